What follows belongs to an exercise in optimizing a design on an open flow for small area; a production flow would make more cautious choices. Where RTL was checked, it was by simulation tests only, not by an equivalence proof against the original. Runs are listed by start time; runs that overlapped did not see each other's results, and the first one shown may already differ from the original design. Some runs may be left out. An edit can pass the tests and still lose a function that they never use. The RTL of runs 13, 20 to 22, 30 to 32, 34 and 38 was laid out without a check of its function.

## flow/config.mk

```make
export PLATFORM = sky130hd
export DESIGN_NAME = chen_cordic
export DESIGN_NICKNAME = chen_cordic
export VERILOG_FILES = /design/flow/design.v
export SDC_FILE = /design/flow/constraint.sdc
export NUM_CORES = 4
export LEC_CHECK = 0
export CAP_MARGIN = 20
export CORE_MARGIN = 2
export CORE_UTILIZATION = 40
export SLEW_MARGIN = 20
```

## flow/constraint.sdc

```tcl
create_clock -name core_clock -period 6.5 [get_ports {clk}]
set_input_delay 1.3000 -clock core_clock [delete_from_list [all_inputs] [get_ports {clk}]]
set_output_delay 1.3000 -clock core_clock [all_outputs]
set_load 0.01 [all_outputs]
```

## flow/design.v

```verilog
module  chen_cordic #(
    parameter ROTATE_TYPE = "ROTATE",   
    parameter DATABITS = 17,   
    parameter ITERATIONS = 16   
    )(
    input clk,
    input rst_n,
    input Validin,
    input signed [DATABITS-1:0] Xin,
    input signed [DATABITS-1:0] Yin,  
    input signed [17:0] Ain,
    output reg Validout,
    output reg signed [DATABITS-1:0] Xout,
    output reg signed [DATABITS-1:0] Yout,
    output reg signed [17:0] Aout
    );
    localparam pi = 18'sd102943;  
    localparam half_pi = 18'sd51471;   
    localparam K = 16'sb0100110110111010; 
    reg signed [DATABITS-1:0] xtemp,ytemp;
    reg signed [17:0] atemp;
generate
if (ROTATE_TYPE == "ROTATE") begin: Rotating
    always@(posedge clk)
    if(!rst_n)
        {xtemp,ytemp,atemp} <= 0;
    else if( Ain <= half_pi && Ain >= -half_pi)     
        begin
            xtemp <= Xin;
            ytemp <= Yin;
            atemp <= Ain;
        end
    else if( Ain > half_pi )
        begin
            xtemp <= -Xin;
            ytemp <= -Yin;
            atemp <= Ain - pi;
        end
    else if( Ain < -half_pi )
        begin
            xtemp <= -Xin;
            ytemp <= -Yin;
            atemp <= Ain + pi;
        end
end else if(ROTATE_TYPE == "VECTOR") begin : Vectoring
    always@(posedge clk)
    if(!rst_n)
        {xtemp,ytemp,atemp} <= 0;
    else if(Xin>=0)
        begin
            xtemp <= Xin;
            ytemp <= Yin;
            atemp <= 0;
        end
    else if( Xin < 0 && Yin >= 0 )   
        begin 
            xtemp <= -Xin;
            ytemp <= -Yin;
            atemp <= +pi;
        end
    else if( Xin < 0 && Yin < 0 )
        begin 
            xtemp <= -Xin;
            ytemp <= -Yin;
            atemp <= -pi;
        end
end
endgenerate
    wire [DATABITS-1:0] x[ITERATIONS:0];
    wire [DATABITS-1:0] y[ITERATIONS:0];
    wire [17:0] a[ITERATIONS:0];
    assign { x[0],y[0],a[0] } = {xtemp,ytemp,atemp};
    genvar i;
    generate for(i=0;i<=ITERATIONS-1;i=i+1) begin
      rotator #(
        .ROTATE_TYPE(ROTATE_TYPE),
        .ITERATE_INDEX(i),
        .DATABITS(DATABITS),
        .angle(angle(i))
      ) inst_rotator (clk,rst_n,x[i],y[i],a[i],x[i+1],y[i+1],a[i+1]);
    end 
    endgenerate
    reg [ITERATIONS:0] valid_temp;
    always@(posedge clk)
    if(~rst_n)
        valid_temp <= 0;
    else 
        valid_temp <= {valid_temp[ITERATIONS-1:0],Validin};
    reg Validout_reg;
    reg signed [DATABITS+16-1:0] Xout_reg,Yout_reg;
    reg signed [17:0] Aout_reg;
    always@(posedge clk)
    if(!rst_n)
        begin
            { Validout_reg,Xout_reg,Yout_reg,Aout_reg } <= 0;
            { Validout,Xout,Yout,Aout } <= 0;
        end
    else 
        begin
            Validout_reg <= valid_temp[ITERATIONS];
            Xout_reg <= K*$signed(x[ITERATIONS]);
            Yout_reg <= K*$signed(y[ITERATIONS]);
            Aout_reg <= a[ITERATIONS];
            if(Validout_reg)
                begin
                    Validout <= Validout_reg;
                    Xout <= Xout_reg[DATABITS+14:15];
                    Yout <= Yout_reg[DATABITS+14:15];
                    Aout <= Aout_reg;
                end
            else 
                { Validout,Xout,Yout,Aout } <= 0;
        end
function signed [18:0] angle;   
  input [3:0] i;
  begin
    case (i)
    4'b0000: angle = 18'd25736 ;    
    4'b0001: angle = 18'd15192;     
    4'b0010: angle = 18'd8027;      
    4'b0011: angle = 18'd4075;      
    4'b0100: angle = 18'd2045;      
    4'b0101: angle = 18'd1024;      
    4'b0110: angle = 18'd512;       
    4'b0111: angle = 18'd256;       
    4'b1000: angle = 18'd128;       
    4'b1001: angle = 18'd64;        
    4'b1010: angle = 18'd32;        
    4'b1011: angle = 18'd16;        
    4'b1100: angle = 18'd8;         
    4'b1101: angle = 18'd4;         
    4'b1110: angle = 18'd2;         
    4'b1111: angle = 18'd1;         
    endcase
  end
endfunction
endmodule
module rotator(clk,rst_n,xin,yin,ain,xout,yout,aout);
    parameter ROTATE_TYPE = "ROTATE";   
    parameter ITERATE_INDEX = 0;
    parameter DATABITS = 17;
    parameter signed [17:0] angle=0;
    input clk;
    input rst_n;
    input signed [DATABITS-1:0] xin,yin;
    input signed [17:0] ain;
    output reg signed [DATABITS-1:0] xout,yout;
    output reg signed [17:0] aout;
generate
    if (ROTATE_TYPE == "ROTATE") begin: Rotating
    always@(posedge clk)
    if(!rst_n)
        {xout,yout,aout} <= 0;
    else if(ain < 0)
        begin       
            xout <= xin + (yin>>>ITERATE_INDEX);
            yout <= yin - (xin>>>ITERATE_INDEX);
            aout <= ain + angle;
        end
    else 
        begin
            xout <= xin - (yin>>>ITERATE_INDEX);
            yout <= yin + (xin>>>ITERATE_INDEX);
            aout <= ain - angle;
        end
    end else if(ROTATE_TYPE == "VECTOR") begin : Vectoring
    always@(posedge clk)
    if(!rst_n)
        {xout,yout,aout} <= 0;
    else if(yin > 0)
        begin       
            xout <= xin + (yin>>>ITERATE_INDEX);
            yout <= yin - (xin>>>ITERATE_INDEX);
            aout <= ain + angle;
        end
    else 
        begin
            xout <= xin - (yin>>>ITERATE_INDEX);
            yout <= yin + (xin>>>ITERATE_INDEX);
            aout <= ain - angle;
        end
end
endgenerate
endmodule
```

## flow/run.sh

```bash
#!/bin/bash
# synth_recipe.tcl (not shown) runs the flow's synth.tcl, then flattens the netlist and writes it again
# the make line also repeats each setting of config.mk as NAME=value (left out here)
make -C /OpenROAD-flow-scripts/flow DESIGN_CONFIG=/design/flow/config.mk WORK_HOME=/design/flow/orfs CLKGATE_MAP_FILE= SYNTH_SCRIPT=/design/flow/synth_recipe.tcl finish
```

==> flow_metrics.py, run 1 <==
metrics = {
    "global_route": {
        "grt_pass1_wl_um": 276000,
        "antenna_found_initial": 2,
        "grt_pass1_vias": 56000,
        "grt.overflow.total": 0,
        "grt.total_usage": 0.179,
        "grt_max_degree": 198,
    },
    "floorplan": {
        "core_area_mm2": 0.181,
        "ioPinCount": 108,
        "num_rows": 156,
        "die_h_um": 430,
        "die_x_um": 430,
        "start_util": 0.402,
        "die_area_mm2": 0.185,
    },
    "cts": {
        "cts_tree": "yes",
        "clkSinkCount": 1006,
        "htreeDepth": 3,
        "post_cts_buffers": 0,
        "post_cts_resized": 0,
        "hold_buffers": 0,
        "cts.path.max_buffers": 3,
        "root_buffer": "clkbuf_16",
        "numCtsBuffers": 114,
        "clock_latency_ns": 0.74,
        "clk_pin_slew_worst_paths_ns": 0.06,
    },
    "yosys": {
        "synthCells": 8401,
        "synth_area_leader_cell": "dfxtp_1",
        "synthTopCellsByArea": "dfxtp_1 28%, ha_1 18%, fa_1 7.6%",
        "netlist_area_mm2": 0.0726,
        "seq_area_frac_synth": 0.278,
        "synth_cell_types": 69,
        "synth-edff-count": 0,
        "synth_top_area_share": 0.278,
        "ys_ff_latch": 1006,
        "ys_async_sr_fraction": 0,
        "yosysWarnings": 17,
        "syn_nets": 9749,
        "synth-main-ff-cell": "dfxtp_1",
        "syn_avg_cell_area_um2": 8.64,
    },
    "setup_path": {
        "worstPathMaxFanout": 5,
        "crit_path_end_kind": "flop",
        "worstPathArrival_ns": 6.77,
        "required_ns": 7.12,
        "critPathKind": "reg -> reg",
        "critPathLaunchType": "flop",
    },
    "routing": {
        "remaining_drc_errors": 0,
        "antenna_left": 0,
        "viasPerCell": 5.13,
        "drtIter0Drc": 2449,
        "via_count": 56100,
        "wl_per_cell_um": 15.2,
        "firstDrtPassIters": 5,
        "totalWireLength_um": 166000,
    },
    "final_layout": {
        "syn2layout_area_growth_pct": 10.9,
        "reg_top3": "genblk2.inst_rotator.aout: 288 flops, genblk2.inst_rotator.xout: 272 flops, genblk2.inst_rotator.yout: 271 flops",
        "register_area_mm2": 0.0201,
        "multiInputGateArea_mm2": 0.0486,
        "layout.nets": 9812,
        "utilization": 0.446,
        "fillers": 17700,
        "regMostFlops": "genblk2.inst_rotator.aout",
        "drive_gt1_frac": 0.0339,
        "largest_reg_flops": 288,
    },
    "sta": {
        "finalCriticalPeriod_ns": 6.15,
        "finalSetupTns_ns": 0,
        "timing.final.crit_share": 0.947,
        "fmax_mhz": 162,
        "worstMarginPinSlew_ns": 1.07,
        "relSlewSlack": 0.267,
        "fin_skew_ns": 0.0251,
        "rsz0062_at_grt": "false",
        "hold_viol": 0,
        "final_max_slew_viol_count": 0,
        "setup_viol": 0,
    },
    "placed_design": {
        "hpwl_um": 131000,
        "port_buffers": 107,
        "place_congestion": 0.864,
    },
    "worst_hold_path": {
        "hold_path.class": "reg -> reg",
    },
    "outcome": {
        "status": "complete, no violations",
    },
    "run": {
        "maxCapViolations": 0,
    },
}
## worst max-delay path: stages (launching register included)
cell and delay, ns:
dfxtp_1 0.48, ha_1 0.31, inv_1 0.14, fa_1 0.43, fa_1 0.52, inv_1 0.07
fa_1 0.50, fa_1 0.56, inv_1 0.06, fa_1 0.53, inv_1 0.05, ha_1 0.33
nand4_1 0.14, a211oi_1 0.10, a2111oi_2 0.46, o21a_1 0.22, o21ai_1 0.14, a31o_2 0.31
or2_2 0.30, a21oi_1 0.18, xor2_1 0.15, nor2_1 0.05
## cells by family after synthesis
| kind of cell | Yosys count | share of synthesized area |
|---|---|---|
| flip-flops | 1006 | 0.278 |
| XOR/XNOR | 825 | 0.0996 |
| adder cells (fa/ha/maj) | 1293 | 0.251 |
| buffers and inverters | 1020 | 0.0528 |
| AND/OR/NAND/NOR | 2494 | 0.163 |
| multiplexers | 71 | 0.0101 |
| AO/OA/AOI/OAI | 1692 | 0.146 |
## final cells by class
type,instances,area share
multi-input cells,6375,0.604
flip-flops and latches,1006,0.250
clock buffers,147,0.0397
inverters,828,0.0387
well taps,2370,0.0368
repair buffers,139,0.0168
clock inverters,66,0.0136
diodes,2,0.0000622
## Yosys cell counts, types with 43 or more instances
library cell,n
o21bai_1,127
nor4_1,47
dfxtp_1,1006
xnor2_1,498
nor2b_1,96
and3_1,116
nand3_1,106
and2_1,208
nand2_1,332
nand4_1,50
xor2_1,327
nor3b_1,57
o21ai_0,303
a21oi_1,637
fa_1,274
a31oi_1,60
mux2i_1,52
nor2_1,1065
ha_1,1019
clkbuf_1,179
nand2b_1,99
a21o_1,242
or3_1,43
nor3_1,243
inv_1,824
## metrics by stage
step	cells	area (um2)	setup WS [ns]	hold WS (ns)
3_5_place_dp	10700	76200	0.241	0.415
4_1_cts	10900	80500	0.220	0.428
3_3_place_gp	10700	76200	0.329	0.415
5_1_grt	10900	80500	0.00880	0.436
2_1_floorplan	8401	72600	0.880	0.406
6_report	10900	80500	0.346	0.426
## placed cells by master, fill, tap and decap left out, types with 96 or more instances in the layout
cell,count
and2_1,208
ha_1,1019
a21oi_1,637
clkdlybuf4s50_1,106
o21bai_1,127
xor2_1,327
fa_1,274
nor2_1,1065
o21ai_0,301
nor2b_1,96
nand2_1,332
nand3_1,106
nand2b_1,99
dfxtp_1,1004
clkbuf_16,114
a21o_1,242
and3_1,116
inv_1,823
xnor2_1,498
nor3_1,243
## routing by layer
layer / routed length [um] / global-route usage / share of wire
met5: 0 / 0 / 0
met1: 76700 / 0.228 / 0.46
met2: 81200 / 0.319 / 0.49
met4: 3770 / 0.0446 / 0.023
met3: 4560 / 0.0204 / 0.027
## worst paths after layout
check	startpoint	endpoint	slack [ns]	cells past startpoint
max reg2reg	genblk2[15].inst_rotator.yout[8]	Yout_reg[28]	0.35	21
min	genblk2[5].inst_rotator.aout[7]	genblk2[6].inst_rotator.aout[7]	0.43	1
max	genblk2[15].inst_rotator.yout[8]	Yout_reg[28]	0.35	21
min reg2reg	genblk2[5].inst_rotator.aout[7]	genblk2[6].inst_rotator.aout[7]	0.43	1
Power of run 1 is not shown: default switching activity piles up to over one toggle a cycle in this logic, so the estimate is an artifact.
==> run 2, diff against run 1 <==
==> flow/design.v (replaced) <==
module chen_cordic #(
    parameter ROTATE_TYPE = "ROTATE",
    parameter DATABITS = 17,
    parameter ITERATIONS = 16
)(
    input clk,
    input rst_n,
    input Validin,
    input signed [DATABITS-1:0] Xin,
    input signed [DATABITS-1:0] Yin,
    input signed [17:0] Ain,
    output Validout,
    output signed [DATABITS-1:0] Xout,
    output signed [DATABITS-1:0] Yout,
    output signed [17:0] Aout
);
    reg [8:0] vld;
    always @(posedge clk)
        if (!rst_n) vld <= 0;
        else vld <= {vld[7:0], Validin};
    assign Validout = vld[8];
    wire hi = $signed(Ain) > 18'sd51471;
    wire lo = $signed(Ain) < -18'sd51471;
    wire neg = hi | lo;
    wire hp = $signed(Ain) >= 18'sd102943;
    wire p_0 = neg ? (lo | hp) : ~Ain[17];
    wire [17:0] c0 = hi ? (p_0 ? -18'sd102943-18'sd25736 : -18'sd102943+18'sd25736) : lo ? (18'sd102943-18'sd25736) : Ain[17] ? 18'sd25736 : -18'sd25736;
    wire [17:0] a1f = Ain + c0;
    wire [15:0] a1 = a1f[15:0];
    wire signed [16:0] xq = neg ? -Xin : Xin;
    wire signed [16:0] yq = neg ? -Yin : Yin;
    wire signed [16:0] x1 = p_0 ? xq - ($signed(yq) >>> 0) : xq + ($signed(yq) >>> 0);
    wire signed [16:0] y1 = ~p_0 ? yq - ($signed(xq) >>> 0) : yq + ($signed(xq) >>> 0);
    reg signed [16:0] xr1;
    always @(posedge clk) xr1 <= x1;
    reg signed [16:0] yr1;
    always @(posedge clk) yr1 <= y1;
    reg signed [15:0] ar1;
    always @(posedge clk) ar1 <= a1;
    wire p_1 = ~ar1[15];
    wire [14:0] a2 = p_1 ? ar1 - 15192 : ar1 + 15192;
    wire signed [16:0] x2 = p_1 ? xr1 - ($signed(yr1) >>> 1) : xr1 + ($signed(yr1) >>> 1);
    wire signed [16:0] y2 = ~p_1 ? yr1 - ($signed(xr1) >>> 1) : yr1 + ($signed(xr1) >>> 1);
    reg signed [16:0] xr2;
    always @(posedge clk) xr2 <= x2;
    reg signed [16:0] yr2;
    always @(posedge clk) yr2 <= y2;
    reg signed [14:0] ar2;
    always @(posedge clk) ar2 <= a2;
    wire p_2 = ~ar2[14];
    wire [13:0] a3 = p_2 ? ar2 - 8027 : ar2 + 8027;
    wire signed [16:0] x3 = p_2 ? xr2 - ($signed(yr2) >>> 2) : xr2 + ($signed(yr2) >>> 2);
    wire signed [16:0] y3 = ~p_2 ? yr2 - ($signed(xr2) >>> 2) : yr2 + ($signed(xr2) >>> 2);
    wire p_3 = ~a3[13];
    wire [12:0] a4 = p_3 ? a3 - 4075 : a3 + 4075;
    wire signed [16:0] x4 = p_3 ? x3 - ($signed(y3) >>> 3) : x3 + ($signed(y3) >>> 3);
    wire signed [16:0] y4 = ~p_3 ? y3 - ($signed(x3) >>> 3) : y3 + ($signed(x3) >>> 3);
    reg signed [16:0] xr4;
    always @(posedge clk) xr4 <= x4;
    reg signed [16:0] yr4;
    always @(posedge clk) yr4 <= y4;
    reg signed [12:0] ar4;
    always @(posedge clk) ar4 <= a4;
    wire p_4 = ~ar4[12];
    wire [11:0] a5 = p_4 ? ar4 - 2045 : ar4 + 2045;
    wire signed [16:0] x5 = p_4 ? xr4 - ($signed(yr4) >>> 4) : xr4 + ($signed(yr4) >>> 4);
    wire signed [16:0] y5 = ~p_4 ? yr4 - ($signed(xr4) >>> 4) : yr4 + ($signed(xr4) >>> 4);
    wire p_5 = ~a5[11];
    wire signed [16:0] x6 = p_5 ? x5 - ($signed(y5) >>> 5) : x5 + ($signed(y5) >>> 5);
    wire signed [16:0] y6 = ~p_5 ? y5 - ($signed(x5) >>> 5) : y5 + ($signed(x5) >>> 5);
    reg signed [16:0] xr6;
    always @(posedge clk) xr6 <= x6;
    reg signed [16:0] yr6;
    always @(posedge clk) yr6 <= y6;
    reg [11:0] ar6;
    always @(posedge clk) ar6 <= a5;
    wire p_6 = ar6[10];
    wire signed [16:0] x7 = p_6 ? xr6 - ($signed(yr6) >>> 6) : xr6 + ($signed(yr6) >>> 6);
    wire signed [16:0] y7 = ~p_6 ? yr6 - ($signed(xr6) >>> 6) : yr6 + ($signed(xr6) >>> 6);
    wire p_7 = ar6[9];
    wire signed [16:0] x8 = p_7 ? x7 - ($signed(y7) >>> 7) : x7 + ($signed(y7) >>> 7);
    wire signed [16:0] y8 = ~p_7 ? y7 - ($signed(x7) >>> 7) : y7 + ($signed(x7) >>> 7);
    reg signed [16:0] xr8;
    always @(posedge clk) xr8 <= x8;
    reg signed [16:0] yr8;
    always @(posedge clk) yr8 <= y8;
    reg [11:0] ar8;
    always @(posedge clk) ar8 <= ar6;
    wire p_8 = ar8[8];
    wire signed [16:0] x9 = p_8 ? xr8 - ($signed(yr8) >>> 8) : xr8 + ($signed(yr8) >>> 8);
    wire signed [16:0] y9 = ~p_8 ? yr8 - ($signed(xr8) >>> 8) : yr8 + ($signed(xr8) >>> 8);
    wire p_9 = ar8[7];
    wire signed [16:0] x10 = p_9 ? x9 - ($signed(y9) >>> 9) : x9 + ($signed(y9) >>> 9);
    wire signed [16:0] y10 = ~p_9 ? y9 - ($signed(x9) >>> 9) : y9 + ($signed(x9) >>> 9);
    reg signed [16:0] xr10;
    always @(posedge clk) xr10 <= x10;
    reg signed [16:0] yr10;
    always @(posedge clk) yr10 <= y10;
    reg [11:0] ar10;
    always @(posedge clk) ar10 <= ar8;
    wire p_10 = ar10[6];
    wire signed [16:0] x11 = p_10 ? xr10 - ($signed(yr10) >>> 10) : xr10 + ($signed(yr10) >>> 10);
    wire signed [16:0] y11 = ~p_10 ? yr10 - ($signed(xr10) >>> 10) : yr10 + ($signed(xr10) >>> 10);
    wire p_11 = ar10[5];
    wire signed [16:0] x12 = p_11 ? x11 - ($signed(y11) >>> 11) : x11 + ($signed(y11) >>> 11);
    wire signed [16:0] y12 = ~p_11 ? y11 - ($signed(x11) >>> 11) : y11 + ($signed(x11) >>> 11);
    reg signed [16:0] xr12;
    always @(posedge clk) xr12 <= x12;
    reg signed [16:0] yr12;
    always @(posedge clk) yr12 <= y12;
    reg [11:0] ar12;
    always @(posedge clk) ar12 <= ar10;
    wire p_12 = ar12[4];
    wire signed [16:0] x13 = p_12 ? xr12 - ($signed(yr12) >>> 12) : xr12 + ($signed(yr12) >>> 12);
    wire signed [16:0] y13 = ~p_12 ? yr12 - ($signed(xr12) >>> 12) : yr12 + ($signed(xr12) >>> 12);
    wire p_13 = ar12[3];
    wire signed [16:0] x14 = p_13 ? x13 - ($signed(y13) >>> 13) : x13 + ($signed(y13) >>> 13);
    wire signed [16:0] y14 = ~p_13 ? y13 - ($signed(x13) >>> 13) : y13 + ($signed(x13) >>> 13);
    reg signed [16:0] xr14;
    always @(posedge clk) xr14 <= x14;
    reg signed [16:0] yr14;
    always @(posedge clk) yr14 <= y14;
    reg [11:0] ar14;
    always @(posedge clk) ar14 <= ar12;
    wire p_14 = ar14[2];
    wire signed [16:0] x15 = p_14 ? xr14 - ($signed(yr14) >>> 14) : xr14 + ($signed(yr14) >>> 14);
    wire signed [16:0] y15 = ~p_14 ? yr14 - ($signed(xr14) >>> 14) : yr14 + ($signed(xr14) >>> 14);
    wire p_15 = ar14[1];
    wire signed [16:0] x16 = p_15 ? x15 - ($signed(y15) >>> 15) : x15 + ($signed(y15) >>> 15);
    wire signed [16:0] y16 = ~p_15 ? y15 - ($signed(x15) >>> 15) : y15 + ($signed(x15) >>> 15);
    reg signed [16:0] xr16;
    always @(posedge clk) xr16 <= x16;
    reg signed [16:0] yr16;
    always @(posedge clk) yr16 <= y16;
    reg [0:0] ar16;
    always @(posedge clk) ar16 <= ar14[0];
    assign Aout = {18{~ar16}};
    wire signed [32:0] mx_e = $signed(xr16);
    wire signed [32:0] mx_p = (mx_e <<< 14) + (mx_e <<< 12) - (mx_e <<< 9) - (mx_e <<< 6) - (mx_e <<< 3) + (mx_e <<< 1);
    wire signed [32:0] my_e = $signed(yr16);
    wire signed [32:0] my_p = (my_e <<< 14) + (my_e <<< 12) - (my_e <<< 9) - (my_e <<< 6) - (my_e <<< 3) + (my_e <<< 1);
    assign Xout = mx_p[31:15];
    assign Yout = my_p[31:15];
endmodule
==> run 2 against run 1 <==
Compared with the run above:
- register-to-register slack lost 0.06 ns
- utilization rose by 0.57 points
- wire length is 25% lower
- non-clock buffer count increased by 121
- area after synthesis shrank 33%
- synthesized cell count decreased by 29%
- clock skew rose by 0.0020 ns
- hold slack worse by 0.10 ns
- critical path depth is 8 lower
- via count shrank 25%
- critical path type is now reg -> out
- sequential share of layout area is 11 points lower
==> flow_metrics.py, run 2 <==
metrics = {
    "global_route": {
        "grt_max_degree": 50,
        "grt_pass1_vias": 40800,
        "grt_pass1_wl_um": 205000,
        "grt.overflow.total": 0,
        "antenna_found_initial": 1,
        "grt.total_usage": 0.196,
    },
    "setup_path": {
        "reg2reg_slack_ns": 0.29,
        "worst_r2r_path_depth": 27,
        "critPathMaxStageDelay_ns": 0.61,
        "reg2reg_to": "yr14[15]",
        "worstPathMaxFanout": 4,
        "critPathKind": "reg -> out",
        "cpMostUsedCell": "fa_1",
        "critPathLaunchType": "flop",
        "required_ns": 5.20,
        "path_cells": "inv_1 > fa_1 > fa_1 > fa_1 > ha_4 > o21a_1 > or2_2 > a31o_2 > a21o_1 > a21oi_1 > o21ai_0 > xor2_1 > clkdlybuf4s50_1",
        "crit_path_end_kind": "output pin",
        "cpMaxStageDelayCell": "fa_1",
        "worstPathArrival_ns": 5.03,
        "reg2reg_from": "yr12[13]",
    },
    "yosys": {
        "synthCells": 5967,
        "netlist_area_mm2": 0.0489,
        "syn_avg_cell_area_um2": 8.19,
        "synth-edff-count": 0,
        "syn_nets": 6963,
        "synth_cell_types": 94,
        "synth-main-ff-cell": "dfxtp_1",
        "synth_commonest_cells": "784 x ha_1, 571 x nor2_1, 526 x xnor2_1",
        "synth_area_leader_cell": "ha_1",
        "ys_async_sr_fraction": 0,
        "seq_area_frac_synth": 0.161,
        "synth_top_area_share": 0.201,
        "yosysMostFrequentCell": "ha_1",
        "synthTopCellsByArea": "ha_1 20%, dfxtp_1 16%, xnor2_1 9.4%",
        "ys_ff_latch": 394,
        "yosysWarnings": 1,
    },
    "cts": {
        "clock_latency_ns": 0.64,
        "numCtsBuffers": 49,
        "hold_buffers": 0,
        "root_buffer": "clkbuf_16",
        "clk_pin_slew_worst_paths_ns": 0.06,
        "cts.path.max_buffers": 3,
        "clkSinkCount": 394,
        "htreeDepth": 2,
        "cts_tree": "yes",
    },
    "placed_design": {
        "dp_cells": 7739,
        "place_congestion": 0.881,
        "port_buffers": 107,
        "hpwl_um": 105000,
    },
    "floorplan": {
        "die_x_um": 354,
        "start_util": 0.402,
        "num_rows": 128,
        "core_area_mm2": 0.122,
        "die_h_um": 354,
        "ioPinCount": 108,
        "die_area_mm2": 0.125,
    },
    "routing": {
        "remaining_drc_errors": 0,
        "wl_per_cell_um": 16.0,
        "via_count": 41900,
        "drtIter0Drc": 2275,
        "antenna_left": 0,
        "totalWireLength_um": 125000,
        "viasPerCell": 5.34,
        "firstDrtPassIters": 6,
    },
    "sta": {
        "timing.final.crit_share": 0.973,
        "final_max_slew_viol_count": 0,
        "setup_viol": 0,
        "finalSetupTns_ns": 0,
        "fin_skew_ns": 0.0270,
        "finalCriticalPeriod_ns": 6.33,
        "hold_viol": 0,
        "fmax_mhz": 158,
        "relSlewSlack": 0.424,
        "worstMarginPinSlew_ns": 0.850,
    },
    "worst_hold_path": {
        "hold_path.class": "reg -> reg",
        "worstHoldPathCells": 0,
        "hp-start": "ar8[4]",
        "hold_path_end": "ar10[4]",
    },
    "run": {
        "maxCapViolations": 0,
    },
    "outcome": {
        "status": "complete, no violations",
    },
    "final_layout": {
        "drive_gt1_frac": 0.0748,
        "final_common_cell": "ha_1",
        "final_cell_mix": "773 x ha_1, 568 x nor2_1, 521 x xnor2_1",
        "syn2layout_area_growth_pct": 12.3,
        "finalNonFillerCells": 7845,
        "layout.nets": 7179,
        "n_antenna_cell": 0,
    },
}
[run 2: per-layer routing]
metal  vias to the layer above  global-route usage  wire length [um]
li1                      21700                   -                 -
met1                     19500               0.257             59000
met2                       592               0.342             59000
met3                       159              0.0177              3860
met4                         2              0.0577              3400
met5                         -                   0                13
[run 2: what timing repair did]
| action | in CTS | in global routing |
|---|---|---|
| setup buffers | 7 | 11 |
| gates cloned | 0 | 0 |
| setup endpoints to repair | 22 | 48 |
| resized for setup | 53 | 113 |
| pin swaps | 5 | 24 |
[run 2: layout make-up]
cell class	instances	area (um2)
fillers	12000	66700
multi-input cells	4990	39200
flip-flops and latches	394	7920
repair buffers	260	2220
well taps	1625	2030
inverters	488	1840
clock buffers	59	1340
clock inverters	29	328
[run 2: critical path, delay by kind of cell, from the launching register on]
family | cells | cell delay (ns)
buffers and inverters | 2 | 0.70
AO/OA/AOI/OAI | 5 | 0.93
AND/OR/NAND/NOR | 1 | 0.32
XOR/XNOR | 1 | 0.22
adder cells (fa/ha/maj) | 4 | 1.90
flip-flops | 1 | 0.33
[run 2: how the worst max path moves through the flow]
stage / cells past startpoint / startpoint / slack, ns / to
detailed placement: 27 / xr14[14] / -0.09 / xr16[16]
global route: 27 / yr10[15] / -0.03 / yr12[16]
global placement: 27 / xr14[14] / -0.12 / xr16[16]
floorplan: 28 / yr10[15] / 0.11 / yr12[16]
finish: 13 / yr16[12] / 0.17 / Yout[11]
CTS: 14 / yr16[10] / 0.0003 / Yout[10]
[run 2: kinds of logic (layout without fill, tap and decap cells)]
logic type | Yosys count | after routing | synth area share
AOI/OAI and AO/OA | 1553 | 1553 | 0.209
muxes | 68 | 68 | 0.0146
DFF | 394 | 394 | 0.161
adders and majority gates | 942 | 942 | 0.265
xor gates and xnor gates | 740 | 740 | 0.135
and+or+nand+nor | 1687 | 1687 | 0.168
buffers and inverters | 583 | 836 | 0.0462
[run 2: stage by stage]
stage	hold WS, ns	area [um2]	setup slack [ns]	util
2_1_floorplan	0.310	48900	0.105	-
3_3_place_gp	0.313	52600	-0.118	0.433
3_5_place_dp	0.312	52600	-0.0930	0.433
4_1_cts	0.325	54400	0.000297	0.448
5_1_grt	0.329	54900	-0.0335	0.452
6_report	0.324	54900	0.173	0.452
Power of run 2 is left out for the same reason.
==> run 3: too many edits to list; what changed since run 2 <==
flow/design.v: 144 -> 5618 lines; modules unchanged: 0
  chen_cordic: edited, 144 -> 5618 lines, shown in part
==> module chen_cordic, changes in run 3, first 35 of 5731 lines <==
@@ -14,131 +14,5605 @@
     output signed [DATABITS-1:0] Yout,
     output signed [17:0] Aout
 );
-    reg [8:0] vld;
+    function hi_; input [17:0] v; hi_ = $signed(v) > 18'sd51471; endfunction
+    function lo_; input [17:0] v; lo_ = $signed(v) < -18'sd51471; endfunction
+    function hp_; input [17:0] v; hp_ = $signed(v) >= 18'sd102943; endfunction
+    function [15:0] a1_; input [17:0] v; input hi, lo, p0;
+        reg [17:0] c0;
+        begin
+            c0 = hi ? (p0 ? -18'sd102943-18'sd25736 : -18'sd102943+18'sd25736) : lo ? (18'sd102943-18'sd25736) : v[17] ? 18'sd25736 : -18'sd25736;
+            a1_ = v + c0;
+        end
+    endfunction
+    function [10:0] trunc11_; input [11:0] v; trunc11_ = v[10:0]; endfunction
+    function [11:0] trunc12_; input [12:0] v; trunc12_ = v[11:0]; endfunction
+    function [12:0] trunc13_; input [13:0] v; trunc13_ = v[12:0]; endfunction
+    function [13:0] trunc14_; input [14:0] v; trunc14_ = v[13:0]; endfunction
+    function [14:0] trunc15_; input [15:0] v; trunc15_ = v[14:0]; endfunction
+    reg [14:1] vld;
     always @(posedge clk)
         if (!rst_n) vld <= 0;
-        else vld <= {vld[7:0], Validin};
-    assign Validout = vld[8];
-    wire hi = $signed(Ain) > 18'sd51471;
-    wire lo = $signed(Ain) < -18'sd51471;
-    wire neg = hi | lo;
-    wire hp = $signed(Ain) >= 18'sd102943;
-    wire p_0 = neg ? (lo | hp) : ~Ain[17];
-    wire [17:0] c0 = hi ? (p_0 ? -18'sd102943-18'sd25736 : -18'sd102943+18'sd25736) : lo ? (18'sd102943-18'sd25736) : Ain[17] ? 18'sd25736 : -18'sd25736;
-    wire [17:0] a1f = Ain + c0;
-    wire [15:0] a1 = a1f[15:0];
-    wire signed [16:0] xq = neg ? -Xin : Xin;
-    wire signed [16:0] yq = neg ? -Yin : Yin;
==> run 3 against run 2 <==
Compared with the run above:
- sequential share of layout area rose by 20 points
- critical path type is now reg -> reg
- global-route usage fell by 6.8 points
- design area is 19% lower
- highest routed layer is now met4
- first-iteration DRC count decreased by 72%
- clock skew down 0.0050 ns
- register-to-register slack got worse by 0.07 ns
- utilization up 0.86 points
- synthesized cell count shrank 46%
- die area shrank 20%
- largest cell class unchanged
==> flow_metrics.py, run 3 <==
metrics = {
    "yosys": {
        "netlist_area_mm2": 0.0390,
        "synthCells": 3229,
        "seq_area_frac_synth": 0.392,
        "yosysWarnings": 1,
        "synth-main-ff-cell": "dfxtp_1",
        "ys_ff_latch": 764,
        "synth_commonest_cells": "821 x inv_1, 764 x dfxtp_1, 605 x fa_1",
        "synth_top_area_share": 0.392,
        "synth_area_leader_cell": "dfxtp_1",
        "ys_async_sr_fraction": 0,
        "syn_avg_cell_area_um2": 12.1,
        "syn_nets": 4025,
        "synth-edff-count": 0,
        "synth_cell_types": 62,
        "synthTopCellsByArea": "dfxtp_1 39%, fa_1 31%, inv_1 7.9%",
        "yosysMostFrequentCell": "inv_1",
    },
    "cts": {
        "htreeDepth": 3,
        "cts.path.max_buffers": 3,
        "numCtsBuffers": 84,
        "clock_latency_ns": 0.65,
        "cts_tree": "yes",
        "clkSinkCount": 764,
        "root_buffer": "clkbuf_16",
        "clk_pin_slew_worst_paths_ns": 0.06,
    },
    "worst_hold_path": {
        "hold_path_end": "r13_n915_s",
        "worstHoldPathCells": 0,
        "hold_path.class": "reg -> reg",
        "hp-start": "r12_n915_s",
    },
    "setup_path": {
        "critPathKind": "reg -> reg",
        "crit_path_end_kind": "flop",
        "required_ns": 7.03,
        "worstPathArrival_ns": 6.81,
        "cpMaxStageDelayCell": "fa_1",
        "critPathLaunchType": "flop",
        "critical-path-top-delay-family": "adder cells",
        "worstPathMaxFanout": 2,
        "cp_num_buf_inv": 2,
        "critPathMaxStageDelay_ns": 0.51,
        "path_cells": "fa_1 > inv_1 > fa_1 > xnor2_1 > fa_1 > fa_2 > fa_1 > fa_1 > xnor2_1 > fa_1 > fa_2 > fa_1 > fa_1 > fa_2 > fa_2 > fa_1 > inv_1",
        "worst_r2r_path_depth": 17,
        "reg2reg_from": "r3_n283_s",
        "reg2reg_to": "r4_n475_s",
        "reg2reg_slack_ns": 0.22,
        "cpMostUsedCell": "fa_1",
    },
    "global_route": {
        "grt_pass1_vias": 21900,
        "antenna_found_initial": 0,
        "grt.total_usage": 0.129,
        "grt_max_degree": 35,
        "grt.overflow.total": 0,
        "grt_pass1_wl_um": 103000,
    },
    "placed_design": {
        "hpwl_um": 48500,
        "port_buffers": 107,
        "place_congestion": 0.812,
        "postPlaceCellArea_mm2": 0.0415,
        "post-place-ws_ns": -0.0111,
    },
    "outcome": {
        "status": "complete, no violations",
    },
    "sta": {
        "fmax_mhz": 159,
        "final_max_slew_viol_count": 0,
        "timing.final.crit_share": 0.966,
        "finalCriticalPeriod_ns": 6.28,
        "fin_skew_ns": 0.0221,
        "hold_viol": 0,
        "holdWs_ns": 0.321,
        "rsz0062_at_grt": "false",
        "relSlewSlack": 0.330,
        "worstMarginPinSlew_ns": 0.999,
        "fin_ws_ns": 0.223,
        "setup_viol": 0,
    },
    "final_layout": {
        "utilization": 0.460,
        "final_common_cell": "inv_1",
        "final_cell_mix": "821 x inv_1, 761 x dfxtp_1, 572 x fa_1",
        "n_antenna_cell": 0,
        "fillers": 8871,
        "stdcell_area_mm2": 0.0445,
        "largest_reg_flops": 14,
        "syn2layout_area_growth_pct": 14.1,
        "regMostFlops": "vld",
        "drive_gt1_frac": 0.0700,
        "layout.nets": 4176,
    },
    "routing": {
        "viasPerCell": 4.14,
        "wl_per_cell_um": 12.6,
        "antenna_left": 0,
        "drtIter0Drc": 640,
        "remaining_drc_errors": 0,
        "totalWireLength_um": 59400,
        "via_count": 19600,
        "firstDrtPassIters": 4,
    },
    "floorplan": {
        "num_rows": 114,
        "start_util": 0.403,
        "die_x_um": 316,
        "die_h_um": 316,
        "ioPinCount": 108,
        "die_area_mm2": 0.100,
        "core_area_mm2": 0.0967,
    },
    "run": {
        "maxCapViolations": 0,
    },
}
==> run 3: cell count changes after synthesis, moves of 89 or more <==
cell and change:
nand3_1 -92, ha_1 -648, a21o_1 -102, dfxtp_1 +370
nor3_1 -174, nor2b_1 -89, o21ai_0 -260, a21oi_1 -395
fa_1 +448, xnor2_1 -218, o21a_1 -104, nand2_1 -270
nor2_1 -524, inv_1 +337
==> run 3: logic make-up after synthesis <==
| group | after synthesis | synth area share |
|---|---|---|
| buffers and inverters | 910 | 0.0927 |
| DFF | 764 | 0.392 |
| adders and majority gates | 743 | 0.355 |
| xor gates and xnor gates | 469 | 0.107 |
| AOI/OAI and AO/OA | 183 | 0.0307 |
| and+or+nand+nor | 139 | 0.0176 |
| muxes | 21 | 0.00565 |
==> run 3: final cells by class <==
cell class	instances	area, um2	share of cell area
clock buffers	113	2370	0.0533
inverters	822	3090	0.0693
multi-input cells	1555	20200	0.454
repair buffers	153	1420	0.0318
flip-flops and latches	764	15300	0.344
well taps	1276	1600	0.0359
clock inverters	37	510	0.0115
==> run 3: worst max path at each step <==
stage / from / to / slack [ns] / cells past startpoint
after floorplan: r1_n6_w_15 / r2_n179_s / 0.04 / 15
after global placement: r3_n283_s / r4_n475_s / 0.03 / 17
after detailed placement: r5_n503_s / r6_n661_s / -0.01 / 17
after CTS: r1_n55_s / r2_n184_y / 0.005 / 19
after global routing: r1_n55_s / r2_n179_s / 0.0004 / 15
final: r3_n283_s / r4_n475_s / 0.22 / 17
==> run 3: routing by layer <==
metal	up-vias	GRT usage	share of wire
met5	-	0	0
met4	0	0.0426	0.030
li1	9667	-	-
met1	9589	0.133	0.37
met2	201	0.255	0.57
met3	107	0.0249	0.031
==> run 3: metrics by stage <==
| stage | instances | setup TNS, ns |
|---|---|---|
| after floorplan | 3229 | 0 |
| after detailed placement | 4569 | -0.0201 |
| after global placement | 4569 | 0 |
| final | 4720 | 0 |
| after CTS | 4719 | 0 |
| after global routing | 4720 | 0 |
==> run 3: what timing repair did <==
item | CTS | global route
setup buffers | 0 | 1
setup endpoints to repair | 2 | 29
hold buffers | 0 | 0
resized for setup | 2 | 38
pin swaps | 0 | 7
Power of run 3 is left out for the same reason.
--- run 4: outline of the changes from run 3 ---
flow/design.v: 5618 -> 4800 lines; modules unchanged: 0
  chen_cordic: edited, 5618 -> 4792 lines, shown in part
  cfa: new, 4 lines
  cha: new, 4 lines
==> module chen_cordic as of run 4, first 53 of 4792 lines <==
module chen_cordic #(
    parameter ROTATE_TYPE = "ROTATE",
    parameter DATABITS = 17,
    parameter ITERATIONS = 16
)(
    input clk,
    input rst_n,
    input Validin,
    input signed [DATABITS-1:0] Xin,
    input signed [DATABITS-1:0] Yin,
    input signed [17:0] Ain,
    output Validout,
    output signed [DATABITS-1:0] Xout,
    output signed [DATABITS-1:0] Yout,
    output signed [17:0] Aout
);
    function hi_; input [17:0] v; hi_ = $signed(v) > 18'sd51471; endfunction
    function lo_; input [17:0] v; lo_ = $signed(v) < -18'sd51471; endfunction
    function hp_; input [17:0] v; hp_ = $signed(v) >= 18'sd102943; endfunction
    function [15:0] a1_; input [17:0] v; input hi, lo, p0;
        reg [17:0] c0;
        begin
            c0 = hi ? (p0 ? -18'sd102943-18'sd25736 : -18'sd102943+18'sd25736) : lo ? (18'sd102943-18'sd25736) : v[17] ? 18'sd25736 : -18'sd25736;
            a1_ = v + c0;
        end
    endfunction
    function [10:0] trunc11_; input [11:0] v; trunc11_ = v[10:0]; endfunction
    function [11:0] trunc12_; input [12:0] v; trunc12_ = v[11:0]; endfunction
    function [12:0] trunc13_; input [13:0] v; trunc13_ = v[12:0]; endfunction
    function [13:0] trunc14_; input [14:0] v; trunc14_ = v[13:0]; endfunction
    function [14:0] trunc15_; input [15:0] v; trunc15_ = v[14:0]; endfunction
    reg [14:1] vld;
    always @(posedge clk)
        if (!rst_n) vld <= 0;
        else vld <= {vld[13:1], Validin};
    assign Validout = vld[14];
    wire [3:0] n4_w;
    wire [1:0] n5_w;
    wire [15:0] n6_w;
    wire n7_y;
    wire [14:0] n8_w;
    wire n9_y;
    wire [13:0] n10_w;
    wire n11_y;
    wire [12:0] n12_w;
    wire n13_y;
    wire [11:0] n14_w;
    wire n15_y;
    wire n16_y;
    wire n17_s;
    wire n17_c;
    wire n18_y;
    wire n19_s;
==> module cfa as of run 4 <==
module cfa(input a, input b, input c, output s, output co);
    assign s = a ^ b ^ c;
    assign co = (a & b) | (a & c) | (b & c);
endmodule
==> module cha as of run 4 <==
module cha(input a, input b, output s, output co);
    assign s = a ^ b;
    assign co = a & b;
endmodule
--- a/flow/config.mk
+++ b/flow/config.mk
@@ -9,3 +9,5 @@
 export CORE_MARGIN = 2
 export CORE_UTILIZATION = 40
 export SLEW_MARGIN = 20
+export SYNTH_HIERARCHICAL = 1
+export SYNTH_MINIMUM_KEEP_SIZE = 0
==> run 4 against run 3 <==
Compared with the run above:
- flip-flop and latch count fell by 50
- wire length fell by 2.4%
- area after synthesis fell by 8.3%
- utilization rose by 0.36 points
- cell count fell by 20%
- critical path type unchanged
- worst setup slack got worse by 0.049 ns
- count of clock-buffer cells in the layout fell by 6
- critical endpoint is now r6_n661_s
==> flow_metrics.py, run 4 <==
metrics = {
    "placed_design": {
        "port_buffers": 107,
        "postPlaceCellArea_mm2": 0.0381,
        "place_congestion": 0.802,
        "hpwl_um": 48000,
    },
    "final_layout": {
        "largest_reg_flops": 14,
        "n_antenna_cell": 0,
        "layout.nets": 3419,
        "regMostFlops": "vld",
        "stdcell_area_mm2": 0.0411,
        "utilization": 0.464,
        "register_area_mm2": 0.0143,
        "final_cell_mix": "711 x dfxtp_1, 617 x fa_1, 245 x xnor2_1",
        "multiInputGateArea_mm2": 0.0207,
        "fillers": 7697,
        "syn2layout_area_growth_pct": 14.8,
        "drive_gt1_frac": 0.0998,
        "final_common_cell": "dfxtp_1",
    },
    "yosys": {
        "yosysWarnings": 7,
        "synth_commonest_cells": "714 x dfxtp_1, 658 x fa_1, 251 x xnor2_1",
        "synth_area_leader_cell": "dfxtp_1",
        "ys_ff_latch": 714,
        "syn_nets": 3272,
        "synthTopCellsByArea": "dfxtp_1 40%, fa_1 37%, xnor2_1 6.1%",
        "synth-edff-count": 0,
        "synth_top_area_share": 0.400,
        "syn_avg_cell_area_um2": 14.8,
        "seq_area_frac_synth": 0.400,
        "netlist_area_mm2": 0.0357,
        "synth_cell_types": 58,
        "yosysMostFrequentCell": "dfxtp_1",
        "ys_async_sr_fraction": 0,
        "synth-main-ff-cell": "dfxtp_1",
        "synthCells": 2423,
    },
    "cts": {
        "root_buffer": "clkbuf_16",
        "hold_buffers": 0,
        "htreeDepth": 3,
        "cts_tree": "yes",
        "clk_pin_slew_worst_paths_ns": 0.06,
        "clock_latency_ns": 0.63,
        "cts.path.max_buffers": 3,
        "numCtsBuffers": 79,
        "clkSinkCount": 714,
    },
    "setup_path": {
        "crit_path_end_kind": "flop",
        "cp_num_buf_inv": 0,
        "critPathKind": "reg -> reg",
        "worstPathArrival_ns": 6.82,
        "reg2reg_slack_ns": 0.17,
        "cpMostUsedCell": "fa_1",
        "critPathMaxStageDelay_ns": 0.58,
        "reg2reg_from": "r5_n571_s",
        "required_ns": 7.00,
        "path_cells": "fa_1 > fa_1 > fa_1 > fa_1 > fa_2 > fa_1 > fa_2 > fa_2 > fa_1 > fa_1 > fa_1 > fa_2 > fa_2 > xor2_2 > fa_1",
        "cpMaxStageDelayCell": "fa_2",
        "critPathLaunchType": "flop",
        "worstPathMaxFanout": 2,
        "crit_start": "r5_n571_s",
        "worst_r2r_path_depth": 15,
        "critical-path-top-delay-family": "adder cells",
        "reg2reg_to": "r6_n661_s",
    },
    "global_route": {
        "grt_pass1_wl_um": 100000,
        "grt.overflow.total": 0,
        "grt.total_usage": 0.137,
        "antenna_found_initial": 0,
        "grt_max_degree": 35,
        "grt_pass1_vias": 19800,
    },
    "worst_hold_path": {
        "hold_path.class": "reg -> reg",
        "worstHoldPathCells": 0,
        "hold_path_end": "r5_n14_w_1",
        "hp-start": "r4_n14_w_1",
    },
    "routing": {
        "firstDrtPassIters": 19,
        "remaining_drc_errors": 0,
        "antenna_left": 0,
        "via_count": 16600,
        "viasPerCell": 4.36,
        "wl_per_cell_um": 15.3,
        "totalWireLength_um": 58000,
        "drtIter0Drc": 567,
    },
    "sta": {
        "fmax_mhz": 158,
        "finalCriticalPeriod_ns": 6.33,
        "final_max_slew_viol_count": 0,
        "worstMarginPinSlew_ns": 1.00,
        "relSlewSlack": 0.333,
        "fin_skew_ns": 0.0171,
        "setup_viol": 0,
        "hold_viol": 0,
        "timing.final.crit_share": 0.973,
    },
    "outcome": {
        "status": "complete, no violations",
    },
    "floorplan": {
        "start_util": 0.404,
        "die_x_um": 303,
        "num_rows": 109,
        "die_h_um": 303,
        "core_area_mm2": 0.0885,
        "die_area_mm2": 0.0918,
        "ioPinCount": 108,
    },
    "run": {
        "maxCapViolations": 0,
    },
}
-- run 4: changes by cell type after synthesis, moves of 17 or more --
cell     before  now
a21oi_1      60   35
dfxtp_1     764  714
fa_1        605  658
nor2_1       47   30
xor2_1      157  211
inv_1       821  111
xnor2_1     308  251
-- run 4: what timing repair did --
| item | CTS | global route |
|---|---|---|
| setup endpoints to repair | 3 | 25 |
| setup buffers | 0 | 4 |
| resized for setup | 3 | 53 |
| pin swaps | 0 | 13 |
-- run 4: modules after synthesis (local to each module, per instance) --
module       cell area, um2  copies in the design
chen_cordic           22000                     1
cha                    12.5                    54
cfa                    20.0                   654
-- run 4: how the worst max path moves through the flow --
stage	cells past startpoint	endpoint
after floorplan	16	r3_n370_s
after global placement	15	r4_n492_s
after detailed placement	15	r6_n661_s
after CTS	15	r6_n661_s
after global routing	15	r5_n625_s
final	15	r6_n661_s
-- run 4: cells by family (layout without fill, tap and decap cells) --
family | Yosys count | in the layout | synth area share
AO/OA/AOI/OAI | 131 | 131 | 0.0257
XOR/XNOR | 463 | 463 | 0.114
adder cells (fa/ha/maj) | 794 | 794 | 0.416
buffers and inverters | 205 | 416 | 0.0277
flip-flops | 714 | 714 | 0.400
multiplexers | 4 | 4 | 0.00115
AND/OR/NAND/NOR | 112 | 112 | 0.0160
-- run 4: final cells by class --
cell class | count | area share
clock inverter | 38 | 0.0117
multi-input combinational | 1504 | 0.504
inverter | 112 | 0.0102
timing repair buffer | 159 | 0.0356
clock buffer | 107 | 0.0544
tap | 1165 | 0.0355
sequential | 714 | 0.348
-- run 4: through the flow --
step	hold WS, ns	cells	setup TNS (ns)	setup WS [ns]
global placement	0.311	3650	0	0.0339
finish	0.318	3799	0	0.174
detailed placement	0.312	3650	-0.0630	-0.0301
floorplan	0.310	2423	0	0.154
global route	0.322	3799	-0.0350	-0.0215
CTS	0.317	3795	0	0.0209
-- run 4: routing by layer --
metal / share of wire / track usage / up-vias
met5: 0 / 0 / -
met4: 0.023 / 0.0425 / 0
met3: 0.031 / 0.0232 / 98
met2: 0.53 / 0.249 / 196
met1: 0.42 / 0.166 / 8474
li1: - / - / 7793
-- run 4: worst reg2reg max path, stage by stage (launching register included) --
cell     delay, ns
dfxtp_1       0.31
fa_1          0.44
fa_1          0.39
fa_1          0.40
fa_1          0.41
fa_2          0.36
fa_1          0.40
fa_2          0.38
fa_2          0.36
fa_1          0.39
fa_1          0.40
fa_1          0.40
fa_2          0.36
fa_2          0.58
xor2_2        0.17
fa_1          0.43
Power of run 4 is left out for the same reason.
==> run 5, diff against run 4 <==
--- a/flow/config.mk
+++ b/flow/config.mk
@@ -8,6 +8,9 @@
 export CAP_MARGIN = 20
 export CORE_MARGIN = 2
 export CORE_UTILIZATION = 40
+export CTS_BUF_LIST = sky130_fd_sc_hd__clkbuf_4 sky130_fd_sc_hd__clkbuf_8 sky130_fd_sc_hd__clkbuf_16
+export CTS_CLUSTER_DIAMETER = 40
+export CTS_CLUSTER_SIZE = 16
 export SLEW_MARGIN = 20
 export SYNTH_HIERARCHICAL = 1
 export SYNTH_MINIMUM_KEEP_SIZE = 0
==> run 5 against run 4 <==
Compared with the run above:
- still clean
- flip-flop and latch count stayed put
- clock skew is 0.011 ns higher
- via count is 0.48% higher
- area after synthesis is the same
- cell count up 0.82%
- utilization grew 0.83 points
- critical path depth unchanged
==> flow_metrics.py, run 5 <==
metrics = {
    "setup_path": {
        "critPathLaunchType": "flop",
        "path_cells": "fa_1 > fa_1 > fa_1 > fa_1 > fa_2 > fa_1 > fa_2 > fa_2 > fa_1 > xor2_1 > fa_1 > fa_1 > fa_1 > fa_1 > fa_1",
        "critPathMaxStageDelay_ns": 0.47,
        "worstPathMaxFanout": 2,
        "crit_path_end_kind": "flop",
        "cpMostUsedCell": "fa_1",
        "critPathKind": "reg -> reg",
        "required_ns": 7.00,
        "cpMaxStageDelayCell": "fa_1",
        "worstPathArrival_ns": 6.86,
    },
    "cts": {
        "htreeDepth": 3,
        "numCtsBuffers": 95,
        "hold_buffers": 0,
        "clkSinkCount": 714,
        "cts.path.max_buffers": 3,
        "clk_pin_slew_worst_paths_ns": 0.06,
        "root_buffer": "clkbuf_16",
        "clock_latency_ns": 0.65,
        "cts_tree": "yes",
    },
    "final_layout": {
        "largest_reg_flops": 14,
        "layout.nets": 3437,
        "n_antenna_cell": 0,
        "syn2layout_area_growth_pct": 16.9,
        "regMostFlops": "vld",
        "final_common_cell": "dfxtp_1",
        "final_cell_mix": "711 x dfxtp_1, 621 x fa_1, 245 x xnor2_1",
        "finalNonFillerCells": 3830,
        "drive_gt1_frac": 0.114,
        "utilization": 0.472,
    },
    "yosys": {
        "seq_area_frac_synth": 0.400,
        "syn_avg_cell_area_um2": 14.8,
        "yosysWarnings": 7,
        "syn_nets": 3272,
        "synthCells": 2423,
        "yosysMostFrequentCell": "dfxtp_1",
        "synth_area_leader_cell": "dfxtp_1",
        "ys_ff_latch": 714,
        "netlist_area_mm2": 0.0357,
        "synth-main-ff-cell": "dfxtp_1",
        "ys_async_sr_fraction": 0,
        "synth_commonest_cells": "714 x dfxtp_1, 658 x fa_1, 251 x xnor2_1",
        "synth-edff-count": 0,
        "synthTopCellsByArea": "dfxtp_1 40%, fa_1 37%, xnor2_1 6.1%",
        "synth_top_area_share": 0.400,
        "synth_cell_types": 58,
    },
    "floorplan": {
        "die_x_um": 303,
        "num_rows": 109,
        "die_area_mm2": 0.0918,
        "ioPinCount": 108,
        "core_area_mm2": 0.0885,
        "die_h_um": 303,
        "start_util": 0.404,
    },
    "sta": {
        "timing.final.crit_share": 0.977,
        "hold_viol": 0,
        "finalCriticalPeriod_ns": 6.35,
        "fin_skew_ns": 0.0280,
        "relSlewSlack": 0.341,
        "worstMarginPinSlew_ns": 0.987,
        "setup_viol": 0,
        "final_max_slew_viol_count": 0,
        "fmax_mhz": 157,
        "holdWs_ns": 0.320,
        "finalSetupTns_ns": 0,
    },
    "global_route": {
        "antenna_found_initial": 0,
        "grt_max_degree": 35,
        "grt_pass1_vias": 19900,
        "grt.overflow.total": 0,
        "grt_pass1_wl_um": 100000,
        "grt.total_usage": 0.137,
    },
    "placed_design": {
        "port_buffers": 107,
        "place_congestion": 0.802,
        "dp_cells": 3650,
        "hpwl_um": 48000,
    },
    "routing": {
        "wl_per_cell_um": 15.1,
        "remaining_drc_errors": 0,
        "drtIter0Drc": 577,
        "totalWireLength_um": 57900,
        "viasPerCell": 4.34,
        "antenna_left": 0,
        "via_count": 16600,
        "firstDrtPassIters": 18,
    },
    "outcome": {
        "status": "complete, no violations",
    },
    "worst_hold_path": {
        "hold_path.class": "reg -> reg",
    },
    "run": {
        "maxCapViolations": 0,
    },
}
==> run 5: changes by cell type in the layout (fill, tap and decap cells not counted), moves of 2 or more <==
cell	before	now
buf_4	52	54
bufinv_16	6	11
clkbuf_1	13	0
clkbuf_16	79	97
clkbuf_4	0	7
clkbuf_8	15	12
clkinv_2	14	10
clkinv_4	5	8
clkinv_8	2	6
fa_1	617	621
fa_2	41	37
inv_6	2	12
inv_8	0	4
==> run 5: cells by family after synthesis <==
kind of cell	share of synthesized area
compound gates	0.0257
mux	0.00115
simple gates	0.0160
flops	0.400
buf+inv	0.0277
xor+xnor	0.114
fa+ha+maj	0.416
==> run 5: layout make-up <==
type | count | area (um2)
flip-flops and latches | 714 | 14300
multi-input cells | 1504 | 20700
well taps | 1165 | 1460
clock inverters | 58 | 795
clock buffers | 116 | 2650
inverters | 112 | 420
repair buffers | 161 | 1480
fillers | 7636 | 46700
==> run 5: stage by stage <==
stage               area (um2)  setup WS [ns]
floorplan                35800          0.154
detailed placement       38100        -0.0301
global placement         38100         0.0339
finish                   41800          0.147
CTS                      41500         0.0131
global route             41800       -0.00154
==> run 5: modules after synthesis (local to each module, per instance) <==
| module | flops+latches | cells inside | area, um2 | copies in the design |
|---|---|---|---|---|
| cha | 0 | 1 | 12.5 | 54 |
| chen_cordic | 714 | 1715 | 22000 | 1 |
| cfa | 0 | 1 | 20.0 | 654 |
==> run 5: per-layer routing <==
metal | vias up | routed length, um | part of all wire | track usage
met5 | - | 0 | 0 | 0
met4 | 0 | 1270 | 0.022 | 0.0426
met3 | 89 | 2180 | 0.038 | 0.0271
met2 | 213 | 30500 | 0.53 | 0.246
met1 | 8495 | 23900 | 0.41 | 0.164
li1 | 7843 | - | - | -
==> run 5: path summary, 6_finish.rpt <==
kind | start | end | slack [ns] | cells after the start
hold / removal | r6_n14_w_5 | r7_n14_w_5 | 0.32 | 0
setup / recovery | r5_n571_s | r6_n661_s | 0.15 | 15
hold reg to reg | r6_n14_w_5 | r7_n14_w_5 | 0.32 | 0
setup reg to reg | r5_n571_s | r6_n661_s | 0.15 | 15
==> run 5: timing repair <==
item | 4_1_cts | 5_1_grt
gates resized for setup | 3 | 49
setup buffers | 0 | 6
setup endpoints to repair | 3 | 24
pin swaps | 0 | 17
==> run 5: worst max-delay path: cells and delay by family (launching register included) <==
kind | cells | cell delay [ns]
adder cells (fa/ha/maj) | 14 | 5.69
XOR/XNOR | 1 | 0.19
flip-flops | 1 | 0.31
Power of run 5 is left out for the same reason.
==> run 6, diff against run 5 <==
--- a/flow/config.mk
+++ b/flow/config.mk
@@ -8,8 +8,8 @@
 export CAP_MARGIN = 20
 export CORE_MARGIN = 2
 export CORE_UTILIZATION = 40
-export CTS_BUF_LIST = sky130_fd_sc_hd__clkbuf_4 sky130_fd_sc_hd__clkbuf_8 sky130_fd_sc_hd__clkbuf_16
-export CTS_CLUSTER_DIAMETER = 40
+export CTS_BUF_LIST = sky130_fd_sc_hd__clkbuf_8
+export CTS_CLUSTER_DIAMETER = 50
 export CTS_CLUSTER_SIZE = 16
 export SLEW_MARGIN = 20
 export SYNTH_HIERARCHICAL = 1
==> run 6 against run 5 <==
Compared with the run above:
- still clean
- fmax grew 0.36%
- register-to-register slack improved by 0.02 ns
- hold slack better by 0.0038 ns
- via count fell by 0.37%
- critical path depth stayed put
- non-clock buffer count down 2
- critical path type unchanged
==> flow_metrics.py, run 6 <==
metrics = {
    "floorplan": {
        "core_area_mm2": 0.0885,
        "ioPinCount": 108,
        "start_util": 0.404,
        "num_rows": 109,
        "die_x_um": 303,
        "die_h_um": 303,
        "die_area_mm2": 0.0918,
    },
    "sta": {
        "worstMarginPinSlew_ns": 0.975,
        "final_max_slew_viol_count": 0,
        "hold_viol": 0,
        "relSlewSlack": 0.349,
        "finalCriticalPeriod_ns": 6.33,
        "setup_viol": 0,
        "fin_skew_ns": 0.0410,
        "fmax_mhz": 158,
        "timing.final.crit_share": 0.974,
    },
    "final_layout": {
        "fillers": 7820,
        "final_common_cell": "dfxtp_1",
        "layout.nets": 3422,
        "largest_reg_flops": 14,
        "drive_gt1_frac": 0.103,
        "utilization": 0.454,
        "final_cell_mix": "710 x dfxtp_1, 623 x fa_1, 246 x xnor2_1",
        "finalNonFillerCells": 3807,
        "regMostFlops": "vld",
        "syn2layout_area_growth_pct": 12.5,
    },
    "setup_path": {
        "required_ns": 7.08,
        "path_cells": "fa_1 > fa_1 > fa_1 > fa_1 > fa_2 > fa_1 > fa_2 > fa_2 > fa_1 > fa_1 > fa_1 > fa_2 > fa_2 > xor2_2 > fa_1",
        "worstPathMaxFanout": 2,
        "crit_start": "r5_n571_s",
        "critPathKind": "reg -> reg",
        "critPathMaxStageDelay_ns": 0.59,
        "worstPathArrival_ns": 6.91,
        "cpMostUsedCell": "fa_1",
        "cpMaxStageDelayCell": "fa_2",
        "reg2reg_from": "r5_n571_s",
        "crit_path_end_kind": "flop",
        "critPathLaunchType": "flop",
    },
    "routing": {
        "firstDrtPassIters": 19,
        "viasPerCell": 4.35,
        "wl_per_cell_um": 15.2,
        "via_count": 16600,
        "remaining_drc_errors": 0,
        "drtIter0Drc": 530,
        "totalWireLength_um": 57700,
        "antenna_left": 0,
    },
    "cts": {
        "clkSinkCount": 714,
        "numCtsBuffers": 82,
        "cts_tree": "yes",
        "clk_pin_slew_worst_paths_ns": 0.09,
        "cts.path.max_buffers": 3,
        "clock_latency_ns": 0.71,
        "root_buffer": "clkbuf_8",
        "htreeDepth": 3,
    },
    "placed_design": {
        "hpwl_um": 48000,
        "place_congestion": 0.802,
        "port_buffers": 107,
        "dp_cells": 3650,
    },
    "yosys": {
        "synth_cell_types": 58,
        "syn_nets": 3272,
        "yosysMostFrequentCell": "dfxtp_1",
        "syn_avg_cell_area_um2": 14.8,
        "synth-edff-count": 0,
        "netlist_area_mm2": 0.0357,
        "ys_ff_latch": 714,
        "ys_async_sr_fraction": 0,
        "seq_area_frac_synth": 0.400,
        "synthCells": 2423,
        "synth_commonest_cells": "714 x dfxtp_1, 658 x fa_1, 251 x xnor2_1",
        "yosysWarnings": 7,
        "synth-main-ff-cell": "dfxtp_1",
        "synth_top_area_share": 0.400,
        "synth_area_leader_cell": "dfxtp_1",
        "synthTopCellsByArea": "dfxtp_1 40%, fa_1 37%, xnor2_1 6.1%",
    },
    "global_route": {
        "grt_pass1_wl_um": 99400,
        "antenna_found_initial": 1,
        "grt.overflow.total": 0,
        "grt.total_usage": 0.136,
        "grt_pass1_vias": 19600,
        "grt_max_degree": 35,
    },
    "run": {
        "maxCapViolations": 0,
    },
    "worst_hold_path": {
        "hp-start": "r4_n14_w_1",
        "hold_path.class": "reg -> reg",
    },
    "outcome": {
        "status": "complete, no violations",
    },
}
-- run 6: worst max-delay path, delay by kind of cell (launching register included) --
| kind | cells | cell delay [ns] |
|---|---|---|
| XOR/XNOR | 1 | 0.17 |
| adder cells (fa/ha/maj) | 14 | 5.72 |
| flip-flops | 1 | 0.32 |
-- run 6: logic make-up (layout without fill, tap and decap cells) --
group           after synthesis  after routing  synth area share
mux                           4              4           0.00115
fa+ha+maj                   794            794             0.416
xor+xnor                    463            463             0.114
other cells                   0              4                 0
compound gates              131            131            0.0257
buf+inv                     205            420            0.0277
flops                       714            714             0.400
simple gates                112            112            0.0160
-- run 6: repair_timing --
action,in CTS,in global routing
pin swaps,0,12
hold buffers,0,0
gates resized for setup,3,48
setup endpoints to repair,3,25
buffers inserted,0,4
-- run 6: final cells by class --
class	count	area (um2)	share of cell area
clock inverters	63	686	0.0171
inverters	112	420	0.0105
repair buffers	159	1460	0.0363
well taps	1165	1460	0.0363
multi-input cells	1504	20700	0.515
clock buffers	86	1180	0.0294
flip-flops and latches	714	14300	0.356
diodes	4	10.0	0.000249
-- run 6: stage by stage --
stage	TNS [ns]	instance area, um2	hold WS, ns	worst slack (ns)
6_report	0	40200	0.324	0.170
5_1_grt	-0.000441	40200	0.328	-0.000441
3_3_place_gp	0	38100	0.311	0.0339
3_5_place_dp	-0.0630	38100	0.312	-0.0301
4_1_cts	0	40000	0.325	0.00703
2_1_floorplan	0	35800	0.310	0.154
-- run 6: final timing paths --
| check | endpoint | slack (ns) | cells after the start |
|---|---|---|---|
| setup reg to reg | r6_n661_s | 0.17 | 15 |
| setup / recovery | r6_n661_s | 0.17 | 15 |
| hold / removal | r5_n14_w_1 | 0.32 | 0 |
| hold reg to reg | r5_n14_w_1 | 0.32 | 0 |
-- run 6: per-module statistics from Yosys (local to each module, per instance) --
module / cell area (um2) / flops+latches / cells / copies in the design
chen_cordic: 22000 / 714 / 1715 / 1
cfa: 20.0 / 0 / 1 / 654
cha: 12.5 / 0 / 1 / 54
-- run 6: layer usage --
| layer | track usage | part of all wire | vias to the layer above |
|---|---|---|---|
| met5 | 0 | 0 | - |
| met4 | 0.0413 | 0.020 | 0 |
| met3 | 0.0238 | 0.034 | 86 |
| met2 | 0.246 | 0.53 | 207 |
| met1 | 0.165 | 0.42 | 8470 |
| li1 | - | - | 7816 |
Power of run 6 is left out for the same reason.
==> run 7, diff against run 6 <==
--- a/flow/config.mk
+++ b/flow/config.mk
@@ -9,8 +9,8 @@
 export CORE_MARGIN = 2
 export CORE_UTILIZATION = 40
 export CTS_BUF_LIST = sky130_fd_sc_hd__clkbuf_8
-export CTS_CLUSTER_DIAMETER = 50
-export CTS_CLUSTER_SIZE = 16
+export CTS_CLUSTER_DIAMETER = 40
+export CTS_CLUSTER_SIZE = 20
 export SLEW_MARGIN = 20
 export SYNTH_HIERARCHICAL = 1
 export SYNTH_MINIMUM_KEEP_SIZE = 0
==> run 7 against run 6 <==
Compared with the run above:
- hold slack got worse by 0.013 ns
- still clean
- clock skew decreased by 0.0041 ns
- highest routed layer unchanged
- non-clock buffer count increased by 4
- first-iteration DRC count decreased by 3.8%
- sequential share of layout area decreased by 0.40 points
- global-route usage about the same
- critical path depth unchanged
- design area increased by 1.1%
- register-to-register slack about the same
==> flow_metrics.py, run 7 <==
metrics = {
    "setup_path": {
        "critical-path-top-delay-family": "adder cells",
        "worstPathArrival_ns": 6.89,
        "cpMaxStageDelayCell": "fa_2",
        "worstPathMaxFanout": 2,
        "required_ns": 7.07,
        "worst_r2r_path_depth": 15,
        "path_cells": "fa_1 > fa_1 > fa_1 > fa_1 > fa_2 > fa_1 > fa_2 > fa_2 > fa_1 > fa_1 > fa_1 > fa_2 > fa_2 > xor2_2 > fa_1",
        "cpMostUsedCell": "fa_1",
        "critPathMaxStageDelay_ns": 0.58,
        "reg2reg_from": "r5_n571_s",
        "critPathLaunchType": "flop",
        "cp_num_buf_inv": 0,
        "reg2reg_slack_ns": 0.18,
        "crit_path_end_kind": "flop",
        "reg2reg_to": "r6_n661_s",
        "critPathKind": "reg -> reg",
    },
    "global_route": {
        "grt_pass1_vias": 19800,
        "grt.overflow.total": 0,
        "antenna_found_initial": 1,
        "grt_max_degree": 35,
        "grt.total_usage": 0.136,
        "grt_pass1_wl_um": 99700,
    },
    "floorplan": {
        "die_x_um": 303,
        "num_rows": 109,
        "die_area_mm2": 0.0918,
        "die_h_um": 303,
        "core_area_mm2": 0.0885,
        "start_util": 0.404,
        "ioPinCount": 108,
    },
    "final_layout": {
        "largest_reg_flops": 14,
        "final_common_cell": "dfxtp_1",
        "multiInputGateArea_mm2": 0.0207,
        "final_cell_mix": "710 x dfxtp_1, 619 x fa_1, 246 x xnor2_1",
        "drive_gt1_frac": 0.114,
        "register_area_mm2": 0.0143,
        "syn2layout_area_growth_pct": 13.7,
        "regMostFlops": "vld",
        "layout.nets": 3439,
        "fillers": 7761,
    },
    "outcome": {
        "status": "complete, no violations",
    },
    "yosys": {
        "syn_nets": 3272,
        "netlist_area_mm2": 0.0357,
        "synth_cell_types": 58,
        "synth-main-ff-cell": "dfxtp_1",
        "ys_async_sr_fraction": 0,
        "synthTopCellsByArea": "dfxtp_1 40%, fa_1 37%, xnor2_1 6.1%",
        "ys_ff_latch": 714,
        "seq_area_frac_synth": 0.400,
        "synth_commonest_cells": "714 x dfxtp_1, 658 x fa_1, 251 x xnor2_1",
        "synth_area_leader_cell": "dfxtp_1",
        "synth_top_area_share": 0.400,
        "yosysMostFrequentCell": "dfxtp_1",
        "syn_avg_cell_area_um2": 14.8,
        "synthCells": 2423,
        "yosysWarnings": 7,
        "synth-edff-count": 0,
    },
    "cts": {
        "cts.path.max_buffers": 3,
        "root_buffer": "clkbuf_8",
        "cts_tree": "yes",
        "htreeDepth": 3,
        "clkSinkCount": 714,
        "clk_pin_slew_worst_paths_ns": 0.08,
        "clock_latency_ns": 0.71,
        "numCtsBuffers": 95,
    },
    "sta": {
        "timing.final.crit_share": 0.972,
        "finalCriticalPeriod_ns": 6.32,
        "fin_skew_ns": 0.0369,
        "hold_viol": 0,
        "relSlewSlack": 0.321,
        "holdWs_ns": 0.311,
        "worstMarginPinSlew_ns": 1.02,
        "fmax_mhz": 158,
        "setup_viol": 0,
        "final_max_slew_viol_count": 0,
    },
    "routing": {
        "remaining_drc_errors": 0,
        "viasPerCell": 4.35,
        "via_count": 16700,
        "drtIter0Drc": 510,
        "wl_per_cell_um": 15.1,
        "antenna_left": 0,
        "firstDrtPassIters": 18,
        "totalWireLength_um": 57800,
    },
    "placed_design": {
        "hpwl_um": 48000,
        "port_buffers": 107,
        "place_congestion": 0.802,
    },
    "worst_hold_path": {
        "hold_path_end": "r7_n14_w_5",
        "hp-start": "r6_n14_w_5",
        "worstHoldPathCells": 0,
        "hold_path.class": "reg -> reg",
    },
    "run": {
        "maxCapViolations": 0,
    },
}
[run 7: changes by cell type in the layout (fill, tap and decap cells not counted), sizes merged]
cell,change
clkbuf,+23
bufinv,+7
clkinv,+6
inv,-6
clkinvlp,-5
buf,+4
diode,-3
[run 7: per-module statistics from Yosys, one instance, submodules excluded]
module       times used  cell area, um2  flops+latches  cells
cfa                 654            20.0              0      1
cha                  54            12.5              0      1
chen_cordic           1           22000            714   1715
[run 7: worst max-delay path by stage]
stage / startpoint / to / slack [ns] / cells past startpoint
floorplan: r2_n11_y / r3_n370_s / 0.15 / 16
global placement: r3_n283_s / r4_n492_s / 0.03 / 15
detailed placement: r5_n571_s / r6_n661_s / -0.03 / 15
CTS: r5_n571_s / r6_n661_s / 0.01 / 15
global route: r4_n442_y / r5_n625_s / -0.01 / 15
finish: r5_n571_s / r6_n661_s / 0.18 / 15
[run 7: repair_timing]
item / CTS / global route
pin swaps: 0 / 18
hold buffers: 0 / 0
setup endpoints to repair: 3 / 26
gates resized for setup: 3 / 54
buffers inserted: 0 / 8
[run 7: per-stage QoR]
stage	TNS, ns	std cells	util	instance area, um2	setup WS [ns]
global route	-0.0205	3833	0.459	40700	-0.0137
floorplan	0	2423	-	35800	0.154
detailed placement	-0.0630	3650	0.430	38100	-0.0301
CTS	0	3824	0.456	40400	0.0132
finish	0	3833	0.459	40700	0.181
global placement	0	3650	0.430	38100	0.0339
[run 7: cells by family (layout without fill, tap and decap cells)]
family                     after synthesis  after routing  share of synthesized area
DFF                                    714            714                      0.400
buffers and inverters                  205            449                     0.0277
adders and majority gates              794            794                      0.416
and+or+nand+nor                        112            112                     0.0160
AOI/OAI and AO/OA                      131            131                     0.0257
muxes                                    4              4                    0.00115
other                                    0              1                          0
xor gates and xnor gates               463            463                      0.114
[run 7: final cells by class]
type,count,area share
sequential,714,0.352
multi-input combinational,1504,0.509
timing repair buffer,163,0.0367
antenna,1,0.0000615
inverter,112,0.0103
clock inverter,65,0.0194
tap,1165,0.0358
clock buffer,109,0.0369
[run 7: routing by layer]
layer,global-route usage,part of all wire,vias to the layer above,wire (um)
met1,0.163,0.41,8522,23900
li1,-,-,7839,-
met4,0.0442,0.022,0,1280
met2,0.246,0.53,220,30400
met3,0.0258,0.036,101,2110
met5,0,0,-,0
Power of run 7 is left out for the same reason.
==> run 8, diff against run 7 <==
--- a/flow/config.mk
+++ b/flow/config.mk
@@ -9,7 +9,7 @@
 export CORE_MARGIN = 2
 export CORE_UTILIZATION = 40
 export CTS_BUF_LIST = sky130_fd_sc_hd__clkbuf_8
-export CTS_CLUSTER_DIAMETER = 40
+export CTS_CLUSTER_DIAMETER = 60
 export CTS_CLUSTER_SIZE = 20
 export SLEW_MARGIN = 20
 export SYNTH_HIERARCHICAL = 1
==> run 8 against run 7 <==
Compared with the run above:
- still clean
- wire length shrank 1.4%
- worst setup slack worse by 0.040 ns
- die area unchanged
- register-to-register slack worse by 0.04 ns
- first-iteration DRC count rose by 9.6%
- flip-flop and latch count unchanged
- fmax down 0.63%
- utilization down 0.98 points
- clock skew grew 0.015 ns
- via count fell by 1.4%
- design area shrank 2.1%
- hold slack better by 0.0065 ns
==> flow_metrics.py, run 8 <==
metrics = {
    "sta": {
        "hold_viol": 0,
        "final_max_slew_viol_count": 0,
        "setup_viol": 0,
        "finalCriticalPeriod_ns": 6.36,
        "worstMarginPinSlew_ns": 0.981,
        "relSlewSlack": 0.345,
        "fin_skew_ns": 0.0523,
        "timing.final.crit_share": 0.978,
        "fmax_mhz": 157,
        "fin_ws_ns": 0.140,
    },
    "yosys": {
        "yosysWarnings": 7,
        "seq_area_frac_synth": 0.400,
        "ys_ff_latch": 714,
        "netlist_area_mm2": 0.0357,
        "synth-edff-count": 0,
        "ys_async_sr_fraction": 0,
        "yosysMostFrequentCell": "dfxtp_1",
        "synthTopCellsByArea": "dfxtp_1 40%, fa_1 37%, xnor2_1 6.1%",
        "synthCells": 2423,
        "synth_area_leader_cell": "dfxtp_1",
        "synth-main-ff-cell": "dfxtp_1",
        "syn_avg_cell_area_um2": 14.8,
        "synth_cell_types": 58,
        "synth_commonest_cells": "714 x dfxtp_1, 658 x fa_1, 251 x xnor2_1",
        "syn_nets": 3272,
        "synth_top_area_share": 0.400,
    },
    "final_layout": {
        "multiInputGateArea_mm2": 0.0207,
        "finalNonFillerCells": 3767,
        "final_cell_mix": "710 x dfxtp_1, 616 x fa_1, 247 x xnor2_1",
        "final_common_cell": "dfxtp_1",
        "regMostFlops": "vld",
        "stdcell_area_mm2": 0.0398,
        "largest_reg_flops": 14,
        "drive_gt1_frac": 0.0927,
        "layout.nets": 3403,
        "syn2layout_area_growth_pct": 11.3,
        "fillers": 7811,
        "register_area_mm2": 0.0143,
    },
    "routing": {
        "wl_per_cell_um": 15.1,
        "totalWireLength_um": 57000,
        "drtIter0Drc": 559,
        "via_count": 16400,
        "viasPerCell": 4.37,
        "remaining_drc_errors": 0,
        "antenna_left": 0,
        "firstDrtPassIters": 19,
    },
    "cts": {
        "cts_tree": "yes",
        "clkSinkCount": 714,
        "root_buffer": "clkbuf_8",
        "cts.path.max_buffers": 3,
        "htreeDepth": 2,
        "hold_buffers": 0,
        "clk_pin_slew_worst_paths_ns": 0.11,
        "numCtsBuffers": 59,
        "clock_latency_ns": 0.73,
    },
    "setup_path": {
        "reg2reg_from": "r5_n571_s",
        "cpMaxStageDelayCell": "fa_1",
        "critical-path-top-delay-family": "adder cells",
        "path_cells": "fa_1 > fa_1 > fa_1 > fa_1 > fa_2 > fa_1 > fa_2 > fa_1 > fa_1 > xor2_1 > fa_1 > fa_1 > fa_1 > fa_1 > fa_1",
        "required_ns": 7.12,
        "worstPathArrival_ns": 6.98,
        "reg2reg_to": "r6_n661_s",
        "critPathLaunchType": "flop",
        "crit_path_end_kind": "flop",
        "reg2reg_slack_ns": 0.14,
        "cp.depth": 15,
        "cpMostUsedCell": "fa_1",
        "critPathKind": "reg -> reg",
        "worstPathMaxFanout": 2,
        "critPathMaxStageDelay_ns": 0.48,
        "worst_r2r_path_depth": 15,
        "cp_num_buf_inv": 0,
    },
    "placed_design": {
        "place_congestion": 0.802,
        "post-place-ws_ns": -0.0301,
        "hpwl_um": 48000,
        "postPlaceCellArea_mm2": 0.0381,
        "port_buffers": 107,
        "dp_cells": 3650,
    },
    "run": {
        "maxCapViolations": 0,
    },
    "floorplan": {
        "ioPinCount": 108,
        "core_area_mm2": 0.0885,
        "die_area_mm2": 0.0918,
        "start_util": 0.404,
        "num_rows": 109,
        "die_x_um": 303,
        "die_h_um": 303,
    },
    "outcome": {
        "status": "complete, no violations",
    },
    "worst_hold_path": {
        "worstHoldPathCells": 0,
        "hp-start": "r5_n14_w_0",
        "hold_path.class": "reg -> reg",
        "hold_path_end": "r6_n14_w_0",
    },
    "global_route": {
        "antenna_found_initial": 1,
        "grt_pass1_vias": 19400,
        "grt.overflow.total": 0,
        "grt_pass1_wl_um": 98300,
        "grt_max_degree": 35,
        "grt.total_usage": 0.134,
    },
}
[run 8: how the worst max path moves through the flow]
stage                    from         to  slack, ns
CTS                 r5_n571_s  r6_n661_s      0.007
global route        r4_n433_s  r5_n600_s     -0.007
detailed placement  r5_n571_s  r6_n661_s      -0.03
global placement    r3_n283_s  r4_n492_s       0.03
floorplan            r2_n11_y  r3_n370_s       0.15
finish              r5_n571_s  r6_n661_s       0.14
[run 8: cells by family (layout without fill, tap and decap cells)]
kind of cell | count (synthesis) | after routing | synth area share
fa+ha+maj | 794 | 794 | 0.416
flops | 714 | 714 | 0.400
xor+xnor | 463 | 463 | 0.114
buf+inv | 205 | 383 | 0.0277
compound gates | 131 | 131 | 0.0257
simple gates | 112 | 112 | 0.0160
mux | 4 | 4 | 0.00115
other cells | 0 | 1 | 0
[run 8: layer usage]
metal | track usage | wire length (um) | vias up
li1 | - | - | 7746
met1 | 0.165 | 24100 | 8459
met2 | 0.244 | 30100 | 173
met3 | 0.0213 | 1620 | 69
met4 | 0.0321 | 1160 | 0
met5 | 0 | 0 | -
[run 8: per-stage QoR]
step / hold WS, ns / util / setup TNS, ns
6_report: 0.317 / 0.450 / 0
5_1_grt: 0.322 / 0.450 / -0.00690
4_1_cts: 0.319 / 0.447 / 0
3_5_place_dp: 0.312 / 0.430 / -0.0630
3_3_place_gp: 0.311 / 0.430 / 0
2_1_floorplan: 0.310 / - / 0
[run 8: cell type report]
cell class	count	share of cell area
inverter	112	0.0106
antenna	1	0.0000629
multi-input combinational	1504	0.520
clock buffer	61	0.0211
timing repair buffer	163	0.0375
clock inverter	47	0.0148
tap	1165	0.0366
sequential	714	0.359
[run 8: what timing repair did]
| action | 4_1_cts | 5_1_grt |
|---|---|---|
| endpoints found under the setup margin | 4 | 27 |
| buffers inserted | 0 | 8 |
| pin swaps | 1 | 17 |
| resized for setup | 2 | 55 |
[run 8: modules after synthesis, one instance, submodules excluded]
module	cells	flops+latches
chen_cordic	1715	714
cha	1	0
cfa	1	0
Power of run 8 is left out for the same reason.
==> run 9, diff against run 8 <==
--- a/flow/config.mk
+++ b/flow/config.mk
@@ -8,9 +8,9 @@
 export CAP_MARGIN = 20
 export CORE_MARGIN = 2
 export CORE_UTILIZATION = 40
-export CTS_BUF_LIST = sky130_fd_sc_hd__clkbuf_8
-export CTS_CLUSTER_DIAMETER = 60
-export CTS_CLUSTER_SIZE = 20
+export CTS_BUF_LIST = sky130_fd_sc_hd__clkbuf_4 sky130_fd_sc_hd__clkbuf_8
+export CTS_CLUSTER_DIAMETER = 40
+export CTS_CLUSTER_SIZE = 12
 export SLEW_MARGIN = 20
 export SYNTH_HIERARCHICAL = 1
 export SYNTH_MINIMUM_KEEP_SIZE = 0
==> run 9 against run 8 <==
Compared with the run above:
- fmax rose by 0.66%
- first-iteration DRC count increased by 11%
- clock skew shrank 0.0051 ns
- register-to-register slack better by 0.04 ns
- utilization up 0.83 points
- cell count is 1.5% higher
- wire length increased by 1.1%
- worst setup slack better by 0.042 ns
- die area did not move
- largest cell class unchanged
- highest routed layer unchanged
- count of clock-buffer cells in the layout increased by 56
- via count grew 1.3%
- flip-flop and latch count unchanged
- still clean on timing, DRC and antenna
==> flow_metrics.py, run 9 <==
metrics = {
    "yosys": {
        "synthTopCellsByArea": "dfxtp_1 40%, fa_1 37%, xnor2_1 6.1%",
        "ys_ff_latch": 714,
        "synth-main-ff-cell": "dfxtp_1",
        "synthCells": 2423,
        "yosysMostFrequentCell": "dfxtp_1",
        "synth_cell_types": 58,
        "synth_area_leader_cell": "dfxtp_1",
        "netlist_area_mm2": 0.0357,
        "synth_top_area_share": 0.400,
        "synth-edff-count": 0,
        "syn_nets": 3272,
        "syn_avg_cell_area_um2": 14.8,
        "ys_async_sr_fraction": 0,
        "yosysWarnings": 7,
        "synth_commonest_cells": "714 x dfxtp_1, 658 x fa_1, 251 x xnor2_1",
        "seq_area_frac_synth": 0.400,
    },
    "floorplan": {
        "die_x_um": 303,
        "die_area_mm2": 0.0918,
        "die_h_um": 303,
        "core_area_mm2": 0.0885,
        "start_util": 0.404,
        "num_rows": 109,
        "ioPinCount": 108,
    },
    "outcome": {
        "status": "complete, no violations",
    },
    "final_layout": {
        "fillers": 7772,
        "syn2layout_area_growth_pct": 13.4,
        "final_common_cell": "dfxtp_1",
        "finalNonFillerCells": 3825,
        "final_cell_mix": "710 x dfxtp_1, 620 x fa_1, 246 x xnor2_1",
        "multiInputGateArea_mm2": 0.0207,
        "largest_reg_flops": 14,
        "register_area_mm2": 0.0143,
        "stdcell_area_mm2": 0.0405,
        "regMostFlops": "vld",
        "drive_gt1_frac": 0.113,
        "layout.nets": 3438,
    },
    "sta": {
        "final_max_slew_viol_count": 0,
        "hold_viol": 0,
        "worstMarginPinSlew_ns": 1.02,
        "finalCriticalPeriod_ns": 6.32,
        "relSlewSlack": 0.321,
        "timing.final.crit_share": 0.972,
        "fin_ws_ns": 0.182,
        "fin_skew_ns": 0.0472,
        "setup_viol": 0,
        "fmax_mhz": 158,
    },
    "cts": {
        "root_buffer": "clkbuf_8",
        "cts_tree": "yes",
        "clk_pin_slew_worst_paths_ns": 0.07,
        "numCtsBuffers": 95,
        "clock_latency_ns": 0.72,
        "htreeDepth": 3,
        "cts.path.max_buffers": 3,
        "clkSinkCount": 714,
        "hold_buffers": 0,
    },
    "setup_path": {
        "worst_r2r_path_depth": 15,
        "reg2reg_to": "r6_n661_s",
        "critPathKind": "reg -> reg",
        "reg2reg_slack_ns": 0.18,
        "worstPathMaxFanout": 2,
        "crit_path_end_kind": "flop",
        "required_ns": 7.08,
        "critPathLaunchType": "flop",
        "worstPathArrival_ns": 6.90,
        "reg2reg_from": "r5_n571_s",
    },
    "placed_design": {
        "place_congestion": 0.802,
        "hpwl_um": 48000,
        "post-place-ws_ns": -0.0301,
        "port_buffers": 107,
        "dp_cells": 3650,
        "postPlaceCellArea_mm2": 0.0381,
    },
    "routing": {
        "wl_per_cell_um": 15.1,
        "via_count": 16700,
        "remaining_drc_errors": 0,
        "viasPerCell": 4.36,
        "totalWireLength_um": 57600,
        "drtIter0Drc": 622,
        "antenna_left": 0,
        "firstDrtPassIters": 18,
    },
    "worst_hold_path": {
        "hold_path_end": "r7_n14_w_5",
        "hold_path.class": "reg -> reg",
        "hp-start": "r6_n14_w_5",
        "worstHoldPathCells": 0,
    },
    "global_route": {
        "grt_pass1_vias": 19800,
        "grt.total_usage": 0.136,
        "grt_pass1_wl_um": 99500,
        "antenna_found_initial": 1,
        "grt_max_degree": 35,
        "grt.overflow.total": 0,
    },
    "run": {
        "maxCapViolations": 0,
    },
}
run 9: final cells by class:
| class | instances | share of cell area |
|---|---|---|
| clock inverter | 50 | 0.0153 |
| multi-input combinational | 1504 | 0.511 |
| inverter | 112 | 0.0104 |
| sequential | 714 | 0.353 |
| tap | 1165 | 0.0360 |
| timing repair buffer | 162 | 0.0366 |
| antenna | 1 | 0.0000617 |
| clock buffer | 117 | 0.0382 |
run 9: timing repair:
item	4_1_cts	5_1_grt
endpoints found under the hold margin	0	0
gates cloned	0	0
resized for setup	3	53
setup endpoints to repair	3	26
setup buffers	0	7
pin swaps	0	17
run 9: worst max path at each step:
stage / start / end / slack, ns / depth (start not counted)
3_3_place_gp: r3_n283_s / r4_n492_s / 0.03 / 15
4_1_cts: r5_n571_s / r6_n661_s / 0.02 / 15
5_1_grt: r4_n442_y / r5_n625_s / -0.02 / 15
6_report: r5_n571_s / r6_n661_s / 0.18 / 15
3_5_place_dp: r5_n571_s / r6_n661_s / -0.03 / 15
2_1_floorplan: r2_n11_y / r3_n370_s / 0.15 / 16
run 9: kinds of logic after synthesis:
family / count (synthesis) / synth area share
xor gates and xnor gates: 463 / 0.114
muxes: 4 / 0.00115
DFF: 714 / 0.400
and+or+nand+nor: 112 / 0.0160
AOI/OAI and AO/OA: 131 / 0.0257
adders and majority gates: 794 / 0.416
buffers and inverters: 205 / 0.0277
run 9: through the flow:
| step | TNS, ns | util | hold WS, ns |
|---|---|---|---|
| 6_report | 0 | 0.458 | 0.297 |
| 3_3_place_gp | 0 | 0.430 | 0.311 |
| 5_1_grt | -0.0237 | 0.458 | 0.302 |
| 3_5_place_dp | -0.0630 | 0.430 | 0.312 |
| 2_1_floorplan | 0 | - | 0.310 |
| 4_1_cts | 0 | 0.455 | 0.289 |
run 9: layer usage:
| metal | vias to the layer above | wire length, um | track usage |
|---|---|---|---|
| li1 | 7827 | - | - |
| met1 | 8526 | 24000 | 0.163 |
| met3 | 102 | 1910 | 0.0253 |
| met2 | 213 | 30400 | 0.246 |
| met5 | - | 0 | 0 |
| met4 | 0 | 1330 | 0.0440 |
run 9: Yosys stat by module, one instance, submodules excluded:
module,area [um2],cells
cfa,20.0,1
chen_cordic,22000,1715
cha,12.5,1
run 9: critical path, cell delays in order, from the launching register on:
cell	delay, ns
dfxtp_1	0.32
fa_1	0.44
fa_1	0.39
fa_1	0.40
fa_1	0.40
fa_2	0.36
fa_1	0.39
fa_2	0.38
fa_2	0.36
fa_1	0.39
fa_1	0.40
fa_1	0.40
fa_2	0.36
fa_2	0.58
xor2_2	0.17
fa_1	0.43
Power of run 9 is left out for the same reason.
==> run 10, diff against run 9 <==
==> flow/flow/run.sh (new file) <==
#!/bin/bash
# The standard layout (standard.sh, all steps), with one change: the buffer that
# placement puts on every input and output port is a plain sky130_fd_sc_hd__buf_2 instead of
# the cell buffer_ports picks by itself (a 10 um2 delay buffer). Every port still gets its buffer.
set -euo pipefail
export BUFFER_PORTS_ARGS="-buffer_cell sky130_fd_sc_hd__buf_2"
bash standard.sh > standard.log 2>&1
==> flow/standard.sh (new file) <==
#!/bin/bash
# synth_recipe.tcl (not shown) runs the flow's synth.tcl, then flattens the netlist and writes it again
# the make line also repeats each setting of config.mk as NAME=value (left out here)
make -C /OpenROAD-flow-scripts/flow DESIGN_CONFIG=/design/flow/config.mk WORK_HOME=/design/flow/orfs CLKGATE_MAP_FILE= SYNTH_SCRIPT=/design/flow/synth_recipe.tcl "${@:-finish}"
--- a/flow/config.mk
+++ b/flow/config.mk
@@ -8,9 +8,9 @@
 export CAP_MARGIN = 20
 export CORE_MARGIN = 2
 export CORE_UTILIZATION = 40
-export CTS_BUF_LIST = sky130_fd_sc_hd__clkbuf_4 sky130_fd_sc_hd__clkbuf_8
-export CTS_CLUSTER_DIAMETER = 40
-export CTS_CLUSTER_SIZE = 12
+export CTS_BUF_LIST = sky130_fd_sc_hd__clkbuf_8
+export CTS_CLUSTER_DIAMETER = 50
+export CTS_CLUSTER_SIZE = 16
 export SLEW_MARGIN = 20
 export SYNTH_HIERARCHICAL = 1
 export SYNTH_MINIMUM_KEEP_SIZE = 0
removed: flow/run.sh
==> run 10 against run 9 <==
Compared with the run above:
- cell count shrank 0.52%
- fmax shrank 0.42%
- synthesized cell count did not move
- critical path type unchanged
- hold slack better by 0.022 ns
- critical path depth unchanged
- register-to-register slack worse by 0.03 ns
- die area stayed put
- first-iteration DRC count down 15%
- design area is 1.8% lower
- sequential share of layout area rose by 0.66 points
- count of clock-buffer cells in the layout fell by 31
==> flow_metrics.py, run 10 <==
metrics = {
    "cts": {
        "root_buffer": "clkbuf_8",
        "clkSinkCount": 714,
        "cts.path.max_buffers": 3,
        "numCtsBuffers": 83,
        "htreeDepth": 3,
        "cts_tree": "yes",
        "hold_buffers": 0,
        "clk_pin_slew_worst_paths_ns": 0.09,
        "clock_latency_ns": 0.70,
    },
    "routing": {
        "remaining_drc_errors": 0,
        "wl_per_cell_um": 15.3,
        "antenna_left": 0,
        "totalWireLength_um": 58200,
        "via_count": 16700,
        "viasPerCell": 4.39,
        "firstDrtPassIters": 20,
        "drtIter0Drc": 531,
    },
    "yosys": {
        "netlist_area_mm2": 0.0357,
        "syn_avg_cell_area_um2": 14.8,
        "syn_nets": 3272,
        "ys_ff_latch": 714,
        "synth-main-ff-cell": "dfxtp_1",
        "synth_commonest_cells": "714 x dfxtp_1, 658 x fa_1, 251 x xnor2_1",
        "yosysMostFrequentCell": "dfxtp_1",
        "seq_area_frac_synth": 0.400,
        "synth_top_area_share": 0.400,
        "synth_cell_types": 58,
        "synth_area_leader_cell": "dfxtp_1",
        "yosysWarnings": 7,
        "synthCells": 2423,
        "synth-edff-count": 0,
        "synthTopCellsByArea": "dfxtp_1 40%, fa_1 37%, xnor2_1 6.1%",
        "ys_async_sr_fraction": 0,
    },
    "sta": {
        "relSlewSlack": 0.318,
        "fmax_mhz": 158,
        "finalCriticalPeriod_ns": 6.34,
        "worstMarginPinSlew_ns": 1.02,
        "setup_viol": 0,
        "finalSetupTns_ns": 0,
        "timing.final.crit_share": 0.976,
        "holdWs_ns": 0.319,
        "hold_viol": 0,
        "fin_skew_ns": 0.0343,
        "final_max_slew_viol_count": 0,
    },
    "global_route": {
        "grt_max_degree": 35,
        "grt_pass1_wl_um": 99800,
        "antenna_found_initial": 1,
        "grt_pass1_vias": 19900,
        "grt.total_usage": 0.137,
        "grt.overflow.total": 0,
    },
    "floorplan": {
        "core_area_mm2": 0.0885,
        "ioPinCount": 108,
        "die_area_mm2": 0.0918,
        "die_x_um": 303,
        "die_h_um": 303,
        "start_util": 0.404,
        "num_rows": 109,
    },
    "setup_path": {
        "critPathMaxStageDelay_ns": 0.62,
        "required_ns": 7.07,
        "cpMaxStageDelayCell": "fa_2",
        "critPathKind": "reg -> reg",
        "cp_num_buf_inv": 0,
        "critical-path-top-delay-family": "adder cells",
        "cpMostUsedCell": "fa_1",
        "crit_path_end_kind": "flop",
        "worstPathMaxFanout": 2,
        "worstPathArrival_ns": 6.91,
        "critPathLaunchType": "flop",
        "path_cells": "fa_2 > xor2_2 > fa_1 > xor2_1 > fa_1 > fa_2 > fa_1 > fa_1 > fa_1 > fa_1 > fa_1 > fa_1 > fa_1 > fa_1 > fa_1",
    },
    "worst_hold_path": {
        "hold_path.class": "reg -> reg",
    },
    "final_layout": {
        "final_common_cell": "dfxtp_1",
        "largest_reg_flops": 14,
        "drive_gt1_frac": 0.145,
        "final_cell_mix": "711 x dfxtp_1, 620 x fa_1, 248 x xnor2_1",
        "syn2layout_area_growth_pct": 11.3,
        "utilization": 0.450,
        "regMostFlops": "vld",
        "layout.nets": 3421,
    },
    "placed_design": {
        "hpwl_um": 48500,
        "place_congestion": 0.813,
        "port_buffers": 107,
    },
    "outcome": {
        "status": "complete, no violations",
    },
    "run": {
        "maxCapViolations": 0,
    },
}
-- run 10: cell counts after synthesis --
No cell type changed its count.
-- run 10: worst paths after layout --
check | startpoint | endpoint | slack, ns | depth (start not counted)
worst min register to register | r12_n915_s | r13_n915_s | 0.32 | 0
worst max register to register | r4_n383_s | r5_n560_s | 0.16 | 15
worst min-delay path | r12_n915_s | r13_n915_s | 0.32 | 0
worst max-delay path | r4_n383_s | r5_n560_s | 0.16 | 15
-- run 10: kinds of logic (layout without fill, tap and decap cells) --
| group | after synthesis | count (layout) | synth area share |
|---|---|---|---|
| XOR/XNOR | 463 | 463 | 0.114 |
| multiplexers | 4 | 4 | 0.00115 |
| flip-flops | 714 | 714 | 0.400 |
| AND/OR/NAND/NOR | 112 | 112 | 0.0160 |
| AO/OA/AOI/OAI | 131 | 131 | 0.0257 |
| buffers and inverters | 205 | 421 | 0.0277 |
| adder cells (fa/ha/maj) | 794 | 794 | 0.416 |
| other | 0 | 1 | 0 |
-- run 10: timing repair --
action,in CTS,in global routing
buffers inserted,0,4
endpoints found under the setup margin,1,30
resized for setup,2,51
pin swaps,1,16
-- run 10: cell type report --
| cell class | count | area [um2] |
|---|---|---|
| clock inverter | 66 | 828 |
| sequential | 714 | 14300 |
| clock buffer | 86 | 1180 |
| antenna | 1 | 2.50 |
| tap | 1165 | 1460 |
| timing repair buffer | 157 | 911 |
| fill | 7794 | 48700 |
| inverter | 112 | 420 |
| multi-input combinational | 1504 | 20700 |
-- run 10: metrics by stage --
step / cell area, um2 / setup slack, ns / instances
detailed placement: 37500 / -0.00310 / 3648
finish: 39800 / 0.156 / 3805
global route: 39800 / -0.0174 / 3805
global placement: 37500 / 0.0388 / 3648
CTS: 39600 / 0.00426 / 3800
floorplan: 35800 / 0.154 / 2423
-- run 10: layer usage --
layer / track usage / part of all wire
met5: 0 / 0
met4: 0.0408 / 0.023
met3: 0.0282 / 0.042
met2: 0.247 / 0.52
met1: 0.163 / 0.41
-- run 10: per-module statistics from Yosys, one instance, submodules excluded --
module / flops+latches / cells / copies in the design / area (um2)
cfa: 0 / 1 / 654 / 20.0
cha: 0 / 1 / 54 / 12.5
chen_cordic: 714 / 1715 / 1 / 22000
Power of run 10 is left out for the same reason.
## Run 11: large edit since run 10, in outline
flow/design.v: 4800 -> 4740 lines; modules unchanged: 2
  chen_cordic: edited, 4792 -> 4732 lines, shown in part
==> module chen_cordic, changes in run 11, first 77 of 2821 lines <==
@@ -29,11 +29,11 @@
     function [12:0] trunc13_; input [13:0] v; trunc13_ = v[12:0]; endfunction
     function [13:0] trunc14_; input [14:0] v; trunc14_ = v[13:0]; endfunction
     function [14:0] trunc15_; input [15:0] v; trunc15_ = v[14:0]; endfunction
-    reg [14:1] vld;
+    reg [13:1] vld;
     always @(posedge clk)
         if (!rst_n) vld <= 0;
-        else vld <= {vld[13:1], Validin};
-    assign Validout = vld[14];
+        else vld <= {vld[12:1], Validin};
+    assign Validout = vld[13];
     wire [3:0] n4_w;
     wire [1:0] n5_w;
     wire [15:0] n6_w;
@@ -2063,7 +2063,7 @@
     reg r1_n6_w_7;
     reg r1_n6_w_8;
     reg r1_n6_w_9;
-    reg r2_n7_y;
+    reg r1_n7_y;
     reg r2_n9_y;
     reg r2_n10_w_0;
     reg r2_n10_w_1;
@@ -2092,7 +2092,6 @@
     reg r11_n14_w_0;
     reg r12_n14_w_0;
     reg r13_n14_w_0;
-    reg r14_n14_w_0;
     reg r3_n14_w_1;
     reg r4_n14_w_1;
     reg r5_n14_w_1;
@@ -2144,130 +2143,145 @@
     reg r3_n14_w_9;
     reg r4_n14_w_9;
     reg r3_n15_y;
-    reg r1_n21_s;
-    reg r1_n23_s;
-    reg r1_n25_s;
-    reg r1_n27_c;
-    reg r1_n27_s;
-    reg r1_n28_y;
-    reg r1_n30_y;
-    reg r1_n32_y;
-    reg r1_n34_y;
-    reg r1_n36_y;
-    reg r1_n38_y;
+    reg r1_n29_s;
+    reg r1_n31_s;
+    reg r1_n33_s;
+    reg r1_n35_s;
+    reg r1_n37_s;
+    reg r1_n39_c;
+    reg r1_n39_s;
     reg r1_n40_y;
     reg r1_n42_y;
     reg r1_n44_y;
     reg r1_n46_y;
     reg r1_n48_y;
-    reg r1_n55_s;
-    reg r1_n57_s;
-    reg r1_n59_s;
-    reg r1_n61_c;
-    reg r1_n61_s;
-    reg r1_n62_y;
-    reg r1_n64_y;
-    reg r1_n66_y;
-    reg r1_n68_y;
-    reg r1_n70_y;
-    reg r1_n72_y;
+    reg r1_n63_s;
+    reg r1_n65_s;
+    reg r1_n67_s;
+    reg r1_n69_s;
+    reg r1_n71_s;
+    reg r1_n73_c;
+    reg r1_n73_s;
removed: flow/flow/run.sh
removed: flow/standard.sh
==> flow/run.sh (new file) <==
#!/bin/bash
# synth_recipe.tcl (not shown) runs the flow's synth.tcl, then flattens the netlist and writes it again
# the make line also repeats each setting of config.mk as NAME=value (left out here)
make -C /OpenROAD-flow-scripts/flow DESIGN_CONFIG=/design/flow/config.mk WORK_HOME=/design/flow/orfs CLKGATE_MAP_FILE= SYNTH_SCRIPT=/design/flow/synth_recipe.tcl finish
--- a/flow/config.mk
+++ b/flow/config.mk
@@ -9,8 +9,8 @@
 export CORE_MARGIN = 2
 export CORE_UTILIZATION = 40
 export CTS_BUF_LIST = sky130_fd_sc_hd__clkbuf_8
-export CTS_CLUSTER_DIAMETER = 50
-export CTS_CLUSTER_SIZE = 16
+export CTS_CLUSTER_DIAMETER = 60
+export CTS_CLUSTER_SIZE = 20
 export SLEW_MARGIN = 20
 export SYNTH_HIERARCHICAL = 1
 export SYNTH_MINIMUM_KEEP_SIZE = 0
==> run 11 against run 10 <==
Compared with the run above:
- highest routed layer unchanged
- worst setup slack better by 0.023 ns
- sequential share of layout area down 1.6 points
- utilization is 0.62 points higher
- via count down 2.1%
- non-clock buffer count is 56 higher
- first-iteration DRC count down 0.19%
- global-route usage is 0.17 points lower
- design area fell by 0.48%
- critical path depth is the same
- area after synthesis decreased by 1.8%
- still clean on timing, DRC and antenna
==> flow_metrics.py, run 11 <==
metrics = {
    "routing": {
        "via_count": 16400,
        "firstDrtPassIters": 5,
        "antenna_left": 0,
        "drtIter0Drc": 530,
        "totalWireLength_um": 56200,
        "viasPerCell": 4.32,
        "wl_per_cell_um": 14.9,
        "remaining_drc_errors": 0,
    },
    "placed_design": {
        "hpwl_um": 47500,
        "place_congestion": 0.874,
        "port_buffers": 107,
        "postPlaceCellArea_mm2": 0.0378,
    },
    "cts": {
        "htreeDepth": 2,
        "clkSinkCount": 680,
        "cts.path.max_buffers": 3,
        "numCtsBuffers": 59,
        "clk_pin_slew_worst_paths_ns": 0.11,
        "root_buffer": "clkbuf_8",
        "clock_latency_ns": 0.72,
        "cts_tree": "yes",
    },
    "yosys": {
        "synth-main-ff-cell": "dfxtp_1",
        "synth_top_family_by_area": "adder cells",
        "synth_commonest_cells": "680 x dfxtp_1, 658 x fa_1, 269 x xnor2_1",
        "synthCells": 2399,
        "yosysMostFrequentCell": "dfxtp_1",
        "synth_top_area_share": 0.388,
        "synth-compound-area-share": 0.0243,
        "synthSimpleGateAreaFrac": 0.0175,
        "syn_avg_cell_area_um2": 14.6,
        "netlist_area_mm2": 0.0351,
        "synthTopCellsByArea": "dfxtp_1 39%, fa_1 38%, xnor2_1 6.7%",
        "synth_cell_types": 64,
        "seq_area_frac_synth": 0.388,
        "muxShareOfSynthArea": 0.000570,
        "ys_async_sr_fraction": 0,
        "syn_nets": 3248,
        "ys_ff_latch": 680,
        "synth-edff-count": 0,
        "synth_area_leader_cell": "dfxtp_1",
        "yosysWarnings": 7,
        "synthAdderAreaFrac": 0.424,
        "synth_xor_area_frac": 0.117,
    },
    "floorplan": {
        "die_area_mm2": 0.0902,
        "num_rows": 108,
        "die_x_um": 300,
        "core_area_mm2": 0.0869,
        "ioPinCount": 108,
        "start_util": 0.404,
        "die_h_um": 300,
    },
    "global_route": {
        "grt.total_usage": 0.135,
        "antenna_found_initial": 1,
        "grt_pass1_wl_um": 98400,
        "grt_pass1_vias": 20000,
        "grt.overflow.total": 0,
        "grt_max_degree": 31,
    },
    "sta": {
        "relSlewSlack": 0.427,
        "timing.final.crit_share": 0.973,
        "fin_skew_ns": 0.0707,
        "rsz0062_at_grt": "true",
        "hold_viol": 0,
        "fmax_mhz": 158,
        "setup_viol": 0,
        "final_max_slew_viol_count": 0,
        "finalCriticalPeriod_ns": 6.32,
        "worstMarginPinSlew_ns": 0.856,
        "finalSetupTns_ns": 0,
    },
    "final_layout": {
        "stdcell_area_mm2": 0.0396,
        "largest_reg_flops": 13,
        "final_common_cell": "dfxtp_1",
        "syn2layout_area_growth_pct": 12.8,
        "regMostFlops": "vld",
        "utilization": 0.456,
        "layout.nets": 3429,
        "drive_gt1_frac": 0.123,
        "final_cell_mix": "679 x dfxtp_1, 578 x fa_1, 265 x xnor2_1",
    },
    "setup_path": {
        "crit_path_end_kind": "flop",
        "critPathKind": "reg -> reg",
        "worstPathMaxFanout": 2,
        "worstPathArrival_ns": 6.92,
        "crit_start": "r5_n571_s",
        "critPathLaunchType": "flop",
        "reg2reg_from": "r5_n571_s",
        "required_ns": 7.10,
    },
    "worst_hold_path": {
        "hp-start": "r6_n14_w_5",
        "hold_path.class": "reg -> reg",
    },
    "outcome": {
        "status": "complete, no violations",
    },
    "run": {
        "maxCapViolations": 0,
    },
}
[run 11: worst paths after layout]
path	end	slack, ns	cells after the start
worst min register to register	r7_n14_w_5	0.32	0
worst max register to register	r6_n661_s	0.18	15
worst max-delay path	r6_n661_s	0.18	15
worst min-delay path	r7_n14_w_5	0.32	0
[run 11: routing by layer]
metal	GRT usage	vias to the layer above	part of all wire
met5	0	-	0
met4	0.0375	0	0.025
met3	0.0204	93	0.033
met2	0.252	199	0.53
met1	0.160	8316	0.41
li1	-	7751	-
[run 11: cell type report]
cell class	count	area, um2
antenna	1	2.50
clock buffer	63	867
clock inverter	45	608
fill	7680	47300
inverter	123	462
multi-input combinational	1503	20700
sequential	680	13600
tap	1155	1450
timing repair buffer	213	1870
[run 11: stage by stage]
step / hold slack (ns) / std cells / setup slack (ns)
2_1_floorplan: 0.310 / 2399 / 0.0904
3_3_place_gp: 0.310 / 3669 / -0.109
3_5_place_dp: 0.312 / 3669 / -0.235
4_1_cts: 0.325 / 3777 / 0.0158
5_1_grt: 0.323 / 3783 / -0.0284
6_report: 0.324 / 3783 / 0.179
[run 11: modules after synthesis, one instance, submodules excluded]
module | copies in the design | flip-flops and latches | cell area, um2
cfa | 654 | 0 | 20.0
cha | 54 | 0 | 12.5
chen_cordic | 1 | 680 | 21300
[run 11: kinds of logic (layout without fill, tap and decap cells)]
family / count (synthesis) / after routing
AOI/OAI and AO/OA: 129 / 129
xor gates and xnor gates: 457 / 457
adders and majority gates: 794 / 794
buffers and inverters: 216 / 444
DFF: 680 / 680
muxes: 2 / 2
other: 0 / 1
and+or+nand+nor: 121 / 121
[run 11: worst max-delay path, cell delays in order, from the launching register on]
cell,delay [ns]
dfxtp_1,0.33
fa_1,0.45
fa_2,0.36
fa_1,0.39
fa_1,0.40
fa_1,0.40
fa_2,0.38
fa_2,0.36
fa_1,0.41
fa_1,0.40
fa_1,0.40
fa_1,0.40
fa_1,0.39
fa_1,0.53
xor2_1,0.20
fa_1,0.45
[run 11: repair_timing]
item / in CTS / in global routing
endpoints found under the hold margin: 0 / 0
endpoints found under the setup margin: 6 / 46
hold buffers: 0 / 0
gates resized for setup: 13 / 77
setup buffers: 0 / 5
pin swaps: 5 / 10
Power of run 11 is left out for the same reason.
==> run 12, diff against run 11 <==
==> flow/flow/run.sh (new file) <==
#!/bin/bash
# The standard layout (standard.sh, all steps), with one change: the buffer that
# placement puts on every input and output port is a plain sky130_fd_sc_hd__buf_1 instead of
# the cell buffer_ports picks by itself (a 10 um2 delay buffer). Every port still gets its buffer.
set -euo pipefail
export BUFFER_PORTS_ARGS="-buffer_cell sky130_fd_sc_hd__buf_1"
bash standard.sh > standard.log 2>&1
==> flow/standard.sh (new file) <==
#!/bin/bash
# synth_recipe.tcl (not shown) runs the flow's synth.tcl, then flattens the netlist and writes it again
# the make line also repeats each setting of config.mk as NAME=value (left out here)
make -C /OpenROAD-flow-scripts/flow DESIGN_CONFIG=/design/flow/config.mk WORK_HOME=/design/flow/orfs CLKGATE_MAP_FILE= SYNTH_SCRIPT=/design/flow/synth_recipe.tcl "${@:-finish}"
removed: flow/run.sh
==> run 12 against run 11 <==
Compared with the run above:
- non-clock buffer count decreased by 29
- via count decreased by 0.71%
- global-route usage shrank 0.21 points
- cell count shrank 0.82%
- fmax decreased by 0.41%
- sequential share of layout area up 0.81 points
- design area fell by 2.3%
- critical endpoint is now r11_n929_s
- largest cell class unchanged
==> flow_metrics.py, run 12 <==
metrics = {
    "routing": {
        "drtIter0Drc": 457,
        "via_count": 16200,
        "viasPerCell": 4.33,
        "wl_per_cell_um": 14.9,
        "totalWireLength_um": 55900,
        "antenna_left": 0,
        "remaining_drc_errors": 0,
        "firstDrtPassIters": 5,
    },
    "setup_path": {
        "path_cells": "fa_1 > fa_1 > fa_1 > fa_2 > fa_1 > fa_1 > xnor2_1 > fa_2 > fa_1 > fa_1 > fa_2 > fa_2 > fa_1 > fa_2 > fa_1",
        "crit_path_end_kind": "flop",
        "worstPathArrival_ns": 6.93,
        "worstPathMaxFanout": 2,
        "critPathKind": "reg -> reg",
        "critPathMaxStageDelay_ns": 0.54,
        "cpMaxStageDelayCell": "fa_1",
        "critPathLaunchType": "flop",
        "reg2reg_slack_ns": 0.15,
        "required_ns": 7.08,
        "cpMostUsedCell": "fa_1",
    },
    "final_layout": {
        "syn2layout_area_growth_pct": 10.2,
        "stdcell_area_mm2": 0.0387,
        "largest_reg_flops": 13,
        "final_cell_mix": "677 x dfxtp_1, 574 x fa_1, 263 x xnor2_1",
        "drive_gt1_frac": 0.117,
        "layout.nets": 3400,
        "regMostFlops": "vld",
        "utilization": 0.445,
        "final_common_cell": "dfxtp_1",
    },
    "global_route": {
        "grt_pass1_vias": 19300,
        "antenna_found_initial": 1,
        "grt_max_degree": 32,
        "grt.overflow.total": 0,
        "grt.total_usage": 0.133,
        "grt_pass1_wl_um": 96900,
    },
    "floorplan": {
        "start_util": 0.404,
        "ioPinCount": 108,
        "die_h_um": 300,
        "die_x_um": 300,
        "core_area_mm2": 0.0869,
        "die_area_mm2": 0.0902,
        "num_rows": 108,
    },
    "placed_design": {
        "postPlaceCellArea_mm2": 0.0369,
        "port_buffers": 107,
        "hpwl_um": 47200,
        "place_congestion": 0.820,
        "post-place-ws_ns": -0.0513,
    },
    "yosys": {
        "netlist_area_mm2": 0.0351,
        "synth_commonest_cells": "680 x dfxtp_1, 658 x fa_1, 269 x xnor2_1",
        "syn_nets": 3248,
        "seq_area_frac_synth": 0.388,
        "ys_async_sr_fraction": 0,
        "synth-edff-count": 0,
        "yosysMostFrequentCell": "dfxtp_1",
        "synth_area_leader_cell": "dfxtp_1",
        "synth-main-ff-cell": "dfxtp_1",
        "synth_cell_types": 64,
        "synthCells": 2399,
        "ys_ff_latch": 680,
        "syn_avg_cell_area_um2": 14.6,
        "synth_top_area_share": 0.388,
        "yosysWarnings": 7,
        "synthTopCellsByArea": "dfxtp_1 39%, fa_1 38%, xnor2_1 6.7%",
    },
    "worst_hold_path": {
        "hold_path.class": "reg -> reg",
    },
    "sta": {
        "fin_skew_ns": 0.0896,
        "fin_ws_ns": 0.152,
        "finalCriticalPeriod_ns": 6.35,
        "timing.final.crit_share": 0.977,
        "worstMarginPinSlew_ns": 0.825,
        "final_max_slew_viol_count": 0,
        "relSlewSlack": 0.449,
        "holdWs_ns": 0.316,
        "setup_viol": 0,
        "fmax_mhz": 158,
        "hold_viol": 0,
    },
    "cts": {
        "root_buffer": "clkbuf_8",
        "clkSinkCount": 680,
        "clock_latency_ns": 0.73,
        "hold_buffers": 0,
        "clk_pin_slew_worst_paths_ns": 0.11,
        "cts_tree": "yes",
        "htreeDepth": 2,
        "numCtsBuffers": 59,
        "cts.path.max_buffers": 3,
    },
    "outcome": {
        "status": "complete, no violations",
    },
    "run": {
        "maxCapViolations": 0,
    },
}
[run 12: path summary, 6_finish.rpt]
kind / from / end / cells past startpoint
worst min register to register: r3_n14_w_5 / r4_n14_w_5 / 0
worst min-delay path: r3_n14_w_5 / r4_n14_w_5 / 0
worst max register to register: r10_n820_s / r11_n929_s / 15
worst max-delay path: r10_n820_s / r11_n929_s / 15
[run 12: cell type report]
type / instances / area [um2]
fill: 7763 / 48200
multi-input combinational: 1503 / 20800
sequential: 680 / 13600
tap: 1155 / 1450
timing repair buffer: 184 / 980
clock buffer: 66 / 908
clock inverter: 40 / 518
inverter: 123 / 462
antenna: 1 / 2.50
[run 12: cell families (layout without fill, tap and decap cells)]
| family | Yosys count | after routing | synth area share |
|---|---|---|---|
| mux | 2 | 2 | 0.000570 |
| simple gates | 121 | 121 | 0.0175 |
| xor+xnor | 457 | 457 | 0.117 |
| fa+ha+maj | 794 | 794 | 0.424 |
| buf+inv | 216 | 413 | 0.0296 |
| compound gates | 129 | 129 | 0.0243 |
| flops | 680 | 680 | 0.388 |
| other cells | 0 | 1 | 0 |
[run 12: Yosys stat by module, one instance, submodules excluded]
module	copies in the design	area (um2)	flip-flops and latches
chen_cordic	1	21300	680
cha	54	12.5	0
cfa	654	20.0	0
[run 12: stage by stage]
| stage | setup TNS [ns] | cells |
|---|---|---|
| after floorplan | 0 | 2399 |
| after CTS | 0 | 3746 |
| after detailed placement | -0.160 | 3639 |
| final | 0 | 3752 |
| after global routing | -0.0394 | 3752 |
| after global placement | 0 | 3639 |
[run 12: repair_timing]
action / CTS / global route
endpoints found under the setup margin: 6 / 51
gates resized for setup: 8 / 91
pin swaps: 1 / 16
setup buffers: 1 / 5
[run 12: critical path, delay by kind of cell, from the launching register on]
family / cells / cell delay [ns]
flops: 1 / 0.35
xor+xnor: 1 / 0.17
fa+ha+maj: 14 / 5.69
[run 12: per-layer routing]
layer / global-route usage / vias to the layer above / part of all wire
met5: 0 / - / 0
met4: 0.0286 / 0 / 0.019
met1: 0.160 / 8293 / 0.41
li1: - / 7688 / -
met3: 0.0212 / 71 / 0.033
met2: 0.248 / 191 / 0.54
Power of run 12 is left out for the same reason.
## Run 13: large edit since run 12, in outline
flow/design.v: 4740 -> 4692 lines; modules unchanged: 2
  chen_cordic: edited, 4732 -> 4684 lines, shown in part
==> module chen_cordic, changes in run 13, first 88 of 2287 lines <==
@@ -2079,7 +2079,7 @@
     reg r2_n10_w_7;
     reg r2_n10_w_8;
     reg r2_n10_w_9;
-    reg r2_n11_y;
+    reg r3_n11_y;
     reg r3_n13_y;
     reg r3_n14_w_0;
     reg r4_n14_w_0;
@@ -2103,6 +2103,7 @@
     reg r11_n14_w_1;
     reg r3_n14_w_10;
     reg r4_n14_w_10;
+    reg r3_n14_w_11;
     reg r3_n14_w_2;
     reg r4_n14_w_2;
     reg r5_n14_w_2;
@@ -2142,7 +2143,6 @@
     reg r5_n14_w_8;
     reg r3_n14_w_9;
     reg r4_n14_w_9;
-    reg r3_n15_y;
     reg r1_n29_s;
     reg r1_n31_s;
     reg r1_n33_s;
@@ -2174,11 +2174,9 @@
     reg r1_n94_s;
     reg r1_n96_c;
     reg r1_n96_s;
-    reg r1_n97_y;
-    reg r1_n99_y;
-    reg r1_n101_y;
-    reg r1_n103_y;
-    reg r1_n105_y;
+    reg r2_n112_s;
+    reg r2_n114_s;
+    reg r2_n116_s;
     reg r1_n121_s;
     reg r1_n123_s;
     reg r1_n125_s;
@@ -2186,46 +2184,36 @@
     reg r1_n129_s;
     reg r1_n131_c;
     reg r1_n131_s;
-    reg r1_n132_y;
-    reg r1_n134_y;
-    reg r1_n136_y;
-    reg r1_n138_y;
-    reg r1_n140_y;
+    reg r2_n145_s;
+    reg r2_n147_s;
     reg r2_n149_s;
     reg r2_n151_s;
     reg r1_n155_y;
     reg r1_n157_c;
     reg r1_n157_s;
-    reg r1_n158_y;
-    reg r1_n160_y;
-    reg r1_n162_y;
-    reg r1_n164_y;
+    reg r2_n169_s;
     reg r2_n171_s;
     reg r2_n173_s;
     reg r2_n175_s;
     reg r2_n177_s;
     reg r2_n179_s;
+    reg r2_n181_c;
     reg r2_n181_s;
-    reg r2_n183_s;
-    reg r2_n185_s;
-    reg r2_n187_c;
-    reg r2_n187_s;
+    reg r2_n182_y;
+    reg r2_n184_y;
+    reg r2_n186_y;
     reg r2_n188_y;
-    reg r1_n190_y;
-    reg r1_n192_y;
-    reg r1_n194_y;
-    reg r1_n196_y;
-    reg r1_n198_y;
+    reg r2_n199_s;
     reg r2_n201_s;
     reg r2_n203_s;
     reg r2_n205_s;
     reg r2_n207_s;
     reg r2_n209_s;
     reg r2_n211_s;
==> run 13 against run 12 <==
Compared with the run above:
- cell count rose by 0.45%
- critical path depth stayed put
- sequential share of layout area down 1.2 points
- flip-flop and latch count down 26
- die area down 1.2%
- wire length up 0.89%
- clock skew fell by 0.024 ns
- count of clock-buffer cells in the layout shrank 7
- critical path type unchanged
- utilization increased by 0.061 points
- still clean
- global-route usage about the same
==> flow_metrics.py, run 13 <==
metrics = {
    "floorplan": {
        "die_x_um": 299,
        "ioPinCount": 108,
        "core_area_mm2": 0.0863,
        "die_h_um": 299,
        "start_util": 0.402,
        "die_area_mm2": 0.0891,
        "num_rows": 108,
    },
    "final_layout": {
        "multiInputGateArea_mm2": 0.0210,
        "regMostFlops": "vld",
        "final_cell_mix": "651 x dfxtp_1, 559 x fa_1, 245 x xor2_1",
        "utilization": 0.446,
        "syn2layout_area_growth_pct": 11.0,
        "finalNonFillerCells": 3769,
        "drive_gt1_frac": 0.132,
        "largest_reg_flops": 13,
        "final_common_cell": "dfxtp_1",
        "register_area_mm2": 0.0131,
        "fillers": 7724,
        "layout.nets": 3420,
    },
    "routing": {
        "remaining_drc_errors": 0,
        "antenna_left": 0,
        "wl_per_cell_um": 15.0,
        "firstDrtPassIters": 4,
        "viasPerCell": 4.39,
        "drtIter0Drc": 492,
        "totalWireLength_um": 56400,
        "via_count": 16500,
    },
    "setup_path": {
        "worstPathArrival_ns": 6.93,
        "worstPathMaxFanout": 2,
        "critPathLaunchType": "flop",
        "critPathKind": "reg -> reg",
        "required_ns": 7.08,
        "crit_path_end_kind": "flop",
    },
    "yosys": {
        "yosysWarnings": 7,
        "synth_cell_types": 62,
        "seq_area_frac_synth": 0.377,
        "synthTopCellsByArea": "fa_1 38%, dfxtp_1 38%, xor2_1 6.5%",
        "ys_async_sr_fraction": 0,
        "ys_ff_latch": 654,
        "synth-main-ff-cell": "dfxtp_1",
        "synth_top_area_share": 0.380,
        "netlist_area_mm2": 0.0347,
        "synth-edff-count": 0,
        "syn_nets": 3245,
        "synthCells": 2396,
        "yosysMostFrequentCell": "fa_1",
        "synth_commonest_cells": "658 x fa_1, 654 x dfxtp_1, 256 x xor2_1",
        "synth_area_leader_cell": "fa_1",
        "syn_avg_cell_area_um2": 14.5,
    },
    "global_route": {
        "grt_max_degree": 33,
        "grt_pass1_vias": 19800,
        "grt.total_usage": 0.133,
        "grt_pass1_wl_um": 96300,
        "antenna_found_initial": 1,
        "grt.overflow.total": 0,
    },
    "run": {
        "maxCapViolations": 0,
    },
    "sta": {
        "hold_viol": 0,
        "setup_viol": 0,
        "timing.final.crit_share": 0.977,
        "rsz0062_at_grt": "true",
        "finalCriticalPeriod_ns": 6.35,
        "fin_skew_ns": 0.0658,
        "finalSetupTns_ns": 0,
        "relSlewSlack": 0.489,
        "worstMarginPinSlew_ns": 0.761,
        "final_max_slew_viol_count": 0,
        "fmax_mhz": 157,
    },
    "cts": {
        "clock_latency_ns": 0.70,
        "hold_buffers": 0,
        "numCtsBuffers": 56,
        "cts.path.max_buffers": 3,
        "root_buffer": "clkbuf_8",
        "clk_pin_slew_worst_paths_ns": 0.10,
        "cts_tree": "yes",
        "htreeDepth": 2,
        "clkSinkCount": 654,
    },
    "placed_design": {
        "dp_cells": 3662,
        "hpwl_um": 47500,
        "place_congestion": 0.815,
        "port_buffers": 107,
    },
    "worst_hold_path": {
        "hold_path.class": "reg -> reg",
    },
    "outcome": {
        "status": "complete, no violations",
    },
}
## run 13: cell families after synthesis
family | share of synthesized area
AO/OA/AOI/OAI | 0.0247
multiplexers | 0.00151
adder cells (fa/ha/maj) | 0.429
flip-flops | 0.377
AND/OR/NAND/NOR | 0.0225
buffers and inverters | 0.0294
XOR/XNOR | 0.116
## run 13: stage by stage
step | setup slack, ns | hold slack [ns] | area (um2)
detailed placement | -0.324 | 0.312 | 36700
global placement | -0.304 | 0.310 | 36700
finish | 0.148 | 0.316 | 38500
CTS | 0.0124 | 0.320 | 38200
global route | -0.0580 | 0.327 | 38500
floorplan | -0.00767 | 0.310 | 34700
## run 13: final timing paths
check,startpoint,end,slack (ns),depth (start not counted)
max,r4_n429_s,r5_n587_s,0.15,15
min reg2reg,r12_n14_w_0,r13_n14_w_0,0.32,0
min,r12_n14_w_0,r13_n14_w_0,0.32,0
max reg2reg,r4_n429_s,r5_n587_s,0.15,15
## run 13: worst max-delay path, cell delays in order (launching register included)
cell and delay (ns):
dfxtp_1 0.33, fa_1 0.46, fa_1 0.41, fa_2 0.37, fa_2 0.62, xnor2_1 0.09
fa_2 0.38, fa_2 0.37, fa_1 0.40, fa_1 0.41, fa_1 0.40, fa_2 0.36
fa_1 0.40, fa_2 0.39, fa_1 0.40, fa_1 0.43
## run 13: final cells by class
class                   instances  share of cell area
flip-flops and latches        654               0.340
clock inverters                40              0.0142
multi-input cells            1532               0.545
well taps                    1155              0.0375
repair buffers                211              0.0307
diodes                          2            0.000130
clock buffers                  59              0.0211
inverters                     116              0.0113
## run 13: layer usage
metal	track usage	part of all wire	wire [um]	up-vias
met3	0.0193	0.030	1690	90
met4	0.0402	0.028	1600	0
met1	0.140	0.37	20800	8455
met2	0.269	0.57	32400	225
li1	-	-	-	7760
met5	0	0	0	-
## run 13: repair_timing
action | in CTS | in global routing
resized for setup | 33 | 84
buffers inserted | 0 | 6
endpoints found under the setup margin | 21 | 49
pin swaps | 6 | 23
## run 13: modules after synthesis (local to each module, per instance)
| module | copies in the design | flops+latches | cell area, um2 | cells inside |
|---|---|---|---|---|
| chen_cordic | 1 | 654 | 20900 | 1688 |
| cha | 54 | 0 | 12.5 | 1 |
| cfa | 654 | 0 | 20.0 | 1 |
Power of run 13 is left out for the same reason.
==> run 14, diff against run 13 <==
--- a/flow/design.v
+++ b/flow/design.v
@@ -2079,7 +2079,6 @@
     reg r2_n10_w_7;
     reg r2_n10_w_8;
     reg r2_n10_w_9;
-    reg r3_n11_y;
     reg r3_n13_y;
     reg r3_n14_w_0;
     reg r4_n14_w_0;
@@ -2174,7 +2173,6 @@
     reg r1_n94_s;
     reg r1_n96_c;
     reg r1_n96_s;
-    reg r2_n112_s;
     reg r2_n114_s;
     reg r2_n116_s;
     reg r1_n121_s;
@@ -2184,35 +2182,32 @@
     reg r1_n129_s;
     reg r1_n131_c;
     reg r1_n131_s;
-    reg r2_n145_s;
     reg r2_n147_s;
     reg r2_n149_s;
     reg r2_n151_s;
     reg r1_n155_y;
     reg r1_n157_c;
     reg r1_n157_s;
-    reg r2_n169_s;
     reg r2_n171_s;
     reg r2_n173_s;
     reg r2_n175_s;
     reg r2_n177_s;
     reg r2_n179_s;
-    reg r2_n181_c;
     reg r2_n181_s;
-    reg r2_n182_y;
+    reg r2_n183_c;
+    reg r2_n183_s;
     reg r2_n184_y;
     reg r2_n186_y;
     reg r2_n188_y;
-    reg r2_n199_s;
     reg r2_n201_s;
     reg r2_n203_s;
     reg r2_n205_s;
     reg r2_n207_s;
     reg r2_n209_s;
     reg r2_n211_s;
-    reg r2_n213_c;
     reg r2_n213_s;
-    reg r2_n214_y;
+    reg r2_n215_c;
+    reg r2_n215_s;
     reg r2_n216_y;
     reg r2_n218_y;
     reg r2_n220_y;
@@ -2223,45 +2218,45 @@
     reg r2_n230_s;
     reg r2_n232_s;
     reg r2_n234_s;
-    reg r2_n236_c;
     reg r2_n236_s;
-    reg r3_n248_s;
-    reg r3_n250_s;
+    reg r2_n238_c;
+    reg r2_n238_s;
     reg r3_n252_s;
     reg r3_n254_s;
     reg r3_n255_s;
-    reg r3_n257_y;
     reg r2_n259_s;
     reg r2_n261_s;
     reg r2_n263_s;
-    reg r2_n265_c;
     reg r2_n265_s;
-    reg r3_n279_s;
+    reg r2_n267_c;
+    reg r2_n267_s;
     reg r3_n281_s;
     reg r3_n283_s;
     reg r3_n285_s;
     reg r3_n287_s;
     reg r3_n288_s;
-    reg r3_n290_y;
     reg r3_n303_s;
     reg r3_n305_s;
     reg r3_n307_s;
     reg r3_n309_s;
     reg r3_n311_s;
-    reg r3_n313_c;
     reg r3_n313_s;
-    reg r3_n314_y;
-    reg r3_n333_s;
+    reg r3_n315_s;
+    reg r3_n317_c;
+    reg r3_n317_s;
+    reg r3_n318_y;
+    reg r3_n322_y;
     reg r3_n335_s;
     reg r3_n337_s;
     reg r3_n339_s;
     reg r3_n341_s;
-    reg r3_n343_c;
     reg r3_n343_s;
-    reg r3_n344_y;
+    reg r3_n345_c;
+    reg r3_n345_s;
     reg r3_n346_y;
     reg r3_n348_y;
     reg r3_n350_y;
+    reg r3_n354_y;
     reg r3_n356_y;
     reg r3_n358_s;
     reg r3_n360_s;
@@ -2269,17 +2264,18 @@
     reg r3_n364_s;
     reg r3_n366_c;
     reg r3_n366_s;
-    reg r4_n380_s;
+    reg r3_n367_y;
+    reg r3_n369_y;
     reg r4_n382_s;
     reg r4_n383_s;
     reg r4_n384_s;
     reg r4_n385_s;
-    reg r4_n387_y;
     reg r3_n389_s;
     reg r3_n391_s;
     reg r3_n393_s;
-    reg r3_n395_c;
     reg r3_n395_s;
+    reg r3_n397_c;
+    reg r3_n397_s;
     reg r4_n413_s;
     reg r4_n414_s;
     reg r4_n415_s;
@@ -2290,10 +2286,11 @@
     reg r4_n435_s;
     reg r4_n437_s;
     reg r4_n439_s;
-    reg r4_n441_c;
     reg r4_n441_s;
     reg r4_n442_y;
-    reg r4_n457_s;
+    reg r4_n443_c;
+    reg r4_n443_s;
+    reg r4_n448_y;
     reg r4_n459_s;
     reg r4_n461_s;
     reg r4_n463_s;
@@ -2312,19 +2309,18 @@
     reg r4_n488_c;
     reg r4_n488_s;
     reg r4_n489_y;
-    reg r5_n500_s;
     reg r5_n502_s;
     reg r5_n503_s;
     reg r5_n504_s;
     reg r5_n505_s;
     reg r5_n506_s;
     reg r5_n507_s;
-    reg r5_n509_y;
     reg r4_n511_s;
     reg r4_n513_s;
-    reg r4_n515_c;
     reg r4_n515_s;
-    reg r4_n516_y;
+    reg r4_n517_c;
+    reg r4_n517_s;
+    reg r4_n518_y;
     reg r5_n531_s;
     reg r5_n532_s;
     reg r5_n533_s;
@@ -2339,11 +2335,13 @@
     reg r5_n551_s;
     reg r5_n553_s;
     reg r5_n555_s;
-    reg r5_n557_c;
     reg r5_n557_s;
     reg r5_n558_y;
+    reg r5_n559_c;
+    reg r5_n559_s;
     reg r6_n564_s;
     reg r6_n565_s;
+    reg r5_n566_y;
     reg r5_n569_s;
     reg r5_n571_s;
     reg r5_n573_s;
@@ -2356,12 +2354,11 @@
     reg r5_n586_y;
     reg r5_n587_c;
     reg r5_n587_s;
-    reg r6_n591_s;
     reg r6_n592_s;
     reg r6_n593_s;
     reg r5_n594_y;
-    reg r6_n602_s;
-    reg r6_n604_s;
+    reg r5_n596_y;
+    reg r5_n597_y;
     reg r6_n606_s;
     reg r6_n608_s;
     reg r6_n610_s;
@@ -2375,7 +2372,7 @@
     reg r6_n619_c;
     reg r6_n619_s;
     reg r6_n622_y;
-    reg r6_n631_s;
+    reg r5_n624_y;
     reg r6_n633_s;
     reg r6_n635_s;
     reg r6_n637_s;
@@ -2385,14 +2382,17 @@
     reg r6_n642_s;
     reg r6_n643_s;
     reg r6_n644_s;
-    reg r6_n645_c;
     reg r6_n645_s;
+    reg r6_n646_c;
+    reg r6_n646_s;
     reg r6_n649_y;
     reg r6_n651_y;
     reg r6_n653_s;
-    reg r6_n655_c;
     reg r6_n655_s;
-    reg r6_n656_y;
+    reg r6_n657_s;
+    reg r6_n659_c;
+    reg r6_n659_s;
+    reg r6_n660_y;
     reg r7_n665_s;
     reg r7_n667_s;
     reg r7_n668_s;
@@ -2405,9 +2405,10 @@
     reg r7_n675_s;
     reg r6_n679_s;
     reg r6_n681_s;
-    reg r6_n683_c;
     reg r6_n683_s;
-    reg r6_n684_y;
+    reg r6_n685_c;
+    reg r6_n685_s;
+    reg r6_n686_y;
     reg r7_n691_s;
     reg r7_n693_s;
     reg r7_n694_s;
@@ -2418,7 +2419,6 @@
     reg r7_n699_s;
     reg r7_n700_s;
     reg r7_n701_s;
-    reg r7_n703_y;
     reg r7_n706_s;
     reg r7_n708_s;
     reg r7_n710_s;
@@ -2452,6 +2452,7 @@
     reg r8_n750_s;
     reg r8_n751_s;
     reg r8_n752_s;
+    reg r7_n753_y;
     reg r8_n757_s;
     reg r8_n759_s;
     reg r8_n761_s;
@@ -2573,6 +2574,7 @@
     reg r11_n903_s;
     reg r11_n904_s;
     reg r11_n905_s;
+    reg r12_n905_s;
     reg r11_n906_s;
     reg r12_n906_s;
     reg r11_n907_c;
@@ -2594,6 +2596,7 @@
     reg r11_n924_s;
     reg r11_n925_s;
     reg r11_n926_s;
+    reg r12_n926_s;
     reg r11_n927_s;
     reg r12_n927_s;
     reg r11_n928_c;
@@ -2613,9 +2616,8 @@
     reg r12_n943_s;
     reg r12_n944_s;
     reg r12_n945_s;
+    reg r12_n946_c;
     reg r12_n946_s;
-    reg r12_n947_c;
-    reg r12_n947_s;
     reg r13_n957_s;
     reg r12_n958_y;
     reg r12_n961_s;
@@ -2623,30 +2625,27 @@
     reg r12_n963_s;
     reg r12_n964_s;
     reg r12_n965_s;
+    reg r12_n966_c;
     reg r12_n966_s;
-    reg r12_n967_c;
-    reg r12_n967_s;
     reg r13_n977_s;
     reg r12_n978_y;
     reg r13_n980_y;
-    reg r12_n984_y;
-    reg r12_n987_y;
-    reg r12_n1002_y;
-    reg r12_n1005_y;
-    reg r12_n1023_y;
-    reg r12_n1039_c;
+    reg r12_n983_y;
+    reg r12_n1001_y;
+    reg r12_n1004_y;
+    reg r12_n1020_y;
+    reg r12_n1022_y;
+    reg r12_n1038_c;
+    reg r12_n1040_c;
     reg r12_n1040_s;
-    reg r12_n1042_c;
-    reg r12_n1042_s;
+    reg r12_n1046_c;
     reg r12_n1046_s;
-    reg r12_n1049_c;
-    reg r12_n1049_s;
     reg r13_n1072_s;
     reg r13_n1077_s;
+    reg r13_n1083_c;
     reg r13_n1083_s;
     reg r13_n1088_c;
-    reg r13_n1089_c;
-    reg r13_n1089_s;
+    reg r13_n1088_s;
     reg r13_n1093_s;
     reg r13_n1097_c;
     reg r13_n1098_c;
@@ -2665,19 +2664,27 @@
     reg r13_n1128_c;
     reg r13_n1128_s;
     reg r13_n1132_y;
-    reg r12_n1191_c;
+    reg r12_n1135_y;
+    reg r12_n1136_y;
+    reg r12_n1137_y;
+    reg r13_n1149_y;
+    reg r12_n1153_y;
+    reg r12_n1154_y;
+    reg r12_n1156_y;
+    reg r13_n1167_y;
+    reg r12_n1172_y;
+    reg r12_n1174_y;
+    reg r12_n1190_c;
+    reg r12_n1192_c;
     reg r12_n1192_s;
-    reg r12_n1194_c;
-    reg r12_n1194_s;
+    reg r12_n1198_c;
     reg r12_n1198_s;
-    reg r12_n1201_c;
-    reg r12_n1201_s;
     reg r13_n1224_s;
     reg r13_n1229_s;
+    reg r13_n1235_c;
     reg r13_n1235_s;
     reg r13_n1240_c;
-    reg r13_n1241_c;
-    reg r13_n1241_s;
+    reg r13_n1240_s;
     reg r13_n1245_s;
     reg r13_n1250_c;
     reg r13_n1250_s;
@@ -2727,7 +2734,6 @@
         r2_n10_w_7 <= n10_w[7];
         r2_n10_w_8 <= n10_w[8];
         r2_n10_w_9 <= n10_w[9];
-        r3_n11_y <= n11_y;
         r3_n13_y <= n13_y;
         r3_n14_w_0 <= n14_w[0];
         r4_n14_w_0 <= r3_n14_w_0;
@@ -2822,7 +2828,6 @@
         r1_n94_s <= n94_s;
         r1_n96_c <= n96_c;
         r1_n96_s <= n96_s;
-        r2_n112_s <= n112_s;
         r2_n114_s <= n114_s;
         r2_n116_s <= n116_s;
         r1_n121_s <= n121_s;
@@ -2832,35 +2837,32 @@
         r1_n129_s <= n129_s;
         r1_n131_c <= n131_c;
         r1_n131_s <= n131_s;
-        r2_n145_s <= n145_s;
         r2_n147_s <= n147_s;
         r2_n149_s <= n149_s;
         r2_n151_s <= n151_s;
         r1_n155_y <= n155_y;
         r1_n157_c <= n157_c;
         r1_n157_s <= n157_s;
-        r2_n169_s <= n169_s;
         r2_n171_s <= n171_s;
         r2_n173_s <= n173_s;
         r2_n175_s <= n175_s;
         r2_n177_s <= n177_s;
         r2_n179_s <= n179_s;
-        r2_n181_c <= n181_c;
         r2_n181_s <= n181_s;
-        r2_n182_y <= n182_y;
+        r2_n183_c <= n183_c;
+        r2_n183_s <= n183_s;
         r2_n184_y <= n184_y;
         r2_n186_y <= n186_y;
         r2_n188_y <= n188_y;
-        r2_n199_s <= n199_s;
         r2_n201_s <= n201_s;
         r2_n203_s <= n203_s;
         r2_n205_s <= n205_s;
         r2_n207_s <= n207_s;
         r2_n209_s <= n209_s;
         r2_n211_s <= n211_s;
-        r2_n213_c <= n213_c;
         r2_n213_s <= n213_s;
-        r2_n214_y <= n214_y;
+        r2_n215_c <= n215_c;
+        r2_n215_s <= n215_s;
         r2_n216_y <= n216_y;
         r2_n218_y <= n218_y;
         r2_n220_y <= n220_y;
@@ -2871,45 +2873,45 @@
         r2_n230_s <= n230_s;
         r2_n232_s <= n232_s;
         r2_n234_s <= n234_s;
-        r2_n236_c <= n236_c;
         r2_n236_s <= n236_s;
-        r3_n248_s <= n248_s;
-        r3_n250_s <= n250_s;
+        r2_n238_c <= n238_c;
+        r2_n238_s <= n238_s;
         r3_n252_s <= n252_s;
         r3_n254_s <= n254_s;
         r3_n255_s <= n255_s;
-        r3_n257_y <= n257_y;
         r2_n259_s <= n259_s;
         r2_n261_s <= n261_s;
         r2_n263_s <= n263_s;
-        r2_n265_c <= n265_c;
         r2_n265_s <= n265_s;
-        r3_n279_s <= n279_s;
+        r2_n267_c <= n267_c;
+        r2_n267_s <= n267_s;
         r3_n281_s <= n281_s;
         r3_n283_s <= n283_s;
         r3_n285_s <= n285_s;
         r3_n287_s <= n287_s;
         r3_n288_s <= n288_s;
-        r3_n290_y <= n290_y;
         r3_n303_s <= n303_s;
         r3_n305_s <= n305_s;
         r3_n307_s <= n307_s;
         r3_n309_s <= n309_s;
         r3_n311_s <= n311_s;
-        r3_n313_c <= n313_c;
         r3_n313_s <= n313_s;
-        r3_n314_y <= n314_y;
-        r3_n333_s <= n333_s;
+        r3_n315_s <= n315_s;
+        r3_n317_c <= n317_c;
+        r3_n317_s <= n317_s;
+        r3_n318_y <= n318_y;
+        r3_n322_y <= n322_y;
         r3_n335_s <= n335_s;
         r3_n337_s <= n337_s;
         r3_n339_s <= n339_s;
         r3_n341_s <= n341_s;
-        r3_n343_c <= n343_c;
         r3_n343_s <= n343_s;
-        r3_n344_y <= n344_y;
+        r3_n345_c <= n345_c;
+        r3_n345_s <= n345_s;
         r3_n346_y <= n346_y;
         r3_n348_y <= n348_y;
         r3_n350_y <= n350_y;
+        r3_n354_y <= n354_y;
         r3_n356_y <= n356_y;
         r3_n358_s <= n358_s;
         r3_n360_s <= n360_s;
@@ -2917,17 +2919,18 @@
         r3_n364_s <= n364_s;
         r3_n366_c <= n366_c;
         r3_n366_s <= n366_s;
-        r4_n380_s <= n380_s;
+        r3_n367_y <= n367_y;
+        r3_n369_y <= n369_y;
         r4_n382_s <= n382_s;
         r4_n383_s <= n383_s;
         r4_n384_s <= n384_s;
         r4_n385_s <= n385_s;
-        r4_n387_y <= n387_y;
         r3_n389_s <= n389_s;
         r3_n391_s <= n391_s;
         r3_n393_s <= n393_s;
-        r3_n395_c <= n395_c;
         r3_n395_s <= n395_s;
+        r3_n397_c <= n397_c;
+        r3_n397_s <= n397_s;
         r4_n413_s <= n413_s;
         r4_n414_s <= n414_s;
         r4_n415_s <= n415_s;
@@ -2938,10 +2941,11 @@
         r4_n435_s <= n435_s;
         r4_n437_s <= n437_s;
         r4_n439_s <= n439_s;
-        r4_n441_c <= n441_c;
         r4_n441_s <= n441_s;
         r4_n442_y <= n442_y;
-        r4_n457_s <= n457_s;
+        r4_n443_c <= n443_c;
+        r4_n443_s <= n443_s;
+        r4_n448_y <= n448_y;
         r4_n459_s <= n459_s;
         r4_n461_s <= n461_s;
         r4_n463_s <= n463_s;
@@ -2960,19 +2964,18 @@
         r4_n488_c <= n488_c;
         r4_n488_s <= n488_s;
         r4_n489_y <= n489_y;
-        r5_n500_s <= n500_s;
         r5_n502_s <= n502_s;
         r5_n503_s <= n503_s;
         r5_n504_s <= n504_s;
         r5_n505_s <= n505_s;
         r5_n506_s <= n506_s;
         r5_n507_s <= n507_s;
-        r5_n509_y <= n509_y;
         r4_n511_s <= n511_s;
         r4_n513_s <= n513_s;
-        r4_n515_c <= n515_c;
         r4_n515_s <= n515_s;
-        r4_n516_y <= n516_y;
+        r4_n517_c <= n517_c;
+        r4_n517_s <= n517_s;
+        r4_n518_y <= n518_y;
         r5_n531_s <= n531_s;
         r5_n532_s <= n532_s;
         r5_n533_s <= n533_s;
@@ -2987,11 +2990,13 @@
         r5_n551_s <= n551_s;
         r5_n553_s <= n553_s;
         r5_n555_s <= n555_s;
-        r5_n557_c <= n557_c;
         r5_n557_s <= n557_s;
         r5_n558_y <= n558_y;
+        r5_n559_c <= n559_c;
+        r5_n559_s <= n559_s;
         r6_n564_s <= n564_s;
         r6_n565_s <= n565_s;
+        r5_n566_y <= n566_y;
         r5_n569_s <= n569_s;
         r5_n571_s <= n571_s;
         r5_n573_s <= n573_s;
@@ -3004,12 +3009,11 @@
         r5_n586_y <= n586_y;
         r5_n587_c <= n587_c;
         r5_n587_s <= n587_s;
-        r6_n591_s <= n591_s;
         r6_n592_s <= n592_s;
         r6_n593_s <= n593_s;
         r5_n594_y <= n594_y;
-        r6_n602_s <= n602_s;
-        r6_n604_s <= n604_s;
+        r5_n596_y <= n596_y;
+        r5_n597_y <= n597_y;
         r6_n606_s <= n606_s;
         r6_n608_s <= n608_s;
         r6_n610_s <= n610_s;
@@ -3023,7 +3027,7 @@
         r6_n619_c <= n619_c;
         r6_n619_s <= n619_s;
         r6_n622_y <= n622_y;
-        r6_n631_s <= n631_s;
+        r5_n624_y <= n624_y;
         r6_n633_s <= n633_s;
         r6_n635_s <= n635_s;
         r6_n637_s <= n637_s;
@@ -3033,14 +3037,17 @@
         r6_n642_s <= n642_s;
         r6_n643_s <= n643_s;
         r6_n644_s <= n644_s;
-        r6_n645_c <= n645_c;
         r6_n645_s <= n645_s;
+        r6_n646_c <= n646_c;
+        r6_n646_s <= n646_s;
         r6_n649_y <= n649_y;
         r6_n651_y <= n651_y;
         r6_n653_s <= n653_s;
-        r6_n655_c <= n655_c;
         r6_n655_s <= n655_s;
-        r6_n656_y <= n656_y;
+        r6_n657_s <= n657_s;
+        r6_n659_c <= n659_c;
+        r6_n659_s <= n659_s;
+        r6_n660_y <= n660_y;
         r7_n665_s <= n665_s;
         r7_n667_s <= n667_s;
         r7_n668_s <= n668_s;
@@ -3053,9 +3060,10 @@
         r7_n675_s <= n675_s;
         r6_n679_s <= n679_s;
         r6_n681_s <= n681_s;
-        r6_n683_c <= n683_c;
         r6_n683_s <= n683_s;
-        r6_n684_y <= n684_y;
+        r6_n685_c <= n685_c;
+        r6_n685_s <= n685_s;
+        r6_n686_y <= n686_y;
         r7_n691_s <= n691_s;
         r7_n693_s <= n693_s;
         r7_n694_s <= n694_s;
@@ -3066,7 +3074,6 @@
         r7_n699_s <= n699_s;
         r7_n700_s <= n700_s;
         r7_n701_s <= n701_s;
-        r7_n703_y <= n703_y;
         r7_n706_s <= n706_s;
         r7_n708_s <= n708_s;
         r7_n710_s <= n710_s;
@@ -3100,6 +3107,7 @@
         r8_n750_s <= n750_s;
         r8_n751_s <= n751_s;
         r8_n752_s <= n752_s;
+        r7_n753_y <= n753_y;
         r8_n757_s <= n757_s;
         r8_n759_s <= n759_s;
         r8_n761_s <= n761_s;
@@ -3221,6 +3229,7 @@
         r11_n903_s <= n903_s;
         r11_n904_s <= n904_s;
         r11_n905_s <= n905_s;
+        r12_n905_s <= r11_n905_s;
         r11_n906_s <= n906_s;
         r12_n906_s <= r11_n906_s;
         r11_n907_c <= n907_c;
@@ -3242,6 +3251,7 @@
         r11_n924_s <= n924_s;
         r11_n925_s <= n925_s;
         r11_n926_s <= n926_s;
+        r12_n926_s <= r11_n926_s;
         r11_n927_s <= n927_s;
         r12_n927_s <= r11_n927_s;
         r11_n928_c <= n928_c;
@@ -3261,9 +3271,8 @@
         r12_n943_s <= n943_s;
         r12_n944_s <= n944_s;
         r12_n945_s <= n945_s;
+        r12_n946_c <= n946_c;
         r12_n946_s <= n946_s;
-        r12_n947_c <= n947_c;
-        r12_n947_s <= n947_s;
         r13_n957_s <= n957_s;
         r12_n958_y <= n958_y;
         r12_n961_s <= n961_s;
@@ -3271,30 +3280,27 @@
         r12_n963_s <= n963_s;
         r12_n964_s <= n964_s;
         r12_n965_s <= n965_s;
+        r12_n966_c <= n966_c;
         r12_n966_s <= n966_s;
-        r12_n967_c <= n967_c;
-        r12_n967_s <= n967_s;
         r13_n977_s <= n977_s;
         r12_n978_y <= n978_y;
         r13_n980_y <= n980_y;
-        r12_n984_y <= n984_y;
-        r12_n987_y <= n987_y;
-        r12_n1002_y <= n1002_y;
-        r12_n1005_y <= n1005_y;
-        r12_n1023_y <= n1023_y;
-        r12_n1039_c <= n1039_c;
+        r12_n983_y <= n983_y;
+        r12_n1001_y <= n1001_y;
+        r12_n1004_y <= n1004_y;
+        r12_n1020_y <= n1020_y;
+        r12_n1022_y <= n1022_y;
+        r12_n1038_c <= n1038_c;
+        r12_n1040_c <= n1040_c;
         r12_n1040_s <= n1040_s;
-        r12_n1042_c <= n1042_c;
-        r12_n1042_s <= n1042_s;
+        r12_n1046_c <= n1046_c;
         r12_n1046_s <= n1046_s;
-        r12_n1049_c <= n1049_c;
-        r12_n1049_s <= n1049_s;
         r13_n1072_s <= n1072_s;
         r13_n1077_s <= n1077_s;
+        r13_n1083_c <= n1083_c;
         r13_n1083_s <= n1083_s;
         r13_n1088_c <= n1088_c;
-        r13_n1089_c <= n1089_c;
-        r13_n1089_s <= n1089_s;
+        r13_n1088_s <= n1088_s;
         r13_n1093_s <= n1093_s;
         r13_n1097_c <= n1097_c;
         r13_n1098_c <= n1098_c;
@@ -3313,19 +3319,27 @@
         r13_n1128_c <= n1128_c;
         r13_n1128_s <= n1128_s;
         r13_n1132_y <= n1132_y;
-        r12_n1191_c <= n1191_c;
+        r12_n1135_y <= n1135_y;
+        r12_n1136_y <= n1136_y;
+        r12_n1137_y <= n1137_y;
+        r13_n1149_y <= n1149_y;
+        r12_n1153_y <= n1153_y;
+        r12_n1154_y <= n1154_y;
+        r12_n1156_y <= n1156_y;
+        r13_n1167_y <= n1167_y;
+        r12_n1172_y <= n1172_y;
+        r12_n1174_y <= n1174_y;
+        r12_n1190_c <= n1190_c;
+        r12_n1192_c <= n1192_c;
         r12_n1192_s <= n1192_s;
-        r12_n1194_c <= n1194_c;
-        r12_n1194_s <= n1194_s;
+        r12_n1198_c <= n1198_c;
         r12_n1198_s <= n1198_s;
-        r12_n1201_c <= n1201_c;
-        r12_n1201_s <= n1201_s;
         r13_n1224_s <= n1224_s;
         r13_n1229_s <= n1229_s;
+        r13_n1235_c <= n1235_c;
         r13_n1235_s <= n1235_s;
         r13_n1240_c <= n1240_c;
-        r13_n1241_c <= n1241_c;
-        r13_n1241_s <= n1241_s;
+        r13_n1240_s <= n1240_s;
         r13_n1245_s <= n1245_s;
         r13_n1250_c <= n1250_c;
         r13_n1250_s <= n1250_s;
@@ -3521,9 +3535,9 @@
     assign n180_y = ~(n147_s ^ ~r1_n7_y);
     cfa u_n181 (.a(n110_s), .b(n180_y), .c(n179_c), .s(n181_s), .co(n181_c));
     assign n182_y = ~(n149_s ^ ~r1_n7_y);
-    cfa u_n183 (.a(r2_n112_s), .b(r2_n182_y), .c(r2_n181_c), .s(n183_s), .co(n183_c));
+    cfa u_n183 (.a(n112_s), .b(n182_y), .c(n181_c), .s(n183_s), .co(n183_c));
     assign n184_y = ~(n151_s ^ ~r1_n7_y);
-    cfa u_n185 (.a(r2_n114_s), .b(r2_n184_y), .c(n183_c), .s(n185_s), .co(n185_c));
+    cfa u_n185 (.a(r2_n114_s), .b(r2_n184_y), .c(r2_n183_c), .s(n185_s), .co(n185_c));
     assign n186_y = ~(n154_y ^ ~r1_n7_y);
     cfa u_n187 (.a(r2_n116_s), .b(r2_n186_y), .c(n185_c), .s(n187_s), .co(n187_c));
     assign n188_y = ~(n119_y ^ ~n186_y);
@@ -3553,9 +3567,9 @@
     assign n212_y = ~(n110_s ^ ~r1_n155_y);
     cfa u_n213 (.a(n143_s), .b(n212_y), .c(n211_c), .s(n213_s), .co(n213_c));
     assign n214_y = ~(n112_s ^ ~r1_n155_y);
-    cfa u_n215 (.a(r2_n145_s), .b(r2_n214_y), .c(r2_n213_c), .s(n215_s), .co(n215_c));
+    cfa u_n215 (.a(n145_s), .b(n214_y), .c(n213_c), .s(n215_s), .co(n215_c));
     assign n216_y = ~(n114_s ^ ~r1_n155_y);
-    cfa u_n217 (.a(r2_n147_s), .b(r2_n216_y), .c(n215_c), .s(n217_s), .co(n217_c));
+    cfa u_n217 (.a(r2_n147_s), .b(r2_n216_y), .c(r2_n215_c), .s(n217_s), .co(n217_c));
     assign n218_y = ~(n116_s ^ ~r1_n155_y);
     cfa u_n219 (.a(r2_n149_s), .b(r2_n218_y), .c(n217_c), .s(n219_s), .co(n219_c));
     assign n220_y = ~(n119_y ^ ~r1_n155_y);
@@ -3575,22 +3589,22 @@
     cfa u_n234 (.a(n165_s), .b(n233_y), .c(n232_c), .s(n234_s), .co(n234_c));
     assign n235_y = ~(n205_s ^ ~n9_y);
     cfa u_n236 (.a(n167_s), .b(n235_y), .c(n234_c), .s(n236_s), .co(n236_c));
-    assign n237_y = ~(r2_n207_s ^ ~r2_n9_y);
-    cfa u_n238 (.a(r2_n169_s), .b(n237_y), .c(r2_n236_c), .s(n238_s), .co(n238_c));
+    assign n237_y = ~(n207_s ^ ~n9_y);
+    cfa u_n238 (.a(n169_s), .b(n237_y), .c(n236_c), .s(n238_s), .co(n238_c));
     assign n239_y = ~(r2_n209_s ^ ~r2_n9_y);
-    cfa u_n240 (.a(r2_n171_s), .b(n239_y), .c(n238_c), .s(n240_s), .co(n240_c));
+    cfa u_n240 (.a(r2_n171_s), .b(n239_y), .c(r2_n238_c), .s(n240_s), .co(n240_c));
     assign n241_y = ~(r2_n211_s ^ ~r2_n9_y);
     cfa u_n242 (.a(r2_n173_s), .b(n241_y), .c(n240_c), .s(n242_s), .co(n242_c));
     assign n243_y = ~(r2_n213_s ^ ~r2_n9_y);
     cfa u_n244 (.a(r2_n175_s), .b(n243_y), .c(n242_c), .s(n244_s), .co(n244_c));
-    assign n245_y = ~(n215_s ^ ~r2_n9_y);
+    assign n245_y = ~(r2_n215_s ^ ~r2_n9_y);
     cfa u_n246 (.a(r2_n177_s), .b(n245_y), .c(n244_c), .s(n246_s), .co(n246_c));
     assign n247_y = ~(n217_s ^ ~r2_n9_y);
     cfa u_n248 (.a(r2_n179_s), .b(n247_y), .c(n246_c), .s(n248_s), .co(n248_c));
     assign n249_y = ~(n219_s ^ ~r2_n9_y);
     cfa u_n250 (.a(r2_n181_s), .b(n249_y), .c(n248_c), .s(n250_s), .co(n250_c));
     assign n251_y = ~(n221_s ^ ~r2_n9_y);
-    cfa u_n252 (.a(n183_s), .b(n251_y), .c(n250_c), .s(n252_s), .co(n252_c));
+    cfa u_n252 (.a(r2_n183_s), .b(n251_y), .c(n250_c), .s(n252_s), .co(n252_c));
     assign n253_y = ~(n223_y ^ ~r2_n9_y);
     cfa u_n254 (.a(n185_s), .b(n253_y), .c(n252_c), .s(n254_s), .co(n254_c));
     cfa u_n255 (.a(n187_s), .b(n253_y), .c(n254_c), .s(n255_s), .co(n255_c));
@@ -3604,10 +3618,10 @@
     cfa u_n263 (.a(n195_s), .b(n262_y), .c(n261_c), .s(n263_s), .co(n263_c));
     assign n264_y = ~(n167_s ^ ~n224_y);
     cfa u_n265 (.a(n197_s), .b(n264_y), .c(n263_c), .s(n265_s), .co(n265_c));
-    assign n266_y = ~(r2_n169_s ^ ~r2_n224_y);
-    cfa u_n267 (.a(r2_n199_s), .b(n266_y), .c(r2_n265_c), .s(n267_s), .co(n267_c));
+    assign n266_y = ~(n169_s ^ ~n224_y);
+    cfa u_n267 (.a(n199_s), .b(n266_y), .c(n265_c), .s(n267_s), .co(n267_c));
     assign n268_y = ~(r2_n171_s ^ ~r2_n224_y);
-    cfa u_n269 (.a(r2_n201_s), .b(n268_y), .c(n267_c), .s(n269_s), .co(n269_c));
+    cfa u_n269 (.a(r2_n201_s), .b(n268_y), .c(r2_n267_c), .s(n269_s), .co(n269_c));
     assign n270_y = ~(r2_n173_s ^ ~r2_n224_y);
     cfa u_n271 (.a(r2_n203_s), .b(n270_y), .c(n269_c), .s(n271_s), .co(n271_c));
     assign n272_y = ~(r2_n175_s ^ ~r2_n224_y);
@@ -3618,10 +3632,10 @@
     cfa u_n277 (.a(r2_n209_s), .b(n276_y), .c(n275_c), .s(n277_s), .co(n277_c));
     assign n278_y = ~(r2_n181_s ^ ~r2_n224_y);
     cfa u_n279 (.a(r2_n211_s), .b(n278_y), .c(n277_c), .s(n279_s), .co(n279_c));
-    assign n280_y = ~(n183_s ^ ~r2_n224_y);
+    assign n280_y = ~(r2_n183_s ^ ~r2_n224_y);
     cfa u_n281 (.a(r2_n213_s), .b(n280_y), .c(n279_c), .s(n281_s), .co(n281_c));
     assign n282_y = ~(n185_s ^ ~r2_n224_y);
-    cfa u_n283 (.a(n215_s), .b(n282_y), .c(n281_c), .s(n283_s), .co(n283_c));
+    cfa u_n283 (.a(r2_n215_s), .b(n282_y), .c(n281_c), .s(n283_s), .co(n283_c));
     assign n284_y = ~(n187_s ^ ~r2_n224_y);
     cfa u_n285 (.a(n217_s), .b(n284_y), .c(n283_c), .s(n285_s), .co(n285_c));
     assign n286_y = ~(n189_y ^ ~r2_n224_y);
@@ -3632,7 +3646,7 @@
     assign n291_y = ~n11_y;
     assign n292_y = ~(r2_n265_s ^ ~n11_y);
     cfa u_n293 (.a(r2_n226_s), .b(n292_y), .c(n11_y), .s(n293_s), .co(n293_c));
-    assign n294_y = ~(n267_s ^ ~n11_y);
+    assign n294_y = ~(r2_n267_s ^ ~n11_y);
     cfa u_n295 (.a(r2_n228_s), .b(n294_y), .c(n293_c), .s(n295_s), .co(n295_c));
     assign n296_y = ~(n269_s ^ ~n11_y);
     cfa u_n297 (.a(r2_n230_s), .b(n296_y), .c(n295_c), .s(n297_s), .co(n297_c));
@@ -3643,7 +3657,7 @@
     assign n302_y = ~(n275_s ^ ~n11_y);
     cfa u_n303 (.a(r2_n236_s), .b(n302_y), .c(n301_c), .s(n303_s), .co(n303_c));
     assign n304_y = ~(n277_s ^ ~n11_y);
-    cfa u_n305 (.a(n238_s), .b(n304_y), .c(n303_c), .s(n305_s), .co(n305_c));
+    cfa u_n305 (.a(r2_n238_s), .b(n304_y), .c(n303_c), .s(n305_s), .co(n305_c));
     assign n306_y = ~(n279_s ^ ~n11_y);
     cfa u_n307 (.a(n240_s), .b(n306_y), .c(n305_c), .s(n307_s), .co(n307_c));
     assign n308_y = ~(n281_s ^ ~n11_y);
@@ -3653,25 +3667,25 @@
     assign n312_y = ~(n285_s ^ ~n11_y);
     cfa u_n313 (.a(n246_s), .b(n312_y), .c(n311_c), .s(n313_s), .co(n313_c));
     assign n314_y = ~(n287_s ^ ~n11_y);
-    cfa u_n315 (.a(r3_n248_s), .b(r3_n314_y), .c(r3_n313_c), .s(n315_s), .co(n315_c));
-    assign n316_y = ~(r3_n288_s ^ ~r3_n11_y);
-    cfa u_n317 (.a(r3_n250_s), .b(n316_y), .c(n315_c), .s(n317_s), .co(n317_c));
-    assign n318_y = ~(r3_n290_y ^ ~r3_n11_y);
-    cfa u_n319 (.a(r3_n252_s), .b(n318_y), .c(n317_c), .s(n319_s), .co(n319_c));
-    cfa u_n320 (.a(r3_n254_s), .b(n318_y), .c(n319_c), .s(n320_s), .co(n320_c));
-    cfa u_n321 (.a(r3_n255_s), .b(n318_y), .c(n320_c), .s(n321_s), .co(n321_c));
-    assign n322_y = ~(r3_n257_y ^ ~n318_y);
-    assign n323_y = ~(n322_y ^ ~n321_c);
+    cfa u_n315 (.a(n248_s), .b(n314_y), .c(n313_c), .s(n315_s), .co(n315_c));
+    assign n316_y = ~(n288_s ^ ~n11_y);
+    cfa u_n317 (.a(n250_s), .b(n316_y), .c(n315_c), .s(n317_s), .co(n317_c));
+    assign n318_y = ~(n290_y ^ ~n11_y);
+    cfa u_n319 (.a(r3_n252_s), .b(r3_n318_y), .c(r3_n317_c), .s(n319_s), .co(n319_c));
+    cfa u_n320 (.a(r3_n254_s), .b(r3_n318_y), .c(n319_c), .s(n320_s), .co(n320_c));
+    cfa u_n321 (.a(r3_n255_s), .b(r3_n318_y), .c(n320_c), .s(n321_s), .co(n321_c));
+    assign n322_y = ~(n257_y ^ ~n318_y);
+    assign n323_y = ~(r3_n322_y ^ ~n321_c);
     assign n324_y = ~(r2_n232_s ^ ~n291_y);
     cfa u_n325 (.a(r2_n259_s), .b(n324_y), .c(n291_y), .s(n325_s), .co(n325_c));
     assign n326_y = ~(r2_n234_s ^ ~n291_y);
     cfa u_n327 (.a(r2_n261_s), .b(n326_y), .c(n325_c), .s(n327_s), .co(n327_c));
     assign n328_y = ~(r2_n236_s ^ ~n291_y);
     cfa u_n329 (.a(r2_n263_s), .b(n328_y), .c(n327_c), .s(n329_s), .co(n329_c));
-    assign n330_y = ~(n238_s ^ ~n291_y);
+    assign n330_y = ~(r2_n238_s ^ ~n291_y);
     cfa u_n331 (.a(r2_n265_s), .b(n330_y), .c(n329_c), .s(n331_s), .co(n331_c));
     assign n332_y = ~(n240_s ^ ~n291_y);
-    cfa u_n333 (.a(n267_s), .b(n332_y), .c(n331_c), .s(n333_s), .co(n333_c));
+    cfa u_n333 (.a(r2_n267_s), .b(n332_y), .c(n331_c), .s(n333_s), .co(n333_c));
     assign n334_y = ~(n242_s ^ ~n291_y);
     cfa u_n335 (.a(n269_s), .b(n334_y), .c(n333_c), .s(n335_s), .co(n335_c));
     assign n336_y = ~(n244_s ^ ~n291_y);
@@ -3683,17 +3697,17 @@
     assign n342_y = ~(n250_s ^ ~n291_y);
     cfa u_n343 (.a(n277_s), .b(n342_y), .c(n341_c), .s(n343_s), .co(n343_c));
     assign n344_y = ~(n252_s ^ ~n291_y);
-    cfa u_n345 (.a(r3_n279_s), .b(r3_n344_y), .c(r3_n343_c), .s(n345_s), .co(n345_c));
+    cfa u_n345 (.a(n279_s), .b(n344_y), .c(n343_c), .s(n345_s), .co(n345_c));
     assign n346_y = ~(n254_s ^ ~n291_y);
-    cfa u_n347 (.a(r3_n281_s), .b(r3_n346_y), .c(n345_c), .s(n347_s), .co(n347_c));
+    cfa u_n347 (.a(r3_n281_s), .b(r3_n346_y), .c(r3_n345_c), .s(n347_s), .co(n347_c));
     assign n348_y = ~(n255_s ^ ~n291_y);
     cfa u_n349 (.a(r3_n283_s), .b(r3_n348_y), .c(n347_c), .s(n349_s), .co(n349_c));
     assign n350_y = ~(n257_y ^ ~n291_y);
     cfa u_n351 (.a(r3_n285_s), .b(r3_n350_y), .c(n349_c), .s(n351_s), .co(n351_c));
     cfa u_n352 (.a(r3_n287_s), .b(r3_n350_y), .c(n351_c), .s(n352_s), .co(n352_c));
     cfa u_n353 (.a(r3_n288_s), .b(r3_n350_y), .c(n352_c), .s(n353_s), .co(n353_c));
-    assign n354_y = ~(r3_n290_y ^ ~r3_n350_y);
-    assign n355_y = ~(n354_y ^ ~n353_c);
+    assign n354_y = ~(n290_y ^ ~n350_y);
+    assign n355_y = ~(r3_n354_y ^ ~n353_c);
     assign n356_y = ~n13_y;
     assign n357_y = ~(n333_s ^ ~n13_y);
     cfa u_n358 (.a(n293_s), .b(n357_y), .c(n13_y), .s(n358_s), .co(n358_c));
@@ -3705,10 +3719,10 @@
     cfa u_n364 (.a(n299_s), .b(n363_y), .c(n362_c), .s(n364_s), .co(n364_c));
     assign n365_y = ~(n341_s ^ ~n13_y);
     cfa u_n366 (.a(n301_s), .b(n365_y), .c(n364_c), .s(n366_s), .co(n366_c));
-    assign n367_y = ~(r3_n343_s ^ ~r3_n13_y);
-    cfa u_n368 (.a(r3_n303_s), .b(n367_y), .c(r3_n366_c), .s(n368_s), .co(n368_c));
-    assign n369_y = ~(n345_s ^ ~r3_n13_y);
-    cfa u_n370 (.a(r3_n305_s), .b(n369_y), .c(n368_c), .s(n370_s), .co(n370_c));
+    assign n367_y = ~(n343_s ^ ~n13_y);
+    cfa u_n368 (.a(r3_n303_s), .b(r3_n367_y), .c(r3_n366_c), .s(n368_s), .co(n368_c));
+    assign n369_y = ~(n345_s ^ ~n13_y);
+    cfa u_n370 (.a(r3_n305_s), .b(r3_n369_y), .c(n368_c), .s(n370_s), .co(n370_c));
     assign n371_y = ~(n347_s ^ ~r3_n13_y);
     cfa u_n372 (.a(r3_n307_s), .b(n371_y), .c(n370_c), .s(n372_s), .co(n372_c));
     assign n373_y = ~(n349_s ^ ~r3_n13_y);
@@ -3718,9 +3732,9 @@
     assign n377_y = ~(n352_s ^ ~r3_n13_y);
     cfa u_n378 (.a(r3_n313_s), .b(n377_y), .c(n376_c), .s(n378_s), .co(n378_c));
     assign n379_y = ~(n353_s ^ ~r3_n13_y);
-    cfa u_n380 (.a(n315_s), .b(n379_y), .c(n378_c), .s(n380_s), .co(n380_c));
+    cfa u_n380 (.a(r3_n315_s), .b(n379_y), .c(n378_c), .s(n380_s), .co(n380_c));
     assign n381_y = ~(n355_y ^ ~r3_n13_y);
-    cfa u_n382 (.a(n317_s), .b(n381_y), .c(n380_c), .s(n382_s), .co(n382_c));
+    cfa u_n382 (.a(r3_n317_s), .b(n381_y), .c(n380_c), .s(n382_s), .co(n382_c));
     cfa u_n383 (.a(n319_s), .b(n381_y), .c(n382_c), .s(n383_s), .co(n383_c));
     cfa u_n384 (.a(n320_s), .b(n381_y), .c(n383_c), .s(n384_s), .co(n384_c));
     cfa u_n385 (.a(n321_s), .b(n381_y), .c(n384_c), .s(n385_s), .co(n385_c));
@@ -3734,20 +3748,20 @@
     cfa u_n393 (.a(n329_s), .b(n392_y), .c(n391_c), .s(n393_s), .co(n393_c));
     assign n394_y = ~(n307_s ^ ~n356_y);
     cfa u_n395 (.a(n331_s), .b(n394_y), .c(n393_c), .s(n395_s), .co(n395_c));
-    assign n396_y = ~(r3_n309_s ^ ~r3_n356_y);
-    cfa u_n397 (.a(r3_n333_s), .b(n396_y), .c(r3_n395_c), .s(n397_s), .co(n397_c));
+    assign n396_y = ~(n309_s ^ ~n356_y);
+    cfa u_n397 (.a(n333_s), .b(n396_y), .c(n395_c), .s(n397_s), .co(n397_c));
     assign n398_y = ~(r3_n311_s ^ ~r3_n356_y);
-    cfa u_n399 (.a(r3_n335_s), .b(n398_y), .c(n397_c), .s(n399_s), .co(n399_c));
+    cfa u_n399 (.a(r3_n335_s), .b(n398_y), .c(r3_n397_c), .s(n399_s), .co(n399_c));
     assign n400_y = ~(r3_n313_s ^ ~r3_n356_y);
     cfa u_n401 (.a(r3_n337_s), .b(n400_y), .c(n399_c), .s(n401_s), .co(n401_c));
-    assign n402_y = ~(n315_s ^ ~r3_n356_y);
+    assign n402_y = ~(r3_n315_s ^ ~r3_n356_y);
     cfa u_n403 (.a(r3_n339_s), .b(n402_y), .c(n401_c), .s(n403_s), .co(n403_c));
-    assign n404_y = ~(n317_s ^ ~r3_n356_y);
+    assign n404_y = ~(r3_n317_s ^ ~r3_n356_y);
     cfa u_n405 (.a(r3_n341_s), .b(n404_y), .c(n403_c), .s(n405_s), .co(n405_c));
     assign n406_y = ~(n319_s ^ ~r3_n356_y);
     cfa u_n407 (.a(r3_n343_s), .b(n406_y), .c(n405_c), .s(n407_s), .co(n407_c));
     assign n408_y = ~(n320_s ^ ~r3_n356_y);
-    cfa u_n409 (.a(n345_s), .b(n408_y), .c(n407_c), .s(n409_s), .co(n409_c));
+    cfa u_n409 (.a(r3_n345_s), .b(n408_y), .c(n407_c), .s(n409_s), .co(n409_c));
     assign n410_y = ~(n321_s ^ ~r3_n356_y);
     cfa u_n411 (.a(n347_s), .b(n410_y), .c(n409_c), .s(n411_s), .co(n411_c));
     assign n412_y = ~(n323_y ^ ~r3_n356_y);
@@ -3781,13 +3795,13 @@
     assign n440_y = ~(n416_s ^ ~n15_y);
     cfa u_n441 (.a(n378_s), .b(n440_y), .c(n439_c), .s(n441_s), .co(n441_c));
     assign n442_y = ~(n418_y ^ ~n15_y);
-    cfa u_n443 (.a(r4_n380_s), .b(r4_n442_y), .c(r4_n441_c), .s(n443_s), .co(n443_c));
-    cfa u_n444 (.a(r4_n382_s), .b(r4_n442_y), .c(n443_c), .s(n444_s), .co(n444_c));
+    cfa u_n443 (.a(n380_s), .b(n442_y), .c(n441_c), .s(n443_s), .co(n443_c));
+    cfa u_n444 (.a(r4_n382_s), .b(r4_n442_y), .c(r4_n443_c), .s(n444_s), .co(n444_c));
     cfa u_n445 (.a(r4_n383_s), .b(r4_n442_y), .c(n444_c), .s(n445_s), .co(n445_c));
     cfa u_n446 (.a(r4_n384_s), .b(r4_n442_y), .c(n445_c), .s(n446_s), .co(n446_c));
     cfa u_n447 (.a(r4_n385_s), .b(r4_n442_y), .c(n446_c), .s(n447_s), .co(n447_c));
-    assign n448_y = ~(r4_n387_y ^ ~r4_n442_y);
-    assign n449_y = ~(n448_y ^ ~n447_c);
+    assign n448_y = ~(n387_y ^ ~n442_y);
+    assign n449_y = ~(r4_n448_y ^ ~n447_c);
     assign n450_y = ~(n368_s ^ ~n419_y);
     cfa u_n451 (.a(r3_n389_s), .b(n450_y), .c(n419_y), .s(n451_s), .co(n451_c));
     assign n452_y = ~(n370_s ^ ~n419_y);
@@ -3797,7 +3811,7 @@
     assign n456_y = ~(n374_s ^ ~n419_y);
     cfa u_n457 (.a(r3_n395_s), .b(n456_y), .c(n455_c), .s(n457_s), .co(n457_c));
     assign n458_y = ~(n376_s ^ ~n419_y);
-    cfa u_n459 (.a(n397_s), .b(n458_y), .c(n457_c), .s(n459_s), .co(n459_c));
+    cfa u_n459 (.a(r3_n397_s), .b(n458_y), .c(n457_c), .s(n459_s), .co(n459_c));
     assign n460_y = ~(n378_s ^ ~n419_y);
     cfa u_n461 (.a(n399_s), .b(n460_y), .c(n459_c), .s(n461_s), .co(n461_c));
     assign n462_y = ~(n380_s ^ ~n419_y);
@@ -3841,7 +3855,7 @@
     cfa u_n500 (.a(r4_n439_s), .b(n499_y), .c(n498_c), .s(n500_s), .co(n500_c));
     assign n501_y = ~(n479_y ^ ~r4_n14_w_10);
     cfa u_n502 (.a(r4_n441_s), .b(n501_y), .c(n500_c), .s(n502_s), .co(n502_c));
-    cfa u_n503 (.a(n443_s), .b(n501_y), .c(n502_c), .s(n503_s), .co(n503_c));
+    cfa u_n503 (.a(r4_n443_s), .b(n501_y), .c(n502_c), .s(n503_s), .co(n503_c));
     cfa u_n504 (.a(n444_s), .b(n501_y), .c(n503_c), .s(n504_s), .co(n504_c));
     cfa u_n505 (.a(n445_s), .b(n501_y), .c(n504_c), .s(n505_s), .co(n505_c));
     cfa u_n506 (.a(n446_s), .b(n501_y), .c(n505_c), .s(n506_s), .co(n506_c));
@@ -3855,10 +3869,10 @@
     assign n514_y = ~(n437_s ^ ~n480_y);
     cfa u_n515 (.a(n455_s), .b(n514_y), .c(n513_c), .s(n515_s), .co(n515_c));
     assign n516_y = ~(n439_s ^ ~n480_y);
-    cfa u_n517 (.a(r4_n457_s), .b(r4_n516_y), .c(r4_n515_c), .s(n517_s), .co(n517_c));
-    assign n518_y = ~(r4_n441_s ^ ~r4_n480_y);
-    cfa u_n519 (.a(r4_n459_s), .b(n518_y), .c(n517_c), .s(n519_s), .co(n519_c));
-    assign n520_y = ~(n443_s ^ ~r4_n480_y);
+    cfa u_n517 (.a(n457_s), .b(n516_y), .c(n515_c), .s(n517_s), .co(n517_c));
+    assign n518_y = ~(n441_s ^ ~n480_y);
+    cfa u_n519 (.a(r4_n459_s), .b(r4_n518_y), .c(r4_n517_c), .s(n519_s), .co(n519_c));
+    assign n520_y = ~(r4_n443_s ^ ~r4_n480_y);
     cfa u_n521 (.a(r4_n461_s), .b(n520_y), .c(n519_c), .s(n521_s), .co(n521_c));
     assign n522_y = ~(n444_s ^ ~r4_n480_y);
     cfa u_n523 (.a(r4_n463_s), .b(n522_y), .c(n521_c), .s(n523_s), .co(n523_c));
@@ -3897,15 +3911,15 @@
     assign n556_y = ~(n536_s ^ ~r4_n14_w_9);
     cfa u_n557 (.a(n498_s), .b(n556_y), .c(n555_c), .s(n557_s), .co(n557_c));
     assign n558_y = ~(n538_y ^ ~r4_n14_w_9);
-    cfa u_n559 (.a(r5_n500_s), .b(r5_n558_y), .c(r5_n557_c), .s(n559_s), .co(n559_c));
-    cfa u_n560 (.a(r5_n502_s), .b(r5_n558_y), .c(n559_c), .s(n560_s), .co(n560_c));
+    cfa u_n559 (.a(n500_s), .b(n558_y), .c(n557_c), .s(n559_s), .co(n559_c));
+    cfa u_n560 (.a(r5_n502_s), .b(r5_n558_y), .c(r5_n559_c), .s(n560_s), .co(n560_c));
     cfa u_n561 (.a(r5_n503_s), .b(r5_n558_y), .c(n560_c), .s(n561_s), .co(n561_c));
     cfa u_n562 (.a(r5_n504_s), .b(r5_n558_y), .c(n561_c), .s(n562_s), .co(n562_c));
     cfa u_n563 (.a(r5_n505_s), .b(r5_n558_y), .c(n562_c), .s(n563_s), .co(n563_c));
     cfa u_n564 (.a(r5_n506_s), .b(r5_n558_y), .c(n563_c), .s(n564_s), .co(n564_c));
     cfa u_n565 (.a(r5_n507_s), .b(r5_n558_y), .c(n564_c), .s(n565_s), .co(n565_c));
-    assign n566_y = ~(r5_n509_y ^ ~r5_n558_y);
-    assign n567_y = ~(n566_y ^ ~n565_c);
+    assign n566_y = ~(n509_y ^ ~n558_y);
+    assign n567_y = ~(r5_n566_y ^ ~n565_c);
     assign n568_y = ~(n496_s ^ ~n539_y);
     cfa u_n569 (.a(r4_n511_s), .b(n568_y), .c(n539_y), .s(n569_s), .co(n569_c));
     assign n570_y = ~(n498_s ^ ~n539_y);
@@ -3913,7 +3927,7 @@
     assign n572_y = ~(n500_s ^ ~n539_y);
     cfa u_n573 (.a(r4_n515_s), .b(n572_y), .c(n571_c), .s(n573_s), .co(n573_c));
     assign n574_y = ~(n502_s ^ ~n539_y);
-    cfa u_n575 (.a(n517_s), .b(n574_y), .c(n573_c), .s(n575_s), .co(n575_c));
+    cfa u_n575 (.a(r4_n517_s), .b(n574_y), .c(n573_c), .s(n575_s), .co(n575_c));
     assign n576_y = ~(n503_s ^ ~n539_y);
     cfa u_n577 (.a(n519_s), .b(n576_y), .c(n575_c), .s(n577_s), .co(n577_c));
     assign n578_y = ~(n504_s ^ ~n539_y);
@@ -3934,9 +3948,9 @@
     cfa u_n593 (.a(r5_n536_s), .b(r5_n586_y), .c(n592_c), .s(n593_s), .co(n593_c));
     assign n594_y = ~(n538_y ^ ~n586_y);
     assign n595_y = ~(r5_n594_y ^ ~n593_c);
-    assign n596_y = ~r5_n14_w_8;
-    assign n597_y = ~(r5_n585_s ^ ~r5_n14_w_8);
-    cfa u_n598 (.a(r5_n541_s), .b(n597_y), .c(r5_n14_w_8), .s(n598_s), .co(n598_c));
+    assign n596_y = ~r4_n14_w_8;
+    assign n597_y = ~(n585_s ^ ~r4_n14_w_8);
+    cfa u_n598 (.a(r5_n541_s), .b(r5_n597_y), .c(r5_n14_w_8), .s(n598_s), .co(n598_c));
     assign n599_y = ~(r5_n587_s ^ ~r5_n14_w_8);
     cfa u_n600 (.a(r5_n543_s), .b(n599_y), .c(n598_c), .s(n600_s), .co(n600_c));
     assign n601_y = ~(n588_s ^ ~r5_n14_w_8);
@@ -3953,7 +3967,7 @@
     cfa u_n612 (.a(r5_n555_s), .b(n611_y), .c(n610_c), .s(n612_s), .co(n612_c));
     assign n613_y = ~(n595_y ^ ~r5_n14_w_8);
     cfa u_n614 (.a(r5_n557_s), .b(n613_y), .c(n612_c), .s(n614_s), .co(n614_c));
-    cfa u_n615 (.a(n559_s), .b(n613_y), .c(n614_c), .s(n615_s), .co(n615_c));
+    cfa u_n615 (.a(r5_n559_s), .b(n613_y), .c(n614_c), .s(n615_s), .co(n615_c));
     cfa u_n616 (.a(n560_s), .b(n613_y), .c(n615_c), .s(n616_s), .co(n616_c));
     cfa u_n617 (.a(n561_s), .b(n613_y), .c(n616_c), .s(n617_s), .co(n617_c));
     cfa u_n618 (.a(n562_s), .b(n613_y), .c(n617_c), .s(n618_s), .co(n618_c));
@@ -3962,30 +3976,30 @@
     cfa u_n621 (.a(r6_n565_s), .b(r6_n613_y), .c(n620_c), .s(n621_s), .co(n621_c));
     assign n622_y = ~(n567_y ^ ~n613_y);
     assign n623_y = ~(r6_n622_y ^ ~n621_c);
-    assign n624_y = ~(r5_n557_s ^ ~n596_y);
-    cfa u_n625 (.a(r5_n569_s), .b(n624_y), .c(n596_y), .s(n625_s), .co(n625_c));
-    assign n626_y = ~(n559_s ^ ~n596_y);
+    assign n624_y = ~(n557_s ^ ~n596_y);
+    cfa u_n625 (.a(r5_n569_s), .b(r5_n624_y), .c(r5_n596_y), .s(n625_s), .co(n625_c));
+    assign n626_y = ~(r5_n559_s ^ ~r5_n596_y);
     cfa u_n627 (.a(r5_n571_s), .b(n626_y), .c(n625_c), .s(n627_s), .co(n627_c));
-    assign n628_y = ~(n560_s ^ ~n596_y);
+    assign n628_y = ~(n560_s ^ ~r5_n596_y);
     cfa u_n629 (.a(r5_n573_s), .b(n628_y), .c(n627_c), .s(n629_s), .co(n629_c));
-    assign n630_y = ~(n561_s ^ ~n596_y);
+    assign n630_y = ~(n561_s ^ ~r5_n596_y);
     cfa u_n631 (.a(r5_n575_s), .b(n630_y), .c(n629_c), .s(n631_s), .co(n631_c));
-    assign n632_y = ~(n562_s ^ ~n596_y);
+    assign n632_y = ~(n562_s ^ ~r5_n596_y);
     cfa u_n633 (.a(r5_n577_s), .b(n632_y), .c(n631_c), .s(n633_s), .co(n633_c));
-    assign n634_y = ~(n563_s ^ ~n596_y);
+    assign n634_y = ~(n563_s ^ ~r5_n596_y);
     cfa u_n635 (.a(r5_n579_s), .b(n634_y), .c(n633_c), .s(n635_s), .co(n635_c));
-    assign n636_y = ~(n564_s ^ ~n596_y);
+    assign n636_y = ~(n564_s ^ ~r5_n596_y);
     cfa u_n637 (.a(r5_n581_s), .b(n636_y), .c(n635_c), .s(n637_s), .co(n637_c));
-    assign n638_y = ~(n565_s ^ ~n596_y);
+    assign n638_y = ~(n565_s ^ ~r5_n596_y);
     cfa u_n639 (.a(r5_n583_s), .b(n638_y), .c(n637_c), .s(n639_s), .co(n639_c));
-    assign n640_y = ~(n567_y ^ ~n596_y);
+    assign n640_y = ~(n567_y ^ ~r5_n596_y);
     cfa u_n641 (.a(r5_n585_s), .b(n640_y), .c(n639_c), .s(n641_s), .co(n641_c));
     cfa u_n642 (.a(r5_n587_s), .b(n640_y), .c(n641_c), .s(n642_s), .co(n642_c));
     cfa u_n643 (.a(n588_s), .b(n640_y), .c(n642_c), .s(n643_s), .co(n643_c));
     cfa u_n644 (.a(n589_s), .b(n640_y), .c(n643_c), .s(n644_s), .co(n644_c));
     cfa u_n645 (.a(n590_s), .b(n640_y), .c(n644_c), .s(n645_s), .co(n645_c));
-    cfa u_n646 (.a(r6_n591_s), .b(r6_n640_y), .c(r6_n645_c), .s(n646_s), .co(n646_c));
-    cfa u_n647 (.a(r6_n592_s), .b(r6_n640_y), .c(n646_c), .s(n647_s), .co(n647_c));
+    cfa u_n646 (.a(n591_s), .b(n640_y), .c(n645_c), .s(n646_s), .co(n646_c));
+    cfa u_n647 (.a(r6_n592_s), .b(r6_n640_y), .c(r6_n646_c), .s(n647_s), .co(n647_c));
     cfa u_n648 (.a(r6_n593_s), .b(r6_n640_y), .c(n647_c), .s(n648_s), .co(n648_c));
     assign n649_y = ~(n595_y ^ ~n640_y);
     assign n650_y = ~(r6_n649_y ^ ~n648_c);
@@ -3995,11 +4009,11 @@
     assign n654_y = ~(n643_s ^ ~r5_n14_w_7);
     cfa u_n655 (.a(n600_s), .b(n654_y), .c(n653_c), .s(n655_s), .co(n655_c));
     assign n656_y = ~(n644_s ^ ~r5_n14_w_7);
-    cfa u_n657 (.a(r6_n602_s), .b(r6_n656_y), .c(r6_n655_c), .s(n657_s), .co(n657_c));
-    assign n658_y = ~(r6_n645_s ^ ~r6_n14_w_7);
-    cfa u_n659 (.a(r6_n604_s), .b(n658_y), .c(n657_c), .s(n659_s), .co(n659_c));
-    assign n660_y = ~(n646_s ^ ~r6_n14_w_7);
-    cfa u_n661 (.a(r6_n606_s), .b(n660_y), .c(n659_c), .s(n661_s), .co(n661_c));
+    cfa u_n657 (.a(n602_s), .b(n656_y), .c(n655_c), .s(n657_s), .co(n657_c));
+    assign n658_y = ~(n645_s ^ ~r5_n14_w_7);
+    cfa u_n659 (.a(n604_s), .b(n658_y), .c(n657_c), .s(n659_s), .co(n659_c));
+    assign n660_y = ~(n646_s ^ ~r5_n14_w_7);
+    cfa u_n661 (.a(r6_n606_s), .b(r6_n660_y), .c(r6_n659_c), .s(n661_s), .co(n661_c));
     assign n662_y = ~(n647_s ^ ~r6_n14_w_7);
     cfa u_n663 (.a(r6_n608_s), .b(n662_y), .c(n661_c), .s(n663_s), .co(n663_c));
     assign n664_y = ~(n648_s ^ ~r6_n14_w_7);
@@ -4023,9 +4037,9 @@
     assign n682_y = ~(n617_s ^ ~n651_y);
     cfa u_n683 (.a(n629_s), .b(n682_y), .c(n681_c), .s(n683_s), .co(n683_c));
     assign n684_y = ~(n618_s ^ ~n651_y);
-    cfa u_n685 (.a(r6_n631_s), .b(r6_n684_y), .c(r6_n683_c), .s(n685_s), .co(n685_c));
-    assign n686_y = ~(r6_n619_s ^ ~r6_n651_y);
-    cfa u_n687 (.a(r6_n633_s), .b(n686_y), .c(n685_c), .s(n687_s), .co(n687_c));
+    cfa u_n685 (.a(n631_s), .b(n684_y), .c(n683_c), .s(n685_s), .co(n685_c));
+    assign n686_y = ~(n619_s ^ ~n651_y);
+    cfa u_n687 (.a(r6_n633_s), .b(r6_n686_y), .c(r6_n685_c), .s(n687_s), .co(n687_c));
     assign n688_y = ~(n620_s ^ ~r6_n651_y);
     cfa u_n689 (.a(r6_n635_s), .b(n688_y), .c(n687_c), .s(n689_s), .co(n689_c));
     assign n690_y = ~(n621_s ^ ~r6_n651_y);
@@ -4037,7 +4051,7 @@
     cfa u_n696 (.a(r6_n643_s), .b(n692_y), .c(n695_c), .s(n696_s), .co(n696_c));
     cfa u_n697 (.a(r6_n644_s), .b(n692_y), .c(n696_c), .s(n697_s), .co(n697_c));
     cfa u_n698 (.a(r6_n645_s), .b(n692_y), .c(n697_c), .s(n698_s), .co(n698_c));
-    cfa u_n699 (.a(n646_s), .b(n692_y), .c(n698_c), .s(n699_s), .co(n699_c));
+    cfa u_n699 (.a(r6_n646_s), .b(n692_y), .c(n698_c), .s(n699_s), .co(n699_c));
     cfa u_n700 (.a(n647_s), .b(n692_y), .c(n699_c), .s(n700_s), .co(n700_c));
     cfa u_n701 (.a(n648_s), .b(n692_y), .c(n700_c), .s(n701_s), .co(n701_c));
     assign n702_y = ~(n650_y ^ ~n692_y);
@@ -4048,9 +4062,9 @@
     assign n707_y = ~(n697_s ^ ~r6_n14_w_6);
     cfa u_n708 (.a(r6_n655_s), .b(n707_y), .c(n706_c), .s(n708_s), .co(n708_c));
     assign n709_y = ~(n698_s ^ ~r6_n14_w_6);
-    cfa u_n710 (.a(n657_s), .b(n709_y), .c(n708_c), .s(n710_s), .co(n710_c));
+    cfa u_n710 (.a(r6_n657_s), .b(n709_y), .c(n708_c), .s(n710_s), .co(n710_c));
     assign n711_y = ~(n699_s ^ ~r6_n14_w_6);
-    cfa u_n712 (.a(n659_s), .b(n711_y), .c(n710_c), .s(n712_s), .co(n712_c));
+    cfa u_n712 (.a(r6_n659_s), .b(n711_y), .c(n710_c), .s(n712_s), .co(n712_c));
     assign n713_y = ~(n700_s ^ ~r6_n14_w_6);
     cfa u_n714 (.a(n661_s), .b(n713_y), .c(n712_c), .s(n714_s), .co(n714_c));
     assign n715_y = ~(n701_s ^ ~r6_n14_w_6);
@@ -4075,7 +4089,7 @@
     assign n734_y = ~(n672_s ^ ~n704_y);
     cfa u_n735 (.a(r6_n683_s), .b(n734_y), .c(n733_c), .s(n735_s), .co(n735_c));
     assign n736_y = ~(n673_s ^ ~n704_y);
-    cfa u_n737 (.a(n685_s), .b(n736_y), .c(n735_c), .s(n737_s), .co(n737_c));
+    cfa u_n737 (.a(r6_n685_s), .b(n736_y), .c(n735_c), .s(n737_s), .co(n737_c));
     assign n738_y = ~(n674_s ^ ~n704_y);
     cfa u_n739 (.a(n687_s), .b(n738_y), .c(n737_c), .s(n739_s), .co(n739_c));
     assign n740_y = ~(n675_s ^ ~n704_y);
@@ -4091,8 +4105,8 @@
     cfa u_n750 (.a(r7_n699_s), .b(r7_n742_y), .c(n749_c), .s(n750_s), .co(n750_c));
     cfa u_n751 (.a(r7_n700_s), .b(r7_n742_y), .c(n750_c), .s(n751_s), .co(n751_c));
     cfa u_n752 (.a(r7_n701_s), .b(r7_n742_y), .c(n751_c), .s(n752_s), .co(n752_c));
-    assign n753_y = ~(r7_n703_y ^ ~r7_n742_y);
-    assign n754_y = ~(n753_y ^ ~n752_c);
+    assign n753_y = ~(n703_y ^ ~n742_y);
+    assign n754_y = ~(r7_n753_y ^ ~n752_c);
     assign n755_y = ~r7_n14_w_5;
     assign n756_y = ~(n748_s ^ ~r7_n14_w_5);
     cfa u_n757 (.a(r7_n706_s), .b(n756_y), .c(r7_n14_w_5), .s(n757_s), .co(n757_c));
@@ -4285,8 +4299,8 @@
     cfa u_n944 (.a(r11_n902_s), .b(n942_y), .c(n943_c), .s(n944_s), .co(n944_c));
     cfa u_n945 (.a(r11_n903_s), .b(n942_y), .c(n944_c), .s(n945_s), .co(n945_c));
     cfa u_n946 (.a(r11_n904_s), .b(n942_y), .c(n945_c), .s(n946_s), .co(n946_c));
-    cfa u_n947 (.a(r11_n905_s), .b(n942_y), .c(n946_c), .s(n947_s), .co(n947_c));
-    cfa u_n948 (.a(r12_n906_s), .b(r12_n942_y), .c(r12_n947_c), .s(n948_s), .co(n948_c));
+    cfa u_n947 (.a(r12_n905_s), .b(r12_n942_y), .c(r12_n946_c), .s(n947_s), .co(n947_c));
+    cfa u_n948 (.a(r12_n906_s), .b(r12_n942_y), .c(n947_c), .s(n948_s), .co(n948_c));
     cfa u_n949 (.a(r12_n907_s), .b(r12_n942_y), .c(n948_c), .s(n949_s), .co(n949_c));
     cfa u_n950 (.a(r12_n908_s), .b(r12_n942_y), .c(n949_c), .s(n950_s), .co(n950_c));
     cfa u_n951 (.a(r12_n909_s), .b(r12_n942_y), .c(n950_c), .s(n951_s), .co(n951_c));
@@ -4305,8 +4319,8 @@
     cfa u_n964 (.a(r11_n923_s), .b(n962_y), .c(n963_c), .s(n964_s), .co(n964_c));
     cfa u_n965 (.a(r11_n924_s), .b(n962_y), .c(n964_c), .s(n965_s), .co(n965_c));
     cfa u_n966 (.a(r11_n925_s), .b(n962_y), .c(n965_c), .s(n966_s), .co(n966_c));
-    cfa u_n967 (.a(r11_n926_s), .b(n962_y), .c(n966_c), .s(n967_s), .co(n967_c));
-    cfa u_n968 (.a(r12_n927_s), .b(r12_n962_y), .c(r12_n967_c), .s(n968_s), .co(n968_c));
+    cfa u_n967 (.a(r12_n926_s), .b(r12_n962_y), .c(r12_n966_c), .s(n967_s), .co(n967_c));
+    cfa u_n968 (.a(r12_n927_s), .b(r12_n962_y), .c(n967_c), .s(n968_s), .co(n968_c));
     cfa u_n969 (.a(r12_n928_s), .b(r12_n962_y), .c(n968_c), .s(n969_s), .co(n969_c));
     cfa u_n970 (.a(r12_n929_s), .b(r12_n962_y), .c(n969_c), .s(n970_s), .co(n970_c));
     cfa u_n971 (.a(r12_n930_s), .b(r12_n962_y), .c(n970_c), .s(n971_s), .co(n971_c));
@@ -4322,7 +4336,7 @@
     assign n981_y = ~n959_y;
     assign n982_y = ~n941_s;
     assign n983_y = ~n943_s;
-    assign n984_y = ~n944_s;
+    assign n984_y = ~r12_n944_s;
     assign n985_y = ~r12_n945_s;
     assign n986_y = ~r12_n946_s;
     assign n987_y = ~n947_s;
@@ -4340,7 +4354,7 @@
     assign n999_y = ~n998_y;
     assign n1000_y = ~n941_s;
     assign n1001_y = ~n943_s;
-    assign n1002_y = ~n944_s;
+    assign n1002_y = ~r12_n944_s;
     assign n1003_y = ~n945_s;
     assign n1004_y = ~n946_s;
     assign n1005_y = ~n947_s;
@@ -4378,22 +4392,22 @@
     assign n1037_s = ~(n1018_y ^ n944_s);
     assign n1037_c = n1018_y | n944_s;
     cfa u_n1038 (.a(n1019_y), .b(n1037_c), .c(n945_s), .s(n1038_s), .co(n1038_c));
-    cfa u_n1039 (.a(n1020_y), .b(n946_s), .c(n1038_c), .s(n1039_s), .co(n1039_c));
+    cfa u_n1039 (.a(r12_n1020_y), .b(r12_n946_s), .c(r12_n1038_c), .s(n1039_s), .co(n1039_c));
     assign n1040_s = ~(n1000_y ^ n1021_y);
     assign n1040_c = n1000_y | n1021_y;
-    cfa u_n1041 (.a(r12_n1040_s), .b(r12_n947_s), .c(r12_n1039_c), .s(n1041_s), .co(n1041_c));
-    cfa u_n1042 (.a(n1001_y), .b(n1040_c), .c(n1022_y), .s(n1042_s), .co(n1042_c));
-    cfa u_n1043 (.a(r12_n1042_s), .b(n948_s), .c(n1041_c), .s(n1043_s), .co(n1043_c));
-    cfa u_n1044 (.a(r12_n1002_y), .b(r12_n1023_y), .c(r12_n1042_c), .s(n1044_s), .co(n1044_c));
+    cfa u_n1041 (.a(r12_n1040_s), .b(n947_s), .c(n1039_c), .s(n1041_s), .co(n1041_c));
+    cfa u_n1042 (.a(r12_n1001_y), .b(r12_n1040_c), .c(r12_n1022_y), .s(n1042_s), .co(n1042_c));
+    cfa u_n1043 (.a(n1042_s), .b(n948_s), .c(n1041_c), .s(n1043_s), .co(n1043_c));
+    cfa u_n1044 (.a(n1002_y), .b(n1023_y), .c(n1042_c), .s(n1044_s), .co(n1044_c));
     cfa u_n1045 (.a(n1044_s), .b(n949_s), .c(n1043_c), .s(n1045_s), .co(n1045_c));
     assign n1046_s = ~(n982_y ^ n1003_y);
     assign n1046_c = n982_y | n1003_y;
     cfa u_n1047 (.a(r12_n1046_s), .b(n1024_y), .c(n1044_c), .s(n1047_s), .co(n1047_c));
     cfa u_n1048 (.a(n1047_s), .b(n950_s), .c(n1045_c), .s(n1048_s), .co(n1048_c));
-    cfa u_n1049 (.a(n983_y), .b(n1046_c), .c(n1004_y), .s(n1049_s), .co(n1049_c));
-    cfa u_n1050 (.a(r12_n1049_s), .b(n1025_y), .c(n1047_c), .s(n1050_s), .co(n1050_c));
+    cfa u_n1049 (.a(r12_n983_y), .b(r12_n1046_c), .c(r12_n1004_y), .s(n1049_s), .co(n1049_c));
+    cfa u_n1050 (.a(n1049_s), .b(n1025_y), .c(n1047_c), .s(n1050_s), .co(n1050_c));
     cfa u_n1051 (.a(n1050_s), .b(n951_s), .c(n1048_c), .s(n1051_s), .co(n1051_c));
-    cfa u_n1052 (.a(r12_n984_y), .b(r12_n1005_y), .c(r12_n1049_c), .s(n1052_s), .co(n1052_c));
+    cfa u_n1052 (.a(n984_y), .b(n1005_y), .c(n1049_c), .s(n1052_s), .co(n1052_c));
     cfa u_n1053 (.a(n1052_s), .b(n1026_y), .c(n1050_c), .s(n1053_s), .co(n1053_c));
     cfa u_n1054 (.a(n1053_s), .b(n952_s), .c(n1051_c), .s(n1054_s), .co(n1054_c));
     cfa u_n1055 (.a(r12_n941_s), .b(n985_y), .c(n1006_y), .s(n1055_s), .co(n1055_c));
@@ -4404,7 +4418,7 @@
     cfa u_n1060 (.a(n1055_c), .b(n1059_s), .c(n1028_y), .s(n1060_s), .co(n1060_c));
     cfa u_n1061 (.a(n1056_c), .b(n1060_s), .c(n954_s), .s(n1061_s), .co(n1061_c));
     cfa u_n1062 (.a(n1057_c), .b(n1058_c), .c(n1061_s), .s(n1062_s), .co(n1062_c));
-    cfa u_n1063 (.a(r12_n941_s), .b(r12_n944_s), .c(r12_n987_y), .s(n1063_s), .co(n1063_c));
+    cfa u_n1063 (.a(r12_n941_s), .b(r12_n944_s), .c(n987_y), .s(n1063_s), .co(n1063_c));
     cfa u_n1064 (.a(n1063_s), .b(n1008_y), .c(n1059_c), .s(n1064_s), .co(n1064_c));
     cfa u_n1065 (.a(n1064_s), .b(n1029_y), .c(n1060_c), .s(n1065_s), .co(n1065_c));
     cfa u_n1066 (.a(n1065_s), .b(n955_s), .c(n1061_c), .s(n1066_s), .co(n1066_c));
@@ -4419,8 +4433,8 @@
     cfa u_n1075 (.a(n1069_c), .b(n1074_s), .c(n1031_y), .s(n1075_s), .co(n1075_c));
     cfa u_n1076 (.a(n1070_c), .b(n1075_s), .c(n957_s), .s(n1076_s), .co(n1076_c));
     cfa u_n1077 (.a(n1071_c), .b(n1072_c), .c(n1076_s), .s(n1077_s), .co(n1077_c));
-    assign n1078_s = ~(r12_n945_s ^ r12_n947_s);
-    assign n1078_c = r12_n945_s | r12_n947_s;
+    assign n1078_s = ~(r12_n945_s ^ n947_s);
+    assign n1078_c = r12_n945_s | n947_s;
     cfa u_n1079 (.a(n1078_s), .b(n990_y), .c(n1073_c), .s(n1079_s), .co(n1079_c));
     cfa u_n1080 (.a(n1079_s), .b(n1011_y), .c(n1074_c), .s(n1080_s), .co(n1080_c));
     cfa u_n1081 (.a(n1080_s), .b(n1032_y), .c(n1075_c), .s(n1081_s), .co(n1081_c));
@@ -4432,12 +4446,12 @@
     cfa u_n1086 (.a(n1079_c), .b(n1085_s), .c(n1012_y), .s(n1086_s), .co(n1086_c));
     cfa u_n1087 (.a(n1080_c), .b(n1086_s), .c(n1033_y), .s(n1087_s), .co(n1087_c));
     cfa u_n1088 (.a(n1081_c), .b(n1087_s), .c(n1082_c), .s(n1088_s), .co(n1088_c));
-    cha u_n1089 (.a(n1083_c), .b(n1088_s), .s(n1089_s), .co(n1089_c));
-    cfa u_n1090 (.a(r12_n947_s), .b(n1084_c), .c(n949_s), .s(n1090_s), .co(n1090_c));
+    cha u_n1089 (.a(r13_n1083_c), .b(r13_n1088_s), .s(n1089_s), .co(n1089_c));
+    cfa u_n1090 (.a(n947_s), .b(n1084_c), .c(n949_s), .s(n1090_s), .co(n1090_c));
     cfa u_n1091 (.a(n1090_s), .b(n992_y), .c(n1085_c), .s(n1091_s), .co(n1091_c));
     cfa u_n1092 (.a(n1091_s), .b(n1013_y), .c(n1086_c), .s(n1092_s), .co(n1092_c));
     cfa u_n1093 (.a(n1092_s), .b(n1035_y), .c(n1087_c), .s(n1093_s), .co(n1093_c));
-    cfa u_n1094 (.a(r13_n1093_s), .b(r13_n1088_c), .c(r13_n1089_c), .s(n1094_s), .co(n1094_c));
+    cfa u_n1094 (.a(r13_n1093_s), .b(r13_n1088_c), .c(n1089_c), .s(n1094_s), .co(n1094_c));
     assign n1095_s = ~(n948_s ^ n950_s);
     assign n1095_c = n948_s | n950_s;
     cfa u_n1096 (.a(n1090_c), .b(n1095_s), .c(n993_y), .s(n1096_s), .co(n1096_c));
@@ -4486,10 +4500,10 @@
     assign n1133_y = ~n979_y;
     assign n1134_y = ~n961_s;
     assign n1135_y = ~n963_s;
-    assign n1136_y = ~r12_n964_s;
-    assign n1137_y = ~r12_n965_s;
+    assign n1136_y = ~n964_s;
+    assign n1137_y = ~n965_s;
     assign n1138_y = ~r12_n966_s;
-    assign n1139_y = ~r12_n967_s;
+    assign n1139_y = ~n967_s;
     assign n1140_y = ~n968_s;
     assign n1141_y = ~n969_s;
     assign n1142_y = ~n970_s;
@@ -4499,15 +4513,15 @@
     assign n1146_y = ~n974_s;
     assign n1147_y = ~n975_s;
     assign n1148_y = ~n976_s;
-    assign n1149_y = ~r13_n977_s;
+    assign n1149_y = ~n977_s;
     assign n1150_y = ~n979_y;
     assign n1151_y = ~n1150_y;
     assign n1152_y = ~n961_s;
     assign n1153_y = ~n963_s;
-    assign n1154_y = ~r12_n964_s;
+    assign n1154_y = ~n964_s;
     assign n1155_y = ~n965_s;
     assign n1156_y = ~n966_s;
-    assign n1157_y = ~r12_n967_s;
+    assign n1157_y = ~n967_s;
     assign n1158_y = ~n968_s;
     assign n1159_y = ~n969_s;
     assign n1160_y = ~n970_s;
@@ -4517,7 +4531,7 @@
     assign n1164_y = ~n974_s;
     assign n1165_y = ~n975_s;
     assign n1166_y = ~n976_s;
-    assign n1167_y = ~r13_n977_s;
+    assign n1167_y = ~n977_s;
     assign n1168_y = ~n979_y;
     assign n1169_y = ~n1168_y;
     assign n1170_y = ~n961_s;
@@ -4525,7 +4539,7 @@
     assign n1172_y = ~n964_s;
     assign n1173_y = ~n965_s;
     assign n1174_y = ~n966_s;
-    assign n1175_y = ~r12_n967_s;
+    assign n1175_y = ~n967_s;
     assign n1176_y = ~n968_s;
     assign n1177_y = ~n969_s;
     assign n1178_y = ~n970_s;
@@ -4542,25 +4556,25 @@
     assign n1189_s = ~(n1170_y ^ n964_s);
     assign n1189_c = n1170_y | n964_s;
     cfa u_n1190 (.a(n1171_y), .b(n1189_c), .c(n965_s), .s(n1190_s), .co(n1190_c));
-    cfa u_n1191 (.a(n1172_y), .b(n966_s), .c(n1190_c), .s(n1191_s), .co(n1191_c));
+    cfa u_n1191 (.a(r12_n1172_y), .b(r12_n966_s), .c(r12_n1190_c), .s(n1191_s), .co(n1191_c));
     assign n1192_s = ~(n1152_y ^ n1173_y);
     assign n1192_c = n1152_y | n1173_y;
-    cfa u_n1193 (.a(r12_n1192_s), .b(r12_n967_s), .c(r12_n1191_c), .s(n1193_s), .co(n1193_c));
-    cfa u_n1194 (.a(n1153_y), .b(n1192_c), .c(n1174_y), .s(n1194_s), .co(n1194_c));
-    cfa u_n1195 (.a(r12_n1194_s), .b(n968_s), .c(n1193_c), .s(n1195_s), .co(n1195_c));
-    cfa u_n1196 (.a(n1154_y), .b(n1175_y), .c(r12_n1194_c), .s(n1196_s), .co(n1196_c));
+    cfa u_n1193 (.a(r12_n1192_s), .b(n967_s), .c(n1191_c), .s(n1193_s), .co(n1193_c));
+    cfa u_n1194 (.a(r12_n1153_y), .b(r12_n1192_c), .c(r12_n1174_y), .s(n1194_s), .co(n1194_c));
+    cfa u_n1195 (.a(n1194_s), .b(n968_s), .c(n1193_c), .s(n1195_s), .co(n1195_c));
+    cfa u_n1196 (.a(r12_n1154_y), .b(n1175_y), .c(n1194_c), .s(n1196_s), .co(n1196_c));
     cfa u_n1197 (.a(n1196_s), .b(n969_s), .c(n1195_c), .s(n1197_s), .co(n1197_c));
     assign n1198_s = ~(n1134_y ^ n1155_y);
     assign n1198_c = n1134_y | n1155_y;
     cfa u_n1199 (.a(r12_n1198_s), .b(n1176_y), .c(n1196_c), .s(n1199_s), .co(n1199_c));
     cfa u_n1200 (.a(n1199_s), .b(n970_s), .c(n1197_c), .s(n1200_s), .co(n1200_c));
-    cfa u_n1201 (.a(n1135_y), .b(n1198_c), .c(n1156_y), .s(n1201_s), .co(n1201_c));
-    cfa u_n1202 (.a(r12_n1201_s), .b(n1177_y), .c(n1199_c), .s(n1202_s), .co(n1202_c));
+    cfa u_n1201 (.a(r12_n1135_y), .b(r12_n1198_c), .c(r12_n1156_y), .s(n1201_s), .co(n1201_c));
+    cfa u_n1202 (.a(n1201_s), .b(n1177_y), .c(n1199_c), .s(n1202_s), .co(n1202_c));
     cfa u_n1203 (.a(n1202_s), .b(n971_s), .c(n1200_c), .s(n1203_s), .co(n1203_c));
-    cfa u_n1204 (.a(n1136_y), .b(n1157_y), .c(r12_n1201_c), .s(n1204_s), .co(n1204_c));
+    cfa u_n1204 (.a(r12_n1136_y), .b(n1157_y), .c(n1201_c), .s(n1204_s), .co(n1204_c));
     cfa u_n1205 (.a(n1204_s), .b(n1178_y), .c(n1202_c), .s(n1205_s), .co(n1205_c));
     cfa u_n1206 (.a(n1205_s), .b(n972_s), .c(n1203_c), .s(n1206_s), .co(n1206_c));
-    cfa u_n1207 (.a(r12_n961_s), .b(n1137_y), .c(n1158_y), .s(n1207_s), .co(n1207_c));
+    cfa u_n1207 (.a(r12_n961_s), .b(r12_n1137_y), .c(n1158_y), .s(n1207_s), .co(n1207_c));
     cfa u_n1208 (.a(n1204_c), .b(n1207_s), .c(n1179_y), .s(n1208_s), .co(n1208_c));
     cfa u_n1209 (.a(n1205_c), .b(n1208_s), .c(n973_s), .s(n1209_s), .co(n1209_c));
     cha u_n1210 (.a(n1206_c), .b(n1209_s), .s(n1210_s), .co(n1210_c));
@@ -4583,8 +4597,8 @@
     cfa u_n1227 (.a(n1221_c), .b(n1226_s), .c(n1183_y), .s(n1227_s), .co(n1227_c));
     cfa u_n1228 (.a(n1222_c), .b(n1227_s), .c(n1223_c), .s(n1228_s), .co(n1228_c));
     cfa u_n1229 (.a(n977_s), .b(n1224_c), .c(n1228_s), .s(n1229_s), .co(n1229_c));
-    assign n1230_s = ~(r12_n965_s ^ r12_n967_s);
-    assign n1230_c = r12_n965_s | r12_n967_s;
+    assign n1230_s = ~(r12_n965_s ^ n967_s);
+    assign n1230_c = r12_n965_s | n967_s;
     cfa u_n1231 (.a(n1230_s), .b(n1142_y), .c(n1225_c), .s(n1231_s), .co(n1231_c));
     cfa u_n1232 (.a(n1231_s), .b(n1163_y), .c(n1226_c), .s(n1232_s), .co(n1232_c));
     cfa u_n1233 (.a(n1232_s), .b(n1184_y), .c(n1227_c), .s(n1233_s), .co(n1233_c));
@@ -4596,12 +4610,12 @@
     cfa u_n1238 (.a(n1231_c), .b(n1237_s), .c(n1164_y), .s(n1238_s), .co(n1238_c));
     cfa u_n1239 (.a(n1232_c), .b(n1238_s), .c(n1185_y), .s(n1239_s), .co(n1239_c));
     cfa u_n1240 (.a(n1233_c), .b(n1239_s), .c(n1234_c), .s(n1240_s), .co(n1240_c));
-    cha u_n1241 (.a(n1235_c), .b(n1240_s), .s(n1241_s), .co(n1241_c));
-    cfa u_n1242 (.a(r12_n967_s), .b(n1236_c), .c(n969_s), .s(n1242_s), .co(n1242_c));
+    cha u_n1241 (.a(r13_n1235_c), .b(r13_n1240_s), .s(n1241_s), .co(n1241_c));
+    cfa u_n1242 (.a(n967_s), .b(n1236_c), .c(n969_s), .s(n1242_s), .co(n1242_c));
     cfa u_n1243 (.a(n1242_s), .b(n1144_y), .c(n1237_c), .s(n1243_s), .co(n1243_c));
     cfa u_n1244 (.a(n1243_s), .b(n1165_y), .c(n1238_c), .s(n1244_s), .co(n1244_c));
     cfa u_n1245 (.a(n1244_s), .b(n1187_y), .c(n1239_c), .s(n1245_s), .co(n1245_c));
-    cfa u_n1246 (.a(r13_n1245_s), .b(r13_n1240_c), .c(r13_n1241_c), .s(n1246_s), .co(n1246_c));
+    cfa u_n1246 (.a(r13_n1245_s), .b(r13_n1240_c), .c(n1241_c), .s(n1246_s), .co(n1246_c));
     assign n1247_s = ~(n968_s ^ n970_s);
     assign n1247_c = n968_s | n970_s;
     cfa u_n1248 (.a(n1242_c), .b(n1247_s), .c(n1145_y), .s(n1248_s), .co(n1248_c));
@@ -4612,7 +4626,7 @@
     assign n1252_c = n969_s | n1247_c;
     cfa u_n1253 (.a(n971_s), .b(n1252_s), .c(n1146_y), .s(n1253_s), .co(n1253_c));
     cfa u_n1254 (.a(n1248_c), .b(n1253_s), .c(n1249_c), .s(n1254_s), .co(n1254_c));
-    cfa u_n1255 (.a(n1167_y), .b(r13_n1254_s), .c(r13_n1250_c), .s(n1255_s), .co(n1255_c));
+    cfa u_n1255 (.a(r13_n1167_y), .b(r13_n1254_s), .c(r13_n1250_c), .s(n1255_s), .co(n1255_c));
     cha u_n1256 (.a(n1255_s), .b(n1251_c), .s(n1256_s), .co(n1256_c));
     cfa u_n1257 (.a(n970_s), .b(n1252_c), .c(n972_s), .s(n1257_s), .co(n1257_c));
     cfa u_n1258 (.a(n1257_s), .b(n1147_y), .c(n1253_c), .s(n1258_s), .co(n1258_c));
@@ -4626,7 +4640,7 @@
     assign n1265_s = ~(n972_s ^ n1261_c);
     assign n1265_c = n972_s | n1261_c;
     cfa u_n1266 (.a(n974_s), .b(n1265_s), .c(n1262_c), .s(n1266_s), .co(n1266_c));
-    cfa u_n1267 (.a(n1149_y), .b(r13_n1266_s), .c(r13_n1263_c), .s(n1267_s), .co(n1267_c));
+    cfa u_n1267 (.a(r13_n1149_y), .b(r13_n1266_s), .c(r13_n1263_c), .s(n1267_s), .co(n1267_c));
     cha u_n1268 (.a(n1267_s), .b(n1264_c), .s(n1268_s), .co(n1268_c));
     cfa u_n1269 (.a(n973_s), .b(n1265_c), .c(n975_s), .s(n1269_s), .co(n1269_c));
     cfa u_n1270 (.a(n1269_s), .b(n1151_y), .c(n1266_c), .s(n1270_s), .co(n1270_c));
@@ -4649,7 +4663,7 @@
     assign Xout[0] = r13_n1072_s;
     assign Xout[1] = r13_n1077_s;
     assign Xout[2] = r13_n1083_s;
-    assign Xout[3] = r13_n1089_s;
+    assign Xout[3] = n1089_s;
     assign Xout[4] = n1094_s;
     assign Xout[5] = n1099_s;
     assign Xout[6] = n1104_s;
@@ -4666,7 +4680,7 @@
     assign Yout[0] = r13_n1224_s;
     assign Yout[1] = r13_n1229_s;
     assign Yout[2] = r13_n1235_s;
-    assign Yout[3] = r13_n1241_s;
+    assign Yout[3] = n1241_s;
     assign Yout[4] = n1246_s;
     assign Yout[5] = n1251_s;
     assign Yout[6] = n1256_s;
==> run 14 against run 13 <==
Compared with the run above:
- wire length is essentially flat
- sequential share of layout area up 0.54 points
- flip-flop and latch count increased by 1
- register-to-register slack better by 0.02 ns
- largest cell class unchanged
- synthesized cell count down 1.9%
- via count shrank 2.9%
- fmax increased by 0.27%
- count of clock-buffer cells in the layout up 3
- cell count is 2.0% lower
- critical endpoint is now r9_n841_c
==> flow_metrics.py, run 14 <==
metrics = {
    "yosys": {
        "synthAdderAreaFrac": 0.432,
        "synth-main-ff-cell": "dfxtp_1",
        "synth-edff-count": 0,
        "ys_async_sr_fraction": 0,
        "yosysMostFrequentCell": "fa_1",
        "synth_top_area_share": 0.383,
        "synth_commonest_cells": "658 x fa_1, 655 x dfxtp_1, 245 x xnor2_1",
        "syn_nets": 3200,
        "synth_area_leader_cell": "fa_1",
        "synth_xor_area_frac": 0.117,
        "synth_top_family_by_area": "adder cells",
        "synthCells": 2351,
        "netlist_area_mm2": 0.0344,
        "seq_area_frac_synth": 0.381,
        "synthSimpleGateAreaFrac": 0.0169,
        "synth-compound-area-share": 0.0253,
        "muxShareOfSynthArea": 0,
        "synth_cell_types": 56,
        "syn_avg_cell_area_um2": 14.6,
        "ys_ff_latch": 655,
        "yosysWarnings": 7,
        "synthTopCellsByArea": "fa_1 38%, dfxtp_1 38%, xnor2_1 6.2%",
    },
    "final_layout": {
        "final_cell_mix": "651 x dfxtp_1, 589 x fa_1, 241 x xnor2_1",
        "syn2layout_area_growth_pct": 10.3,
        "final_common_cell": "dfxtp_1",
        "largest_reg_flops": 13,
        "regMostFlops": "vld",
        "utilization": 0.445,
        "drive_gt1_frac": 0.106,
        "fillers": 7751,
        "layout.nets": 3346,
    },
    "sta": {
        "timing.final.crit_share": 0.975,
        "setup_viol": 0,
        "worstMarginPinSlew_ns": 0.873,
        "hold_viol": 0,
        "rsz0062_at_grt": "true",
        "fmax_mhz": 158,
        "finalCriticalPeriod_ns": 6.33,
        "final_max_slew_viol_count": 0,
        "relSlewSlack": 0.415,
        "fin_skew_ns": 0.0621,
        "fin_ws_ns": 0.165,
    },
    "placed_design": {
        "port_buffers": 107,
        "hpwl_um": 48000,
        "post-place-ws_ns": -0.00346,
        "place_congestion": 0.837,
    },
    "routing": {
        "totalWireLength_um": 56500,
        "firstDrtPassIters": 4,
        "wirelength_met1_um": 23700,
        "antenna_left": 0,
        "met3_length_um": 2130,
        "viasPerCell": 4.35,
        "top_layer": "met4",
        "remaining_drc_errors": 0,
        "drtIter0Drc": 464,
        "via_count": 16100,
        "dr_wl_met2_um": 29400,
        "wl_per_cell_um": 15.3,
    },
    "floorplan": {
        "ioPinCount": 108,
        "core_area_mm2": 0.0853,
        "start_util": 0.404,
        "die_x_um": 297,
        "die_area_mm2": 0.0884,
        "die_h_um": 297,
        "num_rows": 107,
    },
    "global_route": {
        "grt.total_usage": 0.136,
        "grt.overflow.total": 0,
        "grt_pass1_wl_um": 98100,
        "antenna_found_initial": 1,
        "grt_max_degree": 33,
        "grt_pass1_vias": 19100,
    },
    "setup_path": {
        "crit_path_end_kind": "flop",
        "critPathLaunchType": "flop",
        "critPathKind": "reg -> reg",
        "worstPathArrival_ns": 6.91,
        "reg2reg_slack_ns": 0.17,
        "required_ns": 7.08,
        "worst_r2r_path_depth": 15,
        "worstPathMaxFanout": 2,
    },
    "cts": {
        "root_buffer": "clkbuf_8",
        "clock_latency_ns": 0.72,
        "clkSinkCount": 655,
        "cts_tree": "yes",
        "numCtsBuffers": 59,
        "cts.path.max_buffers": 3,
        "htreeDepth": 2,
        "clk_pin_slew_worst_paths_ns": 0.11,
    },
    "worst_hold_path": {
        "hold_path.class": "reg -> reg",
        "worstHoldPathCells": 0,
    },
    "run": {
        "maxCapViolations": 0,
    },
    "outcome": {
        "status": "complete, no violations",
    },
}
run 14: timing repair:
item / CTS / global route
gates cloned: 0 / 0
endpoints found under the hold margin: 0 / 0
setup endpoints to repair: 1 / 42
gates resized for setup: 1 / 82
setup buffers: 0 / 7
pin swaps: 0 / 16
hold buffers: 0 / 0
run 14: kinds of logic (layout without fill, tap and decap cells):
logic type                 after synthesis  in the layout
adders and majority gates              794            794
DFF                                    655            655
xor gates and xnor gates               459            459
buffers and inverters                  206            402
AOI/OAI and AO/OA                      125            125
and+or+nand+nor                        112            112
other                                    0              2
run 14: final cells by class:
cell class,count,area (um2),share of cell area
Inverter,118,443,0.0117
Multi-Input combinational cell,1490,20600,0.543
Clock buffer,62,853,0.0225
Sequential cell,655,13100,0.345
Timing Repair Buffer,173,897,0.0236
Tap cell,1144,1430,0.0377
Antenna cell,2,5.00,0.000132
Clock inverter,49,607,0.0160
run 14: final timing paths:
check | start | endpoint
worst max-delay path | r8_n720_s | r9_n841_c
worst min register to register | r4_n14_w_5 | r5_n14_w_5
worst max register to register | r8_n720_s | r9_n841_c
worst min-delay path | r4_n14_w_5 | r5_n14_w_5
run 14: metal layers:
metal | global-route usage | vias up
li1 | - | 7563
met1 | 0.168 | 8221
met2 | 0.248 | 192
met3 | 0.0232 | 79
met4 | 0.0343 | 0
met5 | 0 | -
run 14: worst max-delay path: stages, from the launching register on:
cell and delay (ns):
dfxtp_1 0.33, fa_1 0.43, fa_1 0.39, fa_1 0.40
fa_1 0.39, fa_1 0.39, fa_1 0.39, fa_1 0.49
xnor2_1 0.16, fa_1 0.44, fa_1 0.40, fa_1 0.40
fa_1 0.39, fa_1 0.39, fa_1 0.39, fa_1 0.41
run 14: Yosys stat by module, one instance, submodules excluded:
module / cell area (um2) / times used / flops+latches / cells inside
chen_cordic: 20700 / 1 / 655 / 1643
cfa: 20.0 / 654 / 0 / 1
cha: 12.5 / 54 / 0 / 1
run 14: metrics by stage:
step                      setup TNS, ns  cells  instance area (um2)  hold slack (ns)
after global routing            -0.0298   3692                38000            0.299
after floorplan                       0   2351                34400            0.310
after global placement                0   3573                36200            0.310
after detailed placement       -0.00346   3573                36200            0.312
after CTS                             0   3684                37700            0.280
final                                 0   3693                38000            0.294
Power of run 14 is left out for the same reason.
==> run 15, diff against run 14 <==
--- a/flow/config.mk
+++ b/flow/config.mk
@@ -7,7 +7,7 @@
 export LEC_CHECK = 0
 export CAP_MARGIN = 20
 export CORE_MARGIN = 2
-export CORE_UTILIZATION = 40
+export CORE_UTILIZATION = 55
 export CTS_BUF_LIST = sky130_fd_sc_hd__clkbuf_8
 export CTS_CLUSTER_DIAMETER = 60
 export CTS_CLUSTER_SIZE = 20
==> run 15 against run 14 <==
Compared with the run above:
- die area decreased by 27%
- synthesized cell count unchanged
- critical endpoint is now r13_n1250_s
- cell count down 8.8%
==> flow_metrics.py, run 15 <==
metrics = {
    "final_layout": {
        "final_cell_mix": "651 x dfxtp_1, 590 x fa_1, 241 x xnor2_1",
        "largest_reg_flops": 13,
        "syn2layout_area_growth_pct": 8.31,
        "fillers": 4856,
        "regMostFlops": "vld",
        "layout.nets": 3348,
        "multiInputGateArea_mm2": 0.0206,
        "drive_gt1_frac": 0.0992,
        "register_area_mm2": 0.0131,
        "final_common_cell": "dfxtp_1",
    },
    "cts": {
        "cts_tree": "yes",
        "numCtsBuffers": 50,
        "clock_latency_ns": 0.67,
        "clk_pin_slew_worst_paths_ns": 0.12,
        "htreeDepth": 2,
        "cts.path.max_buffers": 3,
        "clkSinkCount": 655,
        "root_buffer": "clkbuf_8",
    },
    "routing": {
        "viasPerCell": 4.76,
        "drtIter0Drc": 566,
        "wl_per_cell_um": 17.5,
        "totalWireLength_um": 58800,
        "firstDrtPassIters": 4,
        "remaining_drc_errors": 0,
        "via_count": 16100,
        "antenna_left": 0,
    },
    "sta": {
        "relSlewSlack": 0.420,
        "worstMarginPinSlew_ns": 0.849,
        "hold_viol": 0,
        "finalCriticalPeriod_ns": 6.32,
        "timing.final.crit_share": 0.973,
        "fin_skew_ns": 0.0487,
        "fin_ws_ns": 0.178,
        "fmax_mhz": 158,
        "rsz0062_at_grt": "false",
        "final_max_slew_viol_count": 0,
        "setup_viol": 0,
    },
    "setup_path": {
        "critPathKind": "reg -> reg",
        "cpMaxStageDelayCell": "fa_1",
        "critical-path-top-delay-family": "adder cells",
        "cp_num_buf_inv": 1,
        "worstPathMaxFanout": 3,
        "critPathLaunchType": "flop",
        "crit_path_end_kind": "flop",
        "critPathMaxStageDelay_ns": 0.55,
        "cpMostUsedCell": "fa_1",
        "path_cells": "fa_1 > fa_1 > fa_1 > fa_1 > fa_1 > fa_1 > fa_1 > fa_1 > fa_2 > fa_1 > fa_1 > inv_1 > fa_1 > fa_1 > fa_1",
        "required_ns": 7.04,
        "worstPathArrival_ns": 6.86,
    },
    "yosys": {
        "synth_xor_area_frac": 0.117,
        "muxShareOfSynthArea": 0,
        "synth-edff-count": 0,
        "netlist_area_mm2": 0.0344,
        "yosysWarnings": 7,
        "synth_commonest_cells": "658 x fa_1, 655 x dfxtp_1, 245 x xnor2_1",
        "synthAdderAreaFrac": 0.432,
        "syn_nets": 3200,
        "ys_ff_latch": 655,
        "synth-compound-area-share": 0.0253,
        "synthSimpleGateAreaFrac": 0.0169,
        "seq_area_frac_synth": 0.381,
        "synthCells": 2351,
        "synth_area_leader_cell": "fa_1",
        "synth_cell_types": 56,
        "synth-main-ff-cell": "dfxtp_1",
        "synthTopCellsByArea": "fa_1 38%, dfxtp_1 38%, xnor2_1 6.2%",
        "yosysMostFrequentCell": "fa_1",
        "ys_async_sr_fraction": 0,
        "synth_top_area_share": 0.383,
        "syn_avg_cell_area_um2": 14.6,
        "synth_top_family_by_area": "adder cells",
    },
    "global_route": {
        "grt.overflow.total": 0,
        "grt_pass1_wl_um": 98400,
        "grt_max_degree": 31,
        "grt.total_usage": 0.199,
        "grt_pass1_vias": 19000,
        "antenna_found_initial": 1,
    },
    "outcome": {
        "status": "complete, no violations",
    },
    "floorplan": {
        "ioPinCount": 108,
        "die_x_um": 254,
        "die_h_um": 254,
        "core_area_mm2": 0.0618,
        "num_rows": 91,
        "die_area_mm2": 0.0646,
        "start_util": 0.557,
    },
    "placed_design": {
        "place_congestion": 0.851,
        "post-place-ws_ns": -0.0156,
        "port_buffers": 107,
        "hpwl_um": 49300,
    },
    "run": {
        "maxCapViolations": 0,
    },
    "worst_hold_path": {
        "hold_path.class": "reg -> reg",
    },
}
-- run 15: modules after synthesis, one instance, submodules excluded --
| module | cell area [um2] | flip-flops and latches | times used |
|---|---|---|---|
| cfa | 20.0 | 0 | 654 |
| cha | 12.5 | 0 | 54 |
| chen_cordic | 20700 | 655 | 1 |
-- run 15: worst paths after layout --
path | startpoint | end | slack [ns] | depth (start not counted)
setup / recovery | r12_n926_s | r13_n1250_s | 0.18 | 15
hold / removal | r12_n14_w_0 | r13_n14_w_0 | 0.34 | 0
hold reg to reg | r12_n14_w_0 | r13_n14_w_0 | 0.34 | 0
setup reg to reg | r12_n926_s | r13_n1250_s | 0.18 | 15
-- run 15: worst register-to-register path: cells and delay by family (launching register included) --
| family | cells | cell delay [ns] |
|---|---|---|
| flip-flops | 1 | 0.34 |
| buffers and inverters | 1 | 0.13 |
| adder cells (fa/ha/maj) | 14 | 5.73 |
-- run 15: kinds of logic (layout without fill, tap and decap cells) --
group,after synthesis,after routing
buffers and inverters,206,386
AOI/OAI and AO/OA,125,125
xor gates and xnor gates,459,459
and+or+nand+nor,112,112
other,0,1
DFF,655,655
adders and majority gates,794,794
-- run 15: layout make-up --
cell class,instances,area share
Multi-Input combinational cell,1490,0.553
Sequential cell,655,0.352
Tap cell,837,0.0281
Timing Repair Buffer,184,0.0263
Clock buffer,56,0.0207
Inverter,118,0.0119
Clock inverter,28,0.00856
Antenna cell,1,0.0000671
-- run 15: metal layers --
layer / vias to the layer above / track usage / wire, um / share of wire
li1: 7538 / - / - / -
met5: - / 0 / 0 / 0
met1: 8244 / 0.242 / 23700 / 0.40
met2: 170 / 0.366 / 31700 / 0.54
met3: 99 / 0.0277 / 1680 / 0.029
met4: 0 / 0.0588 / 1710 / 0.029
-- run 15: per-stage QoR --
step                      cell area, um2   util  hold WS [ns]  TNS, ns  instances
after floorplan                    34400      -         0.310        0       2351
after global placement             35900  0.581         0.311        0       3276
after detailed placement           35900  0.581         0.312  -0.0156       3276
after CTS                          37000  0.598         0.338        0       3360
after global routing               37300  0.603         0.331        0       3369
final                              37300  0.603         0.336        0       3369
-- run 15: timing repair --
item                       4_1_cts  5_1_grt
resized for setup                2       81
pin swaps                        0       14
hold buffers                     0        0
buffers inserted                 0        8
setup endpoints to repair        2       39
Power of run 15 is left out for the same reason.
==> run 16, diff against run 15 <==
--- a/flow/config.mk
+++ b/flow/config.mk
@@ -8,9 +8,9 @@
 export CAP_MARGIN = 20
 export CORE_MARGIN = 2
 export CORE_UTILIZATION = 55
-export CTS_BUF_LIST = sky130_fd_sc_hd__clkbuf_8
-export CTS_CLUSTER_DIAMETER = 60
-export CTS_CLUSTER_SIZE = 20
+export CTS_BUF_LIST = sky130_fd_sc_hd__clkbuf_16
+export CTS_CLUSTER_DIAMETER = 80
+export CTS_CLUSTER_SIZE = 32
 export SLEW_MARGIN = 20
 export SYNTH_HIERARCHICAL = 1
 export SYNTH_MINIMUM_KEEP_SIZE = 0
==> run 16 against run 15 <==
Compared with the run above:
- utilization rose by 0.38 points
- critical path depth did not move
- sequential share of layout area fell by 0.22 points
- register-to-register slack barely moved
- area after synthesis did not move
- worst setup slack got worse by 0.014 ns
- clock skew fell by 0.011 ns
- design area rose by 0.63%
- die area did not move
- via count fell by 0.60%
- non-clock buffer count rose by 1
- fmax fell by 0.22%
==> flow_metrics.py, run 16 <==
metrics = {
    "floorplan": {
        "start_util": 0.557,
        "ioPinCount": 108,
        "die_x_um": 254,
        "die_area_mm2": 0.0646,
        "num_rows": 91,
        "die_h_um": 254,
        "core_area_mm2": 0.0618,
    },
    "yosys": {
        "syn_nets": 3200,
        "syn_avg_cell_area_um2": 14.6,
        "ys_async_sr_fraction": 0,
        "yosysMostFrequentCell": "fa_1",
        "synthCells": 2351,
        "synth_area_leader_cell": "fa_1",
        "synth-edff-count": 0,
        "netlist_area_mm2": 0.0344,
        "yosysWarnings": 7,
        "synth_commonest_cells": "658 x fa_1, 655 x dfxtp_1, 245 x xnor2_1",
        "synth_cell_types": 56,
        "seq_area_frac_synth": 0.381,
        "synth_top_area_share": 0.383,
        "synth-main-ff-cell": "dfxtp_1",
        "synthTopCellsByArea": "fa_1 38%, dfxtp_1 38%, xnor2_1 6.2%",
        "ys_ff_latch": 655,
    },
    "final_layout": {
        "drive_gt1_frac": 0.0936,
        "largest_reg_flops": 13,
        "n_antenna_cell": 0,
        "final_cell_mix": "651 x dfxtp_1, 592 x fa_1, 240 x xnor2_1",
        "final_common_cell": "dfxtp_1",
        "syn2layout_area_growth_pct": 8.99,
        "finalNonFillerCells": 3348,
        "regMostFlops": "vld",
        "layout.nets": 3336,
    },
    "global_route": {
        "grt.overflow.total": 0,
        "use_met2": 0.367,
        "grtUsageMet1": 0.243,
        "grt_pass1_wl_um": 98100,
        "antenna_found_initial": 0,
        "gr-max-usage-layer": "met2",
        "grt.total_usage": 0.198,
        "grt_util_met3": 0.0264,
        "grt_pass1_vias": 18900,
        "grt_max_degree": 33,
    },
    "routing": {
        "antenna_left": 0,
        "totalWireLength_um": 58200,
        "via_count": 16000,
        "wl_per_cell_um": 17.4,
        "drtIter0Drc": 561,
        "firstDrtPassIters": 6,
        "viasPerCell": 4.77,
        "remaining_drc_errors": 0,
    },
    "cts": {
        "htreeDepth": 2,
        "cts_tree": "yes",
        "clkSinkCount": 655,
        "cts.path.max_buffers": 3,
        "clock_latency_ns": 0.58,
        "numCtsBuffers": 37,
        "root_buffer": "clkbuf_16",
        "clk_pin_slew_worst_paths_ns": 0.11,
        "hold_buffers": 0,
    },
    "sta": {
        "rsz0062_at_grt": "true",
        "fmax_mhz": 158,
        "fin_skew_ns": 0.0381,
        "finalCriticalPeriod_ns": 6.34,
        "setup_viol": 0,
        "fin_ws_ns": 0.164,
        "timing.final.crit_share": 0.975,
        "relSlewSlack": 0.454,
        "worstMarginPinSlew_ns": 0.799,
        "hold_viol": 0,
        "final_max_slew_viol_count": 0,
    },
    "setup_path": {
        "critPathLaunchType": "flop",
        "worstPathArrival_ns": 6.80,
        "critPathKind": "reg -> reg",
        "worstPathMaxFanout": 2,
        "crit_path_end_kind": "flop",
        "required_ns": 6.96,
    },
    "worst_hold_path": {
        "hold_path.class": "reg -> reg",
    },
    "placed_design": {
        "hpwl_um": 49300,
        "place_congestion": 0.851,
        "port_buffers": 107,
        "dp_cells": 3276,
        "post-place-ws_ns": -0.0156,
    },
    "run": {
        "maxCapViolations": 0,
    },
    "outcome": {
        "status": "complete, no violations",
    },
}
[run 16: repair_timing]
action | CTS | global route
resized for setup | 2 | 79
setup endpoints to repair | 2 | 41
setup buffers | 0 | 9
pin swaps | 0 | 15
[run 16: final cells by class]
class	count	area [um2]
Multi-Input combinational cell	1490	20600
Clock inverter	26	392
Timing Repair Buffer	185	987
Fill cell	4827	24300
Clock buffer	37	926
Sequential cell	655	13100
Tap cell	837	1050
Inverter	118	443
[run 16: cells by family (layout without fill, tap and decap cells)]
logic type / Yosys count / in the layout / share of synthesized area
AO/OA/AOI/OAI: 125 / 125 / 0.0253
XOR/XNOR: 459 / 459 / 0.117
adder cells (fa/ha/maj): 794 / 794 / 0.432
buffers and inverters: 206 / 366 / 0.0281
flip-flops: 655 / 655 / 0.381
AND/OR/NAND/NOR: 112 / 112 / 0.0169
[run 16: layer usage]
layer | up-vias | share of wire
met5 | - | 0
met4 | 0 | 0.026
met3 | 83 | 0.029
met2 | 152 | 0.54
met1 | 8198 | 0.40
li1 | 7522 | -
[run 16: worst max-delay path, cell delays in order (launching register included)]
cell,delay [ns]
dfxtp_1,0.34
fa_1,0.44
fa_1,0.39
fa_1,0.39
fa_1,0.39
fa_1,0.40
fa_2,0.36
fa_1,0.54
xnor2_2,0.17
fa_2,0.39
fa_1,0.39
fa_1,0.40
fa_1,0.39
fa_1,0.39
fa_1,0.38
fa_1,0.43
[run 16: per-stage QoR]
step	hold WS, ns	utilization	instance area, um2	TNS (ns)
4_1_cts	0.328	0.602	37200	0
3_3_place_gp	0.311	0.581	35900	0
3_5_place_dp	0.312	0.581	35900	-0.0156
6_report	0.327	0.607	37500	0
2_1_floorplan	0.310	-	34400	0
5_1_grt	0.334	0.607	37500	-0.00306
[run 16: final timing paths]
| path | slack, ns | from | cells past startpoint | endpoint |
|---|---|---|---|---|
| setup reg to reg | 0.16 | r10_n819_s | 15 | r11_n928_s |
| setup / recovery | 0.16 | r10_n819_s | 15 | r11_n928_s |
| hold reg to reg | 0.33 | r6_n14_w_5 | 0 | r7_n14_w_5 |
| hold / removal | 0.33 | r6_n14_w_5 | 0 | r7_n14_w_5 |
[run 16: Yosys stat by module (local to each module, per instance)]
module	cell area, um2	flops+latches
chen_cordic	20700	655
cfa	20.0	0
cha	12.5	0
Power of run 16 is left out for the same reason.
==> run 17, diff against run 16 <==
==> flow/config.mk (replaced) <==
export PLATFORM = sky130hd
export DESIGN_NAME = chen_cordic
export DESIGN_NICKNAME = chen_cordic
export VERILOG_FILES = /design/flow/design.v
export SDC_FILE = /design/flow/constraint.sdc
export NUM_CORES = 4
export LEC_CHECK = 0
export CAP_MARGIN = 20
export CORE_MARGIN = 2
export CORE_UTILIZATION = 70
export CTS_BUF_LIST = sky130_fd_sc_hd__clkbuf_8
export CTS_CLUSTER_DIAMETER = 60
export CTS_CLUSTER_SIZE = 20
export SLEW_MARGIN = 20
export SYNTH_HIERARCHICAL = 1
export SYNTH_MINIMUM_KEEP_SIZE = 0
==> run 17 against run 16 <==
Compared with the run above:
- still clean on timing, DRC and antenna
- worst setup slack worse by 0.044 ns
- first-iteration DRC count up 9.8%
- design area down 1.8%
- via count up 2.0%
- die area down 21%
- synthesized cell count unchanged
- global-route usage up 4.5 points
- wire length down 2.9%
- fmax down 0.69%
- clock skew up 0.0033 ns
- register-to-register slack worse by 0.04 ns
==> flow_metrics.py, run 17 <==
metrics = {
    "cts": {
        "cts_tree": "yes",
        "clk_pin_slew_worst_paths_ns": 0.12,
        "numCtsBuffers": 46,
        "root_buffer": "clkbuf_8",
        "cts.path.max_buffers": 3,
        "clock_latency_ns": 0.69,
        "clkSinkCount": 655,
        "hold_buffers": 0,
        "htreeDepth": 2,
    },
    "sta": {
        "fmax_mhz": 157,
        "relSlewSlack": 0.401,
        "final_max_slew_viol_count": 0,
        "hold_viol": 0,
        "timing.final.crit_share": 0.982,
        "setup_viol": 0,
        "finalCriticalPeriod_ns": 6.38,
        "fin_skew_ns": 0.0415,
        "worstMarginPinSlew_ns": 0.898,
    },
    "final_layout": {
        "layout.nets": 3331,
        "final_common_cell": "dfxtp_1",
        "stdcell_area_mm2": 0.0369,
        "utilization": 0.756,
        "regMostFlops": "vld",
        "drive_gt1_frac": 0.0927,
        "syn2layout_area_growth_pct": 7.08,
        "largest_reg_flops": 13,
        "final_cell_mix": "652 x dfxtp_1, 590 x fa_1, 241 x xnor2_1",
    },
    "outcome": {
        "status": "complete, no violations",
    },
    "routing": {
        "antenna_left": 0,
        "via_count": 16300,
        "firstDrtPassIters": 4,
        "remaining_drc_errors": 0,
        "totalWireLength_um": 56500,
        "wl_per_cell_um": 17.8,
        "viasPerCell": 5.12,
        "drtIter0Drc": 616,
    },
    "yosys": {
        "synth_top_area_share": 0.383,
        "seq_area_frac_synth": 0.381,
        "syn_nets": 3200,
        "synth_commonest_cells": "658 x fa_1, 655 x dfxtp_1, 245 x xnor2_1",
        "synthTopCellsByArea": "fa_1 38%, dfxtp_1 38%, xnor2_1 6.2%",
        "synth-main-ff-cell": "dfxtp_1",
        "synth_area_leader_cell": "fa_1",
        "yosysMostFrequentCell": "fa_1",
        "syn_avg_cell_area_um2": 14.6,
        "synthCells": 2351,
        "ys_async_sr_fraction": 0,
        "yosysWarnings": 7,
        "synth-edff-count": 0,
        "netlist_area_mm2": 0.0344,
        "ys_ff_latch": 655,
        "synth_cell_types": 56,
    },
    "setup_path": {
        "reg2reg_slack_ns": 0.12,
        "critPathLaunchType": "flop",
        "worstPathMaxFanout": 4,
        "crit_path_end_kind": "flop",
        "required_ns": 7.03,
        "critPathKind": "reg -> reg",
        "worstPathArrival_ns": 6.91,
    },
    "global_route": {
        "grt.overflow.total": 0,
        "antenna_found_initial": 1,
        "grt_pass1_wl_um": 95100,
        "grt_pass1_vias": 19200,
        "grt_max_degree": 31,
        "grt.total_usage": 0.243,
    },
    "floorplan": {
        "die_area_mm2": 0.0510,
        "die_h_um": 226,
        "die_x_um": 226,
        "start_util": 0.706,
        "core_area_mm2": 0.0487,
        "num_rows": 81,
        "ioPinCount": 108,
    },
    "placed_design": {
        "port_buffers": 107,
        "postPlaceCellArea_mm2": 0.0356,
        "hpwl_um": 48000,
        "place_congestion": 0.874,
    },
    "worst_hold_path": {
        "hold_path.class": "reg -> reg",
    },
    "run": {
        "maxCapViolations": 0,
    },
}
==> run 17: cell counts after synthesis <==
Identical to the previous run, type by type.
==> run 17: worst max-delay path, stage by stage (launching register included) <==
cell     delay, ns
dfxtp_1       0.33
fa_1          0.43
fa_1          0.41
fa_1          0.42
fa_1          0.42
fa_1          0.40
fa_1          0.41
fa_1          0.42
fa_1          0.51
xnor2_1       0.19
fa_1          0.43
fa_1          0.41
fa_1          0.48
fa_1          0.55
fa_1          0.41
==> run 17: logic make-up after synthesis <==
family	synth area share
AND/OR/NAND/NOR	0.0169
adder cells (fa/ha/maj)	0.432
XOR/XNOR	0.117
AO/OA/AOI/OAI	0.0253
buffers and inverters	0.0281
flip-flops	0.381
==> run 17: per-layer routing <==
layer | vias to the layer above | part of all wire | wire length, um | global-route usage
met5 | - | 0 | 0 | 0
met4 | 0 | 0.031 | 1740 | 0.0775
met3 | 85 | 0.025 | 1440 | 0.0284
met2 | 167 | 0.56 | 31700 | 0.463
met1 | 8501 | 0.38 | 21700 | 0.284
li1 | 7517 | - | - | -
==> run 17: metrics by stage <==
| step | instances | worst slack [ns] | hold WS, ns | TNS [ns] |
|---|---|---|---|---|
| final | 3178 | 0.120 | 0.304 | 0 |
| after global routing | 3178 | -0.0254 | 0.307 | -0.0454 |
| after CTS | 3173 | -0.0195 | 0.314 | -0.0195 |
| after detailed placement | 3094 | -0.0503 | 0.312 | -0.0740 |
| after global placement | 3094 | 0.0161 | 0.310 | 0 |
| after floorplan | 2351 | 0.0166 | 0.310 | 0 |
==> run 17: repair_timing <==
action | CTS | global route
endpoints found under the hold margin | 0 | 0
resized for setup | 5 | 76
cloned | 0 | 0
pin swaps | 0 | 15
setup buffers | 0 | 4
setup endpoints to repair | 6 | 39
==> run 17: per-module statistics from Yosys (local to each module, per instance) <==
module | cells | copies in the design
chen_cordic | 1643 | 1
cfa | 1 | 654
cha | 1 | 54
==> run 17: final cells by class <==
class	count	area, um2
multi-input cells	1490	20600
flip-flops and latches	655	13100
fillers	3100	11900
repair buffers	171	882
well taps	664	831
clock buffers	51	702
inverters	118	443
clock inverters	28	279
diodes	1	2.50
==> run 17: final timing paths <==
path,from,endpoint,depth (start not counted)
min,r3_n14_w_3,r4_n14_w_3,0
max,r11_n864_s,r12_n1190_c,14
max reg2reg,r11_n864_s,r12_n1190_c,14
min reg2reg,r3_n14_w_3,r4_n14_w_3,0
Power of run 17 is left out for the same reason.
==> run 18, diff against run 17 <==
--- a/flow/config.mk
+++ b/flow/config.mk
@@ -7,7 +7,7 @@
 export LEC_CHECK = 0
 export CAP_MARGIN = 20
 export CORE_MARGIN = 2
-export CORE_UTILIZATION = 70
+export CORE_UTILIZATION = 82
 export CTS_BUF_LIST = sky130_fd_sc_hd__clkbuf_8
 export CTS_CLUSTER_DIAMETER = 60
 export CTS_CLUSTER_SIZE = 20
==> run 18 against run 17 <==
Compared with the run above:
- now fails the layout checks on negative setup slack
- hold slack got worse by 0.0013 ns
- non-clock buffer count rose by 3
- die area fell by 14%
- first-iteration DRC count grew 61%
- clock skew decreased by 0.0072 ns
- critical path type unchanged
- critical endpoint is now r7_n716_s
==> flow_metrics.py, run 18 <==
metrics = {
    "setup_path": {
        "required_ns": 7.05,
        "worstPathMaxFanout": 2,
        "reg2reg_to": "r7_n716_s",
        "critPathLaunchType": "flop",
        "crit_start": "r6_n613_y",
        "crit_path_end_kind": "flop",
        "critPathKind": "reg -> reg",
        "worstPathArrival_ns": 7.12,
        "reg2reg_slack_ns": -0.06,
        "worst_r2r_path_depth": 15,
        "crit_path_end": "r7_n716_s",
        "reg2reg_from": "r6_n613_y",
    },
    "global_route": {
        "grt.total_usage": 0.314,
        "grt_pass1_vias": 20200,
        "antenna_found_initial": 1,
        "grt_max_degree": 32,
        "grt.overflow.total": 0,
        "grt_pass1_wl_um": 104000,
    },
    "yosys": {
        "yosysMostFrequentCell": "fa_1",
        "synth_top_area_share": 0.383,
        "synthTopCellsByArea": "fa_1 38%, dfxtp_1 38%, xnor2_1 6.2%",
        "synth_cell_types": 56,
        "yosysWarnings": 7,
        "synth-edff-count": 0,
        "synth_area_leader_cell": "fa_1",
        "netlist_area_mm2": 0.0344,
        "synth-main-ff-cell": "dfxtp_1",
        "synth_commonest_cells": "658 x fa_1, 655 x dfxtp_1, 245 x xnor2_1",
        "ys_ff_latch": 655,
        "synthCells": 2351,
        "seq_area_frac_synth": 0.381,
        "syn_avg_cell_area_um2": 14.6,
        "syn_nets": 3200,
        "ys_async_sr_fraction": 0,
    },
    "floorplan": {
        "die_area_mm2": 0.0436,
        "die_x_um": 209,
        "core_area_mm2": 0.0417,
        "ioPinCount": 108,
        "die_h_um": 209,
        "num_rows": 75,
        "start_util": 0.826,
    },
    "final_layout": {
        "regMostFlops": "vld",
        "n_antenna_cell": 0,
        "stdcell_area_mm2": 0.0367,
        "largest_reg_flops": 13,
        "layout.nets": 3332,
        "syn2layout_area_growth_pct": 6.61,
        "final_cell_mix": "652 x dfxtp_1, 565 x fa_1, 240 x xnor2_1",
        "finalNonFillerCells": 3044,
        "drive_gt1_frac": 0.100,
        "fillers": 1741,
        "final_common_cell": "dfxtp_1",
    },
    "cts": {
        "cts_tree": "yes",
        "cts.path.max_buffers": 3,
        "clkSinkCount": 655,
        "clk_pin_slew_worst_paths_ns": 0.12,
        "clock_latency_ns": 0.67,
        "numCtsBuffers": 44,
        "htreeDepth": 2,
        "root_buffer": "clkbuf_8",
    },
    "sta": {
        "setup_viol": 2,
        "fin_skew_ns": 0.0343,
        "relSlewSlack": 0.326,
        "hold_viol": 0,
        "worstMarginPinSlew_ns": 1.01,
        "final_max_slew_viol_count": 0,
        "finalCriticalPeriod_ns": 6.56,
        "timing.final.crit_share": 1.01,
        "fmax_mhz": 152,
        "fin_ws_ns": -0.0647,
    },
    "routing": {
        "firstDrtPassIters": 5,
        "via_count": 17100,
        "antenna_left": 0,
        "remaining_drc_errors": 0,
        "wl_per_cell_um": 22.2,
        "drtIter0Drc": 990,
        "viasPerCell": 5.62,
        "totalWireLength_um": 67400,
    },
    "placed_design": {
        "port_buffers": 107,
        "postPlaceCellArea_mm2": 0.0355,
        "post-place-ws_ns": -0.240,
        "dp_cells": 2969,
        "hpwl_um": 50800,
        "place_congestion": 0.893,
    },
    "outcome": {
        "status": "complete, but fails checks",
        "violations": "negative setup slack",
    },
    "run": {
        "maxCapViolations": 0,
    },
    "worst_hold_path": {
        "hold_path.class": "reg -> reg",
    },
}
[run 18: cell counts after synthesis]
Identical to the previous run, type by type.
[run 18: metrics by stage]
stage | hold slack, ns | util | TNS (ns)
CTS | 0.313 | 0.875 | 0
global placement | 0.311 | 0.851 | 0
global route | 0.330 | 0.881 | -0.820
floorplan | 0.310 | - | 0
detailed placement | 0.312 | 0.851 | -0.654
finish | 0.303 | 0.881 | -0.0945
[run 18: how the worst min path moves through the flow]
stage	start	endpoint	slack, ns	cells past startpoint
2_1_floorplan	r9_n14_w_0	r10_n14_w_0	0.31	0
3_3_place_gp	r8_n14_w_3	r9_n14_w_3	0.31	0
3_5_place_dp	r3_n14_w_9	r4_n14_w_9	0.31	0
4_1_cts	r3_n14_w_9	r4_n14_w_9	0.31	0
5_1_grt	r6_n14_w_3	r7_n14_w_3	0.33	0
6_report	r3_n14_w_9	r4_n14_w_9	0.30	0
[run 18: cell families after synthesis]
group	share of synthesized area
adder cells (fa/ha/maj)	0.432
buffers and inverters	0.0281
AO/OA/AOI/OAI	0.0253
flip-flops	0.381
XOR/XNOR	0.117
AND/OR/NAND/NOR	0.0169
[run 18: timing repair]
item / CTS / global route
setup buffers: 3 / 4
resized for setup: 33 / 75
pin swaps: 6 / 13
setup endpoints to repair: 19 / 43
gates cloned: 0 / 0
hold buffers: 0 / 0
[run 18: worst max-delay path: stages, from the launching register on]
cell	delay, ns
dfxtp_2	0.37
fa_2	0.40
fa_1	0.65
xor2_1	0.15
fa_1	0.45
fa_2	0.38
fa_1	0.42
fa_2	0.39
fa_2	0.38
fa_1	0.41
fa_1	0.40
fa_1	0.41
fa_2	0.37
fa_1	0.63
xor2_2	0.21
fa_1	0.45
[run 18: area by class of cell]
class	instances	area (um2)	area share
Sequential cell	655	13100	0.357
Timing Repair Buffer	174	905	0.0246
Tap cell	539	674	0.0184
Clock buffer	45	619	0.0169
Clock inverter	23	267	0.00726
Inverter	118	443	0.0121
Multi-Input combinational cell	1490	20700	0.563
[run 18: per-layer routing]
metal	global-route usage	wire length, um	vias up
met5	0	9	-
met4	0.114	3060	2
met3	0.0490	2280	195
met2	0.609	39100	413
met1	0.348	23000	8989
li1	-	-	7522
[run 18: per-module statistics from Yosys, one instance, submodules excluded]
module       cell area, um2  cells inside  copies in the design  flops+latches
chen_cordic           20700          1643                     1            655
cfa                    20.0             1                   654              0
cha                    12.5             1                    54              0
Power of run 18 is left out for the same reason.
--- run 19: outline of the changes from run 18 ---
flow/design.v: 4706 -> 4666 lines; modules unchanged: 2
  chen_cordic: edited, 4698 -> 4633 lines, shown in part
  wm4: new, 4 lines
  wm6: new, 7 lines
  wm8: new, 4 lines
  wm11: new, 3 lines
  wm13: new, 4 lines
  wm16: new, 3 lines
==> module chen_cordic, changes in run 19, first 54 of 5647 lines <==
@@ -14,21 +14,6 @@
     output signed [DATABITS-1:0] Yout,
     output signed [17:0] Aout
 );
-    function hi_; input [17:0] v; hi_ = $signed(v) > 18'sd51471; endfunction
-    function lo_; input [17:0] v; lo_ = $signed(v) < -18'sd51471; endfunction
-    function hp_; input [17:0] v; hp_ = $signed(v) >= 18'sd102943; endfunction
-    function [15:0] a1_; input [17:0] v; input hi, lo, p0;
-        reg [17:0] c0;
-        begin
-            c0 = hi ? (p0 ? -18'sd102943-18'sd25736 : -18'sd102943+18'sd25736) : lo ? (18'sd102943-18'sd25736) : v[17] ? 18'sd25736 : -18'sd25736;
-            a1_ = v + c0;
-        end
-    endfunction
-    function [10:0] trunc11_; input [11:0] v; trunc11_ = v[10:0]; endfunction
-    function [11:0] trunc12_; input [12:0] v; trunc12_ = v[11:0]; endfunction
-    function [12:0] trunc13_; input [13:0] v; trunc13_ = v[12:0]; endfunction
-    function [13:0] trunc14_; input [14:0] v; trunc14_ = v[13:0]; endfunction
-    function [14:0] trunc15_; input [15:0] v; trunc15_ = v[14:0]; endfunction
     reg [13:1] vld;
     always @(posedge clk)
         if (!rst_n) vld <= 0;
@@ -38,17 +23,16 @@
     wire [1:0] n5_w;
     wire [15:0] n6_w;
     wire n7_y;
-    wire [14:0] n8_w;
-    wire n9_y;
+    wire [1:0] n8_w;
+    wire [0:0] n9_w;
     wire [13:0] n10_w;
-    wire n11_y;
-    wire [12:0] n12_w;
-    wire n13_y;
-    wire [11:0] n14_w;
-    wire n15_y;
-    wire n16_y;
-    wire n17_s;
-    wire n17_c;
+    wire [13:0] n11_w;
+    wire n12_y;
+    wire [1:0] n13_w;
+    wire [0:0] n14_w;
+    wire [11:0] n15_w;
+    wire [11:0] n16_w;
+    wire n17_y;
     wire n18_y;
     wire n19_s;
     wire n19_c;
@@ -95,10 +79,10 @@
     wire n47_s;
     wire n47_c;
     wire n48_y;
-    wire n49_y;
==> module wm4 as of run 19 <==
module wm4(input [17:0] i, output [3:0] o);
    wire signed [17:0] v = i;
    assign o = {1'b0, v >= 18'sd102943, v < -18'sd51471, v > 18'sd51471};
endmodule
==> module wm6 as of run 19 <==
module wm6(input [20:0] i, output [15:0] o);
    wire [17:0] v = i[17:0];
    wire hi = i[18], lo = i[19], p0 = i[20];
    wire [17:0] c0 = hi ? (p0 ? -18'sd102943-18'sd25736 : -18'sd102943+18'sd25736) : lo ? (18'sd102943-18'sd25736) : v[17] ? 18'sd25736 : -18'sd25736;
    wire [17:0] sum = v + c0;
    assign o = sum[15:0];
endmodule
==> module wm8 as of run 19 <==
module wm8(input [15:0] i, output [1:0] o);
    wire signed [15:0] v = i;
    assign o = {v >= -16'sd15192, v >= 16'sd15192};
endmodule
==> module wm11 as of run 19 <==
module wm11(input [27:0] i, output [13:0] o);
    assign o = i[13:0] + i[27:14];
endmodule
==> module wm13 as of run 19 <==
module wm13(input [13:0] i, output [1:0] o);
    wire signed [13:0] v = i;
    assign o = {v >= -14'sd4075, v >= 14'sd4075};
endmodule
==> module wm16 as of run 19 <==
module wm16(input [23:0] i, output [11:0] o);
    assign o = i[11:0] + i[23:12];
endmodule
--- a/flow/config.mk
+++ b/flow/config.mk
@@ -7,7 +7,7 @@
 export LEC_CHECK = 0
 export CAP_MARGIN = 20
 export CORE_MARGIN = 2
-export CORE_UTILIZATION = 82
+export CORE_UTILIZATION = 70
 export CTS_BUF_LIST = sky130_fd_sc_hd__clkbuf_8
 export CTS_CLUSTER_DIAMETER = 60
 export CTS_CLUSTER_SIZE = 20
==> run 19 against run 18 <==
Compared with the run above:
- the run now finishes clean
- flip-flop and latch count shrank 18
- worst setup slack improved by 0.22 ns
- die area increased by 15%
- first-iteration DRC count down 36%
- fmax up 3.5%
- count of clock-buffer cells in the layout up 5
- synthesized cell count decreased by 0.81%
- non-clock buffer count decreased by 5
- utilization decreased by 12 points
==> flow_metrics.py, run 19 <==
metrics = {
    "sta": {
        "final_max_slew_viol_count": 0,
        "hold_viol": 0,
        "finalCriticalPeriod_ns": 6.34,
        "finalSetupTns_ns": 0,
        "fin_skew_ns": 0.0261,
        "fin_ws_ns": 0.159,
        "setup_viol": 0,
        "relSlewSlack": 0.388,
        "worstMarginPinSlew_ns": 0.917,
        "timing.final.crit_share": 0.976,
        "fmax_mhz": 158,
    },
    "final_layout": {
        "layout.nets": 3279,
        "n_antenna_cell": 0,
        "largest_reg_flops": 13,
        "final_cell_mix": "631 x dfxtp_1, 616 x fa_1, 214 x xor2_1",
        "finalNonFillerCells": 3095,
        "drive_gt1_frac": 0.0891,
        "regMostFlops": "vld",
        "syn2layout_area_growth_pct": 6.70,
        "final_common_cell": "dfxtp_1",
    },
    "setup_path": {
        "critPathLaunchType": "flop",
        "worstPathMaxFanout": 2,
        "crit_path_end": "r6_n696_s",
        "crit_start": "r5_n553_s",
        "reg2reg_to": "r6_n696_s",
        "worstPathArrival_ns": 6.90,
        "reg2reg_from": "r5_n553_s",
        "worst_r2r_path_depth": 15,
        "required_ns": 7.06,
        "crit_path_end_kind": "flop",
        "critPathKind": "reg -> reg",
        "reg2reg_slack_ns": 0.16,
    },
    "global_route": {
        "grt_max_degree": 33,
        "grt.overflow.total": 0,
        "antenna_found_initial": 0,
        "grt.total_usage": 0.240,
        "grt_pass1_vias": 18900,
        "grt_pass1_wl_um": 94600,
    },
    "cts": {
        "htreeDepth": 2,
        "hold_buffers": 0,
        "clk_pin_slew_worst_paths_ns": 0.12,
        "cts.path.max_buffers": 3,
        "numCtsBuffers": 47,
        "clkSinkCount": 637,
        "clock_latency_ns": 0.66,
        "root_buffer": "clkbuf_8",
        "cts_tree": "yes",
    },
    "yosys": {
        "netlist_area_mm2": 0.0340,
        "synthCells": 2332,
        "syn_nets": 3157,
        "yosysWarnings": 7,
        "syn_avg_cell_area_um2": 14.6,
    },
    "routing": {
        "antenna_left": 0,
        "viasPerCell": 5.18,
        "wl_per_cell_um": 17.6,
        "drtIter0Drc": 635,
        "firstDrtPassIters": 5,
        "remaining_drc_errors": 0,
        "totalWireLength_um": 54500,
        "via_count": 16000,
    },
    "run": {
        "maxCapViolations": 0,
    },
    "placed_design": {
        "post-place-ws_ns": -0.0164,
        "port_buffers": 107,
        "place_congestion": 0.884,
        "hpwl_um": 45600,
        "dp_cells": 3016,
    },
    "floorplan": {
        "die_h_um": 224,
        "die_x_um": 224,
        "core_area_mm2": 0.0478,
        "start_util": 0.711,
        "die_area_mm2": 0.0504,
        "num_rows": 80,
        "ioPinCount": 108,
    },
    "worst_hold_path": {
        "hold_path.class": "reg -> reg",
    },
    "outcome": {
        "status": "complete, no violations",
    },
}
run 19: worst min path at each step:
stage	slack, ns	startpoint	end	depth (start not counted)
CTS	0.33	r11_n932_s	r12_n932_s	0
floorplan	0.31	r9_n16_w_0	r10_n16_w_0	0
global route	0.33	r11_n932_s	r12_n932_s	0
detailed placement	0.31	r12_n16_w_0	r13_n16_w_0	0
global placement	0.31	r3_n16_w_1	r4_n16_w_1	0
finish	0.33	r11_n932_s	r12_n932_s	0
run 19: stage by stage:
| step | util | area, um2 | hold slack [ns] |
|---|---|---|---|
| after CTS | 0.754 | 36100 | 0.329 |
| after floorplan | - | 34000 | 0.310 |
| after detailed placement | 0.733 | 35100 | 0.312 |
| after global routing | 0.759 | 36300 | 0.333 |
| final | 0.759 | 36300 | 0.332 |
| after global placement | 0.733 | 35100 | 0.311 |
run 19: per-layer routing:
metal / routed length, um / global-route usage
met1: 22900 / 0.315
met2: 29100 / 0.430
met3: 1520 / 0.0291
met4: 921 / 0.0564
met5: 0 / 0
run 19: timing repair:
item,in CTS,in global routing
buffers inserted,0,4
setup endpoints to repair,1,22
pin swaps,0,8
resized for setup,1,60
run 19: critical path: stages (launching register included):
cell and delay (ns):
dfxtp_1 0.34, fa_1 0.43, fa_1 0.40, fa_2 0.37, fa_1 0.40, fa_2 0.57
xnor2_1 0.09, fa_1 0.42, fa_1 0.39, fa_1 0.39, fa_1 0.39, fa_1 0.40
fa_1 0.39, fa_1 0.43, fa_1 0.40, fa_1 0.42
run 19: final cells by class:
type / count / area, um2
Inverter: 116 / 438
Multi-Input combinational cell: 1483 / 20500
Clock inverter: 25 / 308
Fill cell: 3055 / 11600
Tap cell: 615 / 769
Clock buffer: 50 / 688
Sequential cell: 637 / 12800
Timing Repair Buffer: 169 / 867
Power of run 19 is left out for the same reason.
--- run 20: outline of the changes from run 19 ---
flow/design.v: 4666 -> 4533 lines; modules unchanged: 8
  chen_cordic: edited, 4633 -> 4491 lines, shown in part
  cao: new, 3 lines
  hbit: new, 6 lines
==> module chen_cordic, changes in run 20, first 80 of 3411 lines <==
@@ -14,11 +14,11 @@
     output signed [DATABITS-1:0] Yout,
     output signed [17:0] Aout
 );
-    reg [13:1] vld;
+    reg [11:1] vld;
     always @(posedge clk)
         if (!rst_n) vld <= 0;
-        else vld <= {vld[12:1], Validin};
-    assign Validout = vld[13];
+        else vld <= {vld[10:1], Validin};
+    assign Validout = vld[11];
     wire [3:0] n4_w;
     wire [1:0] n5_w;
     wire [15:0] n6_w;
@@ -2050,8 +2050,7 @@
     reg r1_n6_w_9;
     reg r1_n7_y;
     reg r2_n7_y;
-    reg r1_n8_w_0;
-    reg r1_n8_w_1;
+    reg r1_n9_w_0;
     reg r2_n9_w_0;
     reg r2_n11_w_0;
     reg r2_n11_w_1;
@@ -2067,7 +2066,18 @@
     reg r2_n11_w_9;
     reg r2_n12_y;
     reg r2_n14_w_0;
-    reg r3_n14_w_0;
+    reg r2_n15_w_0;
+    reg r2_n15_w_1;
+    reg r2_n15_w_10;
+    reg r2_n15_w_11;
+    reg r2_n15_w_2;
+    reg r2_n15_w_3;
+    reg r2_n15_w_4;
+    reg r2_n15_w_5;
+    reg r2_n15_w_6;
+    reg r2_n15_w_7;
+    reg r2_n15_w_8;
+    reg r2_n15_w_9;
     reg r3_n16_w_0;
     reg r4_n16_w_0;
     reg r5_n16_w_0;
@@ -2077,8 +2087,6 @@
     reg r9_n16_w_0;
     reg r10_n16_w_0;
     reg r11_n16_w_0;
-    reg r12_n16_w_0;
-    reg r13_n16_w_0;
     reg r3_n16_w_1;
     reg r4_n16_w_1;
     reg r5_n16_w_1;
@@ -2086,8 +2094,6 @@
     reg r7_n16_w_1;
     reg r8_n16_w_1;
     reg r9_n16_w_1;
-    reg r10_n16_w_1;
-    reg r11_n16_w_1;
     reg r3_n16_w_10;
     reg r3_n16_w_2;
     reg r4_n16_w_2;
@@ -2095,26 +2101,20 @@
     reg r6_n16_w_2;
     reg r7_n16_w_2;
     reg r8_n16_w_2;
-    reg r9_n16_w_2;
-    reg r10_n16_w_2;
     reg r3_n16_w_3;
     reg r4_n16_w_3;
     reg r5_n16_w_3;
     reg r6_n16_w_3;
     reg r7_n16_w_3;
-    reg r8_n16_w_3;
-    reg r9_n16_w_3;
     reg r3_n16_w_4;
     reg r4_n16_w_4;
     reg r5_n16_w_4;
     reg r6_n16_w_4;
==> module cao as of run 20 <==
module cao(input g, input p, input c, output co);
    assign co = g | (p & c);
endmodule
==> module hbit as of run 20 <==
module hbit(input a, input b, input c, output s, output co);
    wire p, g;
    cha u (.a(a), .b(b), .s(p), .co(g));
    cao v (.g(g), .p(p), .c(c), .co(co));
    assign s = p ^ c;
endmodule
==> run 20 against run 19 <==
Compared with the run above:
- synthesized cell count rose by 13%
- largest cell class unchanged
- utilization fell by 0.17 points
- first-iteration DRC count rose by 2.2%
- flip-flop and latch count fell by 82
- via count rose by 13%
- critical path type unchanged
==> flow_metrics.py, run 20 <==
metrics = {
    "routing": {
        "viasPerCell": 5.31,
        "totalWireLength_um": 58300,
        "remaining_drc_errors": 0,
        "drtIter0Drc": 649,
        "via_count": 18000,
        "firstDrtPassIters": 5,
        "antenna_left": 0,
        "wl_per_cell_um": 17.2,
    },
    "yosys": {
        "syn_nets": 3460,
        "netlist_area_mm2": 0.0342,
        "syn_avg_cell_area_um2": 13.0,
        "synthCells": 2637,
        "yosysWarnings": 7,
    },
    "final_layout": {
        "final_common_cell": "dfxtp_1",
        "largest_reg_flops": 11,
        "drive_gt1_frac": 0.0716,
        "n_antenna_cell": 0,
        "syn2layout_area_growth_pct": 6.18,
        "final_cell_mix": "554 x dfxtp_1, 445 x fa_1, 398 x xor2_1",
        "layout.nets": 3579,
        "regMostFlops": "vld",
    },
    "global_route": {
        "grt.total_usage": 0.249,
        "grt_pass1_wl_um": 100000,
        "grt_pass1_vias": 20200,
        "grt_max_degree": 32,
        "antenna_found_initial": 0,
        "grt.overflow.total": 0,
    },
    "cts": {
        "root_buffer": "clkbuf_8",
        "clock_latency_ns": 0.66,
        "hold_buffers": 0,
        "htreeDepth": 2,
        "cts.path.max_buffers": 3,
        "numCtsBuffers": 42,
        "cts_tree": "yes",
        "clk_pin_slew_worst_paths_ns": 0.11,
        "clkSinkCount": 555,
    },
    "sta": {
        "final_max_slew_viol_count": 0,
        "worstMarginPinSlew_ns": 0.686,
        "hold_viol": 0,
        "fin_skew_ns": 0.0372,
        "setup_viol": 0,
        "timing.final.crit_share": 0.975,
        "fmax_mhz": 158,
        "rsz0062_at_grt": "false",
        "finalSetupTns_ns": 0,
        "finalCriticalPeriod_ns": 6.34,
        "relSlewSlack": 0.542,
        "fin_ws_ns": 0.165,
    },
    "setup_path": {
        "crit_path_end_kind": "flop",
        "reg2reg_to": "r6_n673_s",
        "reg2reg_from": "r5_n587_s",
        "worstPathMaxFanout": 2,
        "critPathLaunchType": "flop",
        "critPathKind": "reg -> reg",
        "worstPathArrival_ns": 6.88,
        "reg2reg_slack_ns": 0.16,
        "required_ns": 7.04,
        "worst_r2r_path_depth": 15,
    },
    "floorplan": {
        "die_x_um": 225,
        "die_area_mm2": 0.0506,
        "num_rows": 80,
        "start_util": 0.713,
        "ioPinCount": 108,
        "die_h_um": 225,
        "core_area_mm2": 0.0479,
    },
    "placed_design": {
        "hpwl_um": 48900,
        "place_congestion": 0.917,
        "post-place-ws_ns": -0.00182,
        "port_buffers": 107,
    },
    "outcome": {
        "status": "complete, no violations",
    },
    "worst_hold_path": {
        "hold_path.class": "reg -> reg",
        "hold_path_end": "r8_n16_w_0",
        "hp-start": "r7_n16_w_0",
        "worstHoldPathCells": 0,
    },
    "run": {
        "maxCapViolations": 0,
    },
}
## run 20: timing repair
item	CTS	global route
pin swaps	2	5
gates resized for setup	4	28
setup endpoints to repair	2	26
buffers inserted	1	0
## run 20: metrics by stage
stage | util | cell area (um2) | hold slack [ns] | std cells
2_1_floorplan | - | 34200 | 0.310 | 2637
3_3_place_gp | 0.735 | 35300 | 0.310 | 3326
3_5_place_dp | 0.735 | 35300 | 0.312 | 3326
4_1_cts | 0.754 | 36200 | 0.335 | 3396
5_1_grt | 0.757 | 36300 | 0.326 | 3396
6_report | 0.757 | 36300 | 0.335 | 3396
## run 20: critical path, cell delays in order, from the launching register on
cell     delay, ns
dfxtp_1       0.34
fa_2          0.41
fa_2          0.37
fa_1          0.45
fa_2          0.35
fa_1          0.39
fa_1          0.39
fa_1          0.39
fa_1          0.49
xor2_1        0.19
fa_1          0.42
fa_2          0.37
fa_1          0.39
fa_1          0.42
fa_1          0.41
fa_1          0.45
## run 20: routing by layer
layer  vias up  track usage  share of wire
li1       8738            -              -
met1      8994        0.309           0.42
met4         0       0.0662          0.025
met5         -            0              0
met2       211        0.459           0.53
met3        98       0.0321          0.030
## run 20: worst max-delay path by stage
stage	start	end	slack [ns]	depth (start not counted)
final	r5_n587_s	r6_n673_s	0.16	15
after global routing	r3_n383_y	r4_n506_s	0.0001	15
after CTS	r5_n559_s	r6_n699_s	0.01	15
after detailed placement	r5_n559_s	r6_n699_s	-0.002	15
after global placement	r5_n559_s	r6_n699_s	0.15	15
after floorplan	r1_n7_y	r2_n283_s	0.01	17
## run 20: final cells by class
type / instances / area (um2)
clock inverters: 26 / 295
repair buffers: 176 / 920
flip-flops and latches: 555 / 11100
well taps: 615 / 769
clock buffers: 43 / 592
inverters: 119 / 449
fillers: 3166 / 11700
multi-input cells: 1862 / 22100
Power of run 20 is left out for the same reason.
==> run 21: too many edits to list; what changed since run 20 <==
flow/design.v: 4533 -> 4499 lines; modules unchanged: 10
  chen_cordic: edited, 4491 -> 4457 lines, shown in part
==> module chen_cordic, changes in run 21, first 88 of 1290 lines <==
@@ -2180,6 +2180,7 @@
     reg r2_n187_s;
     reg r1_n193_c;
     reg r1_n193_s;
+    reg r2_n215_s;
     reg r2_n217_s;
     reg r2_n219_c;
     reg r2_n219_s;
@@ -2195,9 +2196,8 @@
     reg r2_n275_s;
     reg r2_n277_s;
     reg r2_n279_s;
+    reg r2_n281_c;
     reg r2_n281_s;
-    reg r2_n283_c;
-    reg r2_n283_s;
     reg r2_n293_y;
     reg r2_n295_s;
     reg r2_n297_s;
@@ -2291,7 +2291,7 @@
     reg r4_n547_s;
     reg r4_n549_c;
     reg r4_n549_s;
-    reg r5_n559_s;
+    reg r4_n550_y;
     reg r5_n561_s;
     reg r5_n562_s;
     reg r5_n563_s;
@@ -2305,7 +2305,7 @@
     reg r4_n575_s;
     reg r4_n577_c;
     reg r4_n577_s;
-    reg r5_n587_s;
+    reg r4_n578_y;
     reg r5_n589_s;
     reg r5_n590_s;
     reg r5_n591_s;
@@ -2321,10 +2321,10 @@
     reg r5_n608_s;
     reg r5_n610_s;
     reg r5_n612_s;
-    reg r5_n614_c;
     reg r5_n614_s;
     reg r5_n615_y;
-    reg r6_n620_s;
+    reg r5_n616_c;
+    reg r5_n616_s;
     reg r6_n621_s;
     reg r6_n622_s;
     reg r6_n623_s;
@@ -2336,16 +2336,14 @@
     reg r5_n635_s;
     reg r5_n637_s;
     reg r5_n639_s;
-    reg r5_n641_c;
     reg r5_n641_s;
     reg r5_n642_y;
-    reg r6_n647_s;
+    reg r5_n643_c;
+    reg r5_n643_s;
     reg r6_n648_s;
     reg r6_n649_s;
     reg r6_n650_s;
     reg r6_n652_y;
-    reg r6_n655_s;
-    reg r6_n657_s;
     reg r6_n659_s;
     reg r6_n661_s;
     reg r6_n663_s;
@@ -2356,10 +2354,9 @@
     reg r6_n670_s;
     reg r6_n671_s;
     reg r6_n672_s;
-    reg r6_n673_c;
     reg r6_n673_s;
-    reg r6_n681_s;
-    reg r6_n683_s;
+    reg r6_n674_c;
+    reg r6_n674_s;
     reg r6_n685_s;
     reg r6_n687_s;
     reg r6_n689_s;
@@ -2370,10 +2367,13 @@
     reg r6_n696_s;
     reg r6_n697_s;
     reg r6_n698_s;
-    reg r6_n699_c;
     reg r6_n699_s;
==> run 21 against run 20 <==
Compared with the run above:
- flip-flop and latch count fell by 17
- wire length fell by 0.33%
- critical path depth rose by 2
- die area fell by 1.1%
- hold slack barely moved
- first-iteration DRC count rose by 4.6%
- sequential share of layout area fell by 0.93 points
- synthesized cell count fell by 0.76%
- via count fell by 0.95%
- worst setup slack got worse by 0.024 ns
- global-route usage rose by 0.24 points
- register-to-register slack got worse by 0.02 ns
==> flow_metrics.py, run 21 <==
metrics = {
    "final_layout": {
        "register_area_mm2": 0.0108,
        "layout.nets": 3567,
        "fillers": 3096,
        "syn2layout_area_growth_pct": 7.43,
        "final_cell_mix": "532 x dfxtp_1, 405 x xor2_1, 400 x fa_1",
        "utilization": 0.760,
        "multiInputGateArea_mm2": 0.0223,
        "largest_reg_flops": 11,
        "drive_gt1_frac": 0.0994,
        "final_common_cell": "dfxtp_1",
        "finalNonFillerCells": 3393,
        "regMostFlops": "vld",
    },
    "cts": {
        "cts.path.max_buffers": 3,
        "clock_latency_ns": 0.67,
        "cts_tree": "yes",
        "clkSinkCount": 538,
        "htreeDepth": 2,
        "hold_buffers": 0,
        "clk_pin_slew_worst_paths_ns": 0.11,
        "root_buffer": "clkbuf_8",
        "numCtsBuffers": 44,
    },
    "floorplan": {
        "ioPinCount": 108,
        "die_x_um": 224,
        "core_area_mm2": 0.0477,
        "die_area_mm2": 0.0501,
        "start_util": 0.708,
        "die_h_um": 224,
        "num_rows": 80,
    },
    "yosys": {
        "syn_avg_cell_area_um2": 12.9,
        "synthCells": 2617,
        "netlist_area_mm2": 0.0338,
        "yosysWarnings": 7,
        "syn_nets": 3440,
    },
    "global_route": {
        "grt_pass1_vias": 20300,
        "grt.overflow.total": 0,
        "antenna_found_initial": 1,
        "grt_max_degree": 32,
        "grt.total_usage": 0.252,
        "grt_pass1_wl_um": 100000,
    },
    "worst_hold_path": {
        "worstHoldPathCells": 0,
        "hold_path.class": "reg -> reg",
        "hold_path_end": "r6_n16_w_0",
        "hp-start": "r5_n16_w_0",
    },
    "setup_path": {
        "crit_path_end_kind": "flop",
        "worstPathArrival_ns": 6.91,
        "worstPathMaxFanout": 2,
        "reg2reg_slack_ns": 0.14,
        "worst_r2r_path_depth": 17,
        "reg2reg_to": "r6_n735_c",
        "required_ns": 7.05,
        "critPathLaunchType": "flop",
        "critPathKind": "reg -> reg",
        "reg2reg_from": "r5_n589_s",
    },
    "sta": {
        "relSlewSlack": 0.462,
        "worstMarginPinSlew_ns": 0.801,
        "fmax_mhz": 157,
        "hold_viol": 0,
        "setup_viol": 0,
        "timing.final.crit_share": 0.978,
        "finalCriticalPeriod_ns": 6.36,
        "fin_skew_ns": 0.0438,
        "holdWs_ns": 0.335,
        "finalSetupTns_ns": 0,
        "final_max_slew_viol_count": 0,
    },
    "placed_design": {
        "hpwl_um": 48000,
        "dp_cells": 3305,
        "port_buffers": 107,
        "place_congestion": 0.920,
    },
    "routing": {
        "totalWireLength_um": 58100,
        "viasPerCell": 5.27,
        "firstDrtPassIters": 5,
        "wl_per_cell_um": 17.1,
        "drtIter0Drc": 679,
        "antenna_left": 0,
        "remaining_drc_errors": 0,
        "via_count": 17900,
    },
    "run": {
        "maxCapViolations": 0,
    },
    "outcome": {
        "status": "complete, no violations",
    },
}
-- run 21: critical path, cell delays in order (launching register included) --
cell and delay, ns:
dfxtp_1 0.34, fa_2 0.42, fa_2 0.56, xor2_1 0.09, fa_1 0.43, fa_1 0.39
fa_2 0.35, fa_2 0.35, fa_2 0.36, fa_2 0.35, fa_2 0.37, fa_2 0.35
fa_1 0.39, fa_2 0.35, fa_1 0.47, xnor2_1 0.14, ha_1 0.33, a21o_1 0.20
-- run 21: how the worst max path moves through the flow --
stage | cells past startpoint | slack [ns] | endpoint | from
2_1_floorplan | 15 | 0.006 | r5_n616_s | r4_n503_y
3_3_place_gp | 17 | -0.1 | r6_n710_c | r5_n615_y
3_5_place_dp | 17 | -0.32 | r6_n735_c | r5_n589_s
4_1_cts | 15 | 0.003 | r4_n535_s | r3_n353_s
5_1_grt | 25 | -0.03 | r7_n797_s | r6_n694_y
6_report | 17 | 0.14 | r6_n735_c | r5_n589_s
-- run 21: what timing repair did --
item | CTS | global route
endpoints found under the setup margin | 9 | 29
hold endpoints to repair | 0 | 0
pin swaps | 3 | 18
setup buffers | 1 | 7
resized for setup | 23 | 65
-- run 21: layer usage --
| metal | up-vias | global-route usage | share of wire |
|---|---|---|---|
| met5 | - | 0 | 0 |
| met4 | 0 | 0.0624 | 0.021 |
| met3 | 77 | 0.0323 | 0.027 |
| met2 | 213 | 0.462 | 0.54 |
| met1 | 8868 | 0.316 | 0.41 |
| li1 | 8712 | - | - |
-- run 21: cell type report --
cell class                 instances  share of cell area
multi-input combinational       1863               0.614
timing repair buffer             184              0.0270
antenna                            1           0.0000689
clock buffer                      48              0.0182
inverter                         113              0.0118
sequential                       538               0.297
clock inverter                    31              0.0108
tap                              615              0.0212
-- run 21: metrics by stage --
step                      setup slack, ns  instance area (um2)
after floorplan                   0.00619                33800
after global placement            -0.0956                34900
after detailed placement           -0.316                34900
after CTS                         0.00331                36000
after global routing              -0.0264                36300
final                               0.141                36300
Power of run 21 is left out for the same reason.
## Run 22: large edit since run 21, in outline
flow/design.v: 4499 -> 4309 lines; modules unchanged: 10
  chen_cordic: edited, 4457 -> 4267 lines, shown in part
==> module chen_cordic, changes in run 22, first 82 of 3757 lines <==
@@ -14,11 +14,11 @@
     output signed [DATABITS-1:0] Yout,
     output signed [17:0] Aout
 );
-    reg [11:1] vld;
+    reg [9:1] vld;
     always @(posedge clk)
         if (!rst_n) vld <= 0;
-        else vld <= {vld[10:1], Validin};
-    assign Validout = vld[11];
+        else vld <= {vld[8:1], Validin};
+    assign Validout = vld[9];
     wire [3:0] n4_w;
     wire [1:0] n5_w;
     wire [15:0] n6_w;
@@ -2049,9 +2049,8 @@
     reg r1_n6_w_8;
     reg r1_n6_w_9;
     reg r1_n7_y;
-    reg r2_n7_y;
-    reg r1_n9_w_0;
-    reg r2_n9_w_0;
+    reg r1_n8_w_0;
+    reg r1_n8_w_1;
     reg r2_n11_w_0;
     reg r2_n11_w_1;
     reg r2_n11_w_10;
@@ -2085,52 +2084,34 @@
     reg r7_n16_w_0;
     reg r8_n16_w_0;
     reg r9_n16_w_0;
-    reg r10_n16_w_0;
-    reg r11_n16_w_0;
     reg r3_n16_w_1;
     reg r4_n16_w_1;
     reg r5_n16_w_1;
     reg r6_n16_w_1;
     reg r7_n16_w_1;
-    reg r8_n16_w_1;
-    reg r9_n16_w_1;
     reg r3_n16_w_10;
     reg r3_n16_w_2;
     reg r4_n16_w_2;
     reg r5_n16_w_2;
     reg r6_n16_w_2;
     reg r7_n16_w_2;
-    reg r8_n16_w_2;
     reg r3_n16_w_3;
     reg r4_n16_w_3;
     reg r5_n16_w_3;
     reg r6_n16_w_3;
-    reg r7_n16_w_3;
     reg r3_n16_w_4;
     reg r4_n16_w_4;
     reg r5_n16_w_4;
-    reg r6_n16_w_4;
-    reg r7_n16_w_4;
     reg r3_n16_w_5;
     reg r4_n16_w_5;
     reg r5_n16_w_5;
-    reg r6_n16_w_5;
     reg r3_n16_w_6;
     reg r4_n16_w_6;
-    reg r5_n16_w_6;
-    reg r6_n16_w_6;
     reg r3_n16_w_7;
     reg r4_n16_w_7;
-    reg r5_n16_w_7;
     reg r3_n16_w_8;
-    reg r4_n16_w_8;
     reg r3_n16_w_9;
-    reg r4_n16_w_9;
-    reg r3_n17_y;
-    reg r1_n31_c;
-    reg r1_n32_y;
-    reg r1_n34_y;
-    reg r1_n36_y;
+    reg r1_n37_c;
     reg r1_n38_y;
     reg r1_n40_y;
     reg r1_n42_y;
@@ -2138,10 +2119,7 @@
==> run 22 against run 21 <==
Compared with the run above:
- still clean
- design area is 1.8% higher
- wire length up 11%
- die area up 2.2%
- largest cell class unchanged
==> flow_metrics.py, run 22 <==
metrics = {
    "placed_design": {
        "port_buffers": 107,
        "dp_cells": 3864,
        "place_congestion": 0.866,
        "hpwl_um": 52800,
        "postPlaceCellArea_mm2": 0.0356,
    },
    "final_layout": {
        "syn2layout_area_growth_pct": 6.95,
        "multiInputGateArea_mm2": 0.0251,
        "stdcell_area_mm2": 0.0370,
        "drive_gt1_frac": 0.0655,
        "largest_reg_flops": 9,
        "register_area_mm2": 0.00880,
        "final_common_cell": "xor2_1",
        "final_cell_mix": "679 x xor2_1, 621 x ha_1, 528 x a21o_1",
        "finalNonFillerCells": 3946,
        "layout.nets": 4072,
        "regMostFlops": "vld",
        "fillers": 3362,
    },
    "cts": {
        "cts_tree": "yes",
        "numCtsBuffers": 41,
        "cts.path.max_buffers": 3,
        "root_buffer": "clkbuf_8",
        "clkSinkCount": 439,
        "clk_pin_slew_worst_paths_ns": 0.11,
        "clock_latency_ns": 0.66,
        "htreeDepth": 2,
    },
    "routing": {
        "via_count": 21500,
        "drtIter0Drc": 727,
        "antenna_left": 0,
        "viasPerCell": 5.46,
        "totalWireLength_um": 64600,
        "remaining_drc_errors": 0,
        "firstDrtPassIters": 6,
        "wl_per_cell_um": 16.4,
    },
    "sta": {
        "final_max_slew_viol_count": 0,
        "worstMarginPinSlew_ns": 0.632,
        "relSlewSlack": 0.578,
        "fin_skew_ns": 0.0355,
        "hold_viol": 0,
        "timing.final.crit_share": 0.984,
        "fmax_mhz": 156,
        "holdWs_ns": 0.328,
        "finalCriticalPeriod_ns": 6.40,
        "setup_viol": 0,
    },
    "setup_path": {
        "critPathLaunchType": "flop",
        "cp_num_buf_inv": 0,
        "cpMostUsedCell": "a21o_1",
        "worstPathArrival_ns": 6.97,
        "reg2reg_from": "r3_n474_y",
        "worstPathMaxFanout": 4,
        "crit_start": "r3_n474_y",
        "critPathMaxStageDelay_ns": 0.41,
        "critical-path-top-delay-family": "compound AO/OA/AOI/OAI gates",
        "required_ns": 7.07,
        "cpMaxStageDelayCell": "dfxtp_2",
        "critPathKind": "reg -> reg",
        "crit_path_end_kind": "flop",
    },
    "yosys": {
        "syn_nets": 3965,
        "netlist_area_mm2": 0.0346,
        "syn_avg_cell_area_um2": 11.0,
        "yosysWarnings": 7,
        "synthCells": 3142,
    },
    "outcome": {
        "status": "complete, no violations",
    },
    "global_route": {
        "grt.total_usage": 0.261,
        "grt_pass1_wl_um": 110000,
        "grt.overflow.total": 0,
        "grt_max_degree": 36,
        "antenna_found_initial": 1,
        "grt_pass1_vias": 23200,
    },
    "worst_hold_path": {
        "hold_path.class": "reg -> reg",
        "hp-start": "r3_n16_w_2",
    },
    "floorplan": {
        "num_rows": 81,
        "die_area_mm2": 0.0512,
        "ioPinCount": 108,
        "die_x_um": 226,
        "core_area_mm2": 0.0488,
        "die_h_um": 226,
        "start_util": 0.707,
    },
    "run": {
        "maxCapViolations": 0,
    },
}
==> run 22: per-stage QoR <==
| stage | setup TNS [ns] | setup WS [ns] | utilization |
|---|---|---|---|
| final | 0 | 0.104 | 0.756 |
| after global routing | -0.301 | -0.0691 | 0.756 |
| after CTS | 0 | 0.0622 | 0.749 |
| after detailed placement | 0 | 0.0244 | 0.728 |
| after global placement | 0 | 0.234 | 0.728 |
| after floorplan | 0 | 0.144 | - |
==> run 22: worst paths after layout <==
kind                 to  slack [ns]  cells after the start
max           r4_n616_c        0.10                     27
min          r4_n16_w_2        0.33                      0
max reg2reg   r4_n616_c        0.10                     27
min reg2reg  r4_n16_w_2        0.33                      0
==> run 22: layer usage <==
layer	part of all wire	vias to the layer above	wire, um	global-route usage
met2	0.51	245	32800	0.480
li1	-	10900	-	-
met4	0.024	0	1530	0.0675
met5	0	-	0	0
met1	0.44	10300	28600	0.320
met3	0.026	112	1650	0.0323
==> run 22: layout make-up <==
cell class / count / area share
Antenna cell: 1 / 0.0000677
Timing Repair Buffer: 158 / 0.0212
Inverter: 115 / 0.0117
Clock inverter: 30 / 0.0108
Multi-Input combinational cell: 2494 / 0.679
Sequential cell: 439 / 0.238
Tap cell: 664 / 0.0225
Clock buffer: 45 / 0.0168
==> run 22: what timing repair did <==
item	in CTS	in global routing
resized for setup	1	48
setup buffers	0	6
endpoints found under the setup margin	2	28
hold buffers	0	0
endpoints found under the hold margin	0	0
pin swaps	0	14
Power of run 22 is left out for the same reason.
==> run 23, diff against run 22 <==
==> flow/design.v: back to that of run 19 <==
--- a/flow/config.mk
+++ b/flow/config.mk
@@ -7,7 +7,7 @@
 export LEC_CHECK = 0
 export CAP_MARGIN = 20
 export CORE_MARGIN = 2
-export CORE_UTILIZATION = 70
+export CORE_UTILIZATION = 62
 export CTS_BUF_LIST = sky130_fd_sc_hd__clkbuf_8
 export CTS_CLUSTER_DIAMETER = 60
 export CTS_CLUSTER_SIZE = 20
==> run 23 against run 22 <==
Compared with the run above:
- flip-flop and latch count rose by 198
- hold slack got worse by 0.0057 ns
- still clean on timing, DRC and antenna
- worst setup slack improved by 0.047 ns
- register-to-register slack improved by 0.05 ns
- area after synthesis fell by 1.6%
==> flow_metrics.py, run 23 <==
metrics = {
    "outcome": {
        "status": "complete, no violations",
    },
    "yosys": {
        "syn_nets": 3157,
        "yosysWarnings": 7,
        "netlist_area_mm2": 0.0340,
        "syn_avg_cell_area_um2": 14.6,
        "synthCells": 2332,
    },
    "floorplan": {
        "core_area_mm2": 0.0540,
        "ioPinCount": 108,
        "die_x_um": 238,
        "die_area_mm2": 0.0568,
        "start_util": 0.630,
        "die_h_um": 238,
        "num_rows": 85,
    },
    "routing": {
        "antenna_left": 0,
        "drtIter0Drc": 525,
        "top_layer": "met4",
        "remaining_drc_errors": 0,
        "viasPerCell": 4.98,
        "wirelength_met1_um": 23100,
        "wl_per_cell_um": 17.0,
        "firstDrtPassIters": 5,
        "via_count": 15800,
        "dr_wl_met2_um": 28300,
        "totalWireLength_um": 54100,
        "met3_length_um": 1430,
    },
    "cts": {
        "root_buffer": "clkbuf_8",
        "numCtsBuffers": 47,
        "cts.path.max_buffers": 3,
        "htreeDepth": 2,
        "cts_tree": "yes",
        "hold_buffers": 0,
        "clk_pin_slew_worst_paths_ns": 0.11,
        "clock_latency_ns": 0.68,
        "clkSinkCount": 637,
    },
    "setup_path": {
        "critPathLaunchType": "flop",
        "worst_r2r_path_depth": 15,
        "crit_path_end_kind": "flop",
        "worstPathMaxFanout": 2,
        "worstPathArrival_ns": 6.90,
        "reg2reg_slack_ns": 0.15,
        "required_ns": 7.05,
        "reg2reg_from": "r3_n399_s",
        "reg2reg_to": "r4_n573_s",
        "critPathKind": "reg -> reg",
    },
    "final_layout": {
        "largest_reg_flops": 13,
        "final_cell_mix": "633 x dfxtp_1, 616 x fa_1, 214 x xor2_1",
        "regMostFlops": "vld",
        "layout.nets": 3279,
        "syn2layout_area_growth_pct": 6.76,
        "fillers": 3895,
        "final_common_cell": "dfxtp_1",
        "drive_gt1_frac": 0.0878,
    },
    "worst_hold_path": {
        "hp-start": "r6_n16_w_5",
        "worstHoldPathCells": 0,
        "hold_path.class": "reg -> reg",
        "hold_path_end": "r7_n16_w_5",
    },
    "sta": {
        "worstMarginPinSlew_ns": 1.02,
        "relSlewSlack": 0.322,
        "fin_skew_ns": 0.0413,
        "fin_ws_ns": 0.151,
        "timing.final.crit_share": 0.977,
        "final_max_slew_viol_count": 0,
        "rsz0062_at_grt": "true",
        "finalCriticalPeriod_ns": 6.35,
        "setup_viol": 0,
        "hold_viol": 0,
        "fmax_mhz": 158,
    },
    "placed_design": {
        "port_buffers": 107,
        "place_congestion": 0.853,
        "hpwl_um": 45700,
        "post-place-ws_ns": -0.0584,
    },
    "run": {
        "maxCapViolations": 0,
    },
    "global_route": {
        "grt_pass1_wl_um": 93400,
        "grt_max_degree": 33,
        "grt_pass1_vias": 18500,
        "grt.overflow.total": 0,
        "grt.total_usage": 0.209,
        "antenna_found_initial": 1,
    },
}
## run 23: worst max-delay path: stages, from the launching register on
cell,delay [ns]
dfxtp_1,0.35
fa_1,0.44
fa_1,0.40
fa_2,0.60
xor2_1,0.10
fa_1,0.42
fa_1,0.40
fa_1,0.40
fa_1,0.40
fa_1,0.39
fa_1,0.39
fa_1,0.39
fa_1,0.41
fa_2,0.60
xnor2_2,0.13
fa_1,0.43
## run 23: layer usage
metal	vias to the layer above	track usage
met4	0	0.0511
met1	8124	0.271
met2	164	0.375
met5	-	0
li1	7454	-
met3	81	0.0293
## run 23: timing repair
| item | in CTS | in global routing |
|---|---|---|
| pin swaps | 3 | 5 |
| resized for setup | 5 | 48 |
| endpoints found under the setup margin | 2 | 21 |
| setup buffers | 2 | 3 |
## run 23: final cells by class
cell class	instances	area, um2	share of cell area
Clock inverter	29	275	0.00758
Timing Repair Buffer	169	867	0.0239
Multi-Input combinational cell	1483	20400	0.563
Tap cell	696	871	0.0240
Inverter	116	438	0.0121
Sequential cell	637	12800	0.351
Clock buffer	49	674	0.0186
Antenna cell	1	2.50	0.0000689
## run 23: per-stage QoR
| stage | std cells | area, um2 | utilization | hold slack [ns] | TNS, ns |
|---|---|---|---|---|---|
| after floorplan | 2332 | 34000 | - | 0.310 | 0 |
| after global placement | 3096 | 35200 | 0.651 | 0.310 | 0 |
| after detailed placement | 3096 | 35200 | 0.651 | 0.312 | -0.0813 |
| after CTS | 3176 | 36100 | 0.669 | 0.309 | 0 |
| after global routing | 3180 | 36300 | 0.672 | 0.333 | -0.0221 |
| final | 3180 | 36300 | 0.672 | 0.323 | 0 |
## run 23: how the worst max path moves through the flow
| stage | startpoint | end | slack (ns) | depth (start not counted) |
|---|---|---|---|---|
| finish | r3_n399_s | r4_n573_s | 0.15 | 15 |
| global route | r5_n553_s | r6_n696_s | -0.02 | 15 |
| detailed placement | r9_n815_y | r10_n892_s | -0.06 | 15 |
| CTS | r3_n351_s | r4_n534_s | 0.02 | 15 |
| global placement | r9_n815_y | r10_n892_s | 0.1 | 15 |
| floorplan | r1_n157_y | r2_n219_s | 0.02 | 17 |
Power of run 23 is left out for the same reason.
==> run 24, diff against run 23 <==
--- a/flow/config.mk
+++ b/flow/config.mk
@@ -7,7 +7,7 @@
 export LEC_CHECK = 0
 export CAP_MARGIN = 20
 export CORE_MARGIN = 2
-export CORE_UTILIZATION = 62
+export CORE_UTILIZATION = 76
 export CTS_BUF_LIST = sky130_fd_sc_hd__clkbuf_8
 export CTS_CLUSTER_DIAMETER = 60
 export CTS_CLUSTER_SIZE = 20
==> run 24 against run 23 <==
Compared with the run above:
- clock skew rose by 0.0095 ns
- critical path type unchanged
- count of clock-buffer cells in the layout is 1 lower
- wire length grew 8.9%
- critical endpoint is now r4_n534_s
- non-clock buffer count decreased by 2
- register-to-register slack got worse by 0.05 ns
- via count increased by 3.3%
==> flow_metrics.py, run 24 <==
metrics = {
    "outcome": {
        "status": "complete, no violations",
    },
    "yosys": {
        "syn_avg_cell_area_um2": 14.6,
        "netlist_area_mm2": 0.0340,
        "syn_nets": 3157,
        "synthCells": 2332,
        "yosysWarnings": 7,
    },
    "sta": {
        "relSlewSlack": 0.281,
        "fin_skew_ns": 0.0508,
        "finalCriticalPeriod_ns": 6.40,
        "worstMarginPinSlew_ns": 1.08,
        "timing.final.crit_share": 0.984,
        "hold_viol": 0,
        "fin_ws_ns": 0.102,
        "setup_viol": 0,
        "final_max_slew_viol_count": 0,
        "fmax_mhz": 156,
    },
    "final_layout": {
        "fillers": 2256,
        "final_common_cell": "dfxtp_1",
        "layout.nets": 3276,
        "regMostFlops": "vld",
        "final_cell_mix": "632 x dfxtp_1, 601 x fa_1, 210 x xor2_1",
        "syn2layout_area_growth_pct": 6.45,
        "drive_gt1_frac": 0.0946,
        "multiInputGateArea_mm2": 0.0205,
        "largest_reg_flops": 13,
        "register_area_mm2": 0.0128,
    },
    "routing": {
        "via_count": 16300,
        "totalWireLength_um": 58900,
        "viasPerCell": 5.33,
        "firstDrtPassIters": 5,
        "remaining_drc_errors": 0,
        "wl_per_cell_um": 19.2,
        "drtIter0Drc": 710,
        "antenna_left": 0,
    },
    "global_route": {
        "grt.total_usage": 0.273,
        "grt.overflow.total": 0,
        "grt_pass1_vias": 19300,
        "grt_pass1_wl_um": 98400,
        "antenna_found_initial": 1,
        "grt_max_degree": 33,
    },
    "floorplan": {
        "core_area_mm2": 0.0442,
        "num_rows": 77,
        "ioPinCount": 108,
        "die_x_um": 216,
        "start_util": 0.769,
        "die_area_mm2": 0.0465,
        "die_h_um": 216,
    },
    "placed_design": {
        "post-place-ws_ns": -0.228,
        "place_congestion": 0.890,
        "port_buffers": 107,
        "hpwl_um": 47800,
    },
    "setup_path": {
        "critPathLaunchType": "flop",
        "crit_path_end_kind": "flop",
        "worstPathArrival_ns": 6.97,
        "critPathKind": "reg -> reg",
        "required_ns": 7.07,
        "worstPathMaxFanout": 2,
    },
    "cts": {
        "root_buffer": "clkbuf_8",
        "clock_latency_ns": 0.69,
        "numCtsBuffers": 46,
        "clkSinkCount": 637,
        "htreeDepth": 2,
        "clk_pin_slew_worst_paths_ns": 0.12,
        "cts_tree": "yes",
        "cts.path.max_buffers": 3,
    },
    "worst_hold_path": {
        "hold_path.class": "reg -> reg",
    },
    "run": {
        "maxCapViolations": 0,
    },
}
[run 24: critical path: stages, from the launching register on]
cell and delay [ns]:
dfxtp_1 0.35, fa_1 0.48, fa_2 0.60, xnor2_1 0.10, fa_1 0.41, fa_1 0.40, fa_1 0.39, fa_1 0.39
fa_2 0.39, fa_1 0.39, fa_1 0.40, fa_1 0.40, fa_2 0.36, fa_1 0.40, fa_1 0.39, fa_1 0.43
[run 24: final timing paths]
path,cells after the start,slack (ns),end,startpoint
hold / removal,0,0.33,r10_n16_w_1,r9_n16_w_1
setup reg to reg,15,0.10,r4_n534_s,r3_n370_s
hold reg to reg,0,0.33,r10_n16_w_1,r9_n16_w_1
setup / recovery,15,0.10,r4_n534_s,r3_n370_s
[run 24: cell type report]
class / count / area share
clock inverters: 23 / 0.00660
well taps: 592 / 0.0205
multi-input cells: 1483 / 0.566
repair buffers: 167 / 0.0235
diodes: 1 / 0.0000691
flip-flops and latches: 637 / 0.353
clock buffers: 48 / 0.0182
inverters: 116 / 0.0121
[run 24: per-stage QoR]
stage,instances,instance area (um2),utilization,TNS [ns],hold WS (ns)
after floorplan,2332,34000,-,0,0.310
after global placement,2989,35000,0.791,0,0.312
after detailed placement,2989,35000,0.791,-0.449,0.312
after CTS,3060,35900,0.812,0,0.327
after global routing,3067,36200,0.819,-0.135,0.323
final,3067,36200,0.819,0,0.327
[run 24: layer usage]
layer / wire length, um / global-route usage / vias to the layer above / share of wire
met1: 23500 / 0.348 / 8512 / 0.40
met4: 1580 / 0.0745 / 0 / 0.027
met5: 0 / 0 / - / 0
li1: - / - / 7435 / -
met2: 32000 / 0.492 / 280 / 0.54
met3: 1830 / 0.0400 / 111 / 0.031
[run 24: what timing repair did]
item,4_1_cts,5_1_grt
hold buffers,0,0
setup buffers,0,6
gates resized for setup,10,67
pin swaps,1,11
endpoints found under the setup margin,6,23
Power of run 24 is left out for the same reason.
==> run 25: too many edits to list; what changed since run 24 <==
flow/design.v: 4666 -> 4664 lines; modules unchanged: 2
  chen_cordic: edited, 4633 -> 4656 lines, shown in part
  removed: wm4, wm6, wm8, wm11, wm13, wm16
==> module chen_cordic, changes in run 25, first 55 of 1659 lines <==
@@ -14,6 +14,21 @@
     output signed [DATABITS-1:0] Yout,
     output signed [17:0] Aout
 );
+    function hi_; input [17:0] v; hi_ = $signed(v) > 18'sd51471; endfunction
+    function lo_; input [17:0] v; lo_ = $signed(v) < -18'sd51471; endfunction
+    function hp_; input [17:0] v; hp_ = $signed(v) >= 18'sd102943; endfunction
+    function [15:0] a1_; input [17:0] v; input hi, lo, p0;
+        reg [17:0] c0;
+        begin
+            c0 = hi ? (p0 ? -18'sd102943-18'sd25736 : -18'sd102943+18'sd25736) : lo ? (18'sd102943-18'sd25736) : v[17] ? 18'sd25736 : -18'sd25736;
+            a1_ = v + c0;
+        end
+    endfunction
+    function [10:0] trunc11_; input [11:0] v; trunc11_ = v[10:0]; endfunction
+    function [11:0] trunc12_; input [12:0] v; trunc12_ = v[11:0]; endfunction
+    function [12:0] trunc13_; input [13:0] v; trunc13_ = v[12:0]; endfunction
+    function [13:0] trunc14_; input [14:0] v; trunc14_ = v[13:0]; endfunction
+    function [14:0] trunc15_; input [15:0] v; trunc15_ = v[14:0]; endfunction
     reg [13:1] vld;
     always @(posedge clk)
         if (!rst_n) vld <= 0;
@@ -2089,6 +2104,7 @@
     reg r10_n16_w_1;
     reg r11_n16_w_1;
     reg r3_n16_w_10;
+    reg r4_n16_w_10;
     reg r3_n16_w_2;
     reg r4_n16_w_2;
     reg r5_n16_w_2;
@@ -2159,6 +2175,7 @@
     reg r1_n96_s;
     reg r1_n98_c;
     reg r1_n98_s;
+    reg r2_n116_s;
     reg r2_n118_s;
     reg r2_n121_y;
     reg r1_n123_s;
@@ -2168,6 +2185,7 @@
     reg r1_n131_s;
     reg r1_n133_c;
     reg r1_n133_s;
+    reg r2_n149_s;
     reg r2_n151_s;
     reg r2_n153_s;
     reg r2_n156_y;
@@ -2175,39 +2193,42 @@
     reg r2_n157_y;
     reg r1_n159_c;
     reg r1_n159_s;
+    reg r2_n177_s;
     reg r2_n179_s;
     reg r2_n181_s;
     reg r2_n183_s;
+    reg r2_n185_c;
--- a/flow/config.mk
+++ b/flow/config.mk
@@ -7,7 +7,7 @@
 export LEC_CHECK = 0
 export CAP_MARGIN = 20
 export CORE_MARGIN = 2
-export CORE_UTILIZATION = 76
+export CORE_UTILIZATION = 70
 export CTS_BUF_LIST = sky130_fd_sc_hd__clkbuf_8
 export CTS_CLUSTER_DIAMETER = 60
 export CTS_CLUSTER_SIZE = 20
==> run 25 against run 24 <==
Compared with the run above:
- cell count shrank 1.1%
- worst setup slack gained 0.032 ns
- count of clock-buffer cells in the layout grew 1
- critical path depth is the same
- clock skew shrank 0.021 ns
- fmax grew 0.50%
- area after synthesis shrank 1.2%
- global-route usage shrank 3.9 points
- wire length shrank 10%
- critical endpoint is now r6_n670_s
- largest cell class unchanged
==> flow_metrics.py, run 25 <==
metrics = {
    "placed_design": {
        "port_buffers": 107,
        "postPlaceCellArea_mm2": 0.0347,
        "place_congestion": 0.898,
        "hpwl_um": 44700,
    },
    "sta": {
        "worstMarginPinSlew_ns": 0.697,
        "finalSetupTns_ns": 0,
        "relSlewSlack": 0.535,
        "fmax_mhz": 157,
        "timing.final.crit_share": 0.979,
        "final_max_slew_viol_count": 0,
        "fin_skew_ns": 0.0296,
        "finalCriticalPeriod_ns": 6.37,
        "setup_viol": 0,
        "hold_viol": 0,
    },
    "setup_path": {
        "reg2reg_from": "r5_n581_s",
        "required_ns": 7.05,
        "cpMaxStageDelayCell": "fa_1",
        "critPathMaxStageDelay_ns": 0.47,
        "cpMostUsedCell": "fa_1",
        "crit_path_end_kind": "flop",
        "reg2reg_slack_ns": 0.13,
        "worstPathArrival_ns": 6.91,
        "path_cells": "fa_1 > fa_2 > fa_2 > fa_1 > fa_1 > xor2_1 > fa_1 > fa_2 > fa_1 > fa_1 > fa_2 > fa_1 > fa_1 > fa_1 > fa_1",
        "critical-path-top-delay-family": "adder cells",
        "worst_r2r_path_depth": 15,
        "cp_num_buf_inv": 0,
        "critPathLaunchType": "flop",
        "critPathKind": "reg -> reg",
        "worstPathMaxFanout": 2,
        "reg2reg_to": "r6_n670_s",
    },
    "yosys": {
        "syn_nets": 3099,
        "yosysWarnings": 7,
        "yosysMostFrequentCell": "fa_1",
        "synth_top_area_share": 0.391,
        "synthTopCellsByArea": "fa_1 39%, dfxtp_1 38%, xor2_1 5.9%",
        "ys_ff_latch": 644,
        "synth-edff-count": 0,
        "synth_cell_types": 59,
        "seq_area_frac_synth": 0.383,
        "synthCells": 2267,
        "synth_xor_area_frac": 0.116,
        "ys_async_sr_fraction": 0,
        "syn_avg_cell_area_um2": 14.8,
        "synth_commonest_cells": "657 x fa_1, 644 x dfxtp_1, 228 x xor2_1",
        "netlist_area_mm2": 0.0336,
        "synthAdderAreaFrac": 0.436,
        "synthSimpleGateAreaFrac": 0.0136,
        "muxShareOfSynthArea": 0.000595,
        "synth_area_leader_cell": "fa_1",
        "synth_top_family_by_area": "adder cells",
        "synth-main-ff-cell": "dfxtp_1",
        "synth-compound-area-share": 0.0206,
    },
    "global_route": {
        "grt_pass1_wl_um": 90800,
        "grt.overflow.total": 0,
        "antenna_found_initial": 0,
        "grt.total_usage": 0.234,
        "grt_pass1_vias": 18100,
        "grt_max_degree": 33,
    },
    "floorplan": {
        "die_x_um": 223,
        "num_rows": 80,
        "core_area_mm2": 0.0475,
        "start_util": 0.707,
        "ioPinCount": 108,
        "die_area_mm2": 0.0498,
        "die_h_um": 223,
    },
    "worst_hold_path": {
        "hold_path_end": "r4_n16_w_0",
        "hold_path.class": "reg -> reg",
        "worstHoldPathCells": 0,
        "hp-start": "r3_n16_w_0",
    },
    "final_layout": {
        "register_area_mm2": 0.0129,
        "final_common_cell": "dfxtp_1",
        "largest_reg_flops": 13,
        "multiInputGateArea_mm2": 0.0199,
        "stdcell_area_mm2": 0.0359,
        "final_cell_mix": "638 x dfxtp_1, 613 x fa_1, 223 x xor2_1",
        "syn2layout_area_growth_pct": 6.84,
        "n_antenna_cell": 0,
        "fillers": 3044,
        "layout.nets": 3223,
        "regMostFlops": "vld",
        "drive_gt1_frac": 0.0890,
    },
    "outcome": {
        "status": "complete, no violations",
    },
    "routing": {
        "drtIter0Drc": 509,
        "antenna_left": 0,
        "via_count": 15400,
        "remaining_drc_errors": 0,
        "viasPerCell": 5.08,
        "firstDrtPassIters": 5,
        "wl_per_cell_um": 17.4,
        "totalWireLength_um": 52900,
    },
    "cts": {
        "numCtsBuffers": 46,
        "cts.path.max_buffers": 3,
        "root_buffer": "clkbuf_8",
        "htreeDepth": 2,
        "clock_latency_ns": 0.66,
        "cts_tree": "yes",
        "clk_pin_slew_worst_paths_ns": 0.11,
        "clkSinkCount": 644,
        "hold_buffers": 0,
    },
    "run": {
        "maxCapViolations": 0,
    },
}
==> run 25: changes by cell type in the layout (fill, tap and decap cells not counted), sizes merged, moves of 8 or more <==
cell / delta
inv: +10
nand4: -8
nor2: -22
nand2: -14
xor2: +11
nand3: -9
==> run 25: kinds of logic after synthesis <==
family                   Yosys count
adder cells (fa/ha/maj)          777
flip-flops                       644
XOR/XNOR                         441
buffers and inverters            218
AO/OA/AOI/OAI                    101
AND/OR/NAND/NOR                   84
multiplexers                       2
==> run 25: worst max-delay path by stage <==
stage / startpoint / endpoint / slack [ns] / cells past startpoint
after floorplan: r5_n588_y / r6_n693_s / 0.03 / 16
after global placement: r5_n581_s / r6_n670_s / 0.11 / 15
after detailed placement: r6_n617_s / r7_n750_s / -0.02 / 15
after CTS: r8_n768_y / r9_n848_s / 0.009 / 15
after global routing: r6_n641_s / r7_n723_s / -0.01 / 15
final: r5_n581_s / r6_n670_s / 0.13 / 15
==> run 25: worst register-to-register path: stages (launching register included) <==
cell,delay [ns]
dfxtp_1,0.34
fa_1,0.45
fa_2,0.37
fa_2,0.43
fa_1,0.40
fa_1,0.48
xor2_1,0.20
fa_1,0.42
fa_2,0.37
fa_1,0.39
fa_1,0.40
fa_2,0.35
fa_1,0.39
fa_1,0.40
fa_1,0.41
fa_1,0.45
==> run 25: modules after synthesis (local to each module, per instance) <==
| module | copies in the design | cells inside |
|---|---|---|
| cfa | 654 | 1 |
| cha | 54 | 1 |
| chen_cordic | 1 | 1559 |
==> run 25: final cells by class <==
type / count / area share
repair buffers: 166 / 0.0235
well taps: 615 / 0.0214
clock inverters: 25 / 0.00843
inverters: 128 / 0.0134
flip-flops and latches: 644 / 0.359
multi-input cells: 1405 / 0.555
clock buffers: 49 / 0.0188
==> run 25: timing repair <==
action | in CTS | in global routing
pin swaps | 0 | 11
gates resized for setup | 4 | 62
buffers inserted | 0 | 4
setup endpoints to repair | 4 | 31
==> run 25: layer usage <==
metal  track usage  routed length, um  share of wire
met1         0.302              21800           0.41
met2         0.417              27900           0.53
met3        0.0382               1870          0.035
met4        0.0600               1250          0.024
met5             0                  0              0
==> run 25: stage by stage <==
| step | worst slack (ns) | hold WS [ns] | std cells | util |
|---|---|---|---|---|
| floorplan | 0.0323 | 0.310 | 2267 | - |
| global placement | 0.110 | 0.311 | 2954 | 0.730 |
| detailed placement | -0.0241 | 0.312 | 2954 | 0.730 |
| CTS | 0.00872 | 0.324 | 3028 | 0.750 |
| global route | -0.0105 | 0.333 | 3032 | 0.756 |
| finish | 0.134 | 0.325 | 3032 | 0.756 |
Power of run 25 is left out for the same reason.
==> run 26, diff against run 25 <==
--- a/flow/config.mk
+++ b/flow/config.mk
@@ -5,12 +5,12 @@
 export SDC_FILE = /design/flow/constraint.sdc
 export NUM_CORES = 4
 export LEC_CHECK = 0
-export CAP_MARGIN = 20
+export CAP_MARGIN = 0
 export CORE_MARGIN = 2
 export CORE_UTILIZATION = 70
 export CTS_BUF_LIST = sky130_fd_sc_hd__clkbuf_8
 export CTS_CLUSTER_DIAMETER = 60
 export CTS_CLUSTER_SIZE = 20
-export SLEW_MARGIN = 20
+export SLEW_MARGIN = 0
 export SYNTH_HIERARCHICAL = 1
 export SYNTH_MINIMUM_KEEP_SIZE = 0
==> run 26 against run 25 <==
Compared with the run above:
- area after synthesis did not move
- synthesized cell count did not move
- die area did not move
- register-to-register slack barely moved
==> flow_metrics.py, run 26 <==
metrics = {
    "yosys": {
        "syn_avg_cell_area_um2": 14.8,
        "synth_area_leader_cell": "fa_1",
        "ys_ff_latch": 644,
        "yosysWarnings": 7,
        "synth_top_area_share": 0.391,
        "synth_cell_types": 59,
        "synthCells": 2267,
        "synth-edff-count": 0,
        "ys_async_sr_fraction": 0,
        "yosysMostFrequentCell": "fa_1",
        "syn_nets": 3099,
        "netlist_area_mm2": 0.0336,
        "synth-main-ff-cell": "dfxtp_1",
        "synth_commonest_cells": "657 x fa_1, 644 x dfxtp_1, 228 x xor2_1",
        "seq_area_frac_synth": 0.383,
        "synthTopCellsByArea": "fa_1 39%, dfxtp_1 38%, xor2_1 5.9%",
    },
    "cts": {
        "cts_tree": "yes",
        "numCtsBuffers": 46,
        "clk_pin_slew_worst_paths_ns": 0.11,
        "root_buffer": "clkbuf_8",
        "clock_latency_ns": 0.66,
        "cts.path.max_buffers": 3,
        "clkSinkCount": 644,
        "htreeDepth": 2,
    },
    "worst_hold_path": {
        "worstHoldPathCells": 0,
        "hp-start": "r3_n16_w_0",
        "hold_path.class": "reg -> reg",
    },
    "sta": {
        "fmax_mhz": 157,
        "finalSetupTns_ns": 0,
        "relSlewSlack": 0.535,
        "worstMarginPinSlew_ns": 0.697,
        "hold_viol": 0,
        "fin_ws_ns": 0.134,
        "timing.final.crit_share": 0.979,
        "final_max_slew_viol_count": 0,
        "setup_viol": 0,
        "fin_skew_ns": 0.0296,
        "finalCriticalPeriod_ns": 6.37,
    },
    "routing": {
        "antenna_left": 0,
        "totalWireLength_um": 52900,
        "wl_per_cell_um": 17.4,
        "via_count": 15400,
        "firstDrtPassIters": 5,
        "viasPerCell": 5.08,
        "drtIter0Drc": 509,
        "remaining_drc_errors": 0,
    },
    "outcome": {
        "status": "complete, no violations",
    },
    "final_layout": {
        "layout.nets": 3223,
        "regMostFlops": "vld",
        "drive_gt1_frac": 0.0890,
        "final_common_cell": "dfxtp_1",
        "largest_reg_flops": 13,
        "syn2layout_area_growth_pct": 6.84,
        "final_cell_mix": "638 x dfxtp_1, 613 x fa_1, 223 x xor2_1",
        "utilization": 0.756,
        "n_antenna_cell": 0,
    },
    "setup_path": {
        "critPathKind": "reg -> reg",
        "critPathMaxStageDelay_ns": 0.47,
        "required_ns": 7.05,
        "reg2reg_from": "r5_n581_s",
        "path_cells": "fa_1 > fa_2 > fa_2 > fa_1 > fa_1 > xor2_1 > fa_1 > fa_2 > fa_1 > fa_1 > fa_2 > fa_1 > fa_1 > fa_1 > fa_1",
        "worstPathMaxFanout": 2,
        "worstPathArrival_ns": 6.91,
        "critPathLaunchType": "flop",
        "cpMostUsedCell": "fa_1",
        "cpMaxStageDelayCell": "fa_1",
        "crit_path_end_kind": "flop",
        "worst_r2r_path_depth": 15,
        "crit_start": "r5_n581_s",
    },
    "floorplan": {
        "die_h_um": 223,
        "start_util": 0.707,
        "core_area_mm2": 0.0475,
        "die_x_um": 223,
        "num_rows": 80,
        "ioPinCount": 108,
        "die_area_mm2": 0.0498,
    },
    "global_route": {
        "grt.overflow.total": 0,
        "antenna_found_initial": 0,
        "grt_pass1_wl_um": 90800,
        "grt_max_degree": 33,
        "grt_pass1_vias": 18100,
        "grt.total_usage": 0.234,
    },
    "placed_design": {
        "port_buffers": 107,
        "hpwl_um": 44700,
        "post-place-ws_ns": -0.0241,
        "place_congestion": 0.898,
    },
    "run": {
        "maxCapViolations": 0,
    },
}
==> run 26: cell counts after synthesis <==
No cell type changed its count.
==> run 26: worst paths after layout <==
path,slack [ns],endpoint
worst max-delay path,0.13,r6_n670_s
worst max register to register,0.13,r6_n670_s
worst min register to register,0.32,r4_n16_w_0
worst min-delay path,0.32,r4_n16_w_0
==> run 26: layout make-up <==
class / count / area, um2
Clock inverter: 25 / 303
Tap cell: 615 / 769
Inverter: 128 / 480
Fill cell: 3044 / 11600
Multi-Input combinational cell: 1405 / 19900
Timing Repair Buffer: 166 / 845
Clock buffer: 49 / 674
Sequential cell: 644 / 12900
==> run 26: per-stage QoR <==
| stage | cells | area, um2 | hold WS (ns) |
|---|---|---|---|
| after floorplan | 2267 | 33600 | 0.310 |
| after global placement | 2954 | 34700 | 0.311 |
| after detailed placement | 2954 | 34700 | 0.312 |
| after CTS | 3028 | 35700 | 0.324 |
| final | 3032 | 35900 | 0.325 |
| after global routing | 3032 | 35900 | 0.333 |
==> run 26: logic make-up after synthesis <==
group           synth area share
compound gates            0.0206
xor+xnor                   0.116
fa+ha+maj                  0.436
buf+inv                   0.0303
flops                      0.383
mux                     0.000595
simple gates              0.0136
==> run 26: timing repair <==
action | CTS | global route
buffers inserted | 0 | 4
resized for setup | 4 | 62
setup endpoints to repair | 4 | 31
hold buffers | 0 | 0
pin swaps | 0 | 11
==> run 26: worst max-delay path: cells and delay by family (launching register included) <==
kind	cells	cell delay, ns
fa+ha+maj	14	5.69
flops	1	0.34
xor+xnor	1	0.19
==> run 26: per-layer routing <==
layer	GRT usage	share of wire	routed length, um	vias to the layer above
li1	-	-	-	7164
met1	0.302	0.41	21800	7965
met2	0.417	0.53	27900	192
met3	0.0382	0.035	1870	71
met4	0.0600	0.024	1250	0
met5	0	0	0	-
==> run 26: Yosys stat by module, one instance, submodules excluded <==
| module | area, um2 | cells |
|---|---|---|
| cfa | 20.0 | 1 |
| cha | 12.5 | 1 |
| chen_cordic | 19900 | 1559 |
Power of run 26 is left out for the same reason.
==> run 27, diff against run 26 <==
--- a/flow/config.mk
+++ b/flow/config.mk
@@ -5,12 +5,12 @@
 export SDC_FILE = /design/flow/constraint.sdc
 export NUM_CORES = 4
 export LEC_CHECK = 0
-export CAP_MARGIN = 0
+export CAP_MARGIN = 8
 export CORE_MARGIN = 2
 export CORE_UTILIZATION = 70
 export CTS_BUF_LIST = sky130_fd_sc_hd__clkbuf_8
 export CTS_CLUSTER_DIAMETER = 60
 export CTS_CLUSTER_SIZE = 20
-export SLEW_MARGIN = 0
+export SLEW_MARGIN = 8
 export SYNTH_HIERARCHICAL = 1
 export SYNTH_MINIMUM_KEEP_SIZE = 0
==> run 27 against run 26 <==
Compared with the run above:
- fmax unchanged
- global-route usage unchanged
- flip-flop and latch count unchanged
- via count unchanged
==> flow_metrics.py, run 27 <==
metrics = {
    "setup_path": {
        "reg2reg_from": "r5_n581_s",
        "critical-path-top-delay-family": "adder cells",
        "critPathMaxStageDelay_ns": 0.47,
        "required_ns": 7.05,
        "reg2reg_to": "r6_n670_s",
        "worstPathMaxFanout": 2,
        "cpMaxStageDelayCell": "fa_1",
        "worst_r2r_path_depth": 15,
        "cp.depth": 15,
        "path_cells": "fa_1 > fa_2 > fa_2 > fa_1 > fa_1 > xor2_1 > fa_1 > fa_2 > fa_1 > fa_1 > fa_2 > fa_1 > fa_1 > fa_1 > fa_1",
        "cpMostUsedCell": "fa_1",
        "critPathLaunchType": "flop",
        "reg2reg_slack_ns": 0.13,
        "cp_num_buf_inv": 0,
        "crit_path_end_kind": "flop",
        "critPathKind": "reg -> reg",
        "worstPathArrival_ns": 6.91,
    },
    "placed_design": {
        "place_congestion": 0.898,
        "postPlaceCellArea_mm2": 0.0347,
        "port_buffers": 107,
        "dp_cells": 2954,
        "hpwl_um": 44700,
    },
    "yosys": {
        "synth_cell_types": 59,
        "synth-main-ff-cell": "dfxtp_1",
        "seq_area_frac_synth": 0.383,
        "synthTopCellsByArea": "fa_1 39%, dfxtp_1 38%, xor2_1 5.9%",
        "ys_async_sr_fraction": 0,
        "ys_ff_latch": 644,
        "netlist_area_mm2": 0.0336,
        "syn_avg_cell_area_um2": 14.8,
        "synth_area_leader_cell": "fa_1",
        "yosysWarnings": 7,
        "syn_nets": 3099,
        "synth_top_area_share": 0.391,
        "synthCells": 2267,
        "synth_commonest_cells": "657 x fa_1, 644 x dfxtp_1, 228 x xor2_1",
        "synth-edff-count": 0,
        "yosysMostFrequentCell": "fa_1",
    },
    "final_layout": {
        "regMostFlops": "vld",
        "largest_reg_flops": 13,
        "register_area_mm2": 0.0129,
        "drive_gt1_frac": 0.0890,
        "final_cell_mix": "638 x dfxtp_1, 613 x fa_1, 223 x xor2_1",
        "finalNonFillerCells": 3032,
        "multiInputGateArea_mm2": 0.0199,
        "syn2layout_area_growth_pct": 6.84,
        "fillers": 3044,
        "n_antenna_cell": 0,
        "stdcell_area_mm2": 0.0359,
        "layout.nets": 3223,
        "final_common_cell": "dfxtp_1",
    },
    "routing": {
        "via_count": 15400,
        "totalWireLength_um": 52900,
        "dr_wl_met2_um": 27900,
        "remaining_drc_errors": 0,
        "wirelength_met1_um": 21800,
        "drtIter0Drc": 509,
        "antenna_left": 0,
        "top_layer": "met4",
        "firstDrtPassIters": 5,
        "wl_per_cell_um": 17.4,
        "viasPerCell": 5.08,
        "met3_length_um": 1870,
    },
    "sta": {
        "finalCriticalPeriod_ns": 6.37,
        "fin_skew_ns": 0.0296,
        "timing.final.crit_share": 0.979,
        "final_max_slew_viol_count": 0,
        "setup_viol": 0,
        "finalSetupTns_ns": 0,
        "relSlewSlack": 0.535,
        "fmax_mhz": 157,
        "worstMarginPinSlew_ns": 0.697,
        "hold_viol": 0,
    },
    "worst_hold_path": {
        "hp-start": "r3_n16_w_0",
        "hold_path_end": "r4_n16_w_0",
        "hold_path.class": "reg -> reg",
        "worstHoldPathCells": 0,
    },
    "cts": {
        "hold_buffers": 0,
        "clock_latency_ns": 0.66,
        "clk_pin_slew_worst_paths_ns": 0.11,
        "root_buffer": "clkbuf_8",
        "htreeDepth": 2,
        "cts_tree": "yes",
        "cts.path.max_buffers": 3,
        "clkSinkCount": 644,
        "numCtsBuffers": 46,
    },
    "global_route": {
        "grt_max_degree": 33,
        "grt.total_usage": 0.234,
        "grt.overflow.total": 0,
        "grt_pass1_vias": 18100,
        "grt_pass1_wl_um": 90800,
        "antenna_found_initial": 0,
    },
    "outcome": {
        "status": "complete, no violations",
    },
    "floorplan": {
        "core_area_mm2": 0.0475,
        "die_h_um": 223,
        "start_util": 0.707,
        "die_x_um": 223,
        "die_area_mm2": 0.0498,
        "num_rows": 80,
        "ioPinCount": 108,
    },
    "run": {
        "maxCapViolations": 0,
    },
}
-- run 27: final cells by class --
cell class	instances	area share
Tap cell	615	0.0214
Inverter	128	0.0134
Clock inverter	25	0.00843
Sequential cell	644	0.359
Multi-Input combinational cell	1405	0.555
Clock buffer	49	0.0188
Timing Repair Buffer	166	0.0235
-- run 27: routing by layer --
metal,vias to the layer above,GRT usage
met5,-,0
met2,192,0.417
li1,7164,-
met1,7965,0.302
met3,71,0.0382
met4,0,0.0600
-- run 27: how the worst max path moves through the flow --
| stage | start | endpoint | slack, ns |
|---|---|---|---|
| final | r5_n581_s | r6_n670_s | 0.13 |
| after global routing | r6_n641_s | r7_n723_s | -0.01 |
| after CTS | r8_n768_y | r9_n848_s | 0.009 |
| after detailed placement | r6_n617_s | r7_n750_s | -0.02 |
| after global placement | r5_n581_s | r6_n670_s | 0.11 |
| after floorplan | r5_n588_y | r6_n693_s | 0.03 |
-- run 27: logic make-up after synthesis --
family,synth area share
buffers and inverters,0.0303
AND/OR/NAND/NOR,0.0136
AO/OA/AOI/OAI,0.0206
XOR/XNOR,0.116
flip-flops,0.383
adder cells (fa/ha/maj),0.436
multiplexers,0.000595
-- run 27: metrics by stage --
step / hold WS [ns] / util / setup slack, ns
final: 0.325 / 0.756 / 0.134
after global routing: 0.333 / 0.756 / -0.0105
after CTS: 0.324 / 0.750 / 0.00872
after detailed placement: 0.312 / 0.730 / -0.0241
after global placement: 0.311 / 0.730 / 0.110
after floorplan: 0.310 / - / 0.0323
-- run 27: per-module statistics from Yosys, one instance, submodules excluded --
module	area (um2)	flops+latches
chen_cordic	19900	644
cfa	20.0	0
cha	12.5	0
-- run 27: what timing repair did --
item                       4_1_cts  5_1_grt
pin swaps                        0       11
gates resized for setup          4       62
setup endpoints to repair        4       31
buffers inserted                 0        4
Power of run 27 is left out for the same reason.
==> run 28, diff against run 27 <==
--- a/flow/config.mk
+++ b/flow/config.mk
@@ -5,12 +5,13 @@
 export SDC_FILE = /design/flow/constraint.sdc
 export NUM_CORES = 4
 export LEC_CHECK = 0
-export CAP_MARGIN = 8
+export CAP_MARGIN = 20
 export CORE_MARGIN = 2
 export CORE_UTILIZATION = 70
 export CTS_BUF_LIST = sky130_fd_sc_hd__clkbuf_8
 export CTS_CLUSTER_DIAMETER = 60
 export CTS_CLUSTER_SIZE = 20
-export SLEW_MARGIN = 8
+export GPL_TIMING_DRIVEN = 0
+export SLEW_MARGIN = 20
 export SYNTH_HIERARCHICAL = 1
 export SYNTH_MINIMUM_KEEP_SIZE = 0
==> run 28 against run 27 <==
Compared with the run above:
- flip-flop and latch count is the same
- largest cell class unchanged
- die area is the same
- design area up 2.4%
- sequential share of layout area shrank 0.76 points
- first-iteration DRC count grew 12%
- wire length rose by 4.0%
- non-clock buffer count rose by 62
- global-route usage up 0.50 points
- cell count increased by 2.2%
- register-to-register slack worse by 0.04 ns
- clock skew increased by 0.018 ns
- area after synthesis unchanged
==> flow_metrics.py, run 28 <==
metrics = {
    "outcome": {
        "status": "complete, no violations",
    },
    "cts": {
        "clkSinkCount": 644,
        "htreeDepth": 2,
        "cts.path.max_buffers": 3,
        "cts_tree": "yes",
        "clk_pin_slew_worst_paths_ns": 0.11,
        "clock_latency_ns": 0.68,
        "root_buffer": "clkbuf_8",
        "numCtsBuffers": 47,
        "hold_buffers": 0,
    },
    "setup_path": {
        "worstPathMaxFanout": 10,
        "cpMostUsedCell": "fa_1",
        "worstPathArrival_ns": 6.93,
        "reg2reg_to": "r3_n431_s",
        "reg2reg_from": "r2_n12_y",
        "critPathLaunchType": "flop",
        "path_cells": "buf_8 > xor2_2 > fa_2 > xnor2_1 > fa_1 > fa_1 > fa_1 > fa_1 > fa_1 > fa_1 > fa_1 > fa_1 > fa_1 > xnor2_1 > fa_1 > fa_1",
        "required_ns": 7.02,
        "cpMaxStageDelayCell": "fa_2",
        "worst_r2r_path_depth": 16,
        "critPathKind": "reg -> reg",
        "crit_path_end_kind": "flop",
        "crit_start": "r2_n12_y",
        "reg2reg_slack_ns": 0.1,
        "crit_path_end": "r3_n431_s",
        "critPathMaxStageDelay_ns": 0.52,
    },
    "worst_hold_path": {
        "hold_path.class": "reg -> reg",
    },
    "final_layout": {
        "finalNonFillerCells": 3098,
        "final_common_cell": "dfxtp_1",
        "regMostFlops": "vld",
        "syn2layout_area_growth_pct": 9.46,
        "layout.nets": 3286,
        "drive_gt1_frac": 0.135,
        "n_antenna_cell": 0,
        "final_cell_mix": "623 x dfxtp_1, 588 x fa_1, 214 x xor2_1",
        "largest_reg_flops": 13,
        "fillers": 2821,
    },
    "global_route": {
        "grt_pass1_vias": 18300,
        "grt.total_usage": 0.239,
        "antenna_found_initial": 0,
        "grt_pass1_wl_um": 92300,
        "grt_max_degree": 21,
        "grt.overflow.total": 0,
    },
    "sta": {
        "worstMarginPinSlew_ns": 0.832,
        "hold_viol": 0,
        "final_max_slew_viol_count": 0,
        "timing.final.crit_share": 0.985,
        "finalSetupTns_ns": 0,
        "finalCriticalPeriod_ns": 6.40,
        "fmax_mhz": 156,
        "setup_viol": 0,
        "fin_skew_ns": 0.0480,
        "relSlewSlack": 0.446,
    },
    "placed_design": {
        "dp_cells": 2992,
        "port_buffers": 107,
        "place_congestion": 0.872,
        "hpwl_um": 44400,
    },
    "yosys": {
        "synth_area_leader_cell": "fa_1",
        "syn_nets": 3099,
        "synth-main-ff-cell": "dfxtp_1",
        "yosysMostFrequentCell": "fa_1",
        "netlist_area_mm2": 0.0336,
        "synth_top_area_share": 0.391,
        "synth_cell_types": 59,
        "syn_avg_cell_area_um2": 14.8,
        "yosysWarnings": 7,
        "synth-edff-count": 0,
        "synthCells": 2267,
        "synthTopCellsByArea": "fa_1 39%, dfxtp_1 38%, xor2_1 5.9%",
        "seq_area_frac_synth": 0.383,
        "ys_ff_latch": 644,
        "ys_async_sr_fraction": 0,
        "synth_commonest_cells": "657 x fa_1, 644 x dfxtp_1, 228 x xor2_1",
    },
    "routing": {
        "via_count": 15800,
        "antenna_left": 0,
        "wl_per_cell_um": 17.7,
        "drtIter0Drc": 571,
        "firstDrtPassIters": 5,
        "remaining_drc_errors": 0,
        "viasPerCell": 5.10,
        "totalWireLength_um": 55000,
    },
    "floorplan": {
        "num_rows": 80,
        "ioPinCount": 108,
        "die_x_um": 223,
        "core_area_mm2": 0.0475,
        "die_h_um": 223,
        "die_area_mm2": 0.0498,
        "start_util": 0.707,
    },
    "run": {
        "maxCapViolations": 0,
    },
}
## run 28: cell counts after synthesis
No cell type changed its count.
## run 28: how the worst min path moves through the flow
| stage | startpoint | depth (start not counted) | end | slack (ns) |
|---|---|---|---|---|
| final | r9_n846_s | 0 | r10_n846_s | 0.31 |
| after global placement | r3_n16_w_1 | 0 | r4_n16_w_1 | 0.31 |
| after CTS | r7_n16_w_4 | 0 | r8_n16_w_4 | 0.31 |
| after global routing | r9_n846_s | 0 | r10_n846_s | 0.32 |
| after detailed placement | r3_n16_w_6 | 0 | r4_n16_w_6 | 0.31 |
| after floorplan | r9_n16_w_0 | 0 | r10_n16_w_0 | 0.31 |
## run 28: cell type report
cell class | count | area [um2] | share of cell area
flip-flops and latches | 644 | 12900 | 0.352
clock buffers | 49 | 674 | 0.0183
multi-input cells | 1405 | 20400 | 0.554
clock inverters | 29 | 295 | 0.00802
inverters | 128 | 480 | 0.0131
plain buffers | 85 | 572 | 0.0155
well taps | 615 | 769 | 0.0209
repair buffers | 143 | 683 | 0.0186
## run 28: Yosys stat by module (local to each module, per instance)
module,flops+latches,copies in the design,cell area (um2),cells inside
chen_cordic,644,1,19900,1559
cha,0,54,12.5,1
cfa,0,654,20.0,1
## run 28: per-stage QoR
stage / worst slack, ns / hold slack, ns / cell area [um2] / utilization
floorplan: 0.0323 / 0.310 / 33600 / -
global placement: -0.387 / 0.311 / 34800 / 0.732
detailed placement: -0.638 / 0.312 / 34900 / 0.734
CTS: -0.0406 / 0.314 / 36300 / 0.763
global route: -0.0892 / 0.319 / 36800 / 0.774
finish: 0.0962 / 0.313 / 36800 / 0.774
## run 28: metal layers
layer  share of wire  track usage  routed length, um
met1            0.41        0.308              22700
met3           0.027       0.0299               1500
met4           0.022       0.0628               1220
met5          0.0013       0.0108                 70
met2            0.54        0.432              29500
## run 28: critical path: cells and delay by family (launching register included)
kind / cells / cell delay [ns]
XOR/XNOR: 3 / 0.56
adder cells (fa/ha/maj): 12 / 5.12
buffers and inverters: 1 / 0.18
flip-flops: 1 / 0.40
## run 28: timing repair
action / in CTS / in global routing
endpoints found under the setup margin: 58 / 59
gates resized for setup: 72 / 106
setup buffers: 10 / 23
pin swaps: 9 / 24
## run 28: logic make-up after synthesis
logic type	after synthesis	synth area share
compound gates	101	0.0206
simple gates	84	0.0136
flops	644	0.383
fa+ha+maj	777	0.436
mux	2	0.000595
xor+xnor	441	0.116
buf+inv	218	0.0303
Power of run 28 is left out for the same reason.
==> run 29: too many edits to list; what changed since run 28 <==
flow/design.v: 4664 -> 4485 lines; modules unchanged: 2
  chen_cordic: edited, 4656 -> 4468 lines, shown in part
  cao: new, 3 lines
  hbit: new, 6 lines
==> module chen_cordic, changes in run 29, first 73 of 2301 lines <==
@@ -29,11 +29,11 @@
     function [12:0] trunc13_; input [13:0] v; trunc13_ = v[12:0]; endfunction
     function [13:0] trunc14_; input [14:0] v; trunc14_ = v[13:0]; endfunction
     function [14:0] trunc15_; input [15:0] v; trunc15_ = v[14:0]; endfunction
-    reg [13:1] vld;
+    reg [11:1] vld;
     always @(posedge clk)
         if (!rst_n) vld <= 0;
-        else vld <= {vld[12:1], Validin};
-    assign Validout = vld[13];
+        else vld <= {vld[10:1], Validin};
+    assign Validout = vld[11];
     wire [3:0] n4_w;
     wire [1:0] n5_w;
     wire [15:0] n6_w;
@@ -2092,8 +2092,6 @@
     reg r9_n16_w_0;
     reg r10_n16_w_0;
     reg r11_n16_w_0;
-    reg r12_n16_w_0;
-    reg r13_n16_w_0;
     reg r3_n16_w_1;
     reg r4_n16_w_1;
     reg r5_n16_w_1;
@@ -2101,8 +2099,6 @@
     reg r7_n16_w_1;
     reg r8_n16_w_1;
     reg r9_n16_w_1;
-    reg r10_n16_w_1;
-    reg r11_n16_w_1;
     reg r3_n16_w_10;
     reg r4_n16_w_10;
     reg r3_n16_w_2;
@@ -2112,20 +2108,17 @@
     reg r7_n16_w_2;
     reg r8_n16_w_2;
     reg r9_n16_w_2;
-    reg r10_n16_w_2;
     reg r3_n16_w_3;
     reg r4_n16_w_3;
     reg r5_n16_w_3;
     reg r6_n16_w_3;
     reg r7_n16_w_3;
     reg r8_n16_w_3;
-    reg r9_n16_w_3;
     reg r3_n16_w_4;
     reg r4_n16_w_4;
     reg r5_n16_w_4;
     reg r6_n16_w_4;
     reg r7_n16_w_4;
-    reg r8_n16_w_4;
     reg r3_n16_w_5;
     reg r4_n16_w_5;
     reg r5_n16_w_5;
@@ -2261,7 +2254,6 @@
     reg r3_n409_s;
     reg r3_n411_c;
     reg r3_n411_s;
-    reg r3_n412_y;
     reg r3_n421_y;
     reg r3_n423_s;
     reg r3_n425_s;
@@ -2282,6 +2274,7 @@
     reg r3_n457_c;
     reg r3_n457_s;
     reg r3_n458_y;
+    reg r4_n471_s;
     reg r4_n473_s;
     reg r4_n475_s;
     reg r4_n476_s;
@@ -2289,6 +2282,8 @@
     reg r4_n478_s;
     reg r4_n479_s;
==> module cao as of run 29 <==
module cao(input g, input p, input c, output co);
    assign co = g | (p & c);
endmodule
==> module hbit as of run 29 <==
module hbit(input a, input b, input c, output s, output co);
    wire p, g;
    cha u (.a(a), .b(b), .s(p), .co(g));
    cao v (.g(g), .p(p), .c(c), .co(co));
    assign s = p ^ c;
endmodule
--- a/flow/config.mk
+++ b/flow/config.mk
@@ -11,7 +11,6 @@
 export CTS_BUF_LIST = sky130_fd_sc_hd__clkbuf_8
 export CTS_CLUSTER_DIAMETER = 60
 export CTS_CLUSTER_SIZE = 20
-export GPL_TIMING_DRIVEN = 0
 export SLEW_MARGIN = 20
 export SYNTH_HIERARCHICAL = 1
 export SYNTH_MINIMUM_KEEP_SIZE = 0
==> run 29 against run 28 <==
Compared with the run above:
- still clean on timing, DRC and antenna
- flip-flop and latch count is 96 lower
- area after synthesis is 0.58% lower
- register-to-register slack better by 0.04 ns
- wire length is 0.23% higher
- cell count is 7.5% higher
- fmax is 0.66% higher
- critical endpoint is now r6_n669_s
==> flow_metrics.py, run 29 <==
metrics = {
    "outcome": {
        "status": "complete, no violations",
    },
    "setup_path": {
        "critPathKind": "reg -> reg",
        "critPathMaxStageDelay_ns": 0.57,
        "reg2reg_slack_ns": 0.14,
        "required_ns": 7.05,
        "critPathLaunchType": "flop",
        "path_cells": "fa_1 > fa_1 > fa_1 > fa_1 > fa_2 > fa_2 > fa_1 > fa_1 > fa_2 > xor2_1 > fa_1 > fa_1 > fa_1 > fa_1 > fa_1",
        "crit_start": "r5_n579_s",
        "cpMaxStageDelayCell": "fa_2",
        "crit_path_end_kind": "flop",
        "reg2reg_to": "r6_n669_s",
        "cpMostUsedCell": "fa_1",
        "worstPathMaxFanout": 2,
        "worstPathArrival_ns": 6.91,
        "worst_r2r_path_depth": 15,
        "reg2reg_from": "r5_n579_s",
    },
    "cts": {
        "htreeDepth": 2,
        "root_buffer": "clkbuf_8",
        "hold_buffers": 0,
        "clk_pin_slew_worst_paths_ns": 0.12,
        "clkSinkCount": 548,
        "clock_latency_ns": 0.66,
        "numCtsBuffers": 41,
        "cts_tree": "yes",
        "cts.path.max_buffers": 3,
    },
    "routing": {
        "viasPerCell": 5.22,
        "remaining_drc_errors": 0,
        "totalWireLength_um": 55100,
        "wl_per_cell_um": 16.5,
        "antenna_left": 0,
        "firstDrtPassIters": 5,
        "drtIter0Drc": 465,
        "via_count": 17400,
    },
    "global_route": {
        "antenna_found_initial": 1,
        "grt.total_usage": 0.241,
        "grt_pass1_vias": 19800,
        "grt.overflow.total": 0,
        "grt_max_degree": 33,
        "grt_pass1_wl_um": 95700,
    },
    "run": {
        "maxCapViolations": 0,
    },
    "placed_design": {
        "hpwl_um": 46500,
        "port_buffers": 107,
        "post-place-ws_ns": -0.117,
        "place_congestion": 0.846,
    },
    "yosys": {
        "synth_area_leader_cell": "dfxtp_1",
        "ys_async_sr_fraction": 0,
        "ys_ff_latch": 548,
        "synth-main-ff-cell": "dfxtp_1",
        "synthCells": 2574,
        "yosysWarnings": 7,
        "yosysMostFrequentCell": "dfxtp_1",
        "synth_commonest_cells": "548 x dfxtp_1, 465 x fa_1, 419 x xor2_1",
        "synth-edff-count": 0,
        "syn_avg_cell_area_um2": 13.0,
        "synthTopCellsByArea": "dfxtp_1 33%, fa_1 28%, ha_1 12%",
        "synth_cell_types": 58,
        "syn_nets": 3405,
        "netlist_area_mm2": 0.0334,
        "seq_area_frac_synth": 0.328,
        "synth_top_area_share": 0.328,
    },
    "floorplan": {
        "die_area_mm2": 0.0495,
        "core_area_mm2": 0.0474,
        "start_util": 0.705,
        "num_rows": 80,
        "die_h_um": 223,
        "die_x_um": 223,
        "ioPinCount": 108,
    },
    "sta": {
        "setup_viol": 0,
        "finalCriticalPeriod_ns": 6.36,
        "fin_skew_ns": 0.0291,
        "fmax_mhz": 157,
        "worstMarginPinSlew_ns": 0.809,
        "timing.final.crit_share": 0.979,
        "final_max_slew_viol_count": 0,
        "hold_viol": 0,
        "relSlewSlack": 0.460,
        "fin_ws_ns": 0.138,
    },
    "final_layout": {
        "final_cell_mix": "542 x dfxtp_1, 441 x fa_1, 417 x xor2_1",
        "final_common_cell": "dfxtp_1",
        "drive_gt1_frac": 0.0645,
        "layout.nets": 3522,
        "regMostFlops": "vld",
        "syn2layout_area_growth_pct": 6.19,
        "largest_reg_flops": 11,
    },
    "worst_hold_path": {
        "hold_path.class": "reg -> reg",
        "hold_path_end": "r5_n16_w_6",
        "hp-start": "r4_n16_w_6",
        "worstHoldPathCells": 0,
    },
}
run 29: changes by cell type after synthesis, sizes merged, moves of 7 or more:
cell   previous run  this run
inv             127       134
a21o             12       201
nand2            13        22
ha              120       311
dfxtp           644       548
and3              2         9
fa              657       465
xor2            228       419
nor2             17        27
run 29: cell families (layout without fill, tap and decap cells):
family / after synthesis / after routing / share of synthesized area
fa+ha+maj: 776 / 776 / 0.395
xor+xnor: 627 / 627 / 0.165
flops: 548 / 548 / 0.328
compound gates: 296 / 296 / 0.0649
buf+inv: 224 / 365 / 0.0311
simple gates: 100 / 100 / 0.0151
mux: 3 / 3 / 0.000898
other cells: 0 / 1 / 0
run 29: worst max-delay path by stage:
stage             endpoint  slack, ns  depth (start not counted)
3_3_place_gp   r11_n1266_s      -0.03                         20
2_1_floorplan  r11_n1266_s       0.03                         20
5_1_grt          r4_n500_s     -0.006                         15
4_1_cts        r11_n1266_s       0.02                         20
6_report         r6_n669_s       0.14                         15
3_5_place_dp   r11_n1266_s      -0.12                         20
run 29: per-layer routing:
layer | share of wire | wire (um) | global-route usage | up-vias
li1 | - | - | - | 8473
met1 | 0.41 | 22400 | 0.294 | 8676
met2 | 0.54 | 29800 | 0.445 | 169
met3 | 0.032 | 1750 | 0.0407 | 85
met4 | 0.021 | 1150 | 0.0565 | 0
met5 | 0 | 0 | 0 | -
run 29: Yosys stat by module, one instance, submodules excluded:
| module | area [um2] | copies in the design |
|---|---|---|
| cha | 12.5 | 246 |
| hbit | 8.76 | 192 |
| cao | 7.51 | 192 |
| chen_cordic | 18000 | 1 |
| cfa | 20.0 | 462 |
run 29: area by class of cell:
class,count,area [um2]
inverter,134,503
antenna,1,2.50
fill,3175,12000
timing repair buffer,164,830
tap,615,769
clock buffer,45,619
multi-input combinational,1802,21600
sequential,548,11000
clock inverter,22,240
run 29: per-stage QoR:
step | hold slack [ns] | instance area (um2) | TNS [ns] | instances | utilization
2_1_floorplan | 0.310 | 33400 | 0 | 2574 | -
3_3_place_gp | 0.311 | 34500 | -0.0275 | 3260 | 0.727
3_5_place_dp | 0.313 | 34500 | -0.149 | 3260 | 0.727
4_1_cts | 0.337 | 35400 | 0 | 3327 | 0.745
5_1_grt | 0.346 | 35500 | -0.00594 | 3331 | 0.748
6_report | 0.336 | 35500 | 0 | 3331 | 0.748
run 29: worst max-delay path: cells and delay by family, from the launching register on:
| kind | cells | cell delay (ns) |
|---|---|---|
| xor+xnor | 1 | 0.08 |
| flops | 1 | 0.33 |
| fa+ha+maj | 14 | 5.85 |
run 29: repair_timing:
action / in CTS / in global routing
setup buffers: 0 / 3
pin swaps: 0 / 5
endpoints found under the setup margin: 3 / 13
gates resized for setup: 5 / 31
Power of run 29 is left out for the same reason.
## Run 30: large edit since run 29, in outline
flow/design.v: 4485 -> 4385 lines; modules unchanged: 4
  chen_cordic: edited, 4468 -> 4368 lines, shown in part
==> module chen_cordic, changes in run 30, first 73 of 2504 lines <==
@@ -29,11 +29,11 @@
     function [12:0] trunc13_; input [13:0] v; trunc13_ = v[12:0]; endfunction
     function [13:0] trunc14_; input [14:0] v; trunc14_ = v[13:0]; endfunction
     function [14:0] trunc15_; input [15:0] v; trunc15_ = v[14:0]; endfunction
-    reg [11:1] vld;
+    reg [10:1] vld;
     always @(posedge clk)
         if (!rst_n) vld <= 0;
-        else vld <= {vld[10:1], Validin};
-    assign Validout = vld[11];
+        else vld <= {vld[9:1], Validin};
+    assign Validout = vld[10];
     wire [3:0] n4_w;
     wire [1:0] n5_w;
     wire [15:0] n6_w;
@@ -2091,14 +2091,12 @@
     reg r8_n16_w_0;
     reg r9_n16_w_0;
     reg r10_n16_w_0;
-    reg r11_n16_w_0;
     reg r3_n16_w_1;
     reg r4_n16_w_1;
     reg r5_n16_w_1;
     reg r6_n16_w_1;
     reg r7_n16_w_1;
     reg r8_n16_w_1;
-    reg r9_n16_w_1;
     reg r3_n16_w_10;
     reg r4_n16_w_10;
     reg r3_n16_w_2;
@@ -2107,27 +2105,22 @@
     reg r6_n16_w_2;
     reg r7_n16_w_2;
     reg r8_n16_w_2;
-    reg r9_n16_w_2;
     reg r3_n16_w_3;
     reg r4_n16_w_3;
     reg r5_n16_w_3;
     reg r6_n16_w_3;
     reg r7_n16_w_3;
-    reg r8_n16_w_3;
     reg r3_n16_w_4;
     reg r4_n16_w_4;
     reg r5_n16_w_4;
     reg r6_n16_w_4;
-    reg r7_n16_w_4;
     reg r3_n16_w_5;
     reg r4_n16_w_5;
     reg r5_n16_w_5;
     reg r6_n16_w_5;
-    reg r7_n16_w_5;
     reg r3_n16_w_6;
     reg r4_n16_w_6;
     reg r5_n16_w_6;
-    reg r6_n16_w_6;
     reg r3_n16_w_7;
     reg r4_n16_w_7;
     reg r5_n16_w_7;
@@ -2198,6 +2191,7 @@
     reg r2_n217_c;
     reg r2_n217_s;
     reg r2_n226_y;
+    reg r2_n234_s;
     reg r2_n236_s;
     reg r2_n238_s;
     reg r2_n240_s;
@@ -2217,9 +2211,8 @@
     reg r2_n293_y;
     reg r2_n295_s;
     reg r2_n297_s;
+    reg r2_n299_c;
     reg r2_n299_s;
-    reg r2_n301_c;
==> run 30 against run 29 <==
Compared with the run above:
- critical path depth unchanged
- die area down 0.58%
- cell count rose by 3.7%
- register-to-register slack worse by 0.03 ns
- wire length up 6.6%
- still clean
- clock skew grew 0.0050 ns
==> flow_metrics.py, run 30 <==
metrics = {
    "outcome": {
        "status": "complete, no violations",
    },
    "yosys": {
        "yosysWarnings": 7,
        "synth_top_area_share": 0.299,
        "synthCells": 2706,
        "seq_area_frac_synth": 0.299,
        "yosysMostFrequentCell": "xor2_1",
        "synth-edff-count": 0,
        "ys_ff_latch": 496,
        "synth-main-ff-cell": "dfxtp_1",
        "netlist_area_mm2": 0.0332,
        "synthTopCellsByArea": "dfxtp_1 30%, fa_1 22%, ha_1 15%",
        "synth_area_leader_cell": "dfxtp_1",
        "synth_commonest_cells": "542 x xor2_1, 496 x dfxtp_1, 408 x ha_1",
        "ys_async_sr_fraction": 0,
        "syn_nets": 3538,
        "syn_avg_cell_area_um2": 12.3,
        "synth_cell_types": 61,
    },
    "cts": {
        "root_buffer": "clkbuf_8",
        "hold_buffers": 0,
        "numCtsBuffers": 41,
        "cts.path.max_buffers": 3,
        "clkSinkCount": 496,
        "clock_latency_ns": 0.64,
        "clk_pin_slew_worst_paths_ns": 0.10,
        "htreeDepth": 2,
        "cts_tree": "yes",
    },
    "setup_path": {
        "path_cells": "fa_1 > fa_2 > fa_2 > xor2_2 > fa_2 > xor2_1 > fa_2 > fa_1 > fa_1 > fa_1 > fa_1 > fa_1 > fa_1 > fa_1 > fa_1",
        "cpMaxStageDelayCell": "fa_2",
        "cpMostUsedCell": "fa_1",
        "critPathKind": "reg -> reg",
        "critPathLaunchType": "flop",
        "cp_num_buf_inv": 0,
        "worstPathMaxFanout": 2,
        "critPathMaxStageDelay_ns": 0.62,
        "crit_path_end_kind": "flop",
        "required_ns": 7.01,
        "critical-path-top-delay-family": "adder cells",
        "worstPathArrival_ns": 6.91,
    },
    "floorplan": {
        "die_h_um": 222,
        "die_x_um": 222,
        "start_util": 0.712,
        "ioPinCount": 108,
        "core_area_mm2": 0.0467,
        "num_rows": 79,
        "die_area_mm2": 0.0492,
    },
    "worst_hold_path": {
        "hold_path.class": "reg -> reg",
    },
    "final_layout": {
        "layout.nets": 3648,
        "regMostFlops": "vld",
        "syn2layout_area_growth_pct": 6.66,
        "final_cell_mix": "533 x xor2_1, 493 x dfxtp_1, 406 x ha_1",
        "utilization": 0.760,
        "final_common_cell": "xor2_1",
        "finalNonFillerCells": 3454,
        "drive_gt1_frac": 0.0618,
        "largest_reg_flops": 10,
    },
    "routing": {
        "remaining_drc_errors": 0,
        "drtIter0Drc": 652,
        "firstDrtPassIters": 5,
        "antenna_left": 0,
        "via_count": 18500,
        "viasPerCell": 5.37,
        "totalWireLength_um": 58700,
        "wl_per_cell_um": 17.0,
    },
    "placed_design": {
        "place_congestion": 0.869,
        "hpwl_um": 47300,
        "post-place-ws_ns": 0.0772,
        "dp_cells": 3375,
        "port_buffers": 107,
    },
    "global_route": {
        "grt_pass1_wl_um": 101000,
        "grt_pass1_vias": 20900,
        "grt.overflow.total": 0,
        "antenna_found_initial": 0,
        "grt_max_degree": 32,
        "grt.total_usage": 0.251,
    },
    "run": {
        "maxCapViolations": 0,
    },
    "sta": {
        "relSlewSlack": 0.435,
        "fmax_mhz": 156,
        "holdWs_ns": 0.336,
        "timing.final.crit_share": 0.984,
        "setup_viol": 0,
        "worstMarginPinSlew_ns": 0.847,
        "final_max_slew_viol_count": 0,
        "fin_ws_ns": 0.104,
        "hold_viol": 0,
        "fin_skew_ns": 0.0342,
        "finalCriticalPeriod_ns": 6.40,
    },
}
run 30: cell types whose count changed in the layout (fill, tap and decap cells not counted), sizes merged, moves of 6 or more:
cell	before	now
xor2	419	542
dfxtp	548	496
nand2	22	15
and3	9	3
inv	145	137
ha	311	408
fa	465	369
xnor2	208	177
buf	164	157
a21o	201	303
run 30: timing repair:
action | in CTS | in global routing
endpoints found under the setup margin | 0 | 15
resized for setup | 0 | 38
setup buffers | 0 | 5
endpoints found under the hold margin | 0 | 0
run 30: area by class of cell:
class	instances	area (um2)
multi-input combinational	1990	22400
fill	3083	11200
sequential	496	9930
timing repair buffer	157	777
tap	607	759
clock buffer	48	661
inverter	130	488
clock inverter	25	378
antenna	1	2.50
run 30: final timing paths:
check / from / to / slack (ns) / cells past startpoint
worst max register to register: r3_n376_c / r4_n500_s / 0.10 / 15
worst max-delay path: r3_n376_c / r4_n500_s / 0.10 / 15
worst min register to register: r4_n16_w_0 / r5_n16_w_0 / 0.34 / 0
worst min-delay path: r4_n16_w_0 / r5_n16_w_0 / 0.34 / 0
run 30: per-stage QoR:
step / area, um2 / setup TNS [ns]
4_1_cts: 35200 / 0
5_1_grt: 35400 / -0.135
6_report: 35400 / 0
3_5_place_dp: 34200 / 0
3_3_place_gp: 34200 / 0
2_1_floorplan: 33200 / 0
run 30: logic make-up (layout without fill, tap and decap cells):
| group | count (synthesis) | in the layout | share of synthesized area |
|---|---|---|---|
| DFF | 496 | 496 | 0.299 |
| buffers and inverters | 220 | 360 | 0.0308 |
| xor gates and xnor gates | 719 | 719 | 0.190 |
| adders and majority gates | 777 | 777 | 0.376 |
| muxes | 3 | 3 | 0.000904 |
| and+or+nand+nor | 99 | 99 | 0.0160 |
| AOI/OAI and AO/OA | 392 | 392 | 0.0875 |
| other | 0 | 1 | 0 |
run 30: layer usage:
metal / routed length, um / GRT usage / up-vias
met5: 0 / 0 / -
met4: 1270 / 0.0643 / 0
met3: 1610 / 0.0306 / 87
met2: 31100 / 0.467 / 200
met1: 24800 / 0.309 / 9168
li1: - / - / 9080
run 30: per-module statistics from Yosys (local to each module, per instance):
module / cells / copies in the design / area, um2
cao: 1 / 288 / 7.51
cfa: 1 / 366 / 20.0
cha: 1 / 342 / 12.5
chen_cordic: 1422 / 1 / 16900
hbit: 1 / 288 / 8.76
Power of run 30 is left out for the same reason.
## Run 31: large edit since run 30, in outline
flow/design.v: 4385 -> 4369 lines; modules unchanged: 4
  chen_cordic: edited, 4368 -> 4352 lines, shown in part
==> module chen_cordic, changes in run 31, first 89 of 1990 lines <==
@@ -2055,6 +2055,7 @@
     reg r1_n6_w_11;
     reg r1_n6_w_12;
     reg r1_n6_w_13;
+    reg r1_n6_w_15;
     reg r1_n6_w_2;
     reg r1_n6_w_3;
     reg r1_n6_w_4;
@@ -2063,7 +2064,6 @@
     reg r1_n6_w_7;
     reg r1_n6_w_8;
     reg r1_n6_w_9;
-    reg r1_n7_y;
     reg r2_n7_y;
     reg r1_n8_w_0;
     reg r1_n8_w_1;
@@ -2098,7 +2098,6 @@
     reg r7_n16_w_1;
     reg r8_n16_w_1;
     reg r3_n16_w_10;
-    reg r4_n16_w_10;
     reg r3_n16_w_2;
     reg r4_n16_w_2;
     reg r5_n16_w_2;
@@ -2126,11 +2125,11 @@
     reg r5_n16_w_7;
     reg r3_n16_w_8;
     reg r4_n16_w_8;
-    reg r5_n16_w_8;
     reg r3_n16_w_9;
     reg r4_n16_w_9;
     reg r3_n17_y;
-    reg r1_n29_c;
+    reg r1_n27_c;
+    reg r1_n28_y;
     reg r1_n30_y;
     reg r1_n32_y;
     reg r1_n34_y;
@@ -2142,7 +2141,8 @@
     reg r1_n46_y;
     reg r1_n48_y;
     reg r1_n50_y;
-    reg r1_n63_c;
+    reg r1_n61_c;
+    reg r1_n62_y;
     reg r1_n64_y;
     reg r1_n66_y;
     reg r1_n68_y;
@@ -2155,12 +2155,13 @@
     reg r1_n82_y;
     reg r1_n84_y;
     reg r1_n86_y;
+    reg r1_n88_s;
     reg r1_n90_s;
     reg r1_n92_s;
     reg r1_n94_s;
+    reg r1_n96_c;
     reg r1_n96_s;
-    reg r1_n98_c;
-    reg r1_n98_s;
+    reg r2_n114_s;
     reg r2_n116_s;
     reg r2_n118_s;
     reg r2_n121_y;
@@ -2168,36 +2169,30 @@
     reg r1_n125_s;
     reg r1_n127_s;
     reg r1_n129_s;
+    reg r1_n131_c;
     reg r1_n131_s;
-    reg r1_n133_c;
-    reg r1_n133_s;
+    reg r2_n147_s;
     reg r2_n149_s;
     reg r2_n151_s;
     reg r2_n153_s;
     reg r2_n156_y;
-    reg r1_n157_y;
     reg r2_n157_y;
-    reg r1_n159_c;
-    reg r1_n159_s;
+    reg r2_n175_s;
     reg r2_n177_s;
     reg r2_n179_s;
     reg r2_n181_s;
+    reg r2_n183_c;
     reg r2_n183_s;
-    reg r2_n185_c;
-    reg r2_n185_s;
==> run 31 against run 30 <==
Compared with the run above:
- flip-flop and latch count shrank 7
- global-route usage is 0.31 points lower
- area after synthesis shrank 0.27%
- hold slack got worse by 0.0096 ns
- cell count hardly changed
==> flow_metrics.py, run 31 <==
metrics = {
    "outcome": {
        "status": "complete, no violations",
    },
    "sta": {
        "hold_viol": 0,
        "holdWs_ns": 0.327,
        "finalSetupTns_ns": 0,
        "fin_ws_ns": 0.148,
        "finalCriticalPeriod_ns": 6.35,
        "final_max_slew_viol_count": 0,
        "timing.final.crit_share": 0.977,
        "fmax_mhz": 157,
        "setup_viol": 0,
        "relSlewSlack": 0.500,
        "fin_skew_ns": 0.0355,
        "worstMarginPinSlew_ns": 0.748,
    },
    "yosys": {
        "synth-edff-count": 0,
        "synthTopCellsByArea": "dfxtp_1 30%, fa_1 22%, ha_1 15%",
        "syn_avg_cell_area_um2": 12.3,
        "ys_async_sr_fraction": 0,
        "synth-compound-area-share": 0.0886,
        "synth-main-ff-cell": "dfxtp_1",
        "yosysMostFrequentCell": "xor2_1",
        "synthAdderAreaFrac": 0.377,
        "synth_top_family_by_area": "adder cells",
        "netlist_area_mm2": 0.0331,
        "synth_top_area_share": 0.295,
        "synth_commonest_cells": "495 x xor2_1, 489 x dfxtp_1, 409 x ha_1",
        "ys_ff_latch": 489,
        "synth_xor_area_frac": 0.192,
        "synthSimpleGateAreaFrac": 0.0146,
        "seq_area_frac_synth": 0.295,
        "synthCells": 2702,
        "yosysWarnings": 7,
        "syn_nets": 3535,
        "muxShareOfSynthArea": 0.000944,
        "synth_area_leader_cell": "dfxtp_1",
        "synth_cell_types": 64,
    },
    "routing": {
        "wl_per_cell_um": 16.4,
        "totalWireLength_um": 56700,
        "firstDrtPassIters": 16,
        "drtIter0Drc": 515,
        "remaining_drc_errors": 0,
        "via_count": 18400,
        "viasPerCell": 5.33,
        "antenna_left": 0,
    },
    "global_route": {
        "grt.overflow.total": 0,
        "grt_pass1_vias": 20600,
        "antenna_found_initial": 1,
        "grt_max_degree": 33,
        "grt.total_usage": 0.248,
        "grt_pass1_wl_um": 99200,
    },
    "setup_path": {
        "required_ns": 7.03,
        "reg2reg_from": "r3_n414_y",
        "path_cells": "fa_2 > xor2_1 > fa_2 > xnor2_1 > fa_1 > fa_1 > fa_1 > fa_1 > fa_1 > fa_1 > fa_1 > fa_2 > fa_1 > fa_1 > fa_1",
        "crit_path_end_kind": "flop",
        "critPathMaxStageDelay_ns": 0.60,
        "worstPathArrival_ns": 6.88,
        "critPathKind": "reg -> reg",
        "critical-path-top-delay-family": "adder cells",
        "cp_num_buf_inv": 0,
        "crit_start": "r3_n414_y",
        "worstPathMaxFanout": 2,
        "cpMaxStageDelayCell": "fa_2",
        "cpMostUsedCell": "fa_1",
        "critPathLaunchType": "flop",
    },
    "cts": {
        "root_buffer": "clkbuf_8",
        "clock_latency_ns": 0.67,
        "hold_buffers": 0,
        "numCtsBuffers": 42,
        "clkSinkCount": 489,
        "cts_tree": "yes",
        "cts.path.max_buffers": 3,
        "clk_pin_slew_worst_paths_ns": 0.12,
        "htreeDepth": 2,
    },
    "final_layout": {
        "final_common_cell": "xor2_1",
        "layout.nets": 3653,
        "regMostFlops": "vld",
        "syn2layout_area_growth_pct": 7.04,
        "largest_reg_flops": 10,
        "stdcell_area_mm2": 0.0355,
        "drive_gt1_frac": 0.0783,
        "final_cell_mix": "483 x xor2_1, 482 x dfxtp_1, 409 x ha_1",
    },
    "placed_design": {
        "postPlaceCellArea_mm2": 0.0341,
        "port_buffers": 107,
        "place_congestion": 0.884,
        "post-place-ws_ns": -0.0113,
        "hpwl_um": 47200,
    },
    "run": {
        "maxCapViolations": 0,
    },
    "floorplan": {
        "die_area_mm2": 0.0491,
        "num_rows": 79,
        "start_util": 0.710,
        "die_x_um": 222,
        "ioPinCount": 108,
        "core_area_mm2": 0.0467,
        "die_h_um": 222,
    },
    "worst_hold_path": {
        "hp-start": "r3_n16_w_8",
        "hold_path.class": "reg -> reg",
    },
}
[run 31: cells by family after synthesis]
family | after synthesis
adders and majority gates | 778
AOI/OAI and AO/OA | 394
and+or+nand+nor | 94
muxes | 3
DFF | 489
xor gates and xnor gates | 725
buffers and inverters | 219
[run 31: final timing paths]
check / end / slack, ns / cells past startpoint
setup / recovery: r4_n534_s / 0.15 / 15
hold / removal: r4_n16_w_8 / 0.33 / 0
setup reg to reg: r4_n534_s / 0.15 / 15
hold reg to reg: r4_n16_w_8 / 0.33 / 0
[run 31: final cells by class]
cell class              instances  area, um2
flip-flops and latches        489       9800
well taps                     607        759
inverters                     128        482
fillers                      3146      11200
multi-input cells            1994      22600
clock buffers                  44        606
diodes                          1       2.50
repair buffers                165        837
clock inverters                29        392
[run 31: timing repair]
action,CTS,global route
resized for setup,6,60
setup buffers,1,10
endpoints found under the setup margin,2,22
pin swaps,4,23
[run 31: modules after synthesis, one instance, submodules excluded]
| module | flip-flops and latches | cells inside |
|---|---|---|
| chen_cordic | 489 | 1418 |
| cfa | 0 | 1 |
| cha | 0 | 1 |
| hbit | 0 | 1 |
| cao | 0 | 1 |
[run 31: per-stage QoR]
stage / instances / utilization
after floorplan: 2702 / -
after global placement: 3372 / 0.731
after detailed placement: 3372 / 0.731
after CTS: 3446 / 0.753
after global routing: 3457 / 0.760
final: 3457 / 0.760
[run 31: metal layers]
metal	vias up	share of wire	GRT usage
li1	9064	-	-
met1	9094	0.42	0.305
met2	169	0.53	0.460
met3	83	0.026	0.0362
met4	0	0.021	0.0573
met5	-	0	0
Power of run 31 is left out for the same reason.
## Run 32: large edit since run 31, in outline
flow/design.v: 4369 -> 4479 lines; modules unchanged: 4
  chen_cordic: edited, 4352 -> 4462 lines, shown in part
==> module chen_cordic, changes in run 32, first 73 of 3056 lines <==
@@ -29,11 +29,11 @@
     function [12:0] trunc13_; input [13:0] v; trunc13_ = v[12:0]; endfunction
     function [13:0] trunc14_; input [14:0] v; trunc14_ = v[13:0]; endfunction
     function [14:0] trunc15_; input [15:0] v; trunc15_ = v[14:0]; endfunction
-    reg [10:1] vld;
+    reg [11:1] vld;
     always @(posedge clk)
         if (!rst_n) vld <= 0;
-        else vld <= {vld[9:1], Validin};
-    assign Validout = vld[10];
+        else vld <= {vld[10:1], Validin};
+    assign Validout = vld[11];
     wire [3:0] n4_w;
     wire [1:0] n5_w;
     wire [15:0] n6_w;
@@ -2055,7 +2055,6 @@
     reg r1_n6_w_11;
     reg r1_n6_w_12;
     reg r1_n6_w_13;
-    reg r1_n6_w_15;
     reg r1_n6_w_2;
     reg r1_n6_w_3;
     reg r1_n6_w_4;
@@ -2064,9 +2063,9 @@
     reg r1_n6_w_7;
     reg r1_n6_w_8;
     reg r1_n6_w_9;
+    reg r1_n7_y;
     reg r2_n7_y;
-    reg r1_n8_w_0;
-    reg r1_n8_w_1;
+    reg r1_n9_w_0;
     reg r2_n9_w_0;
     reg r2_n11_w_0;
     reg r2_n11_w_1;
@@ -2091,12 +2090,14 @@
     reg r8_n16_w_0;
     reg r9_n16_w_0;
     reg r10_n16_w_0;
+    reg r11_n16_w_0;
     reg r3_n16_w_1;
     reg r4_n16_w_1;
     reg r5_n16_w_1;
     reg r6_n16_w_1;
     reg r7_n16_w_1;
     reg r8_n16_w_1;
+    reg r9_n16_w_1;
     reg r3_n16_w_10;
     reg r3_n16_w_2;
     reg r4_n16_w_2;
@@ -2104,33 +2105,38 @@
     reg r6_n16_w_2;
     reg r7_n16_w_2;
     reg r8_n16_w_2;
+    reg r9_n16_w_2;
     reg r3_n16_w_3;
     reg r4_n16_w_3;
     reg r5_n16_w_3;
     reg r6_n16_w_3;
     reg r7_n16_w_3;
+    reg r8_n16_w_3;
     reg r3_n16_w_4;
     reg r4_n16_w_4;
     reg r5_n16_w_4;
     reg r6_n16_w_4;
+    reg r7_n16_w_4;
+    reg r8_n16_w_4;
     reg r3_n16_w_5;
     reg r4_n16_w_5;
     reg r5_n16_w_5;
     reg r6_n16_w_5;
+    reg r7_n16_w_5;
     reg r3_n16_w_6;
==> run 32 against run 31 <==
Compared with the run above:
- design area increased by 0.17%
- critical path type unchanged
- wire length decreased by 2.7%
- highest routed layer unchanged
- synthesized cell count shrank 9.1%
- still clean on timing, DRC and antenna
- largest cell class unchanged
- hold slack gained 0.0023 ns
- area after synthesis down 0.62%
- critical endpoint is now r5_n595_s
- global-route usage shrank 0.48 points
==> flow_metrics.py, run 32 <==
metrics = {
    "routing": {
        "firstDrtPassIters": 4,
        "drtIter0Drc": 606,
        "totalWireLength_um": 55200,
        "remaining_drc_errors": 0,
        "antenna_left": 0,
        "viasPerCell": 5.21,
        "via_count": 16800,
        "wl_per_cell_um": 17.1,
    },
    "sta": {
        "relSlewSlack": 0.489,
        "fin_skew_ns": 0.0317,
        "setup_viol": 0,
        "hold_viol": 0,
        "timing.final.crit_share": 0.989,
        "worstMarginPinSlew_ns": 0.766,
        "rsz0062_at_grt": "true",
        "finalCriticalPeriod_ns": 6.43,
        "fmax_mhz": 156,
        "final_max_slew_viol_count": 0,
    },
    "final_layout": {
        "drive_gt1_frac": 0.110,
        "syn2layout_area_growth_pct": 7.89,
        "largest_reg_flops": 11,
        "regMostFlops": "vld",
        "multiInputGateArea_mm2": 0.0214,
        "register_area_mm2": 0.0109,
        "final_common_cell": "dfxtp_1",
        "fillers": 2942,
        "n_antenna_cell": 0,
        "stdcell_area_mm2": 0.0355,
        "final_cell_mix": "541 x dfxtp_1, 433 x fa_1, 355 x xor2_1",
        "finalNonFillerCells": 3232,
        "layout.nets": 3427,
    },
    "cts": {
        "numCtsBuffers": 43,
        "htreeDepth": 2,
        "clock_latency_ns": 0.65,
        "root_buffer": "clkbuf_8",
        "clk_pin_slew_worst_paths_ns": 0.12,
        "clkSinkCount": 545,
        "cts_tree": "yes",
        "hold_buffers": 0,
        "cts.path.max_buffers": 3,
    },
    "yosys": {
        "synthTopCellsByArea": "dfxtp_1 33%, fa_1 32%, xor2_1 9.6%",
        "ys_ff_latch": 545,
        "synth_commonest_cells": "545 x dfxtp_1, 529 x fa_1, 362 x xor2_1",
        "syn_avg_cell_area_um2": 13.4,
        "synth-main-ff-cell": "dfxtp_1",
        "synth-edff-count": 0,
        "yosysMostFrequentCell": "dfxtp_1",
        "netlist_area_mm2": 0.0329,
        "ys_async_sr_fraction": 0,
        "synth_cell_types": 65,
        "yosysWarnings": 7,
        "seq_area_frac_synth": 0.331,
        "synth_top_area_share": 0.331,
        "synthCells": 2457,
        "syn_nets": 3288,
        "synth_area_leader_cell": "dfxtp_1",
    },
    "worst_hold_path": {
        "worstHoldPathCells": 0,
        "hold_path_end": "r8_n16_w_0",
        "hold_path.class": "reg -> reg",
        "hp-start": "r7_n16_w_0",
    },
    "floorplan": {
        "num_rows": 79,
        "die_h_um": 221,
        "start_util": 0.709,
        "core_area_mm2": 0.0465,
        "ioPinCount": 108,
        "die_area_mm2": 0.0488,
        "die_x_um": 221,
    },
    "setup_path": {
        "cpMaxStageDelayCell": "fa_2",
        "critPathMaxStageDelay_ns": 0.60,
        "path_cells": "fa_2 > fa_1 > fa_1 > fa_2 > xor2_1 > fa_1 > fa_2 > fa_1 > fa_2 > fa_1 > fa_2 > fa_1 > fa_1 > fa_1 > fa_1",
        "critPathLaunchType": "flop",
        "reg2reg_from": "r4_n443_s",
        "worstPathMaxFanout": 2,
        "cpMostUsedCell": "fa_1",
        "critPathKind": "reg -> reg",
        "worstPathArrival_ns": 6.96,
        "crit_path_end_kind": "flop",
        "required_ns": 7.03,
        "worst_r2r_path_depth": 15,
        "reg2reg_slack_ns": 0.07,
        "reg2reg_to": "r5_n595_s",
    },
    "outcome": {
        "status": "complete, no violations",
    },
    "placed_design": {
        "place_congestion": 0.865,
        "postPlaceCellArea_mm2": 0.0342,
        "hpwl_um": 45600,
        "port_buffers": 107,
        "dp_cells": 3152,
    },
    "global_route": {
        "grt.overflow.total": 0,
        "grt_pass1_wl_um": 96000,
        "grt_util_met3": 0.0292,
        "use_met2": 0.447,
        "gr-max-usage-layer": "met2",
        "antenna_found_initial": 0,
        "grtUsageMet1": 0.302,
        "grt.total_usage": 0.243,
        "grt_pass1_vias": 19500,
        "grt_max_degree": 31,
    },
    "run": {
        "maxCapViolations": 0,
    },
}
-- run 32: cells by family after synthesis --
| kind of cell | share of synthesized area |
|---|---|
| fa+ha+maj | 0.415 |
| xor+xnor | 0.151 |
| flops | 0.331 |
| compound gates | 0.0528 |
| buf+inv | 0.0325 |
| simple gates | 0.0163 |
| mux | 0.000646 |
-- run 32: per-stage QoR --
step	utilization	hold slack [ns]	TNS [ns]	setup WS, ns
finish	0.765	0.329	0	0.0720
global route	0.765	0.331	-0.123	-0.0448
CTS	0.760	0.330	0	0.00214
detailed placement	0.737	0.312	-1.25	-0.171
global placement	0.737	0.310	-0.272	-0.0977
floorplan	-	0.310	-0.0392	-0.0392
-- run 32: layer usage --
| metal | up-vias | routed length [um] |
|---|---|---|
| met5 | - | 0 |
| met2 | 177 | 29800 |
| met4 | 0 | 1530 |
| met3 | 102 | 1470 |
| li1 | 8071 | - |
| met1 | 8486 | 22400 |
-- run 32: critical path: cells and delay by family (launching register included) --
family | cells | cell delay [ns]
xor+xnor | 1 | 0.10
fa+ha+maj | 14 | 5.85
flops | 1 | 0.34
-- run 32: area by class of cell --
| cell class | instances | area share |
|---|---|---|
| multi-input combinational | 1681 | 0.601 |
| sequential | 545 | 0.307 |
| timing repair buffer | 188 | 0.0284 |
| tap | 607 | 0.0214 |
| clock buffer | 47 | 0.0182 |
| inverter | 137 | 0.0146 |
| clock inverter | 27 | 0.00891 |
-- run 32: what timing repair did --
item | in CTS | in global routing
resized for setup | 30 | 60
setup buffers | 2 | 4
pin swaps | 9 | 15
setup endpoints to repair | 18 | 29
endpoints found under the hold margin | 0 | 0
-- run 32: worst max path at each step --
stage / slack (ns) / start / endpoint / cells past startpoint
after detailed placement: -0.17 / r6_n619_s / r7_n753_s / 16
final: 0.07 / r4_n443_s / r5_n595_s / 15
after CTS: 0.002 / r4_n443_s / r5_n595_s / 15
after global placement: -0.1 / r6_n645_s / r7_n727_s / 16
after global routing: -0.04 / r3_n351_s / r4_n547_s / 15
after floorplan: -0.04 / r6_n668_y / r7_n753_s / 17
-- run 32: per-module statistics from Yosys (local to each module, per instance) --
module	cells	flip-flops and latches	copies in the design
hbit	1	0	128
cfa	1	0	526
cha	1	0	182
cao	1	0	128
chen_cordic	1493	545	1
Power of run 32 is left out for the same reason.
==> run 33, diff against run 32 <==
==> flow/design.v: back to that of run 29 <==
==> flow/run.sh (new file) <==
#!/bin/bash
# synth_recipe.tcl (not shown) runs the flow's synth.tcl, then flattens the netlist and writes it again
# the make line also repeats each setting of config.mk as NAME=value (left out here)
make -C /OpenROAD-flow-scripts/flow DESIGN_CONFIG=/design/flow/config.mk WORK_HOME=/design/flow/orfs CLKGATE_MAP_FILE= SYNTH_SCRIPT=/design/flow/synth_recipe.tcl finish
removed: flow/flow/run.sh
removed: flow/standard.sh
==> run 33 against run 32 <==
Compared with the run above:
- fmax about the same
- synthesized cell count grew 4.8%
- sequential share of layout area down 0.61 points
- global-route usage increased by 0.21 points
- hold slack improved by 0.0083 ns
- worst setup slack better by 0.0043 ns
- area after synthesis grew 1.5%
- critical path depth unchanged
- critical endpoint is now r4_n500_s
- highest routed layer unchanged
==> flow_metrics.py, run 33 <==
metrics = {
    "outcome": {
        "status": "complete, no violations",
    },
    "routing": {
        "remaining_drc_errors": 0,
        "antenna_left": 0,
        "totalWireLength_um": 56500,
        "drtIter0Drc": 532,
        "firstDrtPassIters": 4,
        "viasPerCell": 5.25,
        "wl_per_cell_um": 16.9,
        "via_count": 17600,
    },
    "cts": {
        "numCtsBuffers": 44,
        "clk_pin_slew_worst_paths_ns": 0.12,
        "clock_latency_ns": 0.66,
        "cts_tree": "yes",
        "root_buffer": "clkbuf_8",
        "clkSinkCount": 548,
        "htreeDepth": 2,
        "cts.path.max_buffers": 3,
    },
    "floorplan": {
        "die_area_mm2": 0.0495,
        "die_x_um": 223,
        "ioPinCount": 108,
        "die_h_um": 223,
        "start_util": 0.705,
        "core_area_mm2": 0.0474,
        "num_rows": 80,
    },
    "placed_design": {
        "postPlaceCellArea_mm2": 0.0352,
        "port_buffers": 107,
        "hpwl_um": 46800,
        "place_congestion": 0.838,
    },
    "final_layout": {
        "stdcell_area_mm2": 0.0364,
        "syn2layout_area_growth_pct": 8.99,
        "drive_gt1_frac": 0.0714,
        "fillers": 3094,
        "regMostFlops": "vld",
        "final_common_cell": "dfxtp_1",
        "utilization": 0.768,
        "layout.nets": 3532,
        "final_cell_mix": "545 x dfxtp_1, 441 x fa_1, 415 x xor2_1",
        "largest_reg_flops": 11,
    },
    "setup_path": {
        "required_ns": 7.04,
        "worstPathMaxFanout": 2,
        "worstPathArrival_ns": 6.96,
        "critPathLaunchType": "flop",
        "critPathKind": "reg -> reg",
        "crit_path_end_kind": "flop",
    },
    "global_route": {
        "grt_util_met3": 0.0308,
        "gr-max-usage-layer": "met2",
        "grtUsageMet1": 0.306,
        "grt_pass1_vias": 20000,
        "use_met2": 0.452,
        "grt_max_degree": 33,
        "grt.total_usage": 0.245,
        "grt_pass1_wl_um": 97800,
        "antenna_found_initial": 2,
        "grt.overflow.total": 0,
    },
    "yosys": {
        "synthCells": 2574,
        "ys_async_sr_fraction": 0,
        "synth-edff-count": 0,
        "syn_nets": 3405,
        "seq_area_frac_synth": 0.328,
        "synth_cell_types": 58,
        "ys_ff_latch": 548,
        "synth_area_leader_cell": "dfxtp_1",
        "synth-main-ff-cell": "dfxtp_1",
        "yosysMostFrequentCell": "dfxtp_1",
        "synth_top_area_share": 0.328,
        "synth_commonest_cells": "548 x dfxtp_1, 465 x fa_1, 419 x xor2_1",
        "synthTopCellsByArea": "dfxtp_1 33%, fa_1 28%, ha_1 12%",
        "syn_avg_cell_area_um2": 13.0,
        "yosysWarnings": 7,
        "netlist_area_mm2": 0.0334,
    },
    "sta": {
        "finalCriticalPeriod_ns": 6.42,
        "timing.final.crit_share": 0.988,
        "final_max_slew_viol_count": 0,
        "finalSetupTns_ns": 0,
        "worstMarginPinSlew_ns": 1.00,
        "fmax_mhz": 156,
        "hold_viol": 0,
        "relSlewSlack": 0.333,
        "fin_skew_ns": 0.0295,
        "setup_viol": 0,
    },
    "run": {
        "maxCapViolations": 0,
    },
    "worst_hold_path": {
        "hold_path.class": "reg -> reg",
    },
}
## run 33: changes by cell type after synthesis, moves of 4 or more
cell,delta
nand3_1,-7
nor2_1,+9
a21oi_1,+7
nand2_1,+4
o21ai_0,-8
xor2_1,+57
a21o_1,+66
or3_1,-4
and3_1,+5
ha_1,+64
fa_1,-64
clkbuf_1,-8
## run 33: per-layer routing
| layer | share of wire | wire [um] |
|---|---|---|
| met5 | 0 | 0 |
| met4 | 0.020 | 1120 |
| met3 | 0.028 | 1560 |
| met2 | 0.54 | 30500 |
| met1 | 0.41 | 23300 |
## run 33: layout make-up
| type | instances | area [um2] | share of cell area |
|---|---|---|---|
| Tap cell | 615 | 769 | 0.0211 |
| Sequential cell | 548 | 11000 | 0.301 |
| Inverter | 134 | 503 | 0.0138 |
| Antenna cell | 1 | 2.50 | 0.0000687 |
| Timing Repair Buffer | 171 | 1550 | 0.0426 |
| Clock inverter | 31 | 398 | 0.0109 |
| Multi-Input combinational cell | 1802 | 21600 | 0.593 |
| Clock buffer | 47 | 647 | 0.0178 |
## run 33: metrics by stage
step | cells | setup WS (ns) | hold WS, ns
floorplan | 2574 | 0.0333 | 0.310
global placement | 3267 | -0.0315 | 0.311
detailed placement | 3267 | -0.155 | 0.312
CTS | 3345 | 0.00116 | 0.339
global route | 3349 | -0.0381 | 0.340
finish | 3349 | 0.0763 | 0.337
## run 33: path summary, 6_finish.rpt
kind / from / end / slack, ns / cells after the start
setup / recovery: r3_n376_c / r4_n500_s / 0.08 / 15
hold / removal: r9_n16_w_0 / r10_n16_w_0 / 0.34 / 0
setup reg to reg: r3_n376_c / r4_n500_s / 0.08 / 15
hold reg to reg: r9_n16_w_0 / r10_n16_w_0 / 0.34 / 0
## run 33: kinds of logic after synthesis
group	after synthesis	share of synthesized area
buf+inv	224	0.0311
xor+xnor	627	0.165
fa+ha+maj	776	0.395
mux	3	0.000898
compound gates	296	0.0649
flops	548	0.328
simple gates	100	0.0151
## run 33: Yosys stat by module, one instance, submodules excluded
module,flops+latches,cells,cell area [um2]
cfa,0,1,20.0
chen_cordic,548,1482,18000
cao,0,1,7.51
hbit,0,1,8.76
cha,0,1,12.5
## run 33: critical path, cell delays in order (launching register included)
cell	delay [ns]
dfxtp_1	0.34
fa_2	0.40
fa_2	0.38
fa_1	0.44
fa_1	0.42
fa_2	0.59
xor2_1	0.21
fa_2	0.50
xor2_1	0.19
fa_1	0.43
fa_1	0.39
fa_1	0.39
fa_1	0.39
fa_1	0.42
fa_1	0.40
fa_1	0.43
## run 33: what timing repair did
action / CTS / global route
hold buffers: 0 / 0
endpoints found under the setup margin: 4 / 18
setup buffers: 0 / 3
pin swaps: 0 / 5
gates resized for setup: 6 / 32
Power of run 33 is left out for the same reason.
--- run 34: outline of the changes from run 33 ---
flow/design.v: 4485 -> 4602 lines; modules unchanged: 4
  chen_cordic: edited, 4468 -> 4585 lines, shown in part
==> module chen_cordic, changes in run 34, first 100 of 7230 lines <==
@@ -37,118 +37,138 @@
     wire [3:0] n4_w;
     wire [1:0] n5_w;
     wire [15:0] n6_w;
-    wire n7_y;
-    wire [1:0] n8_w;
-    wire [0:0] n9_w;
-    wire [13:0] n10_w;
-    wire [13:0] n11_w;
-    wire n12_y;
-    wire [1:0] n13_w;
-    wire [0:0] n14_w;
-    wire [11:0] n15_w;
-    wire [11:0] n16_w;
-    wire n17_y;
-    wire n18_y;
+    wire n7_s;
+    wire n7_c;
+    wire n8_s;
+    wire n8_c;
+    wire n9_s;
+    wire n9_c;
+    wire n10_s;
+    wire n10_c;
+    wire n11_s;
+    wire n11_c;
+    wire n12_s;
+    wire n12_c;
+    wire n13_s;
+    wire n13_c;
+    wire n14_s;
+    wire n14_c;
+    wire n15_s;
+    wire n15_c;
+    wire n16_s;
+    wire n16_c;
+    wire n17_s;
+    wire n17_c;
+    wire n18_s;
+    wire n18_c;
     wire n19_s;
     wire n19_c;
-    wire n20_y;
+    wire n20_s;
+    wire n20_c;
     wire n21_s;
     wire n21_c;
     wire n22_y;
-    wire n23_s;
-    wire n23_c;
+    wire n23_y;
     wire n24_y;
-    wire n25_s;
-    wire n25_c;
-    wire n26_y;
-    wire n27_s;
-    wire n27_c;
-    wire n28_y;
+    wire [1:0] n25_w;
+    wire [0:0] n26_w;
+    wire [13:0] n27_w;
+    wire n28_s;
+    wire n28_c;
     wire n29_s;
     wire n29_c;
-    wire n30_y;
+    wire n30_s;
+    wire n30_c;
     wire n31_s;
     wire n31_c;
-    wire n32_y;
+    wire n32_s;
+    wire n32_c;
     wire n33_s;
     wire n33_c;
-    wire n34_y;
+    wire n34_s;
+    wire n34_c;
     wire n35_s;
     wire n35_c;
-    wire n36_y;
+    wire n36_s;
+    wire n36_c;
     wire n37_s;
     wire n37_c;
-    wire n38_y;
+    wire n38_s;
+    wire n38_c;
     wire n39_s;
     wire n39_c;
-    wire n40_y;
-    wire n41_s;
-    wire n41_c;
+    wire n40_s;
+    wire n40_c;
+    wire n41_y;
     wire n42_y;
-    wire n43_s;
-    wire n43_c;
-    wire n44_y;
removed: flow/run.sh
==> flow/flow/run.sh (new file) <==
#!/bin/bash
# The standard layout (standard.sh, all steps), with one change: the buffer that
# placement puts on every input and output port is a plain sky130_fd_sc_hd__buf_1 instead of
# the cell buffer_ports picks by itself (a 10 um2 delay buffer). Every port still gets its buffer.
set -euo pipefail
export BUFFER_PORTS_ARGS="-buffer_cell sky130_fd_sc_hd__buf_1"
bash standard.sh > standard.log 2>&1
==> flow/standard.sh (new file) <==
#!/bin/bash
# synth_recipe.tcl (not shown) runs the flow's synth.tcl, then flattens the netlist and writes it again
# the make line also repeats each setting of config.mk as NAME=value (left out here)
make -C /OpenROAD-flow-scripts/flow DESIGN_CONFIG=/design/flow/config.mk WORK_HOME=/design/flow/orfs CLKGATE_MAP_FILE= SYNTH_SCRIPT=/design/flow/synth_recipe.tcl "${@:-finish}"
==> run 34 against run 33 <==
Compared with the run above:
- first-iteration DRC count up 18%
- synthesized cell count shrank 2.7%
- non-clock buffer count grew 5
- die area decreased by 1.0%
- hold slack got worse by 0.0057 ns
- critical path depth is the same
- design area decreased by 2.6%
- cell count fell by 2.4%
- flip-flop and latch count shrank 4
- critical path type unchanged
==> flow_metrics.py, run 34 <==
metrics = {
    "sta": {
        "finalCriticalPeriod_ns": 6.39,
        "hold_viol": 0,
        "worstMarginPinSlew_ns": 0.840,
        "rsz0062_at_grt": "true",
        "fmax_mhz": 157,
        "holdWs_ns": 0.332,
        "fin_skew_ns": 0.0333,
        "timing.final.crit_share": 0.983,
        "relSlewSlack": 0.440,
        "setup_viol": 0,
        "final_max_slew_viol_count": 0,
    },
    "final_layout": {
        "utilization": 0.762,
        "final_common_cell": "dfxtp_1",
        "layout.nets": 3454,
        "syn2layout_area_growth_pct": 7.24,
        "final_cell_mix": "536 x dfxtp_1, 465 x xor2_1, 436 x fa_1",
        "drive_gt1_frac": 0.0800,
        "largest_reg_flops": 11,
        "n_antenna_cell": 0,
        "regMostFlops": "vld",
    },
    "global_route": {
        "grt_max_degree": 29,
        "grt_pass1_wl_um": 96000,
        "antenna_found_initial": 1,
        "grt.total_usage": 0.244,
        "grt.overflow.total": 0,
        "grt_pass1_vias": 19300,
    },
    "setup_path": {
        "critPathLaunchType": "flop",
        "cpMaxStageDelayCell": "fa_1",
        "reg2reg_from": "r4_n472_s",
        "critical-path-top-delay-family": "adder cells",
        "worstPathArrival_ns": 6.93,
        "reg2reg_to": "r5_n630_s",
        "path_cells": "fa_1 > fa_1 > fa_1 > fa_1 > fa_2 > fa_1 > fa_2 > fa_2 > fa_1 > fa_1 > fa_1 > fa_1 > xnor2_1 > fa_1 > fa_1",
        "critPathKind": "reg -> reg",
        "reg2reg_slack_ns": 0.11,
        "worst_r2r_path_depth": 15,
        "cp_num_buf_inv": 0,
        "worstPathMaxFanout": 2,
        "required_ns": 7.04,
        "critPathMaxStageDelay_ns": 0.49,
        "cpMostUsedCell": "fa_1",
        "crit_path_end_kind": "flop",
        "cp.depth": 15,
    },
    "yosys": {
        "ys_async_sr_fraction": 0,
        "ys_ff_latch": 544,
        "yosysMostFrequentCell": "dfxtp_1",
        "netlist_area_mm2": 0.0331,
        "synth_area_leader_cell": "dfxtp_1",
        "syn_avg_cell_area_um2": 13.2,
        "seq_area_frac_synth": 0.329,
        "syn_nets": 3331,
        "synthTopCellsByArea": "dfxtp_1 33%, fa_1 28%, xor2_1 12%",
        "synth-main-ff-cell": "dfxtp_1",
        "synth_commonest_cells": "544 x dfxtp_1, 470 x xor2_1, 462 x fa_1",
        "synthCells": 2504,
        "yosysWarnings": 7,
        "synth-edff-count": 0,
        "synth_cell_types": 46,
        "synth_top_area_share": 0.329,
    },
    "placed_design": {
        "place_congestion": 0.846,
        "hpwl_um": 45800,
        "port_buffers": 107,
    },
    "worst_hold_path": {
        "hold_path_end": "r5_n51_s",
        "worstHoldPathCells": 0,
        "hold_path.class": "reg -> reg",
        "hp-start": "r4_n51_s",
    },
    "cts": {
        "cts_tree": "yes",
        "cts.path.max_buffers": 3,
        "hold_buffers": 0,
        "clk_pin_slew_worst_paths_ns": 0.11,
        "clkSinkCount": 544,
        "root_buffer": "clkbuf_8",
        "clock_latency_ns": 0.65,
        "htreeDepth": 2,
        "numCtsBuffers": 45,
    },
    "run": {
        "maxCapViolations": 0,
    },
    "routing": {
        "totalWireLength_um": 56400,
        "wl_per_cell_um": 17.2,
        "via_count": 17200,
        "firstDrtPassIters": 4,
        "drtIter0Drc": 628,
        "viasPerCell": 5.26,
        "antenna_left": 0,
        "remaining_drc_errors": 0,
    },
    "outcome": {
        "status": "complete, no violations",
    },
    "floorplan": {
        "num_rows": 79,
        "die_area_mm2": 0.0490,
        "ioPinCount": 108,
        "core_area_mm2": 0.0466,
        "die_x_um": 221,
        "start_util": 0.711,
        "die_h_um": 221,
    },
}
[run 34: cell types whose count changed after synthesis, moves of 6 or more]
cell and change:
xor2_1 +51, xnor2_1 -50, inv_1 -32, a21o_1 +30
a21oi_1 -17, nand2_1 -15, nor2_1 -13, nand3_1 +9
o21ai_0 -9, and3_1 -8, nand4_1 +7, nor4_1 +7
a211oi_1 -6, clkbuf_1 +6
[run 34: worst max-delay path by stage]
stage / startpoint / end / slack (ns)
2_1_floorplan: r8_n51_s / r9_n935_s / 0.02
3_3_place_gp: r6_n663_s / r7_n761_c / 0.1
3_5_place_dp: r5_n603_y / r6_n704_s / 0.02
4_1_cts: r5_n574_s / r6_n664_s / 0.01
5_1_grt: r8_n51_s / r9_n935_s / -0.08
6_report: r4_n472_s / r5_n630_s / 0.11
[run 34: cell families (layout without fill, tap and decap cells)]
group	Yosys count	in the layout	synth area share
and+or+nand+nor	82	82	0.0139
adders and majority gates	772	772	0.397
xor gates and xnor gates	628	628	0.166
AOI/OAI and AO/OA	275	275	0.0632
buffers and inverters	201	358	0.0301
DFF	544	544	0.329
other	2	2	0.000227
[run 34: routing by layer]
layer	vias to the layer above	share of wire	track usage
met5	-	0	0
met4	0	0.024	0.0589
met3	88	0.030	0.0369
met2	204	0.53	0.441
met1	8608	0.42	0.310
li1	8285	-	-
[run 34: final cells by class]
cell class	instances	area [um2]
clock buffers	50	688
repair buffers	176	920
multi-input cells	1759	21400
well taps	607	759
fillers	3017	11100
inverters	101	379
flip-flops and latches	544	10900
clock inverters	31	423
[run 34: Yosys stat by module, one instance, submodules excluded]
module	times used	cells inside
cfa	462	1
hbit	228	1
cao	228	1
cha	285	1
chen_cordic	1	1301
[run 34: what timing repair did]
| action | CTS | global route |
|---|---|---|
| setup buffers | 0 | 23 |
| pin swaps | 1 | 14 |
| setup endpoints to repair | 3 | 21 |
| gates resized for setup | 3 | 43 |
| hold endpoints to repair | 0 | 0 |
| gates cloned | 0 | 0 |
[run 34: through the flow]
step           std cells  setup TNS (ns)  area (um2)  worst slack (ns)
6_report            3268               0       35500             0.111
5_1_grt             3268          -0.198       35500           -0.0762
4_1_cts             3245               0       35100            0.0106
3_5_place_dp        3164               0       34000            0.0243
3_3_place_gp        3164               0       34000            0.0992
2_1_floorplan       2504               0       33100            0.0200
Power of run 34 is left out for the same reason.
==> run 35, diff against run 34 <==
==> flow/design.v: back to that of run 29 <==
--- a/flow/config.mk
+++ b/flow/config.mk
@@ -8,9 +8,9 @@
 export CAP_MARGIN = 20
 export CORE_MARGIN = 2
 export CORE_UTILIZATION = 70
-export CTS_BUF_LIST = sky130_fd_sc_hd__clkbuf_8
-export CTS_CLUSTER_DIAMETER = 60
-export CTS_CLUSTER_SIZE = 20
+export CTS_BUF_LIST = sky130_fd_sc_hd__clkbuf_4
+export CTS_CLUSTER_DIAMETER = 40
+export CTS_CLUSTER_SIZE = 10
 export SLEW_MARGIN = 20
 export SYNTH_HIERARCHICAL = 1
 export SYNTH_MINIMUM_KEEP_SIZE = 0
==> run 35 against run 34 <==
Compared with the run above:
- synthesized cell count increased by 2.8%
- wire length down 0.62%
- register-to-register slack improved by 0.06 ns
- sequential share of layout area fell by 0.12 points
- hold slack worse by 0.0055 ns
- utilization decreased by 0.62 points
- count of clock-buffer cells in the layout rose by 41
- non-clock buffer count is 13 lower
- design area is 1.1% higher
- area after synthesis grew 1.0%
- die area up 1.0%
- cell count up 4.2%
==> flow_metrics.py, run 35 <==
metrics = {
    "global_route": {
        "grt_pass1_vias": 20200,
        "antenna_found_initial": 2,
        "grt.overflow.total": 0,
        "grt_max_degree": 33,
        "grt_pass1_wl_um": 96900,
        "grt.total_usage": 0.245,
    },
    "final_layout": {
        "final_common_cell": "dfxtp_1",
        "regMostFlops": "vld",
        "stdcell_area_mm2": 0.0359,
        "final_cell_mix": "542 x dfxtp_1, 440 x fa_1, 414 x xor2_1",
        "utilization": 0.756,
        "finalNonFillerCells": 3405,
        "drive_gt1_frac": 0.0894,
        "layout.nets": 3564,
        "syn2layout_area_growth_pct": 7.28,
        "fillers": 3146,
        "largest_reg_flops": 11,
    },
    "setup_path": {
        "critical-path-top-delay-family": "adder cells",
        "reg2reg_from": "r5_n536_s",
        "required_ns": 7.22,
        "crit_path_end_kind": "flop",
        "cpMostUsedCell": "fa_1",
        "reg2reg_slack_ns": 0.17,
        "critPathLaunchType": "flop",
        "critPathKind": "reg -> reg",
        "path_cells": "fa_2 > xor2_1 > fa_1 > fa_1 > fa_1 > fa_1 > fa_1 > fa_1 > fa_1 > fa_1 > fa_1 > fa_1 > fa_2 > xnor2_2 > fa_1",
        "cpMaxStageDelayCell": "fa_2",
        "worstPathMaxFanout": 2,
        "cp_num_buf_inv": 0,
        "crit_start": "r5_n536_s",
        "worstPathArrival_ns": 7.05,
        "critPathMaxStageDelay_ns": 0.62,
    },
    "worst_hold_path": {
        "hp-start": "r3_n16_w_4",
        "hold_path.class": "reg -> reg",
    },
    "yosys": {
        "syn_avg_cell_area_um2": 13.0,
        "synth_area_leader_cell": "dfxtp_1",
        "synth-main-ff-cell": "dfxtp_1",
        "synth_top_area_share": 0.328,
        "ys_ff_latch": 548,
        "synthTopCellsByArea": "dfxtp_1 33%, fa_1 28%, ha_1 12%",
        "synth-edff-count": 0,
        "synth_cell_types": 58,
        "netlist_area_mm2": 0.0334,
        "yosysMostFrequentCell": "dfxtp_1",
        "syn_nets": 3405,
        "ys_async_sr_fraction": 0,
        "yosysWarnings": 7,
        "synthCells": 2574,
        "synth_commonest_cells": "548 x dfxtp_1, 465 x fa_1, 419 x xor2_1",
        "seq_area_frac_synth": 0.328,
    },
    "routing": {
        "drtIter0Drc": 572,
        "antenna_left": 0,
        "remaining_drc_errors": 0,
        "wl_per_cell_um": 16.4,
        "firstDrtPassIters": 5,
        "viasPerCell": 5.19,
        "via_count": 17700,
        "totalWireLength_um": 56000,
    },
    "cts": {
        "clock_latency_ns": 0.85,
        "clkSinkCount": 548,
        "root_buffer": "clkbuf_4",
        "clk_pin_slew_worst_paths_ns": 0.11,
        "numCtsBuffers": 84,
        "hold_buffers": 0,
        "cts.path.max_buffers": 3,
        "cts_tree": "yes",
        "htreeDepth": 3,
    },
    "placed_design": {
        "place_congestion": 0.846,
        "port_buffers": 107,
        "hpwl_um": 46500,
        "postPlaceCellArea_mm2": 0.0345,
        "dp_cells": 3260,
    },
    "floorplan": {
        "die_h_um": 223,
        "die_area_mm2": 0.0495,
        "start_util": 0.705,
        "die_x_um": 223,
        "num_rows": 80,
        "ioPinCount": 108,
        "core_area_mm2": 0.0474,
    },
    "sta": {
        "finalCriticalPeriod_ns": 6.33,
        "fmax_mhz": 158,
        "worstMarginPinSlew_ns": 0.804,
        "fin_skew_ns": 0.0613,
        "final_max_slew_viol_count": 0,
        "timing.final.crit_share": 0.973,
        "hold_viol": 0,
        "holdWs_ns": 0.326,
        "setup_viol": 0,
        "relSlewSlack": 0.463,
        "rsz0062_at_grt": "false",
    },
    "run": {
        "maxCapViolations": 0,
    },
    "outcome": {
        "status": "complete, no violations",
    },
}
run 35: cell count changes in the layout (fill, tap and decap cells not counted), moves of 15 or more:
cell and delta:
a21o_1 -30, a21oi_1 +17, clkbuf_4 +91, nand2_1 +15, clkbuf_8 -50, inv_1 +29
xnor2_1 +51, xor2_1 -51
run 35: area by class of cell:
cell class                 instances  area [um2]  share of cell area
multi-input combinational       1802       21600               0.602
sequential                       548       11000               0.306
timing repair buffer             163         822              0.0229
tap                              615         769              0.0215
clock buffer                      91         683              0.0191
clock inverter                    48         508              0.0142
inverter                         134         503              0.0140
antenna                            4        10.0            0.000279
run 35: Yosys stat by module (local to each module, per instance):
module	flip-flops and latches	times used	cells inside	area, um2
chen_cordic	548	1	1482	18000
cfa	0	462	1	20.0
cha	0	246	1	12.5
hbit	0	192	1	8.76
cao	0	192	1	7.51
run 35: repair_timing:
| item | CTS | global route |
|---|---|---|
| pin swaps | 0 | 5 |
| setup buffers | 0 | 2 |
| gates resized for setup | 5 | 36 |
| setup endpoints to repair | 3 | 17 |
run 35: per-layer routing:
layer	GRT usage	vias to the layer above	routed length, um
li1	-	8614	-
met1	0.296	8755	22700
met2	0.446	206	30100
met3	0.0443	104	1860
met4	0.0721	0	1360
met5	0	-	0
run 35: worst paths after layout:
| path | end | cells after the start |
|---|---|---|
| worst min register to register | r4_n16_w_4 | 0 |
| worst max register to register | r6_n693_s | 15 |
| worst min-delay path | r4_n16_w_4 | 0 |
| worst max-delay path | r6_n693_s | 15 |
run 35: cell families after synthesis:
family,synth area share
compound gates,0.0649
flops,0.328
mux,0.000898
fa+ha+maj,0.395
buf+inv,0.0311
simple gates,0.0151
xor+xnor,0.165
run 35: per-stage QoR:
step / setup WS, ns / TNS [ns]
finish: 0.173 / 0
global route: 0.00184 / 0
CTS: 0.0323 / 0
detailed placement: -0.117 / -0.149
global placement: -0.0275 / -0.0275
floorplan: 0.0333 / 0
run 35: worst reg2reg max path: stages, from the launching register on:
cell,delay (ns)
dfxtp_1,0.33
fa_2,0.62
xor2_1,0.10
fa_1,0.42
fa_1,0.40
fa_1,0.41
fa_1,0.40
fa_1,0.41
fa_1,0.39
fa_1,0.40
fa_1,0.39
fa_1,0.40
fa_1,0.41
fa_2,0.58
xnor2_2,0.12
fa_1,0.42
Power of run 35 is left out for the same reason.
==> run 36, diff against run 35 <==
--- a/flow/config.mk
+++ b/flow/config.mk
@@ -8,9 +8,9 @@
 export CAP_MARGIN = 20
 export CORE_MARGIN = 2
 export CORE_UTILIZATION = 70
-export CTS_BUF_LIST = sky130_fd_sc_hd__clkbuf_4
-export CTS_CLUSTER_DIAMETER = 40
-export CTS_CLUSTER_SIZE = 10
+export CTS_BUF_LIST = sky130_fd_sc_hd__clkbuf_16
+export CTS_CLUSTER_DIAMETER = 80
+export CTS_CLUSTER_SIZE = 36
 export SLEW_MARGIN = 20
 export SYNTH_HIERARCHICAL = 1
 export SYNTH_MINIMUM_KEEP_SIZE = 0
==> run 36 against run 35 <==
Compared with the run above:
- still clean
- clock skew fell by 0.037 ns
- utilization rose by 0.22 points
- global-route usage fell by 0.49 points
- cell count fell by 2.4%
- flip-flop and latch count did not move
- count of clock-buffer cells in the layout fell by 60
- largest cell class unchanged
- highest routed layer unchanged
==> flow_metrics.py, run 36 <==
metrics = {
    "floorplan": {
        "core_area_mm2": 0.0474,
        "ioPinCount": 108,
        "die_x_um": 223,
        "die_area_mm2": 0.0495,
        "num_rows": 80,
        "die_h_um": 223,
        "start_util": 0.705,
    },
    "placed_design": {
        "port_buffers": 107,
        "hpwl_um": 46500,
        "place_congestion": 0.846,
    },
    "final_layout": {
        "regMostFlops": "vld",
        "fillers": 3096,
        "largest_reg_flops": 11,
        "final_common_cell": "dfxtp_1",
        "syn2layout_area_growth_pct": 7.60,
        "n_antenna_cell": 0,
        "final_cell_mix": "542 x dfxtp_1, 441 x fa_1, 410 x xor2_1",
        "layout.nets": 3514,
        "drive_gt1_frac": 0.0661,
    },
    "routing": {
        "wl_per_cell_um": 16.7,
        "viasPerCell": 5.23,
        "firstDrtPassIters": 5,
        "drtIter0Drc": 554,
        "via_count": 17400,
        "totalWireLength_um": 55600,
        "remaining_drc_errors": 0,
        "antenna_left": 0,
    },
    "setup_path": {
        "path_cells": "inv_2 > fa_1 > fa_2 > fa_2 > fa_1 > fa_2 > fa_2 > fa_1 > ha_1 > fa_1 > ha_1 > fa_1 > fa_2 > ha_1 > ha_1 > fa_1 > ha_1 > ha_1 > fa_1 > ha_1",
        "critPathLaunchType": "flop",
        "reg2reg_to": "r11_n1266_s",
        "critical-path-top-delay-family": "adder cells",
        "critPathKind": "reg -> reg",
        "worst_r2r_path_depth": 20,
        "worstPathMaxFanout": 2,
        "critPathMaxStageDelay_ns": 0.43,
        "cp_num_buf_inv": 1,
        "cpMaxStageDelayCell": "fa_1",
        "reg2reg_slack_ns": 0.14,
        "worstPathArrival_ns": 6.87,
        "required_ns": 7.00,
        "reg2reg_from": "r10_n966_s",
        "crit_path_end_kind": "flop",
    },
    "yosys": {
        "synth-edff-count": 0,
        "synth_commonest_cells": "548 x dfxtp_1, 465 x fa_1, 419 x xor2_1",
        "seq_area_frac_synth": 0.328,
        "syn_avg_cell_area_um2": 13.0,
        "synth_top_area_share": 0.328,
        "synth-main-ff-cell": "dfxtp_1",
        "synth_area_leader_cell": "dfxtp_1",
        "netlist_area_mm2": 0.0334,
        "synth_cell_types": 58,
        "syn_nets": 3405,
        "synthTopCellsByArea": "dfxtp_1 33%, fa_1 28%, ha_1 12%",
        "ys_ff_latch": 548,
        "yosysMostFrequentCell": "dfxtp_1",
        "synthCells": 2574,
        "ys_async_sr_fraction": 0,
        "yosysWarnings": 7,
    },
    "sta": {
        "hold_viol": 0,
        "setup_viol": 0,
        "fin_skew_ns": 0.0239,
        "fmax_mhz": 157,
        "worstMarginPinSlew_ns": 0.870,
        "timing.final.crit_share": 0.979,
        "finalCriticalPeriod_ns": 6.36,
        "final_max_slew_viol_count": 0,
        "relSlewSlack": 0.419,
        "holdWs_ns": 0.322,
    },
    "cts": {
        "numCtsBuffers": 31,
        "cts_tree": "yes",
        "root_buffer": "clkbuf_16",
        "clk_pin_slew_worst_paths_ns": 0.10,
        "clock_latency_ns": 0.61,
        "htreeDepth": 1,
        "clkSinkCount": 548,
        "hold_buffers": 0,
        "cts.path.max_buffers": 3,
    },
    "global_route": {
        "grt_max_degree": 37,
        "antenna_found_initial": 0,
        "grt_pass1_wl_um": 96000,
        "grt.overflow.total": 0,
        "grt_pass1_vias": 19700,
        "grt.total_usage": 0.240,
    },
    "run": {
        "maxCapViolations": 0,
    },
    "worst_hold_path": {
        "worstHoldPathCells": 0,
        "hold_path.class": "reg -> reg",
        "hold_path_end": "r9_n16_w_0",
        "hp-start": "r8_n16_w_0",
    },
    "outcome": {
        "status": "complete, no violations",
    },
}
==> run 36: changes by cell type in the layout (fill, tap and decap cells not counted), sizes merged <==
cell | before | now
bufinv | 9 | 0
clkinvlp | 9 | 1
diode | 4 | 0
buf | 163 | 166
clkbuf | 91 | 31
inv | 142 | 150
clkinv | 22 | 9
==> run 36: worst max path at each step <==
stage | from | end | slack, ns | cells after the start
2_1_floorplan | r10_n966_s | r11_n1266_s | 0.03 | 20
3_3_place_gp | r10_n966_s | r11_n1266_s | -0.03 | 20
3_5_place_dp | r10_n966_s | r11_n1266_s | -0.12 | 20
4_1_cts | r10_n966_s | r11_n1266_s | 0.009 | 20
5_1_grt | r10_n966_s | r11_n1266_s | -0.006 | 20
6_report | r10_n966_s | r11_n1266_s | 0.14 | 20
==> run 36: routing by layer <==
| layer | wire [um] | global-route usage |
|---|---|---|
| met1 | 22900 | 0.300 |
| met2 | 30300 | 0.452 |
| met3 | 1250 | 0.0261 |
| met4 | 1070 | 0.0463 |
| met5 | 0 | 0 |
==> run 36: final cells by class <==
class	instances	area, um2	area share
inverters	134	503	0.0140
multi-input cells	1802	21600	0.602
repair buffers	166	845	0.0235
clock buffers	31	776	0.0216
well taps	615	769	0.0214
flip-flops and latches	548	11000	0.305
clock inverters	26	460	0.0128
==> run 36: per-module statistics from Yosys, one instance, submodules excluded <==
module	copies in the design	cells	flip-flops and latches	area, um2
cao	192	1	0	7.51
cha	246	1	0	12.5
cfa	462	1	0	20.0
chen_cordic	1	1482	548	18000
hbit	192	1	0	8.76
==> run 36: logic make-up (layout without fill, tap and decap cells) <==
group / after synthesis / after routing / share of synthesized area
AND/OR/NAND/NOR: 100 / 100 / 0.0151
flip-flops: 548 / 548 / 0.328
XOR/XNOR: 627 / 627 / 0.165
multiplexers: 3 / 3 / 0.000898
adder cells (fa/ha/maj): 776 / 776 / 0.395
AO/OA/AOI/OAI: 296 / 296 / 0.0649
buffers and inverters: 224 / 357 / 0.0311
==> run 36: per-stage QoR <==
stage | cells | area (um2) | setup slack (ns) | util | TNS, ns
2_1_floorplan | 2574 | 33400 | 0.0333 | - | 0
3_3_place_gp | 3260 | 34500 | -0.0275 | 0.727 | -0.0275
3_5_place_dp | 3260 | 34500 | -0.117 | 0.727 | -0.149
4_1_cts | 3317 | 35700 | 0.00883 | 0.753 | 0
5_1_grt | 3322 | 36000 | -0.00604 | 0.758 | -0.00826
6_report | 3322 | 36000 | 0.139 | 0.758 | 0
==> run 36: repair_timing <==
item | CTS | global route
setup endpoints to repair | 3 | 21
resized for setup | 4 | 42
buffers inserted | 0 | 5
pin swaps | 0 | 7
hold endpoints to repair | 0 | 0
==> run 36: worst reg2reg max path, stage by stage (launching register included) <==
cell	delay, ns
dfxtp_2	0.34
inv_2	0.05
fa_1	0.43
fa_2	0.36
fa_2	0.35
fa_1	0.39
fa_2	0.35
fa_2	0.34
fa_1	0.36
ha_1	0.20
fa_1	0.37
ha_1	0.21
fa_1	0.39
fa_2	0.36
ha_1	0.20
ha_1	0.19
fa_1	0.37
ha_1	0.20
ha_1	0.19
fa_1	0.37
ha_1	0.28
Power of run 36 is left out for the same reason.
==> run 37, diff against run 36 <==
--- a/flow/config.mk
+++ b/flow/config.mk
@@ -8,9 +8,9 @@
 export CAP_MARGIN = 20
 export CORE_MARGIN = 2
 export CORE_UTILIZATION = 70
-export CTS_BUF_LIST = sky130_fd_sc_hd__clkbuf_16
-export CTS_CLUSTER_DIAMETER = 80
-export CTS_CLUSTER_SIZE = 36
+export CTS_BUF_LIST = sky130_fd_sc_hd__clkbuf_8
+export CTS_CLUSTER_DIAMETER = 70
+export CTS_CLUSTER_SIZE = 18
 export SLEW_MARGIN = 20
 export SYNTH_HIERARCHICAL = 1
 export SYNTH_MINIMUM_KEEP_SIZE = 0
==> run 37 against run 36 <==
Compared with the run above:
- cell count down 0.12%
- register-to-register slack about the same
- sequential share of layout area up 0.49 points
- utilization down 1.2 points
- area after synthesis unchanged
- synthesized cell count unchanged
- clock skew up 0.010 ns
- critical path depth down 5
- hold slack better by 0.0093 ns
==> flow_metrics.py, run 37 <==
metrics = {
    "cts": {
        "cts_tree": "yes",
        "numCtsBuffers": 39,
        "clock_latency_ns": 0.66,
        "cts.path.max_buffers": 3,
        "htreeDepth": 2,
        "clkSinkCount": 548,
        "clk_pin_slew_worst_paths_ns": 0.11,
        "root_buffer": "clkbuf_8",
        "hold_buffers": 0,
    },
    "sta": {
        "relSlewSlack": 0.426,
        "holdWs_ns": 0.332,
        "worstMarginPinSlew_ns": 0.861,
        "timing.final.crit_share": 0.979,
        "setup_viol": 0,
        "hold_viol": 0,
        "final_max_slew_viol_count": 0,
        "fmax_mhz": 157,
        "finalCriticalPeriod_ns": 6.36,
        "fin_skew_ns": 0.0340,
        "fin_ws_ns": 0.139,
    },
    "routing": {
        "firstDrtPassIters": 5,
        "totalWireLength_um": 55200,
        "viasPerCell": 5.23,
        "wl_per_cell_um": 16.6,
        "via_count": 17400,
        "drtIter0Drc": 508,
        "antenna_left": 0,
        "remaining_drc_errors": 0,
    },
    "floorplan": {
        "die_area_mm2": 0.0495,
        "die_h_um": 223,
        "ioPinCount": 108,
        "die_x_um": 223,
        "core_area_mm2": 0.0474,
        "start_util": 0.705,
        "num_rows": 80,
    },
    "global_route": {
        "grt.overflow.total": 0,
        "grt.total_usage": 0.240,
        "grt_pass1_vias": 19800,
        "antenna_found_initial": 0,
        "grt_pass1_wl_um": 95600,
        "grt_max_degree": 33,
    },
    "placed_design": {
        "port_buffers": 107,
        "post-place-ws_ns": -0.117,
        "place_congestion": 0.846,
        "hpwl_um": 46500,
    },
    "yosys": {
        "ys_async_sr_fraction": 0,
        "synthCells": 2574,
        "yosysWarnings": 7,
        "synth-main-ff-cell": "dfxtp_1",
        "synth_top_area_share": 0.328,
        "syn_nets": 3405,
        "netlist_area_mm2": 0.0334,
        "syn_avg_cell_area_um2": 13.0,
        "yosysMostFrequentCell": "dfxtp_1",
        "synth_commonest_cells": "548 x dfxtp_1, 465 x fa_1, 419 x xor2_1",
        "synthTopCellsByArea": "dfxtp_1 33%, fa_1 28%, ha_1 12%",
        "synth-edff-count": 0,
        "synth_area_leader_cell": "dfxtp_1",
        "synth_cell_types": 58,
        "ys_ff_latch": 548,
        "seq_area_frac_synth": 0.328,
    },
    "final_layout": {
        "largest_reg_flops": 11,
        "regMostFlops": "vld",
        "n_antenna_cell": 0,
        "layout.nets": 3519,
        "syn2layout_area_growth_pct": 5.88,
        "final_cell_mix": "542 x dfxtp_1, 443 x fa_1, 411 x xor2_1",
        "drive_gt1_frac": 0.0629,
        "final_common_cell": "dfxtp_1",
        "fillers": 3193,
    },
    "setup_path": {
        "worst_r2r_path_depth": 15,
        "cpMostUsedCell": "fa_1",
        "crit_path_end_kind": "flop",
        "required_ns": 7.04,
        "critPathMaxStageDelay_ns": 0.57,
        "worstPathMaxFanout": 2,
        "critPathLaunchType": "flop",
        "critPathKind": "reg -> reg",
        "cpMaxStageDelayCell": "fa_2",
        "worstPathArrival_ns": 6.90,
        "path_cells": "fa_1 > fa_1 > fa_1 > fa_1 > fa_2 > fa_2 > fa_1 > fa_1 > fa_2 > xor2_1 > fa_1 > fa_1 > fa_1 > fa_1 > fa_1",
    },
    "outcome": {
        "status": "complete, no violations",
    },
    "worst_hold_path": {
        "worstHoldPathCells": 0,
        "hold_path.class": "reg -> reg",
    },
    "run": {
        "maxCapViolations": 0,
    },
}
## run 37: area by class of cell
class                   instances  area (um2)  share of cell area
inverters                     134         503              0.0142
clock inverters                13         128             0.00361
repair buffers                163         822              0.0232
clock buffers                  43         592              0.0167
well taps                     615         769              0.0217
multi-input cells            1802       21600               0.610
flip-flops and latches        548       11000               0.310
## run 37: path summary, 6_finish.rpt
| check | start | to | slack, ns |
|---|---|---|---|
| worst min-delay path | r6_n16_w_1 | r7_n16_w_1 | 0.33 |
| worst min register to register | r6_n16_w_1 | r7_n16_w_1 | 0.33 |
| worst max-delay path | r5_n579_s | r6_n669_s | 0.14 |
| worst max register to register | r5_n579_s | r6_n669_s | 0.14 |
## run 37: Yosys stat by module, one instance, submodules excluded
module       area [um2]  flip-flops and latches  copies in the design  cells
cfa                20.0                       0                   462      1
chen_cordic       18000                     548                     1   1482
cao                7.51                       0                   192      1
cha                12.5                       0                   246      1
hbit               8.76                       0                   192      1
## run 37: layer usage
layer / track usage / vias up / share of wire
met4: 0.0632 / 0 / 0.021
li1: - / 8449 / -
met1: 0.298 / 8665 / 0.41
met3: 0.0303 / 81 / 0.026
met5: 0 / - / 0
met2: 0.444 / 163 / 0.54
## run 37: cells by family after synthesis
group,Yosys count,synth area share
AOI/OAI and AO/OA,296,0.0649
muxes,3,0.000898
adders and majority gates,776,0.395
xor gates and xnor gates,627,0.165
and+or+nand+nor,100,0.0151
DFF,548,0.328
buffers and inverters,224,0.0311
## run 37: worst max-delay path: cells and delay by family, from the launching register on
family,cells,cell delay [ns]
flip-flops,1,0.33
adder cells (fa/ha/maj),14,5.82
XOR/XNOR,1,0.09
## run 37: timing repair
action / CTS / global route
endpoints found under the setup margin: 3 / 17
pin swaps: 0 / 6
buffers inserted: 0 / 2
gates resized for setup: 6 / 35
## run 37: per-stage QoR
stage / area (um2) / setup TNS, ns / utilization / cells
after global routing: 35400 / -0.0242 / 0.746 / 3318
after CTS: 35200 / 0 / 0.743 / 3316
final: 35400 / 0 / 0.746 / 3318
after global placement: 34500 / -0.0275 / 0.727 / 3260
after floorplan: 33400 / 0 / - / 2574
after detailed placement: 34500 / -0.149 / 0.727 / 3260
Power of run 37 is left out for the same reason.
--- run 38: outline of the changes from run 37 ---
flow/design.v: 4485 -> 4417 lines; modules unchanged: 4
  chen_cordic: edited, 4468 -> 4400 lines, shown in part
==> module chen_cordic, changes in run 38, first 73 of 3624 lines <==
@@ -29,11 +29,11 @@
     function [12:0] trunc13_; input [13:0] v; trunc13_ = v[12:0]; endfunction
     function [13:0] trunc14_; input [14:0] v; trunc14_ = v[13:0]; endfunction
     function [14:0] trunc15_; input [15:0] v; trunc15_ = v[14:0]; endfunction
-    reg [11:1] vld;
+    reg [10:1] vld;
     always @(posedge clk)
         if (!rst_n) vld <= 0;
-        else vld <= {vld[10:1], Validin};
-    assign Validout = vld[11];
+        else vld <= {vld[9:1], Validin};
+    assign Validout = vld[10];
     wire [3:0] n4_w;
     wire [1:0] n5_w;
     wire [15:0] n6_w;
@@ -2064,25 +2064,25 @@
     reg r1_n6_w_8;
     reg r1_n6_w_9;
     reg r1_n7_y;
-    reg r2_n7_y;
-    reg r1_n8_w_0;
-    reg r1_n8_w_1;
+    reg r1_n9_w_0;
     reg r2_n9_w_0;
-    reg r2_n11_w_0;
-    reg r2_n11_w_1;
-    reg r2_n11_w_10;
-    reg r2_n11_w_11;
-    reg r2_n11_w_2;
-    reg r2_n11_w_3;
-    reg r2_n11_w_4;
-    reg r2_n11_w_5;
-    reg r2_n11_w_6;
-    reg r2_n11_w_7;
-    reg r2_n11_w_8;
-    reg r2_n11_w_9;
+    reg r1_n10_w_0;
+    reg r1_n10_w_1;
+    reg r1_n10_w_10;
+    reg r1_n10_w_11;
+    reg r1_n10_w_12;
+    reg r1_n10_w_13;
+    reg r1_n10_w_2;
+    reg r1_n10_w_3;
+    reg r1_n10_w_4;
+    reg r1_n10_w_5;
+    reg r1_n10_w_6;
+    reg r1_n10_w_7;
+    reg r1_n10_w_8;
+    reg r1_n10_w_9;
     reg r2_n12_y;
     reg r2_n14_w_0;
-    reg r3_n14_w_0;
+    reg r2_n16_w_0;
     reg r3_n16_w_0;
     reg r4_n16_w_0;
     reg r5_n16_w_0;
@@ -2091,7 +2091,7 @@
     reg r8_n16_w_0;
     reg r9_n16_w_0;
     reg r10_n16_w_0;
-    reg r11_n16_w_0;
+    reg r2_n16_w_1;
     reg r3_n16_w_1;
     reg r4_n16_w_1;
     reg r5_n16_w_1;
@@ -2099,47 +2099,50 @@
     reg r7_n16_w_1;
     reg r8_n16_w_1;
     reg r9_n16_w_1;
+    reg r2_n16_w_10;
     reg r3_n16_w_10;
-    reg r4_n16_w_10;
--- a/flow/config.mk
+++ b/flow/config.mk
@@ -9,8 +9,8 @@
 export CORE_MARGIN = 2
 export CORE_UTILIZATION = 70
 export CTS_BUF_LIST = sky130_fd_sc_hd__clkbuf_8
-export CTS_CLUSTER_DIAMETER = 70
-export CTS_CLUSTER_SIZE = 18
+export CTS_CLUSTER_DIAMETER = 60
+export CTS_CLUSTER_SIZE = 20
 export SLEW_MARGIN = 20
 export SYNTH_HIERARCHICAL = 1
 export SYNTH_MINIMUM_KEEP_SIZE = 0
==> run 38 against run 37 <==
Compared with the run above:
- now fails the layout checks on negative setup slack
- die area fell by 2.1%
- highest routed layer is now met5
- clock skew grew 0.016 ns
- utilization up 2.7 points
- fmax shrank 3.3%
- largest cell class unchanged
==> flow_metrics.py, run 38 <==
metrics = {
    "yosys": {
        "syn_nets": 3379,
        "yosysMostFrequentCell": "dfxtp_1",
        "yosysWarnings": 7,
        "ys_async_sr_fraction": 0,
        "ys_ff_latch": 500,
        "synth_commonest_cells": "500 x dfxtp_1, 465 x fa_1, 420 x xor2_1",
        "synth_area_leader_cell": "dfxtp_1",
        "synth_top_area_share": 0.306,
        "netlist_area_mm2": 0.0327,
        "synthCells": 2548,
        "synth-edff-count": 0,
        "syn_avg_cell_area_um2": 12.8,
        "synth_cell_types": 66,
        "synth-main-ff-cell": "dfxtp_1",
        "synthTopCellsByArea": "dfxtp_1 31%, fa_1 28%, ha_1 12%",
        "seq_area_frac_synth": 0.306,
    },
    "setup_path": {
        "worst_r2r_path_depth": 17,
        "critPathKind": "reg -> reg",
        "crit_path_end": "r2_n362_s",
        "worstPathArrival_ns": 7.13,
        "critPathMaxStageDelay_ns": 0.60,
        "required_ns": 7.05,
        "cpMostUsedCell": "fa_2",
        "reg2reg_to": "r2_n362_s",
        "critPathLaunchType": "flop",
        "reg2reg_from": "r1_n193_c",
        "path_cells": "fa_2 > fa_2 > fa_2 > fa_2 > fa_2 > fa_2 > xor2_2 > fa_2 > xnor2_1 > fa_2 > fa_2 > fa_2 > fa_2 > fa_2 > o211ai_1 > o211a_1 > fa_1",
        "reg2reg_slack_ns": -0.08,
        "crit_path_end_kind": "flop",
        "cpMaxStageDelayCell": "fa_2",
        "worstPathMaxFanout": 4,
        "crit_start": "r1_n193_c",
    },
    "final_layout": {
        "multiInputGateArea_mm2": 0.0223,
        "drive_gt1_frac": 0.129,
        "syn2layout_area_growth_pct": 9.55,
        "n_antenna_cell": 0,
        "utilization": 0.773,
        "fillers": 2920,
        "largest_reg_flops": 10,
        "final_cell_mix": "489 x dfxtp_1, 401 x xor2_1, 380 x fa_1",
        "regMostFlops": "vld",
        "layout.nets": 3559,
        "stdcell_area_mm2": 0.0358,
        "register_area_mm2": 0.0100,
        "final_common_cell": "dfxtp_1",
    },
    "global_route": {
        "antenna_found_initial": 1,
        "grt_pass1_vias": 20000,
        "grt.total_usage": 0.258,
        "grt_max_degree": 31,
        "grt.overflow.total": 0,
        "grt_pass1_wl_um": 98600,
    },
    "sta": {
        "final_max_slew_viol_count": 0,
        "relSlewSlack": 0.331,
        "finalCriticalPeriod_ns": 6.58,
        "timing.final.crit_share": 1.01,
        "setup_viol": 2,
        "fin_skew_ns": 0.0501,
        "fmax_mhz": 152,
        "rsz0062_at_grt": "true",
        "finalSetupTns_ns": -0.117,
        "worstMarginPinSlew_ns": 0.994,
        "hold_viol": 0,
        "fin_ws_ns": -0.0777,
    },
    "floorplan": {
        "num_rows": 79,
        "start_util": 0.706,
        "die_x_um": 220,
        "core_area_mm2": 0.0464,
        "die_area_mm2": 0.0485,
        "die_h_um": 220,
        "ioPinCount": 108,
    },
    "routing": {
        "wl_per_cell_um": 17.6,
        "remaining_drc_errors": 0,
        "viasPerCell": 5.32,
        "via_count": 17900,
        "antenna_left": 0,
        "firstDrtPassIters": 5,
        "totalWireLength_um": 59100,
        "drtIter0Drc": 680,
    },
    "cts": {
        "root_buffer": "clkbuf_8",
        "htreeDepth": 2,
        "hold_buffers": 0,
        "clk_pin_slew_worst_paths_ns": 0.11,
        "clkSinkCount": 500,
        "cts_tree": "yes",
        "cts.path.max_buffers": 3,
        "clock_latency_ns": 0.68,
        "numCtsBuffers": 42,
    },
    "placed_design": {
        "hpwl_um": 48400,
        "port_buffers": 107,
        "postPlaceCellArea_mm2": 0.0345,
        "place_congestion": 0.894,
    },
    "outcome": {
        "violations": "negative setup slack",
        "status": "complete, but fails checks",
    },
    "run": {
        "maxCapViolations": 0,
    },
    "worst_hold_path": {
        "hold_path.class": "reg -> reg",
    },
}
==> run 38: cell count changes after synthesis, sizes merged, moves of 6 or more <==
cell    previous run  this run
o21bai             5        14
nand3              3         9
o211ai             2        14
clkbuf            20        27
dfxtp            548       500
a21o             201       209
inv              134       124
and3               9         1
nand2             22        13
xnor2            208       202
==> run 38: worst min-delay path by stage <==
stage	start	end	slack, ns	depth (start not counted)
2_1_floorplan	r9_n16_w_0	r10_n16_w_0	0.31	0
3_3_place_gp	r2_n16_w_2	r3_n16_w_2	0.31	0
3_5_place_dp	r2_n16_w_1	r3_n16_w_1	0.31	0
4_1_cts	r2_n16_w_2	r3_n16_w_2	0.32	0
5_1_grt	r2_n16_w_6	r3_n16_w_6	0.32	0
6_report	r2_n16_w_2	r3_n16_w_2	0.32	0
==> run 38: logic make-up (layout without fill, tap and decap cells) <==
kind of cell / count (synthesis) / count (layout) / share of synthesized area
muxes: 3 / 3 / 0.000956
DFF: 500 / 500 / 0.306
buffers and inverters: 220 / 430 / 0.0315
and+or+nand+nor: 95 / 95 / 0.0156
xor gates and xnor gates: 623 / 623 / 0.168
AOI/OAI and AO/OA: 331 / 331 / 0.0748
adders and majority gates: 776 / 776 / 0.403
==> run 38: per-layer routing <==
layer,share of wire,global-route usage
met1,0.41,0.322
met2,0.53,0.470
met3,0.029,0.0326
met4,0.029,0.0772
met5,0.00022,0
==> run 38: modules after synthesis, one instance, submodules excluded <==
module       area [um2]  flip-flops and latches  times used
cao                7.51                       0         192
cfa                20.0                       0         462
cha                12.5                       0         246
chen_cordic       17300                     500           1
hbit               8.76                       0         192
==> run 38: final cells by class <==
cell class,count,area share
Inverter,125,0.0131
Multi-Input combinational cell,1828,0.621
Timing Repair Buffer,231,0.0372
Clock buffer,44,0.0169
Tap cell,607,0.0212
Clock inverter,30,0.0106
Sequential cell,500,0.280
==> run 38: metrics by stage <==
step	std cells	hold WS (ns)	setup WS, ns
after CTS	3356	0.324	-0.155
final	3365	0.321	-0.0777
after detailed placement	3281	0.312	-0.431
after global placement	3281	0.310	-0.252
after floorplan	2548	0.310	-0.198
after global routing	3365	0.319	-0.223
==> run 38: worst max-delay path, delay by kind of cell, from the launching register on <==
family                     cells  cell delay, ns
AOI/OAI and AO/OA              2            0.35
xor gates and xnor gates       2            0.37
adders and majority gates     13            5.40
DFF                            1            0.34
==> run 38: what timing repair did <==
item | CTS | global route
buffers inserted | 1 | 9
gates resized for setup | 13 | 58
endpoints found under the setup margin | 12 | 35
pin swaps | 17 | 26
Power of run 38 is left out for the same reason.

==> afterwards: timing with drivers on the ports <==
The flow's constraints put no driver on any port. The routed layouts listed below were extracted and timed again, unchanged, in two steps.
Step 1 (the two cells are an assumption about what drives the block):
set clk [get_ports {clk}]
set_driving_cell -lib_cell sky130_fd_sc_hd__clkbuf_16 $clk
set_driving_cell -lib_cell sky130_fd_sc_hd__buf_2 [delete_from_list [all_inputs] $clk]
Step 2 also shifts input and output timing later by t, the mid clock arrival at the registers, as if the neighbouring blocks saw the same clock.
Three values: ideal ports, drivers, drivers and shift; two values: the first two.
run | shift t [ns] | slack for setup (ns) | worst hold slack (ns) | clock arrival spread, ns
run 1 | 0.815 | 0.346 / 0.346 / 0.346 | 0.426 / 0.426 / 0.426 | 0.034 / 0.034
run 2 | 0.702 | 0.173 / 0.099 / 0.120 | 0.324 / 0.324 / 0.324 | 0.027 / 0.027
run 3 | 0.698 | 0.223 / 0.223 / 0.223 | 0.321 / 0.321 / 0.321 | 0.024 / 0.024
run 4 | 0.684 | 0.174 / 0.174 / 0.174 | 0.318 / 0.318 / 0.318 | 0.018 / 0.018
run 5 | 0.696 | 0.147 / 0.147 / 0.147 | 0.320 / 0.320 / 0.320 | 0.028 / 0.029
run 6 | 0.752 | 0.170 / 0.170 / 0.170 | 0.324 / 0.324 / 0.324 | 0.043 / 0.043
run 7 | 0.755 | 0.181 / 0.181 / 0.181 | 0.311 / 0.311 / 0.311 | 0.047 / 0.046
run 8 | 0.764 | 0.140 / 0.140 / 0.140 | 0.317 / 0.317 / 0.317 | 0.056 / 0.056
run 9 | 0.758 | 0.182 / 0.182 / 0.182 | 0.297 / 0.297 / 0.297 | 0.047 / 0.048
run 10 | 0.736 | 0.156 / 0.156 / 0.156 | 0.319 / 0.319 / 0.319 | 0.038 / 0.038
run 11 | 0.738 | 0.179 / 0.179 / -0.159 | 0.324 / 0.324 / 0.324 | 0.071 / 0.070
run 12 | 0.745 | 0.152 / 0.152 / 0.017 | 0.316 / 0.316 / 0.316 | 0.090 / 0.090
run 13 | 0.726 | 0.148 / 0.148 / -0.071 | 0.316 / 0.316 / 0.316 | 0.075 / 0.075
run 14 | 0.744 | 0.165 / 0.165 / 0.165 | 0.294 / 0.294 / 0.294 | 0.063 / 0.063
run 15 | 0.708 | 0.178 / 0.178 / 0.178 | 0.336 / 0.336 / 0.336 | 0.056 / 0.056
run 16 | 0.630 | 0.164 / 0.164 / 0.164 | 0.327 / 0.327 / 0.327 | 0.048 / 0.048
run 17 | 0.722 | 0.120 / 0.120 / 0.120 | 0.304 / 0.304 / 0.304 | 0.042 / 0.042
run 18 | 0.698 | -0.065 / -0.065 / -0.065 | 0.303 / 0.303 / 0.303 | 0.047 / 0.048
run 19 | 0.706 | 0.159 / 0.159 / 0.159 | 0.332 / 0.332 / 0.332 | 0.034 / 0.033
run 20 | 0.693 | 0.165 / 0.165 / 0.165 | 0.335 / 0.335 / 0.335 | 0.048 / 0.048
run 21 | 0.700 | 0.141 / 0.141 / -0.019 | 0.335 / 0.335 / 0.335 | 0.057 / 0.057
run 22 | 0.697 | 0.104 / 0.104 / 0.104 | 0.328 / 0.328 / 0.328 | 0.039 / 0.039
run 23 | 0.716 | 0.151 / 0.151 / 0.151 | 0.323 / 0.323 / 0.323 | 0.048 / 0.048
run 24 | 0.725 | 0.102 / 0.102 / 0.102 | 0.327 / 0.327 / 0.327 | 0.054 / 0.054
run 25 | 0.706 | 0.134 / 0.134 / 0.134 | 0.325 / 0.325 / 0.325 | 0.033 / 0.032
run 26 | 0.706 | 0.134 / 0.134 / 0.134 | 0.325 / 0.325 / 0.325 | 0.033 / 0.032
run 27 | 0.706 | 0.134 / 0.134 / 0.134 | 0.325 / 0.325 / 0.325 | 0.033 / 0.032
run 28 | 0.708 | 0.096 / 0.096 / -0.305 | 0.313 / 0.313 / 0.313 | 0.049 / 0.049
run 29 | 0.696 | 0.138 / 0.138 / 0.138 | 0.336 / 0.336 / 0.336 | 0.035 / 0.035
run 30 | 0.686 | 0.104 / 0.104 / 0.104 | 0.336 / 0.336 / 0.336 | 0.044 / 0.044
run 31 | 0.704 | 0.148 / 0.148 / 0.148 | 0.327 / 0.327 / 0.327 | 0.046 / 0.045
run 32 | 0.690 | 0.072 / 0.072 / -0.030 | 0.329 / 0.329 / 0.329 | 0.042 / 0.043
run 33 | 0.699 | 0.076 / 0.076 / -0.135 | 0.337 / 0.337 / 0.337 | 0.038 / 0.038
run 34 | 0.696 | 0.111 / 0.111 / 0.095 | 0.332 / 0.332 / 0.332 | 0.048 / 0.048
run 35 | 0.876 | 0.173 / 0.173 / 0.158 | 0.326 / 0.326 / 0.326 | 0.065 / 0.066
run 36 | 0.662 | 0.139 / 0.139 / 0.139 | 0.322 / 0.322 / 0.322 | 0.036 / 0.036
run 37 | 0.693 | 0.139 / 0.139 / 0.139 | 0.332 / 0.332 / 0.332 | 0.036 / 0.036
run 38 | 0.704 | -0.078 / -0.078 / -0.078 | 0.321 / 0.321 / 0.321 | 0.067 / 0.068
Met with ideal ports but missed after step 2: setup timing in 6 of these runs. For run 28, which loses most, drivers alone change the setup slack by 0.000 ns; drivers and shift together by -0.401 ns.
